Context: an optimization exercise on an open-source flow, tuned for small area. The choices shown serve that exercise and are no tape-out recipe. RTL that was checked went through simulation tests only; none was proved equivalent to the original. The runs stand in the order in which they began. Some may have run side by side, so a run need not build on the results above it, and the first need not be the original design. The series may have gaps, and a smaller design here may also do less where the tests do not look. For runs 4 to 6, 9, 10, 12, 14, 15, 20 and 22, only the layout was checked, not whether the RTL still works. No activity file was given, so power comes from the tool's default toggle rates.

==> flow/design.v <==
module SatTruncFP
  #(
    parameter	NB_XI  	= 20,
    parameter	NBF_XI	= 12,
    parameter	NB_XO	= 8,
    parameter	NBF_XO	= 6
    )
   (
    input [(NB_XI)-1:0]  i_data,
    output [(NB_XO)-1:0] o_data
    );
   localparam	NBI_XI	=	NB_XI	-	NBF_XI;
   localparam	NBI_XO	=	NB_XO	-	NBF_XO;
   wire [NB_XO-1:0] 	 aux_Sat;
   wire [NBF_XO-1:0] 	 aux_trunc;
   wire 		 condicion;
   wire [NB_XO-1:0] 	 resultado1;
   wire [NB_XO-1:0] 	 resultado2;
	generate
	   if (NBF_XI >= NBF_XO)
	     begin
		assign	aux_trunc = i_data[(NBF_XI-1):(NBF_XI - NBF_XO)];
	     end
	   else
	     begin
		assign	aux_trunc = {i_data[NBF_XI-1:0],{(NBF_XO - NBF_XI){1'b0}}};
	     end
	   if (NBI_XI > NBI_XO)
	     begin
		assign	condicion		=	(i_data[(NB_XI-2)-:(NBI_XI-NBI_XO)] == {(NBI_XI-NBI_XO){i_data[NB_XI-1]}});
		assign	resultado1		=	{i_data[(NB_XI-1)],{(NB_XO-1){~i_data[(NB_XI-1)]}}};
		assign	resultado2		=	{i_data[(NB_XI-1)],i_data[NBF_XI +:NBI_XO-1],aux_trunc};
		assign	aux_Sat			=	condicion	?	resultado2	:	resultado1;
	     end
	   else
	     begin
		if (NBI_XO == NBI_XI)
                  assign  aux_Sat = {i_data[(NB_XI-1)-:NBI_XI],aux_trunc};
		else
		  assign  aux_Sat	= {{(NBI_XO - NBI_XI){i_data[NB_XI-1]}},i_data[(NB_XI-1)-:NBI_XI],aux_trunc};
	     end
	endgenerate
   assign	o_data=aux_Sat;
endmodule
module filtro_fir
  #(
    parameter WW_INPUT  = 8,
    parameter WW_OUTPUT = 8
    ) 
   (
    input 			  clk,
    input 			  i_en,
    input 			  i_srst,
    input signed [ WW_INPUT-1:0]  i_data,
    output signed [WW_OUTPUT-1:0] o_data
    );
  localparam WW_COEFF = 8;
   reg  signed [WW_INPUT           -1:0] register [14:1];
   wire signed [         WW_COEFF  -1:0] coeff    [14:0];
   wire signed [WW_INPUT+WW_COEFF  -1:0] prod     [14:0];
   wire signed [WW_INPUT+WW_COEFF+1-1:0] sum      [8:1]; 
   wire signed [WW_INPUT+WW_COEFF+2-1:0] sum1     [4:1]; 
   wire signed [WW_INPUT+WW_COEFF+3-1:0] sum2     [2:1]; 
   wire signed [WW_INPUT+WW_COEFF+4-1:0] sum3; 
   reg signed [WW_INPUT+WW_COEFF   -1:0] prod_d   [14:0];
   reg signed [WW_INPUT+WW_COEFF+4 -1:0] sum3_d;
   reg signed [WW_INPUT+WW_COEFF+1 -1:0] sum_d    [8:1];
    assign coeff[ 0] = 8'hFF;
    assign coeff[ 1] = 8'hFF;
    assign coeff[ 2] = 8'hFF;
    assign coeff[ 3] = 8'h00;
    assign coeff[ 4] = 8'h03;
    assign coeff[ 5] = 8'h08;
    assign coeff[ 6] = 8'h0D;
    assign coeff[ 7] = 8'h10;
    assign coeff[ 8] = 8'h0D;
    assign coeff[ 9] = 8'h08;
    assign coeff[10] = 8'h03;
    assign coeff[11] = 8'h00;
    assign coeff[12] = 8'hFF;
    assign coeff[13] = 8'hFF;
    assign coeff[14] = 8'hFF;
  always @(posedge clk) begin
    if (i_srst == 1'b1) begin
      register[ 1] <= {WW_INPUT{1'b0}};
      register[ 2] <= {WW_INPUT{1'b0}};
      register[ 3] <= {WW_INPUT{1'b0}};
      register[ 4] <= {WW_INPUT{1'b0}};
      register[ 5] <= {WW_INPUT{1'b0}};
      register[ 6] <= {WW_INPUT{1'b0}};
      register[ 7] <= {WW_INPUT{1'b0}};
      register[ 8] <= {WW_INPUT{1'b0}};
      register[ 9] <= {WW_INPUT{1'b0}};
      register[10] <= {WW_INPUT{1'b0}};
      register[11] <= {WW_INPUT{1'b0}};
      register[12] <= {WW_INPUT{1'b0}};
      register[13] <= {WW_INPUT{1'b0}};
      register[14] <= {WW_INPUT{1'b0}};
    end else begin
      if (i_en == 1'b1) begin
        register[ 1] <= i_data;
        register[ 2] <= register[ 1];
        register[ 3] <= register[ 2];
        register[ 4] <= register[ 3];
        register[ 5] <= register[ 4];
        register[ 6] <= register[ 5];
        register[ 7] <= register[ 6];
        register[ 8] <= register[ 7];
        register[ 9] <= register[ 8];
        register[10] <= register[ 9];
        register[11] <= register[10];
        register[12] <= register[11];
        register[13] <= register[12];
	    register[14] <= register[13];
      end
    end
  end
  assign prod[ 0] = coeff[ 0] * i_data;
  assign prod[ 1] = coeff[ 1] * register[ 1];
  assign prod[ 2] = coeff[ 2] * register[ 2];
  assign prod[ 3] = coeff[ 3] * register[ 3];
  assign prod[ 4] = coeff[ 4] * register[ 4];
  assign prod[ 5] = coeff[ 5] * register[ 5];
  assign prod[ 6] = coeff[ 6] * register[ 6];
  assign prod[ 7] = coeff[ 7] * register[ 7];
  assign prod[ 8] = coeff[ 8] * register[ 8];
  assign prod[ 9] = coeff[ 9] * register[ 9];
  assign prod[10] = coeff[10] * register[10];
  assign prod[11] = coeff[11] * register[11];
  assign prod[12] = coeff[12] * register[12];
  assign prod[13] = coeff[13] * register[13];
  assign prod[14] = coeff[14] * register[14];
  always@(posedge clk) begin
    prod_d[ 0] <= prod[ 0];
    prod_d[ 1] <= prod[ 1];
    prod_d[ 2] <= prod[ 2];
    prod_d[ 3] <= prod[ 3];
    prod_d[ 4] <= prod[ 4];
    prod_d[ 5] <= prod[ 5];
    prod_d[ 6] <= prod[ 6];
    prod_d[ 7] <= prod[ 7];
    prod_d[ 8] <= prod[ 8];
    prod_d[ 9] <= prod[ 9];
    prod_d[10] <= prod[10];
    prod_d[11] <= prod[11];
    prod_d[12] <= prod[12];
    prod_d[13] <= prod[13];
    prod_d[14] <= prod[14];
  end
  assign sum[ 1] = prod_d[ 0] + prod_d[ 1]; 
  assign sum[ 2] = prod_d[ 2] + prod_d[ 3];
  assign sum[ 3] = prod_d[ 4] + prod_d[ 5];
  assign sum[ 4] = prod_d[ 6] + prod_d[ 7];
  assign sum[ 5] = prod_d[08] + prod_d[ 9];
  assign sum[ 6] = prod_d[10] + prod_d[11];
  assign sum[ 7] = prod_d[12] + prod_d[13];
  assign sum[ 8] = {prod_d[14][WW_INPUT+WW_COEFF-1],prod_d[14]};
  always@(posedge clk) begin
    sum_d[1] <= sum[1];
    sum_d[2] <= sum[2];
    sum_d[3] <= sum[3];
    sum_d[4] <= sum[4];
    sum_d[5] <= sum[5];
    sum_d[6] <= sum[6];
    sum_d[7] <= sum[7];
    sum_d[8] <= sum[8];
  end
  assign sum1[ 1] = sum_d[ 1] + sum_d[ 2]; 
  assign sum1[ 2] = sum_d[ 3] + sum_d[ 4];
  assign sum1[ 3] = sum_d[ 5] + sum_d[ 6];
  assign sum1[ 4] = sum_d[ 7] + sum_d[ 8];
  assign sum2[ 1] = sum1[ 1] + sum1[ 2]; 
  assign sum2[ 2] = sum1[ 3] + sum1[ 4];
  assign sum3 = sum2[ 1] + sum2[ 2]; 
  always@(posedge clk)
    sum3_d <= sum3;
  SatTruncFP
	inst_SatTruncFP_dataB
	(
	  .i_data(	sum3_d	),
	  .o_data(	o_data	)
	);
endmodule
==> flow/run.sh <==
#!/bin/bash
# synth_recipe.tcl (not shown) runs the flow's synth.tcl, then flattens the netlist and writes it again
# the make line also repeats each setting of config.mk as NAME=value (left out here)
make -C /OpenROAD-flow-scripts/flow DESIGN_CONFIG=/design/flow/config.mk WORK_HOME=/design/flow/orfs CLKGATE_MAP_FILE= SYNTH_SCRIPT=/design/flow/synth_recipe.tcl finish
==> flow/config.mk <==
export PLATFORM = sky130hd
export DESIGN_NAME = filtro_fir
export DESIGN_NICKNAME = filtro_fir
export VERILOG_FILES = /design/flow/design.v
export SDC_FILE = /design/flow/constraint.sdc
export NUM_CORES = 4
export LEC_CHECK = 0
export CAP_MARGIN = 20
export CORE_MARGIN = 2
export CORE_UTILIZATION = 40
export SLEW_MARGIN = 20
==> flow/constraint.sdc <==
create_clock -name core_clock -period 5.5 [get_ports {clk}]
set_input_delay 1.1000 -clock core_clock [delete_from_list [all_inputs] [get_ports {clk}]]
set_output_delay 1.1000 -clock core_clock [all_outputs]
set_load 0.01 [all_outputs]
==> results of run 1 <==
final cells by class:
type                       count  share of cell area
sequential                   411               0.388
clock buffer                  60              0.0619
multi-input combinational   1032               0.438
clock inverter                16             0.00714
inverter                     337              0.0596
tap                          607              0.0358
timing repair buffer          21             0.00949
flip-flops by register name, indices dropped and copies added, names as in the netlist:
signal    count
register    112
sum_d       117
prod_d      168
sum3_d       14
report_power, final:
part	switching [uW]	total (uW)	internal, uW
Sequential	64.8	3230	3170
Clock	1180	2940	1760
Combinational	916	1620	703
cells in the mapped netlist, drive strengths merged (3+ instances only):
| library cell | count | area share |
|---|---|---|
| nor2b | 13 | 0.0043 |
| nand2b | 14 | 0.0046 |
| xor2 | 36 | 0.017 |
| dfxtp | 411 | 0.43 |
| a31o | 4 | 0.0019 |
| o21bai | 12 | 0.0048 |
| o21ai | 40 | 0.011 |
| a31oi | 6 | 0.0020 |
| nand3b | 5 | 0.0020 |
| xnor2 | 86 | 0.040 |
| or2 | 4 | 0.0013 |
| o21a | 10 | 0.0040 |
| a41oi | 3 | 0.0014 |
| a21o | 17 | 0.0067 |
| nand3 | 8 | 0.0021 |
| ha | 163 | 0.11 |
| nor2 | 166 | 0.033 |
| a21oi | 103 | 0.027 |
| a21boi | 3 | 0.0012 |
| o211ai | 8 | 0.0032 |
| mux2i | 113 | 0.060 |
| fa | 121 | 0.13 |
| inv | 337 | 0.067 |
| nor3 | 19 | 0.0050 |
| nand2 | 44 | 0.0087 |
| buf | 11 | 0.0024 |
| clkbuf | 27 | 0.0054 |
| a211oi | 5 | 0.0020 |
| or4 | 6 | 0.0024 |
cells in the final DEF, fill, tap and decap left out, types with 3 or more instances in the layout:
cell type	netlist	final
xnor2_1	86	86
a21oi_1	102	102
o21a_1	10	10
a41oi_1	3	3
nand2_1	44	44
or2_2	4	4
clkdlybuf4s50_1	0	16
a21boi_0	3	3
a31oi_1	6	6
or4_1	6	6
inv_1	337	337
nor2_1	166	166
xor2_1	36	36
nand3_1	8	8
clkinv_2	0	7
mux2i_1	113	113
nand3b_1	5	5
ha_1	163	163
nand2b_1	14	14
dfxtp_1	411	411
nor3_1	19	19
o21ai_0	39	39
clkinv_4	0	3
a21o_1	17	17
clkbuf_8	0	13
nor2b_1	13	13
a31o_2	3	3
o21bai_1	12	12
buf_4	1	4
clkinvlp_4	0	4
fa_1	121	121
a211oi_1	5	5
clkbuf_16	0	45
o211ai_1	8	8
cells by family (layout without fill, tap and decap cells):
kind of cell,Yosys count,in the layout,synth area share
flip-flops,411,411,0.434
buffers and inverters,375,434,0.0745
AND/OR/NAND/NOR,289,289,0.0676
adder cells (fa/ha/maj),284,284,0.236
AO/OA/AOI/OAI,223,223,0.0712
XOR/XNOR,122,122,0.0564
multiplexers,114,114,0.0603
stage by stage:
stage / utilization / setup slack, ns / power (uW) / hold WS, ns
3_3_place_gp: 0.423 / 0.865 / 4900 / 0.313
6_report: 0.455 / 0.751 / 7800 / 0.318
4_1_cts: 0.455 / 0.728 / 7910 / 0.320
2_1_floorplan: - / 1.06 / 4550 / 0.310
5_1_grt: 0.455 / 0.462 / 8270 / 0.329
3_5_place_dp: 0.423 / 0.722 / 4950 / 0.312
final timing paths:
check,from,end,depth (start not counted)
setup reg to reg,sum_d[6][10]$_DFF_P_,sum3_d[18]$_DFF_P_,16
hold reg to reg,prod_d[10][1]$_DFF_P_,sum_d[6][1]$_DFF_P_,0
setup / recovery,sum_d[6][10]$_DFF_P_,sum3_d[18]$_DFF_P_,16
hold / removal,prod_d[10][1]$_DFF_P_,sum_d[6][1]$_DFF_P_,0
metal layers:
metal | track usage | share of wire | vias up
li1 | - | - | 5823
met1 | 0.202 | 0.50 | 5357
met2 | 0.242 | 0.45 | 106
met3 | 0.0252 | 0.031 | 57
met4 | 0.0403 | 0.022 | 0
met5 | 0 | 0 | -
==> key figures, run 1 <==
Worst setup path
  – Crit path max-delay family: adder cells
  – Reg2reg setup slack: 0.75 ns
  – Crit path arrival time: 5.21 ns
  – CP Max Fanout: 5
  – Kind of critical path: reg2reg
  – Crit start category: register
  – Largest stage delay, worst path: between 0.6 and 0.7 ns
  – Critical path required time: 5.96 ns
  – Worst Setup End Kind: register
  – Critical path cell sequence: inv_1 -> fa_1 -> inv_1 -> fa_1 -> fa_1 -> inv_1 -> fa_1 -> inv_1 -> ha_1 -> nand2_1 -> o2111ai_1 -> a31oi_1 -> o41ai_2 -> o21ai_1 -> or4b_2 -> o311ai_1
  – Sum of buffers and inverters on the critical path: 4
  – Slowest-stage cell, CP: or4b_2

Route
  – DRT Wirelength: 35.3 mm
  – DRC: 0
  – Initial drt markers: between 500 and 600
  – Drt pass-1 iters: 15
  – Vias per inst: 4.57
  – Antenna Nets Post-Route: 0
  – Average wire per cell in the routed design: 14.2 um
  – Vias: 11300

Clocking
  – Htree depth: 2
  – Worst skew pair latency: 0.55 ns
  – # clock sinks: between 400 and 500
  – Post-CTS sizing: 0
  – Post-CTS Hold Buffers: 0
  – Number of post-CTS setup repair buffers: 0
  – Max clock buf depth: 3
  – CTS tree: built
  – Clk slew on worst S/H paths: 0.06 ns
  – CTS root buf: clkbuf_16
  – Total CTS buffers: 44

Synthesis
  – Cell Area, Synth: between 15000 and 20000 um^2
  – Count of cell types in the netlist: 52
  – Yosys warning total: 4
  – Ys flop type: dfxtp_1
  – Post-Syn Instances: 1818
  – Async SR Flop Fraction: 0
  – Synth Area per Inst: 10.4 um^2
  – Post-synthesis sequential area ratio: 0.434
  – Number of synthesized register bits: 411
  – Post-synth EDFFs: 0

Run
  – MaxCap Viol Count: 0

Timing
  – Final Max Slew Viols: 0
  – Setup TNS: 0 ns
  – Tmin final: 4.75 ns
  – Worst Clk Skew: 0.00896 ns
  – RSZ-0062 raised after global routing: no
  – Relative slew slack: 0.411
  – Setup violators final: 0
  – FMAX: between 200 and 250 MHz
  – Tcrit/Tclk final: 0.863
  – Final hold vios: 0
  – Slew @ Worst Pin: 0.883 ns

Placed design
  – Buffers added on ports: 18
  – Gp weighted congestion: 0.795
  – HPWL after DPL: ~27 mm
  – Placed cell count: 2408
  – Dpl cell area: 19800 um^2

Floorplan
  – Die width: 222 um
  – Die H: 222 um
  – Die area: 49100 um^2
  – Core Rows: 79
  – Core ar.: 46700 um^2
  – # IOs: 19
  – Starting Density: 0.406

GRT
  – Gr ovfl total: 0
  – GRT Resource Usage Total: 0.148
  – Largest net degree at the start of global routing: between 70 and 80
  – First-pass GRT wire length: 58.7 mm
  – Number of global-route vias before repair: 11500
  – Initial antenna violation count: 4

Power and ir drop
  – Pwr Density: 367 nW/um^2
  – Lkg Pwr: ~0.01 uW
  – VDD IR max: ~0.00018 V

Status
  – Status: complete, no violations

Final layout
  – Multi-input gate area: 9300 um^2
  – Layout cell share with drive strength beyond 1: 0.0490
  – Fin area: between 20000 and 25000 um^2
  – Final Instance Count excl. Fillers: approximately 2500
  – Sequential Area: 8230 um^2
  – Layout area overhead: 12.0%
  – # fillers: 4461
  – Fin nets: 2142
  – Ant diodes: 0

Min path
  – Worst Hold Class: reg2reg
==> run 2: changes to the inputs <==
==> flow/design.v (replaced) <==
module SatTruncFP
  #(
    parameter	NB_XI  	= 20,
    parameter	NBF_XI	= 12,
    parameter	NB_XO	= 8,
    parameter	NBF_XO	= 6
    )
   (
    input [(NB_XI)-1:0]  i_data,
    output [(NB_XO)-1:0] o_data
    );
   localparam	NBI_XI	=	NB_XI	-	NBF_XI;
   localparam	NBI_XO	=	NB_XO	-	NBF_XO;
   wire [NB_XO-1:0] 	 aux_Sat;
   wire [NBF_XO-1:0] 	 aux_trunc;
   wire 		 condicion;
   wire [NB_XO-1:0] 	 resultado1;
   wire [NB_XO-1:0] 	 resultado2;
	generate
	   if (NBF_XI >= NBF_XO)
	     begin
		assign	aux_trunc = i_data[(NBF_XI-1):(NBF_XI - NBF_XO)];
	     end
	   else
	     begin
		assign	aux_trunc = {i_data[NBF_XI-1:0],{(NBF_XO - NBF_XI){1'b0}}};
	     end
	   if (NBI_XI > NBI_XO)
	     begin
		assign	condicion		=	(i_data[(NB_XI-2)-:(NBI_XI-NBI_XO)] == {(NBI_XI-NBI_XO){i_data[NB_XI-1]}});
		assign	resultado1		=	{i_data[(NB_XI-1)],{(NB_XO-1){~i_data[(NB_XI-1)]}}};
		assign	resultado2		=	{i_data[(NB_XI-1)],i_data[NBF_XI +:NBI_XO-1],aux_trunc};
		assign	aux_Sat			=	condicion	?	resultado2	:	resultado1;
	     end
	   else
	     begin
		if (NBI_XO == NBI_XI)
                  assign  aux_Sat = {i_data[(NB_XI-1)-:NBI_XI],aux_trunc};
		else
		  assign  aux_Sat	= {{(NBI_XO - NBI_XI){i_data[NB_XI-1]}},i_data[(NB_XI-1)-:NBI_XI],aux_trunc};
	     end
	endgenerate
   assign	o_data=aux_Sat;
endmodule
module filtro_fir
  #(
    parameter WW_INPUT  = 8,
    parameter WW_OUTPUT = 8
    )
   (
    input                         clk,
    input                         i_en,
    input                         i_srst,
    input  signed [ WW_INPUT-1:0] i_data,
    output signed [WW_OUTPUT-1:0] o_data
    );
  reg signed [7:0] d [1:14];
  integer k;
  always @(posedge clk) begin
    if (i_srst) begin
      for (k = 1; k <= 14; k = k + 1) d[k] <= 8'sd0;
    end else if (i_en) begin
      d[1] <= i_data;
      for (k = 2; k <= 14; k = k + 1) d[k] <= d[k-1];
    end
  end
  wire signed [8:0]  a = d[4] + d[10];
  wire signed [8:0]  b = d[5] + d[9];
  wire signed [8:0]  c = d[6] + d[8];
  wire signed [14:0] s = 3*a + 8*b + 13*c + 16*d[7]
                         - i_data - d[1] - d[2] - d[12] - d[13] - d[14];
  wire signed [7:0] sat;
  SatTruncFP #(.NB_XI(15), .NBF_XI(12), .NB_XO(8), .NBF_XO(6))
    u_sat (.i_data(s), .o_data(sat));
  reg signed [7:0] r1, r2, r3;
  always @(posedge clk) begin
    r1 <= sat;
    r2 <= r1;
    r3 <= r2;
  end
  assign o_data = r3;
endmodule
==> key figures, run 2 <==
Clocking
  – Clk slew on worst S/H paths: approximately 0.060 ns
  – CTS root buf: clkbuf_16
  – Max clock buf depth: 2
  – # clock sinks: 136
  – Worst skew pair latency: 0.43 ns
  – Total CTS buffers: 17
  – Htree depth: 4
  – CTS tree: built

Synthesis
  – Synth Area in Simple Gates: 0.0734
  – Count of cell types in the netlist: 43
  – Cell Area, Synth: 9030 um^2
  – Post-synth top cells: inv_1 (194), dfxtp_1 (136), nor2_1 (119)
  – Synth Area in Compound Gates: 0.0460
  – Post-synthesis mux area share: 0.125
  – Yosys warning total: 2
  – Async SR Flop Fraction: 0
  – Post-Synth Adder-Cell Area: 0.331
  – Synth Area per Inst: 10.1 um^2
  – Top cell type's share of synthesized area: 0.301
  – Ys flop type: dfxtp_1
  – Area contributors post-synth: dfxtp_1 (30%), fa_1 (24%), mux2i_1 (13%)
  – Count leader, synth: inv_1
  – Post-Syn Instances: 894
  – Post-synth EDFFs: 0
  – Number of synthesized register bits: 136
  – Largest family of logic cells by synthesized area: adder cells
  – Synth Area in XOR/XNOR: 0.0317
  – Yosys top cell by area: dfxtp_1
  – Post-synthesis sequential area ratio: 0.301

Final layout
  – Most flop-heavy register: d
  – Commonest non-fill, non-tap cells in the layout: inv_1 (181), buf_4 (140), dfxtp_1 (132)
  – Layout cell share with drive strength beyond 1: 0.227
  – Flip-flop count of the largest register after layout: 112
  – # fillers: 1920
  – Fin nets: 1232
  – Ant diodes: 0
  – Most common cell after layout, fill and taps aside: inv_1
  – Layout Utilization: 0.516
  – Layout area overhead: 25.8%

GRT
  – Met1 usage: 0.223
  – Met2 Resource Use GR: 0.260
  – Global routing usage on met3: 0.0272
  – GRT Resource Usage Total: 0.161
  – Busiest layer in global routing: met2
  – Gr ovfl total: 0
  – First-pass GRT wire length: 30.5 mm
  – Initial antenna violation count: 0
  – Number of global-route vias before repair: 6309
  – Largest net degree at the start of global routing: 79

Power and ir drop
  – VDD IR max: 0.000257 V
  – NetSw: approximately 1200 uW
  – Pwr Density: 322 nW/um^2
  – Combinational power share: 0.379
  – Clock power share: 0.314
  – Net Sw Frac: 0.320
  – Internal power: between 2000 and 2500 uW
  – Flop pwr share: 0.307
  – Lkg Pwr: 0.00556 uW
  – Pwr Total: 3650 uW

Timing
  – Slew @ Worst Pin: 0.953 ns
  – Worst Clk Skew: 0.00731 ns
  – Final Max Slew Viols: 0
  – Tmin final: roughly 6.4 ns
  – RSZ-0062 raised after global routing: yes
  – Final hold vios: 0
  – PnR worst setup slack: -0.891 ns
  – Relative slew slack: 0.365
  – Setup violators final: 8
  – FMAX: around 160 MHz
  – Tcrit/Tclk final: 1.16

Placed design
  – HPWL after DPL: 13.4 mm
  – Worst slack, placed: -1.29 ns
  – Buffers added on ports: 18
  – Gp weighted congestion: 0.812

Route
  – Drt pass-1 iters: 4
  – Vias: 5989
  – Vias per inst: 4.47
  – Antenna Nets Post-Route: 0
  – DRT Wirelength: 17.7 mm
  – Initial drt markers: 291
  – DRC: 0
  – Average wire per cell in the routed design: 13.2 um

Min path
  – Hold Path Origin: r2[4]$_DFF_P_
  – Worst Hold Class: reg2reg
  – Worst Hold End: r3[4]$_DFF_P_
  – Hold path depth: 0

Worst setup path
  – Slowest-stage cell, CP: fa_1
  – Kind of critical path: reg2reg
  – CP dominant cell by count: inv_2
  – CP Max Fanout: 5
  – Worst Setup End Kind: register
  – Reg-to-Reg Start: d[10][0]$_SDFFE_PP0P_
  – Reg2Reg Depth: 25
  – Crit path arrival time: ~6.7 ns
  – Largest stage delay, worst path: 0.57 ns
  – Crit start category: register
  – Crit Reg-Reg Endpoint: r1[3]$_DFF_P_
  – Reg2reg setup slack: -0.89 ns
  – Critical path required time: 5.81 ns

Status
  – Violated checks: negative setup slack
  – Status: complete, but fails checks

Run
  – MaxCap Viol Count: 0

Floorplan
  – Die H: 154 um
  – # IOs: 19
  – Die width: 154 um
  – Core Rows: 54
  – Die area: 23800 um^2
  – Starting Density: 0.410
  – Core ar.: 22000 um^2
[run 2: changes by cell type after synthesis, moves of 22 or more]
cell,before,now
xor2_1,36,14
a21oi_1,102,22
o21ai_0,39,9
nor2_1,166,119
inv_1,337,194
xnor2_1,86,16
ha_1,163,66
nand2_1,44,14
dfxtp_1,411,136
[run 2: area by class of cell]
type	instances	area [um^2]	share of cell area
clock buffers	18	439	0.0387
clock inverters	14	150	0.0132
inverters	194	728	0.0641
multi-input cells	539	5710	0.502
flip-flops and latches	136	2730	0.240
well taps	280	350	0.0308
repair buffers	160	1260	0.111
[run 2: stage by stage]
stage	std cells	hold slack (ns)	TNS (ns)	instance area (um^2)
floorplan	894	0.310	-5.62	9120
global placement	1293	0.310	-9.14	10500
detailed placement	1293	0.312	-9.88	10500
CTS	1340	0.325	-6.70	11300
global route	1341	0.330	-8.86	11400
finish	1341	0.321	-6.81	11400
[run 2: worst max-delay path, delay by kind of cell, from the launching register on]
| kind | cells | cell delay (ns) |
|---|---|---|
| and+or+nand+nor | 4 | 0.50 |
| DFF | 1 | 0.34 |
| adders and majority gates | 10 | 3.61 |
| xor gates and xnor gates | 2 | 0.57 |
| buffers and inverters | 5 | 0.29 |
| AOI/OAI and AO/OA | 4 | 0.96 |
[run 2: per-layer routing]
layer / share of wire / vias to the layer above
met5: 0 / -
li1: - / 3080
met4: 0.014 / 0
met2: 0.45 / 72
met1: 0.51 / 2814
met3: 0.024 / 23
[run 2: power by group through the flow]
stage	logic, uW	registers, uW	clock network [uW]
6_report	1380	1120	1150
5_1_grt	1550	1130	1220
4_1_cts	1270	1120	1170
3_5_place_dp	1200	1150	0
3_3_place_gp	1180	1140	0
2_1_floorplan	803	1160	0
[run 2: cells by family after synthesis]
| family | after synthesis |
|---|---|
| mux | 113 |
| compound gates | 63 |
| buf+inv | 219 |
| xor+xnor | 31 |
| simple gates | 157 |
| flops | 136 |
| fa+ha+maj | 175 |
[run 2: worst max path at each step]
stage / startpoint / to / slack, ns / cells past startpoint
6_report: d[10][0]$_SDFFE_PP0P_ / r1[3]$_DFF_P_ / -0.89 / 25
5_1_grt: d[10][0]$_SDFFE_PP0P_ / r1[3]$_DFF_P_ / -1.14 / 25
4_1_cts: d[10][0]$_SDFFE_PP0P_ / r1[3]$_DFF_P_ / -0.86 / 26
3_5_place_dp: i_data[4] / r1[3]$_DFF_P_ / -1.29 / 20
3_3_place_gp: i_data[4] / r1[3]$_DFF_P_ / -1.21 / 20
2_1_floorplan: d[10][0]$_SDFFE_PP0P_ / r1[0]$_DFF_P_ / -0.79 / 25
[run 2: repair_timing]
action	4_1_cts	5_1_grt
setup buffers	17	1
hold buffers	0	0
endpoints found under the setup margin	8	8
gates cloned	0	0
pin swaps	29	4
resized for setup	26	15
==> run 3: changes to the inputs <==
--- a/flow/design.v
+++ b/flow/design.v
@@ -71,9 +71,10 @@
                          - i_data - d[1] - d[2] - d[12] - d[13] - d[14];
-  wire signed [7:0] sat;
-  SatTruncFP #(.NB_XI(15), .NBF_XI(12), .NB_XO(8), .NBF_XO(6))
-    u_sat (.i_data(s), .o_data(sat));
-  reg signed [7:0] r1, r2, r3;
+  reg signed [8:0] r1;
+  reg signed [7:0] r2, r3;
+  wire [7:0] sat;
+  SatTruncFP #(.NB_XI(9), .NBF_XI(6), .NB_XO(8), .NBF_XO(6))
+    u_sat (.i_data(r1), .o_data(sat));
   always @(posedge clk) begin
-    r1 <= sat;
-    r2 <= r1;
+    r1 <= s[14:6];
+    r2 <= sat;
     r3 <= r2;
==> key figures, run 3 <==
Worst setup path
  – Critical path required time: 5.86 ns
  – Crit path arrival time: 6.43 ns
  – Kind of critical path: reg2reg
  – Crit start category: register
  – Worst Setup End Kind: register
  – CP Max Fanout: 4

GRT
  – Largest net degree at the start of global routing: 63
  – GRT Resource Usage Total: 0.164
  – Global routing usage on met3: 0.0337
  – Met2 Resource Use GR: 0.273
  – Busiest layer in global routing: met2
  – Met1 usage: 0.222
  – First-pass GRT wire length: 31.0 mm
  – Gr ovfl total: 0
  – Number of global-route vias before repair: 6378
  – Initial antenna violation count: 0

Floorplan
  – Starting Density: 0.405
  – Core ar.: roughly 23000 um^2
  – Die width: 155 um
  – Die H: about 150 um
  – # IOs: 19
  – Die area: 24000 um^2
  – Core Rows: 55

Synthesis
  – Post-synth EDFFs: 0
  – Post-synth top cells: inv_1 (189), nor2_1 (139), dfxtp_1 (137)
  – Top cell type's share of synthesized area: 0.301
  – Area contributors post-synth: dfxtp_1 (30%), fa_1 (24%), mux2i_1 (12%)
  – Synth Area per Inst: 10.0 um^2
  – Ys flop type: dfxtp_1
  – Async SR Flop Fraction: 0
  – Yosys top cell by area: dfxtp_1
  – Number of synthesized register bits: 137
  – Count leader, synth: inv_1
  – Post-Syn Instances: 911
  – Cell Area, Synth: 9110 um^2
  – Post-synthesis sequential area ratio: 0.301
  – Count of cell types in the netlist: 44
  – Yosys warning total: 2

Timing
  – Worst Clk Skew: 0.0115 ns
  – Setup TNS: -3.97 ns
  – Setup violators final: 8
  – Slew @ Worst Pin: 0.752 ns
  – PnR worst setup slack: -0.574 ns
  – Tmin final: 6.07 ns
  – FMAX: around 160 MHz
  – Relative slew slack: 0.499
  – Tcrit/Tclk final: 1.10
  – Final Max Slew Viols: 0
  – Final hold vios: 0
  – RSZ-0062 raised after global routing: yes

Min path
  – Worst Hold Class: reg2reg

Final layout
  – Flip-flop count of the largest register after layout: 112
  – Commonest non-fill, non-tap cells in the layout: inv_1 (172), nor2_1 (136), dfxtp_1 (133)
  – Layout cell share with drive strength beyond 1: 0.203
  – Most flop-heavy register: d
  – Most common cell after layout, fill and taps aside: inv_1
  – Ant diodes: 0
  – Layout area overhead: 23.6%
  – Fin nets: ~1200
  – Top Registers: d (112), r1 (9)

Clocking
  – CTS root buf: clkbuf_16
  – Total CTS buffers: 17
  – Worst skew pair latency: 0.43 ns
  – Post-CTS Hold Buffers: 0
  – Max clock buf depth: 2
  – CTS tree: built
  – # clock sinks: 137
  – Clk slew on worst S/H paths: 0.07 ns
  – Htree depth: 4

Route
  – Antenna Nets Post-Route: 0
  – Average wire per cell in the routed design: 13.6 um
  – DRC: 0
  – Initial drt markers: 264
  – DRT Wirelength: 18.1 mm
  – Vias per inst: 4.57
  – Vias: 6108
  – Drt pass-1 iters: 4

Placed design
  – Buffers added on ports: 18
  – HPWL after DPL: 13.7 mm
  – Worst slack, placed: -1.02 ns
  – Gp weighted congestion: 0.797

Power and ir drop
  – VDD IR max: 0.000174 V
  – Pwr Density: 302 nW/um^2
  – Lkg Pwr: between 0.005 and 0.006 uW

Status
  – Status: complete, but fails checks
  – Violated checks: negative setup slack

Run
  – MaxCap Viol Count: 0
[run 3: cell types whose count changed in the layout (fill, tap and decap cells not counted), sizes merged, moves of 3 or more]
cell | previous run | this run
xnor2 | 16 | 19
nor2 | 121 | 139
clkinv | 7 | 1
o21ai | 10 | 19
a21oi | 25 | 15
buf | 144 | 119
[run 3: cells by family (layout without fill, tap and decap cells)]
group | after synthesis | count (layout) | synth area share
DFF | 137 | 137 | 0.301
and+or+nand+nor | 173 | 173 | 0.0770
xor gates and xnor gates | 35 | 35 | 0.0336
AOI/OAI and AO/OA | 65 | 65 | 0.0486
adders and majority gates | 173 | 173 | 0.326
buffers and inverters | 215 | 356 | 0.0898
muxes | 113 | 113 | 0.124
[run 3: critical path, stage by stage (launching register included)]
cell and delay, ns:
dfxtp_4 0.36, buf_4 0.14, fa_2 0.42, a21oi_4 0.18, nor2_2 0.06, a211o_1 0.26, a21oi_2 0.18, xor2_2 0.11
fa_1 0.55, inv_2 0.05, ha_4 0.25, inv_2 0.03, fa_1 0.51, inv_2 0.05, fa_1 0.44, fa_1 0.50
inv_2 0.04, fa_1 0.51, inv_2 0.04, ha_4 0.21, nor2b_1 0.12, a311o_1 0.33, or3_4 0.39, a21oi_2 0.13
xnor2_1 0.12
[run 3: final timing paths]
| kind | from | to | slack (ns) | depth (start not counted) |
|---|---|---|---|---|
| worst max-delay path | d[4][1]$_SDFFE_PP0P_ | r1[4]$_DFF_P_ | -0.57 | 24 |
| worst min register to register | r2[0]$_DFF_P_ | r3[0]$_DFF_P_ | 0.33 | 0 |
| worst max register to register | d[4][1]$_SDFFE_PP0P_ | r1[4]$_DFF_P_ | -0.57 | 24 |
| worst min-delay path | r2[0]$_DFF_P_ | r3[0]$_DFF_P_ | 0.33 | 0 |
[run 3: layout make-up]
class / instances / area, um^2
clock buffers: 17 / 425
repair buffers: 135 / 1060
inverters: 189 / 709
fillers: 2045 / 11200
well taps: 285 / 357
flip-flops and latches: 137 / 2750
clock inverters: 15 / 159
multi-input cells: 559 / 5800
[run 3: through the flow]
stage / util / cell area, um^2 / hold WS (ns) / total power, uW / cells
after floorplan: - / 9200 / 0.310 / 1820 / 911
after global placement: 0.465 / 10500 / 0.310 / 2150 / 1299
after detailed placement: 0.465 / 10500 / 0.314 / 2170 / 1299
after CTS: 0.494 / 11100 / 0.329 / 3360 / 1332
after global routing: 0.501 / 11300 / 0.333 / 3640 / 1337
final: 0.501 / 11300 / 0.326 / 3400 / 1337
[run 3: report_power, final]
group	total [uW]	switching (uW)	leakage (uW)	internal [uW]
clock network	1150	510	0.000272	641
registers	1160	51.2	0.00112	1110
logic	1090	504	0.00398	586
[run 3: repair_timing]
item / in CTS / in global routing
resized for setup: 10 / 38
buffers inserted: 1 / 5
pin swaps: 4 / 24
endpoints found under the setup margin: 9 / 9
[run 3: layer usage]
layer / vias to the layer above / wire, um
met5: - / 0
met4: 0 / 143
met3: 13 / 349
met2: 43 / 8560
met1: 2953 / 9070
li1: 3099 / -
==> run 4: changes to the inputs <==
--- a/flow/design.v
+++ b/flow/design.v
@@ -56,19 +56,417 @@
     );
-  reg signed [7:0] d [1:14];
+  reg  [7:0] d [1:14];
+  wire [7:0] dn [1:14];         
+  wire ld = i_en & ~i_srst;     
+  wire hd = ~i_en & ~i_srst;    
+  wire hs = ~ld;                
+  wire ls = ~hd;                
+  wire [7:0] xu = {i_data[7], ~i_data[6:0]};   
+  fir_dl_f1 u_dl1_0 (.ld(ld), .ls(ls), .a(i_data[0]), .q(d[1][0]), .n(dn[1][0]));
+  fir_dl_f1 u_dl1_1 (.ld(ld), .ls(ls), .a(i_data[1]), .q(d[1][1]), .n(dn[1][1]));
+  fir_dl_f1 u_dl1_2 (.ld(ld), .ls(ls), .a(i_data[2]), .q(d[1][2]), .n(dn[1][2]));
+  fir_dl_f1 u_dl1_3 (.ld(ld), .ls(ls), .a(i_data[3]), .q(d[1][3]), .n(dn[1][3]));
+  fir_dl_f1 u_dl1_4 (.ld(ld), .ls(ls), .a(i_data[4]), .q(d[1][4]), .n(dn[1][4]));
+  fir_dl_f1 u_dl1_5 (.ld(ld), .ls(ls), .a(i_data[5]), .q(d[1][5]), .n(dn[1][5]));
+  fir_dl_f1 u_dl1_6 (.ld(ld), .ls(ls), .a(i_data[6]), .q(d[1][6]), .n(dn[1][6]));
+  fir_dl_k0 u_dl1_7 (.ld(ld), .hd(hd), .a(i_data[7]), .q(d[1][7]), .n(dn[1][7]));
+  fir_dl_k1 u_dl2_0 (.hs(hs), .ls(ls), .a(d[1][0]), .q(d[2][0]), .n(dn[2][0]));
+  fir_dl_k1 u_dl2_1 (.hs(hs), .ls(ls), .a(d[1][1]), .q(d[2][1]), .n(dn[2][1]));
+  fir_dl_k1 u_dl2_2 (.hs(hs), .ls(ls), .a(d[1][2]), .q(d[2][2]), .n(dn[2][2]));
+  fir_dl_k1 u_dl2_3 (.hs(hs), .ls(ls), .a(d[1][3]), .q(d[2][3]), .n(dn[2][3]));
+  fir_dl_k1 u_dl2_4 (.hs(hs), .ls(ls), .a(d[1][4]), .q(d[2][4]), .n(dn[2][4]));
+  fir_dl_k1 u_dl2_5 (.hs(hs), .ls(ls), .a(d[1][5]), .q(d[2][5]), .n(dn[2][5]));
+  fir_dl_k1 u_dl2_6 (.hs(hs), .ls(ls), .a(d[1][6]), .q(d[2][6]), .n(dn[2][6]));
+  fir_dl_k0 u_dl2_7 (.ld(ld), .hd(hd), .a(d[1][7]), .q(d[2][7]), .n(dn[2][7]));
+  fir_dl_k1 u_dl3_0 (.hs(hs), .ls(ls), .a(d[2][0]), .q(d[3][0]), .n(dn[3][0]));
+  fir_dl_k1 u_dl3_1 (.hs(hs), .ls(ls), .a(d[2][1]), .q(d[3][1]), .n(dn[3][1]));
+  fir_dl_k1 u_dl3_2 (.hs(hs), .ls(ls), .a(d[2][2]), .q(d[3][2]), .n(dn[3][2]));
+  fir_dl_k1 u_dl3_3 (.hs(hs), .ls(ls), .a(d[2][3]), .q(d[3][3]), .n(dn[3][3]));
+  fir_dl_k1 u_dl3_4 (.hs(hs), .ls(ls), .a(d[2][4]), .q(d[3][4]), .n(dn[3][4]));
+  fir_dl_k1 u_dl3_5 (.hs(hs), .ls(ls), .a(d[2][5]), .q(d[3][5]), .n(dn[3][5]));
+  fir_dl_k1 u_dl3_6 (.hs(hs), .ls(ls), .a(d[2][6]), .q(d[3][6]), .n(dn[3][6]));
+  fir_dl_k0 u_dl3_7 (.ld(ld), .hd(hd), .a(d[2][7]), .q(d[3][7]), .n(dn[3][7]));
+  fir_dl_f0 u_dl4_0 (.hs(hs), .hd(hd), .a(d[3][0]), .q(d[4][0]), .n(dn[4][0]));
+  fir_dl_f0 u_dl4_1 (.hs(hs), .hd(hd), .a(d[3][1]), .q(d[4][1]), .n(dn[4][1]));
+  fir_dl_f0 u_dl4_2 (.hs(hs), .hd(hd), .a(d[3][2]), .q(d[4][2]), .n(dn[4][2]));
+  fir_dl_f0 u_dl4_3 (.hs(hs), .hd(hd), .a(d[3][3]), .q(d[4][3]), .n(dn[4][3]));
+  fir_dl_f0 u_dl4_4 (.hs(hs), .hd(hd), .a(d[3][4]), .q(d[4][4]), .n(dn[4][4]));
+  fir_dl_f0 u_dl4_5 (.hs(hs), .hd(hd), .a(d[3][5]), .q(d[4][5]), .n(dn[4][5]));
+  fir_dl_f0 u_dl4_6 (.hs(hs), .hd(hd), .a(d[3][6]), .q(d[4][6]), .n(dn[4][6]));
+  fir_dl_f1 u_dl4_7 (.ld(ld), .ls(ls), .a(d[3][7]), .q(d[4][7]), .n(dn[4][7]));
+  fir_dl_k0 u_dl5_0 (.ld(ld), .hd(hd), .a(d[4][0]), .q(d[5][0]), .n(dn[5][0]));
+  fir_dl_k0 u_dl5_1 (.ld(ld), .hd(hd), .a(d[4][1]), .q(d[5][1]), .n(dn[5][1]));
+  fir_dl_k0 u_dl5_2 (.ld(ld), .hd(hd), .a(d[4][2]), .q(d[5][2]), .n(dn[5][2]));
+  fir_dl_k0 u_dl5_3 (.ld(ld), .hd(hd), .a(d[4][3]), .q(d[5][3]), .n(dn[5][3]));
+  fir_dl_k0 u_dl5_4 (.ld(ld), .hd(hd), .a(d[4][4]), .q(d[5][4]), .n(dn[5][4]));
+  fir_dl_k0 u_dl5_5 (.ld(ld), .hd(hd), .a(d[4][5]), .q(d[5][5]), .n(dn[5][5]));
+  fir_dl_k0 u_dl5_6 (.ld(ld), .hd(hd), .a(d[4][6]), .q(d[5][6]), .n(dn[5][6]));
+  fir_dl_k1 u_dl5_7 (.hs(hs), .ls(ls), .a(d[4][7]), .q(d[5][7]), .n(dn[5][7]));
+  fir_dl_k0 u_dl6_0 (.ld(ld), .hd(hd), .a(d[5][0]), .q(d[6][0]), .n(dn[6][0]));
+  fir_dl_k0 u_dl6_1 (.ld(ld), .hd(hd), .a(d[5][1]), .q(d[6][1]), .n(dn[6][1]));
+  fir_dl_k0 u_dl6_2 (.ld(ld), .hd(hd), .a(d[5][2]), .q(d[6][2]), .n(dn[6][2]));
+  fir_dl_k0 u_dl6_3 (.ld(ld), .hd(hd), .a(d[5][3]), .q(d[6][3]), .n(dn[6][3]));
+  fir_dl_k0 u_dl6_4 (.ld(ld), .hd(hd), .a(d[5][4]), .q(d[6][4]), .n(dn[6][4]));
+  fir_dl_k0 u_dl6_5 (.ld(ld), .hd(hd), .a(d[5][5]), .q(d[6][5]), .n(dn[6][5]));
+  fir_dl_k0 u_dl6_6 (.ld(ld), .hd(hd), .a(d[5][6]), .q(d[6][6]), .n(dn[6][6]));
+  fir_dl_k1 u_dl6_7 (.hs(hs), .ls(ls), .a(d[5][7]), .q(d[6][7]), .n(dn[6][7]));
+  fir_dl_k0 u_dl7_0 (.ld(ld), .hd(hd), .a(d[6][0]), .q(d[7][0]), .n(dn[7][0]));
+  fir_dl_k0 u_dl7_1 (.ld(ld), .hd(hd), .a(d[6][1]), .q(d[7][1]), .n(dn[7][1]));
+  fir_dl_k0 u_dl7_2 (.ld(ld), .hd(hd), .a(d[6][2]), .q(d[7][2]), .n(dn[7][2]));
+  fir_dl_k0 u_dl7_3 (.ld(ld), .hd(hd), .a(d[6][3]), .q(d[7][3]), .n(dn[7][3]));
+  fir_dl_k0 u_dl7_4 (.ld(ld), .hd(hd), .a(d[6][4]), .q(d[7][4]), .n(dn[7][4]));
+  fir_dl_k0 u_dl7_5 (.ld(ld), .hd(hd), .a(d[6][5]), .q(d[7][5]), .n(dn[7][5]));
+  fir_dl_k0 u_dl7_6 (.ld(ld), .hd(hd), .a(d[6][6]), .q(d[7][6]), .n(dn[7][6]));
+  fir_dl_k1 u_dl7_7 (.hs(hs), .ls(ls), .a(d[6][7]), .q(d[7][7]), .n(dn[7][7]));
+  fir_dl_k0 u_dl8_0 (.ld(ld), .hd(hd), .a(d[7][0]), .q(d[8][0]), .n(dn[8][0]));
+  fir_dl_k0 u_dl8_1 (.ld(ld), .hd(hd), .a(d[7][1]), .q(d[8][1]), .n(dn[8][1]));
+  fir_dl_k0 u_dl8_2 (.ld(ld), .hd(hd), .a(d[7][2]), .q(d[8][2]), .n(dn[8][2]));
+  fir_dl_k0 u_dl8_3 (.ld(ld), .hd(hd), .a(d[7][3]), .q(d[8][3]), .n(dn[8][3]));
+  fir_dl_k0 u_dl8_4 (.ld(ld), .hd(hd), .a(d[7][4]), .q(d[8][4]), .n(dn[8][4]));
+  fir_dl_k0 u_dl8_5 (.ld(ld), .hd(hd), .a(d[7][5]), .q(d[8][5]), .n(dn[8][5]));
+  fir_dl_k0 u_dl8_6 (.ld(ld), .hd(hd), .a(d[7][6]), .q(d[8][6]), .n(dn[8][6]));
+  fir_dl_k1 u_dl8_7 (.hs(hs), .ls(ls), .a(d[7][7]), .q(d[8][7]), .n(dn[8][7]));
+  fir_dl_k0 u_dl9_0 (.ld(ld), .hd(hd), .a(d[8][0]), .q(d[9][0]), .n(dn[9][0]));
+  fir_dl_k0 u_dl9_1 (.ld(ld), .hd(hd), .a(d[8][1]), .q(d[9][1]), .n(dn[9][1]));
+  fir_dl_k0 u_dl9_2 (.ld(ld), .hd(hd), .a(d[8][2]), .q(d[9][2]), .n(dn[9][2]));
+  fir_dl_k0 u_dl9_3 (.ld(ld), .hd(hd), .a(d[8][3]), .q(d[9][3]), .n(dn[9][3]));
+  fir_dl_k0 u_dl9_4 (.ld(ld), .hd(hd), .a(d[8][4]), .q(d[9][4]), .n(dn[9][4]));
+  fir_dl_k0 u_dl9_5 (.ld(ld), .hd(hd), .a(d[8][5]), .q(d[9][5]), .n(dn[9][5]));
+  fir_dl_k0 u_dl9_6 (.ld(ld), .hd(hd), .a(d[8][6]), .q(d[9][6]), .n(dn[9][6]));
+  fir_dl_k1 u_dl9_7 (.hs(hs), .ls(ls), .a(d[8][7]), .q(d[9][7]), .n(dn[9][7]));
+  fir_dl_k0 u_dl10_0 (.ld(ld), .hd(hd), .a(d[9][0]), .q(d[10][0]), .n(dn[10][0]));
+  fir_dl_k0 u_dl10_1 (.ld(ld), .hd(hd), .a(d[9][1]), .q(d[10][1]), .n(dn[10][1]));
+  fir_dl_k0 u_dl10_2 (.ld(ld), .hd(hd), .a(d[9][2]), .q(d[10][2]), .n(dn[10][2]));
+  fir_dl_k0 u_dl10_3 (.ld(ld), .hd(hd), .a(d[9][3]), .q(d[10][3]), .n(dn[10][3]));
+  fir_dl_k0 u_dl10_4 (.ld(ld), .hd(hd), .a(d[9][4]), .q(d[10][4]), .n(dn[10][4]));
+  fir_dl_k0 u_dl10_5 (.ld(ld), .hd(hd), .a(d[9][5]), .q(d[10][5]), .n(dn[10][5]));
+  fir_dl_k0 u_dl10_6 (.ld(ld), .hd(hd), .a(d[9][6]), .q(d[10][6]), .n(dn[10][6]));
+  fir_dl_k1 u_dl10_7 (.hs(hs), .ls(ls), .a(d[9][7]), .q(d[10][7]), .n(dn[10][7]));
+  fir_dl_k0 u_dl11_0 (.ld(ld), .hd(hd), .a(d[10][0]), .q(d[11][0]), .n(dn[11][0]));
+  fir_dl_k0 u_dl11_1 (.ld(ld), .hd(hd), .a(d[10][1]), .q(d[11][1]), .n(dn[11][1]));
+  fir_dl_k0 u_dl11_2 (.ld(ld), .hd(hd), .a(d[10][2]), .q(d[11][2]), .n(dn[11][2]));
+  fir_dl_k0 u_dl11_3 (.ld(ld), .hd(hd), .a(d[10][3]), .q(d[11][3]), .n(dn[11][3]));
+  fir_dl_k0 u_dl11_4 (.ld(ld), .hd(hd), .a(d[10][4]), .q(d[11][4]), .n(dn[11][4]));
+  fir_dl_k0 u_dl11_5 (.ld(ld), .hd(hd), .a(d[10][5]), .q(d[11][5]), .n(dn[11][5]));
+  fir_dl_k0 u_dl11_6 (.ld(ld), .hd(hd), .a(d[10][6]), .q(d[11][6]), .n(dn[11][6]));
+  fir_dl_k1 u_dl11_7 (.hs(hs), .ls(ls), .a(d[10][7]), .q(d[11][7]), .n(dn[11][7]));
+  fir_dl_f1 u_dl12_0 (.ld(ld), .ls(ls), .a(d[11][0]), .q(d[12][0]), .n(dn[12][0]));
+  fir_dl_f1 u_dl12_1 (.ld(ld), .ls(ls), .a(d[11][1]), .q(d[12][1]), .n(dn[12][1]));
+  fir_dl_f1 u_dl12_2 (.ld(ld), .ls(ls), .a(d[11][2]), .q(d[12][2]), .n(dn[12][2]));
+  fir_dl_f1 u_dl12_3 (.ld(ld), .ls(ls), .a(d[11][3]), .q(d[12][3]), .n(dn[12][3]));
+  fir_dl_f1 u_dl12_4 (.ld(ld), .ls(ls), .a(d[11][4]), .q(d[12][4]), .n(dn[12][4]));
+  fir_dl_f1 u_dl12_5 (.ld(ld), .ls(ls), .a(d[11][5]), .q(d[12][5]), .n(dn[12][5]));
+  fir_dl_f1 u_dl12_6 (.ld(ld), .ls(ls), .a(d[11][6]), .q(d[12][6]), .n(dn[12][6]));
+  fir_dl_f0 u_dl12_7 (.hs(hs), .hd(hd), .a(d[11][7]), .q(d[12][7]), .n(dn[12][7]));
+  fir_dl_k1 u_dl13_0 (.hs(hs), .ls(ls), .a(d[12][0]), .q(d[13][0]), .n(dn[13][0]));
+  fir_dl_k1 u_dl13_1 (.hs(hs), .ls(ls), .a(d[12][1]), .q(d[13][1]), .n(dn[13][1]));
+  fir_dl_k1 u_dl13_2 (.hs(hs), .ls(ls), .a(d[12][2]), .q(d[13][2]), .n(dn[13][2]));
+  fir_dl_k1 u_dl13_3 (.hs(hs), .ls(ls), .a(d[12][3]), .q(d[13][3]), .n(dn[13][3]));
+  fir_dl_k1 u_dl13_4 (.hs(hs), .ls(ls), .a(d[12][4]), .q(d[13][4]), .n(dn[13][4]));
+  fir_dl_k1 u_dl13_5 (.hs(hs), .ls(ls), .a(d[12][5]), .q(d[13][5]), .n(dn[13][5]));
+  fir_dl_k1 u_dl13_6 (.hs(hs), .ls(ls), .a(d[12][6]), .q(d[13][6]), .n(dn[13][6]));
+  fir_dl_k0 u_dl13_7 (.ld(ld), .hd(hd), .a(d[12][7]), .q(d[13][7]), .n(dn[13][7]));
+  fir_dl_k1 u_dl14_0 (.hs(hs), .ls(ls), .a(d[13][0]), .q(d[14][0]), .n(dn[14][0]));
+  fir_dl_k1 u_dl14_1 (.hs(hs), .ls(ls), .a(d[13][1]), .q(d[14][1]), .n(dn[14][1]));
+  fir_dl_k1 u_dl14_2 (.hs(hs), .ls(ls), .a(d[13][2]), .q(d[14][2]), .n(dn[14][2]));
+  fir_dl_k1 u_dl14_3 (.hs(hs), .ls(ls), .a(d[13][3]), .q(d[14][3]), .n(dn[14][3]));
+  fir_dl_k1 u_dl14_4 (.hs(hs), .ls(ls), .a(d[13][4]), .q(d[14][4]), .n(dn[14][4]));
+  fir_dl_k1 u_dl14_5 (.hs(hs), .ls(ls), .a(d[13][5]), .q(d[14][5]), .n(dn[14][5]));
+  fir_dl_k1 u_dl14_6 (.hs(hs), .ls(ls), .a(d[13][6]), .q(d[14][6]), .n(dn[14][6]));
+  fir_dl_k0 u_dl14_7 (.ld(ld), .hd(hd), .a(d[13][7]), .q(d[14][7]), .n(dn[14][7]));
   integer k;
-  always @(posedge clk) begin
-    if (i_srst) begin
-      for (k = 1; k <= 14; k = k + 1) d[k] <= 8'sd0;
-    end else if (i_en) begin
-      d[1] <= i_data;
-      for (k = 2; k <= 14; k = k + 1) d[k] <= d[k-1];
-    end
-  end
-  wire signed [8:0]  a = d[4] + d[10];
-  wire signed [8:0]  b = d[5] + d[9];
-  wire signed [8:0]  c = d[6] + d[8];
-  wire signed [14:0] s = 3*a + 8*b + 13*c + 16*d[7]
-                         - i_data - d[1] - d[2] - d[12] - d[13] - d[14];
-  reg signed [8:0] r1;
-  reg signed [7:0] r2, r3;
+  always @(posedge clk)
+    for (k = 1; k <= 14; k = k + 1)
+      d[k] <= dn[k];
+  wire s1, c2;
+  fir_fa1 u_s1 (.a(d[1][2]), .b(d[2][2]), .s(s1), .co(c2));
+  wire s3, c4;
+  fir_fa u_s3 (.a(d[1][3]), .b(d[2][3]), .c(d[12][3]), .s(s3), .co(c4));
+  wire s5, c6;
+  fir_fa u_s5 (.a(d[13][3]), .b(d[14][3]), .c(d[4][3]), .s(s5), .co(c6));
+  wire s7, c8;
+  fir_fa u_s7 (.a(d[4][2]), .b(d[10][3]), .c(d[10][2]), .s(s7), .co(c8));
+  wire s9, c10;
+  fir_fa u_s9 (.a(d[1][4]), .b(d[2][4]), .c(d[12][4]), .s(s9), .co(c10));
+  wire s11, c12;
+  fir_fa u_s11 (.a(d[13][4]), .b(d[14][4]), .c(d[4][4]), .s(s11), .co(c12));
+  wire s13, c14;
+  fir_fa u_s13 (.a(d[4][3]), .b(d[10][4]), .c(d[10][3]), .s(s13), .co(c14));
+  wire s15, c16;
+  fir_fa u_s15 (.a(d[5][1]), .b(d[9][1]), .c(d[6][4]), .s(s15), .co(c16));
+  wire s17, c18;
+  fir_ha u_s17 (.a(d[6][2]), .b(d[6][1]), .s(s17), .co(c18));
+  wire s19, c20;
+  fir_fa u_s19 (.a(d[1][5]), .b(d[2][5]), .c(d[12][5]), .s(s19), .co(c20));
+  wire s21, c22;
+  fir_fa u_s21 (.a(d[13][5]), .b(d[14][5]), .c(d[4][5]), .s(s21), .co(c22));
+  wire s23, c24;
+  fir_fa u_s23 (.a(d[4][4]), .b(d[10][5]), .c(d[10][4]), .s(s23), .co(c24));
+  wire s25, c26;
+  fir_fa u_s25 (.a(d[5][2]), .b(d[9][2]), .c(d[6][5]), .s(s25), .co(c26));
+  wire s27, c28;
+  fir_fa u_s27 (.a(d[6][3]), .b(d[6][2]), .c(d[8][5]), .s(s27), .co(c28));
+  wire s29, c30;
+  fir_ha u_s29 (.a(d[8][3]), .b(d[8][2]), .s(s29), .co(c30));
+  wire s31, c32;
+  fir_fa u_s31 (.a(d[1][6]), .b(d[2][6]), .c(d[12][6]), .s(s31), .co(c32));
+  wire s33, c34;
+  fir_fa u_s33 (.a(d[13][6]), .b(d[14][6]), .c(d[4][6]), .s(s33), .co(c34));
+  wire s35, c36;
+  fir_fa u_s35 (.a(d[4][5]), .b(d[10][6]), .c(d[10][5]), .s(s35), .co(c36));
+  wire s37, c38;
+  fir_fa u_s37 (.a(d[5][3]), .b(d[9][3]), .c(d[6][6]), .s(s37), .co(c38));
+  wire s39, c40;
+  fir_fa u_s39 (.a(d[6][4]), .b(d[6][3]), .c(d[8][6]), .s(s39), .co(c40));
+  wire s41, c42;
+  fir_fa u_s41 (.a(d[8][4]), .b(d[8][3]), .c(d[7][2]), .s(s41), .co(c42));
+  wire s43, c44;
+  fir_fa u_s43 (.a(d[1][7]), .b(d[2][7]), .c(d[12][7]), .s(s43), .co(c44));
+  wire s45, c46;
+  fir_fa u_s45 (.a(d[13][7]), .b(d[14][7]), .c(d[4][7]), .s(s45), .co(c46));
+  wire s47, c48;
+  fir_fa u_s47 (.a(d[4][6]), .b(d[10][7]), .c(d[10][6]), .s(s47), .co(c48));
+  wire s49, c50;
+  fir_fa u_s49 (.a(d[5][4]), .b(d[9][4]), .c(d[6][7]), .s(s49), .co(c50));
+  wire s51, c52;
+  fir_fa u_s51 (.a(d[6][5]), .b(d[6][4]), .c(d[8][7]), .s(s51), .co(c52));
+  wire s53, c54;
+  fir_fa u_s53 (.a(d[8][5]), .b(d[8][4]), .c(d[7][3]), .s(s53), .co(c54));
+  wire s55, c56;
+  fir_fa1 u_s55 (.a(d[4][7]), .b(d[10][7]), .s(s55), .co(c56));
+  wire s57, c58;
+  fir_ha u_s57 (.a(d[5][5]), .b(d[9][5]), .s(s57), .co(c58));
+  wire s59, c60;
+  fir_ha u_s59 (.a(d[1][0]), .b(d[2][0]), .s(s59), .co(c60));
+  wire s61, c62;
+  fir_fa1 u_s61 (.a(d[1][1]), .b(d[2][1]), .s(s61), .co(c62));
+  wire s63, c64;
+  fir_fa u_s63 (.a(d[12][1]), .b(d[13][1]), .c(d[14][1]), .s(s63), .co(c64));
+  wire s65, c66;
+  fir_ha u_s65 (.a(d[4][1]), .b(d[4][0]), .s(s65), .co(c66));
+  wire s67, c68;
+  fir_fa u_s67 (.a(d[12][2]), .b(d[13][2]), .c(d[14][2]), .s(s67), .co(c68));
+  wire s69, c70;
+  fir_fa u_s69 (.a(d[4][2]), .b(d[4][1]), .c(d[10][2]), .s(s69), .co(c70));
+  wire s71, c72;
+  fir_fa u_s71 (.a(d[10][1]), .b(d[6][2]), .c(d[6][0]), .s(s71), .co(c72));
+  wire s73, c74;
+  fir_ha u_s73 (.a(d[8][2]), .b(d[8][0]), .s(s73), .co(c74));
+  wire s75, c76;
+  fir_fa u_s75 (.a(d[5][0]), .b(d[9][0]), .c(d[6][3]), .s(s75), .co(c76));
+  wire s77, c78;
+  fir_fa u_s77 (.a(d[6][1]), .b(d[6][0]), .c(d[8][3]), .s(s77), .co(c78));
+  wire s79, c80;
+  fir_fa u_s79 (.a(d[8][1]), .b(d[8][0]), .c(c2), .s(s79), .co(c80));
+  wire s81, c82;
+  fir_fa u_s81 (.a(s3), .b(s5), .c(s7), .s(s81), .co(c82));
+  wire s83, c84;
+  fir_fa u_s83 (.a(d[8][4]), .b(d[8][2]), .c(d[8][1]), .s(s83), .co(c84));
+  wire s85, c86;
+  fir_fa u_s85 (.a(d[7][0]), .b(s17), .c(c4), .s(s85), .co(c86));
+  wire s87, c88;
+  fir_fa u_s87 (.a(c6), .b(c8), .c(s9), .s(s87), .co(c88));
+  wire s89, c90;
+  fir_fa u_s89 (.a(s11), .b(s13), .c(s15), .s(s89), .co(c90));
+  wire s91, c92;
+  fir_fa u_s91 (.a(d[7][1]), .b(s29), .c(c18), .s(s91), .co(c92));
+  wire s93, c94;
+  fir_fa u_s93 (.a(c10), .b(c12), .c(c14), .s(s93), .co(c94));
+  wire s95, c96;
+  fir_fa u_s95 (.a(c16), .b(s19), .c(s21), .s(s95), .co(c96));
+  wire s97, c98;
+  fir_fa u_s97 (.a(s23), .b(s25), .c(s27), .s(s97), .co(c98));
+  wire s99, c100;
+  fir_fa u_s99 (.a(c30), .b(c20), .c(c22), .s(s99), .co(c100));
+  wire s101, c102;
+  fir_fa u_s101 (.a(c24), .b(c26), .c(c28), .s(s101), .co(c102));
+  wire s103, c104;
+  fir_fa u_s103 (.a(s31), .b(s33), .c(s35), .s(s103), .co(c104));
+  wire s105, c106;
+  fir_fa u_s105 (.a(s37), .b(s39), .c(s41), .s(s105), .co(c106));
+  wire s107, c108;
+  fir_fa u_s107 (.a(c32), .b(c34), .c(c36), .s(s107), .co(c108));
+  wire s109, c110;
+  fir_fa u_s109 (.a(c38), .b(c40), .c(c42), .s(s109), .co(c110));
+  wire s111, c112;
+  fir_fa u_s111 (.a(s43), .b(s45), .c(s47), .s(s111), .co(c112));
+  wire s113, c114;
+  fir_fa u_s113 (.a(s49), .b(s51), .c(s53), .s(s113), .co(c114));
+  wire s115, c116;
+  fir_fa u_s115 (.a(d[6][6]), .b(d[6][5]), .c(d[8][6]), .s(s115), .co(c116));
+  wire s117, c118;
+  fir_fa u_s117 (.a(d[8][5]), .b(d[7][4]), .c(s55), .s(s117), .co(c118));
+  wire s119, c120;
+  fir_fa u_s119 (.a(s57), .b(c44), .c(c46), .s(s119), .co(c120));
+  wire s121, c122;
+  fir_fa u_s121 (.a(c48), .b(c50), .c(c52), .s(s121), .co(c122));
+  wire s123, c124;
+  fir_fa u_s123 (.a(d[5][6]), .b(d[9][6]), .c(d[6][7]), .s(s123), .co(c124));
+  wire s125, c126;
+  fir_fa u_s125 (.a(d[6][6]), .b(d[8][7]), .c(d[8][6]), .s(s125), .co(c126));
+  wire s127, c128;
+  fir_fa u_s127 (.a(d[12][0]), .b(d[13][0]), .c(d[14][0]), .s(s127), .co(c128));
+  wire s129, c130;
+  fir_ha u_s129 (.a(d[4][0]), .b(d[10][0]), .s(s129), .co(c130));
+  wire s131, c132;
+  fir_fa u_s131 (.a(d[10][1]), .b(d[10][0]), .c(d[6][1]), .s(s131), .co(c132));
+  wire s133, c134;
+  fir_fa u_s133 (.a(d[8][1]), .b(s61), .c(s65), .s(s133), .co(c134));
+  wire s135, c136;
+  fir_ha u_s135 (.a(c60), .b(s63), .s(s135), .co(c136));
+  wire s137, c138;
+  fir_fa u_s137 (.a(s1), .b(s73), .c(c62), .s(s137), .co(c138));
+  wire s139, c140;
+  fir_fa u_s139 (.a(c66), .b(c64), .c(s67), .s(s139), .co(c140));
+  wire s141, c142;
+  fir_fa u_s141 (.a(s69), .b(s71), .c(xu[2]), .s(s141), .co(c142));
+  wire s143, c144;
+  fir_fa u_s143 (.a(c74), .b(c68), .c(c70), .s(s143), .co(c144));
+  wire s145, c146;
+  fir_fa u_s145 (.a(c72), .b(s75), .c(s77), .s(s145), .co(c146));
+  wire s147, c148;
+  fir_fa u_s147 (.a(s79), .b(s81), .c(xu[3]), .s(s147), .co(c148));
+  wire s149, c150;
+  fir_fa u_s149 (.a(c76), .b(c78), .c(s83), .s(s149), .co(c150));
+  wire s151, c152;
+  fir_fa u_s151 (.a(c80), .b(s85), .c(c82), .s(s151), .co(c152));
+  wire s153, c154;
+  fir_fa u_s153 (.a(s87), .b(s89), .c(xu[4]), .s(s153), .co(c154));
+  wire s155, c156;
+  fir_fa u_s155 (.a(c84), .b(s91), .c(c86), .s(s155), .co(c156));
+  wire s157, c158;
+  fir_fa u_s157 (.a(s93), .b(c88), .c(c90), .s(s157), .co(c158));
+  wire s159, c160;
+  fir_fa u_s159 (.a(s95), .b(s97), .c(xu[5]), .s(s159), .co(c160));
+  wire s161, c162;
+  fir_fa u_s161 (.a(c92), .b(c94), .c(s99), .s(s161), .co(c162));
+  wire s163, c164;
+  fir_fa u_s163 (.a(s101), .b(c96), .c(c98), .s(s163), .co(c164));
+  wire s165, c166;
+  fir_fa u_s165 (.a(s103), .b(s105), .c(xu[6]), .s(s165), .co(c166));
+  wire s167, c168;
+  fir_fa u_s167 (.a(c100), .b(c102), .c(s107), .s(s167), .co(c168));
+  wire s169, c170;
+  fir_fa u_s169 (.a(s109), .b(c104), .c(c106), .s(s169), .co(c170));
+  wire s171, c172;
+  fir_fa u_s171 (.a(s111), .b(s113), .c(xu[7]), .s(s171), .co(c172));
+  wire s173, c174;
+  fir_fa u_s173 (.a(c54), .b(s115), .c(s117), .s(s173), .co(c174));
+  wire s175, c176;
+  fir_fa u_s175 (.a(c108), .b(c110), .c(s119), .s(s175), .co(c176));
+  wire s177, c178;
+  fir_fa u_s177 (.a(s121), .b(c112), .c(c114), .s(s177), .co(c178));
+  wire s179, c180;
+  fir_fa u_s179 (.a(d[7][5]), .b(c56), .c(c58), .s(s179), .co(c180));
+  wire s181, c182;
+  fir_fa u_s181 (.a(c116), .b(s123), .c(s125), .s(s181), .co(c182));
+  wire s183, c184;
+  fir_fa u_s183 (.a(c118), .b(c120), .c(c122), .s(s183), .co(c184));
+  wire s185, c186;
+  fir_fa1 u_s185 (.a(d[5][7]), .b(d[9][7]), .s(s185), .co(c186));
+  wire s187, c188;
+  fir_fa u_s187 (.a(d[6][7]), .b(d[8][7]), .c(d[7][6]), .s(s187), .co(c188));
+  wire s189, c190;
+  fir_ha u_s189 (.a(c124), .b(c126), .s(s189), .co(c190));
+  wire s191, c192;
+  fir_fa u_s191 (.a(d[6][0]), .b(d[8][0]), .c(s59), .s(s191), .co(c192));
+  wire s193, c194;
+  fir_fa u_s193 (.a(c130), .b(c128), .c(s131), .s(s193), .co(c194));
+  wire s195, c196;
+  fir_ha u_s195 (.a(s133), .b(s135), .s(s195), .co(c196));
+  wire s197, c198;
+  fir_fa u_s197 (.a(c132), .b(c134), .c(s137), .s(s197), .co(c198));
+  wire s199, c200;
+  fir_fa u_s199 (.a(c136), .b(s139), .c(s141), .s(s199), .co(c200));
+  wire s201, c202;
+  fir_fa u_s201 (.a(c138), .b(s143), .c(c140), .s(s201), .co(c202));
+  wire s203, c204;
+  fir_fa u_s203 (.a(s145), .b(c142), .c(s147), .s(s203), .co(c204));
+  wire s205, c206;
+  fir_fa u_s205 (.a(c144), .b(c146), .c(s149), .s(s205), .co(c206));
+  wire s207, c208;
+  fir_fa u_s207 (.a(s151), .b(c148), .c(s153), .s(s207), .co(c208));
+  wire s209, c210;
+  fir_fa u_s209 (.a(c150), .b(s155), .c(c152), .s(s209), .co(c210));
+  wire s211, c212;
+  fir_fa u_s211 (.a(s157), .b(c154), .c(s159), .s(s211), .co(c212));
+  wire s213, c214;
+  fir_fa u_s213 (.a(c156), .b(c158), .c(s161), .s(s213), .co(c214));
+  wire s215, c216;
+  fir_fa u_s215 (.a(s163), .b(c160), .c(s165), .s(s215), .co(c216));
+  wire s217, c218;
+  fir_fa u_s217 (.a(c162), .b(c164), .c(s167), .s(s217), .co(c218));
+  wire s219, c220;
+  fir_fa u_s219 (.a(s169), .b(c166), .c(s171), .s(s219), .co(c220));
+  wire s221, c222;
+  fir_fa u_s221 (.a(s173), .b(c168), .c(c170), .s(s221), .co(c222));
+  wire s223, c224;
+  fir_fa u_s223 (.a(s175), .b(s177), .c(c172), .s(s223), .co(c224));
+  wire s225, c226;
+  fir_fa u_s225 (.a(s179), .b(s181), .c(c174), .s(s225), .co(c226));
+  wire s227, c228;
+  fir_fa u_s227 (.a(s183), .b(c176), .c(c178), .s(s227), .co(c228));
+  wire s229, c230;
+  fir_fa u_s229 (.a(s185), .b(s187), .c(s189), .s(s229), .co(c230));
+  wire s231, c232;
+  fir_fa u_s231 (.a(c180), .b(c182), .c(c184), .s(s231), .co(c232));
+  wire s233, c234;
+  fir_fa1 u_s233 (.a(d[7][7]), .b(c186), .s(s233), .co(c234));
+  wire s235, c236;
+  fir_ha u_s235 (.a(c188), .b(c190), .s(s235), .co(c236));
+  wire s237, c238;
+  fir_ha u_s237 (.a(s129), .b(s127), .s(s237), .co(c238));
+  wire s239, c240;
+  fir_fa u_s239 (.a(c192), .b(s193), .c(xu[1]), .s(s239), .co(c240));
+  wire s241, c242;
+  fir_fa u_s241 (.a(c194), .b(c196), .c(s197), .s(s241), .co(c242));
+  wire s243, c244;
+  fir_fa u_s243 (.a(c198), .b(s201), .c(c200), .s(s243), .co(c244));
+  wire s245, c246;
+  fir_fa u_s245 (.a(c202), .b(s205), .c(c204), .s(s245), .co(c246));
+  wire s247, c248;
+  fir_fa u_s247 (.a(c206), .b(s209), .c(c208), .s(s247), .co(c248));
+  wire s249, c250;
+  fir_fa u_s249 (.a(c210), .b(s213), .c(c212), .s(s249), .co(c250));
+  wire s251, c252;
+  fir_fa u_s251 (.a(c214), .b(s217), .c(c216), .s(s251), .co(c252));
+  wire s253, c254;
+  fir_fa u_s253 (.a(s221), .b(c218), .c(s223), .s(s253), .co(c254));
+  wire s255, c256;
+  fir_fa u_s255 (.a(s225), .b(c222), .c(s227), .s(s255), .co(c256));
+  wire s257, c258;
+  fir_fa u_s257 (.a(s229), .b(c226), .c(s231), .s(s257), .co(c258));
+  wire s259, c260;
+  fir_fa u_s259 (.a(s233), .b(s235), .c(c230), .s(s259), .co(c260));
+  wire i261 = ~c234;
+  wire s262, c263;
+  fir_ha u_s262 (.a(s191), .b(s237), .s(s262), .co(c263));
+  wire s264, c265;
+  fir_fa u_s264 (.a(c238), .b(s195), .c(s239), .s(s264), .co(c265));
+  wire s266, c267;
+  fir_fa u_s266 (.a(c240), .b(s241), .c(s199), .s(s266), .co(c267));
+  wire s268, c269;
+  fir_fa u_s268 (.a(c242), .b(s203), .c(s243), .s(s268), .co(c269));
+  wire s270, c271;
+  fir_fa u_s270 (.a(s207), .b(c244), .c(s245), .s(s270), .co(c271));
+  wire s272, c273;
+  fir_fa u_s272 (.a(s211), .b(c246), .c(s247), .s(s272), .co(c273));
+  wire s274, c275;
+  fir_fa u_s274 (.a(s215), .b(c248), .c(s249), .s(s274), .co(c275));
+  wire s276, c277;
+  fir_fa u_s276 (.a(s219), .b(c250), .c(s251), .s(s276), .co(c277));
+  wire s278, c279;
+  fir_fa u_s278 (.a(c220), .b(c252), .c(s253), .s(s278), .co(c279));
+  wire s280, c281;
+  fir_fa u_s280 (.a(c224), .b(s255), .c(c254), .s(s280), .co(c281));
+  wire s282, c283;
+  fir_fa u_s282 (.a(c228), .b(s257), .c(c256), .s(s282), .co(c283));
+  wire s284, c285;
+  fir_fa u_s284 (.a(c232), .b(s259), .c(c258), .s(s284), .co(c285));
+  wire s286, c287;
+  fir_fa u_s286 (.a(i261), .b(c236), .c(c260), .s(s286), .co(c287));
+  wire [14:0] ra = {1'b1, c234, s286, s284, s282, s280, s278, s276, s274, s272, s270, s268, s266, s264, xu[0]};
+  wire [14:0] rb = {1'b0, c287, c285, c283, c281, c279, c277, c275, c273, c271, c269, c267, c265, c263, s262};
+  wire [14:0] s = ra + rb;
+  reg  [8:0] r1;
+  reg  [7:0] r2, r3;
   wire [7:0] sat;
@@ -83 +481,25 @@
 endmodule
+module fir_fa (input a, input b, input c, output s, output co);
+  assign s  = a ^ b ^ c;
+  assign co = (a & b) | (c & (a ^ b));
+endmodule
+module fir_ha (input a, input b, output s, output co);
+  assign s  = a ^ b;
+  assign co = a & b;
+endmodule
+module fir_fa1 (input a, input b, output s, output co);
+  assign s  = ~(a ^ b);
+  assign co = a | b;
+endmodule
+module fir_dl_k0 (input ld, input hd, input a, input q, output n);   
+  assign n = (ld & a) | (hd & q);
+endmodule
+module fir_dl_k1 (input hs, input ls, input a, input q, output n);   
+  assign n = (a | hs) & (q | ls);
+endmodule
+module fir_dl_f0 (input hs, input hd, input a, input q, output n);   
+  assign n = (~a & ~hs) | (hd & q);
+endmodule
+module fir_dl_f1 (input ld, input ls, input a, input q, output n);   
+  assign n = (~a | ~ld) & (q | ls);
+endmodule
--- a/flow/config.mk
+++ b/flow/config.mk
@@ -9,3 +9,6 @@
 export CORE_MARGIN = 2
-export CORE_UTILIZATION = 40
+export CORE_UTILIZATION = 60
+export GPL_TIMING_DRIVEN = 0
 export SLEW_MARGIN = 20
+export SYNTH_HIERARCHICAL = 1
+export SYNTH_MINIMUM_KEEP_SIZE = 0
==> key figures, run 4 <==
Final layout
  – Fin nets: 721
  – Commonest non-fill, non-tap cells in the layout: dfxtp_1 (137), fa_1 (125), a22o_1 (54)
  – Ant diodes: 0
  – Layout area overhead: 14.5%
  – Most flop-heavy register: d
  – Final Instance Count excl. Fillers: 714
  – # fillers: 847
  – Fin area: about 8400 um^2
  – Most common cell after layout, fill and taps aside: dfxtp_1
  – Top Registers: d (112), r1 (9)
  – Layout cell share with drive strength beyond 1: 0.122
  – Flip-flop count of the largest register after layout: 112

Route
  – Vias per inst: 5.87
  – DRC: 0
  – Drt pass-1 iters: 4
  – DRT Wirelength: 13.4 mm
  – Vias: between 4000 and 5000
  – Antenna Nets Post-Route: 0
  – Average wire per cell in the routed design: 18.7 um
  – Initial drt markers: 193

GRT
  – First-pass GRT wire length: 22.9 mm
  – Gr ovfl total: 0
  – Number of global-route vias before repair: around 4500
  – Largest net degree at the start of global routing: 52
  – Initial antenna violation count: 0
  – GRT Resource Usage Total: 0.235

Timing
  – Relative slew slack: 0.531
  – FMAX: 193 MHz
  – Final Max Slew Viols: 0
  – Worst Clk Skew: 0.0101 ns
  – RSZ-0062 raised after global routing: no
  – Slew @ Worst Pin: between 0.7 and 0.8 ns
  – PnR worst setup slack: 0.310 ns
  – Tmin final: ~5.2 ns
  – Final hold vios: 0
  – Setup violators final: 0
  – Tcrit/Tclk final: 0.944

Synthesis
  – Yosys top cell by area: dfxtp_1
  – Post-synth EDFFs: 0
  – Post-Syn Instances: 514
  – Count of cell types in the netlist: 41
  – Post-Synth Adder-Cell Area: 0.393
  – Top cell type's share of synthesized area: 0.373
  – Async SR Flop Fraction: 0
  – Post-synth top cells: dfxtp_1 (137), fa_1 (125), a22o_1 (54)
  – Area contributors post-synth: dfxtp_1 (37%), fa_1 (34%), a22o_1 (6.4%)
  – Ys flop type: dfxtp_1
  – Count leader, synth: dfxtp_1
  – Synth Area in XOR/XNOR: 0.00596
  – Largest family of logic cells by synthesized area: adder cells
  – Synth Area per Inst: 14.3 um^2
  – Post-synthesis sequential area ratio: 0.373
  – Cell Area, Synth: roughly 7300 um^2
  – Post-synthesis mux area share: 0.00136
  – Synth Area in Simple Gates: 0.0274
  – Yosys warning total: 9
  – Synth Area in Compound Gates: 0.179
  – Number of synthesized register bits: 137

Floorplan
  – Starting Density: 0.614
  – Core ar.: 12000 um^2
  – # IOs: 19
  – Die H: 115 um
  – Die width: 115 um
  – Die area: 13100 um^2
  – Core Rows: 40

Worst setup path
  – CP Max Fanout: 9
  – Sum of buffers and inverters on the critical path: 1
  – Critical path cell sequence: fa_1 -> fa_1 -> fa_1 -> fa_1 -> fa_1 -> fa_1 -> ha_1 -> nand3_1 -> a211oi_1 -> a211o_1 -> buf_6 -> and4b_1 -> or4_1
  – Kind of critical path: reg2reg
  – CP dominant cell by count: fa_1
  – Crit path max-delay family: adder cells
  – Crit start category: register
  – Slowest-stage cell, CP: fa_1
  – Worst Setup End Kind: register
  – Critical path required time: 5.79 ns
  – Crit path arrival time: 5.48 ns
  – Largest stage delay, worst path: 0.55 ns

Placed design
  – Dpl cell area: 7790 um^2
  – HPWL after DPL: a little under 10 mm
  – Buffers added on ports: 18
  – Worst slack, placed: 0.206 ns
  – Placed cell count: 682
  – Gp weighted congestion: 0.811

Power and ir drop
  – VDD IR max: 0.000250 V
  – Lkg Pwr: ~0.0035 uW
  – Pwr Density: between 300 and 400 nW/um^2

Run
  – MaxCap Viol Count: 0

Status
  – Status: complete, no violations

Clocking
  – Number of post-CTS setup repair buffers: 0
  – CTS tree: built
  – Max clock buf depth: 2
  – Clk slew on worst S/H paths: 0.06 ns
  – Htree depth: 4
  – Total CTS buffers: 17
  – # clock sinks: 137
  – Post-CTS Hold Buffers: 0
  – CTS root buf: clkbuf_16
  – Post-CTS sizing: 0
  – Worst skew pair latency: 0.42 ns

Min path
  – Worst Hold Class: reg2reg
[run 4: cell types whose count changed after synthesis, moves of 14 or more]
cell	previous run	this run
clkbuf_1	17	1
mux2i_1	112	1
inv_1	189	30
ha_1	66	31
fa_1	107	125
a2bb2oi_2	0	15
o22a_1	0	35
xor2_1	16	2
xnor2_1	19	3
a22o_1	0	54
nor2_1	139	8
[run 4: logic make-up (layout without fill, tap and decap cells)]
kind of cell	count (synthesis)	after routing
flip-flops	137	137
AND/OR/NAND/NOR	38	38
multiplexers	1	1
adder cells (fa/ha/maj)	156	156
XOR/XNOR	5	5
AO/OA/AOI/OAI	143	143
buffers and inverters	34	87
[run 4: routing by layer]
metal  vias up  wire length [um]  global-route usage
met5         -                 0                   0
met4         0               236              0.0780
met3        18               492              0.0551
met2        77              6820               0.386
met1      2156              5810               0.309
li1       1937                 -                   -
[run 4: final timing paths]
kind | slack (ns) | depth (start not counted) | endpoint | start
setup reg to reg | 0.31 | 13 | r1[5]$_DFF_P_ | d[6][5]$_DFF_P_
setup / recovery | 0.31 | 13 | r1[5]$_DFF_P_ | d[6][5]$_DFF_P_
hold reg to reg | 0.33 | 0 | r3[6]$_DFF_P_ | r2[6]$_DFF_P_
hold / removal | 0.33 | 0 | r3[6]$_DFF_P_ | r2[6]$_DFF_P_
[run 4: final cells by class]
cell class	instances	area [um^2]	area share
clock buffer	19	453	0.0538
timing repair buffer	21	255	0.0303
clock inverter	13	165	0.0196
sequential	137	2740	0.326
tap	147	184	0.0219
multi-input combinational	343	4460	0.531
inverter	30	115	0.0137
buffer	4	33.8	0.00402
[run 4: where the power goes]
part           switching, uW  internal [uW]
logic                    309            302
registers               44.0           1100
clock network            443            742
[run 4: Yosys stat by module, one instance, submodules excluded, a selection]
module | flip-flops and latches | copies in the design | cells inside | area (um^2)
filtro_fir | 137 | 1 | 216 | 3310
fir_dl_k0 | 0 | 54 | 1 | 8.76
fir_fa | 0 | 125 | 1 | 20.0
fir_ha | 0 | 13 | 1 | 12.5
fir_dl_k1 | 0 | 35 | 1 | 8.76
fir_fa1 | 0 | 5 | 5 | 27.5
fir_dl_f1 | 0 | 15 | 1 | 15.0
[run 4: per-stage QoR]
step	total power, uW	hold slack, ns	utilization	TNS (ns)
floorplan	1600	0.310	-	0
global placement	1760	0.311	0.645	-9.14
detailed placement	1780	0.314	0.651	0
CTS	2970	0.328	0.703	0
global route	3110	0.327	0.703	0
finish	2940	0.325	0.703	0
==> run 5: changes to the inputs <==
--- a/flow/config.mk
+++ b/flow/config.mk
@@ -9,4 +9,3 @@
 export CORE_MARGIN = 2
-export CORE_UTILIZATION = 60
-export GPL_TIMING_DRIVEN = 0
+export CORE_UTILIZATION = 40
 export SLEW_MARGIN = 20
==> key figures, run 5 <==
Final layout
  – Layout cell share with drive strength beyond 1: 0.127
  – Layout area overhead: 15.2%
  – Commonest non-fill, non-tap cells in the layout: dfxtp_1 (137), fa_1 (125), a22o_1 (54)
  – Fin nets: 723
  – Flip-flop count of the largest register after layout: around 110
  – Final Instance Count excl. Fillers: 798
  – Most flop-heavy register: d
  – Layout Utilization: 0.470
  – Most common cell after layout, fill and taps aside: dfxtp_1
  – Top Registers: d (112), r1 (9)
  – Ant diodes: 0

Floorplan
  – Die width: about 140 um
  – # IOs: 19
  – Starting Density: 0.408
  – Die H: 140 um
  – Core Rows: 49
  – Core ar.: 18000 um^2
  – Die area: between 15000 and 20000 um^2

Synthesis
  – Ys flop type: dfxtp_1
  – Post-synthesis sequential area ratio: 0.373
  – Top cell type's share of synthesized area: 0.373
  – Post-synth top cells: dfxtp_1 (137), fa_1 (125), a22o_1 (54)
  – Post-Syn Instances: 514
  – Area contributors post-synth: dfxtp_1 (37%), fa_1 (34%), a22o_1 (6.4%)
  – Async SR Flop Fraction: 0
  – Yosys top cell by area: dfxtp_1
  – Yosys warning total: 9
  – Count leader, synth: dfxtp_1
  – Cell Area, Synth: 7350 um^2
  – Post-synth EDFFs: 0
  – Synth Area per Inst: 14.3 um^2
  – Count of cell types in the netlist: 41
  – Number of synthesized register bits: about 140

Worst setup path
  – Crit path arrival time: 5.40 ns
  – Reg2reg setup slack: 0.39 ns
  – CP Launch Point: d[4][4]$_DFF_P_
  – Reg2Reg Depth: 12
  – Crit start category: register
  – CP dominant cell by count: fa_1
  – Critical path required time: 5.79 ns
  – Critical path cell sequence: fa_1 -> fa_1 -> fa_1 -> fa_1 -> fa_1 -> fa_1 -> ha_1 -> a21oi_2 -> nand2_1 -> a211o_1 -> and4b_1 -> or4_1
  – CP Max Fanout: 9
  – Slowest-stage cell, CP: fa_1
  – Largest stage delay, worst path: roughly 0.57 ns
  – Reg-to-Reg Start: d[4][4]$_DFF_P_
  – Kind of critical path: reg2reg
  – Worst Setup End Kind: register
  – Crit Reg-Reg Endpoint: r1[5]$_DFF_P_
  – Crit path to: r1[5]$_DFF_P_

GRT
  – First-pass GRT wire length: 23.3 mm
  – Number of global-route vias before repair: 4557
  – GRT Resource Usage Total: 0.154
  – Initial antenna violation count: 0
  – Gr ovfl total: 0
  – Largest net degree at the start of global routing: 51

Clocking
  – Clk slew on worst S/H paths: 0.06 ns
  – CTS root buf: clkbuf_16
  – Post-CTS sizing: 0
  – Number of post-CTS setup repair buffers: 0
  – Worst skew pair latency: 0.43 ns
  – CTS tree: built
  – Htree depth: 4
  – Max clock buf depth: 2
  – Post-CTS Hold Buffers: 0
  – # clock sinks: 137
  – Total CTS buffers: 17

Min path
  – Hold path depth: 0
  – Hold Path Origin: r2[4]$_DFF_P_
  – Worst Hold Class: reg2reg

Run
  – MaxCap Viol Count: 0

Power and ir drop
  – NetSw: between 800 and 900 uW
  – Flop pwr share: 0.397
  – Internal power: 2100 uW
  – VDD IR max: around 0.00034 V
  – Clock power share: 0.405
  – Lkg Pwr: 0.00349 uW
  – Pwr Density: 344 nW/um^2
  – Net Sw Frac: 0.277
  – Combinational power share: 0.198

Timing
  – Tmin final: 5.11 ns
  – RSZ-0062 raised after global routing: no
  – Tcrit/Tclk final: 0.929
  – Relative slew slack: 0.348
  – PnR worst setup slack: 0.390 ns
  – Final Max Slew Viols: 0
  – Final hold vios: 0
  – Setup TNS: 0 ns
  – FMAX: 196 MHz
  – Worst Clk Skew: around 0.012 ns
  – Slew @ Worst Pin: 0.977 ns
  – Setup violators final: 0

Route
  – Vias: about 4100
  – Vias per inst: 5.13
  – DRC: 0
  – Initial drt markers: 201
  – Antenna Nets Post-Route: 0
  – Drt pass-1 iters: 4
  – DRT Wirelength: about 14 mm
  – Average wire per cell in the routed design: 17.3 um

Placed design
  – Placed cell count: 766
  – Buffers added on ports: 18
  – Worst slack, placed: 0.205 ns
  – HPWL after DPL: 10.3 mm
  – Gp weighted congestion: 0.816

Status
  – Status: complete, no violations
[run 5: cell counts after synthesis]
No cell type changed its count.
[run 5: kinds of logic after synthesis]
kind of cell	after synthesis	synth area share
simple gates	38	0.0274
fa+ha+maj	156	0.393
buf+inv	34	0.0199
flops	137	0.373
compound gates	143	0.179
xor+xnor	5	0.00596
mux	1	0.00136
[run 5: power groups by stage]
stage	clock network (uW)	registers [uW]	logic, uW
after global routing	1250	1170	646
after global placement	0	1180	571
final	1180	1150	576
after floorplan	0	1170	422
after detailed placement	0	1180	584
after CTS	1200	1160	586
[run 5: stage by stage]
step	hold WS (ns)	power, uW	cell area, um^2
2_1_floorplan	0.310	1600	7350
3_3_place_gp	0.318	1750	7850
3_5_place_dp	0.314	1760	7850
4_1_cts	0.329	2940	8460
5_1_grt	0.335	3060	8460
6_report	0.328	2910	8460
[run 5: how the worst min path moves through the flow]
stage	endpoint
floorplan	r3[0]$_DFF_P_
global placement	r3[7]$_DFF_P_
detailed placement	r3[6]$_DFF_P_
CTS	r3[4]$_DFF_P_
global route	r3[4]$_DFF_P_
finish	r3[4]$_DFF_P_
[run 5: Yosys stat by module, one instance, submodules excluded, a selection]
module      cells  copies in the design
filtro_fir    216                     1
fir_dl_f0       1                     8
fir_dl_f1       1                    15
fir_dl_k0       1                    54
fir_dl_k1       1                    35
fir_fa          1                   125
fir_fa1         5                     5
fir_ha          1                    13
[run 5: final cells by class]
class	count	area (um^2)
sequential	137	2740
clock inverter	14	173
inverter	30	113
multi-input combinational	343	4460
clock buffer	18	439
timing repair buffer	27	248
tap	229	287
fill	1610	9560
[run 5: per-layer routing]
layer / track usage / wire [um] / part of all wire / vias up
li1: - / - / - / 1936
met1: 0.195 / 6300 / 0.46 / 2098
met2: 0.253 / 6820 / 0.49 / 40
met3: 0.0392 / 389 / 0.028 / 20
met4: 0.0605 / 288 / 0.021 / 0
met5: 0 / 0 / 0 / -
[run 5: worst max-delay path, delay by kind of cell (launching register included)]
family                     cells  cell delay, ns
AOI/OAI and AO/OA              2            0.54
adders and majority gates      7            3.17
DFF                            1            0.45
and+or+nand+nor                3            0.81
==> run 6: changes to the inputs <==
--- a/flow/config.mk
+++ b/flow/config.mk
@@ -9,3 +9,6 @@
 export CORE_MARGIN = 2
-export CORE_UTILIZATION = 40
+export CORE_UTILIZATION = 55
+export CTS_BUF_LIST = sky130_fd_sc_hd__clkbuf_2 sky130_fd_sc_hd__clkbuf_4
+export CTS_CLUSTER_DIAMETER = 60
+export CTS_CLUSTER_SIZE = 20
 export SLEW_MARGIN = 20
==> key figures, run 6 <==
Floorplan
  – Die area: about 14000 um^2
  – # IOs: 19
  – Core Rows: 42
  – Die width: roughly 120 um
  – Core ar.: 13100 um^2
  – Starting Density: 0.559
  – Die H: 120 um

Timing
  – Final Max Slew Viols: 0
  – FMAX: slightly below 200 MHz
  – Worst Clk Skew: ~0.0093 ns
  – Relative slew slack: 0.440
  – PnR worst setup slack: 0.429 ns
  – Hold slack: between 0.3 and 0.4 ns
  – Final hold vios: 0
  – Tmin final: 5.07 ns
  – Tcrit/Tclk final: 0.922
  – Slew @ Worst Pin: 0.838 ns
  – RSZ-0062 raised after global routing: no
  – Setup violators final: 0
  – Setup TNS: 0 ns

Final layout
  – Flip-flop count of the largest register after layout: 112
  – Most common cell after layout, fill and taps aside: dfxtp_1
  – Fin nets: around 730
  – Layout Utilization: 0.618
  – Layout cell share with drive strength beyond 1: 0.130
  – Commonest non-fill, non-tap cells in the layout: dfxtp_1 (137), fa_1 (125), a22o_1 (54)
  – Layout area overhead: 10.4%
  – Top Registers: d (112), r1 (9)
  – Most flop-heavy register: d

Synthesis
  – Area contributors post-synth: dfxtp_1 (37%), fa_1 (34%), a22o_1 (6.4%)
  – Cell Area, Synth: between 7000 and 8000 um^2
  – Post-synth EDFFs: 0
  – Post-synthesis sequential area ratio: 0.373
  – Count leader, synth: dfxtp_1
  – Yosys warning total: 9
  – Post-Syn Instances: 514
  – Number of synthesized register bits: around 140
  – Synth Area per Inst: 14.3 um^2
  – Yosys top cell by area: dfxtp_1
  – Async SR Flop Fraction: 0
  – Post-synth top cells: dfxtp_1 (137), fa_1 (125), a22o_1 (54)
  – Ys flop type: dfxtp_1
  – Count of cell types in the netlist: 41
  – Top cell type's share of synthesized area: 0.373

Route
  – Initial drt markers: 155
  – DRC: 0
  – Antenna Nets Post-Route: 0
  – Average wire per cell in the routed design: 17.9 um
  – Vias: approximately 4100
  – Drt pass-1 iters: 4
  – Vias per inst: 5.54
  – DRT Wirelength: 13.4 mm

Worst setup path
  – CP Max Fanout: 9
  – Reg-to-Reg Start: d[4][4]$_DFF_P_
  – Crit start category: register
  – Worst Setup End Kind: register
  – Crit path arrival time: roughly 5.5 ns
  – Critical path required time: 5.94 ns
  – Kind of critical path: reg2reg
  – CP Launch Point: d[4][4]$_DFF_P_

Status
  – Status: complete, no violations

Run
  – MaxCap Viol Count: 0

Power and ir drop
  – Lkg Pwr: 0.00338 uW
  – Combinational power share: 0.238
  – Pwr Density: 300 nW/um^2
  – VDD IR max: approximately 0.00018 V
  – Flop pwr share: 0.473
  – Internal power: approximately 1700 uW
  – Clock power share: 0.289
  – Net Sw Frac: 0.301
  – NetSw: about 730 uW

Placed design
  – HPWL after DPL: 10.2 mm
  – Worst slack, placed: roughly 0.22 ns
  – Gp weighted congestion: just over 0.8
  – Buffers added on ports: 18

Clocking
  – Total CTS buffers: 17
  – Post-CTS Hold Buffers: 0
  – Post-CTS sizing: 0
  – CTS tree: built
  – # clock sinks: 137
  – Max clock buf depth: 2
  – Htree depth: 4
  – Number of post-CTS setup repair buffers: 0
  – Clk slew on worst S/H paths: 0.12 ns
  – CTS root buf: clkbuf_4
  – Worst skew pair latency: 0.55 ns

Min path
  – Worst Hold Class: reg2reg
  – Hold Path Origin: r2[7]$_DFF_P_

GRT
  – First-pass GRT wire length: 22.9 mm
  – Largest net degree at the start of global routing: just over 50
  – Initial antenna violation count: 1
  – Number of global-route vias before repair: 4432
  – GRT Resource Usage Total: 0.211
  – Gr ovfl total: 0
==> run 6: cell types whose count changed in the layout (fill, tap and decap cells not counted), sizes merged <==
cell      delta
clkinv       +4
clkinvlp     -3
buf          +2
diode        +1
inv          -1
==> run 6: cells by family (layout without fill, tap and decap cells) <==
| logic type | Yosys count | after routing | synth area share |
|---|---|---|---|
| adders and majority gates | 156 | 156 | 0.393 |
| AOI/OAI and AO/OA | 143 | 143 | 0.179 |
| DFF | 137 | 137 | 0.373 |
| and+or+nand+nor | 38 | 38 | 0.0274 |
| buffers and inverters | 34 | 91 | 0.0199 |
| xor gates and xnor gates | 5 | 5 | 0.00596 |
| muxes | 1 | 1 | 0.00136 |
| other | 0 | 1 | 0 |
==> run 6: path summary, 6_finish.rpt <==
path                         to  slack (ns)  cells after the start
setup / recovery  r1[5]$_DFF_P_        0.43                     12
hold / removal    r3[7]$_DFF_P_        0.34                      0
setup reg to reg  r1[5]$_DFF_P_        0.43                     12
hold reg to reg   r3[7]$_DFF_P_        0.34                      0
==> run 6: area by class of cell <==
class,count,area (um^2)
timing repair buffer,29,263
inverter,30,113
sequential,137,2740
fill,1070,5020
multi-input combinational,343,4460
clock inverter,14,175
clock buffer,18,135
tap,176,220
antenna,1,2.50
==> run 6: critical path, stage by stage (launching register included) <==
cell,delay (ns)
dfxtp_1,0.46
fa_1,0.48
fa_1,0.57
fa_1,0.46
fa_1,0.41
fa_1,0.52
fa_1,0.41
ha_1,0.34
a21oi_2,0.13
nand2_1,0.07
a211o_1,0.40
and4b_1,0.22
or4_1,0.48
==> run 6: metal layers <==
layer	share of wire	up-vias	wire [um]	track usage
met3	0.021	20	284	0.0418
met5	0	-	0	0
met2	0.49	47	6580	0.340
met4	0.018	0	240	0.0735
met1	0.47	2134	6260	0.286
li1	-	1946	-	-
==> run 6: Yosys stat by module (local to each module, per instance), a selection <==
module | cells inside | flip-flops and latches | copies in the design | cell area, um^2
fir_dl_k1 | 1 | 0 | 35 | 8.76
fir_dl_f0 | 1 | 0 | 8 | 15.0
fir_ha | 1 | 0 | 13 | 12.5
fir_dl_f1 | 1 | 0 | 15 | 15.0
fir_dl_k0 | 1 | 0 | 54 | 8.76
fir_fa | 1 | 0 | 125 | 20.0
fir_fa1 | 5 | 0 | 5 | 27.5
filtro_fir | 216 | 137 | 1 | 3310
==> run 6: through the flow <==
step / cells / cell area, um^2 / total power [uW]
2_1_floorplan: 514 / 7350 / 1600
3_3_place_gp: 715 / 7800 / 1740
3_5_place_dp: 715 / 7800 / 1760
4_1_cts: 747 / 8110 / 2470
5_1_grt: 748 / 8110 / 2580
6_report: 748 / 8110 / 2430
==> run 6: power by group through the flow <==
| stage | registers, uW | clock network, uW | logic (uW) |
|---|---|---|---|
| 6_report | 1150 | 703 | 578 |
| 5_1_grt | 1160 | 769 | 652 |
| 4_1_cts | 1150 | 730 | 586 |
| 3_5_place_dp | 1170 | 0 | 584 |
| 3_3_place_gp | 1170 | 0 | 574 |
| 2_1_floorplan | 1170 | 0 | 422 |
==> run 7: changes to the inputs <==
==> flow/design.v (replaced) <==
module SatTruncFP
  #(
    parameter	NB_XI  	= 20,
    parameter	NBF_XI	= 12,
    parameter	NB_XO	= 8,
    parameter	NBF_XO	= 6
    )
   (
    input [(NB_XI)-1:0]  i_data,
    output [(NB_XO)-1:0] o_data
    );
   localparam	NBI_XI	=	NB_XI	-	NBF_XI;
   localparam	NBI_XO	=	NB_XO	-	NBF_XO;
   wire [NB_XO-1:0] 	 aux_Sat;
   wire [NBF_XO-1:0] 	 aux_trunc;
   wire 		 condicion;
   wire [NB_XO-1:0] 	 resultado1;
   wire [NB_XO-1:0] 	 resultado2;
	generate
	   if (NBF_XI >= NBF_XO)
	     begin
		assign	aux_trunc = i_data[(NBF_XI-1):(NBF_XI - NBF_XO)];
	     end
	   else
	     begin
		assign	aux_trunc = {i_data[NBF_XI-1:0],{(NBF_XO - NBF_XI){1'b0}}};
	     end
	   if (NBI_XI > NBI_XO)
	     begin
		assign	condicion		=	(i_data[(NB_XI-2)-:(NBI_XI-NBI_XO)] == {(NBI_XI-NBI_XO){i_data[NB_XI-1]}});
		assign	resultado1		=	{i_data[(NB_XI-1)],{(NB_XO-1){~i_data[(NB_XI-1)]}}};
		assign	resultado2		=	{i_data[(NB_XI-1)],i_data[NBF_XI +:NBI_XO-1],aux_trunc};
		assign	aux_Sat			=	condicion	?	resultado2	:	resultado1;
	     end
	   else
	     begin
		if (NBI_XO == NBI_XI)
                  assign  aux_Sat = {i_data[(NB_XI-1)-:NBI_XI],aux_trunc};
		else
		  assign  aux_Sat	= {{(NBI_XO - NBI_XI){i_data[NB_XI-1]}},i_data[(NB_XI-1)-:NBI_XI],aux_trunc};
	     end
	endgenerate
   assign	o_data=aux_Sat;
endmodule
module filtro_fir
  #(
    parameter WW_INPUT  = 8,
    parameter WW_OUTPUT = 8
    )
   (
    input                         clk,
    input                         i_en,
    input                         i_srst,
    input  signed [ WW_INPUT-1:0] i_data,
    output signed [WW_OUTPUT-1:0] o_data
    );
  reg  [7:0] d1;  wire [7:0] dn1;
  reg  [7:0] d2;  wire [7:0] dn2;
  reg  [7:0] d3;  wire [7:0] dn3;
  reg  [7:0] d4;  wire [7:0] dn4;
  reg  [7:0] d5;  wire [7:0] dn5;
  reg  [7:0] d6;  wire [7:0] dn6;
  reg  [7:0] d7;  wire [7:0] dn7;
  reg  [7:0] d8;  wire [7:0] dn8;
  reg  [7:0] d9;  wire [7:0] dn9;
  reg  [7:0] d10;  wire [7:0] dn10;
  reg  [7:0] d11;  wire [7:0] dn11;
  reg  [7:0] d12;  wire [7:0] dn12;
  reg  [7:0] d13;  wire [7:0] dn13;
  reg  [7:0] d14;  wire [7:0] dn14;
  wire ld = i_en & ~i_srst;     
  wire hd = ~i_en & ~i_srst;    
  wire hs = ~ld;                
  wire ls = ~hd;                
  wire f294 = ~i_data[0];
  fir_dl_k1 u_dl1_0 (.hs(hs), .ls(ls), .a(f294), .q(d1[0]), .n(dn1[0]));
  wire f295 = ~i_data[1];
  fir_dl_k1 u_dl1_1 (.hs(hs), .ls(ls), .a(f295), .q(d1[1]), .n(dn1[1]));
  wire f296 = ~i_data[2];
  fir_dl_k1 u_dl1_2 (.hs(hs), .ls(ls), .a(f296), .q(d1[2]), .n(dn1[2]));
  wire f297 = ~i_data[3];
  fir_dl_k1 u_dl1_3 (.hs(hs), .ls(ls), .a(f297), .q(d1[3]), .n(dn1[3]));
  wire f298 = ~i_data[4];
  fir_dl_k1 u_dl1_4 (.hs(hs), .ls(ls), .a(f298), .q(d1[4]), .n(dn1[4]));
  wire f299 = ~i_data[5];
  fir_dl_k1 u_dl1_5 (.hs(hs), .ls(ls), .a(f299), .q(d1[5]), .n(dn1[5]));
  wire f300 = ~i_data[6];
  fir_dl_k1 u_dl1_6 (.hs(hs), .ls(ls), .a(f300), .q(d1[6]), .n(dn1[6]));
  fir_dl_k0 u_dl1_7 (.ld(ld), .hd(hd), .a(i_data[7]), .q(d1[7]), .n(dn1[7]));
  fir_dl_k1 u_dl2_0 (.hs(hs), .ls(ls), .a(d1[0]), .q(d2[0]), .n(dn2[0]));
  fir_dl_k1 u_dl2_1 (.hs(hs), .ls(ls), .a(d1[1]), .q(d2[1]), .n(dn2[1]));
  fir_dl_k1 u_dl2_2 (.hs(hs), .ls(ls), .a(d1[2]), .q(d2[2]), .n(dn2[2]));
  fir_dl_k1 u_dl2_3 (.hs(hs), .ls(ls), .a(d1[3]), .q(d2[3]), .n(dn2[3]));
  fir_dl_k1 u_dl2_4 (.hs(hs), .ls(ls), .a(d1[4]), .q(d2[4]), .n(dn2[4]));
  fir_dl_k1 u_dl2_5 (.hs(hs), .ls(ls), .a(d1[5]), .q(d2[5]), .n(dn2[5]));
  fir_dl_k1 u_dl2_6 (.hs(hs), .ls(ls), .a(d1[6]), .q(d2[6]), .n(dn2[6]));
  fir_dl_k0 u_dl2_7 (.ld(ld), .hd(hd), .a(d1[7]), .q(d2[7]), .n(dn2[7]));
  fir_dl_k1 u_dl3_0 (.hs(hs), .ls(ls), .a(d2[0]), .q(d3[0]), .n(dn3[0]));
  fir_dl_k1 u_dl3_1 (.hs(hs), .ls(ls), .a(d2[1]), .q(d3[1]), .n(dn3[1]));
  fir_dl_k1 u_dl3_2 (.hs(hs), .ls(ls), .a(d2[2]), .q(d3[2]), .n(dn3[2]));
  fir_dl_k1 u_dl3_3 (.hs(hs), .ls(ls), .a(d2[3]), .q(d3[3]), .n(dn3[3]));
  fir_dl_k1 u_dl3_4 (.hs(hs), .ls(ls), .a(d2[4]), .q(d3[4]), .n(dn3[4]));
  fir_dl_k1 u_dl3_5 (.hs(hs), .ls(ls), .a(d2[5]), .q(d3[5]), .n(dn3[5]));
  fir_dl_k1 u_dl3_6 (.hs(hs), .ls(ls), .a(d2[6]), .q(d3[6]), .n(dn3[6]));
  fir_dl_k0 u_dl3_7 (.ld(ld), .hd(hd), .a(d2[7]), .q(d3[7]), .n(dn3[7]));
  wire f301 = ~d3[0];
  fir_dl_k0 u_dl4_0 (.ld(ld), .hd(hd), .a(f301), .q(d4[0]), .n(dn4[0]));
  wire f302 = ~d3[1];
  fir_dl_k0 u_dl4_1 (.ld(ld), .hd(hd), .a(f302), .q(d4[1]), .n(dn4[1]));
  wire f303 = ~d3[2];
  fir_dl_k0 u_dl4_2 (.ld(ld), .hd(hd), .a(f303), .q(d4[2]), .n(dn4[2]));
  wire f304 = ~d3[3];
  fir_dl_k0 u_dl4_3 (.ld(ld), .hd(hd), .a(f304), .q(d4[3]), .n(dn4[3]));
  wire f305 = ~d3[4];
  fir_dl_k0 u_dl4_4 (.ld(ld), .hd(hd), .a(f305), .q(d4[4]), .n(dn4[4]));
  wire f306 = ~d3[5];
  fir_dl_k0 u_dl4_5 (.ld(ld), .hd(hd), .a(f306), .q(d4[5]), .n(dn4[5]));
  wire f307 = ~d3[6];
  fir_dl_k0 u_dl4_6 (.ld(ld), .hd(hd), .a(f307), .q(d4[6]), .n(dn4[6]));
  wire f308 = ~d3[7];
  fir_dl_k1 u_dl4_7 (.hs(hs), .ls(ls), .a(f308), .q(d4[7]), .n(dn4[7]));
  fir_dl_k0 u_dl5_0 (.ld(ld), .hd(hd), .a(d4[0]), .q(d5[0]), .n(dn5[0]));
  fir_dl_k0 u_dl5_1 (.ld(ld), .hd(hd), .a(d4[1]), .q(d5[1]), .n(dn5[1]));
  fir_dl_k0 u_dl5_2 (.ld(ld), .hd(hd), .a(d4[2]), .q(d5[2]), .n(dn5[2]));
  fir_dl_k0 u_dl5_3 (.ld(ld), .hd(hd), .a(d4[3]), .q(d5[3]), .n(dn5[3]));
  fir_dl_k0 u_dl5_4 (.ld(ld), .hd(hd), .a(d4[4]), .q(d5[4]), .n(dn5[4]));
  fir_dl_k0 u_dl5_5 (.ld(ld), .hd(hd), .a(d4[5]), .q(d5[5]), .n(dn5[5]));
  fir_dl_k0 u_dl5_6 (.ld(ld), .hd(hd), .a(d4[6]), .q(d5[6]), .n(dn5[6]));
  fir_dl_k1 u_dl5_7 (.hs(hs), .ls(ls), .a(d4[7]), .q(d5[7]), .n(dn5[7]));
  fir_dl_k0 u_dl6_0 (.ld(ld), .hd(hd), .a(d5[0]), .q(d6[0]), .n(dn6[0]));
  fir_dl_k0 u_dl6_1 (.ld(ld), .hd(hd), .a(d5[1]), .q(d6[1]), .n(dn6[1]));
  fir_dl_k0 u_dl6_2 (.ld(ld), .hd(hd), .a(d5[2]), .q(d6[2]), .n(dn6[2]));
  fir_dl_k0 u_dl6_3 (.ld(ld), .hd(hd), .a(d5[3]), .q(d6[3]), .n(dn6[3]));
  fir_dl_k0 u_dl6_4 (.ld(ld), .hd(hd), .a(d5[4]), .q(d6[4]), .n(dn6[4]));
  fir_dl_k0 u_dl6_5 (.ld(ld), .hd(hd), .a(d5[5]), .q(d6[5]), .n(dn6[5]));
  fir_dl_k0 u_dl6_6 (.ld(ld), .hd(hd), .a(d5[6]), .q(d6[6]), .n(dn6[6]));
  fir_dl_k1 u_dl6_7 (.hs(hs), .ls(ls), .a(d5[7]), .q(d6[7]), .n(dn6[7]));
  fir_dl_k0 u_dl7_0 (.ld(ld), .hd(hd), .a(d6[0]), .q(d7[0]), .n(dn7[0]));
  fir_dl_k0 u_dl7_1 (.ld(ld), .hd(hd), .a(d6[1]), .q(d7[1]), .n(dn7[1]));
  fir_dl_k0 u_dl7_2 (.ld(ld), .hd(hd), .a(d6[2]), .q(d7[2]), .n(dn7[2]));
  fir_dl_k0 u_dl7_3 (.ld(ld), .hd(hd), .a(d6[3]), .q(d7[3]), .n(dn7[3]));
  fir_dl_k0 u_dl7_4 (.ld(ld), .hd(hd), .a(d6[4]), .q(d7[4]), .n(dn7[4]));
  fir_dl_k0 u_dl7_5 (.ld(ld), .hd(hd), .a(d6[5]), .q(d7[5]), .n(dn7[5]));
  fir_dl_k0 u_dl7_6 (.ld(ld), .hd(hd), .a(d6[6]), .q(d7[6]), .n(dn7[6]));
  fir_dl_k1 u_dl7_7 (.hs(hs), .ls(ls), .a(d6[7]), .q(d7[7]), .n(dn7[7]));
  fir_dl_k0 u_dl8_0 (.ld(ld), .hd(hd), .a(d7[0]), .q(d8[0]), .n(dn8[0]));
  fir_dl_k0 u_dl8_1 (.ld(ld), .hd(hd), .a(d7[1]), .q(d8[1]), .n(dn8[1]));
  fir_dl_k0 u_dl8_2 (.ld(ld), .hd(hd), .a(d7[2]), .q(d8[2]), .n(dn8[2]));
  fir_dl_k0 u_dl8_3 (.ld(ld), .hd(hd), .a(d7[3]), .q(d8[3]), .n(dn8[3]));
  fir_dl_k0 u_dl8_4 (.ld(ld), .hd(hd), .a(d7[4]), .q(d8[4]), .n(dn8[4]));
  fir_dl_k0 u_dl8_5 (.ld(ld), .hd(hd), .a(d7[5]), .q(d8[5]), .n(dn8[5]));
  fir_dl_k0 u_dl8_6 (.ld(ld), .hd(hd), .a(d7[6]), .q(d8[6]), .n(dn8[6]));
  fir_dl_k1 u_dl8_7 (.hs(hs), .ls(ls), .a(d7[7]), .q(d8[7]), .n(dn8[7]));
  fir_dl_k0 u_dl9_0 (.ld(ld), .hd(hd), .a(d8[0]), .q(d9[0]), .n(dn9[0]));
  fir_dl_k0 u_dl9_1 (.ld(ld), .hd(hd), .a(d8[1]), .q(d9[1]), .n(dn9[1]));
  fir_dl_k0 u_dl9_2 (.ld(ld), .hd(hd), .a(d8[2]), .q(d9[2]), .n(dn9[2]));
  fir_dl_k0 u_dl9_3 (.ld(ld), .hd(hd), .a(d8[3]), .q(d9[3]), .n(dn9[3]));
  fir_dl_k0 u_dl9_4 (.ld(ld), .hd(hd), .a(d8[4]), .q(d9[4]), .n(dn9[4]));
  fir_dl_k0 u_dl9_5 (.ld(ld), .hd(hd), .a(d8[5]), .q(d9[5]), .n(dn9[5]));
  fir_dl_k0 u_dl9_6 (.ld(ld), .hd(hd), .a(d8[6]), .q(d9[6]), .n(dn9[6]));
  fir_dl_k1 u_dl9_7 (.hs(hs), .ls(ls), .a(d8[7]), .q(d9[7]), .n(dn9[7]));
  fir_dl_k0 u_dl10_0 (.ld(ld), .hd(hd), .a(d9[0]), .q(d10[0]), .n(dn10[0]));
  fir_dl_k0 u_dl10_1 (.ld(ld), .hd(hd), .a(d9[1]), .q(d10[1]), .n(dn10[1]));
  fir_dl_k0 u_dl10_2 (.ld(ld), .hd(hd), .a(d9[2]), .q(d10[2]), .n(dn10[2]));
  fir_dl_k0 u_dl10_3 (.ld(ld), .hd(hd), .a(d9[3]), .q(d10[3]), .n(dn10[3]));
  fir_dl_k0 u_dl10_4 (.ld(ld), .hd(hd), .a(d9[4]), .q(d10[4]), .n(dn10[4]));
  fir_dl_k0 u_dl10_5 (.ld(ld), .hd(hd), .a(d9[5]), .q(d10[5]), .n(dn10[5]));
  fir_dl_k0 u_dl10_6 (.ld(ld), .hd(hd), .a(d9[6]), .q(d10[6]), .n(dn10[6]));
  fir_dl_k1 u_dl10_7 (.hs(hs), .ls(ls), .a(d9[7]), .q(d10[7]), .n(dn10[7]));
  fir_dl_k0 u_dl11_0 (.ld(ld), .hd(hd), .a(d10[0]), .q(d11[0]), .n(dn11[0]));
  fir_dl_k0 u_dl11_1 (.ld(ld), .hd(hd), .a(d10[1]), .q(d11[1]), .n(dn11[1]));
  fir_dl_k0 u_dl11_2 (.ld(ld), .hd(hd), .a(d10[2]), .q(d11[2]), .n(dn11[2]));
  fir_dl_k0 u_dl11_3 (.ld(ld), .hd(hd), .a(d10[3]), .q(d11[3]), .n(dn11[3]));
  fir_dl_k0 u_dl11_4 (.ld(ld), .hd(hd), .a(d10[4]), .q(d11[4]), .n(dn11[4]));
  fir_dl_k0 u_dl11_5 (.ld(ld), .hd(hd), .a(d10[5]), .q(d11[5]), .n(dn11[5]));
  fir_dl_k0 u_dl11_6 (.ld(ld), .hd(hd), .a(d10[6]), .q(d11[6]), .n(dn11[6]));
  fir_dl_k1 u_dl11_7 (.hs(hs), .ls(ls), .a(d10[7]), .q(d11[7]), .n(dn11[7]));
  wire f309 = ~d11[0];
  fir_dl_k1 u_dl12_0 (.hs(hs), .ls(ls), .a(f309), .q(d12[0]), .n(dn12[0]));
  wire f310 = ~d11[1];
  fir_dl_k1 u_dl12_1 (.hs(hs), .ls(ls), .a(f310), .q(d12[1]), .n(dn12[1]));
  wire f311 = ~d11[2];
  fir_dl_k1 u_dl12_2 (.hs(hs), .ls(ls), .a(f311), .q(d12[2]), .n(dn12[2]));
  wire f312 = ~d11[3];
  fir_dl_k1 u_dl12_3 (.hs(hs), .ls(ls), .a(f312), .q(d12[3]), .n(dn12[3]));
  wire f313 = ~d11[4];
  fir_dl_k1 u_dl12_4 (.hs(hs), .ls(ls), .a(f313), .q(d12[4]), .n(dn12[4]));
  wire f314 = ~d11[5];
  fir_dl_k1 u_dl12_5 (.hs(hs), .ls(ls), .a(f314), .q(d12[5]), .n(dn12[5]));
  wire f315 = ~d11[6];
  fir_dl_k1 u_dl12_6 (.hs(hs), .ls(ls), .a(f315), .q(d12[6]), .n(dn12[6]));
  wire f316 = ~d11[7];
  fir_dl_k0 u_dl12_7 (.ld(ld), .hd(hd), .a(f316), .q(d12[7]), .n(dn12[7]));
  fir_dl_k1 u_dl13_0 (.hs(hs), .ls(ls), .a(d12[0]), .q(d13[0]), .n(dn13[0]));
  fir_dl_k1 u_dl13_1 (.hs(hs), .ls(ls), .a(d12[1]), .q(d13[1]), .n(dn13[1]));
  fir_dl_k1 u_dl13_2 (.hs(hs), .ls(ls), .a(d12[2]), .q(d13[2]), .n(dn13[2]));
  fir_dl_k1 u_dl13_3 (.hs(hs), .ls(ls), .a(d12[3]), .q(d13[3]), .n(dn13[3]));
  fir_dl_k1 u_dl13_4 (.hs(hs), .ls(ls), .a(d12[4]), .q(d13[4]), .n(dn13[4]));
  fir_dl_k1 u_dl13_5 (.hs(hs), .ls(ls), .a(d12[5]), .q(d13[5]), .n(dn13[5]));
  fir_dl_k1 u_dl13_6 (.hs(hs), .ls(ls), .a(d12[6]), .q(d13[6]), .n(dn13[6]));
  fir_dl_k0 u_dl13_7 (.ld(ld), .hd(hd), .a(d12[7]), .q(d13[7]), .n(dn13[7]));
  fir_dl_k1 u_dl14_0 (.hs(hs), .ls(ls), .a(d13[0]), .q(d14[0]), .n(dn14[0]));
  fir_dl_k1 u_dl14_1 (.hs(hs), .ls(ls), .a(d13[1]), .q(d14[1]), .n(dn14[1]));
  fir_dl_k1 u_dl14_2 (.hs(hs), .ls(ls), .a(d13[2]), .q(d14[2]), .n(dn14[2]));
  fir_dl_k1 u_dl14_3 (.hs(hs), .ls(ls), .a(d13[3]), .q(d14[3]), .n(dn14[3]));
  fir_dl_k1 u_dl14_4 (.hs(hs), .ls(ls), .a(d13[4]), .q(d14[4]), .n(dn14[4]));
  fir_dl_k1 u_dl14_5 (.hs(hs), .ls(ls), .a(d13[5]), .q(d14[5]), .n(dn14[5]));
  fir_dl_k1 u_dl14_6 (.hs(hs), .ls(ls), .a(d13[6]), .q(d14[6]), .n(dn14[6]));
  fir_dl_k0 u_dl14_7 (.ld(ld), .hd(hd), .a(d13[7]), .q(d14[7]), .n(dn14[7]));
  always @(posedge clk) begin
    d1 <= dn1;
    d2 <= dn2;
    d3 <= dn3;
    d4 <= dn4;
    d5 <= dn5;
    d6 <= dn6;
    d7 <= dn7;
    d8 <= dn8;
    d9 <= dn9;
    d10 <= dn10;
    d11 <= dn11;
    d12 <= dn12;
    d13 <= dn13;
    d14 <= dn14;
  end
  wire s1, c2;
  fir_fa u_s1 (.a(d1[2]), .b(d2[2]), .c(d12[2]), .s(s1), .co(c2));
  wire s3, c4;
  fir_fa u_s3 (.a(d1[3]), .b(d2[3]), .c(d12[3]), .s(s3), .co(c4));
  wire s5, c6;
  fir_fa u_s5 (.a(d13[3]), .b(d14[3]), .c(d4[2]), .s(s5), .co(c6));
  wire s7, c8;
  fir_fa u_s7 (.a(d4[3]), .b(d10[2]), .c(d10[3]), .s(s7), .co(c8));
  wire s9, c10;
  fir_fa u_s9 (.a(d1[4]), .b(d2[4]), .c(d12[4]), .s(s9), .co(c10));
  wire s11, c12;
  fir_fa u_s11 (.a(d13[4]), .b(d14[4]), .c(d4[3]), .s(s11), .co(c12));
  wire s13, c14;
  fir_fa u_s13 (.a(d4[4]), .b(d10[3]), .c(d10[4]), .s(s13), .co(c14));
  wire s15, c16;
  fir_fa u_s15 (.a(d5[1]), .b(d9[1]), .c(d6[1]), .s(s15), .co(c16));
  wire s17, c18;
  fir_ha u_s17 (.a(d6[2]), .b(d6[4]), .s(s17), .co(c18));
  wire s19, c20;
  fir_fa u_s19 (.a(d1[5]), .b(d2[5]), .c(d12[5]), .s(s19), .co(c20));
  wire s21, c22;
  fir_fa u_s21 (.a(d13[5]), .b(d14[5]), .c(d4[4]), .s(s21), .co(c22));
  wire s23, c24;
  fir_fa u_s23 (.a(d4[5]), .b(d10[4]), .c(d10[5]), .s(s23), .co(c24));
  wire s25, c26;
  fir_fa u_s25 (.a(d5[2]), .b(d9[2]), .c(d6[2]), .s(s25), .co(c26));
  wire s27, c28;
  fir_fa u_s27 (.a(d6[3]), .b(d6[5]), .c(d8[2]), .s(s27), .co(c28));
  wire s29, c30;
  fir_ha u_s29 (.a(d7[1]), .b(d8[3]), .s(s29), .co(c30));
  wire s31, c32;
  fir_fa u_s31 (.a(d1[6]), .b(d2[6]), .c(d12[6]), .s(s31), .co(c32));
  wire s33, c34;
  fir_fa u_s33 (.a(d13[6]), .b(d14[6]), .c(d4[5]), .s(s33), .co(c34));
  wire s35, c36;
  fir_fa u_s35 (.a(d4[6]), .b(d10[5]), .c(d10[6]), .s(s35), .co(c36));
  wire s37, c38;
  fir_fa u_s37 (.a(d5[3]), .b(d9[3]), .c(d6[3]), .s(s37), .co(c38));
  wire s39, c40;
  fir_fa u_s39 (.a(d6[4]), .b(d6[6]), .c(d8[3]), .s(s39), .co(c40));
  wire s41, c42;
  fir_fa u_s41 (.a(d8[4]), .b(d8[6]), .c(d7[2]), .s(s41), .co(c42));
  wire s43, c44;
  fir_fa u_s43 (.a(d1[7]), .b(d2[7]), .c(d12[7]), .s(s43), .co(c44));
  wire s45, c46;
  fir_fa u_s45 (.a(d13[7]), .b(d14[7]), .c(d4[6]), .s(s45), .co(c46));
  wire s47, c48;
  fir_fa u_s47 (.a(d4[7]), .b(d10[6]), .c(d10[7]), .s(s47), .co(c48));
  wire s49, c50;
  fir_fa u_s49 (.a(d5[4]), .b(d9[4]), .c(d6[4]), .s(s49), .co(c50));
  wire s51, c52;
  fir_fa u_s51 (.a(d6[5]), .b(d6[7]), .c(d8[4]), .s(s51), .co(c52));
  wire s53, c54;
  fir_fa u_s53 (.a(d8[5]), .b(d8[7]), .c(d7[3]), .s(s53), .co(c54));
  wire s55, c56;
  fir_fa u_s55 (.a(d4[7]), .b(d10[7]), .c(d5[5]), .s(s55), .co(c56));
  wire s57, c58;
  fir_ha u_s57 (.a(d6[5]), .b(d6[6]), .s(s57), .co(c58));
  wire s59, c60;
  fir_ha u_s59 (.a(d10[0]), .b(d12[0]), .s(s59), .co(c60));
  wire s61, c62;
  fir_fa u_s61 (.a(d1[1]), .b(d2[1]), .c(d12[1]), .s(s61), .co(c62));
  wire s63, c64;
  fir_fa u_s63 (.a(d13[1]), .b(d14[1]), .c(d4[0]), .s(s63), .co(c64));
  wire s65, c66;
  fir_fa u_s65 (.a(d13[2]), .b(d14[2]), .c(d4[1]), .s(s65), .co(c66));
  wire s67, c68;
  fir_fa u_s67 (.a(d4[2]), .b(d10[1]), .c(d10[2]), .s(s67), .co(c68));
  wire s69, c70;
  fir_fa u_s69 (.a(d6[0]), .b(d6[2]), .c(d8[0]), .s(s69), .co(c70));
  wire s71, c72;
  fir_fa u_s71 (.a(d5[0]), .b(d9[0]), .c(d6[0]), .s(s71), .co(c72));
  wire s73, c74;
  fir_fa u_s73 (.a(d6[1]), .b(d6[3]), .c(d8[0]), .s(s73), .co(c74));
  wire s75, c76;
  fir_fa u_s75 (.a(d8[1]), .b(d8[3]), .c(c2), .s(s75), .co(c76));
  wire s77, c78;
  fir_fa u_s77 (.a(s3), .b(s5), .c(s7), .s(s77), .co(c78));
  wire s79, c80;
  fir_fa u_s79 (.a(d8[1]), .b(d8[2]), .c(d8[4]), .s(s79), .co(c80));
  wire s81, c82;
  fir_fa u_s81 (.a(d7[0]), .b(s17), .c(c4), .s(s81), .co(c82));
  wire s83, c84;
  fir_fa u_s83 (.a(c6), .b(c8), .c(s9), .s(s83), .co(c84));
  wire s85, c86;
  fir_fa u_s85 (.a(s11), .b(s13), .c(s15), .s(s85), .co(c86));
  wire s87, c88;
  fir_fa u_s87 (.a(d8[5]), .b(s29), .c(c18), .s(s87), .co(c88));
  wire s89, c90;
  fir_fa u_s89 (.a(c10), .b(c12), .c(c14), .s(s89), .co(c90));
  wire s91, c92;
  fir_fa u_s91 (.a(c16), .b(s19), .c(s21), .s(s91), .co(c92));
  wire s93, c94;
  fir_fa u_s93 (.a(s23), .b(s25), .c(s27), .s(s93), .co(c94));
  wire s95, c96;
  fir_fa u_s95 (.a(c30), .b(c20), .c(c22), .s(s95), .co(c96));
  wire s97, c98;
  fir_fa u_s97 (.a(c24), .b(c26), .c(c28), .s(s97), .co(c98));
  wire s99, c100;
  fir_fa u_s99 (.a(s31), .b(s33), .c(s35), .s(s99), .co(c100));
  wire s101, c102;
  fir_fa u_s101 (.a(s37), .b(s39), .c(s41), .s(s101), .co(c102));
  wire s103, c104;
  fir_fa u_s103 (.a(c32), .b(c34), .c(c36), .s(s103), .co(c104));
  wire s105, c106;
  fir_fa u_s105 (.a(c38), .b(c40), .c(c42), .s(s105), .co(c106));
  wire s107, c108;
  fir_fa u_s107 (.a(s43), .b(s45), .c(s47), .s(s107), .co(c108));
  wire s109, c110;
  fir_fa u_s109 (.a(s49), .b(s51), .c(s53), .s(s109), .co(c110));
  wire s111, c112;
  fir_fa u_s111 (.a(d9[5]), .b(d8[5]), .c(d8[6]), .s(s111), .co(c112));
  wire s113, c114;
  fir_fa u_s113 (.a(d7[4]), .b(s57), .c(c44), .s(s113), .co(c114));
  wire s115, c116;
  fir_fa u_s115 (.a(c46), .b(c48), .c(c50), .s(s115), .co(c116));
  wire s117, c118;
  fir_fa u_s117 (.a(c52), .b(c54), .c(s55), .s(s117), .co(c118));
  wire s119, c120;
  fir_fa u_s119 (.a(d5[6]), .b(d9[6]), .c(d6[6]), .s(s119), .co(c120));
  wire s121, c122;
  fir_fa u_s121 (.a(d6[7]), .b(d8[6]), .c(d8[7]), .s(s121), .co(c122));
  wire s123, c124;
  fir_fa u_s123 (.a(d1[0]), .b(d2[0]), .c(d13[0]), .s(s123), .co(c124));
  wire s125, c126;
  fir_ha u_s125 (.a(d14[0]), .b(d4[0]), .s(s125), .co(c126));
  wire s127, c128;
  fir_fa u_s127 (.a(d4[1]), .b(d10[0]), .c(d10[1]), .s(s127), .co(c128));
  wire s129, c130;
  fir_fa u_s129 (.a(d6[1]), .b(d8[1]), .c(c60), .s(s129), .co(c130));
  wire s131, c132;
  fir_ha u_s131 (.a(s61), .b(s63), .s(s131), .co(c132));
  wire s133, c134;
  fir_fa u_s133 (.a(d8[2]), .b(c62), .c(c64), .s(s133), .co(c134));
  wire s135, c136;
  fir_fa u_s135 (.a(s1), .b(s65), .c(s67), .s(s135), .co(c136));
  wire i137 = ~i_data[1];
  wire s138, c139;
  fir_fa u_s138 (.a(s69), .b(i_data[2]), .c(i137), .s(s138), .co(c139));
  wire s140, c141;
  fir_fa u_s140 (.a(c66), .b(c68), .c(c70), .s(s140), .co(c141));
  wire s142, c143;
  fir_fa u_s142 (.a(s71), .b(s73), .c(s75), .s(s142), .co(c143));
  wire i144 = ~s77;
  wire s145, c146;
  fir_fa u_s145 (.a(i_data[3]), .b(i_data[2]), .c(i144), .s(s145), .co(c146));
  wire s147, c148;
  fir_fa u_s147 (.a(c72), .b(c74), .c(s79), .s(s147), .co(c148));
  wire s149, c150;
  fir_fa u_s149 (.a(c76), .b(s81), .c(c78), .s(s149), .co(c150));
  wire i151 = ~i_data[4];
  wire s152, c153;
  fir_fa u_s152 (.a(s83), .b(s85), .c(i151), .s(s152), .co(c153));
  wire s154, c155;
  fir_fa u_s154 (.a(c80), .b(s87), .c(c82), .s(s154), .co(c155));
  wire s156, c157;
  fir_fa u_s156 (.a(s89), .b(c84), .c(c86), .s(s156), .co(c157));
  wire i158 = ~i_data[5];
  wire s159, c160;
  fir_fa u_s159 (.a(s91), .b(s93), .c(i158), .s(s159), .co(c160));
  wire s161, c162;
  fir_fa u_s161 (.a(c88), .b(c90), .c(s95), .s(s161), .co(c162));
  wire s163, c164;
  fir_fa u_s163 (.a(s97), .b(c92), .c(c94), .s(s163), .co(c164));
  wire i165 = ~i_data[6];
  wire s166, c167;
  fir_fa u_s166 (.a(s101), .b(s99), .c(i165), .s(s166), .co(c167));
  wire s168, c169;
  fir_fa u_s168 (.a(c96), .b(c98), .c(s103), .s(s168), .co(c169));
  wire s170, c171;
  fir_fa u_s170 (.a(s105), .b(c100), .c(c102), .s(s170), .co(c171));
  wire s172, c173;
  fir_fa u_s172 (.a(s107), .b(s109), .c(i_data[7]), .s(s172), .co(c173));
  wire s174, c175;
  fir_fa u_s174 (.a(s111), .b(c104), .c(c106), .s(s174), .co(c175));
  wire s176, c177;
  fir_fa u_s176 (.a(s113), .b(s115), .c(c108), .s(s176), .co(c177));
  wire s178, c179;
  fir_xnor u_s178 (.a(c110), .b(s117), .y(s178));
  fir_or u_c179 (.a(c110), .b(s117), .y(c179));
  wire s180, c181;
  fir_fa u_s180 (.a(d7[5]), .b(c58), .c(c56), .s(s180), .co(c181));
  wire s182, c183;
  fir_fa u_s182 (.a(c112), .b(s119), .c(s121), .s(s182), .co(c183));
  wire s184, c185;
  fir_fa u_s184 (.a(c114), .b(c116), .c(c118), .s(s184), .co(c185));
  wire s186, c187;
  fir_fa u_s186 (.a(d5[7]), .b(d9[7]), .c(d6[7]), .s(s186), .co(c187));
  wire s188, c189;
  fir_fa u_s188 (.a(d8[7]), .b(d7[6]), .c(c120), .s(s188), .co(c189));
  wire i190 = ~1'b0;
  wire s191, c192;
  fir_ha u_s191 (.a(i190), .b(c122), .s(s191), .co(c192));
  wire s193, c194;
  fir_fa u_s193 (.a(d6[0]), .b(d8[0]), .c(s59), .s(s193), .co(c194));
  wire s195, c196;
  fir_fa u_s195 (.a(c126), .b(c124), .c(s127), .s(s195), .co(c196));
  wire s197, c198;
  fir_ha u_s197 (.a(s129), .b(s131), .s(s197), .co(c198));
  wire s199, c200;
  fir_fa u_s199 (.a(c128), .b(c130), .c(c132), .s(s199), .co(c200));
  wire s201, c202;
  fir_fa u_s201 (.a(s133), .b(s135), .c(s138), .s(s201), .co(c202));
  wire s203, c204;
  fir_fa u_s203 (.a(c134), .b(s140), .c(c136), .s(s203), .co(c204));
  wire i205 = ~s145;
  wire s206, c207;
  fir_fa u_s206 (.a(s142), .b(c139), .c(i205), .s(s206), .co(c207));
  wire s208, c209;
  fir_fa u_s208 (.a(c141), .b(s147), .c(c143), .s(s208), .co(c209));
  wire i210 = ~c146;
  wire s211, c212;
  fir_fa u_s211 (.a(s149), .b(s152), .c(i210), .s(s211), .co(c212));
  wire s213, c214;
  fir_fa u_s213 (.a(c148), .b(s154), .c(c150), .s(s213), .co(c214));
  wire s215, c216;
  fir_fa u_s215 (.a(s156), .b(c153), .c(s159), .s(s215), .co(c216));
  wire s217, c218;
  fir_fa u_s217 (.a(c155), .b(c157), .c(s161), .s(s217), .co(c218));
  wire s219, c220;
  fir_fa u_s219 (.a(s163), .b(c160), .c(s166), .s(s219), .co(c220));
  wire s221, c222;
  fir_fa u_s221 (.a(c162), .b(c164), .c(s168), .s(s221), .co(c222));
  wire s223, c224;
  fir_fa u_s223 (.a(s170), .b(s172), .c(c167), .s(s223), .co(c224));
  wire s225, c226;
  fir_fa u_s225 (.a(s178), .b(s174), .c(c169), .s(s225), .co(c226));
  wire s227, c228;
  fir_fa u_s227 (.a(c171), .b(s176), .c(c173), .s(s227), .co(c228));
  wire s229, c230;
  fir_fa u_s229 (.a(s180), .b(s182), .c(c175), .s(s229), .co(c230));
  wire s231, c232;
  fir_fa u_s231 (.a(c179), .b(c177), .c(s184), .s(s231), .co(c232));
  wire s233, c234;
  fir_fa u_s233 (.a(s186), .b(s191), .c(c181), .s(s233), .co(c234));
  wire s235, c236;
  fir_fa u_s235 (.a(s188), .b(c183), .c(c185), .s(s235), .co(c236));
  wire s237, c238;
  fir_fa u_s237 (.a(d7[7]), .b(c187), .c(c192), .s(s237), .co(c238));
  wire i239 = ~1'b0;
  wire s240, c241;
  fir_ha u_s240 (.a(i239), .b(c189), .s(s240), .co(c241));
  wire s242, c243;
  fir_ha u_s242 (.a(s125), .b(s123), .s(s242), .co(c243));
  wire s244, c245;
  fir_fa u_s244 (.a(c194), .b(s195), .c(i_data[1]), .s(s244), .co(c245));
  wire s246, c247;
  fir_fa u_s246 (.a(c196), .b(c198), .c(s199), .s(s246), .co(c247));
  wire s248, c249;
  fir_fa u_s248 (.a(c200), .b(s203), .c(c202), .s(s248), .co(c249));
  wire s250, c251;
  fir_fa u_s250 (.a(c204), .b(s208), .c(c207), .s(s250), .co(c251));
  wire s252, c253;
  fir_fa u_s252 (.a(c209), .b(s213), .c(c212), .s(s252), .co(c253));
  wire s254, c255;
  fir_fa u_s254 (.a(c214), .b(s217), .c(c216), .s(s254), .co(c255));
  wire s256, c257;
  fir_fa u_s256 (.a(c218), .b(s221), .c(s223), .s(s256), .co(c257));
  wire s258, c259;
  fir_fa u_s258 (.a(s225), .b(c222), .c(s227), .s(s258), .co(c259));
  wire s260, c261;
  fir_fa u_s260 (.a(s229), .b(c226), .c(s231), .s(s260), .co(c261));
  wire s262, c263;
  fir_fa u_s262 (.a(s233), .b(c230), .c(s235), .s(s262), .co(c263));
  wire s264, c265;
  fir_fa u_s264 (.a(s240), .b(s237), .c(c234), .s(s264), .co(c265));
  wire s266, c267;
  fir_ha u_s266 (.a(c238), .b(c241), .s(s266), .co(c267));
  wire s268, c269;
  fir_ha u_s268 (.a(s193), .b(s242), .s(s268), .co(c269));
  wire s270, c271;
  fir_fa u_s270 (.a(c243), .b(s197), .c(s244), .s(s270), .co(c271));
  wire s272, c273;
  fir_fa u_s272 (.a(c245), .b(s246), .c(s201), .s(s272), .co(c273));
  wire s274, c275;
  fir_fa u_s274 (.a(c247), .b(s206), .c(s248), .s(s274), .co(c275));
  wire s276, c277;
  fir_fa u_s276 (.a(s211), .b(c249), .c(s250), .s(s276), .co(c277));
  wire s278, c279;
  fir_fa u_s278 (.a(s215), .b(c251), .c(s252), .s(s278), .co(c279));
  wire s280, c281;
  fir_fa u_s280 (.a(s219), .b(c253), .c(s254), .s(s280), .co(c281));
  wire s282, c283;
  fir_fa u_s282 (.a(c220), .b(c255), .c(s256), .s(s282), .co(c283));
  wire s284, c285;
  fir_fa u_s284 (.a(c224), .b(s258), .c(c257), .s(s284), .co(c285));
  wire s286, c287;
  fir_fa u_s286 (.a(c228), .b(s260), .c(c259), .s(s286), .co(c287));
  wire s288, c289;
  fir_fa u_s288 (.a(c232), .b(c261), .c(s262), .s(s288), .co(c289));
  wire s290, c291;
  fir_fa u_s290 (.a(c236), .b(s264), .c(c263), .s(s290), .co(c291));
  wire s292, c293;
  fir_xnor u_s292 (.a(s266), .b(c265), .y(s292));
  fir_or u_c293 (.a(s266), .b(c265), .y(c293));
  wire [14:0] ra = {1'b1, c267, s292, s290, s288, s286, s284, s282, s280, s278, s276, s274, s272, s270, ~i_data[0]};
  wire [14:0] rb = {1'b0, c293, c291, c289, c287, c285, c283, c281, c279, c277, c275, c273, c271, c269, s268};
  wire [14:0] s = ra + rb;
  reg  [8:0] r1;
  reg  [7:0] r2, r3;
  wire [7:0] sat;
  SatTruncFP #(.NB_XI(9), .NBF_XI(6), .NB_XO(8), .NBF_XO(6))
    u_sat (.i_data(r1), .o_data(sat));
  always @(posedge clk) begin
    r1 <= s[14:6];
    r2 <= sat;
    r3 <= r2;
  end
  assign o_data = r3;
endmodule
module fir_fa (input a, input b, input c, output s, output co);
  assign s  = a ^ b ^ c;
  assign co = (a & b) | (c & (a ^ b));
endmodule
module fir_ha (input a, input b, output s, output co);
  assign s  = a ^ b;
  assign co = a & b;
endmodule
module fir_xnor (input a, input b, output y);
  assign y = ~(a ^ b);
endmodule
module fir_or (input a, input b, output y);
  assign y = a | b;
endmodule
module fir_dl_k0 (input ld, input hd, input a, input q, output n);   
  assign n = (ld & a) | (hd & q);
endmodule
module fir_dl_k1 (input hs, input ls, input a, input q, output n);   
  assign n = (a | hs) & (q | ls);
endmodule
module fir_dl_f0 (input hs, input hd, input a, input q, output n);   
  assign n = (~a & ~hs) | (hd & q);
endmodule
module fir_dl_f1 (input ld, input ls, input a, input q, output n);   
  assign n = (~a | ~ld) & (q | ls);
endmodule
==> flow/flow/run.sh (new file) <==
#!/bin/bash
# Layout flow: the standard flow (standard.sh, unchanged synthesis), with two
# changes to how the layout is built:
#  - clock tree synthesis without dummy loads (clock buffers clkbuf_2/clkbuf_4),
#  - port buffers of the smallest buffer cell.
# Each tool's output goes to standard.log here (ORFS's own logs are under orfs/logs).
set -euo pipefail
bash standard.sh \
  CTS_ARGS="-sink_clustering_enable -repair_clock_nets -dont_use_dummy_load -sink_clustering_size 20 -sink_clustering_max_diameter 60 -buf_list {sky130_fd_sc_hd__clkbuf_2 sky130_fd_sc_hd__clkbuf_4}" \
  BUFFER_PORTS_ARGS="-buffer_cell sky130_fd_sc_hd__buf_1" \
  finish > standard.log 2>&1
==> flow/standard.sh (new file) <==
#!/bin/bash
# synth_recipe.tcl (not shown) runs the flow's synth.tcl, then flattens the netlist and writes it again
# the make line also repeats each setting of config.mk as NAME=value (left out here)
make -C /OpenROAD-flow-scripts/flow DESIGN_CONFIG=/design/flow/config.mk WORK_HOME=/design/flow/orfs CLKGATE_MAP_FILE= SYNTH_SCRIPT=/design/flow/synth_recipe.tcl "${@:-finish}"
removed: flow/run.sh
==> key figures, run 7 <==
Status
  – Status: complete, no violations

Route
  – Initial drt markers: ~210
  – Drt pass-1 iters: 4
  – Vias: about 4200
  – DRC: 0
  – Average wire per cell in the routed design: roughly 18 um
  – Antenna Nets Post-Route: 0
  – DRT Wirelength: 13.1 mm
  – Vias per inst: 5.69

Timing
  – Hold slack: 0.325 ns
  – Final Max Slew Viols: 0
  – FMAX: 202 MHz
  – Setup TNS: 0 ns
  – Setup violators final: 0
  – Tcrit/Tclk final: 0.901
  – Tmin final: 4.96 ns
  – Relative slew slack: 0.394
  – Final hold vios: 0
  – Worst Clk Skew: 0.0360 ns
  – Slew @ Worst Pin: 0.910 ns
  – RSZ-0062 raised after global routing: no

Clocking
  – Number of post-CTS setup repair buffers: 0
  – Total CTS buffers: 17
  – # clock sinks: 137
  – CTS root buf: clkbuf_4
  – Max clock buf depth: 2
  – Post-CTS sizing: 0
  – Clk slew on worst S/H paths: 0.12 ns
  – Worst skew pair latency: 0.52 ns
  – Htree depth: 4
  – CTS tree: built
  – Post-CTS Hold Buffers: 0

Synthesis
  – Post-synthesis sequential area ratio: 0.377
  – Async SR Flop Fraction: 0
  – Post-Syn Instances: 525
  – Number of synthesized register bits: 137
  – Top cell type's share of synthesized area: 0.377
  – Synth Area per Inst: 13.9 um^2
  – Area contributors post-synth: dfxtp_1 (38%), fa_1 (35%), a22o_1 (7.5%)
  – Post-synth top cells: dfxtp_1 (137), fa_1 (128), a22o_1 (62)
  – Count of cell types in the netlist: 40
  – Yosys top cell by area: dfxtp_1
  – Yosys warning total: 7
  – Cell Area, Synth: 7280 um^2
  – Count leader, synth: dfxtp_1
  – Ys flop type: dfxtp_1
  – Post-synth EDFFs: 0

Power and ir drop
  – Combinational power share: 0.267
  – NetSw: 674 uW
  – Net Sw Frac: 0.313
  – Lkg Pwr: between 0.003 and 0.004 uW
  – VDD IR max: 0.000137 V
  – Pwr Total: 2150 uW
  – Clock power share: 0.204
  – Flop pwr share: 0.530
  – Pwr Density: about 280 nW/um^2
  – Internal power: 1480 uW

Worst setup path
  – Crit start category: register
  – Slowest-stage cell, CP: dfxtp_1
  – CP dominant cell by count: fa_1
  – CP Max Fanout: 8
  – Worst Setup End Kind: register
  – Critical path required time: 5.90 ns
  – Crit path arrival time: 5.36 ns
  – Kind of critical path: reg2reg
  – Largest stage delay, worst path: about 0.55 ns
  – Critical path cell sequence: fa_1 -> fa_1 -> fa_1 -> fa_1 -> fa_1 -> fa_1 -> ha_1 -> nand3_1 -> a211oi_1 -> o31ai_1 -> and3_1 -> a221oi_2

Final layout
  – Commonest non-fill, non-tap cells in the layout: dfxtp_1 (137), fa_1 (128), a22o_1 (62)
  – Most common cell after layout, fill and taps aside: dfxtp_1
  – Layout area overhead: 5.79%
  – Flip-flop count of the largest register after layout: 9
  – Final Instance Count excl. Fillers: 733
  – Fin nets: 723
  – Layout cell share with drive strength beyond 1: 0.0467
  – Ant diodes: 0
  – Most flop-heavy register: r1

Placed design
  – Placed cell count: 715
  – HPWL after DPL: 10.1 mm
  – Buffers added on ports: 18
  – Gp weighted congestion: slightly above 0.8

Floorplan
  – Core Rows: 42
  – Die area: 14200 um^2
  – Die H: 119 um
  – Core ar.: 13100 um^2
  – Die width: 119 um
  – Starting Density: 0.556
  – # IOs: 19

Run
  – MaxCap Viol Count: 0

GRT
  – GRT Resource Usage Total: 0.206
  – Initial antenna violation count: 0
  – First-pass GRT wire length: 22.4 mm
  – Gr ovfl total: 0
  – Largest net degree at the start of global routing: 63
  – Number of global-route vias before repair: 4393

Min path
  – Worst Hold Class: reg2reg
-- run 7: kinds of logic (layout without fill, tap and decap cells) --
group,count (synthesis),in the layout,synth area share
buffers and inverters,37,68,0.0215
AO/OA/AOI/OAI,150,150,0.172
XOR/XNOR,8,8,0.00962
AND/OR/NAND/NOR,39,39,0.0249
adder cells (fa/ha/maj),153,153,0.395
other,1,2,0.000515
flip-flops,137,137,0.377
-- run 7: layer usage --
layer  vias to the layer above  wire (um)  part of all wire  track usage
met2                        64       6540              0.50        0.332
met3                        22        413             0.032       0.0450
met5                         -          0                 0            0
met4                         0        235             0.018       0.0714
met1                      2148       5910              0.45        0.278
li1                       1938          -                 -            -
-- run 7: metrics by stage --
stage / worst slack [ns] / util / cell area, um^2
floorplan: 0.978 / - / 7280
CTS: 0.513 / 0.586 / 7670
detailed placement: 0.605 / 0.577 / 7550
global route: 0.288 / 0.589 / 7700
global placement: 0.616 / 0.577 / 7550
finish: 0.545 / 0.589 / 7700
-- run 7: power by group through the flow --
stage	clock network, uW	logic, uW	registers, uW
floorplan	0	447	1170
global placement	0	571	1160
detailed placement	0	577	1170
CTS	460	580	1140
global route	502	653	1160
finish	439	574	1140
-- run 7: path summary, 6_finish.rpt --
path                      start            end  slack (ns)  depth (start not counted)
setup / recovery  d6[1]$_DFF_P_  r1[7]$_DFF_P_        0.54                         12
hold / removal    r2[5]$_DFF_P_  r3[5]$_DFF_P_        0.33                          0
setup reg to reg  d6[1]$_DFF_P_  r1[7]$_DFF_P_        0.54                         12
hold reg to reg   r2[5]$_DFF_P_  r3[5]$_DFF_P_        0.33                          0
-- run 7: Yosys stat by module, one instance, submodules excluded, excerpt --
module	cells inside	flip-flops and latches	cell area (um^2)	copies in the design
fir_xnor	1	0	8.76	2
fir_or	1	0	6.26	2
fir_fa	1	0	20.0	128
fir_ha	1	0	12.5	12
filtro_fir	246	137	3450	1
fir_dl_k1	1	0	8.76	50
fir_dl_k0	1	0	8.76	62
-- run 7: worst max-delay path, delay by kind of cell (launching register included) --
| kind | cells | cell delay [ns] |
|---|---|---|
| adders and majority gates | 7 | 3.28 |
| DFF | 1 | 0.55 |
| AOI/OAI and AO/OA | 3 | 0.68 |
| and+or+nand+nor | 2 | 0.31 |
-- run 7: cell type report --
| cell class | instances | area, um^2 |
|---|---|---|
| multi-input combinational | 352 | 4390 |
| tap | 176 | 220 |
| fill | 1111 | 5380 |
| inverter | 30 | 114 |
| sequential | 137 | 2740 |
| clock buffer | 17 | 128 |
| timing repair buffer | 21 | 110 |
==> run 8: changes to the inputs <==
==> flow/run.sh (new file) <==
#!/bin/bash
# synth_recipe.tcl (not shown) runs the flow's synth.tcl, then flattens the netlist and writes it again
# the make line also repeats each setting of config.mk as NAME=value (left out here)
make -C /OpenROAD-flow-scripts/flow DESIGN_CONFIG=/design/flow/config.mk WORK_HOME=/design/flow/orfs CLKGATE_MAP_FILE= SYNTH_SCRIPT=/design/flow/synth_recipe.tcl finish
removed: flow/flow/run.sh
removed: flow/standard.sh
==> key figures, run 8 <==
Clocking
  – Worst skew pair latency: 0.53 ns
  – Post-CTS Hold Buffers: 0
  – Max clock buf depth: 2
  – # clock sinks: 137
  – Htree depth: 4
  – CTS root buf: clkbuf_4
  – Clk slew on worst S/H paths: 0.12 ns
  – Number of post-CTS setup repair buffers: 0
  – CTS tree: built
  – Post-CTS sizing: 0
  – Total CTS buffers: 17

Route
  – Initial drt markers: 165
  – Average wire per cell in the routed design: 18.0 um
  – Vias: 4194
  – Vias per inst: 5.60
  – DRT Wirelength: 13.5 mm
  – DRC: 0
  – Drt pass-1 iters: 4
  – Antenna Nets Post-Route: 0

GRT
  – Global routing usage on met3: 0.0484
  – Met2 Resource Use GR: 0.350
  – Busiest layer in global routing: met2
  – First-pass GRT wire length: around 23 mm
  – Initial antenna violation count: 0
  – GRT Resource Usage Total: 0.213
  – Largest net degree at the start of global routing: 63
  – Met1 usage: 0.284
  – Number of global-route vias before repair: 4510
  – Gr ovfl total: 0

Worst setup path
  – Worst Setup End Kind: register
  – Critical path required time: about 5.9 ns
  – Crit path arrival time: 5.30 ns
  – CP Max Fanout: 8
  – Crit start category: register
  – Kind of critical path: reg2reg

Placed design
  – Buffers added on ports: 18
  – HPWL after DPL: 10.4 mm
  – Worst slack, placed: 0.582 ns
  – Gp weighted congestion: 0.819

Synthesis
  – Post-Syn Instances: 525
  – Post-synth top cells: dfxtp_1 (137), fa_1 (128), a22o_1 (62)
  – Cell Area, Synth: 7280 um^2
  – Synth Area in Compound Gates: 0.172
  – Post-Synth Adder-Cell Area: 0.395
  – Post-synthesis sequential area ratio: 0.377
  – Largest family of logic cells by synthesized area: adder cells
  – Number of synthesized register bits: 137
  – Count of cell types in the netlist: 40
  – Async SR Flop Fraction: 0
  – Top cell type's share of synthesized area: 0.377
  – Area contributors post-synth: dfxtp_1 (38%), fa_1 (35%), a22o_1 (7.5%)
  – Count leader, synth: dfxtp_1
  – Synth Area per Inst: 13.9 um^2
  – Synth Area in Simple Gates: 0.0249
  – Yosys top cell by area: dfxtp_1
  – Post-synthesis mux area share: 0
  – Post-synth EDFFs: 0
  – Yosys warning total: 7
  – Synth Area in XOR/XNOR: 0.00962
  – Ys flop type: dfxtp_1

Floorplan
  – Core ar.: 13100 um^2
  – Core Rows: between 40 and 50
  – Die width: roughly 120 um
  – Starting Density: 0.556
  – # IOs: 19
  – Die area: 14200 um^2
  – Die H: 119 um

Final layout
  – Multi-input gate area: 4390 um^2
  – Flip-flop count of the largest register after layout: 9
  – Commonest non-fill, non-tap cells in the layout: dfxtp_1 (137), fa_1 (128), a22o_1 (62)
  – Ant diodes: 0
  – Layout cell share with drive strength beyond 1: 0.0663
  – Sequential Area: between 2000 and 3000 um^2
  – Layout Utilization: 0.604
  – Layout area overhead: 8.54%
  – Fin nets: 724
  – Most common cell after layout, fill and taps aside: dfxtp_1
  – # fillers: 1029
  – Most flop-heavy register: r1

Timing
  – Relative slew slack: 0.407
  – Final hold vios: 0
  – Final Max Slew Viols: 0
  – Slew @ Worst Pin: 0.889 ns
  – FMAX: approximately 200 MHz
  – RSZ-0062 raised after global routing: no
  – Setup violators final: 0
  – Worst Clk Skew: 0.0153 ns
  – Tmin final: 4.86 ns
  – Setup TNS: 0 ns
  – PnR worst setup slack: 0.643 ns
  – Tcrit/Tclk final: 0.883

Power and ir drop
  – Net Sw Frac: 0.323
  – VDD IR max: approximately 0.00013 V
  – Pwr Density: 293 nW/um^2
  – Clock power share: 0.241
  – Pwr Total: approximately 2300 uW
  – Flop pwr share: 0.493
  – Internal power: 1570 uW
  – Lkg Pwr: 0.00326 uW
  – NetSw: 749 uW
  – Combinational power share: 0.266

Status
  – Status: complete, no violations

Run
  – MaxCap Viol Count: 0

Min path
  – Worst Hold Class: reg2reg
[run 8: cell types whose count changed in the layout (fill, tap and decap cells not counted)]
cell,delta
buf_1,-18
clkdlybuf4s50_1,+18
clkinv_1,+4
clkbuf_4,+3
clkinvlp_4,+3
buf_4,+2
clkinv_4,+2
inv_6,+2
buf_16,-1
clkinv_2,+1
[run 8: cell families after synthesis]
group / count (synthesis)
AO/OA/AOI/OAI: 150
XOR/XNOR: 8
AND/OR/NAND/NOR: 39
flip-flops: 137
other: 1
buffers and inverters: 37
adder cells (fa/ha/maj): 153
[run 8: path summary, 6_finish.rpt]
path                       start             to  slack (ns)  cells after the start
setup / recovery  d10[5]$_DFF_P_  r1[7]$_DFF_P_        0.64                     12
hold / removal     r2[5]$_DFF_P_  r3[5]$_DFF_P_        0.34                      0
setup reg to reg  d10[5]$_DFF_P_  r1[7]$_DFF_P_        0.64                     12
hold reg to reg    r2[5]$_DFF_P_  r3[5]$_DFF_P_        0.34                      0
[run 8: cell type report]
cell class	instances	area share
inverters	30	0.0144
clock buffers	20	0.0190
well taps	176	0.0279
clock inverters	12	0.00982
repair buffers	22	0.0266
multi-input cells	352	0.555
flip-flops and latches	137	0.347
[run 8: stage by stage]
step	hold slack [ns]	area, um^2	cells
floorplan	0.310	7280	526
finish	0.339	7900	749
global route	0.345	7900	749
detailed placement	0.312	7670	717
global placement	0.310	7670	717
CTS	0.339	7900	749
[run 8: routing by layer]
layer,vias to the layer above,share of wire
met2,51,0.50
met4,0,0.012
met1,2175,0.46
met3,12,0.026
li1,1956,-
met5,-,0
[run 8: power by group through the flow]
stage               Clock (uW)  Sequential [uW]  Combinational (uW)
floorplan                    0             1170                 447
global placement             0             1160                 613
detailed placement           0             1170                 623
CTS                        581             1140                 626
global route               624             1160                 696
finish                     559             1140                 616
[run 8: per-module statistics from Yosys (local to each module, per instance), excerpt]
| module | times used | cells inside |
|---|---|---|
| fir_dl_k0 | 62 | 1 |
| fir_xnor | 2 | 1 |
| filtro_fir | 1 | 246 |
| fir_ha | 12 | 1 |
| fir_dl_k1 | 50 | 1 |
| fir_fa | 128 | 1 |
| fir_or | 2 | 1 |
[run 8: critical path, cell delays in order, from the launching register on]
cell and delay, ns:
dfxtp_1 0.48, fa_1 0.50, fa_1 0.59, fa_1 0.44, fa_1 0.41, fa_1 0.51, fa_1 0.42, ha_1 0.44
nand3_1 0.12, a211oi_1 0.33, o31ai_1 0.16, and3_1 0.18, a221oi_2 0.18
==> run 9: changes to the inputs <==
==> flow/design.v (replaced) <==
module SatTruncFP
  #(
    parameter	NB_XI  	= 20,
    parameter	NBF_XI	= 12,
    parameter	NB_XO	= 8,
    parameter	NBF_XO	= 6
    )
   (
    input [(NB_XI)-1:0]  i_data,
    output [(NB_XO)-1:0] o_data
    );
   localparam	NBI_XI	=	NB_XI	-	NBF_XI;
   localparam	NBI_XO	=	NB_XO	-	NBF_XO;
   wire [NB_XO-1:0] 	 aux_Sat;
   wire [NBF_XO-1:0] 	 aux_trunc;
   wire 		 condicion;
   wire [NB_XO-1:0] 	 resultado1;
   wire [NB_XO-1:0] 	 resultado2;
	generate
	   if (NBF_XI >= NBF_XO)
	     begin
		assign	aux_trunc = i_data[(NBF_XI-1):(NBF_XI - NBF_XO)];
	     end
	   else
	     begin
		assign	aux_trunc = {i_data[NBF_XI-1:0],{(NBF_XO - NBF_XI){1'b0}}};
	     end
	   if (NBI_XI > NBI_XO)
	     begin
		assign	condicion		=	(i_data[(NB_XI-2)-:(NBI_XI-NBI_XO)] == {(NBI_XI-NBI_XO){i_data[NB_XI-1]}});
		assign	resultado1		=	{i_data[(NB_XI-1)],{(NB_XO-1){~i_data[(NB_XI-1)]}}};
		assign	resultado2		=	{i_data[(NB_XI-1)],i_data[NBF_XI +:NBI_XO-1],aux_trunc};
		assign	aux_Sat			=	condicion	?	resultado2	:	resultado1;
	     end
	   else
	     begin
		if (NBI_XO == NBI_XI)
                  assign  aux_Sat = {i_data[(NB_XI-1)-:NBI_XI],aux_trunc};
		else
		  assign  aux_Sat	= {{(NBI_XO - NBI_XI){i_data[NB_XI-1]}},i_data[(NB_XI-1)-:NBI_XI],aux_trunc};
	     end
	endgenerate
   assign	o_data=aux_Sat;
endmodule
module filtro_fir
  #(
    parameter WW_INPUT  = 8,
    parameter WW_OUTPUT = 8
    )
   (
    input                         clk,
    input                         i_en,
    input                         i_srst,
    input  signed [ WW_INPUT-1:0] i_data,
    output signed [WW_OUTPUT-1:0] o_data
    );
  reg  [7:0] d1;  wire [7:0] dn1;
  reg  [7:0] d2;  wire [7:0] dn2;
  reg  [7:0] d3;  wire [7:0] dn3;
  reg  [7:0] d4;  wire [7:0] dn4;
  reg  [7:0] d5;  wire [7:0] dn5;
  reg  [7:0] d6;  wire [7:0] dn6;
  reg  [7:0] d7;  wire [7:0] dn7;
  reg  [7:0] d8;  wire [7:0] dn8;
  reg  [7:0] d9;  wire [7:0] dn9;
  reg  [7:0] d10;  wire [7:0] dn10;
  reg  [7:0] d11;  wire [7:0] dn11;
  reg  [7:0] d12;  wire [7:0] dn12;
  reg  [7:0] d13;  wire [7:0] dn13;
  reg  [7:0] d14;  wire [7:0] dn14;
  wire ld = i_en & ~i_srst;     
  wire hd = ~i_en & ~i_srst;    
  wire hs = ~ld;                
  wire ls = ~hd;                
  wire f266 = ~i_data[0];
  fir_dl_k1 u_dl1_0 (.hs(hs), .ls(ls), .a(f266), .q(d1[0]), .n(dn1[0]));
  wire f267 = ~i_data[1];
  fir_dl_k1 u_dl1_1 (.hs(hs), .ls(ls), .a(f267), .q(d1[1]), .n(dn1[1]));
  wire f268 = ~i_data[2];
  fir_dl_k1 u_dl1_2 (.hs(hs), .ls(ls), .a(f268), .q(d1[2]), .n(dn1[2]));
  wire f269 = ~i_data[3];
  fir_dl_k1 u_dl1_3 (.hs(hs), .ls(ls), .a(f269), .q(d1[3]), .n(dn1[3]));
  wire f270 = ~i_data[4];
  fir_dl_k1 u_dl1_4 (.hs(hs), .ls(ls), .a(f270), .q(d1[4]), .n(dn1[4]));
  wire f271 = ~i_data[5];
  fir_dl_k1 u_dl1_5 (.hs(hs), .ls(ls), .a(f271), .q(d1[5]), .n(dn1[5]));
  wire f272 = ~i_data[6];
  fir_dl_k1 u_dl1_6 (.hs(hs), .ls(ls), .a(f272), .q(d1[6]), .n(dn1[6]));
  fir_dl_k0 u_dl1_7 (.ld(ld), .hd(hd), .a(i_data[7]), .q(d1[7]), .n(dn1[7]));
  fir_dl_k1 u_dl2_0 (.hs(hs), .ls(ls), .a(d1[0]), .q(d2[0]), .n(dn2[0]));
  fir_dl_k1 u_dl2_1 (.hs(hs), .ls(ls), .a(d1[1]), .q(d2[1]), .n(dn2[1]));
  fir_dl_k1 u_dl2_2 (.hs(hs), .ls(ls), .a(d1[2]), .q(d2[2]), .n(dn2[2]));
  fir_dl_k1 u_dl2_3 (.hs(hs), .ls(ls), .a(d1[3]), .q(d2[3]), .n(dn2[3]));
  fir_dl_k1 u_dl2_4 (.hs(hs), .ls(ls), .a(d1[4]), .q(d2[4]), .n(dn2[4]));
  fir_dl_k1 u_dl2_5 (.hs(hs), .ls(ls), .a(d1[5]), .q(d2[5]), .n(dn2[5]));
  fir_dl_k1 u_dl2_6 (.hs(hs), .ls(ls), .a(d1[6]), .q(d2[6]), .n(dn2[6]));
  fir_dl_k0 u_dl2_7 (.ld(ld), .hd(hd), .a(d1[7]), .q(d2[7]), .n(dn2[7]));
  fir_dl_k1 u_dl3_0 (.hs(hs), .ls(ls), .a(d2[0]), .q(d3[0]), .n(dn3[0]));
  fir_dl_k1 u_dl3_1 (.hs(hs), .ls(ls), .a(d2[1]), .q(d3[1]), .n(dn3[1]));
  fir_dl_k1 u_dl3_2 (.hs(hs), .ls(ls), .a(d2[2]), .q(d3[2]), .n(dn3[2]));
  fir_dl_k1 u_dl3_3 (.hs(hs), .ls(ls), .a(d2[3]), .q(d3[3]), .n(dn3[3]));
  fir_dl_k1 u_dl3_4 (.hs(hs), .ls(ls), .a(d2[4]), .q(d3[4]), .n(dn3[4]));
  fir_dl_k1 u_dl3_5 (.hs(hs), .ls(ls), .a(d2[5]), .q(d3[5]), .n(dn3[5]));
  fir_dl_k1 u_dl3_6 (.hs(hs), .ls(ls), .a(d2[6]), .q(d3[6]), .n(dn3[6]));
  fir_dl_k0 u_dl3_7 (.ld(ld), .hd(hd), .a(d2[7]), .q(d3[7]), .n(dn3[7]));
  wire f273 = ~d3[0];
  fir_dl_k0 u_dl4_0 (.ld(ld), .hd(hd), .a(f273), .q(d4[0]), .n(dn4[0]));
  wire f274 = ~d3[1];
  fir_dl_k0 u_dl4_1 (.ld(ld), .hd(hd), .a(f274), .q(d4[1]), .n(dn4[1]));
  wire f275 = ~d3[2];
  fir_dl_k0 u_dl4_2 (.ld(ld), .hd(hd), .a(f275), .q(d4[2]), .n(dn4[2]));
  wire f276 = ~d3[3];
  fir_dl_k0 u_dl4_3 (.ld(ld), .hd(hd), .a(f276), .q(d4[3]), .n(dn4[3]));
  wire f277 = ~d3[4];
  fir_dl_k0 u_dl4_4 (.ld(ld), .hd(hd), .a(f277), .q(d4[4]), .n(dn4[4]));
  wire f278 = ~d3[5];
  fir_dl_k0 u_dl4_5 (.ld(ld), .hd(hd), .a(f278), .q(d4[5]), .n(dn4[5]));
  wire f279 = ~d3[6];
  fir_dl_k0 u_dl4_6 (.ld(ld), .hd(hd), .a(f279), .q(d4[6]), .n(dn4[6]));
  wire f280 = ~d3[7];
  fir_dl_k1 u_dl4_7 (.hs(hs), .ls(ls), .a(f280), .q(d4[7]), .n(dn4[7]));
  fir_dl_k0 u_dl5_0 (.ld(ld), .hd(hd), .a(d4[0]), .q(d5[0]), .n(dn5[0]));
  fir_dl_k0 u_dl5_1 (.ld(ld), .hd(hd), .a(d4[1]), .q(d5[1]), .n(dn5[1]));
  fir_dl_k0 u_dl5_2 (.ld(ld), .hd(hd), .a(d4[2]), .q(d5[2]), .n(dn5[2]));
  fir_dl_k0 u_dl5_3 (.ld(ld), .hd(hd), .a(d4[3]), .q(d5[3]), .n(dn5[3]));
  fir_dl_k0 u_dl5_4 (.ld(ld), .hd(hd), .a(d4[4]), .q(d5[4]), .n(dn5[4]));
  fir_dl_k0 u_dl5_5 (.ld(ld), .hd(hd), .a(d4[5]), .q(d5[5]), .n(dn5[5]));
  fir_dl_k0 u_dl5_6 (.ld(ld), .hd(hd), .a(d4[6]), .q(d5[6]), .n(dn5[6]));
  fir_dl_k1 u_dl5_7 (.hs(hs), .ls(ls), .a(d4[7]), .q(d5[7]), .n(dn5[7]));
  fir_dl_k0 u_dl6_0 (.ld(ld), .hd(hd), .a(d5[0]), .q(d6[0]), .n(dn6[0]));
  fir_dl_k0 u_dl6_1 (.ld(ld), .hd(hd), .a(d5[1]), .q(d6[1]), .n(dn6[1]));
  fir_dl_k0 u_dl6_2 (.ld(ld), .hd(hd), .a(d5[2]), .q(d6[2]), .n(dn6[2]));
  fir_dl_k0 u_dl6_3 (.ld(ld), .hd(hd), .a(d5[3]), .q(d6[3]), .n(dn6[3]));
  fir_dl_k0 u_dl6_4 (.ld(ld), .hd(hd), .a(d5[4]), .q(d6[4]), .n(dn6[4]));
  fir_dl_k0 u_dl6_5 (.ld(ld), .hd(hd), .a(d5[5]), .q(d6[5]), .n(dn6[5]));
  fir_dl_k0 u_dl6_6 (.ld(ld), .hd(hd), .a(d5[6]), .q(d6[6]), .n(dn6[6]));
  fir_dl_k1 u_dl6_7 (.hs(hs), .ls(ls), .a(d5[7]), .q(d6[7]), .n(dn6[7]));
  fir_dl_k0 u_dl7_0 (.ld(ld), .hd(hd), .a(d6[0]), .q(d7[0]), .n(dn7[0]));
  fir_dl_k0 u_dl7_1 (.ld(ld), .hd(hd), .a(d6[1]), .q(d7[1]), .n(dn7[1]));
  fir_dl_k0 u_dl7_2 (.ld(ld), .hd(hd), .a(d6[2]), .q(d7[2]), .n(dn7[2]));
  fir_dl_k0 u_dl7_3 (.ld(ld), .hd(hd), .a(d6[3]), .q(d7[3]), .n(dn7[3]));
  fir_dl_k0 u_dl7_4 (.ld(ld), .hd(hd), .a(d6[4]), .q(d7[4]), .n(dn7[4]));
  fir_dl_k0 u_dl7_5 (.ld(ld), .hd(hd), .a(d6[5]), .q(d7[5]), .n(dn7[5]));
  fir_dl_k0 u_dl7_6 (.ld(ld), .hd(hd), .a(d6[6]), .q(d7[6]), .n(dn7[6]));
  fir_dl_k1 u_dl7_7 (.hs(hs), .ls(ls), .a(d6[7]), .q(d7[7]), .n(dn7[7]));
  fir_dl_k0 u_dl8_0 (.ld(ld), .hd(hd), .a(d7[0]), .q(d8[0]), .n(dn8[0]));
  fir_dl_k0 u_dl8_1 (.ld(ld), .hd(hd), .a(d7[1]), .q(d8[1]), .n(dn8[1]));
  fir_dl_k0 u_dl8_2 (.ld(ld), .hd(hd), .a(d7[2]), .q(d8[2]), .n(dn8[2]));
  fir_dl_k0 u_dl8_3 (.ld(ld), .hd(hd), .a(d7[3]), .q(d8[3]), .n(dn8[3]));
  fir_dl_k0 u_dl8_4 (.ld(ld), .hd(hd), .a(d7[4]), .q(d8[4]), .n(dn8[4]));
  fir_dl_k0 u_dl8_5 (.ld(ld), .hd(hd), .a(d7[5]), .q(d8[5]), .n(dn8[5]));
  fir_dl_k0 u_dl8_6 (.ld(ld), .hd(hd), .a(d7[6]), .q(d8[6]), .n(dn8[6]));
  fir_dl_k1 u_dl8_7 (.hs(hs), .ls(ls), .a(d7[7]), .q(d8[7]), .n(dn8[7]));
  fir_dl_k0 u_dl9_0 (.ld(ld), .hd(hd), .a(d8[0]), .q(d9[0]), .n(dn9[0]));
  fir_dl_k0 u_dl9_1 (.ld(ld), .hd(hd), .a(d8[1]), .q(d9[1]), .n(dn9[1]));
  fir_dl_k0 u_dl9_2 (.ld(ld), .hd(hd), .a(d8[2]), .q(d9[2]), .n(dn9[2]));
  fir_dl_k0 u_dl9_3 (.ld(ld), .hd(hd), .a(d8[3]), .q(d9[3]), .n(dn9[3]));
  fir_dl_k0 u_dl9_4 (.ld(ld), .hd(hd), .a(d8[4]), .q(d9[4]), .n(dn9[4]));
  fir_dl_k0 u_dl9_5 (.ld(ld), .hd(hd), .a(d8[5]), .q(d9[5]), .n(dn9[5]));
  fir_dl_k0 u_dl9_6 (.ld(ld), .hd(hd), .a(d8[6]), .q(d9[6]), .n(dn9[6]));
  fir_dl_k1 u_dl9_7 (.hs(hs), .ls(ls), .a(d8[7]), .q(d9[7]), .n(dn9[7]));
  fir_dl_k0 u_dl10_0 (.ld(ld), .hd(hd), .a(d9[0]), .q(d10[0]), .n(dn10[0]));
  fir_dl_k0 u_dl10_1 (.ld(ld), .hd(hd), .a(d9[1]), .q(d10[1]), .n(dn10[1]));
  fir_dl_k0 u_dl10_2 (.ld(ld), .hd(hd), .a(d9[2]), .q(d10[2]), .n(dn10[2]));
  fir_dl_k0 u_dl10_3 (.ld(ld), .hd(hd), .a(d9[3]), .q(d10[3]), .n(dn10[3]));
  fir_dl_k0 u_dl10_4 (.ld(ld), .hd(hd), .a(d9[4]), .q(d10[4]), .n(dn10[4]));
  fir_dl_k0 u_dl10_5 (.ld(ld), .hd(hd), .a(d9[5]), .q(d10[5]), .n(dn10[5]));
  fir_dl_k0 u_dl10_6 (.ld(ld), .hd(hd), .a(d9[6]), .q(d10[6]), .n(dn10[6]));
  fir_dl_k1 u_dl10_7 (.hs(hs), .ls(ls), .a(d9[7]), .q(d10[7]), .n(dn10[7]));
  fir_dl_k0 u_dl11_0 (.ld(ld), .hd(hd), .a(d10[0]), .q(d11[0]), .n(dn11[0]));
  fir_dl_k0 u_dl11_1 (.ld(ld), .hd(hd), .a(d10[1]), .q(d11[1]), .n(dn11[1]));
  fir_dl_k0 u_dl11_2 (.ld(ld), .hd(hd), .a(d10[2]), .q(d11[2]), .n(dn11[2]));
  fir_dl_k0 u_dl11_3 (.ld(ld), .hd(hd), .a(d10[3]), .q(d11[3]), .n(dn11[3]));
  fir_dl_k0 u_dl11_4 (.ld(ld), .hd(hd), .a(d10[4]), .q(d11[4]), .n(dn11[4]));
  fir_dl_k0 u_dl11_5 (.ld(ld), .hd(hd), .a(d10[5]), .q(d11[5]), .n(dn11[5]));
  fir_dl_k0 u_dl11_6 (.ld(ld), .hd(hd), .a(d10[6]), .q(d11[6]), .n(dn11[6]));
  fir_dl_k1 u_dl11_7 (.hs(hs), .ls(ls), .a(d10[7]), .q(d11[7]), .n(dn11[7]));
  wire f281 = ~d11[0];
  fir_dl_k1 u_dl12_0 (.hs(hs), .ls(ls), .a(f281), .q(d12[0]), .n(dn12[0]));
  wire f282 = ~d11[1];
  fir_dl_k1 u_dl12_1 (.hs(hs), .ls(ls), .a(f282), .q(d12[1]), .n(dn12[1]));
  wire f283 = ~d11[2];
  fir_dl_k1 u_dl12_2 (.hs(hs), .ls(ls), .a(f283), .q(d12[2]), .n(dn12[2]));
  wire f284 = ~d11[3];
  fir_dl_k1 u_dl12_3 (.hs(hs), .ls(ls), .a(f284), .q(d12[3]), .n(dn12[3]));
  wire f285 = ~d11[4];
  fir_dl_k1 u_dl12_4 (.hs(hs), .ls(ls), .a(f285), .q(d12[4]), .n(dn12[4]));
  wire f286 = ~d11[5];
  fir_dl_k1 u_dl12_5 (.hs(hs), .ls(ls), .a(f286), .q(d12[5]), .n(dn12[5]));
  wire f287 = ~d11[6];
  fir_dl_k1 u_dl12_6 (.hs(hs), .ls(ls), .a(f287), .q(d12[6]), .n(dn12[6]));
  wire f288 = ~d11[7];
  fir_dl_k0 u_dl12_7 (.ld(ld), .hd(hd), .a(f288), .q(d12[7]), .n(dn12[7]));
  fir_dl_k1 u_dl13_0 (.hs(hs), .ls(ls), .a(d12[0]), .q(d13[0]), .n(dn13[0]));
  fir_dl_k1 u_dl13_1 (.hs(hs), .ls(ls), .a(d12[1]), .q(d13[1]), .n(dn13[1]));
  fir_dl_k1 u_dl13_2 (.hs(hs), .ls(ls), .a(d12[2]), .q(d13[2]), .n(dn13[2]));
  fir_dl_k1 u_dl13_3 (.hs(hs), .ls(ls), .a(d12[3]), .q(d13[3]), .n(dn13[3]));
  fir_dl_k1 u_dl13_4 (.hs(hs), .ls(ls), .a(d12[4]), .q(d13[4]), .n(dn13[4]));
  fir_dl_k1 u_dl13_5 (.hs(hs), .ls(ls), .a(d12[5]), .q(d13[5]), .n(dn13[5]));
  fir_dl_k1 u_dl13_6 (.hs(hs), .ls(ls), .a(d12[6]), .q(d13[6]), .n(dn13[6]));
  fir_dl_k0 u_dl13_7 (.ld(ld), .hd(hd), .a(d12[7]), .q(d13[7]), .n(dn13[7]));
  fir_dl_k1 u_dl14_0 (.hs(hs), .ls(ls), .a(d13[0]), .q(d14[0]), .n(dn14[0]));
  fir_dl_k1 u_dl14_1 (.hs(hs), .ls(ls), .a(d13[1]), .q(d14[1]), .n(dn14[1]));
  fir_dl_k1 u_dl14_2 (.hs(hs), .ls(ls), .a(d13[2]), .q(d14[2]), .n(dn14[2]));
  fir_dl_k1 u_dl14_3 (.hs(hs), .ls(ls), .a(d13[3]), .q(d14[3]), .n(dn14[3]));
  fir_dl_k1 u_dl14_4 (.hs(hs), .ls(ls), .a(d13[4]), .q(d14[4]), .n(dn14[4]));
  fir_dl_k1 u_dl14_5 (.hs(hs), .ls(ls), .a(d13[5]), .q(d14[5]), .n(dn14[5]));
  fir_dl_k1 u_dl14_6 (.hs(hs), .ls(ls), .a(d13[6]), .q(d14[6]), .n(dn14[6]));
  fir_dl_k0 u_dl14_7 (.ld(ld), .hd(hd), .a(d13[7]), .q(d14[7]), .n(dn14[7]));
  always @(posedge clk) begin
    d1 <= dn1;
    d2 <= dn2;
    d3 <= dn3;
    d4 <= dn4;
    d5 <= dn5;
    d6 <= dn6;
    d7 <= dn7;
    d8 <= dn8;
    d9 <= dn9;
    d10 <= dn10;
    d11 <= dn11;
    d12 <= dn12;
    d13 <= dn13;
    d14 <= dn14;
  end
  wire s1, c2;
  fir_ha u_s1 (.a(d4[0]), .b(d10[0]), .s(s1), .co(c2));
  wire s3, c4;
  fir_fa u_s3 (.a(d4[1]), .b(d10[1]), .c(c2), .s(s3), .co(c4));
  wire s5, c6;
  fir_fa u_s5 (.a(d4[2]), .b(d10[2]), .c(c4), .s(s5), .co(c6));
  wire s7, c8;
  fir_fa u_s7 (.a(d4[3]), .b(d10[3]), .c(c6), .s(s7), .co(c8));
  wire s9, c10;
  fir_fa u_s9 (.a(d4[4]), .b(d10[4]), .c(c8), .s(s9), .co(c10));
  wire s11, c12;
  fir_fa u_s11 (.a(d4[5]), .b(d10[5]), .c(c10), .s(s11), .co(c12));
  wire s13, c14;
  fir_fa u_s13 (.a(d4[6]), .b(d10[6]), .c(c12), .s(s13), .co(c14));
  wire s15, c16;
  fir_fa u_s15 (.a(d4[7]), .b(d10[7]), .c(c14), .s(s15), .co(c16));
  wire s17, c18;
  fir_ha u_s17 (.a(d6[0]), .b(d8[0]), .s(s17), .co(c18));
  wire s19, c20;
  fir_fa u_s19 (.a(d6[1]), .b(d8[1]), .c(c18), .s(s19), .co(c20));
  wire s21, c22;
  fir_fa u_s21 (.a(d6[2]), .b(d8[2]), .c(c20), .s(s21), .co(c22));
  wire s23, c24;
  fir_fa u_s23 (.a(d6[3]), .b(d8[3]), .c(c22), .s(s23), .co(c24));
  wire s25, c26;
  fir_fa u_s25 (.a(d6[4]), .b(d8[4]), .c(c24), .s(s25), .co(c26));
  wire s27, c28;
  fir_fa u_s27 (.a(d6[5]), .b(d8[5]), .c(c26), .s(s27), .co(c28));
  wire s29, c30;
  fir_fa u_s29 (.a(d6[6]), .b(d8[6]), .c(c28), .s(s29), .co(c30));
  wire s31, c32;
  fir_fa u_s31 (.a(d6[7]), .b(d8[7]), .c(c30), .s(s31), .co(c32));
  wire s33, c34;
  fir_fa u_s33 (.a(d12[0]), .b(d13[0]), .c(d14[0]), .s(s33), .co(c34));
  wire s35, c36;
  fir_fa u_s35 (.a(d1[0]), .b(d2[0]), .c(s1), .s(s35), .co(c36));
  wire s37, c38;
  fir_fa u_s37 (.a(s17), .b(s33), .c(s35), .s(s37), .co(c38));
  wire s39, c40;
  fir_fa u_s39 (.a(d12[1]), .b(d13[1]), .c(d14[1]), .s(s39), .co(c40));
  wire s41, c42;
  fir_xnor u_s41 (.a(d1[1]), .b(d2[1]), .y(s41));
  fir_or u_c42 (.a(d1[1]), .b(d2[1]), .y(c42));
  wire s43, c44;
  fir_fa u_s43 (.a(s1), .b(s41), .c(c34), .s(s43), .co(c44));
  wire s45, c46;
  fir_fa u_s45 (.a(s39), .b(c36), .c(s19), .s(s45), .co(c46));
  wire s47, c48;
  fir_fa u_s47 (.a(s3), .b(s43), .c(c38), .s(s47), .co(c48));
  wire i49 = ~i_data[1];
  wire s50, c51;
  fir_fa u_s50 (.a(i49), .b(s45), .c(s47), .s(s50), .co(c51));
  wire s52, c53;
  fir_fa u_s52 (.a(d12[2]), .b(d13[2]), .c(d14[2]), .s(s52), .co(c53));
  wire s54, c55;
  fir_xnor u_s54 (.a(d1[2]), .b(d2[2]), .y(s54));
  fir_or u_c55 (.a(d1[2]), .b(d2[2]), .y(c55));
  wire s56, c57;
  fir_fa u_s56 (.a(c42), .b(s17), .c(s54), .s(s56), .co(c57));
  wire s58, c59;
  fir_fa u_s58 (.a(c40), .b(s52), .c(c44), .s(s58), .co(c59));
  wire s60, c61;
  fir_fa u_s60 (.a(s3), .b(s56), .c(c46), .s(s60), .co(c61));
  wire s62, c63;
  fir_fa u_s62 (.a(s21), .b(s5), .c(s58), .s(s62), .co(c63));
  wire s64, c65;
  fir_fa u_s64 (.a(c48), .b(s60), .c(s62), .s(s64), .co(c65));
  wire i66 = ~i_data[2];
  wire s67, c68;
  fir_fa u_s67 (.a(i66), .b(c51), .c(s64), .s(s67), .co(c68));
  wire s69, c70;
  fir_fa u_s69 (.a(d12[3]), .b(d13[3]), .c(d14[3]), .s(s69), .co(c70));
  wire s71, c72;
  fir_fa u_s71 (.a(d1[3]), .b(d2[3]), .c(d5[0]), .s(s71), .co(c72));
  wire s73, c74;
  fir_fa u_s73 (.a(d9[0]), .b(c55), .c(s17), .s(s73), .co(c74));
  wire s75, c76;
  fir_fa u_s75 (.a(c53), .b(s69), .c(s71), .s(s75), .co(c76));
  wire s77, c78;
  fir_fa u_s77 (.a(c57), .b(s19), .c(s73), .s(s77), .co(c78));
  wire s79, c80;
  fir_fa u_s79 (.a(s75), .b(c59), .c(s5), .s(s79), .co(c80));
  wire s81, c82;
  fir_fa u_s81 (.a(s77), .b(c61), .c(s23), .s(s81), .co(c82));
  wire s83, c84;
  fir_fa u_s83 (.a(s7), .b(c63), .c(s79), .s(s83), .co(c84));
  wire s85, c86;
  fir_fa u_s85 (.a(s81), .b(c65), .c(s83), .s(s85), .co(c86));
  wire i87 = ~i_data[3];
  wire s88, c89;
  fir_fa u_s88 (.a(i87), .b(c68), .c(s85), .s(s88), .co(c89));
  wire s90, c91;
  fir_fa u_s90 (.a(d12[4]), .b(d13[4]), .c(d14[4]), .s(s90), .co(c91));
  wire s92, c93;
  fir_fa u_s92 (.a(d1[4]), .b(d2[4]), .c(d5[1]), .s(s92), .co(c93));
  wire s94, c95;
  fir_fa u_s94 (.a(d7[0]), .b(d9[1]), .c(c70), .s(s94), .co(c95));
  wire s96, c97;
  fir_fa u_s96 (.a(c72), .b(s90), .c(s92), .s(s96), .co(c97));
  wire s98, c99;
  fir_fa u_s98 (.a(c74), .b(s19), .c(c76), .s(s98), .co(c99));
  wire s100, c101;
  fir_fa u_s100 (.a(s94), .b(s96), .c(c78), .s(s100), .co(c101));
  wire s102, c103;
  fir_fa u_s102 (.a(s21), .b(s98), .c(c80), .s(s102), .co(c103));
  wire s104, c105;
  fir_fa u_s104 (.a(s7), .b(s100), .c(c82), .s(s104), .co(c105));
  wire s106, c107;
  fir_fa u_s106 (.a(s25), .b(s9), .c(c84), .s(s106), .co(c107));
  wire s108, c109;
  fir_fa u_s108 (.a(s102), .b(s104), .c(c86), .s(s108), .co(c109));
  wire s110, c111;
  fir_fa u_s110 (.a(s106), .b(c89), .c(s108), .s(s110), .co(c111));
  wire s112, c113;
  fir_fa u_s112 (.a(d12[5]), .b(d13[5]), .c(d14[5]), .s(s112), .co(c113));
  wire s114, c115;
  fir_fa u_s114 (.a(d1[5]), .b(d2[5]), .c(d5[2]), .s(s114), .co(c115));
  wire s116, c117;
  fir_fa u_s116 (.a(d7[1]), .b(d9[2]), .c(c91), .s(s116), .co(c117));
  wire s118, c119;
  fir_fa u_s118 (.a(c93), .b(s112), .c(s114), .s(s118), .co(c119));
  wire s120, c121;
  fir_fa u_s120 (.a(c95), .b(c97), .c(s116), .s(s120), .co(c121));
  wire s122, c123;
  fir_fa u_s122 (.a(s118), .b(s21), .c(c99), .s(s122), .co(c123));
  wire s124, c125;
  fir_fa u_s124 (.a(s120), .b(c101), .c(s23), .s(s124), .co(c125));
  wire s126, c127;
  fir_fa u_s126 (.a(s122), .b(c103), .c(s9), .s(s126), .co(c127));
  wire s128, c129;
  fir_fa u_s128 (.a(s124), .b(c105), .c(s11), .s(s128), .co(c129));
  wire s130, c131;
  fir_fa u_s130 (.a(s27), .b(c107), .c(s126), .s(s130), .co(c131));
  wire s132, c133;
  fir_fa u_s132 (.a(s128), .b(c109), .c(s130), .s(s132), .co(c133));
  wire i134 = ~i_data[5];
  wire s135, c136;
  fir_fa u_s135 (.a(i134), .b(s132), .c(c111), .s(s135), .co(c136));
  wire s137, c138;
  fir_fa u_s137 (.a(d12[6]), .b(d13[6]), .c(d14[6]), .s(s137), .co(c138));
  wire s139, c140;
  fir_fa u_s139 (.a(d1[6]), .b(d2[6]), .c(d5[3]), .s(s139), .co(c140));
  wire s141, c142;
  fir_fa u_s141 (.a(d7[2]), .b(d9[3]), .c(c113), .s(s141), .co(c142));
  wire s143, c144;
  fir_fa u_s143 (.a(c115), .b(s137), .c(s139), .s(s143), .co(c144));
  wire s145, c146;
  fir_fa u_s145 (.a(c117), .b(c119), .c(s141), .s(s145), .co(c146));
  wire s147, c148;
  fir_fa u_s147 (.a(s143), .b(c121), .c(s145), .s(s147), .co(c148));
  wire s149, c150;
  fir_fa u_s149 (.a(s23), .b(c123), .c(s147), .s(s149), .co(c150));
  wire s151, c152;
  fir_fa u_s151 (.a(c125), .b(s25), .c(s149), .s(s151), .co(c152));
  wire s153, c154;
  fir_fa u_s153 (.a(c127), .b(s11), .c(s151), .s(s153), .co(c154));
  wire s155, c156;
  fir_fa u_s155 (.a(c129), .b(s13), .c(s29), .s(s155), .co(c156));
  wire s157, c158;
  fir_fa u_s157 (.a(c131), .b(s153), .c(s155), .s(s157), .co(c158));
  wire s159, c160;
  fir_fa u_s159 (.a(d12[7]), .b(d13[7]), .c(d14[7]), .s(s159), .co(c160));
  wire s161, c162;
  fir_fa u_s161 (.a(d1[7]), .b(d2[7]), .c(d5[4]), .s(s161), .co(c162));
  wire s163, c164;
  fir_fa u_s163 (.a(d7[3]), .b(d9[4]), .c(c138), .s(s163), .co(c164));
  wire s165, c166;
  fir_fa u_s165 (.a(c140), .b(s159), .c(s161), .s(s165), .co(c166));
  wire s167, c168;
  fir_fa u_s167 (.a(c142), .b(c144), .c(s163), .s(s167), .co(c168));
  wire s169, c170;
  fir_fa u_s169 (.a(s165), .b(i_data[7]), .c(c146), .s(s169), .co(c170));
  wire s171, c172;
  fir_fa u_s171 (.a(s167), .b(c148), .c(s169), .s(s171), .co(c172));
  wire s173, c174;
  fir_fa u_s173 (.a(s25), .b(c150), .c(s171), .s(s173), .co(c174));
  wire s175, c176;
  fir_fa u_s175 (.a(s27), .b(c152), .c(s173), .s(s175), .co(c176));
  wire s177, c178;
  fir_fa u_s177 (.a(s13), .b(c154), .c(s175), .s(s177), .co(c178));
  wire s179, c180;
  fir_fa u_s179 (.a(c156), .b(s15), .c(s31), .s(s179), .co(c180));
  wire s181, c182;
  fir_fa u_s181 (.a(s177), .b(s179), .c(c158), .s(s181), .co(c182));
  wire s183, c184;
  fir_fa u_s183 (.a(d5[5]), .b(d7[4]), .c(d9[5]), .s(s183), .co(c184));
  wire s185, c186;
  fir_fa u_s185 (.a(c160), .b(c162), .c(s183), .s(s185), .co(c186));
  wire s187, c188;
  fir_fa u_s187 (.a(c164), .b(c166), .c(s185), .s(s187), .co(c188));
  wire s189, c190;
  fir_fa u_s189 (.a(c168), .b(s187), .c(c170), .s(s189), .co(c190));
  wire s191, c192;
  fir_fa u_s191 (.a(c172), .b(s189), .c(s27), .s(s191), .co(c192));
  wire s193, c194;
  fir_fa u_s193 (.a(c174), .b(s29), .c(s191), .s(s193), .co(c194));
  wire s195, c196;
  fir_fa u_s195 (.a(c176), .b(c16), .c(c32), .s(s195), .co(c196));
  wire s197, c198;
  fir_fa u_s197 (.a(s15), .b(s193), .c(c178), .s(s197), .co(c198));
  wire s199, c200;
  fir_xnor u_s199 (.a(s195), .b(c180), .y(s199));
  fir_or u_c200 (.a(s195), .b(c180), .y(c200));
  wire s201, c202;
  fir_fa u_s201 (.a(d5[6]), .b(d7[5]), .c(d9[6]), .s(s201), .co(c202));
  wire s203, c204;
  fir_fa u_s203 (.a(c184), .b(s201), .c(c186), .s(s203), .co(c204));
  wire s205, c206;
  fir_fa u_s205 (.a(c188), .b(s203), .c(c190), .s(s205), .co(c206));
  wire s207, c208;
  fir_fa u_s207 (.a(s205), .b(c192), .c(s29), .s(s207), .co(c208));
  wire s209, c210;
  fir_fa u_s209 (.a(c16), .b(s31), .c(c194), .s(s209), .co(c210));
  wire s211, c212;
  fir_fa u_s211 (.a(s207), .b(c196), .c(s209), .s(s211), .co(c212));
  wire s213, c214;
  fir_fa u_s213 (.a(d5[7]), .b(d7[6]), .c(d9[7]), .s(s213), .co(c214));
  wire s215, c216;
  fir_xnor u_s215 (.a(c202), .b(s213), .y(s215));
  fir_or u_c216 (.a(c202), .b(s213), .y(c216));
  wire s217, c218;
  fir_fa u_s217 (.a(s215), .b(c204), .c(c206), .s(s217), .co(c218));
  wire s219, c220;
  fir_fa u_s219 (.a(s217), .b(c32), .c(c208), .s(s219), .co(c220));
  wire s221, c222;
  fir_fa u_s221 (.a(s31), .b(s219), .c(c210), .s(s221), .co(c222));
  wire s223, c224;
  fir_xnor u_s223 (.a(d7[7]), .b(c214), .y(s223));
  fir_or u_c224 (.a(d7[7]), .b(c214), .y(c224));
  wire s225, c226;
  fir_fa u_s225 (.a(s223), .b(c216), .c(c218), .s(s225), .co(c226));
  wire s227, c228;
  fir_fa u_s227 (.a(c32), .b(s225), .c(c220), .s(s227), .co(c228));
  wire s229, c230;
  fir_xnor u_s229 (.a(c224), .b(c226), .y(s229));
  fir_or u_c230 (.a(c224), .b(c226), .y(c230));
  wire c231 = ~i_data[0] & s37;
  wire c232 = s50 & c231;
  wire c233 = s67 & c232;
  wire c234 = s88 & c233;
  wire c235;
  fir_maj u_c235 (.a(~i_data[4]), .b(s110), .c(c234), .y(c235));
  wire c236 = s135 & c235;
  reg  r1r0_6;
  reg  r1r1_6;
  reg  r1r2_6;
  reg  r1r3_6;
  reg  r1r0_7;
  reg  r1r0_8;
  reg  r1r1_8;
  reg  r1r2_8;
  reg  r1r0_9;
  reg  r1r1_9;
  reg  r1r2_9;
  reg  r1r0_10;
  reg  r1r1_10;
  reg  r1r0_11;
  reg  r1r1_11;
  reg  r1r0_12;
  reg  r1r1_12;
  reg  r1r0_13;
  reg  r1c;
  always @(posedge clk) begin
    r1r0_6 <= ~i_data[6];
    r1r1_6 <= c133;
    r1r2_6 <= s157;
    r1r3_6 <= c136;
    r1r0_7 <= s181;
    r1r0_8 <= s199;
    r1r1_8 <= s197;
    r1r2_8 <= c182;
    r1r0_9 <= c200;
    r1r1_9 <= c198;
    r1r2_9 <= s211;
    r1r0_10 <= c212;
    r1r1_10 <= s221;
    r1r0_11 <= c222;
    r1r1_11 <= s227;
    r1r0_12 <= s229;
    r1r1_12 <= c228;
    r1r0_13 <= c230;
    r1c <= c236;
  end
  wire s237, c238;
  fir_fa u_s237 (.a(r1r0_6), .b(r1r1_6), .c(r1r2_6), .s(s237), .co(c238));
  wire s239, c240;
  fir_fa u_s239 (.a(r1r3_6), .b(r1c), .c(s237), .s(s239), .co(c240));
  wire s241, c242;
  fir_fa u_s241 (.a(r1r0_7), .b(c238), .c(c240), .s(s241), .co(c242));
  wire s243, c244;
  fir_fa u_s243 (.a(r1r0_8), .b(r1r1_8), .c(r1r2_8), .s(s243), .co(c244));
  wire s245, c246;
  fir_ha u_s245 (.a(c242), .b(s243), .s(s245), .co(c246));
  wire s247, c248;
  fir_fa u_s247 (.a(r1r0_9), .b(r1r1_9), .c(r1r2_9), .s(s247), .co(c248));
  wire s249, c250;
  fir_fa u_s249 (.a(c244), .b(c246), .c(s247), .s(s249), .co(c250));
  wire s251, c252;
  fir_fa u_s251 (.a(r1r0_10), .b(r1r1_10), .c(c248), .s(s251), .co(c252));
  wire s253, c254;
  fir_ha u_s253 (.a(c250), .b(s251), .s(s253), .co(c254));
  wire s255, c256;
  fir_fa u_s255 (.a(r1r0_11), .b(r1r1_11), .c(c252), .s(s255), .co(c256));
  wire s257, c258;
  fir_ha u_s257 (.a(c254), .b(s255), .s(s257), .co(c258));
  wire s259, c260;
  fir_fa u_s259 (.a(r1r0_12), .b(r1r1_12), .c(c256), .s(s259), .co(c260));
  wire s261, c262;
  fir_ha u_s261 (.a(c258), .b(s259), .s(s261), .co(c262));
  wire s263, c264;
  fir_fa u_s263 (.a(r1r0_13), .b(c260), .c(c262), .s(s263), .co(c264));
  wire i265 = ~c264;
  wire [8:0] q = {i265, s263, s261, s257, s253, s249, s245, s241, s239};
  wire [7:0] sat;
  SatTruncFP #(.NB_XI(9), .NBF_XI(6), .NB_XO(8), .NBF_XO(6))
    u_sat (.i_data(q), .o_data(sat));
  reg  [7:0] r2, r3;
  always @(posedge clk) begin
    r2 <= sat;
    r3 <= r2;
  end
  assign o_data = r3;
endmodule
module fir_fa (input a, input b, input c, output s, output co);
  assign s  = a ^ b ^ c;
  assign co = (a & b) | (c & (a ^ b));
endmodule
module fir_ha (input a, input b, output s, output co);
  assign s  = a ^ b;
  assign co = a & b;
endmodule
module fir_maj (input a, input b, input c, output y);
  assign y = (a & b) | (c & (a | b));
endmodule
module fir_xnor (input a, input b, output y);
  assign y = ~(a ^ b);
endmodule
module fir_or (input a, input b, output y);
  assign y = a | b;
endmodule
module fir_dl_k0 (input ld, input hd, input a, input q, output n);   
  assign n = (ld & a) | (hd & q);
endmodule
module fir_dl_k1 (input hs, input ls, input a, input q, output n);   
  assign n = (a | hs) & (q | ls);
endmodule
==> flow/flow/run.sh (new file) <==
#!/bin/bash
# Layout flow: the standard flow (standard.sh, unchanged synthesis), with two
# changes to how the layout is built:
#  - clock tree synthesis without dummy loads (clock buffers clkbuf_2/clkbuf_4),
#  - port buffers of the smallest buffer cell.
# Each tool's output goes to standard.log here (ORFS's own logs are under orfs/logs).
set -euo pipefail
bash standard.sh \
  CTS_ARGS="-sink_clustering_enable -repair_clock_nets -dont_use_dummy_load -sink_clustering_size 20 -sink_clustering_max_diameter 60 -buf_list {sky130_fd_sc_hd__clkbuf_2 sky130_fd_sc_hd__clkbuf_4}" \
  BUFFER_PORTS_ARGS="-buffer_cell sky130_fd_sc_hd__buf_1" \
  finish > standard.log 2>&1
==> flow/standard.sh (new file) <==
#!/bin/bash
# synth_recipe.tcl (not shown) runs the flow's synth.tcl, then flattens the netlist and writes it again
# the make line also repeats each setting of config.mk as NAME=value (left out here)
make -C /OpenROAD-flow-scripts/flow DESIGN_CONFIG=/design/flow/config.mk WORK_HOME=/design/flow/orfs CLKGATE_MAP_FILE= SYNTH_SCRIPT=/design/flow/synth_recipe.tcl "${@:-finish}"
removed: flow/run.sh
==> key figures, run 9 <==
Status
  – Status: complete, no violations

Run
  – MaxCap Viol Count: 0

Synthesis
  – Post-synth top cells: dfxtp_1 (147), fa_1 (115), a22o_1 (62)
  – Post-synth EDFFs: 0
  – Yosys warning total: 7
  – Yosys top cell by area: dfxtp_1
  – Area contributors post-synth: dfxtp_1 (44%), fa_1 (35%), a22o_1 (8.2%)
  – Ys flop type: dfxtp_1
  – Count of cell types in the netlist: 21
  – Count leader, synth: dfxtp_1
  – Number of synthesized register bits: 147
  – Synth Area per Inst: 14.9 um^2
  – Top cell type's share of synthesized area: 0.443
  – Async SR Flop Fraction: 0
  – Post-Syn Instances: roughly 450
  – Cell Area, Synth: 6650 um^2
  – Post-synthesis sequential area ratio: 0.443

Route
  – Average wire per cell in the routed design: 18.5 um
  – Initial drt markers: 198
  – Drt pass-1 iters: 4
  – Antenna Nets Post-Route: 0
  – DRT Wirelength: between 10 and 15 mm
  – Vias: 3544
  – DRC: 0
  – Vias per inst: 5.63

Floorplan
  – Die area: 13000 um^2
  – Die width: 114 um
  – # IOs: 19
  – Die H: around 110 um
  – Core ar.: 11900 um^2
  – Core Rows: 40
  – Starting Density: 0.558

Worst setup path
  – Critical path cell sequence: ha_1 -> fa_1 -> fa_1 -> fa_1 -> fa_1 -> fa_1 -> fa_1 -> fa_1 -> fa_1 -> fa_1
  – CP dominant cell by count: fa_1
  – Kind of critical path: reg2reg
  – Worst Setup End Kind: register
  – Reg-to-Reg Start: d6[0]$_DFF_P_
  – Slowest-stage cell, CP: fa_1
  – Critical path required time: 5.91 ns
  – CP Max Fanout: 3
  – Crit path arrival time: approximately 5.1 ns
  – CP Launch Point: d6[0]$_DFF_P_
  – Crit start category: register
  – Largest stage delay, worst path: 0.57 ns

Clocking
  – # clock sinks: ~150
  – Worst skew pair latency: between 0.5 and 0.6 ns
  – Number of post-CTS setup repair buffers: 0
  – Htree depth: 4
  – Max clock buf depth: 2
  – Post-CTS Hold Buffers: 0
  – Clk slew on worst S/H paths: 0.10 ns
  – Total CTS buffers: 17
  – Post-CTS sizing: 0
  – CTS tree: built
  – CTS root buf: clkbuf_4

Power and ir drop
  – Pwr Total: 2290 uW
  – Lkg Pwr: around 0.0028 uW
  – Flop pwr share: 0.528
  – Net Sw Frac: 0.305
  – NetSw: about 700 uW
  – Clock power share: 0.197
  – Combinational power share: 0.275
  – Internal power: 1590 uW
  – VDD IR max: 0.000188 V
  – Pwr Density: ~330 nW/um^2

Final layout
  – Layout area overhead: 5.65%
  – Layout cell share with drive strength beyond 1: 0.0499
  – Most common cell after layout, fill and taps aside: dfxtp_1
  – Final Instance Count excl. Fillers: between 600 and 700
  – Commonest non-fill, non-tap cells in the layout: dfxtp_1 (147), fa_1 (115), a22o_1 (62)
  – Fin nets: 615

GRT
  – Gr ovfl total: 0
  – Initial antenna violation count: 1
  – Largest net degree at the start of global routing: 63
  – GRT Resource Usage Total: 0.208
  – Number of global-route vias before repair: 3838
  – First-pass GRT wire length: around 20 mm

Placed design
  – HPWL after DPL: 8.74 mm
  – Placed cell count: slightly above 600
  – Buffers added on ports: 18
  – Worst slack, placed: 0.762 ns
  – Gp weighted congestion: 0.736

Timing
  – Slew @ Worst Pin: 0.883 ns
  – Tmin final: between 4 and 5 ns
  – RSZ-0062 raised after global routing: no
  – Setup TNS: 0 ns
  – Relative slew slack: 0.411
  – Final Max Slew Viols: 0
  – Final hold vios: 0
  – Tcrit/Tclk final: 0.857
  – PnR worst setup slack: a little under 0.8 ns
  – Setup violators final: 0
  – Worst Clk Skew: roughly 0.023 ns
  – FMAX: 212 MHz

Min path
  – Hold Path Origin: r2[4]$_DFF_P_
  – Worst Hold Class: reg2reg
[run 9: power groups by stage]
stage          clock network [uW]  logic (uW)  registers, uW
6_report                      450         629           1210
3_3_place_gp                    0         621           1230
5_1_grt                       522         751           1220
4_1_cts                       473         648           1210
3_5_place_dp                    0         644           1240
2_1_floorplan                   0         500           1240
[run 9: worst paths after layout]
kind                     to  slack (ns)  cells past startpoint
min reg2reg   r3[4]$_DFF_P_        0.34                      0
max          r1r0_7$_DFF_P_        0.78                     10
min           r3[4]$_DFF_P_        0.34                      0
max reg2reg  r1r0_7$_DFF_P_        0.78                     10
[run 9: metrics by stage]
step | cell area (um^2) | hold WS [ns] | utilization
3_5_place_dp | 6890 | 0.313 | 0.578
2_1_floorplan | 6650 | 0.310 | -
5_1_grt | 7020 | 0.344 | 0.589
4_1_cts | 7020 | 0.339 | 0.589
6_report | 7020 | 0.337 | 0.589
3_3_place_gp | 6890 | 0.311 | 0.578
[run 9: logic make-up after synthesis]
family / after synthesis / synth area share
AOI/OAI and AO/OA: 119 / 0.153
xor gates and xnor gates: 6 / 0.00791
adders and majority gates: 122 / 0.359
buffers and inverters: 28 / 0.0175
DFF: 147 / 0.443
and+or+nand+nor: 25 / 0.0194
[run 9: worst max-delay path: cells and delay by family (launching register included)]
family	cells	cell delay, ns
adders and majority gates	10	4.26
DFF	1	0.34
[run 9: layout make-up]
| type | instances | area (um^2) |
|---|---|---|
| Antenna cell | 1 | 2.50 |
| Sequential cell | 147 | 2940 |
| Multi-Input combinational cell | 272 | 3590 |
| Clock buffer | 17 | 128 |
| Timing Repair Buffer | 19 | 75.1 |
| Tap cell | 147 | 184 |
| Inverter | 26 | 100 |
| Fill cell | 1007 | 4890 |
[run 9: layer usage]
metal | GRT usage | wire, um
met2 | 0.332 | 6030
met3 | 0.0526 | 373
met1 | 0.269 | 5010
met5 | 0 | 0
met4 | 0.0943 | 210
[run 9: Yosys stat by module (local to each module, per instance), excerpt]
module      flops+latches  copies in the design  cells
fir_xnor                0                     6      1
filtro_fir            147                     1    178
fir_maj                 0                     1      1
fir_fa                  0                   115      1
fir_dl_k1               0                    50      1
fir_ha                  0                     6      1
==> run 10: changes to the inputs <==
--- a/flow/design.v
+++ b/flow/design.v
@@ -386,95 +386,103 @@
   wire s159, c160;
-  fir_fa u_s159 (.a(d12[7]), .b(d13[7]), .c(d14[7]), .s(s159), .co(c160));
+  fir_fa u_s159 (.a(c133), .b(s157), .c(c136), .s(s159), .co(c160));
   wire s161, c162;
-  fir_fa u_s161 (.a(d1[7]), .b(d2[7]), .c(d5[4]), .s(s161), .co(c162));
+  fir_fa u_s161 (.a(d12[7]), .b(d13[7]), .c(d14[7]), .s(s161), .co(c162));
   wire s163, c164;
-  fir_fa u_s163 (.a(d7[3]), .b(d9[4]), .c(c138), .s(s163), .co(c164));
+  fir_fa u_s163 (.a(d1[7]), .b(d2[7]), .c(d5[4]), .s(s163), .co(c164));
   wire s165, c166;
-  fir_fa u_s165 (.a(c140), .b(s159), .c(s161), .s(s165), .co(c166));
+  fir_fa u_s165 (.a(d7[3]), .b(d9[4]), .c(c138), .s(s165), .co(c166));
   wire s167, c168;
-  fir_fa u_s167 (.a(c142), .b(c144), .c(s163), .s(s167), .co(c168));
+  fir_fa u_s167 (.a(c140), .b(s161), .c(s163), .s(s167), .co(c168));
   wire s169, c170;
-  fir_fa u_s169 (.a(s165), .b(i_data[7]), .c(c146), .s(s169), .co(c170));
+  fir_fa u_s169 (.a(c142), .b(c144), .c(s165), .s(s169), .co(c170));
   wire s171, c172;
-  fir_fa u_s171 (.a(s167), .b(c148), .c(s169), .s(s171), .co(c172));
+  fir_fa u_s171 (.a(s167), .b(i_data[7]), .c(c146), .s(s171), .co(c172));
   wire s173, c174;
-  fir_fa u_s173 (.a(s25), .b(c150), .c(s171), .s(s173), .co(c174));
+  fir_fa u_s173 (.a(s169), .b(c148), .c(s171), .s(s173), .co(c174));
   wire s175, c176;
-  fir_fa u_s175 (.a(s27), .b(c152), .c(s173), .s(s175), .co(c176));
+  fir_fa u_s175 (.a(s25), .b(c150), .c(s173), .s(s175), .co(c176));
   wire s177, c178;
-  fir_fa u_s177 (.a(s13), .b(c154), .c(s175), .s(s177), .co(c178));
+  fir_fa u_s177 (.a(s27), .b(c152), .c(s175), .s(s177), .co(c178));
   wire s179, c180;
-  fir_fa u_s179 (.a(c156), .b(s15), .c(s31), .s(s179), .co(c180));
+  fir_fa u_s179 (.a(s13), .b(c154), .c(s177), .s(s179), .co(c180));
   wire s181, c182;
-  fir_fa u_s181 (.a(s177), .b(s179), .c(c158), .s(s181), .co(c182));
+  fir_fa u_s181 (.a(c156), .b(s15), .c(s31), .s(s181), .co(c182));
   wire s183, c184;
-  fir_fa u_s183 (.a(d5[5]), .b(d7[4]), .c(d9[5]), .s(s183), .co(c184));
+  fir_fa u_s183 (.a(s179), .b(s181), .c(c158), .s(s183), .co(c184));
   wire s185, c186;
-  fir_fa u_s185 (.a(c160), .b(c162), .c(s183), .s(s185), .co(c186));
+  fir_fa u_s185 (.a(d5[5]), .b(d7[4]), .c(d9[5]), .s(s185), .co(c186));
   wire s187, c188;
-  fir_fa u_s187 (.a(c164), .b(c166), .c(s185), .s(s187), .co(c188));
+  fir_fa u_s187 (.a(c162), .b(c164), .c(s185), .s(s187), .co(c188));
   wire s189, c190;
-  fir_fa u_s189 (.a(c168), .b(s187), .c(c170), .s(s189), .co(c190));
+  fir_fa u_s189 (.a(c166), .b(c168), .c(s187), .s(s189), .co(c190));
   wire s191, c192;
-  fir_fa u_s191 (.a(c172), .b(s189), .c(s27), .s(s191), .co(c192));
+  fir_fa u_s191 (.a(c170), .b(s189), .c(c172), .s(s191), .co(c192));
   wire s193, c194;
-  fir_fa u_s193 (.a(c174), .b(s29), .c(s191), .s(s193), .co(c194));
+  fir_fa u_s193 (.a(c174), .b(s191), .c(s27), .s(s193), .co(c194));
   wire s195, c196;
-  fir_fa u_s195 (.a(c176), .b(c16), .c(c32), .s(s195), .co(c196));
+  fir_fa u_s195 (.a(c176), .b(s29), .c(s193), .s(s195), .co(c196));
   wire s197, c198;
-  fir_fa u_s197 (.a(s15), .b(s193), .c(c178), .s(s197), .co(c198));
+  fir_fa u_s197 (.a(c178), .b(c16), .c(c32), .s(s197), .co(c198));
   wire s199, c200;
-  fir_xnor u_s199 (.a(s195), .b(c180), .y(s199));
-  fir_or u_c200 (.a(s195), .b(c180), .y(c200));
+  fir_fa u_s199 (.a(s15), .b(s195), .c(c180), .s(s199), .co(c200));
   wire s201, c202;
-  fir_fa u_s201 (.a(d5[6]), .b(d7[5]), .c(d9[6]), .s(s201), .co(c202));
+  fir_xnor u_s201 (.a(s197), .b(c182), .y(s201));
+  fir_or u_c202 (.a(s197), .b(c182), .y(c202));
   wire s203, c204;
-  fir_fa u_s203 (.a(c184), .b(s201), .c(c186), .s(s203), .co(c204));
+  fir_fa u_s203 (.a(s201), .b(s199), .c(c184), .s(s203), .co(c204));
   wire s205, c206;
-  fir_fa u_s205 (.a(c188), .b(s203), .c(c190), .s(s205), .co(c206));
+  fir_fa u_s205 (.a(d5[6]), .b(d7[5]), .c(d9[6]), .s(s205), .co(c206));
   wire s207, c208;
-  fir_fa u_s207 (.a(s205), .b(c192), .c(s29), .s(s207), .co(c208));
+  fir_fa u_s207 (.a(c186), .b(s205), .c(c188), .s(s207), .co(c208));
   wire s209, c210;
-  fir_fa u_s209 (.a(c16), .b(s31), .c(c194), .s(s209), .co(c210));
+  fir_fa u_s209 (.a(c190), .b(s207), .c(c192), .s(s209), .co(c210));
   wire s211, c212;
-  fir_fa u_s211 (.a(s207), .b(c196), .c(s209), .s(s211), .co(c212));
+  fir_fa u_s211 (.a(s209), .b(c194), .c(s29), .s(s211), .co(c212));
   wire s213, c214;
-  fir_fa u_s213 (.a(d5[7]), .b(d7[6]), .c(d9[7]), .s(s213), .co(c214));
+  fir_fa u_s213 (.a(c16), .b(s31), .c(c196), .s(s213), .co(c214));
   wire s215, c216;
-  fir_xnor u_s215 (.a(c202), .b(s213), .y(s215));
-  fir_or u_c216 (.a(c202), .b(s213), .y(c216));
+  fir_fa u_s215 (.a(s211), .b(c198), .c(s213), .s(s215), .co(c216));
   wire s217, c218;
-  fir_fa u_s217 (.a(s215), .b(c204), .c(c206), .s(s217), .co(c218));
+  fir_fa u_s217 (.a(c202), .b(c200), .c(s215), .s(s217), .co(c218));
   wire s219, c220;
-  fir_fa u_s219 (.a(s217), .b(c32), .c(c208), .s(s219), .co(c220));
+  fir_fa u_s219 (.a(d5[7]), .b(d7[6]), .c(d9[7]), .s(s219), .co(c220));
   wire s221, c222;
-  fir_fa u_s221 (.a(s31), .b(s219), .c(c210), .s(s221), .co(c222));
+  fir_xnor u_s221 (.a(c206), .b(s219), .y(s221));
+  fir_or u_c222 (.a(c206), .b(s219), .y(c222));
   wire s223, c224;
-  fir_xnor u_s223 (.a(d7[7]), .b(c214), .y(s223));
-  fir_or u_c224 (.a(d7[7]), .b(c214), .y(c224));
+  fir_fa u_s223 (.a(s221), .b(c208), .c(c210), .s(s223), .co(c224));
   wire s225, c226;
-  fir_fa u_s225 (.a(s223), .b(c216), .c(c218), .s(s225), .co(c226));
+  fir_fa u_s225 (.a(s223), .b(c32), .c(c212), .s(s225), .co(c226));
   wire s227, c228;
-  fir_fa u_s227 (.a(c32), .b(s225), .c(c220), .s(s227), .co(c228));
+  fir_fa u_s227 (.a(s31), .b(s225), .c(c214), .s(s227), .co(c228));
   wire s229, c230;
-  fir_xnor u_s229 (.a(c224), .b(c226), .y(s229));
-  fir_or u_c230 (.a(c224), .b(c226), .y(c230));
-  wire c231 = ~i_data[0] & s37;
-  wire c232 = s50 & c231;
-  wire c233 = s67 & c232;
-  wire c234 = s88 & c233;
-  wire c235;
-  fir_maj u_c235 (.a(~i_data[4]), .b(s110), .c(c234), .y(c235));
-  wire c236 = s135 & c235;
+  fir_ha u_s229 (.a(c216), .b(s227), .s(s229), .co(c230));
+  wire s231, c232;
+  fir_xnor u_s231 (.a(d7[7]), .b(c220), .y(s231));
+  fir_or u_c232 (.a(d7[7]), .b(c220), .y(c232));
+  wire s233, c234;
+  fir_fa u_s233 (.a(s231), .b(c222), .c(c224), .s(s233), .co(c234));
+  wire s235, c236;
+  fir_fa u_s235 (.a(c32), .b(s233), .c(c226), .s(s235), .co(c236));
+  wire s237, c238;
+  fir_ha u_s237 (.a(c228), .b(s235), .s(s237), .co(c238));
+  wire s239, c240;
+  fir_xnor u_s239 (.a(c232), .b(c234), .y(s239));
+  fir_or u_c240 (.a(c232), .b(c234), .y(c240));
+  wire s241, c242;
+  fir_ha u_s241 (.a(s239), .b(c236), .s(s241), .co(c242));
+  wire c243 = ~i_data[0] & s37;
+  wire c244 = s50 & c243;
+  wire c245 = s67 & c244;
+  wire c246 = s88 & c245;
+  wire c247;
+  fir_maj u_c247 (.a(~i_data[4]), .b(s110), .c(c246), .y(c247));
+  wire c248 = s135 & c247;
   reg  r1r0_6;
   reg  r1r1_6;
-  reg  r1r2_6;
-  reg  r1r3_6;
   reg  r1r0_7;
+  reg  r1r1_7;
   reg  r1r0_8;
-  reg  r1r1_8;
-  reg  r1r2_8;
   reg  r1r0_9;
   reg  r1r1_9;
-  reg  r1r2_9;
   reg  r1r0_10;
@@ -486,2 +494,3 @@
   reg  r1r0_13;
+  reg  r1r1_13;
   reg  r1c;
@@ -489,51 +498,36 @@
     r1r0_6 <= ~i_data[6];
-    r1r1_6 <= c133;
-    r1r2_6 <= s157;
-    r1r3_6 <= c136;
-    r1r0_7 <= s181;
-    r1r0_8 <= s199;
-    r1r1_8 <= s197;
-    r1r2_8 <= c182;
-    r1r0_9 <= c200;
-    r1r1_9 <= c198;
-    r1r2_9 <= s211;
-    r1r0_10 <= c212;
-    r1r1_10 <= s221;
-    r1r0_11 <= c222;
-    r1r1_11 <= s227;
-    r1r0_12 <= s229;
-    r1r1_12 <= c228;
-    r1r0_13 <= c230;
-    r1c <= c236;
+    r1r1_6 <= s159;
+    r1r0_7 <= s183;
+    r1r1_7 <= c160;
+    r1r0_8 <= s203;
+    r1r0_9 <= c204;
+    r1r1_9 <= s217;
+    r1r0_10 <= s229;
+    r1r1_10 <= c218;
+    r1r0_11 <= s237;
+    r1r1_11 <= c230;
+    r1r0_12 <= s241;
+    r1r1_12 <= c238;
+    r1r0_13 <= c240;
+    r1r1_13 <= c242;
+    r1c <= c248;
   end
-  wire s237, c238;
-  fir_fa u_s237 (.a(r1r0_6), .b(r1r1_6), .c(r1r2_6), .s(s237), .co(c238));
-  wire s239, c240;
-  fir_fa u_s239 (.a(r1r3_6), .b(r1c), .c(s237), .s(s239), .co(c240));
-  wire s241, c242;
-  fir_fa u_s241 (.a(r1r0_7), .b(c238), .c(c240), .s(s241), .co(c242));
-  wire s243, c244;
-  fir_fa u_s243 (.a(r1r0_8), .b(r1r1_8), .c(r1r2_8), .s(s243), .co(c244));
-  wire s245, c246;
-  fir_ha u_s245 (.a(c242), .b(s243), .s(s245), .co(c246));
-  wire s247, c248;
-  fir_fa u_s247 (.a(r1r0_9), .b(r1r1_9), .c(r1r2_9), .s(s247), .co(c248));
   wire s249, c250;
-  fir_fa u_s249 (.a(c244), .b(c246), .c(s247), .s(s249), .co(c250));
+  fir_fa u_s249 (.a(r1r0_6), .b(r1r1_6), .c(r1c), .s(s249), .co(c250));
   wire s251, c252;
-  fir_fa u_s251 (.a(r1r0_10), .b(r1r1_10), .c(c248), .s(s251), .co(c252));
+  fir_fa u_s251 (.a(r1r0_7), .b(r1r1_7), .c(c250), .s(s251), .co(c252));
   wire s253, c254;
-  fir_ha u_s253 (.a(c250), .b(s251), .s(s253), .co(c254));
+  fir_ha u_s253 (.a(r1r0_8), .b(c252), .s(s253), .co(c254));
   wire s255, c256;
-  fir_fa u_s255 (.a(r1r0_11), .b(r1r1_11), .c(c252), .s(s255), .co(c256));
+  fir_fa u_s255 (.a(r1r0_9), .b(r1r1_9), .c(c254), .s(s255), .co(c256));
   wire s257, c258;
-  fir_ha u_s257 (.a(c254), .b(s255), .s(s257), .co(c258));
+  fir_fa u_s257 (.a(r1r0_10), .b(r1r1_10), .c(c256), .s(s257), .co(c258));
   wire s259, c260;
-  fir_fa u_s259 (.a(r1r0_12), .b(r1r1_12), .c(c256), .s(s259), .co(c260));
+  fir_fa u_s259 (.a(r1r0_11), .b(r1r1_11), .c(c258), .s(s259), .co(c260));
   wire s261, c262;
-  fir_ha u_s261 (.a(c258), .b(s259), .s(s261), .co(c262));
+  fir_fa u_s261 (.a(r1r0_12), .b(r1r1_12), .c(c260), .s(s261), .co(c262));
   wire s263, c264;
-  fir_fa u_s263 (.a(r1r0_13), .b(c260), .c(c262), .s(s263), .co(c264));
+  fir_fa u_s263 (.a(r1r0_13), .b(r1r1_13), .c(c262), .s(s263), .co(c264));
   wire i265 = ~c264;
-  wire [8:0] q = {i265, s263, s261, s257, s253, s249, s245, s241, s239};
+  wire [8:0] q = {i265, s263, s261, s259, s257, s255, s253, s251, s249};
   wire [7:0] sat;
==> key figures, run 10 <==
Worst setup path
  – Worst Setup End Kind: register
  – Slowest-stage cell, CP: fa_1
  – Kind of critical path: reg2reg
  – CP dominant cell by count: fa_1
  – Largest stage delay, worst path: 0.66 ns
  – Critical path required time: about 6 ns
  – Critical path cell sequence: ha_1 -> fa_1 -> fa_1 -> fa_1 -> fa_1 -> fa_1 -> fa_1 -> fa_1 -> fa_1 -> fa_1 -> fa_1
  – Sum of buffers and inverters on the critical path: 0
  – Reg2reg setup slack: 0.32 ns
  – Crit path max-delay family: adder cells
  – CP Max Fanout: 3
  – Crit path arrival time: 5.55 ns
  – Crit start category: register

Synthesis
  – Post-synth EDFFs: 0
  – Yosys warning total: 7
  – Synth Area in Simple Gates: 0.0196
  – Post-synthesis mux area share: 0
  – Post-synth top cells: dfxtp_1 (144), fa_1 (115), a22o_1 (62)
  – Post-synthesis sequential area ratio: 0.438
  – Top cell type's share of synthesized area: 0.438
  – Ys flop type: dfxtp_1
  – Post-Syn Instances: ~440
  – Synth Area in XOR/XNOR: 0.00798
  – Post-Synth Adder-Cell Area: 0.363
  – Count leader, synth: dfxtp_1
  – Largest family of logic cells by synthesized area: adder cells
  – Number of synthesized register bits: 144
  – Cell Area, Synth: between 6000 and 7000 um^2
  – Async SR Flop Fraction: 0
  – Synth Area per Inst: 14.8 um^2
  – Area contributors post-synth: dfxtp_1 (44%), fa_1 (35%), a22o_1 (8.2%)
  – Count of cell types in the netlist: 21
  – Yosys top cell by area: dfxtp_1
  – Synth Area in Compound Gates: 0.154

Timing
  – Tmin final: 5.18 ns
  – Setup TNS: 0 ns
  – RSZ-0062 raised after global routing: no
  – FMAX: about 190 MHz
  – Relative slew slack: 0.412
  – Tcrit/Tclk final: 0.942
  – Slew @ Worst Pin: slightly below 0.9 ns
  – Hold slack: 0.327 ns
  – Worst Clk Skew: 0.0381 ns
  – Final hold vios: 0
  – Setup violators final: 0
  – Final Max Slew Viols: 0

Clocking
  – Clk slew on worst S/H paths: ~0.11 ns
  – Worst skew pair latency: 0.52 ns
  – Post-CTS sizing: 0
  – Max clock buf depth: 2
  – Htree depth: 4
  – Post-CTS Hold Buffers: 0
  – Total CTS buffers: 17
  – # clock sinks: 144
  – Number of post-CTS setup repair buffers: 0
  – CTS tree: built
  – CTS root buf: clkbuf_4

GRT
  – Met1 usage: 0.282
  – Busiest layer in global routing: met2
  – Met2 Resource Use GR: 0.307
  – Global routing usage on met3: 0.0531
  – Initial antenna violation count: 0
  – Gr ovfl total: 0
  – GRT Resource Usage Total: 0.199
  – Largest net degree at the start of global routing: 63
  – First-pass GRT wire length: 19.2 mm
  – Number of global-route vias before repair: 3625

Floorplan
  – Starting Density: 0.569
  – Die area: around 13000 um^2
  – Core ar.: 11600 um^2
  – Core Rows: 39
  – Die H: roughly 110 um
  – Die width: around 110 um
  – # IOs: 19

Power and ir drop
  – Pwr Density: 313 nW/um^2
  – VDD IR max: ~0.00016 V
  – Lkg Pwr: 0.00275 uW

Route
  – Initial drt markers: roughly 160
  – Antenna Nets Post-Route: 0
  – DRT Wirelength: about 11 mm
  – Drt pass-1 iters: 4
  – Vias: 3525
  – Average wire per cell in the routed design: 18.1 um
  – Vias per inst: 5.67
  – DRC: 0

Final layout
  – Ant diodes: 0
  – Fin nets: a little over 600
  – Commonest non-fill, non-tap cells in the layout: dfxtp_1 (144), fa_1 (115), a22o_1 (62)
  – Multi-input gate area: 3590 um^2
  – Layout area overhead: 5.87%
  – Sequential Area: approximately 2900 um^2
  – Layout cell share with drive strength beyond 1: 0.0522
  – # fillers: 936
  – Most common cell after layout, fill and taps aside: dfxtp_1

Placed design
  – Gp weighted congestion: 0.780
  – Buffers added on ports: 18
  – HPWL after DPL: roughly 8.5 mm

Run
  – MaxCap Viol Count: 0

Min path
  – Worst Hold Class: reg2reg

Status
  – Status: complete, no violations
==> run 10: cell count changes in the layout (fill, tap and decap cells not counted) <==
cell,change
diode_2,-1
dfxtp_1,-3
inv_2,+1
clkinv_2,-1
buf_12,+1
==> run 10: metal layers <==
layer | share of wire | wire (um)
met1 | 0.48 | 5350
met4 | 0.0078 | 88
met3 | 0.030 | 335
met2 | 0.49 | 5480
met5 | 0 | 0
==> run 10: report_power, final <==
group          switching (uW)  internal (uW)  leakage [uW]
Clock                     298            141     0.0000782
Sequential               34.0           1150       0.00117
Combinational             306            251       0.00150
==> run 10: path summary, 6_finish.rpt <==
| path | depth (start not counted) | start | end |
|---|---|---|---|
| setup / recovery | 11 | d6[0]$_DFF_P_ | r1r1_9$_DFF_P_ |
| hold / removal | 0 | r2[0]$_DFF_P_ | r3[0]$_DFF_P_ |
| setup reg to reg | 11 | d6[0]$_DFF_P_ | r1r1_9$_DFF_P_ |
| hold reg to reg | 0 | r2[0]$_DFF_P_ | r3[0]$_DFF_P_ |
==> run 10: cells by family (layout without fill, tap and decap cells) <==
logic type	count (synthesis)	in the layout
buf+inv	28	63
xor+xnor	6	6
fa+ha+maj	122	122
flops	144	144
compound gates	119	119
simple gates	25	25
==> run 10: metrics by stage <==
step / util / cell area [um^2] / total power (uW) / std cells / setup slack (ns)
after global placement: 0.590 / 6820 / 1770 / 604 / 0.332
after floorplan: - / 6590 / 1660 / 444 / 0.535
after global routing: 0.603 / 6970 / 2350 / 622 / 0.201
after CTS: 0.601 / 6950 / 2220 / 621 / 0.293
final: 0.603 / 6970 / 2180 / 622 / 0.320
after detailed placement: 0.590 / 6820 / 1780 / 604 / 0.285
==> run 10: Yosys stat by module, one instance, submodules excluded, a selection <==
module / flip-flops and latches / copies in the design / cells / area, um^2
filtro_fir: 144 / 1 / 175 / 3020
fir_fa: 0 / 115 / 1 / 20.0
fir_ha: 0 / 6 / 1 / 12.5
fir_maj: 0 / 1 / 1 / 11.3
fir_dl_k0: 0 / 62 / 1 / 8.76
fir_dl_k1: 0 / 50 / 1 / 8.76
fir_xnor: 0 / 6 / 1 / 8.76
fir_or: 0 / 6 / 1 / 6.26
==> run 10: final cells by class <==
type                       instances  area share
sequential                       144       0.413
tap                              143      0.0257
multi-input combinational        272       0.515
timing repair buffer              20      0.0136
inverter                          26      0.0142
clock buffer                      17      0.0183
==> run 11: changes to the inputs <==
--- a/flow/design.v
+++ b/flow/design.v
@@ -467,3 +467,3 @@
   wire s237, c238;
-  fir_ha u_s237 (.a(c228), .b(s235), .s(s237), .co(c238));
+  fir_fa u_s237 (.a(c228), .b(s235), .c(c230), .s(s237), .co(c238));
   wire s239, c240;
@@ -490,3 +490,2 @@
   reg  r1r0_11;
-  reg  r1r1_11;
   reg  r1r0_12;
@@ -507,3 +506,2 @@
     r1r0_11 <= s237;
-    r1r1_11 <= c230;
     r1r0_12 <= s241;
@@ -525,3 +523,3 @@
   wire s259, c260;
-  fir_fa u_s259 (.a(r1r0_11), .b(r1r1_11), .c(c258), .s(s259), .co(c260));
+  fir_ha u_s259 (.a(r1r0_11), .b(c258), .s(s259), .co(c260));
   wire s261, c262;
==> key figures, run 11 <==
Synthesis
  – Post-synth EDFFs: 0
  – Count leader, synth: dfxtp_1
  – Post-synthesis sequential area ratio: 0.436
  – Post-synth top cells: dfxtp_1 (143), fa_1 (115), a22o_1 (62)
  – Async SR Flop Fraction: 0
  – Count of cell types in the netlist: 21
  – Number of synthesized register bits: 143
  – Ys flop type: dfxtp_1
  – Cell Area, Synth: 6570 um^2
  – Synth Area per Inst: 14.8 um^2
  – Yosys warning total: 7
  – Top cell type's share of synthesized area: 0.436
  – Post-Syn Instances: 443
  – Yosys top cell by area: dfxtp_1
  – Area contributors post-synth: dfxtp_1 (44%), fa_1 (35%), a22o_1 (8.3%)

Worst setup path
  – Kind of critical path: reg2reg
  – CP Max Fanout: 3
  – Sum of buffers and inverters on the critical path: 0
  – Crit path arrival time: 5.58 ns
  – Crit start category: register
  – Reg2reg setup slack: about 0.33 ns
  – Slowest-stage cell, CP: fa_1
  – Worst Setup End Kind: register
  – Largest stage delay, worst path: between 0.5 and 0.6 ns
  – Critical path required time: a little under 6 ns
  – Crit path max-delay family: adder cells
  – CP dominant cell by count: fa_1
  – Critical path cell sequence: fa_1 -> fa_1 -> fa_1 -> fa_1 -> fa_1 -> fa_1 -> fa_1 -> fa_1 -> fa_1 -> ha_1 -> fa_1

Route
  – Average wire per cell in the routed design: between 15 and 20 um
  – Vias per inst: between 5 and 6
  – Antenna Nets Post-Route: 0
  – DRT Wirelength: between 10 and 15 mm
  – DRC: 0
  – Drt pass-1 iters: 4
  – Initial drt markers: about 150
  – Vias: 3485

Final layout
  – Layout cell share with drive strength beyond 1: 0.0523
  – Layout Utilization: 0.604
  – Fin nets: 612
  – Ant diodes: 0
  – Commonest non-fill, non-tap cells in the layout: dfxtp_1 (143), fa_1 (115), a22o_1 (62)
  – Layout area overhead: 5.98%
  – Most common cell after layout, fill and taps aside: dfxtp_1

Floorplan
  – Core Rows: 39
  – Core ar.: 11500 um^2
  – Die width: between 100 and 150 um
  – Die area: 12800 um^2
  – # IOs: 19
  – Starting Density: 0.570
  – Die H: 113 um

Clocking
  – # clock sinks: 143
  – Post-CTS sizing: 0
  – Htree depth: 4
  – Worst skew pair latency: ~0.53 ns
  – Clk slew on worst S/H paths: 0.12 ns
  – CTS tree: built
  – Total CTS buffers: 17
  – CTS root buf: clkbuf_4
  – Post-CTS Hold Buffers: 0
  – Number of post-CTS setup repair buffers: 0
  – Max clock buf depth: 2

Placed design
  – HPWL after DPL: between 8 and 9 mm
  – Buffers added on ports: 18
  – Worst slack, placed: approximately 0.29 ns
  – Gp weighted congestion: 0.741

Power and ir drop
  – Pwr Density: roughly 310 nW/um^2
  – NetSw: 638 uW
  – VDD IR max: 0.000150 V
  – Clock power share: 0.205
  – Combinational power share: 0.253
  – Flop pwr share: 0.542
  – Internal power: roughly 1500 uW
  – Lkg Pwr: 0.00275 uW
  – Net Sw Frac: 0.294

Timing
  – Setup violators final: 0
  – Tmin final: 5.17 ns
  – Worst Clk Skew: 0.0350 ns
  – Relative slew slack: 0.277
  – Setup TNS: 0 ns
  – Slew @ Worst Pin: 1.08 ns
  – Final Max Slew Viols: 0
  – PnR worst setup slack: 0.332 ns
  – Tcrit/Tclk final: 0.940
  – FMAX: 194 MHz
  – RSZ-0062 raised after global routing: no
  – Final hold vios: 0

Run
  – MaxCap Viol Count: 0

Min path
  – Worst Hold Class: reg2reg

GRT
  – Initial antenna violation count: 0
  – Largest net degree at the start of global routing: 63
  – Number of global-route vias before repair: 3758
  – First-pass GRT wire length: 19.2 mm
  – Gr ovfl total: 0
  – GRT Resource Usage Total: 0.198

Status
  – Status: complete, no violations
-- run 11: changes by cell type after synthesis, sizes merged --
cell	before	now
dfxtp	144	143
-- run 11: worst paths after layout --
kind              depth (start not counted)              end      startpoint
setup / recovery                         11  r1r0_11$_DFF_P_  d13[5]$_DFF_P_
hold / removal                            0    r3[1]$_DFF_P_   r2[1]$_DFF_P_
setup reg to reg                         11  r1r0_11$_DFF_P_  d13[5]$_DFF_P_
hold reg to reg                           0    r3[1]$_DFF_P_   r2[1]$_DFF_P_
-- run 11: stage by stage --
step / total power, uW / cell area (um^2) / instances / hold slack [ns]
5_1_grt: 2350 / 6960 / 621 / 0.302
2_1_floorplan: 1660 / 6570 / 443 / 0.310
4_1_cts: 2210 / 6930 / 620 / 0.299
3_3_place_gp: 1750 / 6800 / 603 / 0.310
3_5_place_dp: 1770 / 6800 / 603 / 0.312
6_report: 2170 / 6960 / 621 / 0.303
-- run 11: power groups by stage --
| stage | Combinational, uW | Sequential [uW] | Clock (uW) |
|---|---|---|---|
| CTS | 563 | 1180 | 465 |
| global route | 658 | 1190 | 506 |
| detailed placement | 561 | 1200 | 0 |
| finish | 550 | 1180 | 444 |
| global placement | 546 | 1200 | 0 |
| floorplan | 441 | 1220 | 0 |
-- run 11: per-module statistics from Yosys, one instance, submodules excluded, a selection --
module / cell area [um^2] / flops+latches / copies in the design
fir_or: 6.26 / 0 / 6
fir_maj: 11.3 / 0 / 1
filtro_fir: 3000 / 143 / 1
fir_ha: 12.5 / 0 / 6
fir_dl_k1: 8.76 / 0 / 50
fir_fa: 20.0 / 0 / 115
fir_dl_k0: 8.76 / 0 / 62
fir_xnor: 8.76 / 0 / 6
-- run 11: cells by family (layout without fill, tap and decap cells) --
| family | count (synthesis) | after routing | share of synthesized area |
|---|---|---|---|
| AOI/OAI and AO/OA | 119 | 119 | 0.155 |
| xor gates and xnor gates | 6 | 6 | 0.00800 |
| adders and majority gates | 122 | 122 | 0.364 |
| buffers and inverters | 28 | 63 | 0.0177 |
| and+or+nand+nor | 25 | 25 | 0.0196 |
| DFF | 143 | 143 | 0.436 |
-- run 11: final cells by class --
type,count,area [um^2]
fillers,946,4560
multi-input cells,272,3590
flip-flops and latches,143,2860
well taps,143,179
clock buffers,17,128
repair buffers,20,103
inverters,26,97.6
-- run 11: routing by layer --
metal	global-route usage	routed length, um	up-vias
met5	0	0	-
met4	0.0561	112	0
met3	0.0546	335	8
met2	0.308	5360	37
met1	0.277	5380	1809
li1	-	-	1631
==> run 12: changes to the inputs <==
--- a/flow/design.v
+++ b/flow/design.v
@@ -458,3 +458,3 @@
   wire s229, c230;
-  fir_ha u_s229 (.a(c216), .b(s227), .s(s229), .co(c230));
+  fir_fa u_s229 (.a(c216), .b(s227), .c(c218), .s(s229), .co(c230));
   wire s231, c232;
@@ -467,3 +467,3 @@
   wire s237, c238;
-  fir_fa u_s237 (.a(c228), .b(s235), .c(c230), .s(s237), .co(c238));
+  fir_ha u_s237 (.a(c228), .b(s235), .s(s237), .co(c238));
   wire s239, c240;
@@ -472,3 +472,3 @@
   wire s241, c242;
-  fir_ha u_s241 (.a(s239), .b(c236), .s(s241), .co(c242));
+  fir_fa u_s241 (.a(s239), .b(c236), .c(c238), .s(s241), .co(c242));
   wire c243 = ~i_data[0] & s37;
@@ -488,6 +488,5 @@
   reg  r1r0_10;
-  reg  r1r1_10;
   reg  r1r0_11;
+  reg  r1r1_11;
   reg  r1r0_12;
-  reg  r1r1_12;
   reg  r1r0_13;
@@ -504,6 +503,5 @@
     r1r0_10 <= s229;
-    r1r1_10 <= c218;
     r1r0_11 <= s237;
+    r1r1_11 <= c230;
     r1r0_12 <= s241;
-    r1r1_12 <= c238;
     r1r0_13 <= c240;
@@ -521,7 +519,7 @@
   wire s257, c258;
-  fir_fa u_s257 (.a(r1r0_10), .b(r1r1_10), .c(c256), .s(s257), .co(c258));
+  fir_ha u_s257 (.a(r1r0_10), .b(c256), .s(s257), .co(c258));
   wire s259, c260;
-  fir_ha u_s259 (.a(r1r0_11), .b(c258), .s(s259), .co(c260));
+  fir_fa u_s259 (.a(r1r0_11), .b(r1r1_11), .c(c258), .s(s259), .co(c260));
   wire s261, c262;
-  fir_fa u_s261 (.a(r1r0_12), .b(r1r1_12), .c(c260), .s(s261), .co(c262));
+  fir_ha u_s261 (.a(r1r0_12), .b(c260), .s(s261), .co(c262));
   wire s263, c264;
==> key figures, run 12 <==
Worst setup path
  – Worst Setup End Kind: register
  – Reg2Reg Depth: 11
  – CP Max Fanout: 3
  – Reg-to-Reg Start: d12[5]$_DFF_P_
  – Kind of critical path: reg2reg
  – Slowest-stage cell, CP: fa_2
  – Crit start category: register
  – Crit Reg-Reg Endpoint: r1r0_10$_DFF_P_
  – Crit path arrival time: 5.76 ns
  – Largest stage delay, worst path: 0.59 ns
  – CP dominant cell by count: fa_2
  – Reg2reg setup slack: ~0.13 ns
  – Critical path required time: 5.89 ns
  – Critical path cell sequence: fa_2 -> fa_1 -> fa_2 -> fa_2 -> fa_2 -> fa_2 -> fa_2 -> fa_1 -> fa_2 -> fa_2 -> fa_1

Min path
  – Hold Path Origin: r2[6]$_DFF_P_
  – Hold path depth: 0
  – Worst Hold Class: reg2reg
  – Worst Hold End: r3[6]$_DFF_P_

Power and ir drop
  – VDD IR max: approximately 0.00015 V
  – Clock power share: 0.201
  – Internal power: 1530 uW
  – Net Sw Frac: 0.294
  – Combinational power share: 0.259
  – Lkg Pwr: 0.00275 uW
  – Pwr Density: 310 nW/um^2
  – NetSw: 636 uW
  – Flop pwr share: 0.540

Final layout
  – Commonest non-fill, non-tap cells in the layout: dfxtp_1 (140), fa_1 (102), a22o_1 (62)
  – Ant diodes: 0
  – Layout cell share with drive strength beyond 1: 0.0936
  – Layout Utilization: 0.608
  – Fin nets: 615
  – Most common cell after layout, fill and taps aside: dfxtp_1
  – Layout area overhead: 6.98%

Clocking
  – Clk slew on worst S/H paths: 0.11 ns
  – Htree depth: 4
  – Worst skew pair latency: 0.51 ns
  – CTS tree: built
  – CTS root buf: clkbuf_4
  – Post-CTS sizing: 0
  – # clock sinks: 142
  – Total CTS buffers: 17
  – Number of post-CTS setup repair buffers: 0
  – Max clock buf depth: 2
  – Post-CTS Hold Buffers: 0

Synthesis
  – Count of cell types in the netlist: 21
  – Cell Area, Synth: 6550 um^2
  – Post-synth top cells: dfxtp_1 (142), fa_1 (115), a22o_1 (62)
  – Area contributors post-synth: dfxtp_1 (43%), fa_1 (35%), a22o_1 (8.3%)
  – Synth Area per Inst: 14.8 um^2
  – Ys flop type: dfxtp_1
  – Yosys top cell by area: dfxtp_1
  – Count leader, synth: dfxtp_1
  – Async SR Flop Fraction: 0
  – Top cell type's share of synthesized area: 0.434
  – Post-synth EDFFs: 0
  – Number of synthesized register bits: approximately 140
  – Post-synthesis sequential area ratio: 0.434
  – Yosys warning total: 7
  – Post-Syn Instances: 442

Floorplan
  – Core Rows: 39
  – Die area: 12800 um^2
  – Starting Density: 0.568
  – Die width: 113 um
  – # IOs: 19
  – Die H: 113 um
  – Core ar.: roughly 12000 um^2

Route
  – Average wire per cell in the routed design: 18.5 um
  – Drt pass-1 iters: 4
  – Vias per inst: between 5 and 6
  – Initial drt markers: 180
  – Antenna Nets Post-Route: 0
  – DRT Wirelength: ~12 mm
  – Vias: approximately 3500
  – DRC: 0

Timing
  – Slew @ Worst Pin: 1.05 ns
  – Final hold vios: 0
  – RSZ-0062 raised after global routing: yes
  – Tcrit/Tclk final: 0.976
  – Tmin final: around 5.4 ns
  – FMAX: approximately 190 MHz
  – Final Max Slew Viols: 0
  – Setup violators final: 0
  – Hold slack: roughly 0.32 ns
  – PnR worst setup slack: between 0.1 and 0.15 ns
  – Relative slew slack: 0.298
  – Worst Clk Skew: 0.0245 ns

Placed design
  – Gp weighted congestion: 0.820
  – Buffers added on ports: 18
  – HPWL after DPL: 8.69 mm
  – Worst slack, placed: 0.0437 ns

GRT
  – Number of global-route vias before repair: 3757
  – First-pass GRT wire length: 19.5 mm
  – GRT Resource Usage Total: 0.201
  – Gr ovfl total: 0
  – Largest net degree at the start of global routing: 63
  – Initial antenna violation count: 0

Run
  – MaxCap Viol Count: 0

Status
  – Status: complete, no violations
==> run 12: changes by cell type after synthesis <==
cell | before | now
dfxtp_1 | 143 | 142
==> run 12: power by group through the flow <==
stage	Sequential (uW)	Clock, uW	Combinational, uW
detailed placement	1200	0	563
CTS	1170	457	565
finish	1170	436	561
floorplan	1210	0	441
global placement	1200	0	550
global route	1180	496	675
==> run 12: Yosys stat by module, one instance, submodules excluded, a selection <==
module      flops+latches  cells  times used  cell area, um^2
fir_maj                 0      1           1             11.3
fir_ha                  0      1           6             12.5
filtro_fir            142    173           1             2980
fir_dl_k0               0      1          62             8.76
fir_or                  0      1           6             6.26
fir_fa                  0      1         115             20.0
fir_xnor                0      1           6             8.76
fir_dl_k1               0      1          50             8.76
==> run 12: worst max path at each step <==
stage                 endpoint            from  depth (start not counted)
4_1_cts        r1r0_10$_DFF_P_  d12[5]$_DFF_P_                         11
3_5_place_dp   r1r0_10$_DFF_P_  d12[5]$_DFF_P_                         11
3_3_place_gp   r1r0_10$_DFF_P_  d12[4]$_DFF_P_                         11
5_1_grt        r1r0_10$_DFF_P_  d12[5]$_DFF_P_                         11
2_1_floorplan  r1r0_10$_DFF_P_  d12[5]$_DFF_P_                         11
6_report       r1r0_10$_DFF_P_  d12[5]$_DFF_P_                         11
==> run 12: cell type report <==
type,instances,area (um^2)
Timing Repair Buffer,24,113
Sequential cell,142,2850
Multi-Input combinational cell,272,3640
Clock buffer,17,128
Fill cell,934,4510
Inverter,26,98.8
Tap cell,143,179
==> run 12: critical path: cells and delay by family (launching register included) <==
| family | cells | cell delay (ns) |
|---|---|---|
| adders and majority gates | 11 | 4.89 |
| DFF | 1 | 0.36 |
==> run 12: logic make-up after synthesis <==
logic type,Yosys count,synth area share
XOR/XNOR,6,0.00803
AND/OR/NAND/NOR,25,0.0197
AO/OA/AOI/OAI,119,0.155
flip-flops,142,0.434
buffers and inverters,28,0.0178
adder cells (fa/ha/maj),122,0.365
==> run 12: metrics by stage <==
stage          instance area [um^2]  cells  power (uW)  setup TNS (ns)
6_report                       7000    624        2170               0
5_1_grt                        7000    624        2350         -0.0124
4_1_cts                        6950    624        2200               0
3_5_place_dp                   6820    607        1760               0
3_3_place_gp                   6820    607        1740               0
2_1_floorplan                  6550    442        1650               0
==> run 12: metal layers <==
layer,GRT usage,share of wire
met5,0,0
met4,0.0537,0.011
met3,0.0541,0.030
met2,0.319,0.48
met1,0.280,0.47
==> run 13: changes to the inputs <==
--- a/flow/design.v
+++ b/flow/design.v
@@ -458,3 +458,3 @@
   wire s229, c230;
-  fir_fa u_s229 (.a(c216), .b(s227), .c(c218), .s(s229), .co(c230));
+  fir_ha u_s229 (.a(c216), .b(s227), .s(s229), .co(c230));
   wire s231, c232;
@@ -467,3 +467,3 @@
   wire s237, c238;
-  fir_ha u_s237 (.a(c228), .b(s235), .s(s237), .co(c238));
+  fir_fa u_s237 (.a(c228), .b(s235), .c(c230), .s(s237), .co(c238));
   wire s239, c240;
@@ -472,3 +472,3 @@
   wire s241, c242;
-  fir_fa u_s241 (.a(s239), .b(c236), .c(c238), .s(s241), .co(c242));
+  fir_ha u_s241 (.a(s239), .b(c236), .s(s241), .co(c242));
   wire c243 = ~i_data[0] & s37;
@@ -488,5 +488,6 @@
   reg  r1r0_10;
+  reg  r1r1_10;
   reg  r1r0_11;
-  reg  r1r1_11;
   reg  r1r0_12;
+  reg  r1r1_12;
   reg  r1r0_13;
@@ -503,5 +504,6 @@
     r1r0_10 <= s229;
+    r1r1_10 <= c218;
     r1r0_11 <= s237;
-    r1r1_11 <= c230;
     r1r0_12 <= s241;
+    r1r1_12 <= c238;
     r1r0_13 <= c240;
@@ -519,7 +521,7 @@
   wire s257, c258;
-  fir_ha u_s257 (.a(r1r0_10), .b(c256), .s(s257), .co(c258));
+  fir_fa u_s257 (.a(r1r0_10), .b(r1r1_10), .c(c256), .s(s257), .co(c258));
   wire s259, c260;
-  fir_fa u_s259 (.a(r1r0_11), .b(r1r1_11), .c(c258), .s(s259), .co(c260));
+  fir_ha u_s259 (.a(r1r0_11), .b(c258), .s(s259), .co(c260));
   wire s261, c262;
-  fir_ha u_s261 (.a(r1r0_12), .b(c260), .s(s261), .co(c262));
+  fir_fa u_s261 (.a(r1r0_12), .b(r1r1_12), .c(c260), .s(s261), .co(c262));
   wire s263, c264;
--- a/flow/flow/run.sh
+++ b/flow/flow/run.sh
@@ -8,3 +8,3 @@
 bash standard.sh \
-  CTS_ARGS="-sink_clustering_enable -repair_clock_nets -dont_use_dummy_load -sink_clustering_size 20 -sink_clustering_max_diameter 60 -buf_list {sky130_fd_sc_hd__clkbuf_2 sky130_fd_sc_hd__clkbuf_4}" \
+  CTS_ARGS="-sink_clustering_enable -repair_clock_nets -dont_use_dummy_load -sink_clustering_size 30 -sink_clustering_max_diameter 100 -buf_list {sky130_fd_sc_hd__clkbuf_2 sky130_fd_sc_hd__clkbuf_4}" \
   BUFFER_PORTS_ARGS="-buffer_cell sky130_fd_sc_hd__buf_1" \
==> key figures, run 13 <==
Clocking
  – # clock sinks: 143
  – Max clock buf depth: 2
  – Post-CTS Hold Buffers: 0
  – Number of post-CTS setup repair buffers: 0
  – CTS tree: built
  – Htree depth: 4
  – Total CTS buffers: 17
  – Worst skew pair latency: between 0.5 and 0.6 ns
  – Post-CTS sizing: 0
  – CTS root buf: clkbuf_4
  – Clk slew on worst S/H paths: roughly 0.12 ns

Run
  – MaxCap Viol Count: 0

Final layout
  – Layout cell share with drive strength beyond 1: 0.0523
  – # fillers: 946
  – Commonest non-fill, non-tap cells in the layout: dfxtp_1 (143), fa_1 (115), a22o_1 (62)
  – Layout area overhead: 5.98%
  – Fin nets: 612
  – Ant diodes: 0
  – Final Instance Count excl. Fillers: 621
  – Most common cell after layout, fill and taps aside: dfxtp_1

Worst setup path
  – CP Max Fanout: 3
  – Reg-to-Reg Start: d13[5]$_DFF_P_
  – CP Launch Point: d13[5]$_DFF_P_
  – Kind of critical path: reg2reg
  – Crit Reg-Reg Endpoint: r1r0_11$_DFF_P_
  – Worst Setup End Kind: register
  – Reg2reg setup slack: 0.33 ns
  – Critical path required time: 5.91 ns
  – Crit path arrival time: approximately 5.6 ns
  – Crit start category: register
  – Reg2Reg Depth: 11

Synthesis
  – Largest family of logic cells by synthesized area: adder cells
  – Post-synth top cells: dfxtp_1 (143), fa_1 (115), a22o_1 (62)
  – Synth Area in XOR/XNOR: 0.00800
  – Count leader, synth: dfxtp_1
  – Post-synthesis mux area share: 0
  – Async SR Flop Fraction: 0
  – Number of synthesized register bits: 143
  – Ys flop type: dfxtp_1
  – Top cell type's share of synthesized area: 0.436
  – Cell Area, Synth: 6570 um^2
  – Post-Synth Adder-Cell Area: 0.364
  – Post-synthesis sequential area ratio: 0.436
  – Yosys top cell by area: dfxtp_1
  – Post-synth EDFFs: 0
  – Post-Syn Instances: between 400 and 500
  – Yosys warning total: 7
  – Synth Area per Inst: 14.8 um^2
  – Synth Area in Compound Gates: 0.155
  – Count of cell types in the netlist: 21
  – Area contributors post-synth: dfxtp_1 (44%), fa_1 (35%), a22o_1 (8.3%)
  – Synth Area in Simple Gates: 0.0196

Timing
  – RSZ-0062 raised after global routing: no
  – Tcrit/Tclk final: 0.940
  – Worst Clk Skew: 0.0350 ns
  – Tmin final: around 5.2 ns
  – Setup violators final: 0
  – Final Max Slew Viols: 0
  – Hold slack: just over 0.3 ns
  – Setup TNS: 0 ns
  – Slew @ Worst Pin: between 1 and 1.5 ns
  – Final hold vios: 0
  – Relative slew slack: 0.277
  – FMAX: approximately 190 MHz

Status
  – Status: complete, no violations

Floorplan
  – Die area: ~13000 um^2
  – Starting Density: 0.570
  – Die width: 113 um
  – Core ar.: 11500 um^2
  – Core Rows: 39
  – # IOs: 19
  – Die H: 113 um

Route
  – Initial drt markers: about 150
  – DRC: 0
  – Average wire per cell in the routed design: 18.0 um
  – Antenna Nets Post-Route: 0
  – Drt pass-1 iters: 4
  – Vias per inst: approximately 5.6
  – DRT Wirelength: approximately 11 mm
  – Vias: approximately 3500

Min path
  – Hold path depth: 0
  – Hold Path Origin: r2[1]$_DFF_P_
  – Worst Hold Class: reg2reg
  – Worst Hold End: r3[1]$_DFF_P_

GRT
  – Number of global-route vias before repair: 3758
  – Largest net degree at the start of global routing: 63
  – Initial antenna violation count: 0
  – First-pass GRT wire length: about 19 mm
  – Gr ovfl total: 0
  – GRT Resource Usage Total: 0.198

Placed design
  – Placed cell count: 603
  – Buffers added on ports: 18
  – Gp weighted congestion: 0.741
  – HPWL after DPL: 8.31 mm

Power and ir drop
  – VDD IR max: between 0.0001 and 0.00015 V
  – Pwr Density: 312 nW/um^2
  – Pwr Total: approximately 2200 uW
  – Lkg Pwr: 0.00275 uW
==> run 13: cell count changes in the layout (fill, tap and decap cells not counted) <==
cell / before / now
ha_4: 1 / 0
ha_1: 5 / 6
inv_2: 1 / 2
dfxtp_2: 2 / 0
fa_1: 102 / 115
nand2b_2: 0 / 1
buf_4: 6 / 1
dfxtp_1: 140 / 143
clkinv_2: 1 / 0
buf_16: 0 / 1
nand2b_4: 1 / 0
fa_2: 13 / 0
==> run 13: kinds of logic after synthesis <==
kind of cell               after synthesis
and+or+nand+nor                         25
DFF                                    143
adders and majority gates              122
xor gates and xnor gates                 6
buffers and inverters                   28
AOI/OAI and AO/OA                      119
==> run 13: power breakdown <==
group	total (uW)	switching (uW)	internal [uW]	leakage, uW
sequential	1180	34.4	1140	0.00117
combinational	550	301	249	0.00151
clock	444	303	141	0.0000782
total	2170	638	1530	0.00275
==> run 13: worst max-delay path by stage <==
stage | slack, ns | end
final | 0.33 | r1r0_11$_DFF_P_
after global routing | 0.14 | r1r0_8$_DFF_P_
after CTS | 0.30 | r1r0_8$_DFF_P_
after detailed placement | 0.29 | r1r0_11$_DFF_P_
after global placement | 0.33 | r1r0_11$_DFF_P_
after floorplan | 0.46 | r1r0_11$_DFF_P_
==> run 13: per-stage QoR <==
stage | utilization | setup WS [ns] | cell area (um^2)
2_1_floorplan | - | 0.464 | 6570
3_3_place_gp | 0.591 | 0.334 | 6800
3_5_place_dp | 0.591 | 0.285 | 6800
4_1_cts | 0.602 | 0.297 | 6930
5_1_grt | 0.604 | 0.137 | 6960
6_report | 0.604 | 0.332 | 6960
==> run 13: final cells by class <==
cell class	count	area (um^2)	area share
timing repair buffer	20	103	0.0147
sequential	143	2860	0.411
inverter	26	97.6	0.0140
tap	143	179	0.0257
multi-input combinational	272	3590	0.516
clock buffer	17	128	0.0183
==> run 13: modules after synthesis (local to each module, per instance), excerpt <==
module | flops+latches | cells | cell area (um^2) | times used
fir_dl_k0 | 0 | 1 | 8.76 | 62
fir_ha | 0 | 1 | 12.5 | 6
fir_or | 0 | 1 | 6.26 | 6
fir_xnor | 0 | 1 | 8.76 | 6
fir_dl_k1 | 0 | 1 | 8.76 | 50
fir_fa | 0 | 1 | 20.0 | 115
filtro_fir | 143 | 174 | 3000 | 1
fir_maj | 0 | 1 | 11.3 | 1
==> run 13: metal layers <==
metal,share of wire,GRT usage,vias up
li1,-,-,1631
met1,0.48,0.277,1809
met5,0,0,-
met4,0.010,0.0561,0
met2,0.48,0.308,37
met3,0.030,0.0546,8
==> run 13: critical path, stage by stage (launching register included) <==
cell and delay (ns):
dfxtp_1 0.40, fa_1 0.47, fa_1 0.43, fa_1 0.48, fa_1 0.40, fa_1 0.53
fa_1 0.43, fa_1 0.41, fa_1 0.45, fa_1 0.41, ha_1 0.22, fa_1 0.42
==> run 14: changes to the inputs <==
==> flow/design.v (replaced) <==
module SatTruncFP
  #(
    parameter	NB_XI  	= 20,
    parameter	NBF_XI	= 12,
    parameter	NB_XO	= 8,
    parameter	NBF_XO	= 6
    )
   (
    input [(NB_XI)-1:0]  i_data,
    output [(NB_XO)-1:0] o_data
    );
   localparam	NBI_XI	=	NB_XI	-	NBF_XI;
   localparam	NBI_XO	=	NB_XO	-	NBF_XO;
   wire [NB_XO-1:0] 	 aux_Sat;
   wire [NBF_XO-1:0] 	 aux_trunc;
   wire 		 condicion;
   wire [NB_XO-1:0] 	 resultado1;
   wire [NB_XO-1:0] 	 resultado2;
	generate
	   if (NBF_XI >= NBF_XO)
	     begin
		assign	aux_trunc = i_data[(NBF_XI-1):(NBF_XI - NBF_XO)];
	     end
	   else
	     begin
		assign	aux_trunc = {i_data[NBF_XI-1:0],{(NBF_XO - NBF_XI){1'b0}}};
	     end
	   if (NBI_XI > NBI_XO)
	     begin
		assign	condicion		=	(i_data[(NB_XI-2)-:(NBI_XI-NBI_XO)] == {(NBI_XI-NBI_XO){i_data[NB_XI-1]}});
		assign	resultado1		=	{i_data[(NB_XI-1)],{(NB_XO-1){~i_data[(NB_XI-1)]}}};
		assign	resultado2		=	{i_data[(NB_XI-1)],i_data[NBF_XI +:NBI_XO-1],aux_trunc};
		assign	aux_Sat			=	condicion	?	resultado2	:	resultado1;
	     end
	   else
	     begin
		if (NBI_XO == NBI_XI)
                  assign  aux_Sat = {i_data[(NB_XI-1)-:NBI_XI],aux_trunc};
		else
		  assign  aux_Sat	= {{(NBI_XO - NBI_XI){i_data[NB_XI-1]}},i_data[(NB_XI-1)-:NBI_XI],aux_trunc};
	     end
	endgenerate
   assign	o_data=aux_Sat;
endmodule
module filtro_fir
  #(
    parameter WW_INPUT  = 8,
    parameter WW_OUTPUT = 8
    )
   (
    input                         clk,
    input                         i_en,
    input                         i_srst,
    input  signed [ WW_INPUT-1:0] i_data,
    output signed [WW_OUTPUT-1:0] o_data
    );
  reg  [7:0] d1;  wire [7:0] dn1;
  reg  [7:0] d2;  wire [7:0] dn2;
  reg  [7:0] d3;  wire [7:0] dn3;
  reg  [7:0] d4;  wire [7:0] dn4;
  reg  [7:0] d5;  wire [7:0] dn5;
  reg  [7:0] d6;  wire [7:0] dn6;
  reg  [7:0] d7;  wire [7:0] dn7;
  reg  [7:0] d8;  wire [7:0] dn8;
  reg  [7:0] d9;  wire [7:0] dn9;
  reg  [7:0] d10;  wire [7:0] dn10;
  reg  [7:0] d11;  wire [7:0] dn11;
  reg  [7:0] d12;  wire [7:0] dn12;
  reg  [7:0] d13;  wire [7:0] dn13;
  reg  [7:0] d14;  wire [7:0] dn14;
  wire ld = i_en & ~i_srst;     
  wire hd = ~i_en & ~i_srst;    
  wire hs = ~ld;                
  wire ls = ~hd;                
  wire f264 = ~i_data[0];
  fir_dl_k1 u_dl1_0 (.hs(hs), .ls(ls), .a(f264), .q(d1[0]), .n(dn1[0]));
  wire f265 = ~i_data[1];
  fir_dl_k1 u_dl1_1 (.hs(hs), .ls(ls), .a(f265), .q(d1[1]), .n(dn1[1]));
  wire f266 = ~i_data[2];
  fir_dl_k1 u_dl1_2 (.hs(hs), .ls(ls), .a(f266), .q(d1[2]), .n(dn1[2]));
  wire f267 = ~i_data[3];
  fir_dl_k1 u_dl1_3 (.hs(hs), .ls(ls), .a(f267), .q(d1[3]), .n(dn1[3]));
  wire f268 = ~i_data[4];
  fir_dl_k1 u_dl1_4 (.hs(hs), .ls(ls), .a(f268), .q(d1[4]), .n(dn1[4]));
  wire f269 = ~i_data[5];
  fir_dl_k1 u_dl1_5 (.hs(hs), .ls(ls), .a(f269), .q(d1[5]), .n(dn1[5]));
  wire f270 = ~i_data[6];
  fir_dl_k1 u_dl1_6 (.hs(hs), .ls(ls), .a(f270), .q(d1[6]), .n(dn1[6]));
  fir_dl_k0 u_dl1_7 (.ld(ld), .hd(hd), .a(i_data[7]), .q(d1[7]), .n(dn1[7]));
  fir_dl_k1 u_dl2_0 (.hs(hs), .ls(ls), .a(d1[0]), .q(d2[0]), .n(dn2[0]));
  fir_dl_k1 u_dl2_1 (.hs(hs), .ls(ls), .a(d1[1]), .q(d2[1]), .n(dn2[1]));
  fir_dl_k1 u_dl2_2 (.hs(hs), .ls(ls), .a(d1[2]), .q(d2[2]), .n(dn2[2]));
  fir_dl_k1 u_dl2_3 (.hs(hs), .ls(ls), .a(d1[3]), .q(d2[3]), .n(dn2[3]));
  fir_dl_k1 u_dl2_4 (.hs(hs), .ls(ls), .a(d1[4]), .q(d2[4]), .n(dn2[4]));
  fir_dl_k1 u_dl2_5 (.hs(hs), .ls(ls), .a(d1[5]), .q(d2[5]), .n(dn2[5]));
  fir_dl_k1 u_dl2_6 (.hs(hs), .ls(ls), .a(d1[6]), .q(d2[6]), .n(dn2[6]));
  fir_dl_k0 u_dl2_7 (.ld(ld), .hd(hd), .a(d1[7]), .q(d2[7]), .n(dn2[7]));
  fir_dl_k1 u_dl3_0 (.hs(hs), .ls(ls), .a(d2[0]), .q(d3[0]), .n(dn3[0]));
  fir_dl_k1 u_dl3_1 (.hs(hs), .ls(ls), .a(d2[1]), .q(d3[1]), .n(dn3[1]));
  fir_dl_k1 u_dl3_2 (.hs(hs), .ls(ls), .a(d2[2]), .q(d3[2]), .n(dn3[2]));
  fir_dl_k1 u_dl3_3 (.hs(hs), .ls(ls), .a(d2[3]), .q(d3[3]), .n(dn3[3]));
  fir_dl_k1 u_dl3_4 (.hs(hs), .ls(ls), .a(d2[4]), .q(d3[4]), .n(dn3[4]));
  fir_dl_k1 u_dl3_5 (.hs(hs), .ls(ls), .a(d2[5]), .q(d3[5]), .n(dn3[5]));
  fir_dl_k1 u_dl3_6 (.hs(hs), .ls(ls), .a(d2[6]), .q(d3[6]), .n(dn3[6]));
  fir_dl_k0 u_dl3_7 (.ld(ld), .hd(hd), .a(d2[7]), .q(d3[7]), .n(dn3[7]));
  wire f271 = ~d3[0];
  fir_dl_k0 u_dl4_0 (.ld(ld), .hd(hd), .a(f271), .q(d4[0]), .n(dn4[0]));
  wire f272 = ~d3[1];
  fir_dl_k0 u_dl4_1 (.ld(ld), .hd(hd), .a(f272), .q(d4[1]), .n(dn4[1]));
  wire f273 = ~d3[2];
  fir_dl_k0 u_dl4_2 (.ld(ld), .hd(hd), .a(f273), .q(d4[2]), .n(dn4[2]));
  wire f274 = ~d3[3];
  fir_dl_k0 u_dl4_3 (.ld(ld), .hd(hd), .a(f274), .q(d4[3]), .n(dn4[3]));
  wire f275 = ~d3[4];
  fir_dl_k0 u_dl4_4 (.ld(ld), .hd(hd), .a(f275), .q(d4[4]), .n(dn4[4]));
  wire f276 = ~d3[5];
  fir_dl_k0 u_dl4_5 (.ld(ld), .hd(hd), .a(f276), .q(d4[5]), .n(dn4[5]));
  wire f277 = ~d3[6];
  fir_dl_k0 u_dl4_6 (.ld(ld), .hd(hd), .a(f277), .q(d4[6]), .n(dn4[6]));
  wire f278 = ~d3[7];
  fir_dl_k1 u_dl4_7 (.hs(hs), .ls(ls), .a(f278), .q(d4[7]), .n(dn4[7]));
  fir_dl_k0 u_dl5_0 (.ld(ld), .hd(hd), .a(d4[0]), .q(d5[0]), .n(dn5[0]));
  fir_dl_k0 u_dl5_1 (.ld(ld), .hd(hd), .a(d4[1]), .q(d5[1]), .n(dn5[1]));
  fir_dl_k0 u_dl5_2 (.ld(ld), .hd(hd), .a(d4[2]), .q(d5[2]), .n(dn5[2]));
  fir_dl_k0 u_dl5_3 (.ld(ld), .hd(hd), .a(d4[3]), .q(d5[3]), .n(dn5[3]));
  fir_dl_k0 u_dl5_4 (.ld(ld), .hd(hd), .a(d4[4]), .q(d5[4]), .n(dn5[4]));
  fir_dl_k0 u_dl5_5 (.ld(ld), .hd(hd), .a(d4[5]), .q(d5[5]), .n(dn5[5]));
  fir_dl_k0 u_dl5_6 (.ld(ld), .hd(hd), .a(d4[6]), .q(d5[6]), .n(dn5[6]));
  fir_dl_k1 u_dl5_7 (.hs(hs), .ls(ls), .a(d4[7]), .q(d5[7]), .n(dn5[7]));
  fir_dl_k0 u_dl6_0 (.ld(ld), .hd(hd), .a(d5[0]), .q(d6[0]), .n(dn6[0]));
  fir_dl_k0 u_dl6_1 (.ld(ld), .hd(hd), .a(d5[1]), .q(d6[1]), .n(dn6[1]));
  fir_dl_k0 u_dl6_2 (.ld(ld), .hd(hd), .a(d5[2]), .q(d6[2]), .n(dn6[2]));
  fir_dl_k0 u_dl6_3 (.ld(ld), .hd(hd), .a(d5[3]), .q(d6[3]), .n(dn6[3]));
  fir_dl_k0 u_dl6_4 (.ld(ld), .hd(hd), .a(d5[4]), .q(d6[4]), .n(dn6[4]));
  fir_dl_k0 u_dl6_5 (.ld(ld), .hd(hd), .a(d5[5]), .q(d6[5]), .n(dn6[5]));
  fir_dl_k0 u_dl6_6 (.ld(ld), .hd(hd), .a(d5[6]), .q(d6[6]), .n(dn6[6]));
  fir_dl_k1 u_dl6_7 (.hs(hs), .ls(ls), .a(d5[7]), .q(d6[7]), .n(dn6[7]));
  fir_dl_k0 u_dl7_0 (.ld(ld), .hd(hd), .a(d6[0]), .q(d7[0]), .n(dn7[0]));
  fir_dl_k0 u_dl7_1 (.ld(ld), .hd(hd), .a(d6[1]), .q(d7[1]), .n(dn7[1]));
  fir_dl_k0 u_dl7_2 (.ld(ld), .hd(hd), .a(d6[2]), .q(d7[2]), .n(dn7[2]));
  fir_dl_k0 u_dl7_3 (.ld(ld), .hd(hd), .a(d6[3]), .q(d7[3]), .n(dn7[3]));
  fir_dl_k0 u_dl7_4 (.ld(ld), .hd(hd), .a(d6[4]), .q(d7[4]), .n(dn7[4]));
  fir_dl_k0 u_dl7_5 (.ld(ld), .hd(hd), .a(d6[5]), .q(d7[5]), .n(dn7[5]));
  fir_dl_k0 u_dl7_6 (.ld(ld), .hd(hd), .a(d6[6]), .q(d7[6]), .n(dn7[6]));
  fir_dl_k1 u_dl7_7 (.hs(hs), .ls(ls), .a(d6[7]), .q(d7[7]), .n(dn7[7]));
  fir_dl_k0 u_dl8_0 (.ld(ld), .hd(hd), .a(d7[0]), .q(d8[0]), .n(dn8[0]));
  fir_dl_k0 u_dl8_1 (.ld(ld), .hd(hd), .a(d7[1]), .q(d8[1]), .n(dn8[1]));
  fir_dl_k0 u_dl8_2 (.ld(ld), .hd(hd), .a(d7[2]), .q(d8[2]), .n(dn8[2]));
  fir_dl_k0 u_dl8_3 (.ld(ld), .hd(hd), .a(d7[3]), .q(d8[3]), .n(dn8[3]));
  fir_dl_k0 u_dl8_4 (.ld(ld), .hd(hd), .a(d7[4]), .q(d8[4]), .n(dn8[4]));
  fir_dl_k0 u_dl8_5 (.ld(ld), .hd(hd), .a(d7[5]), .q(d8[5]), .n(dn8[5]));
  fir_dl_k0 u_dl8_6 (.ld(ld), .hd(hd), .a(d7[6]), .q(d8[6]), .n(dn8[6]));
  fir_dl_k1 u_dl8_7 (.hs(hs), .ls(ls), .a(d7[7]), .q(d8[7]), .n(dn8[7]));
  fir_dl_k0 u_dl9_0 (.ld(ld), .hd(hd), .a(d8[0]), .q(d9[0]), .n(dn9[0]));
  fir_dl_k0 u_dl9_1 (.ld(ld), .hd(hd), .a(d8[1]), .q(d9[1]), .n(dn9[1]));
  fir_dl_k0 u_dl9_2 (.ld(ld), .hd(hd), .a(d8[2]), .q(d9[2]), .n(dn9[2]));
  fir_dl_k0 u_dl9_3 (.ld(ld), .hd(hd), .a(d8[3]), .q(d9[3]), .n(dn9[3]));
  fir_dl_k0 u_dl9_4 (.ld(ld), .hd(hd), .a(d8[4]), .q(d9[4]), .n(dn9[4]));
  fir_dl_k0 u_dl9_5 (.ld(ld), .hd(hd), .a(d8[5]), .q(d9[5]), .n(dn9[5]));
  fir_dl_k0 u_dl9_6 (.ld(ld), .hd(hd), .a(d8[6]), .q(d9[6]), .n(dn9[6]));
  fir_dl_k1 u_dl9_7 (.hs(hs), .ls(ls), .a(d8[7]), .q(d9[7]), .n(dn9[7]));
  fir_dl_k0 u_dl10_0 (.ld(ld), .hd(hd), .a(d9[0]), .q(d10[0]), .n(dn10[0]));
  fir_dl_k0 u_dl10_1 (.ld(ld), .hd(hd), .a(d9[1]), .q(d10[1]), .n(dn10[1]));
  fir_dl_k0 u_dl10_2 (.ld(ld), .hd(hd), .a(d9[2]), .q(d10[2]), .n(dn10[2]));
  fir_dl_k0 u_dl10_3 (.ld(ld), .hd(hd), .a(d9[3]), .q(d10[3]), .n(dn10[3]));
  fir_dl_k0 u_dl10_4 (.ld(ld), .hd(hd), .a(d9[4]), .q(d10[4]), .n(dn10[4]));
  fir_dl_k0 u_dl10_5 (.ld(ld), .hd(hd), .a(d9[5]), .q(d10[5]), .n(dn10[5]));
  fir_dl_k0 u_dl10_6 (.ld(ld), .hd(hd), .a(d9[6]), .q(d10[6]), .n(dn10[6]));
  fir_dl_k1 u_dl10_7 (.hs(hs), .ls(ls), .a(d9[7]), .q(d10[7]), .n(dn10[7]));
  fir_dl_k0 u_dl11_0 (.ld(ld), .hd(hd), .a(d10[0]), .q(d11[0]), .n(dn11[0]));
  fir_dl_k0 u_dl11_1 (.ld(ld), .hd(hd), .a(d10[1]), .q(d11[1]), .n(dn11[1]));
  fir_dl_k0 u_dl11_2 (.ld(ld), .hd(hd), .a(d10[2]), .q(d11[2]), .n(dn11[2]));
  fir_dl_k0 u_dl11_3 (.ld(ld), .hd(hd), .a(d10[3]), .q(d11[3]), .n(dn11[3]));
  fir_dl_k0 u_dl11_4 (.ld(ld), .hd(hd), .a(d10[4]), .q(d11[4]), .n(dn11[4]));
  fir_dl_k0 u_dl11_5 (.ld(ld), .hd(hd), .a(d10[5]), .q(d11[5]), .n(dn11[5]));
  fir_dl_k0 u_dl11_6 (.ld(ld), .hd(hd), .a(d10[6]), .q(d11[6]), .n(dn11[6]));
  fir_dl_k1 u_dl11_7 (.hs(hs), .ls(ls), .a(d10[7]), .q(d11[7]), .n(dn11[7]));
  wire f279 = ~d11[0];
  fir_dl_k1 u_dl12_0 (.hs(hs), .ls(ls), .a(f279), .q(d12[0]), .n(dn12[0]));
  wire f280 = ~d11[1];
  fir_dl_k1 u_dl12_1 (.hs(hs), .ls(ls), .a(f280), .q(d12[1]), .n(dn12[1]));
  wire f281 = ~d11[2];
  fir_dl_k1 u_dl12_2 (.hs(hs), .ls(ls), .a(f281), .q(d12[2]), .n(dn12[2]));
  wire f282 = ~d11[3];
  fir_dl_k1 u_dl12_3 (.hs(hs), .ls(ls), .a(f282), .q(d12[3]), .n(dn12[3]));
  wire f283 = ~d11[4];
  fir_dl_k1 u_dl12_4 (.hs(hs), .ls(ls), .a(f283), .q(d12[4]), .n(dn12[4]));
  wire f284 = ~d11[5];
  fir_dl_k1 u_dl12_5 (.hs(hs), .ls(ls), .a(f284), .q(d12[5]), .n(dn12[5]));
  wire f285 = ~d11[6];
  fir_dl_k1 u_dl12_6 (.hs(hs), .ls(ls), .a(f285), .q(d12[6]), .n(dn12[6]));
  wire f286 = ~d11[7];
  fir_dl_k0 u_dl12_7 (.ld(ld), .hd(hd), .a(f286), .q(d12[7]), .n(dn12[7]));
  fir_dl_k1 u_dl13_0 (.hs(hs), .ls(ls), .a(d12[0]), .q(d13[0]), .n(dn13[0]));
  fir_dl_k1 u_dl13_1 (.hs(hs), .ls(ls), .a(d12[1]), .q(d13[1]), .n(dn13[1]));
  fir_dl_k1 u_dl13_2 (.hs(hs), .ls(ls), .a(d12[2]), .q(d13[2]), .n(dn13[2]));
  fir_dl_k1 u_dl13_3 (.hs(hs), .ls(ls), .a(d12[3]), .q(d13[3]), .n(dn13[3]));
  fir_dl_k1 u_dl13_4 (.hs(hs), .ls(ls), .a(d12[4]), .q(d13[4]), .n(dn13[4]));
  fir_dl_k1 u_dl13_5 (.hs(hs), .ls(ls), .a(d12[5]), .q(d13[5]), .n(dn13[5]));
  fir_dl_k1 u_dl13_6 (.hs(hs), .ls(ls), .a(d12[6]), .q(d13[6]), .n(dn13[6]));
  fir_dl_k0 u_dl13_7 (.ld(ld), .hd(hd), .a(d12[7]), .q(d13[7]), .n(dn13[7]));
  fir_dl_k1 u_dl14_0 (.hs(hs), .ls(ls), .a(d13[0]), .q(d14[0]), .n(dn14[0]));
  fir_dl_k1 u_dl14_1 (.hs(hs), .ls(ls), .a(d13[1]), .q(d14[1]), .n(dn14[1]));
  fir_dl_k1 u_dl14_2 (.hs(hs), .ls(ls), .a(d13[2]), .q(d14[2]), .n(dn14[2]));
  fir_dl_k1 u_dl14_3 (.hs(hs), .ls(ls), .a(d13[3]), .q(d14[3]), .n(dn14[3]));
  fir_dl_k1 u_dl14_4 (.hs(hs), .ls(ls), .a(d13[4]), .q(d14[4]), .n(dn14[4]));
  fir_dl_k1 u_dl14_5 (.hs(hs), .ls(ls), .a(d13[5]), .q(d14[5]), .n(dn14[5]));
  fir_dl_k1 u_dl14_6 (.hs(hs), .ls(ls), .a(d13[6]), .q(d14[6]), .n(dn14[6]));
  fir_dl_k0 u_dl14_7 (.ld(ld), .hd(hd), .a(d13[7]), .q(d14[7]), .n(dn14[7]));
  always @(posedge clk) begin
    d1 <= dn1;
    d2 <= dn2;
    d3 <= dn3;
    d4 <= dn4;
    d5 <= dn5;
    d6 <= dn6;
    d7 <= dn7;
    d8 <= dn8;
    d9 <= dn9;
    d10 <= dn10;
    d11 <= dn11;
    d12 <= dn12;
    d13 <= dn13;
    d14 <= dn14;
  end
  wire s1, c2;
  fir_ha u_s1 (.a(d4[0]), .b(d10[0]), .s(s1), .co(c2));
  wire s3, c4;
  fir_fa u_s3 (.a(d4[1]), .b(d10[1]), .c(c2), .s(s3), .co(c4));
  wire s5, c6;
  fir_fa u_s5 (.a(d4[2]), .b(d10[2]), .c(c4), .s(s5), .co(c6));
  wire s7, c8;
  fir_fa u_s7 (.a(d4[3]), .b(d10[3]), .c(c6), .s(s7), .co(c8));
  wire s9, c10;
  fir_fa u_s9 (.a(d4[4]), .b(d10[4]), .c(c8), .s(s9), .co(c10));
  wire s11, c12;
  fir_fa u_s11 (.a(d4[5]), .b(d10[5]), .c(c10), .s(s11), .co(c12));
  wire s13, c14;
  fir_fa u_s13 (.a(d4[6]), .b(d10[6]), .c(c12), .s(s13), .co(c14));
  wire s15, c16;
  fir_fa u_s15 (.a(d4[7]), .b(d10[7]), .c(c14), .s(s15), .co(c16));
  wire s17, c18;
  fir_ha u_s17 (.a(d6[0]), .b(d8[0]), .s(s17), .co(c18));
  wire s19, c20;
  fir_fa u_s19 (.a(d6[1]), .b(d8[1]), .c(c18), .s(s19), .co(c20));
  wire s21, c22;
  fir_fa u_s21 (.a(d6[2]), .b(d8[2]), .c(c20), .s(s21), .co(c22));
  wire s23, c24;
  fir_fa u_s23 (.a(d6[3]), .b(d8[3]), .c(c22), .s(s23), .co(c24));
  wire s25, c26;
  fir_fa u_s25 (.a(d6[4]), .b(d8[4]), .c(c24), .s(s25), .co(c26));
  wire s27, c28;
  fir_fa u_s27 (.a(d6[5]), .b(d8[5]), .c(c26), .s(s27), .co(c28));
  wire s29, c30;
  fir_fa u_s29 (.a(d6[6]), .b(d8[6]), .c(c28), .s(s29), .co(c30));
  wire s31, c32;
  fir_fa u_s31 (.a(d6[7]), .b(d8[7]), .c(c30), .s(s31), .co(c32));
  wire i33 = ~s17;
  wire s34, c35;
  fir_ha u_s34 (.a(s1), .b(i33), .s(s34), .co(c35));
  wire i36 = ~s19;
  wire s37, c38;
  fir_fa u_s37 (.a(s3), .b(i36), .c(c35), .s(s37), .co(c38));
  wire i39 = ~s21;
  wire s40, c41;
  fir_fa u_s40 (.a(s5), .b(i39), .c(c38), .s(s40), .co(c41));
  wire i42 = ~s23;
  wire s43, c44;
  fir_fa u_s43 (.a(s7), .b(i42), .c(c41), .s(s43), .co(c44));
  wire i45 = ~s25;
  wire s46, c47;
  fir_fa u_s46 (.a(s9), .b(i45), .c(c44), .s(s46), .co(c47));
  wire i48 = ~s27;
  wire s49, c50;
  fir_fa u_s49 (.a(s11), .b(i48), .c(c47), .s(s49), .co(c50));
  wire i51 = ~s29;
  wire s52, c53;
  fir_fa u_s52 (.a(s13), .b(i51), .c(c50), .s(s52), .co(c53));
  wire i54 = ~s31;
  wire s55, c56;
  fir_fa u_s55 (.a(s15), .b(i54), .c(c53), .s(s55), .co(c56));
  wire i57 = ~c32;
  wire s58, c59;
  fir_fa u_s58 (.a(c16), .b(i57), .c(c56), .s(s58), .co(c59));
  wire s60, c61;
  fir_fa u_s60 (.a(d12[0]), .b(d13[0]), .c(d14[0]), .s(s60), .co(c61));
  wire s62, c63;
  fir_xnor u_s62 (.a(d1[0]), .b(d2[0]), .y(s62));
  fir_or u_c63 (.a(d1[0]), .b(d2[0]), .y(c63));
  wire s64, c65;
  fir_fa u_s64 (.a(s62), .b(s60), .c(s34), .s(s64), .co(c65));
  wire s66, c67;
  fir_fa u_s66 (.a(d12[1]), .b(d13[1]), .c(d14[1]), .s(s66), .co(c67));
  wire s68, c69;
  fir_fa u_s68 (.a(d1[1]), .b(d2[1]), .c(c63), .s(s68), .co(c69));
  wire s70, c71;
  fir_fa u_s70 (.a(c61), .b(s66), .c(s34), .s(s70), .co(c71));
  wire s72, c73;
  fir_fa u_s72 (.a(s68), .b(c65), .c(s70), .s(s72), .co(c73));
  wire i74 = ~i_data[1];
  wire s75, c76;
  fir_fa u_s75 (.a(i74), .b(s37), .c(s72), .s(s75), .co(c76));
  wire s77, c78;
  fir_fa u_s77 (.a(d12[2]), .b(d13[2]), .c(d14[2]), .s(s77), .co(c78));
  wire s79, c80;
  fir_fa u_s79 (.a(d1[2]), .b(d2[2]), .c(c67), .s(s79), .co(c80));
  wire s81, c82;
  fir_fa u_s81 (.a(s77), .b(c69), .c(s79), .s(s81), .co(c82));
  wire s83, c84;
  fir_fa u_s83 (.a(c71), .b(s81), .c(s37), .s(s83), .co(c84));
  wire s85, c86;
  fir_fa u_s85 (.a(c73), .b(s40), .c(s83), .s(s85), .co(c86));
  wire i87 = ~i_data[2];
  wire s88, c89;
  fir_fa u_s88 (.a(i87), .b(c76), .c(s85), .s(s88), .co(c89));
  wire s90, c91;
  fir_fa u_s90 (.a(d12[3]), .b(d13[3]), .c(d14[3]), .s(s90), .co(c91));
  wire s92, c93;
  fir_fa u_s92 (.a(d1[3]), .b(d2[3]), .c(d5[0]), .s(s92), .co(c93));
  wire s94, c95;
  fir_fa u_s94 (.a(d9[0]), .b(c78), .c(s90), .s(s94), .co(c95));
  wire s96, c97;
  fir_fa u_s96 (.a(s92), .b(c80), .c(s94), .s(s96), .co(c97));
  wire i98 = ~c82;
  wire s99, c100;
  fir_ha u_s99 (.a(i_data[3]), .b(i98), .s(s99), .co(c100));
  wire s101, c102;
  fir_fa u_s101 (.a(s96), .b(c84), .c(s40), .s(s101), .co(c102));
  wire s103, c104;
  fir_fa u_s103 (.a(s43), .b(c86), .c(s101), .s(s103), .co(c104));
  wire i105 = ~s99;
  wire s106, c107;
  fir_fa u_s106 (.a(i105), .b(c89), .c(s103), .s(s106), .co(c107));
  wire s108, c109;
  fir_fa u_s108 (.a(d12[4]), .b(d13[4]), .c(d14[4]), .s(s108), .co(c109));
  wire s110, c111;
  fir_fa u_s110 (.a(d1[4]), .b(d2[4]), .c(d5[1]), .s(s110), .co(c111));
  wire s112, c113;
  fir_fa u_s112 (.a(d7[0]), .b(d9[1]), .c(s17), .s(s112), .co(c113));
  wire s114, c115;
  fir_fa u_s114 (.a(c91), .b(c93), .c(s108), .s(s114), .co(c115));
  wire s116, c117;
  fir_fa u_s116 (.a(s110), .b(s112), .c(c95), .s(s116), .co(c117));
  wire s118, c119;
  fir_fa u_s118 (.a(s114), .b(c97), .c(s116), .s(s118), .co(c119));
  wire s120, c121;
  fir_fa u_s120 (.a(s118), .b(c102), .c(s43), .s(s120), .co(c121));
  wire s122, c123;
  fir_fa u_s122 (.a(s46), .b(c104), .c(s120), .s(s122), .co(c123));
  wire i124 = ~c107;
  wire s125, c126;
  fir_fa u_s125 (.a(i_data[4]), .b(c100), .c(i124), .s(s125), .co(c126));
  wire s127, c128;
  fir_fa u_s127 (.a(d12[5]), .b(d13[5]), .c(d14[5]), .s(s127), .co(c128));
  wire s129, c130;
  fir_fa u_s129 (.a(d1[5]), .b(d2[5]), .c(d5[2]), .s(s129), .co(c130));
  wire s131, c132;
  fir_fa u_s131 (.a(d7[1]), .b(d9[2]), .c(c109), .s(s131), .co(c132));
  wire s133, c134;
  fir_fa u_s133 (.a(c111), .b(s127), .c(s129), .s(s133), .co(c134));
  wire s135, c136;
  fir_fa u_s135 (.a(c113), .b(s19), .c(c115), .s(s135), .co(c136));
  wire s137, c138;
  fir_fa u_s137 (.a(s131), .b(s133), .c(c117), .s(s137), .co(c138));
  wire s139, c140;
  fir_fa u_s139 (.a(s135), .b(c119), .c(s137), .s(s139), .co(c140));
  wire s141, c142;
  fir_fa u_s141 (.a(s139), .b(c121), .c(s46), .s(s141), .co(c142));
  wire s143, c144;
  fir_fa u_s143 (.a(s49), .b(c123), .c(s141), .s(s143), .co(c144));
  wire i145 = ~s143;
  wire s146, c147;
  fir_fa u_s146 (.a(i_data[5]), .b(i145), .c(c126), .s(s146), .co(c147));
  wire s148, c149;
  fir_fa u_s148 (.a(d12[6]), .b(d13[6]), .c(d14[6]), .s(s148), .co(c149));
  wire s150, c151;
  fir_fa u_s150 (.a(d1[6]), .b(d2[6]), .c(d5[3]), .s(s150), .co(c151));
  wire s152, c153;
  fir_fa u_s152 (.a(d7[2]), .b(d9[3]), .c(c128), .s(s152), .co(c153));
  wire s154, c155;
  fir_fa u_s154 (.a(c130), .b(s148), .c(s150), .s(s154), .co(c155));
  wire s156, c157;
  fir_fa u_s156 (.a(c132), .b(c134), .c(s152), .s(s156), .co(c157));
  wire s158, c159;
  fir_fa u_s158 (.a(s154), .b(s21), .c(c136), .s(s158), .co(c159));
  wire s160, c161;
  fir_fa u_s160 (.a(s156), .b(c138), .c(s158), .s(s160), .co(c161));
  wire i162 = ~i_data[6];
  wire s163, c164;
  fir_fa u_s163 (.a(i162), .b(c140), .c(s160), .s(s163), .co(c164));
  wire s165, c166;
  fir_fa u_s165 (.a(s163), .b(c142), .c(s49), .s(s165), .co(c166));
  wire s167, c168;
  fir_fa u_s167 (.a(s52), .b(c144), .c(s165), .s(s167), .co(c168));
  wire s169, c170;
  fir_fa u_s169 (.a(d12[7]), .b(d13[7]), .c(d14[7]), .s(s169), .co(c170));
  wire s171, c172;
  fir_fa u_s171 (.a(d1[7]), .b(d2[7]), .c(d5[4]), .s(s171), .co(c172));
  wire s173, c174;
  fir_fa u_s173 (.a(d7[3]), .b(d9[4]), .c(c149), .s(s173), .co(c174));
  wire s175, c176;
  fir_fa u_s175 (.a(c151), .b(s169), .c(s171), .s(s175), .co(c176));
  wire s177, c178;
  fir_fa u_s177 (.a(c153), .b(c155), .c(s173), .s(s177), .co(c178));
  wire s179, c180;
  fir_fa u_s179 (.a(s175), .b(i_data[7]), .c(c157), .s(s179), .co(c180));
  wire s181, c182;
  fir_fa u_s181 (.a(s177), .b(s23), .c(c159), .s(s181), .co(c182));
  wire s183, c184;
  fir_fa u_s183 (.a(s179), .b(c161), .c(s181), .s(s183), .co(c184));
  wire s185, c186;
  fir_fa u_s185 (.a(c164), .b(s183), .c(c166), .s(s185), .co(c186));
  wire s187, c188;
  fir_fa u_s187 (.a(s52), .b(s55), .c(c168), .s(s187), .co(c188));
  wire s189, c190;
  fir_fa u_s189 (.a(d5[5]), .b(d7[4]), .c(d9[5]), .s(s189), .co(c190));
  wire s191, c192;
  fir_fa u_s191 (.a(c170), .b(c172), .c(s189), .s(s191), .co(c192));
  wire s193, c194;
  fir_fa u_s193 (.a(c174), .b(c176), .c(s191), .s(s193), .co(c194));
  wire s195, c196;
  fir_fa u_s195 (.a(c178), .b(s193), .c(c180), .s(s195), .co(c196));
  wire s197, c198;
  fir_fa u_s197 (.a(s25), .b(c182), .c(s195), .s(s197), .co(c198));
  wire s199, c200;
  fir_xnor u_s199 (.a(c184), .b(s197), .y(s199));
  fir_or u_c200 (.a(c184), .b(s197), .y(c200));
  wire s201, c202;
  fir_fa u_s201 (.a(s199), .b(c186), .c(s55), .s(s201), .co(c202));
  wire s203, c204;
  fir_fa u_s203 (.a(s58), .b(c188), .c(s201), .s(s203), .co(c204));
  wire s205, c206;
  fir_fa u_s205 (.a(d5[6]), .b(d7[5]), .c(d9[6]), .s(s205), .co(c206));
  wire s207, c208;
  fir_xnor u_s207 (.a(c190), .b(s205), .y(s207));
  fir_or u_c208 (.a(c190), .b(s205), .y(c208));
  wire s209, c210;
  fir_fa u_s209 (.a(s207), .b(c192), .c(c194), .s(s209), .co(c210));
  wire s211, c212;
  fir_fa u_s211 (.a(s209), .b(c196), .c(s27), .s(s211), .co(c212));
  wire s213, c214;
  fir_fa u_s213 (.a(c198), .b(s211), .c(c200), .s(s213), .co(c214));
  wire s215, c216;
  fir_fa u_s215 (.a(s213), .b(c59), .c(c202), .s(s215), .co(c216));
  wire s217, c218;
  fir_fa u_s217 (.a(s58), .b(c204), .c(s215), .s(s217), .co(c218));
  wire s219, c220;
  fir_fa u_s219 (.a(d5[7]), .b(d7[6]), .c(d9[7]), .s(s219), .co(c220));
  wire s221, c222;
  fir_xnor u_s221 (.a(c206), .b(s219), .y(s221));
  fir_or u_c222 (.a(c206), .b(s219), .y(c222));
  wire s223, c224;
  fir_fa u_s223 (.a(c208), .b(s221), .c(c210), .s(s223), .co(c224));
  wire s225, c226;
  fir_fa u_s225 (.a(s223), .b(c212), .c(s29), .s(s225), .co(c226));
  wire s227, c228;
  fir_fa u_s227 (.a(s225), .b(c214), .c(c59), .s(s227), .co(c228));
  wire s229, c230;
  fir_ha u_s229 (.a(c216), .b(s227), .s(s229), .co(c230));
  wire s231, c232;
  fir_fa u_s231 (.a(d7[7]), .b(c220), .c(c222), .s(s231), .co(c232));
  wire s233, c234;
  fir_fa u_s233 (.a(s231), .b(c224), .c(c226), .s(s233), .co(c234));
  wire s235, c236;
  fir_fa u_s235 (.a(s31), .b(s233), .c(c228), .s(s235), .co(c236));
  wire s237, c238;
  fir_xnor u_s237 (.a(c232), .b(c32), .y(s237));
  fir_or u_c238 (.a(c232), .b(c32), .y(c238));
  wire s239, c240;
  fir_ha u_s239 (.a(s237), .b(c234), .s(s239), .co(c240));
  wire c241 = ~i_data[0] & s64;
  wire c242 = s75 & c241;
  wire c243 = s88 & c242;
  wire c244 = s106 & c243;
  wire c245;
  fir_maj u_c245 (.a(s122), .b(~s125), .c(c244), .y(c245));
  wire c246 = ~s146 & c245;
  reg  r1r0_6;
  reg  r1r1_6;
  reg  r1r0_7;
  reg  r1r1_7;
  reg  r1r0_8;
  reg  r1r0_9;
  reg  r1r0_10;
  reg  r1r1_10;
  reg  r1r0_11;
  reg  r1r1_11;
  reg  r1r0_12;
  reg  r1r1_12;
  reg  r1r0_13;
  reg  r1r1_13;
  reg  r1c;
  always @(posedge clk) begin
    r1r0_6 <= s167;
    r1r1_6 <= ~c147;
    r1r0_7 <= s185;
    r1r1_7 <= s187;
    r1r0_8 <= s203;
    r1r0_9 <= s217;
    r1r0_10 <= s229;
    r1r1_10 <= c218;
    r1r0_11 <= c230;
    r1r1_11 <= s235;
    r1r0_12 <= s239;
    r1r1_12 <= c236;
    r1r0_13 <= c238;
    r1r1_13 <= c240;
    r1c <= c246;
  end
  wire s247, c248;
  fir_fa u_s247 (.a(r1r0_6), .b(r1r1_6), .c(r1c), .s(s247), .co(c248));
  wire s249, c250;
  fir_fa u_s249 (.a(r1r0_7), .b(r1r1_7), .c(c248), .s(s249), .co(c250));
  wire s251, c252;
  fir_ha u_s251 (.a(r1r0_8), .b(c250), .s(s251), .co(c252));
  wire s253, c254;
  fir_ha u_s253 (.a(r1r0_9), .b(c252), .s(s253), .co(c254));
  wire s255, c256;
  fir_fa u_s255 (.a(r1r0_10), .b(r1r1_10), .c(c254), .s(s255), .co(c256));
  wire s257, c258;
  fir_fa u_s257 (.a(r1r0_11), .b(r1r1_11), .c(c256), .s(s257), .co(c258));
  wire s259, c260;
  fir_fa u_s259 (.a(r1r0_12), .b(r1r1_12), .c(c258), .s(s259), .co(c260));
  wire s261, c262;
  fir_fa u_s261 (.a(r1r0_13), .b(r1r1_13), .c(c260), .s(s261), .co(c262));
  wire i263 = ~c262;
  wire [8:0] q = {i263, s261, s259, s257, s255, s253, s251, s249, s247};
  wire [7:0] sat;
  SatTruncFP #(.NB_XI(9), .NBF_XI(6), .NB_XO(8), .NBF_XO(6))
    u_sat (.i_data(q), .o_data(sat));
  reg  [7:0] r2, r3;
  always @(posedge clk) begin
    r2 <= sat;
    r3 <= r2;
  end
  assign o_data = r3;
endmodule
module fir_fa (input a, input b, input c, output s, output co);
  assign s  = a ^ b ^ c;
  assign co = (a & b) | (c & (a ^ b));
endmodule
module fir_ha (input a, input b, output s, output co);
  assign s  = a ^ b;
  assign co = a & b;
endmodule
module fir_maj (input a, input b, input c, output y);
  assign y = (a & b) | (c & (a | b));
endmodule
module fir_xnor (input a, input b, output y);
  assign y = ~(a ^ b);
endmodule
module fir_or (input a, input b, output y);
  assign y = a | b;
endmodule
module fir_dl_k0 (input ld, input hd, input a, input q, output n);   
  assign n = (ld & a) | (hd & q);
endmodule
module fir_dl_k1 (input hs, input ls, input a, input q, output n);   
  assign n = (a | hs) & (q | ls);
endmodule
--- a/flow/flow/run.sh
+++ b/flow/flow/run.sh
@@ -8,3 +8,3 @@
 bash standard.sh \
-  CTS_ARGS="-sink_clustering_enable -repair_clock_nets -dont_use_dummy_load -sink_clustering_size 30 -sink_clustering_max_diameter 100 -buf_list {sky130_fd_sc_hd__clkbuf_2 sky130_fd_sc_hd__clkbuf_4}" \
+  CTS_ARGS="-sink_clustering_enable -repair_clock_nets -dont_use_dummy_load -sink_clustering_size 20 -sink_clustering_max_diameter 60 -buf_list {sky130_fd_sc_hd__clkbuf_2 sky130_fd_sc_hd__clkbuf_4}" \
   BUFFER_PORTS_ARGS="-buffer_cell sky130_fd_sc_hd__buf_1" \
==> key figures, run 14 <==
Worst setup path
  – CP Max Fanout: 2
  – Kind of critical path: reg2reg
  – CP dominant cell by count: fa_2
  – Largest stage delay, worst path: 0.55 ns
  – Crit start category: register
  – Crit path depth: 13
  – Sum of buffers and inverters on the critical path: 1
  – Critical path cell sequence: ha_1 -> fa_2 -> fa_2 -> fa_2 -> fa_2 -> fa_1 -> fa_1 -> fa_1 -> inv_1 -> fa_2 -> fa_2 -> fa_2 -> fa_1
  – Crit path max-delay family: adder cells
  – Crit path arrival time: ~5.8 ns
  – Slowest-stage cell, CP: fa_2
  – Worst Setup End Kind: register
  – Critical path required time: a little under 6 ns
  – Reg2Reg Depth: 13

Power and ir drop
  – Lkg Pwr: between 0.002 and 0.003 uW
  – VDD IR max: ~0.00033 V
  – Internal power: 1520 uW
  – Net Sw Frac: 0.292
  – Pwr Density: 303 nW/um^2
  – Clock power share: 0.206
  – Combinational power share: 0.242
  – Flop pwr share: 0.551
  – NetSw: 627 uW
  – Pwr Total: 2150 uW

Timing
  – Tcrit/Tclk final: 0.973
  – Setup violators final: 0
  – Tmin final: about 5.3 ns
  – Slew @ Worst Pin: 0.677 ns
  – PnR worst setup slack: 0.150 ns
  – FMAX: 187 MHz
  – Final hold vios: 0
  – Worst Clk Skew: 0.0250 ns
  – Final Max Slew Viols: 0
  – RSZ-0062 raised after global routing: no
  – Hold slack: 0.324 ns
  – Relative slew slack: 0.549

Clocking
  – CTS root buf: clkbuf_4
  – Post-CTS Hold Buffers: 0
  – CTS tree: built
  – # clock sinks: about 140
  – Htree depth: 4
  – Clk slew on worst S/H paths: 0.11 ns
  – Max clock buf depth: 2
  – Worst skew pair latency: roughly 0.54 ns
  – Total CTS buffers: 17

GRT
  – First-pass GRT wire length: roughly 19 mm
  – Gr ovfl total: 0
  – Largest net degree at the start of global routing: 63
  – GRT Resource Usage Total: 0.199
  – Number of global-route vias before repair: 3787
  – Initial antenna violation count: 0

Synthesis
  – Area contributors post-synth: dfxtp_1 (44%), fa_1 (33%), a22o_1 (8.4%)
  – Yosys warning total: 7
  – Post-synthesis sequential area ratio: 0.442
  – Post-synth top cells: dfxtp_1 (143), fa_1 (107), a22o_1 (62)
  – Top cell type's share of synthesized area: 0.442
  – Synth Area per Inst: 14.4 um^2
  – Number of synthesized register bits: 143
  – Post-synth EDFFs: 0
  – Yosys top cell by area: dfxtp_1
  – Count leader, synth: dfxtp_1
  – Async SR Flop Fraction: 0
  – Post-Syn Instances: 450
  – Ys flop type: dfxtp_1
  – Count of cell types in the netlist: 21
  – Cell Area, Synth: approximately 6500 um^2

Floorplan
  – Core ar.: approximately 11000 um^2
  – Die area: 12600 um^2
  – Starting Density: 0.564
  – # IOs: 19
  – Core Rows: 39
  – Die H: around 110 um
  – Die width: 112 um

Route
  – Met3 Wirelength: about 280 um
  – Metal-1 WL: ~5.1 mm
  – Vias: approximately 3600
  – Vias per inst: 5.50
  – Antenna Nets Post-Route: 0
  – Drt pass-1 iters: 4
  – Top layer in use: met4
  – DRT Wirelength: 11.1 mm
  – DRC: 0
  – Average wire per cell in the routed design: about 17 um
  – Initial drt markers: 127
  – DR WL met2: 5.48 mm

Final layout
  – Layout area overhead: 9.36%
  – Fin nets: 632
  – Layout cell share with drive strength beyond 1: 0.143
  – Most common cell after layout, fill and taps aside: dfxtp_1
  – Ant diodes: 0
  – Layout Utilization: 0.617
  – Final Instance Count excl. Fillers: 647
  – Commonest non-fill, non-tap cells in the layout: dfxtp_1 (141), fa_1 (80), a22o_1 (62)
  – # fillers: 938

Placed design
  – Gp weighted congestion: 0.739
  – Buffers added on ports: 18
  – HPWL after DPL: 8.17 mm
  – Worst slack, placed: -0.109 ns
  – Placed cell count: approximately 630

Min path
  – Worst Hold Class: reg2reg
  – Hold path depth: 0

Status
  – Status: complete, no violations

Run
  – MaxCap Viol Count: 0
-- run 14: through the flow --
stage	TNS, ns	instance area [um^2]
floorplan	0	6480
global placement	-0.0771	6840
detailed placement	-0.160	6840
CTS	0	6990
global route	0	7080
finish	0	7080
-- run 14: final cells by class --
| type | count | area [um^2] | area share |
|---|---|---|---|
| clock buffers | 17 | 128 | 0.0180 |
| inverters | 41 | 154 | 0.0217 |
| multi-input cells | 264 | 3510 | 0.495 |
| flip-flops and latches | 143 | 2870 | 0.405 |
| well taps | 143 | 179 | 0.0253 |
| repair buffers | 39 | 245 | 0.0347 |
-- run 14: final timing paths --
| check | start | to | slack [ns] |
|---|---|---|---|
| max | d8[0]$_DFF_P_ | r1r0_9$_DFF_P_ | 0.15 |
| min | r2[3]$_DFF_P_ | r3[3]$_DFF_P_ | 0.32 |
| min reg2reg | r2[3]$_DFF_P_ | r3[3]$_DFF_P_ | 0.32 |
| max reg2reg | d8[0]$_DFF_P_ | r1r0_9$_DFF_P_ | 0.15 |
-- run 14: Yosys stat by module, one instance, submodules excluded, excerpt --
module	flip-flops and latches	copies in the design	cells inside	cell area [um^2]
filtro_fir	143	1	189	3060
fir_maj	0	1	1	11.3
fir_dl_k1	0	50	1	8.76
fir_dl_k0	0	62	1	8.76
fir_xnor	0	5	1	8.76
fir_or	0	5	1	6.26
-- run 14: routing by layer --
metal,GRT usage,vias to the layer above
li1,-,1677
met1,0.269,1821
met2,0.308,42
met3,0.0524,20
met4,0.0829,0
met5,0,-
-- run 14: power by group through the flow --
stage,clock network [uW],logic (uW),registers (uW)
2_1_floorplan,0,396,1220
3_3_place_gp,0,510,1210
3_5_place_dp,0,516,1210
4_1_cts,470,524,1190
5_1_grt,510,611,1200
6_report,443,520,1180
-- run 14: cell families after synthesis --
logic type,Yosys count,share of synthesized area
flops,143,0.442
compound gates,119,0.157
fa+ha+maj,116,0.348
buf+inv,43,0.0267
simple gates,24,0.0190
xor+xnor,5,0.00677
-- run 14: repair_timing --
action,CTS,global route
endpoints found under the setup margin,2,2
endpoints found under the hold margin,0,0
buffers inserted,0,3
pin swaps,2,14
resized for setup,11,14
==> run 15: changes to the inputs <==
--- a/flow/design.v
+++ b/flow/design.v
@@ -74,16 +74,16 @@
   wire ls = ~hd;                
-  wire f264 = ~i_data[0];
-  fir_dl_k1 u_dl1_0 (.hs(hs), .ls(ls), .a(f264), .q(d1[0]), .n(dn1[0]));
-  wire f265 = ~i_data[1];
-  fir_dl_k1 u_dl1_1 (.hs(hs), .ls(ls), .a(f265), .q(d1[1]), .n(dn1[1]));
-  wire f266 = ~i_data[2];
-  fir_dl_k1 u_dl1_2 (.hs(hs), .ls(ls), .a(f266), .q(d1[2]), .n(dn1[2]));
-  wire f267 = ~i_data[3];
-  fir_dl_k1 u_dl1_3 (.hs(hs), .ls(ls), .a(f267), .q(d1[3]), .n(dn1[3]));
-  wire f268 = ~i_data[4];
-  fir_dl_k1 u_dl1_4 (.hs(hs), .ls(ls), .a(f268), .q(d1[4]), .n(dn1[4]));
-  wire f269 = ~i_data[5];
-  fir_dl_k1 u_dl1_5 (.hs(hs), .ls(ls), .a(f269), .q(d1[5]), .n(dn1[5]));
-  wire f270 = ~i_data[6];
-  fir_dl_k1 u_dl1_6 (.hs(hs), .ls(ls), .a(f270), .q(d1[6]), .n(dn1[6]));
+  wire f266 = ~i_data[0];
+  fir_dl_k1 u_dl1_0 (.hs(hs), .ls(ls), .a(f266), .q(d1[0]), .n(dn1[0]));
+  wire f267 = ~i_data[1];
+  fir_dl_k1 u_dl1_1 (.hs(hs), .ls(ls), .a(f267), .q(d1[1]), .n(dn1[1]));
+  wire f268 = ~i_data[2];
+  fir_dl_k1 u_dl1_2 (.hs(hs), .ls(ls), .a(f268), .q(d1[2]), .n(dn1[2]));
+  wire f269 = ~i_data[3];
+  fir_dl_k1 u_dl1_3 (.hs(hs), .ls(ls), .a(f269), .q(d1[3]), .n(dn1[3]));
+  wire f270 = ~i_data[4];
+  fir_dl_k1 u_dl1_4 (.hs(hs), .ls(ls), .a(f270), .q(d1[4]), .n(dn1[4]));
+  wire f271 = ~i_data[5];
+  fir_dl_k1 u_dl1_5 (.hs(hs), .ls(ls), .a(f271), .q(d1[5]), .n(dn1[5]));
+  wire f272 = ~i_data[6];
+  fir_dl_k1 u_dl1_6 (.hs(hs), .ls(ls), .a(f272), .q(d1[6]), .n(dn1[6]));
   fir_dl_k0 u_dl1_7 (.ld(ld), .hd(hd), .a(i_data[7]), .q(d1[7]), .n(dn1[7]));
@@ -105,18 +105,18 @@
   fir_dl_k0 u_dl3_7 (.ld(ld), .hd(hd), .a(d2[7]), .q(d3[7]), .n(dn3[7]));
-  wire f271 = ~d3[0];
-  fir_dl_k0 u_dl4_0 (.ld(ld), .hd(hd), .a(f271), .q(d4[0]), .n(dn4[0]));
-  wire f272 = ~d3[1];
-  fir_dl_k0 u_dl4_1 (.ld(ld), .hd(hd), .a(f272), .q(d4[1]), .n(dn4[1]));
-  wire f273 = ~d3[2];
-  fir_dl_k0 u_dl4_2 (.ld(ld), .hd(hd), .a(f273), .q(d4[2]), .n(dn4[2]));
-  wire f274 = ~d3[3];
-  fir_dl_k0 u_dl4_3 (.ld(ld), .hd(hd), .a(f274), .q(d4[3]), .n(dn4[3]));
-  wire f275 = ~d3[4];
-  fir_dl_k0 u_dl4_4 (.ld(ld), .hd(hd), .a(f275), .q(d4[4]), .n(dn4[4]));
-  wire f276 = ~d3[5];
-  fir_dl_k0 u_dl4_5 (.ld(ld), .hd(hd), .a(f276), .q(d4[5]), .n(dn4[5]));
-  wire f277 = ~d3[6];
-  fir_dl_k0 u_dl4_6 (.ld(ld), .hd(hd), .a(f277), .q(d4[6]), .n(dn4[6]));
-  wire f278 = ~d3[7];
-  fir_dl_k1 u_dl4_7 (.hs(hs), .ls(ls), .a(f278), .q(d4[7]), .n(dn4[7]));
+  wire f273 = ~d3[0];
+  fir_dl_k0 u_dl4_0 (.ld(ld), .hd(hd), .a(f273), .q(d4[0]), .n(dn4[0]));
+  wire f274 = ~d3[1];
+  fir_dl_k0 u_dl4_1 (.ld(ld), .hd(hd), .a(f274), .q(d4[1]), .n(dn4[1]));
+  wire f275 = ~d3[2];
+  fir_dl_k0 u_dl4_2 (.ld(ld), .hd(hd), .a(f275), .q(d4[2]), .n(dn4[2]));
+  wire f276 = ~d3[3];
+  fir_dl_k0 u_dl4_3 (.ld(ld), .hd(hd), .a(f276), .q(d4[3]), .n(dn4[3]));
+  wire f277 = ~d3[4];
+  fir_dl_k0 u_dl4_4 (.ld(ld), .hd(hd), .a(f277), .q(d4[4]), .n(dn4[4]));
+  wire f278 = ~d3[5];
+  fir_dl_k0 u_dl4_5 (.ld(ld), .hd(hd), .a(f278), .q(d4[5]), .n(dn4[5]));
+  wire f279 = ~d3[6];
+  fir_dl_k0 u_dl4_6 (.ld(ld), .hd(hd), .a(f279), .q(d4[6]), .n(dn4[6]));
+  wire f280 = ~d3[7];
+  fir_dl_k1 u_dl4_7 (.hs(hs), .ls(ls), .a(f280), .q(d4[7]), .n(dn4[7]));
   fir_dl_k0 u_dl5_0 (.ld(ld), .hd(hd), .a(d4[0]), .q(d5[0]), .n(dn5[0]));
@@ -177,18 +177,18 @@
   fir_dl_k1 u_dl11_7 (.hs(hs), .ls(ls), .a(d10[7]), .q(d11[7]), .n(dn11[7]));
-  wire f279 = ~d11[0];
-  fir_dl_k1 u_dl12_0 (.hs(hs), .ls(ls), .a(f279), .q(d12[0]), .n(dn12[0]));
-  wire f280 = ~d11[1];
-  fir_dl_k1 u_dl12_1 (.hs(hs), .ls(ls), .a(f280), .q(d12[1]), .n(dn12[1]));
-  wire f281 = ~d11[2];
-  fir_dl_k1 u_dl12_2 (.hs(hs), .ls(ls), .a(f281), .q(d12[2]), .n(dn12[2]));
-  wire f282 = ~d11[3];
-  fir_dl_k1 u_dl12_3 (.hs(hs), .ls(ls), .a(f282), .q(d12[3]), .n(dn12[3]));
-  wire f283 = ~d11[4];
-  fir_dl_k1 u_dl12_4 (.hs(hs), .ls(ls), .a(f283), .q(d12[4]), .n(dn12[4]));
-  wire f284 = ~d11[5];
-  fir_dl_k1 u_dl12_5 (.hs(hs), .ls(ls), .a(f284), .q(d12[5]), .n(dn12[5]));
-  wire f285 = ~d11[6];
-  fir_dl_k1 u_dl12_6 (.hs(hs), .ls(ls), .a(f285), .q(d12[6]), .n(dn12[6]));
-  wire f286 = ~d11[7];
-  fir_dl_k0 u_dl12_7 (.ld(ld), .hd(hd), .a(f286), .q(d12[7]), .n(dn12[7]));
+  wire f281 = ~d11[0];
+  fir_dl_k1 u_dl12_0 (.hs(hs), .ls(ls), .a(f281), .q(d12[0]), .n(dn12[0]));
+  wire f282 = ~d11[1];
+  fir_dl_k1 u_dl12_1 (.hs(hs), .ls(ls), .a(f282), .q(d12[1]), .n(dn12[1]));
+  wire f283 = ~d11[2];
+  fir_dl_k1 u_dl12_2 (.hs(hs), .ls(ls), .a(f283), .q(d12[2]), .n(dn12[2]));
+  wire f284 = ~d11[3];
+  fir_dl_k1 u_dl12_3 (.hs(hs), .ls(ls), .a(f284), .q(d12[3]), .n(dn12[3]));
+  wire f285 = ~d11[4];
+  fir_dl_k1 u_dl12_4 (.hs(hs), .ls(ls), .a(f285), .q(d12[4]), .n(dn12[4]));
+  wire f286 = ~d11[5];
+  fir_dl_k1 u_dl12_5 (.hs(hs), .ls(ls), .a(f286), .q(d12[5]), .n(dn12[5]));
+  wire f287 = ~d11[6];
+  fir_dl_k1 u_dl12_6 (.hs(hs), .ls(ls), .a(f287), .q(d12[6]), .n(dn12[6]));
+  wire f288 = ~d11[7];
+  fir_dl_k0 u_dl12_7 (.ld(ld), .hd(hd), .a(f288), .q(d12[7]), .n(dn12[7]));
   fir_dl_k1 u_dl13_0 (.hs(hs), .ls(ls), .a(d12[0]), .q(d13[0]), .n(dn13[0]));
@@ -430,3 +430,3 @@
   wire s203, c204;
-  fir_fa u_s203 (.a(s58), .b(c188), .c(s201), .s(s203), .co(c204));
+  fir_ha u_s203 (.a(s58), .b(c188), .s(s203), .co(c204));
   wire s205, c206;
@@ -445,34 +445,30 @@
   wire s217, c218;
-  fir_fa u_s217 (.a(s58), .b(c204), .c(s215), .s(s217), .co(c218));
+  fir_fa u_s217 (.a(d5[7]), .b(d7[6]), .c(d9[7]), .s(s217), .co(c218));
   wire s219, c220;
-  fir_fa u_s219 (.a(d5[7]), .b(d7[6]), .c(d9[7]), .s(s219), .co(c220));
+  fir_xnor u_s219 (.a(c206), .b(s217), .y(s219));
+  fir_or u_c220 (.a(c206), .b(s217), .y(c220));
   wire s221, c222;
-  fir_xnor u_s221 (.a(c206), .b(s219), .y(s221));
-  fir_or u_c222 (.a(c206), .b(s219), .y(c222));
+  fir_fa u_s221 (.a(c208), .b(s219), .c(c210), .s(s221), .co(c222));
   wire s223, c224;
-  fir_fa u_s223 (.a(c208), .b(s221), .c(c210), .s(s223), .co(c224));
+  fir_fa u_s223 (.a(s221), .b(c212), .c(s29), .s(s223), .co(c224));
   wire s225, c226;
-  fir_fa u_s225 (.a(s223), .b(c212), .c(s29), .s(s225), .co(c226));
+  fir_fa u_s225 (.a(s223), .b(c214), .c(c59), .s(s225), .co(c226));
   wire s227, c228;
-  fir_fa u_s227 (.a(s225), .b(c214), .c(c59), .s(s227), .co(c228));
+  fir_fa u_s227 (.a(d7[7]), .b(c218), .c(c220), .s(s227), .co(c228));
   wire s229, c230;
-  fir_ha u_s229 (.a(c216), .b(s227), .s(s229), .co(c230));
+  fir_fa u_s229 (.a(s227), .b(c222), .c(c224), .s(s229), .co(c230));
   wire s231, c232;
-  fir_fa u_s231 (.a(d7[7]), .b(c220), .c(c222), .s(s231), .co(c232));
+  fir_ha u_s231 (.a(s31), .b(s229), .s(s231), .co(c232));
   wire s233, c234;
-  fir_fa u_s233 (.a(s231), .b(c224), .c(c226), .s(s233), .co(c234));
+  fir_xnor u_s233 (.a(c228), .b(c32), .y(s233));
+  fir_or u_c234 (.a(c228), .b(c32), .y(c234));
   wire s235, c236;
-  fir_fa u_s235 (.a(s31), .b(s233), .c(c228), .s(s235), .co(c236));
-  wire s237, c238;
-  fir_xnor u_s237 (.a(c232), .b(c32), .y(s237));
-  fir_or u_c238 (.a(c232), .b(c32), .y(c238));
-  wire s239, c240;
-  fir_ha u_s239 (.a(s237), .b(c234), .s(s239), .co(c240));
-  wire c241 = ~i_data[0] & s64;
-  wire c242 = s75 & c241;
-  wire c243 = s88 & c242;
-  wire c244 = s106 & c243;
-  wire c245;
-  fir_maj u_c245 (.a(s122), .b(~s125), .c(c244), .y(c245));
-  wire c246 = ~s146 & c245;
+  fir_fa u_s235 (.a(s233), .b(c230), .c(c232), .s(s235), .co(c236));
+  wire c237 = ~i_data[0] & s64;
+  wire c238 = s75 & c237;
+  wire c239 = s88 & c238;
+  wire c240 = s106 & c239;
+  wire c241;
+  fir_maj u_c241 (.a(s122), .b(~s125), .c(c240), .y(c241));
+  wire c242 = ~s146 & c241;
   reg  r1r0_6;
@@ -482,3 +478,6 @@
   reg  r1r0_8;
+  reg  r1r1_8;
   reg  r1r0_9;
+  reg  r1r1_9;
+  reg  r1r2_9;
   reg  r1r0_10;
@@ -488,3 +487,2 @@
   reg  r1r0_12;
-  reg  r1r1_12;
   reg  r1r0_13;
@@ -497,32 +495,40 @@
     r1r1_7 <= s187;
-    r1r0_8 <= s203;
-    r1r0_9 <= s217;
-    r1r0_10 <= s229;
-    r1r1_10 <= c218;
-    r1r0_11 <= c230;
-    r1r1_11 <= s235;
-    r1r0_12 <= s239;
-    r1r1_12 <= c236;
-    r1r0_13 <= c238;
-    r1r1_13 <= c240;
-    r1c <= c246;
+    r1r0_8 <= s201;
+    r1r1_8 <= s203;
+    r1r0_9 <= s58;
+    r1r1_9 <= c204;
+    r1r2_9 <= s215;
+    r1r0_10 <= c216;
+    r1r1_10 <= s225;
+    r1r0_11 <= s231;
+    r1r1_11 <= c226;
+    r1r0_12 <= s235;
+    r1r0_13 <= c234;
+    r1r1_13 <= c236;
+    r1c <= c242;
   end
+  wire s243, c244;
+  fir_fa u_s243 (.a(r1r0_6), .b(r1r1_6), .c(r1c), .s(s243), .co(c244));
+  wire s245, c246;
+  fir_fa u_s245 (.a(r1r0_7), .b(r1r1_7), .c(c244), .s(s245), .co(c246));
   wire s247, c248;
-  fir_fa u_s247 (.a(r1r0_6), .b(r1r1_6), .c(r1c), .s(s247), .co(c248));
+  fir_fa u_s247 (.a(r1r0_8), .b(r1r1_8), .c(c246), .s(s247), .co(c248));
   wire s249, c250;
-  fir_fa u_s249 (.a(r1r0_7), .b(r1r1_7), .c(c248), .s(s249), .co(c250));
+  fir_fa u_s249 (.a(r1r0_9), .b(r1r1_9), .c(r1r2_9), .s(s249), .co(c250));
   wire s251, c252;
-  fir_ha u_s251 (.a(r1r0_8), .b(c250), .s(s251), .co(c252));
+  fir_ha u_s251 (.a(c248), .b(s249), .s(s251), .co(c252));
   wire s253, c254;
-  fir_ha u_s253 (.a(r1r0_9), .b(c252), .s(s253), .co(c254));
+  fir_fa u_s253 (.a(r1r0_10), .b(r1r1_10), .c(c250), .s(s253), .co(c254));
   wire s255, c256;
-  fir_fa u_s255 (.a(r1r0_10), .b(r1r1_10), .c(c254), .s(s255), .co(c256));
+  fir_ha u_s255 (.a(c252), .b(s253), .s(s255), .co(c256));
   wire s257, c258;
-  fir_fa u_s257 (.a(r1r0_11), .b(r1r1_11), .c(c256), .s(s257), .co(c258));
+  fir_fa u_s257 (.a(r1r0_11), .b(r1r1_11), .c(c254), .s(s257), .co(c258));
   wire s259, c260;
-  fir_fa u_s259 (.a(r1r0_12), .b(r1r1_12), .c(c258), .s(s259), .co(c260));
+  fir_ha u_s259 (.a(c256), .b(s257), .s(s259), .co(c260));
   wire s261, c262;
-  fir_fa u_s261 (.a(r1r0_13), .b(r1r1_13), .c(c260), .s(s261), .co(c262));
-  wire i263 = ~c262;
-  wire [8:0] q = {i263, s261, s259, s257, s255, s253, s251, s249, s247};
+  fir_fa u_s261 (.a(r1r0_12), .b(c258), .c(c260), .s(s261), .co(c262));
+  wire s263, c264;
+  fir_fa u_s263 (.a(r1r0_13), .b(r1r1_13), .c(c262), .s(s263), .co(c264));
+  wire i265 = ~c264;
+  wire [8:0] q = {i265, s263, s261, s259, s255, s251, s247, s245, s243};
   wire [7:0] sat;
==> key figures, run 15 <==
Final layout
  – Sequential Area: 2900 um^2
  – # fillers: roughly 970
  – Fin nets: 617
  – Multi-input gate area: roughly 3500 um^2
  – Layout area overhead: 6.10%
  – Most common cell after layout, fill and taps aside: dfxtp_1
  – Layout cell share with drive strength beyond 1: 0.0492
  – Ant diodes: 0
  – Commonest non-fill, non-tap cells in the layout: dfxtp_1 (145), fa_1 (107), a22o_1 (62)

Floorplan
  – Die H: approximately 110 um
  – # IOs: 19
  – Die area: about 13000 um^2
  – Die width: ~110 um
  – Core Rows: 39
  – Starting Density: 0.566
  – Core ar.: 11500 um^2

Timing
  – Setup TNS: 0 ns
  – PnR worst setup slack: between 0.2 and 0.3 ns
  – Relative slew slack: 0.562
  – Final hold vios: 0
  – Setup violators final: 0
  – Tmin final: 5.25 ns
  – Tcrit/Tclk final: 0.954
  – Final Max Slew Viols: 0
  – Slew @ Worst Pin: about 0.66 ns
  – FMAX: 191 MHz
  – RSZ-0062 raised after global routing: no
  – Worst Clk Skew: 0.0326 ns

Placed design
  – Gp weighted congestion: 0.754
  – HPWL after DPL: 8.20 mm
  – Worst slack, placed: around 0.23 ns
  – Buffers added on ports: 18

Worst setup path
  – Kind of critical path: reg2reg
  – CP Max Fanout: 3
  – Largest stage delay, worst path: roughly 0.52 ns
  – CP dominant cell by count: fa_1
  – Worst Setup End Kind: register
  – Reg2reg setup slack: 0.25 ns
  – Crit path arrival time: approximately 5.7 ns
  – Reg-to-Reg Start: d12[1]$_DFF_P_
  – Critical path required time: about 5.9 ns
  – Slowest-stage cell, CP: fa_1
  – Reg2Reg Depth: 11
  – Critical path cell sequence: fa_1 -> fa_1 -> fa_1 -> fa_1 -> fa_1 -> fa_1 -> fa_1 -> fa_1 -> fa_1 -> fa_1 -> fa_1
  – Crit Reg-Reg Endpoint: r1r2_9$_DFF_P_
  – Crit start category: register

Route
  – Drt pass-1 iters: 15
  – Vias: 3550
  – DRT Wirelength: 11.0 mm
  – Initial drt markers: about 150
  – Antenna Nets Post-Route: 0
  – Vias per inst: 5.63
  – DRC: 0
  – Average wire per cell in the routed design: 17.4 um

GRT
  – Number of global-route vias before repair: 3878
  – Gr ovfl total: 0
  – GRT Resource Usage Total: 0.198
  – Initial antenna violation count: 0
  – First-pass GRT wire length: 19.1 mm
  – Largest net degree at the start of global routing: 63

Min path
  – Hold path depth: 0
  – Hold Path Origin: r2[3]$_DFF_P_
  – Worst Hold End: r3[3]$_DFF_P_
  – Worst Hold Class: reg2reg

Power and ir drop
  – Pwr Density: 311 nW/um^2
  – Lkg Pwr: 0.00266 uW
  – VDD IR max: 0.000145 V

Synthesis
  – Post-Syn Instances: 453
  – Count leader, synth: dfxtp_1
  – Number of synthesized register bits: 145
  – Area contributors post-synth: dfxtp_1 (44%), fa_1 (33%), a22o_1 (8.3%)
  – Yosys warning total: 7
  – Ys flop type: dfxtp_1
  – Cell Area, Synth: ~6500 um^2
  – Async SR Flop Fraction: 0
  – Post-synth EDFFs: 0
  – Synth Area per Inst: 14.4 um^2
  – Post-synth top cells: dfxtp_1 (145), fa_1 (107), a22o_1 (62)
  – Post-synthesis sequential area ratio: 0.445
  – Count of cell types in the netlist: 21
  – Yosys top cell by area: dfxtp_1
  – Top cell type's share of synthesized area: 0.445

Clocking
  – Total CTS buffers: 17
  – CTS tree: built
  – Max clock buf depth: 2
  – # clock sinks: between 100 and 150
  – Clk slew on worst S/H paths: 0.11 ns
  – Post-CTS sizing: 0
  – CTS root buf: clkbuf_4
  – Number of post-CTS setup repair buffers: 0
  – Post-CTS Hold Buffers: 0
  – Worst skew pair latency: approximately 0.53 ns
  – Htree depth: 4

Run
  – MaxCap Viol Count: 0

Status
  – Status: complete, no violations
==> run 15: cell types whose count changed after synthesis <==
cell,previous run,this run
dfxtp_1,143,145
ha_1,8,9
==> run 15: cell type report <==
class	instances	area share
flip-flops and latches	145	0.419
well taps	143	0.0258
inverters	41	0.0222
repair buffers	20	0.0148
clock buffers	17	0.0184
multi-input cells	265	0.499
==> run 15: through the flow <==
stage / utilization / power [uW] / hold WS [ns] / area [um^2] / instances
detailed placement: 0.587 / 1750 / 0.313 / 6760 / 613
CTS: 0.598 / 2190 / 0.320 / 6890 / 630
finish: 0.601 / 2150 / 0.321 / 6920 / 631
floorplan: - / 1630 / 0.310 / 6520 / 453
global placement: 0.587 / 1730 / 0.311 / 6760 / 613
global route: 0.601 / 2340 / 0.334 / 6920 / 631
==> run 15: cells by family after synthesis <==
| family | synth area share |
|---|---|
| DFF | 0.445 |
| AOI/OAI and AO/OA | 0.156 |
| adders and majority gates | 0.347 |
| buffers and inverters | 0.0265 |
| and+or+nand+nor | 0.0188 |
| xor gates and xnor gates | 0.00671 |
==> run 15: worst max-delay path by stage <==
stage                         startpoint              to  slack (ns)  depth (start not counted)
after global placement    d12[1]$_DFF_P_  r1r2_9$_DFF_P_        0.29                         11
after CTS                 d12[1]$_DFF_P_  r1r2_9$_DFF_P_        0.21                         11
after global routing       d6[0]$_DFF_P_  r1r2_9$_DFF_P_        0.08                         12
after detailed placement  d12[1]$_DFF_P_  r1r2_9$_DFF_P_        0.23                         11
final                     d12[1]$_DFF_P_  r1r2_9$_DFF_P_        0.25                         11
after floorplan           d12[1]$_DFF_P_  r1r2_9$_DFF_P_        0.40                         11
==> run 15: critical path, delay by kind of cell (launching register included) <==
kind                       cells  cell delay, ns
DFF                            1            0.35
adders and majority gates     11            4.78
==> run 15: Yosys stat by module (local to each module, per instance), excerpt <==
module / cell area [um^2] / flip-flops and latches / copies in the design / cells inside
filtro_fir: 3100 / 145 / 1 / 191
fir_xnor: 8.76 / 0 / 5 / 1
fir_fa: 20.0 / 0 / 107 / 1
fir_dl_k1: 8.76 / 0 / 50 / 1
fir_dl_k0: 8.76 / 0 / 62 / 1
fir_maj: 11.3 / 0 / 1 / 1
fir_ha: 12.5 / 0 / 9 / 1
fir_or: 6.26 / 0 / 5 / 1
==> run 15: layer usage <==
metal	track usage	share of wire
met4	0.0919	0.021
met3	0.0477	0.034
met1	0.265	0.46
met5	0	0
met2	0.309	0.49
==> run 15: where the power goes <==
group          internal, uW  switching [uW]
sequential             1160            39.4
clock                   141             303
combinational           224             283
==> run 16: changes to the inputs <==
--- a/flow/design.v
+++ b/flow/design.v
@@ -430,3 +430,3 @@
   wire s203, c204;
-  fir_ha u_s203 (.a(s58), .b(c188), .s(s203), .co(c204));
+  fir_fa u_s203 (.a(s58), .b(c188), .c(s201), .s(s203), .co(c204));
   wire s205, c206;
@@ -478,3 +478,2 @@
   reg  r1r0_8;
-  reg  r1r1_8;
   reg  r1r0_9;
@@ -495,4 +494,3 @@
     r1r1_7 <= s187;
-    r1r0_8 <= s201;
-    r1r1_8 <= s203;
+    r1r0_8 <= s203;
     r1r0_9 <= s58;
@@ -514,3 +512,3 @@
   wire s247, c248;
-  fir_fa u_s247 (.a(r1r0_8), .b(r1r1_8), .c(c246), .s(s247), .co(c248));
+  fir_ha u_s247 (.a(r1r0_8), .b(c246), .s(s247), .co(c248));
   wire s249, c250;
==> key figures, run 16 <==
Synthesis
  – Synth Area per Inst: 14.4 um^2
  – Yosys top cell by area: dfxtp_1
  – Count leader, synth: dfxtp_1
  – Count of cell types in the netlist: 21
  – Post-Syn Instances: 452
  – Area contributors post-synth: dfxtp_1 (44%), fa_1 (33%), a22o_1 (8.3%)
  – Async SR Flop Fraction: 0
  – Cell Area, Synth: 6500 um^2
  – Post-synth EDFFs: 0
  – Ys flop type: dfxtp_1
  – Top cell type's share of synthesized area: 0.443
  – Post-synthesis sequential area ratio: 0.443
  – Number of synthesized register bits: around 140
  – Yosys warning total: 7
  – Post-synth top cells: dfxtp_1 (144), fa_1 (107), a22o_1 (62)

Floorplan
  – Starting Density: 0.567
  – Core Rows: 39
  – Core ar.: approximately 11000 um^2
  – Die width: 113 um
  – Die H: 113 um
  – Die area: 12700 um^2
  – # IOs: 19

Final layout
  – Ant diodes: 0
  – Fin area: 6880 um^2
  – Layout area overhead: 5.71%
  – Most common cell after layout, fill and taps aside: dfxtp_1
  – Layout cell share with drive strength beyond 1: 0.0473
  – Commonest non-fill, non-tap cells in the layout: dfxtp_1 (144), fa_1 (107), a22o_1 (62)
  – Fin nets: 615
  – Sequential Area: 2880 um^2
  – Multi-input gate area: ~3500 um^2
  – # fillers: 910

Timing
  – Final hold vios: 0
  – Setup violators final: 0
  – Slew @ Worst Pin: 0.857 ns
  – Tmin final: 5.34 ns
  – Worst Clk Skew: 0.0243 ns
  – Setup TNS: 0 ns
  – FMAX: 187 MHz
  – RSZ-0062 raised after global routing: no
  – Final Max Slew Viols: 0
  – Tcrit/Tclk final: 0.970
  – Relative slew slack: 0.428

Power and ir drop
  – VDD IR max: between 0.0002 and 0.0003 V
  – Lkg Pwr: 0.00263 uW
  – Pwr Density: 310 nW/um^2

Route
  – Average wire per cell in the routed design: ~18 um
  – Vias per inst: 5.59
  – Vias: 3515
  – Drt pass-1 iters: 4
  – Initial drt markers: 164
  – DRT Wirelength: 11.1 mm
  – Antenna Nets Post-Route: 0
  – DRC: 0

Clocking
  – Worst skew pair latency: between 0.5 and 0.6 ns
  – # clock sinks: 144
  – Post-CTS sizing: 0
  – Htree depth: 4
  – CTS root buf: clkbuf_4
  – Number of post-CTS setup repair buffers: 0
  – Clk slew on worst S/H paths: 0.10 ns
  – CTS tree: built
  – Post-CTS Hold Buffers: 0
  – Total CTS buffers: 17
  – Max clock buf depth: 2

Worst setup path
  – Worst Setup End Kind: register
  – Reg2reg setup slack: 0.16 ns
  – Crit path arrival time: 5.74 ns
  – Critical path cell sequence: fa_1 -> fa_1 -> fa_1 -> fa_1 -> fa_1 -> fa_1 -> fa_1 -> fa_1 -> fa_1 -> fa_1 -> fa_1
  – Reg2Reg Depth: 11
  – Reg-to-Reg Start: d12[1]$_DFF_P_
  – Largest stage delay, worst path: roughly 0.53 ns
  – CP dominant cell by count: fa_1
  – Crit start category: register
  – Critical path required time: 5.91 ns
  – Crit path max-delay family: adder cells
  – Crit Reg-Reg Endpoint: r1r0_8$_DFF_P_
  – CP Max Fanout: 3
  – Kind of critical path: reg2reg
  – Slowest-stage cell, CP: fa_1
  – Sum of buffers and inverters on the critical path: 0

Run
  – MaxCap Viol Count: 0

GRT
  – GRT Resource Usage Total: 0.196
  – First-pass GRT wire length: 18.7 mm
  – Gr ovfl total: 0
  – Number of global-route vias before repair: 3698
  – Initial antenna violation count: 0
  – Largest net degree at the start of global routing: 63

Min path
  – Hold Path Origin: r2[6]$_DFF_P_
  – Hold path depth: 0
  – Worst Hold Class: reg2reg
  – Worst Hold End: r3[6]$_DFF_P_

Status
  – Status: complete, no violations

Placed design
  – HPWL after DPL: 8.07 mm
  – Gp weighted congestion: approximately 0.76
  – Buffers added on ports: 18
  – Dpl cell area: a little under 7000 um^2
## run 16: how the worst max path moves through the flow
stage                     cells past startpoint      startpoint  slack [ns]             end
after floorplan                              11  d12[1]$_DFF_P_        0.31  r1r0_8$_DFF_P_
after global placement                       11  d12[1]$_DFF_P_        0.23  r1r0_8$_DFF_P_
after detailed placement                     11  d12[1]$_DFF_P_        0.16  r1r0_8$_DFF_P_
after CTS                                    11  d12[1]$_DFF_P_        0.14  r1r0_8$_DFF_P_
after global routing                         11  d12[1]$_DFF_P_       0.009  r1r0_8$_DFF_P_
final                                        11  d12[1]$_DFF_P_        0.16  r1r0_8$_DFF_P_
## run 16: Yosys stat by module, one instance, submodules excluded, excerpt
module      flops+latches  copies in the design  cell area, um^2  cells
filtro_fir            144                     1             3080    190
fir_dl_k0               0                    62             8.76      1
fir_dl_k1               0                    50             8.76      1
fir_fa                  0                   107             20.0      1
fir_ha                  0                     9             12.5      1
fir_maj                 0                     1             11.3      1
fir_or                  0                     5             6.26      1
fir_xnor                0                     5             8.76      1
## run 16: layer usage
| layer | part of all wire | GRT usage | vias up |
|---|---|---|---|
| met2 | 0.48 | 0.306 | 57 |
| li1 | - | - | 1648 |
| met4 | 0.0083 | 0.0610 | 0 |
| met3 | 0.037 | 0.0562 | 6 |
| met1 | 0.47 | 0.268 | 1804 |
| met5 | 0 | 0 | - |
## run 16: kinds of logic (layout without fill, tap and decap cells)
kind of cell,after synthesis,in the layout,share of synthesized area
buffers and inverters,43,77,0.0265
and+or+nand+nor,24,24,0.0189
AOI/OAI and AO/OA,119,119,0.156
xor gates and xnor gates,5,5,0.00673
adders and majority gates,117,117,0.348
DFF,144,144,0.443
## run 16: layout make-up
| cell class | count | area share |
|---|---|---|
| multi-input cells | 265 | 0.503 |
| flip-flops and latches | 144 | 0.419 |
| well taps | 143 | 0.0260 |
| inverters | 41 | 0.0226 |
| clock buffers | 17 | 0.0186 |
| repair buffers | 19 | 0.0109 |
## run 16: metrics by stage
stage / utilization / total power (uW) / std cells / hold WS, ns / setup slack, ns
6_report: 0.600 / 2130 / 629 / 0.320 / 0.164
5_1_grt: 0.600 / 2300 / 629 / 0.320 / 0.00901
4_1_cts: 0.599 / 2180 / 629 / 0.327 / 0.139
3_5_place_dp: 0.588 / 1730 / 612 / 0.312 / 0.162
3_3_place_gp: 0.588 / 1720 / 612 / 0.310 / 0.225
2_1_floorplan: - / 1620 / 452 / 0.310 / 0.310
## run 16: power by group
| group | leakage [uW] | internal [uW] | switching, uW |
|---|---|---|---|
| registers | 0.00117 | 1150 | 37.9 |
| logic | 0.00138 | 217 | 276 |
| clock network | 0.0000782 | 141 | 308 |
==> run 17: changes to the inputs <==
--- a/flow/config.mk
+++ b/flow/config.mk
@@ -9,3 +9,3 @@
 export CORE_MARGIN = 2
-export CORE_UTILIZATION = 55
+export CORE_UTILIZATION = 70
 export CTS_BUF_LIST = sky130_fd_sc_hd__clkbuf_2 sky130_fd_sc_hd__clkbuf_4
==> key figures, run 17 <==
GRT
  – First-pass GRT wire length: 18.9 mm
  – GRT Resource Usage Total: 0.249
  – Number of global-route vias before repair: about 3800
  – Initial antenna violation count: 0
  – Gr ovfl total: 0
  – Largest net degree at the start of global routing: 63

Worst setup path
  – Reg-to-Reg Start: d12[1]$_DFF_P_
  – Critical path required time: 5.86 ns
  – Crit path max-delay family: adder cells
  – Kind of critical path: reg2reg
  – Reg2reg setup slack: 0.20 ns
  – Largest stage delay, worst path: 0.51 ns
  – Sum of buffers and inverters on the critical path: 0
  – Slowest-stage cell, CP: fa_1
  – Reg2Reg Depth: 11
  – Crit Reg-Reg Endpoint: r1r0_8$_DFF_P_
  – CP Max Fanout: 3
  – Crit start category: register
  – CP dominant cell by count: fa_1
  – Crit path arrival time: roughly 5.7 ns
  – Worst Setup End Kind: register
  – Critical path cell sequence: fa_1 -> fa_1 -> fa_1 -> fa_2 -> fa_1 -> fa_1 -> fa_1 -> fa_1 -> fa_1 -> fa_1 -> fa_1

Final layout
  – Ant diodes: 0
  – Final Instance Count excl. Fillers: 597
  – Commonest non-fill, non-tap cells in the layout: dfxtp_1 (144), fa_1 (105), a22o_1 (62)
  – Layout area overhead: 5.16%
  – Layout cell share with drive strength beyond 1: 0.0514
  – Most common cell after layout, fill and taps aside: dfxtp_1
  – Fin nets: 615

Min path
  – Worst Hold End: r3[3]$_DFF_P_
  – Hold Path Origin: r2[3]$_DFF_P_
  – Hold path depth: 0
  – Worst Hold Class: reg2reg

Clocking
  – # clock sinks: 144
  – Worst skew pair latency: slightly below 0.5 ns
  – Number of post-CTS setup repair buffers: 0
  – Post-CTS Hold Buffers: 0
  – CTS tree: built
  – Htree depth: 4
  – Total CTS buffers: 17
  – CTS root buf: clkbuf_4
  – Max clock buf depth: 2
  – Clk slew on worst S/H paths: 0.12 ns
  – Post-CTS sizing: 0

Power and ir drop
  – Net Sw Frac: 0.293
  – VDD IR max: between 0.00015 and 0.0002 V
  – Pwr Total: 2150 uW
  – Combinational power share: 0.236
  – NetSw: between 600 and 700 uW
  – Flop pwr share: 0.556
  – Clock power share: 0.208
  – Pwr Density: approximately 310 nW/um^2
  – Internal power: 1520 uW
  – Lkg Pwr: 0.00264 uW

Floorplan
  – Starting Density: 0.714
  – # IOs: 19
  – Die area: 10100 um^2
  – Die H: about 100 um
  – Core ar.: 9110 um^2
  – Core Rows: 35
  – Die width: between 100 and 150 um

Route
  – Initial drt markers: between 100 and 150
  – Average wire per cell in the routed design: 18.6 um
  – Vias: about 3500
  – DRC: 0
  – DRT Wirelength: 11.1 mm
  – Vias per inst: 5.87
  – Drt pass-1 iters: 4
  – Antenna Nets Post-Route: 0

Synthesis
  – Yosys top cell by area: dfxtp_1
  – Ys flop type: dfxtp_1
  – Count leader, synth: dfxtp_1
  – Number of synthesized register bits: ~140
  – Post-synth EDFFs: 0
  – Async SR Flop Fraction: 0
  – Cell Area, Synth: 6500 um^2
  – Post-synthesis sequential area ratio: 0.443
  – Area contributors post-synth: dfxtp_1 (44%), fa_1 (33%), a22o_1 (8.3%)
  – Top cell type's share of synthesized area: 0.443
  – Synth Area per Inst: 14.4 um^2
  – Post-synth top cells: dfxtp_1 (144), fa_1 (107), a22o_1 (62)
  – Post-Syn Instances: between 400 and 500
  – Yosys warning total: 7
  – Count of cell types in the netlist: 21

Placed design
  – Gp weighted congestion: 0.774
  – HPWL after DPL: ~8.1 mm
  – Placed cell count: 580
  – Buffers added on ports: 18

Status
  – Status: complete, no violations

Timing
  – Final Max Slew Viols: 0
  – FMAX: around 190 MHz
  – Hold slack: 0.319 ns
  – RSZ-0062 raised after global routing: no
  – Final hold vios: 0
  – Tcrit/Tclk final: 0.964
  – Slew @ Worst Pin: between 1 and 1.5 ns
  – Setup TNS: 0 ns
  – Setup violators final: 0
  – Worst Clk Skew: between 0.03 and 0.04 ns
  – Tmin final: roughly 5.3 ns
  – Relative slew slack: 0.282

Run
  – MaxCap Viol Count: 0
==> run 17: changes by cell type in the layout (fill, tap and decap cells not counted) <==
cell / delta
fa_1: -2
fa_2: +2
clkinv_2: -1
inv_2: +1
==> run 17: metal layers <==
| metal | vias to the layer above | global-route usage | part of all wire |
|---|---|---|---|
| li1 | 1649 | - | - |
| met3 | 8 | 0.0550 | 0.038 |
| met4 | 0 | 0.0580 | 0.0082 |
| met1 | 1784 | 0.332 | 0.45 |
| met5 | - | 0 | 0 |
| met2 | 65 | 0.423 | 0.51 |
==> run 17: through the flow <==
stage / cell area (um^2) / utilization / setup WS, ns
finish: 6840 / 0.751 / 0.201
global route: 6840 / 0.751 / 0.0511
CTS: 6830 / 0.750 / 0.102
detailed placement: 6700 / 0.736 / 0.110
global placement: 6700 / 0.736 / 0.239
floorplan: 6500 / - / 0.310
==> run 17: worst max path at each step <==
stage                              start              to  slack (ns)  depth (start not counted)
after detailed placement  d12[1]$_DFF_P_  r1r0_8$_DFF_P_        0.11                         11
after global placement    d12[1]$_DFF_P_  r1r0_8$_DFF_P_        0.24                         11
final                     d12[1]$_DFF_P_  r1r0_8$_DFF_P_        0.20                         11
after global routing      d12[1]$_DFF_P_  r1r0_8$_DFF_P_        0.05                         11
after CTS                 d12[1]$_DFF_P_  r1r0_8$_DFF_P_        0.10                         11
after floorplan           d12[1]$_DFF_P_  r1r0_8$_DFF_P_        0.31                         11
==> run 17: area by class of cell <==
class,instances,area (um^2)
multi-input cells,265,3460
flip-flops and latches,144,2880
fillers,632,2270
inverters,41,154
well taps,111,139
clock buffers,17,128
repair buffers,19,75.1
==> run 17: cells by family after synthesis <==
group / count (synthesis) / share of synthesized area
DFF: 144 / 0.443
AOI/OAI and AO/OA: 119 / 0.156
adders and majority gates: 117 / 0.348
buffers and inverters: 43 / 0.0265
and+or+nand+nor: 24 / 0.0189
xor gates and xnor gates: 5 / 0.00673
==> run 17: power groups by stage <==
stage,Combinational [uW],Clock (uW),Sequential (uW)
after floorplan,388,0,1230
after global placement,492,0,1210
after detailed placement,512,0,1220
after CTS,517,461,1200
after global routing,603,498,1200
final,507,446,1190
==> run 17: per-module statistics from Yosys (local to each module, per instance), a selection <==
module      flip-flops and latches  cell area, um^2  times used
filtro_fir                     144             3080           1
fir_dl_k0                        0             8.76          62
fir_dl_k1                        0             8.76          50
fir_fa                           0             20.0         107
fir_ha                           0             12.5           9
fir_maj                          0             11.3           1
fir_or                           0             6.26           5
fir_xnor                         0             8.76           5
==> run 17: worst register-to-register path, delay by kind of cell, from the launching register on <==
family | cells | cell delay, ns
adders and majority gates | 11 | 4.86
DFF | 1 | 0.35
==> run 18: changes to the inputs <==
--- a/flow/config.mk
+++ b/flow/config.mk
@@ -9,3 +9,3 @@
 export CORE_MARGIN = 2
-export CORE_UTILIZATION = 70
+export CORE_UTILIZATION = 45
 export CTS_BUF_LIST = sky130_fd_sc_hd__clkbuf_2 sky130_fd_sc_hd__clkbuf_4
==> key figures, run 18 <==
Synthesis
  – Post-synth top cells: dfxtp_1 (144), fa_1 (107), a22o_1 (62)
  – Area contributors post-synth: dfxtp_1 (44%), fa_1 (33%), a22o_1 (8.3%)
  – Post-Syn Instances: around 450
  – Number of synthesized register bits: 144
  – Yosys warning total: 7
  – Count of cell types in the netlist: 21
  – Post-synth EDFFs: 0
  – Ys flop type: dfxtp_1
  – Yosys top cell by area: dfxtp_1
  – Cell Area, Synth: between 6000 and 7000 um^2
  – Synth Area per Inst: 14.4 um^2
  – Post-synthesis sequential area ratio: 0.443
  – Async SR Flop Fraction: 0
  – Count leader, synth: dfxtp_1
  – Top cell type's share of synthesized area: 0.443

GRT
  – First-pass GRT wire length: 19.7 mm
  – Largest net degree at the start of global routing: 63
  – GRT Resource Usage Total: 0.166
  – Number of global-route vias before repair: about 3800
  – Gr ovfl total: 0
  – Initial antenna violation count: 1

Clocking
  – # clock sinks: 144
  – CTS root buf: clkbuf_4
  – Total CTS buffers: 17
  – Worst skew pair latency: 0.53 ns
  – CTS tree: built
  – Htree depth: 4
  – Max clock buf depth: 2
  – Post-CTS Hold Buffers: 0
  – Clk slew on worst S/H paths: 0.10 ns

Floorplan
  – Core ar.: 14000 um^2
  – Die area: approximately 15000 um^2
  – Die width: 124 um
  – Starting Density: 0.465
  – # IOs: 19
  – Core Rows: 43
  – Die H: 124 um

Route
  – Initial drt markers: between 150 and 200
  – Vias per inst: around 5.3
  – DRC: 0
  – Antenna Nets Post-Route: 0
  – Average wire per cell in the routed design: around 17 um
  – Drt pass-1 iters: 4
  – DRT Wirelength: 11.4 mm
  – Vias: 3507

Timing
  – PnR worst setup slack: 0.217 ns
  – Relative slew slack: 0.398
  – Slew @ Worst Pin: 0.904 ns
  – Final hold vios: 0
  – RSZ-0062 raised after global routing: no
  – Tmin final: 5.28 ns
  – Hold slack: roughly 0.34 ns
  – Worst Clk Skew: approximately 0.026 ns
  – Setup TNS: 0 ns
  – FMAX: 189 MHz
  – Setup violators final: 0
  – Tcrit/Tclk final: 0.961
  – Final Max Slew Viols: 0

Worst setup path
  – Crit path arrival time: 5.68 ns
  – Critical path required time: ~5.9 ns
  – Crit start category: register
  – CP Max Fanout: 3
  – Reg2Reg Depth: 11
  – Kind of critical path: reg2reg
  – Worst Setup End Kind: register

Run
  – MaxCap Viol Count: 0

Power and ir drop
  – VDD IR max: 0.000178 V
  – Lkg Pwr: ~0.0026 uW
  – Pwr Density: between 300 and 400 nW/um^2

Placed design
  – Dpl cell area: between 6000 and 7000 um^2
  – Worst slack, placed: 0.121 ns
  – Gp weighted congestion: 0.800
  – HPWL after DPL: roughly 8.5 mm
  – Buffers added on ports: 18

Final layout
  – Most common cell after layout, fill and taps aside: dfxtp_1
  – Layout Utilization: 0.496
  – Layout cell share with drive strength beyond 1: 0.0576
  – Fin area: 6930 um^2
  – Commonest non-fill, non-tap cells in the layout: dfxtp_1 (144), fa_1 (103), a22o_1 (62)
  – # fillers: between 1000 and 1500
  – Layout area overhead: 6.60%
  – Fin nets: slightly above 600

Min path
  – Worst Hold Class: reg2reg
  – Hold path depth: 0

Status
  – Status: complete, no violations
-- run 18: cell counts after synthesis --
Identical to the previous run, type by type.
-- run 18: where the power goes --
| part | total (uW) | switching [uW] | internal (uW) |
|---|---|---|---|
| sequential | 1190 | 39.7 | 1150 |
| clock | 454 | 313 | 141 |
| combinational | 511 | 290 | 221 |
| total | 2160 | 642 | 1520 |
-- run 18: final cells by class --
class                      count  area [um^2]  area share
antenna                        2         5.00    0.000722
sequential                   144         2880       0.416
multi-input combinational    265         3460       0.499
timing repair buffer          19         75.1      0.0108
clock buffer                  17          128      0.0184
tap                          180          225      0.0325
inverter                      41          156      0.0226
-- run 18: timing repair --
action                     in CTS  in global routing
setup endpoints to repair       0                  1
buffers inserted                0                  0
gates resized for setup         0                  4
-- run 18: layer usage --
metal,vias up,global-route usage,share of wire
li1,1642,-,-
met1,1811,0.214,0.45
met2,47,0.269,0.51
met3,7,0.0525,0.034
met4,0,0.0496,0.013
met5,-,0,0
-- run 18: stage by stage --
step,power [uW],std cells
after floorplan,1620,452
after global placement,1720,649
after detailed placement,1740,649
after CTS,2200,666
after global routing,2330,668
final,2160,668
-- run 18: kinds of logic (layout without fill, tap and decap cells) --
kind of cell,Yosys count,count (layout),share of synthesized area
flip-flops,144,144,0.443
AO/OA/AOI/OAI,119,119,0.156
adder cells (fa/ha/maj),117,117,0.348
buffers and inverters,43,77,0.0265
AND/OR/NAND/NOR,24,24,0.0189
XOR/XNOR,5,5,0.00673
other,0,2,0
-- run 18: modules after synthesis (local to each module, per instance), a selection --
module      cell area (um^2)  flip-flops and latches  times used  cells inside
fir_dl_k1               8.76                       0          50             1
fir_xnor                8.76                       0           5             1
filtro_fir              3080                     144           1           190
fir_fa                  20.0                       0         107             1
fir_maj                 11.3                       0           1             1
fir_or                  6.26                       0           5             1
fir_dl_k0               8.76                       0          62             1
-- run 18: path summary, 6_finish.rpt --
kind	startpoint	endpoint	slack (ns)
max	d12[1]$_DFF_P_	r1r0_8$_DFF_P_	0.22
min	r2[2]$_DFF_P_	r3[2]$_DFF_P_	0.34
max reg2reg	d12[1]$_DFF_P_	r1r0_8$_DFF_P_	0.22
min reg2reg	r2[2]$_DFF_P_	r3[2]$_DFF_P_	0.34
-- run 18: critical path, cell delays in order (launching register included) --
cell     delay [ns]
dfxtp_1        0.36
fa_1           0.44
fa_1           0.47
fa_1           0.51
fa_2           0.39
fa_1           0.42
fa_1           0.44
fa_2           0.39
fa_1           0.41
fa_1           0.39
fa_1           0.54
fa_1           0.41
==> run 19: changes to the inputs <==
==> flow/flow/run.sh (replaced) <==
#!/bin/bash
# Layout flow: the standard flow (standard.sh) with three changes to how the
# layout is built; the standard synthesis itself runs unchanged.
#  1. After synthesis, remap_flips.py folds each inverter that feeds only a delay-line
#     bit cell into that cell (inv_1 + a22o_1 -> a2bb2o_1, inv_1 + o22a_1 -> o2bb2a_1).
#     Registers are not touched.
#  2. Clock tree synthesis without dummy loads (clock buffers clkbuf_2/clkbuf_4).
#  3. Port buffers of the smallest buffer cell.
# Logs: synth.log (synthesis), remap.log, standard.log (the rest of the flow); ORFS's
# per-step logs are under orfs/logs.
set -euo pipefail
RES=$PWD/orfs/results/$FLOW_PLATFORM/filtro_fir/base
bash standard.sh synth > synth.log 2>&1
cp "$RES/1_2_yosys.v" "$RES/1_2_yosys.std.v"
python3 flow/remap_flips.py "$RES/1_2_yosys.std.v" "$RES/1_2_yosys.v" > remap.log 2>&1
rm -f "$RES/1_synth.odb" "$RES/1_synth.sdc"
bash standard.sh \
  CTS_ARGS="-sink_clustering_enable -repair_clock_nets -dont_use_dummy_load -sink_clustering_size 20 -sink_clustering_max_diameter 60 -buf_list {sky130_fd_sc_hd__clkbuf_2 sky130_fd_sc_hd__clkbuf_4}" \
  BUFFER_PORTS_ARGS="-buffer_cell sky130_fd_sc_hd__buf_1" \
  finish > standard.log 2>&1
==> flow/flow/remap_flips.py (new file) <==
#!/usr/bin/env python3
"""Fold the inverter in front of a delay-line bit cell into the cell.

A delay-line bit that loads the inverse of the previous entry is synthesized as
inv_1 + a22o_1 (n = ld&~a | hd&q) or inv_1 + o22a_1 (n = (~a|hs) & (q|ls)).
sky130 has these functions as single cells: a2bb2o_1 (~A1_N&~A2_N | B1&B2) with
A2_N = hs = ~ld, and o2bb2a_1 ((~A1_N|~A2_N) & (B1|B2)) with A2_N = ld = ~hs.
Only combinational cells change; every register keeps its name and cell.
usage: remap_flips.py IN.v OUT.v
"""
import re, sys

src = open(sys.argv[1]).read()
inst_re = re.compile(r'(\n  (sky130_fd_sc_hd__\w+) (\S+) \((.*?)\n  \);)', re.S)
pin_re = re.compile(r'\.(\w+)\(([^()]*?)\)')
insts = []
for m in inst_re.finditer(src):
    pins = {p: n.strip() for p, n in pin_re.findall(m.group(4))}
    insts.append({'text': m.group(1), 'cell': m.group(2), 'name': m.group(3), 'pins': pins})
OUTS = {'X', 'Y', 'Q', 'Q_N', 'SUM', 'COUT', 'HI', 'LO'}
loads = {}
driver = {}
for it in insts:
    for p, n in it['pins'].items():
        if p in OUTS: driver[n] = it
        else: loads.setdefault(n, []).append((it, p))
# nets ld and hs: ld = ~hs must be an inverter in the netlist
def inv_pair(a, y):
    d = driver.get(y)
    return d is not None and d['cell'].startswith('sky130_fd_sc_hd__inv_') and d['pins'].get('A') == a
if not (inv_pair('hs', 'ld') or inv_pair('ld', 'hs')):
    sys.stderr.write('remap_flips: no ld/hs inverter pair found; netlist left as is\n')
    open(sys.argv[2], 'w').write(src); sys.exit(0)

def esc(n):
    return n + ' ' if n.startswith('\\') else n

out = src
n_done = 0
for it in insts:
    if it['cell'] not in ('sky130_fd_sc_hd__a22o_1', 'sky130_fd_sc_hd__o22a_1'): continue
    p = it['pins']
    want = 'ld' if it['cell'].endswith('a22o_1') else 'hs'
    pairs = [('A1', 'A2'), ('B1', 'B2')]
    found = None
    for x, y in pairs:
        for dp, cp in ((x, y), (y, x)):
            f = p[dp]; dinv = driver.get(f)
            if p[cp] == want and dinv is not None and dinv['cell'] == 'sky130_fd_sc_hd__inv_1' \
               and len(loads.get(f, [])) == 1 and f not in ('ld', 'hs', 'hd', 'ls'):
                other = [q for q in pairs if q != (x, y)][0]
                found = (dinv, dinv['pins']['A'], p[other[0]], p[other[1]])
    if not found: continue
    dinv, a, o1, o2 = found
    if it['cell'].endswith('a22o_1'):
        new = (f"\n  sky130_fd_sc_hd__a2bb2o_1 {it['name']} (\n    .A1_N({esc(a)}),\n    .A2_N(hs),\n"
               f"    .B1({esc(o1)}),\n    .B2({esc(o2)}),\n    .X({esc(p['X'])})\n  );")
    else:
        new = (f"\n  sky130_fd_sc_hd__o2bb2a_1 {it['name']} (\n    .A1_N({esc(a)}),\n    .A2_N(ld),\n"
               f"    .B1({esc(o1)}),\n    .B2({esc(o2)}),\n    .X({esc(p['X'])})\n  );")
    out = out.replace(it['text'], new, 1)
    out = out.replace(dinv['text'], '', 1)
    n_done += 1
sys.stderr.write(f'remap_flips: folded {n_done} inverters\n')
open(sys.argv[2], 'w').write(out)
--- a/flow/config.mk
+++ b/flow/config.mk
@@ -9,3 +9,3 @@
 export CORE_MARGIN = 2
-export CORE_UTILIZATION = 45
+export CORE_UTILIZATION = 55
 export CTS_BUF_LIST = sky130_fd_sc_hd__clkbuf_2 sky130_fd_sc_hd__clkbuf_4
==> key figures, run 19 <==
Floorplan
  – Die H: roughly 110 um
  – Die area: between 10000 and 15000 um^2
  – Core ar.: roughly 11000 um^2
  – Starting Density: 0.565
  – # IOs: 19
  – Die width: 112 um
  – Core Rows: 39

Synthesis
  – Yosys warning total: 7
  – Synth Area per Inst: roughly 15 um^2
  – Cell Area, Synth: approximately 6500 um^2
  – Post-Syn Instances: 432

Timing
  – Worst Clk Skew: about 0.033 ns
  – Setup violators final: 0
  – Slew @ Worst Pin: 1.04 ns
  – Final Max Slew Viols: 0
  – FMAX: between 150 and 200 MHz
  – Relative slew slack: 0.306
  – Setup TNS: 0 ns
  – Final hold vios: 0
  – Tcrit/Tclk final: 0.967
  – Tmin final: 5.32 ns
  – RSZ-0062 raised after global routing: no

Final layout
  – Fin nets: 595
  – Most common cell after layout, fill and taps aside: dfxtp_1
  – Layout area overhead: 5.91%
  – Commonest non-fill, non-tap cells in the layout: dfxtp_1 (144), fa_1 (107), a22o_1 (54)
  – Layout cell share with drive strength beyond 1: 0.0515
  – Fin area: approximately 6800 um^2
  – Layout Utilization: 0.599

GRT
  – Largest net degree at the start of global routing: 67
  – Initial antenna violation count: 1
  – Number of global-route vias before repair: roughly 3700
  – Gr ovfl total: 0
  – First-pass GRT wire length: 18.9 mm
  – GRT Resource Usage Total: 0.200

Placed design
  – HPWL after DPL: 8.20 mm
  – Gp weighted congestion: 0.768
  – Buffers added on ports: 18
  – Dpl cell area: 6680 um^2

Route
  – DRT Wirelength: roughly 11 mm
  – Vias per inst: 5.68
  – Antenna Nets Post-Route: 0
  – DRC: 0
  – Drt pass-1 iters: 4
  – Average wire per cell in the routed design: 18.4 um
  – Initial drt markers: slightly below 200
  – Vias: 3467

Worst setup path
  – Kind of critical path: reg2reg
  – Worst Setup End Kind: register
  – Reg2Reg Depth: 11
  – Crit path arrival time: ~5.7 ns
  – Reg2reg setup slack: 0.18 ns
  – Crit start category: register
  – CP Max Fanout: 3
  – Critical path required time: 5.90 ns

Clocking
  – Clk slew on worst S/H paths: roughly 0.1 ns
  – Total CTS buffers: 17
  – Htree depth: 4
  – Post-CTS Hold Buffers: 0
  – # clock sinks: ~140
  – CTS tree: built
  – Post-CTS sizing: 0
  – Worst skew pair latency: 0.52 ns
  – Number of post-CTS setup repair buffers: 0
  – Max clock buf depth: 2
  – CTS root buf: clkbuf_4

Min path
  – Hold path depth: 0
  – Worst Hold Class: reg2reg

Run
  – MaxCap Viol Count: 0

Power and ir drop
  – Pwr Total: 2140 uW
  – Pwr Density: between 300 and 400 nW/um^2
  – Lkg Pwr: 0.00256 uW
  – VDD IR max: roughly 0.0003 V

Status
  – Status: complete, no violations
==> run 19: worst paths after layout <==
check                       from        endpoint
setup / recovery  d12[1]$_DFF_P_  r1r0_8$_DFF_P_
hold / removal     r2[2]$_DFF_P_   r3[2]$_DFF_P_
setup reg to reg  d12[1]$_DFF_P_  r1r0_8$_DFF_P_
hold reg to reg    r2[2]$_DFF_P_   r3[2]$_DFF_P_
==> run 19: cell type report <==
class                           instances  area [um^2]
Clock buffer                           17          128
Multi-Input combinational cell        265         3480
Timing Repair Buffer                   19         87.6
Antenna cell                            1         2.50
Fill cell                             945         4580
Sequential cell                       144         2880
Inverter                               21         80.1
Tap cell                              143          179
==> run 19: per-stage QoR <==
stage                     hold WS, ns  std cells  setup WS, ns
after floorplan                 0.310        432         0.313
after detailed placement        0.313        591         0.152
after global routing            0.336        610        0.0229
after global placement          0.312        591         0.234
final                           0.327        610         0.182
after CTS                       0.332        608         0.147
==> run 19: power by group <==
part / internal [uW] / switching [uW]
Sequential: 1150 / 37.2
Clock: 141 / 304
Combinational: 221 / 281
Total: 1520 / 623
==> run 19: critical path: stages (launching register included) <==
cell	delay [ns]
dfxtp_1	0.35
fa_1	0.45
fa_1	0.51
fa_1	0.44
fa_1	0.49
fa_1	0.42
fa_1	0.43
fa_1	0.42
fa_1	0.42
fa_1	0.41
fa_1	0.40
fa_1	0.46
==> run 19: layer usage <==
layer  global-route usage  share of wire  vias to the layer above
li1                     -              -                     1606
met1                0.267           0.45                     1804
met2                0.312           0.51                       46
met3               0.0610          0.028                       11
met4               0.0772          0.019                        0
met5                    0              0                        -
==> run 20: changes to the inputs <==
--- a/flow/design.v
+++ b/flow/design.v
@@ -74,16 +74,16 @@
   wire ls = ~hd;                
-  wire f266 = ~i_data[0];
-  fir_dl_k1 u_dl1_0 (.hs(hs), .ls(ls), .a(f266), .q(d1[0]), .n(dn1[0]));
-  wire f267 = ~i_data[1];
-  fir_dl_k1 u_dl1_1 (.hs(hs), .ls(ls), .a(f267), .q(d1[1]), .n(dn1[1]));
-  wire f268 = ~i_data[2];
-  fir_dl_k1 u_dl1_2 (.hs(hs), .ls(ls), .a(f268), .q(d1[2]), .n(dn1[2]));
-  wire f269 = ~i_data[3];
-  fir_dl_k1 u_dl1_3 (.hs(hs), .ls(ls), .a(f269), .q(d1[3]), .n(dn1[3]));
-  wire f270 = ~i_data[4];
-  fir_dl_k1 u_dl1_4 (.hs(hs), .ls(ls), .a(f270), .q(d1[4]), .n(dn1[4]));
-  wire f271 = ~i_data[5];
-  fir_dl_k1 u_dl1_5 (.hs(hs), .ls(ls), .a(f271), .q(d1[5]), .n(dn1[5]));
-  wire f272 = ~i_data[6];
-  fir_dl_k1 u_dl1_6 (.hs(hs), .ls(ls), .a(f272), .q(d1[6]), .n(dn1[6]));
+  wire f259 = ~i_data[0];
+  fir_dl_k1 u_dl1_0 (.hs(hs), .ls(ls), .a(f259), .q(d1[0]), .n(dn1[0]));
+  wire f260 = ~i_data[1];
+  fir_dl_k1 u_dl1_1 (.hs(hs), .ls(ls), .a(f260), .q(d1[1]), .n(dn1[1]));
+  wire f261 = ~i_data[2];
+  fir_dl_k1 u_dl1_2 (.hs(hs), .ls(ls), .a(f261), .q(d1[2]), .n(dn1[2]));
+  wire f262 = ~i_data[3];
+  fir_dl_k1 u_dl1_3 (.hs(hs), .ls(ls), .a(f262), .q(d1[3]), .n(dn1[3]));
+  wire f263 = ~i_data[4];
+  fir_dl_k1 u_dl1_4 (.hs(hs), .ls(ls), .a(f263), .q(d1[4]), .n(dn1[4]));
+  wire f264 = ~i_data[5];
+  fir_dl_k1 u_dl1_5 (.hs(hs), .ls(ls), .a(f264), .q(d1[5]), .n(dn1[5]));
+  wire f265 = ~i_data[6];
+  fir_dl_k1 u_dl1_6 (.hs(hs), .ls(ls), .a(f265), .q(d1[6]), .n(dn1[6]));
   fir_dl_k0 u_dl1_7 (.ld(ld), .hd(hd), .a(i_data[7]), .q(d1[7]), .n(dn1[7]));
@@ -105,18 +105,18 @@
   fir_dl_k0 u_dl3_7 (.ld(ld), .hd(hd), .a(d2[7]), .q(d3[7]), .n(dn3[7]));
-  wire f273 = ~d3[0];
-  fir_dl_k0 u_dl4_0 (.ld(ld), .hd(hd), .a(f273), .q(d4[0]), .n(dn4[0]));
-  wire f274 = ~d3[1];
-  fir_dl_k0 u_dl4_1 (.ld(ld), .hd(hd), .a(f274), .q(d4[1]), .n(dn4[1]));
-  wire f275 = ~d3[2];
-  fir_dl_k0 u_dl4_2 (.ld(ld), .hd(hd), .a(f275), .q(d4[2]), .n(dn4[2]));
-  wire f276 = ~d3[3];
-  fir_dl_k0 u_dl4_3 (.ld(ld), .hd(hd), .a(f276), .q(d4[3]), .n(dn4[3]));
-  wire f277 = ~d3[4];
-  fir_dl_k0 u_dl4_4 (.ld(ld), .hd(hd), .a(f277), .q(d4[4]), .n(dn4[4]));
-  wire f278 = ~d3[5];
-  fir_dl_k0 u_dl4_5 (.ld(ld), .hd(hd), .a(f278), .q(d4[5]), .n(dn4[5]));
-  wire f279 = ~d3[6];
-  fir_dl_k0 u_dl4_6 (.ld(ld), .hd(hd), .a(f279), .q(d4[6]), .n(dn4[6]));
-  wire f280 = ~d3[7];
-  fir_dl_k1 u_dl4_7 (.hs(hs), .ls(ls), .a(f280), .q(d4[7]), .n(dn4[7]));
+  wire f266 = ~d3[0];
+  fir_dl_k0 u_dl4_0 (.ld(ld), .hd(hd), .a(f266), .q(d4[0]), .n(dn4[0]));
+  wire f267 = ~d3[1];
+  fir_dl_k0 u_dl4_1 (.ld(ld), .hd(hd), .a(f267), .q(d4[1]), .n(dn4[1]));
+  wire f268 = ~d3[2];
+  fir_dl_k0 u_dl4_2 (.ld(ld), .hd(hd), .a(f268), .q(d4[2]), .n(dn4[2]));
+  wire f269 = ~d3[3];
+  fir_dl_k0 u_dl4_3 (.ld(ld), .hd(hd), .a(f269), .q(d4[3]), .n(dn4[3]));
+  wire f270 = ~d3[4];
+  fir_dl_k0 u_dl4_4 (.ld(ld), .hd(hd), .a(f270), .q(d4[4]), .n(dn4[4]));
+  wire f271 = ~d3[5];
+  fir_dl_k0 u_dl4_5 (.ld(ld), .hd(hd), .a(f271), .q(d4[5]), .n(dn4[5]));
+  wire f272 = ~d3[6];
+  fir_dl_k0 u_dl4_6 (.ld(ld), .hd(hd), .a(f272), .q(d4[6]), .n(dn4[6]));
+  wire f273 = ~d3[7];
+  fir_dl_k1 u_dl4_7 (.hs(hs), .ls(ls), .a(f273), .q(d4[7]), .n(dn4[7]));
   fir_dl_k0 u_dl5_0 (.ld(ld), .hd(hd), .a(d4[0]), .q(d5[0]), .n(dn5[0]));
@@ -177,18 +177,18 @@
   fir_dl_k1 u_dl11_7 (.hs(hs), .ls(ls), .a(d10[7]), .q(d11[7]), .n(dn11[7]));
-  wire f281 = ~d11[0];
-  fir_dl_k1 u_dl12_0 (.hs(hs), .ls(ls), .a(f281), .q(d12[0]), .n(dn12[0]));
-  wire f282 = ~d11[1];
-  fir_dl_k1 u_dl12_1 (.hs(hs), .ls(ls), .a(f282), .q(d12[1]), .n(dn12[1]));
-  wire f283 = ~d11[2];
-  fir_dl_k1 u_dl12_2 (.hs(hs), .ls(ls), .a(f283), .q(d12[2]), .n(dn12[2]));
-  wire f284 = ~d11[3];
-  fir_dl_k1 u_dl12_3 (.hs(hs), .ls(ls), .a(f284), .q(d12[3]), .n(dn12[3]));
-  wire f285 = ~d11[4];
-  fir_dl_k1 u_dl12_4 (.hs(hs), .ls(ls), .a(f285), .q(d12[4]), .n(dn12[4]));
-  wire f286 = ~d11[5];
-  fir_dl_k1 u_dl12_5 (.hs(hs), .ls(ls), .a(f286), .q(d12[5]), .n(dn12[5]));
-  wire f287 = ~d11[6];
-  fir_dl_k1 u_dl12_6 (.hs(hs), .ls(ls), .a(f287), .q(d12[6]), .n(dn12[6]));
-  wire f288 = ~d11[7];
-  fir_dl_k0 u_dl12_7 (.ld(ld), .hd(hd), .a(f288), .q(d12[7]), .n(dn12[7]));
+  wire f274 = ~d11[0];
+  fir_dl_k1 u_dl12_0 (.hs(hs), .ls(ls), .a(f274), .q(d12[0]), .n(dn12[0]));
+  wire f275 = ~d11[1];
+  fir_dl_k1 u_dl12_1 (.hs(hs), .ls(ls), .a(f275), .q(d12[1]), .n(dn12[1]));
+  wire f276 = ~d11[2];
+  fir_dl_k1 u_dl12_2 (.hs(hs), .ls(ls), .a(f276), .q(d12[2]), .n(dn12[2]));
+  wire f277 = ~d11[3];
+  fir_dl_k1 u_dl12_3 (.hs(hs), .ls(ls), .a(f277), .q(d12[3]), .n(dn12[3]));
+  wire f278 = ~d11[4];
+  fir_dl_k1 u_dl12_4 (.hs(hs), .ls(ls), .a(f278), .q(d12[4]), .n(dn12[4]));
+  wire f279 = ~d11[5];
+  fir_dl_k1 u_dl12_5 (.hs(hs), .ls(ls), .a(f279), .q(d12[5]), .n(dn12[5]));
+  wire f280 = ~d11[6];
+  fir_dl_k1 u_dl12_6 (.hs(hs), .ls(ls), .a(f280), .q(d12[6]), .n(dn12[6]));
+  wire f281 = ~d11[7];
+  fir_dl_k0 u_dl12_7 (.ld(ld), .hd(hd), .a(f281), .q(d12[7]), .n(dn12[7]));
   fir_dl_k1 u_dl13_0 (.hs(hs), .ls(ls), .a(d12[0]), .q(d13[0]), .n(dn13[0]));
@@ -226,3 +226,4 @@
   wire s1, c2;
-  fir_ha u_s1 (.a(d4[0]), .b(d10[0]), .s(s1), .co(c2));
+  fir_xnor u_s1 (.a(d4[0]), .b(d10[0]), .y(s1));
+  fir_or u_c2 (.a(d4[0]), .b(d10[0]), .y(c2));
   wire s3, c4;
@@ -285,190 +286,185 @@
   wire s60, c61;
-  fir_fa u_s60 (.a(d12[0]), .b(d13[0]), .c(d14[0]), .s(s60), .co(c61));
+  fir_fa u_s60 (.a(d1[0]), .b(d2[0]), .c(d12[0]), .s(s60), .co(c61));
   wire s62, c63;
-  fir_xnor u_s62 (.a(d1[0]), .b(d2[0]), .y(s62));
-  fir_or u_c63 (.a(d1[0]), .b(d2[0]), .y(c63));
-  wire s64, c65;
-  fir_fa u_s64 (.a(s62), .b(s60), .c(s34), .s(s64), .co(c65));
-  wire s66, c67;
-  fir_fa u_s66 (.a(d12[1]), .b(d13[1]), .c(d14[1]), .s(s66), .co(c67));
-  wire s68, c69;
-  fir_fa u_s68 (.a(d1[1]), .b(d2[1]), .c(c63), .s(s68), .co(c69));
-  wire s70, c71;
-  fir_fa u_s70 (.a(c61), .b(s66), .c(s34), .s(s70), .co(c71));
-  wire s72, c73;
-  fir_fa u_s72 (.a(s68), .b(c65), .c(s70), .s(s72), .co(c73));
-  wire i74 = ~i_data[1];
+  fir_fa u_s62 (.a(d13[0]), .b(d14[0]), .c(s60), .s(s62), .co(c63));
+  wire i64 = ~i_data[0];
+  wire s65, c66;
+  fir_fa u_s65 (.a(s34), .b(s62), .c(i64), .s(s65), .co(c66));
+  wire s67, c68;
+  fir_fa u_s67 (.a(d1[1]), .b(d2[1]), .c(d12[1]), .s(s67), .co(c68));
+  wire s69, c70;
+  fir_xnor u_s69 (.a(d13[1]), .b(d14[1]), .y(s69));
+  fir_or u_c70 (.a(d13[1]), .b(d14[1]), .y(c70));
+  wire s71, c72;
+  fir_fa u_s71 (.a(s69), .b(c61), .c(s67), .s(s71), .co(c72));
+  wire s73, c74;
+  fir_fa u_s73 (.a(s34), .b(c63), .c(s71), .s(s73), .co(c74));
   wire s75, c76;
-  fir_fa u_s75 (.a(i74), .b(s37), .c(s72), .s(s75), .co(c76));
+  fir_fa u_s75 (.a(s37), .b(s73), .c(c66), .s(s75), .co(c76));
   wire s77, c78;
-  fir_fa u_s77 (.a(d12[2]), .b(d13[2]), .c(d14[2]), .s(s77), .co(c78));
+  fir_fa u_s77 (.a(d1[2]), .b(d2[2]), .c(d12[2]), .s(s77), .co(c78));
   wire s79, c80;
-  fir_fa u_s79 (.a(d1[2]), .b(d2[2]), .c(c67), .s(s79), .co(c80));
+  fir_xnor u_s79 (.a(d13[2]), .b(d14[2]), .y(s79));
+  fir_or u_c80 (.a(d13[2]), .b(d14[2]), .y(c80));
   wire s81, c82;
-  fir_fa u_s81 (.a(s77), .b(c69), .c(s79), .s(s81), .co(c82));
+  fir_fa u_s81 (.a(c70), .b(s79), .c(c68), .s(s81), .co(c82));
   wire s83, c84;
-  fir_fa u_s83 (.a(c71), .b(s81), .c(s37), .s(s83), .co(c84));
+  fir_fa u_s83 (.a(s77), .b(c72), .c(s81), .s(s83), .co(c84));
   wire s85, c86;
-  fir_fa u_s85 (.a(c73), .b(s40), .c(s83), .s(s85), .co(c86));
-  wire i87 = ~i_data[2];
-  wire s88, c89;
-  fir_fa u_s88 (.a(i87), .b(c76), .c(s85), .s(s88), .co(c89));
-  wire s90, c91;
-  fir_fa u_s90 (.a(d12[3]), .b(d13[3]), .c(d14[3]), .s(s90), .co(c91));
-  wire s92, c93;
-  fir_fa u_s92 (.a(d1[3]), .b(d2[3]), .c(d5[0]), .s(s92), .co(c93));
-  wire s94, c95;
-  fir_fa u_s94 (.a(d9[0]), .b(c78), .c(s90), .s(s94), .co(c95));
-  wire s96, c97;
-  fir_fa u_s96 (.a(s92), .b(c80), .c(s94), .s(s96), .co(c97));
-  wire i98 = ~c82;
+  fir_fa u_s85 (.a(c74), .b(s83), .c(s37), .s(s85), .co(c86));
+  wire s87, c88;
+  fir_fa u_s87 (.a(s40), .b(s85), .c(c76), .s(s87), .co(c88));
+  wire s89, c90;
+  fir_fa u_s89 (.a(d1[3]), .b(d2[3]), .c(d12[3]), .s(s89), .co(c90));
+  wire s91, c92;
+  fir_fa u_s91 (.a(d13[3]), .b(d14[3]), .c(d5[0]), .s(s91), .co(c92));
+  wire s93, c94;
+  fir_fa u_s93 (.a(d9[0]), .b(c80), .c(c78), .s(s93), .co(c94));
+  wire s95, c96;
+  fir_fa u_s95 (.a(s89), .b(s91), .c(c82), .s(s95), .co(c96));
+  wire s97, c98;
+  fir_fa u_s97 (.a(s93), .b(c84), .c(s95), .s(s97), .co(c98));
   wire s99, c100;
-  fir_ha u_s99 (.a(i_data[3]), .b(i98), .s(s99), .co(c100));
+  fir_fa u_s99 (.a(s97), .b(s40), .c(c86), .s(s99), .co(c100));
   wire s101, c102;
-  fir_fa u_s101 (.a(s96), .b(c84), .c(s40), .s(s101), .co(c102));
+  fir_fa u_s101 (.a(s43), .b(s99), .c(c88), .s(s101), .co(c102));
   wire s103, c104;
-  fir_fa u_s103 (.a(s43), .b(c86), .c(s101), .s(s103), .co(c104));
-  wire i105 = ~s99;
-  wire s106, c107;
-  fir_fa u_s106 (.a(i105), .b(c89), .c(s103), .s(s106), .co(c107));
-  wire s108, c109;
-  fir_fa u_s108 (.a(d12[4]), .b(d13[4]), .c(d14[4]), .s(s108), .co(c109));
-  wire s110, c111;
-  fir_fa u_s110 (.a(d1[4]), .b(d2[4]), .c(d5[1]), .s(s110), .co(c111));
-  wire s112, c113;
-  fir_fa u_s112 (.a(d7[0]), .b(d9[1]), .c(s17), .s(s112), .co(c113));
-  wire s114, c115;
-  fir_fa u_s114 (.a(c91), .b(c93), .c(s108), .s(s114), .co(c115));
+  fir_fa u_s103 (.a(d1[4]), .b(d2[4]), .c(d12[4]), .s(s103), .co(c104));
+  wire s105, c106;
+  fir_fa u_s105 (.a(d13[4]), .b(d14[4]), .c(d5[1]), .s(s105), .co(c106));
+  wire s107, c108;
+  fir_fa u_s107 (.a(d9[1]), .b(d7[0]), .c(s17), .s(s107), .co(c108));
+  wire s109, c110;
+  fir_fa u_s109 (.a(c90), .b(c92), .c(s103), .s(s109), .co(c110));
+  wire s111, c112;
+  fir_fa u_s111 (.a(s105), .b(c94), .c(s107), .s(s111), .co(c112));
+  wire s113, c114;
+  fir_fa u_s113 (.a(s109), .b(c96), .c(s111), .s(s113), .co(c114));
+  wire i115 = ~i_data[4];
   wire s116, c117;
-  fir_fa u_s116 (.a(s110), .b(s112), .c(c95), .s(s116), .co(c117));
+  fir_fa u_s116 (.a(i115), .b(c98), .c(s113), .s(s116), .co(c117));
   wire s118, c119;
-  fir_fa u_s118 (.a(s114), .b(c97), .c(s116), .s(s118), .co(c119));
+  fir_fa u_s118 (.a(s43), .b(c100), .c(s116), .s(s118), .co(c119));
   wire s120, c121;
-  fir_fa u_s120 (.a(s118), .b(c102), .c(s43), .s(s120), .co(c121));
+  fir_fa u_s120 (.a(s46), .b(s118), .c(c102), .s(s120), .co(c121));
   wire s122, c123;
-  fir_fa u_s122 (.a(s46), .b(c104), .c(s120), .s(s122), .co(c123));
-  wire i124 = ~c107;
-  wire s125, c126;
-  fir_fa u_s125 (.a(i_data[4]), .b(c100), .c(i124), .s(s125), .co(c126));
-  wire s127, c128;
-  fir_fa u_s127 (.a(d12[5]), .b(d13[5]), .c(d14[5]), .s(s127), .co(c128));
-  wire s129, c130;
-  fir_fa u_s129 (.a(d1[5]), .b(d2[5]), .c(d5[2]), .s(s129), .co(c130));
-  wire s131, c132;
-  fir_fa u_s131 (.a(d7[1]), .b(d9[2]), .c(c109), .s(s131), .co(c132));
-  wire s133, c134;
-  fir_fa u_s133 (.a(c111), .b(s127), .c(s129), .s(s133), .co(c134));
-  wire s135, c136;
-  fir_fa u_s135 (.a(c113), .b(s19), .c(c115), .s(s135), .co(c136));
+  fir_fa u_s122 (.a(d1[5]), .b(d2[5]), .c(d12[5]), .s(s122), .co(c123));
+  wire s124, c125;
+  fir_fa u_s124 (.a(d13[5]), .b(d14[5]), .c(d5[2]), .s(s124), .co(c125));
+  wire s126, c127;
+  fir_fa u_s126 (.a(d9[2]), .b(d7[1]), .c(c104), .s(s126), .co(c127));
+  wire s128, c129;
+  fir_fa u_s128 (.a(c106), .b(s122), .c(s124), .s(s128), .co(c129));
+  wire s130, c131;
+  fir_fa u_s130 (.a(c108), .b(s19), .c(c110), .s(s130), .co(c131));
+  wire s132, c133;
+  fir_fa u_s132 (.a(s126), .b(s128), .c(c112), .s(s132), .co(c133));
+  wire s134, c135;
+  fir_fa u_s134 (.a(s130), .b(c114), .c(s132), .s(s134), .co(c135));
+  wire i136 = ~i_data[5];
   wire s137, c138;
-  fir_fa u_s137 (.a(s131), .b(s133), .c(c117), .s(s137), .co(c138));
+  fir_fa u_s137 (.a(i136), .b(c117), .c(s134), .s(s137), .co(c138));
   wire s139, c140;
-  fir_fa u_s139 (.a(s135), .b(c119), .c(s137), .s(s139), .co(c140));
+  fir_fa u_s139 (.a(s46), .b(c119), .c(s137), .s(s139), .co(c140));
   wire s141, c142;
-  fir_fa u_s141 (.a(s139), .b(c121), .c(s46), .s(s141), .co(c142));
+  fir_fa u_s141 (.a(s49), .b(s139), .c(c121), .s(s141), .co(c142));
   wire s143, c144;
-  fir_fa u_s143 (.a(s49), .b(c123), .c(s141), .s(s143), .co(c144));
-  wire i145 = ~s143;
-  wire s146, c147;
-  fir_fa u_s146 (.a(i_data[5]), .b(i145), .c(c126), .s(s146), .co(c147));
-  wire s148, c149;
-  fir_fa u_s148 (.a(d12[6]), .b(d13[6]), .c(d14[6]), .s(s148), .co(c149));
-  wire s150, c151;
-  fir_fa u_s150 (.a(d1[6]), .b(d2[6]), .c(d5[3]), .s(s150), .co(c151));
-  wire s152, c153;
-  fir_fa u_s152 (.a(d7[2]), .b(d9[3]), .c(c128), .s(s152), .co(c153));
-  wire s154, c155;
-  fir_fa u_s154 (.a(c130), .b(s148), .c(s150), .s(s154), .co(c155));
-  wire s156, c157;
-  fir_fa u_s156 (.a(c132), .b(c134), .c(s152), .s(s156), .co(c157));
-  wire s158, c159;
-  fir_fa u_s158 (.a(s154), .b(s21), .c(c136), .s(s158), .co(c159));
-  wire s160, c161;
-  fir_fa u_s160 (.a(s156), .b(c138), .c(s158), .s(s160), .co(c161));
-  wire i162 = ~i_data[6];
+  fir_fa u_s143 (.a(d1[6]), .b(d2[6]), .c(d12[6]), .s(s143), .co(c144));
+  wire s145, c146;
+  fir_fa u_s145 (.a(d13[6]), .b(d14[6]), .c(d5[3]), .s(s145), .co(c146));
+  wire s147, c148;
+  fir_fa u_s147 (.a(d9[3]), .b(d7[2]), .c(c123), .s(s147), .co(c148));
+  wire s149, c150;
+  fir_fa u_s149 (.a(c125), .b(s143), .c(s145), .s(s149), .co(c150));
+  wire s151, c152;
+  fir_fa u_s151 (.a(c127), .b(c129), .c(s147), .s(s151), .co(c152));
+  wire s153, c154;
+  fir_fa u_s153 (.a(s149), .b(s21), .c(c131), .s(s153), .co(c154));
+  wire s155, c156;
+  fir_fa u_s155 (.a(s151), .b(c133), .c(s153), .s(s155), .co(c156));
+  wire s157, c158;
+  fir_fa u_s157 (.a(c135), .b(s155), .c(c138), .s(s157), .co(c158));
+  wire s159, c160;
+  fir_fa u_s159 (.a(s49), .b(c140), .c(s157), .s(s159), .co(c160));
+  wire s161, c162;
+  fir_fa u_s161 (.a(s52), .b(s159), .c(c142), .s(s161), .co(c162));
   wire s163, c164;
-  fir_fa u_s163 (.a(i162), .b(c140), .c(s160), .s(s163), .co(c164));
+  fir_fa u_s163 (.a(d1[7]), .b(d2[7]), .c(d12[7]), .s(s163), .co(c164));
   wire s165, c166;
-  fir_fa u_s165 (.a(s163), .b(c142), .c(s49), .s(s165), .co(c166));
+  fir_fa u_s165 (.a(d13[7]), .b(d14[7]), .c(d5[4]), .s(s165), .co(c166));
   wire s167, c168;
-  fir_fa u_s167 (.a(s52), .b(c144), .c(s165), .s(s167), .co(c168));
+  fir_fa u_s167 (.a(d9[4]), .b(d7[3]), .c(c144), .s(s167), .co(c168));
   wire s169, c170;
-  fir_fa u_s169 (.a(d12[7]), .b(d13[7]), .c(d14[7]), .s(s169), .co(c170));
+  fir_fa u_s169 (.a(c146), .b(s163), .c(s165), .s(s169), .co(c170));
   wire s171, c172;
-  fir_fa u_s171 (.a(d1[7]), .b(d2[7]), .c(d5[4]), .s(s171), .co(c172));
+  fir_fa u_s171 (.a(c148), .b(c150), .c(s167), .s(s171), .co(c172));
   wire s173, c174;
-  fir_fa u_s173 (.a(d7[3]), .b(d9[4]), .c(c149), .s(s173), .co(c174));
+  fir_fa u_s173 (.a(s169), .b(i_data[7]), .c(c152), .s(s173), .co(c174));
   wire s175, c176;
-  fir_fa u_s175 (.a(c151), .b(s169), .c(s171), .s(s175), .co(c176));
+  fir_fa u_s175 (.a(s171), .b(s23), .c(c154), .s(s175), .co(c176));
   wire s177, c178;
-  fir_fa u_s177 (.a(c153), .b(c155), .c(s173), .s(s177), .co(c178));
+  fir_fa u_s177 (.a(s173), .b(c156), .c(s175), .s(s177), .co(c178));
   wire s179, c180;
-  fir_fa u_s179 (.a(s175), .b(i_data[7]), .c(c157), .s(s179), .co(c180));
+  fir_fa u_s179 (.a(s177), .b(c158), .c(s52), .s(s179), .co(c180));
   wire s181, c182;
-  fir_fa u_s181 (.a(s177), .b(s23), .c(c159), .s(s181), .co(c182));
+  fir_fa u_s181 (.a(c160), .b(s55), .c(s179), .s(s181), .co(c182));
   wire s183, c184;
-  fir_fa u_s183 (.a(s179), .b(c161), .c(s181), .s(s183), .co(c184));
+  fir_fa u_s183 (.a(d5[5]), .b(d9[5]), .c(d7[4]), .s(s183), .co(c184));
   wire s185, c186;
-  fir_fa u_s185 (.a(c164), .b(s183), .c(c166), .s(s185), .co(c186));
+  fir_fa u_s185 (.a(c164), .b(c166), .c(s183), .s(s185), .co(c186));
   wire s187, c188;
-  fir_fa u_s187 (.a(s52), .b(s55), .c(c168), .s(s187), .co(c188));
+  fir_fa u_s187 (.a(c168), .b(c170), .c(s185), .s(s187), .co(c188));
   wire s189, c190;
-  fir_fa u_s189 (.a(d5[5]), .b(d7[4]), .c(d9[5]), .s(s189), .co(c190));
+  fir_fa u_s189 (.a(c172), .b(s187), .c(c174), .s(s189), .co(c190));
   wire s191, c192;
-  fir_fa u_s191 (.a(c170), .b(c172), .c(s189), .s(s191), .co(c192));
+  fir_fa u_s191 (.a(s25), .b(c176), .c(s189), .s(s191), .co(c192));
   wire s193, c194;
-  fir_fa u_s193 (.a(c174), .b(c176), .c(s191), .s(s193), .co(c194));
+  fir_xnor u_s193 (.a(c178), .b(s191), .y(s193));
+  fir_or u_c194 (.a(c178), .b(s191), .y(c194));
   wire s195, c196;
-  fir_fa u_s195 (.a(c178), .b(s193), .c(c180), .s(s195), .co(c196));
+  fir_fa u_s195 (.a(s193), .b(s55), .c(c180), .s(s195), .co(c196));
   wire s197, c198;
-  fir_fa u_s197 (.a(s25), .b(c182), .c(s195), .s(s197), .co(c198));
+  fir_fa u_s197 (.a(s58), .b(c182), .c(s195), .s(s197), .co(c198));
   wire s199, c200;
-  fir_xnor u_s199 (.a(c184), .b(s197), .y(s199));
-  fir_or u_c200 (.a(c184), .b(s197), .y(c200));
+  fir_fa u_s199 (.a(d5[6]), .b(d9[6]), .c(d7[5]), .s(s199), .co(c200));
   wire s201, c202;
-  fir_fa u_s201 (.a(s199), .b(c186), .c(s55), .s(s201), .co(c202));
+  fir_xnor u_s201 (.a(c184), .b(s199), .y(s201));
+  fir_or u_c202 (.a(c184), .b(s199), .y(c202));
   wire s203, c204;
-  fir_fa u_s203 (.a(s58), .b(c188), .c(s201), .s(s203), .co(c204));
+  fir_fa u_s203 (.a(s201), .b(c186), .c(c188), .s(s203), .co(c204));
   wire s205, c206;
-  fir_fa u_s205 (.a(d5[6]), .b(d7[5]), .c(d9[6]), .s(s205), .co(c206));
+  fir_fa u_s205 (.a(s203), .b(c190), .c(s27), .s(s205), .co(c206));
   wire s207, c208;
-  fir_xnor u_s207 (.a(c190), .b(s205), .y(s207));
-  fir_or u_c208 (.a(c190), .b(s205), .y(c208));
+  fir_fa u_s207 (.a(c192), .b(s205), .c(c194), .s(s207), .co(c208));
   wire s209, c210;
-  fir_fa u_s209 (.a(s207), .b(c192), .c(c194), .s(s209), .co(c210));
+  fir_fa u_s209 (.a(s207), .b(c59), .c(s58), .s(s209), .co(c210));
   wire s211, c212;
-  fir_fa u_s211 (.a(s209), .b(c196), .c(s27), .s(s211), .co(c212));
+  fir_fa u_s211 (.a(d5[7]), .b(d9[7]), .c(d7[6]), .s(s211), .co(c212));
   wire s213, c214;
-  fir_fa u_s213 (.a(c198), .b(s211), .c(c200), .s(s213), .co(c214));
+  fir_xnor u_s213 (.a(c200), .b(s211), .y(s213));
+  fir_or u_c214 (.a(c200), .b(s211), .y(c214));
   wire s215, c216;
-  fir_fa u_s215 (.a(s213), .b(c59), .c(c202), .s(s215), .co(c216));
+  fir_fa u_s215 (.a(c202), .b(s213), .c(c204), .s(s215), .co(c216));
   wire s217, c218;
-  fir_fa u_s217 (.a(d5[7]), .b(d7[6]), .c(d9[7]), .s(s217), .co(c218));
+  fir_fa u_s217 (.a(s215), .b(s29), .c(c206), .s(s217), .co(c218));
   wire s219, c220;
-  fir_xnor u_s219 (.a(c206), .b(s217), .y(s219));
-  fir_or u_c220 (.a(c206), .b(s217), .y(c220));
+  fir_fa u_s219 (.a(s217), .b(c208), .c(c59), .s(s219), .co(c220));
   wire s221, c222;
-  fir_fa u_s221 (.a(c208), .b(s219), .c(c210), .s(s221), .co(c222));
+  fir_fa u_s221 (.a(d7[7]), .b(c212), .c(c214), .s(s221), .co(c222));
   wire s223, c224;
-  fir_fa u_s223 (.a(s221), .b(c212), .c(s29), .s(s223), .co(c224));
+  fir_fa u_s223 (.a(s221), .b(c216), .c(s31), .s(s223), .co(c224));
   wire s225, c226;
-  fir_fa u_s225 (.a(s223), .b(c214), .c(c59), .s(s225), .co(c226));
+  fir_ha u_s225 (.a(c218), .b(s223), .s(s225), .co(c226));
   wire s227, c228;
-  fir_fa u_s227 (.a(d7[7]), .b(c218), .c(c220), .s(s227), .co(c228));
+  fir_xnor u_s227 (.a(c222), .b(c32), .y(s227));
+  fir_or u_c228 (.a(c222), .b(c32), .y(c228));
   wire s229, c230;
-  fir_fa u_s229 (.a(s227), .b(c222), .c(c224), .s(s229), .co(c230));
-  wire s231, c232;
-  fir_ha u_s231 (.a(s31), .b(s229), .s(s231), .co(c232));
-  wire s233, c234;
-  fir_xnor u_s233 (.a(c228), .b(c32), .y(s233));
-  fir_or u_c234 (.a(c228), .b(c32), .y(c234));
-  wire s235, c236;
-  fir_fa u_s235 (.a(s233), .b(c230), .c(c232), .s(s235), .co(c236));
-  wire c237 = ~i_data[0] & s64;
-  wire c238 = s75 & c237;
-  wire c239 = s88 & c238;
-  wire c240 = s106 & c239;
-  wire c241;
-  fir_maj u_c241 (.a(s122), .b(~s125), .c(c240), .y(c241));
-  wire c242 = ~s146 & c241;
+  fir_fa u_s229 (.a(s227), .b(c224), .c(c226), .s(s229), .co(c230));
+  wire c231 = ~i_data[1] & s75;
+  wire c232;
+  fir_maj u_c232 (.a(~i_data[2]), .b(s87), .c(c231), .y(c232));
+  wire c233;
+  fir_maj u_c233 (.a(~i_data[3]), .b(s101), .c(c232), .y(c233));
+  wire c234 = s120 & c233;
+  wire c235 = s141 & c234;
   reg  r1r0_6;
@@ -490,43 +486,43 @@
   always @(posedge clk) begin
-    r1r0_6 <= s167;
-    r1r1_6 <= ~c147;
-    r1r0_7 <= s185;
-    r1r1_7 <= s187;
-    r1r0_8 <= s203;
-    r1r0_9 <= s58;
-    r1r1_9 <= c204;
-    r1r2_9 <= s215;
-    r1r0_10 <= c216;
-    r1r1_10 <= s225;
-    r1r0_11 <= s231;
-    r1r1_11 <= c226;
-    r1r0_12 <= s235;
-    r1r0_13 <= c234;
-    r1r1_13 <= c236;
-    r1c <= c242;
+    r1r0_6 <= ~i_data[6];
+    r1r1_6 <= s161;
+    r1r0_7 <= c162;
+    r1r1_7 <= s181;
+    r1r0_8 <= s197;
+    r1r0_9 <= c196;
+    r1r1_9 <= c198;
+    r1r2_9 <= s209;
+    r1r0_10 <= c210;
+    r1r1_10 <= s219;
+    r1r0_11 <= s225;
+    r1r1_11 <= c220;
+    r1r0_12 <= s229;
+    r1r0_13 <= c228;
+    r1r1_13 <= c230;
+    r1c <= c235;
   end
-  wire s243, c244;
-  fir_fa u_s243 (.a(r1r0_6), .b(r1r1_6), .c(r1c), .s(s243), .co(c244));
-  wire s245, c246;
-  fir_fa u_s245 (.a(r1r0_7), .b(r1r1_7), .c(c244), .s(s245), .co(c246));
-  wire s247, c248;
-  fir_ha u_s247 (.a(r1r0_8), .b(c246), .s(s247), .co(c248));
-  wire s249, c250;
-  fir_fa u_s249 (.a(r1r0_9), .b(r1r1_9), .c(r1r2_9), .s(s249), .co(c250));
-  wire s251, c252;
-  fir_ha u_s251 (.a(c248), .b(s249), .s(s251), .co(c252));
-  wire s253, c254;
-  fir_fa u_s253 (.a(r1r0_10), .b(r1r1_10), .c(c250), .s(s253), .co(c254));
-  wire s255, c256;
-  fir_ha u_s255 (.a(c252), .b(s253), .s(s255), .co(c256));
-  wire s257, c258;
-  fir_fa u_s257 (.a(r1r0_11), .b(r1r1_11), .c(c254), .s(s257), .co(c258));
-  wire s259, c260;
-  fir_ha u_s259 (.a(c256), .b(s257), .s(s259), .co(c260));
-  wire s261, c262;
-  fir_fa u_s261 (.a(r1r0_12), .b(c258), .c(c260), .s(s261), .co(c262));
-  wire s263, c264;
-  fir_fa u_s263 (.a(r1r0_13), .b(r1r1_13), .c(c262), .s(s263), .co(c264));
-  wire i265 = ~c264;
-  wire [8:0] q = {i265, s263, s261, s259, s255, s251, s247, s245, s243};
+  wire s236, c237;
+  fir_fa u_s236 (.a(r1r0_6), .b(r1r1_6), .c(r1c), .s(s236), .co(c237));
+  wire s238, c239;
+  fir_fa u_s238 (.a(r1r0_7), .b(r1r1_7), .c(c237), .s(s238), .co(c239));
+  wire s240, c241;
+  fir_ha u_s240 (.a(r1r0_8), .b(c239), .s(s240), .co(c241));
+  wire s242, c243;
+  fir_fa u_s242 (.a(r1r0_9), .b(r1r1_9), .c(r1r2_9), .s(s242), .co(c243));
+  wire s244, c245;
+  fir_ha u_s244 (.a(c241), .b(s242), .s(s244), .co(c245));
+  wire s246, c247;
+  fir_fa u_s246 (.a(r1r0_10), .b(r1r1_10), .c(c243), .s(s246), .co(c247));
+  wire s248, c249;
+  fir_ha u_s248 (.a(c245), .b(s246), .s(s248), .co(c249));
+  wire s250, c251;
+  fir_fa u_s250 (.a(r1r0_11), .b(r1r1_11), .c(c247), .s(s250), .co(c251));
+  wire s252, c253;
+  fir_ha u_s252 (.a(c249), .b(s250), .s(s252), .co(c253));
+  wire s254, c255;
+  fir_fa u_s254 (.a(r1r0_12), .b(c251), .c(c253), .s(s254), .co(c255));
+  wire s256, c257;
+  fir_fa u_s256 (.a(r1r0_13), .b(r1r1_13), .c(c255), .s(s256), .co(c257));
+  wire i258 = ~c257;
+  wire [8:0] q = {i258, s256, s254, s252, s248, s244, s240, s238, s236};
   wire [7:0] sat;
==> key figures, run 20 <==
GRT
  – Gr ovfl total: 0
  – First-pass GRT wire length: 19.1 mm
  – Initial antenna violation count: 0
  – Number of global-route vias before repair: 3689
  – GRT Resource Usage Total: 0.200
  – Largest net degree at the start of global routing: 63

Final layout
  – # fillers: ~960
  – Layout cell share with drive strength beyond 1: 0.0519
  – Final Instance Count excl. Fillers: 625
  – Commonest non-fill, non-tap cells in the layout: dfxtp_1 (144), fa_1 (106), a22o_1 (62)
  – Most common cell after layout, fill and taps aside: dfxtp_1
  – Ant diodes: 0
  – Layout area overhead: 5.88%
  – Fin nets: 608

Timing
  – FMAX: around 190 MHz
  – Slew @ Worst Pin: 1.05 ns
  – Final hold vios: 0
  – Worst Clk Skew: 0.0303 ns
  – Setup violators final: 0
  – Setup TNS: 0 ns
  – Tcrit/Tclk final: 0.935
  – Relative slew slack: 0.301
  – Tmin final: 5.14 ns
  – RSZ-0062 raised after global routing: no
  – Final Max Slew Viols: 0

Worst setup path
  – Sum of buffers and inverters on the critical path: 1
  – Critical path required time: 5.90 ns
  – Kind of critical path: reg2reg
  – Crit path depth: 12
  – Worst Setup End Kind: register
  – Slowest-stage cell, CP: fa_1
  – Reg-to-Reg Start: d6[0]$_DFF_P_
  – Largest stage delay, worst path: 0.57 ns
  – Crit Reg-Reg Endpoint: r1r0_8$_DFF_P_
  – Critical path cell sequence: ha_1 -> fa_1 -> inv_1 -> fa_1 -> fa_1 -> fa_1 -> fa_1 -> fa_1 -> fa_1 -> fa_1 -> fa_1 -> fa_1
  – CP dominant cell by count: fa_1
  – Reg2reg setup slack: 0.36 ns
  – Crit path arrival time: about 5.5 ns
  – CP Max Fanout: 3
  – Reg2Reg Depth: 12
  – Crit path max-delay family: adder cells
  – Crit start category: register

Route
  – Vias per inst: 5.60
  – Antenna Nets Post-Route: 0
  – Initial drt markers: 193
  – Vias: 3503
  – DRT Wirelength: 11.3 mm
  – Average wire per cell in the routed design: roughly 18 um
  – DRC: 0
  – Drt pass-1 iters: 4

Synthesis
  – Ys flop type: dfxtp_1
  – Number of synthesized register bits: approximately 140
  – Count of cell types in the netlist: 19
  – Synth Area per Inst: 14.5 um^2
  – Async SR Flop Fraction: 0
  – Count leader, synth: dfxtp_1
  – Post-Syn Instances: 447
  – Post-synthesis sequential area ratio: 0.446
  – Post-synth top cells: dfxtp_1 (144), fa_1 (106), a22o_1 (62)
  – Yosys warning total: 7
  – Yosys top cell by area: dfxtp_1
  – Cell Area, Synth: roughly 6500 um^2
  – Area contributors post-synth: dfxtp_1 (45%), fa_1 (33%), a22o_1 (8.4%)
  – Top cell type's share of synthesized area: 0.446
  – Post-synth EDFFs: 0

Clocking
  – Htree depth: 4
  – Max clock buf depth: 2
  – CTS root buf: clkbuf_4
  – CTS tree: built
  – Clk slew on worst S/H paths: roughly 0.12 ns
  – Number of post-CTS setup repair buffers: 0
  – Total CTS buffers: 17
  – # clock sinks: roughly 140
  – Worst skew pair latency: 0.54 ns
  – Post-CTS sizing: 0
  – Post-CTS Hold Buffers: 0

Floorplan
  – Starting Density: 0.564
  – Die area: about 13000 um^2
  – Core Rows: 39
  – # IOs: 19
  – Die H: 112 um
  – Die width: 112 um
  – Core ar.: 11500 um^2

Power and ir drop
  – Pwr Total: about 2100 uW
  – Lkg Pwr: between 0.002 and 0.003 uW
  – VDD IR max: 0.000284 V
  – Pwr Density: 308 nW/um^2

Placed design
  – Buffers added on ports: 18
  – Placed cell count: a little over 600
  – HPWL after DPL: 8.41 mm
  – Gp weighted congestion: 0.779

Min path
  – Worst Hold Class: reg2reg
  – Hold Path Origin: r2[4]$_DFF_P_
  – Worst Hold End: r3[4]$_DFF_P_
  – Hold path depth: 0

Status
  – Status: complete, no violations

Run
  – MaxCap Viol Count: 0
## run 20: final cells by class
class,count,area [um^2],area share
multi-input cells,268,3450,0.504
inverters,33,124,0.0181
repair buffers,20,82.6,0.0121
flip-flops and latches,144,2880,0.421
clock buffers,17,128,0.0186
well taps,143,179,0.0261
## run 20: per-stage QoR
stage / worst slack, ns / area [um^2] / hold WS, ns / utilization
final: 0.358 / 6850 / 0.326 / 0.597
after global routing: 0.200 / 6850 / 0.328 / 0.597
after CTS: 0.329 / 6850 / 0.320 / 0.597
after detailed placement: 0.379 / 6720 / 0.314 / 0.586
after global placement: 0.441 / 6720 / 0.311 / 0.586
after floorplan: 0.551 / 6470 / 0.310 / -
## run 20: kinds of logic (layout without fill, tap and decap cells)
group / count (synthesis) / in the layout / synth area share
AO/OA/AOI/OAI: 119 / 119 / 0.157
XOR/XNOR: 7 / 7 / 0.00948
adder cells (fa/ha/maj): 115 / 115 / 0.345
AND/OR/NAND/NOR: 27 / 27 / 0.0207
flip-flops: 144 / 144 / 0.446
buffers and inverters: 35 / 70 / 0.0221
## run 20: where the power goes
| part | leakage, uW | total [uW] | internal, uW | switching (uW) |
|---|---|---|---|---|
| Clock | 0.0000782 | 449 | 141 | 308 |
| Combinational | 0.00143 | 472 | 209 | 264 |
| Sequential | 0.00117 | 1190 | 1150 | 37.6 |
| Total | 0.00268 | 2110 | 1500 | 609 |
## run 20: Yosys stat by module, one instance, submodules excluded, a selection
module      cells inside  flops+latches  cell area, um^2
filtro_fir           183            144             3040
fir_fa                 1              0             20.0
fir_ha                 1              0             12.5
fir_maj                1              0             11.3
fir_dl_k0              1              0             8.76
fir_dl_k1              1              0             8.76
fir_xnor               1              0             8.76
fir_or                 1              0             6.26
## run 20: worst max-delay path by stage
stage | start | endpoint | slack (ns)
after floorplan | d6[0]$_DFF_P_ | r1r0_8$_DFF_P_ | 0.55
after global placement | d6[0]$_DFF_P_ | r1r0_8$_DFF_P_ | 0.44
after detailed placement | d6[0]$_DFF_P_ | r1r0_8$_DFF_P_ | 0.38
after CTS | d6[0]$_DFF_P_ | r1r0_8$_DFF_P_ | 0.33
after global routing | d6[0]$_DFF_P_ | r1r0_8$_DFF_P_ | 0.20
final | d6[0]$_DFF_P_ | r1r0_8$_DFF_P_ | 0.36
## run 20: per-layer routing
metal,vias up,share of wire,global-route usage
met5,-,0,0
met2,67,0.47,0.301
met4,0,0.016,0.0764
met1,1784,0.48,0.278
met3,12,0.036,0.0583
li1,1640,-,-
==> run 21: changes to the inputs <==
--- a/flow/design.v
+++ b/flow/design.v
@@ -74,16 +74,16 @@
   wire ls = ~hd;                
-  wire f259 = ~i_data[0];
-  fir_dl_k1 u_dl1_0 (.hs(hs), .ls(ls), .a(f259), .q(d1[0]), .n(dn1[0]));
-  wire f260 = ~i_data[1];
-  fir_dl_k1 u_dl1_1 (.hs(hs), .ls(ls), .a(f260), .q(d1[1]), .n(dn1[1]));
-  wire f261 = ~i_data[2];
-  fir_dl_k1 u_dl1_2 (.hs(hs), .ls(ls), .a(f261), .q(d1[2]), .n(dn1[2]));
-  wire f262 = ~i_data[3];
-  fir_dl_k1 u_dl1_3 (.hs(hs), .ls(ls), .a(f262), .q(d1[3]), .n(dn1[3]));
-  wire f263 = ~i_data[4];
-  fir_dl_k1 u_dl1_4 (.hs(hs), .ls(ls), .a(f263), .q(d1[4]), .n(dn1[4]));
-  wire f264 = ~i_data[5];
-  fir_dl_k1 u_dl1_5 (.hs(hs), .ls(ls), .a(f264), .q(d1[5]), .n(dn1[5]));
-  wire f265 = ~i_data[6];
-  fir_dl_k1 u_dl1_6 (.hs(hs), .ls(ls), .a(f265), .q(d1[6]), .n(dn1[6]));
+  wire f266 = ~i_data[0];
+  fir_dl_k1 u_dl1_0 (.hs(hs), .ls(ls), .a(f266), .q(d1[0]), .n(dn1[0]));
+  wire f267 = ~i_data[1];
+  fir_dl_k1 u_dl1_1 (.hs(hs), .ls(ls), .a(f267), .q(d1[1]), .n(dn1[1]));
+  wire f268 = ~i_data[2];
+  fir_dl_k1 u_dl1_2 (.hs(hs), .ls(ls), .a(f268), .q(d1[2]), .n(dn1[2]));
+  wire f269 = ~i_data[3];
+  fir_dl_k1 u_dl1_3 (.hs(hs), .ls(ls), .a(f269), .q(d1[3]), .n(dn1[3]));
+  wire f270 = ~i_data[4];
+  fir_dl_k1 u_dl1_4 (.hs(hs), .ls(ls), .a(f270), .q(d1[4]), .n(dn1[4]));
+  wire f271 = ~i_data[5];
+  fir_dl_k1 u_dl1_5 (.hs(hs), .ls(ls), .a(f271), .q(d1[5]), .n(dn1[5]));
+  wire f272 = ~i_data[6];
+  fir_dl_k1 u_dl1_6 (.hs(hs), .ls(ls), .a(f272), .q(d1[6]), .n(dn1[6]));
   fir_dl_k0 u_dl1_7 (.ld(ld), .hd(hd), .a(i_data[7]), .q(d1[7]), .n(dn1[7]));
@@ -105,18 +105,18 @@
   fir_dl_k0 u_dl3_7 (.ld(ld), .hd(hd), .a(d2[7]), .q(d3[7]), .n(dn3[7]));
-  wire f266 = ~d3[0];
-  fir_dl_k0 u_dl4_0 (.ld(ld), .hd(hd), .a(f266), .q(d4[0]), .n(dn4[0]));
-  wire f267 = ~d3[1];
-  fir_dl_k0 u_dl4_1 (.ld(ld), .hd(hd), .a(f267), .q(d4[1]), .n(dn4[1]));
-  wire f268 = ~d3[2];
-  fir_dl_k0 u_dl4_2 (.ld(ld), .hd(hd), .a(f268), .q(d4[2]), .n(dn4[2]));
-  wire f269 = ~d3[3];
-  fir_dl_k0 u_dl4_3 (.ld(ld), .hd(hd), .a(f269), .q(d4[3]), .n(dn4[3]));
-  wire f270 = ~d3[4];
-  fir_dl_k0 u_dl4_4 (.ld(ld), .hd(hd), .a(f270), .q(d4[4]), .n(dn4[4]));
-  wire f271 = ~d3[5];
-  fir_dl_k0 u_dl4_5 (.ld(ld), .hd(hd), .a(f271), .q(d4[5]), .n(dn4[5]));
-  wire f272 = ~d3[6];
-  fir_dl_k0 u_dl4_6 (.ld(ld), .hd(hd), .a(f272), .q(d4[6]), .n(dn4[6]));
-  wire f273 = ~d3[7];
-  fir_dl_k1 u_dl4_7 (.hs(hs), .ls(ls), .a(f273), .q(d4[7]), .n(dn4[7]));
+  wire f273 = ~d3[0];
+  fir_dl_k0 u_dl4_0 (.ld(ld), .hd(hd), .a(f273), .q(d4[0]), .n(dn4[0]));
+  wire f274 = ~d3[1];
+  fir_dl_k0 u_dl4_1 (.ld(ld), .hd(hd), .a(f274), .q(d4[1]), .n(dn4[1]));
+  wire f275 = ~d3[2];
+  fir_dl_k0 u_dl4_2 (.ld(ld), .hd(hd), .a(f275), .q(d4[2]), .n(dn4[2]));
+  wire f276 = ~d3[3];
+  fir_dl_k0 u_dl4_3 (.ld(ld), .hd(hd), .a(f276), .q(d4[3]), .n(dn4[3]));
+  wire f277 = ~d3[4];
+  fir_dl_k0 u_dl4_4 (.ld(ld), .hd(hd), .a(f277), .q(d4[4]), .n(dn4[4]));
+  wire f278 = ~d3[5];
+  fir_dl_k0 u_dl4_5 (.ld(ld), .hd(hd), .a(f278), .q(d4[5]), .n(dn4[5]));
+  wire f279 = ~d3[6];
+  fir_dl_k0 u_dl4_6 (.ld(ld), .hd(hd), .a(f279), .q(d4[6]), .n(dn4[6]));
+  wire f280 = ~d3[7];
+  fir_dl_k1 u_dl4_7 (.hs(hs), .ls(ls), .a(f280), .q(d4[7]), .n(dn4[7]));
   fir_dl_k0 u_dl5_0 (.ld(ld), .hd(hd), .a(d4[0]), .q(d5[0]), .n(dn5[0]));
@@ -177,18 +177,18 @@
   fir_dl_k1 u_dl11_7 (.hs(hs), .ls(ls), .a(d10[7]), .q(d11[7]), .n(dn11[7]));
-  wire f274 = ~d11[0];
-  fir_dl_k1 u_dl12_0 (.hs(hs), .ls(ls), .a(f274), .q(d12[0]), .n(dn12[0]));
-  wire f275 = ~d11[1];
-  fir_dl_k1 u_dl12_1 (.hs(hs), .ls(ls), .a(f275), .q(d12[1]), .n(dn12[1]));
-  wire f276 = ~d11[2];
-  fir_dl_k1 u_dl12_2 (.hs(hs), .ls(ls), .a(f276), .q(d12[2]), .n(dn12[2]));
-  wire f277 = ~d11[3];
-  fir_dl_k1 u_dl12_3 (.hs(hs), .ls(ls), .a(f277), .q(d12[3]), .n(dn12[3]));
-  wire f278 = ~d11[4];
-  fir_dl_k1 u_dl12_4 (.hs(hs), .ls(ls), .a(f278), .q(d12[4]), .n(dn12[4]));
-  wire f279 = ~d11[5];
-  fir_dl_k1 u_dl12_5 (.hs(hs), .ls(ls), .a(f279), .q(d12[5]), .n(dn12[5]));
-  wire f280 = ~d11[6];
-  fir_dl_k1 u_dl12_6 (.hs(hs), .ls(ls), .a(f280), .q(d12[6]), .n(dn12[6]));
-  wire f281 = ~d11[7];
-  fir_dl_k0 u_dl12_7 (.ld(ld), .hd(hd), .a(f281), .q(d12[7]), .n(dn12[7]));
+  wire f281 = ~d11[0];
+  fir_dl_k1 u_dl12_0 (.hs(hs), .ls(ls), .a(f281), .q(d12[0]), .n(dn12[0]));
+  wire f282 = ~d11[1];
+  fir_dl_k1 u_dl12_1 (.hs(hs), .ls(ls), .a(f282), .q(d12[1]), .n(dn12[1]));
+  wire f283 = ~d11[2];
+  fir_dl_k1 u_dl12_2 (.hs(hs), .ls(ls), .a(f283), .q(d12[2]), .n(dn12[2]));
+  wire f284 = ~d11[3];
+  fir_dl_k1 u_dl12_3 (.hs(hs), .ls(ls), .a(f284), .q(d12[3]), .n(dn12[3]));
+  wire f285 = ~d11[4];
+  fir_dl_k1 u_dl12_4 (.hs(hs), .ls(ls), .a(f285), .q(d12[4]), .n(dn12[4]));
+  wire f286 = ~d11[5];
+  fir_dl_k1 u_dl12_5 (.hs(hs), .ls(ls), .a(f286), .q(d12[5]), .n(dn12[5]));
+  wire f287 = ~d11[6];
+  fir_dl_k1 u_dl12_6 (.hs(hs), .ls(ls), .a(f287), .q(d12[6]), .n(dn12[6]));
+  wire f288 = ~d11[7];
+  fir_dl_k0 u_dl12_7 (.ld(ld), .hd(hd), .a(f288), .q(d12[7]), .n(dn12[7]));
   fir_dl_k1 u_dl13_0 (.hs(hs), .ls(ls), .a(d12[0]), .q(d13[0]), .n(dn13[0]));
@@ -226,4 +226,3 @@
   wire s1, c2;
-  fir_xnor u_s1 (.a(d4[0]), .b(d10[0]), .y(s1));
-  fir_or u_c2 (.a(d4[0]), .b(d10[0]), .y(c2));
+  fir_ha u_s1 (.a(d4[0]), .b(d10[0]), .s(s1), .co(c2));
   wire s3, c4;
@@ -288,17 +287,17 @@
   wire s62, c63;
-  fir_fa u_s62 (.a(d13[0]), .b(d14[0]), .c(s60), .s(s62), .co(c63));
-  wire i64 = ~i_data[0];
-  wire s65, c66;
-  fir_fa u_s65 (.a(s34), .b(s62), .c(i64), .s(s65), .co(c66));
-  wire s67, c68;
-  fir_fa u_s67 (.a(d1[1]), .b(d2[1]), .c(d12[1]), .s(s67), .co(c68));
-  wire s69, c70;
-  fir_xnor u_s69 (.a(d13[1]), .b(d14[1]), .y(s69));
-  fir_or u_c70 (.a(d13[1]), .b(d14[1]), .y(c70));
-  wire s71, c72;
-  fir_fa u_s71 (.a(s69), .b(c61), .c(s67), .s(s71), .co(c72));
-  wire s73, c74;
-  fir_fa u_s73 (.a(s34), .b(c63), .c(s71), .s(s73), .co(c74));
+  fir_xnor u_s62 (.a(d13[0]), .b(d14[0]), .y(s62));
+  fir_or u_c63 (.a(d13[0]), .b(d14[0]), .y(c63));
+  wire s64, c65;
+  fir_fa u_s64 (.a(s62), .b(s60), .c(s34), .s(s64), .co(c65));
+  wire s66, c67;
+  fir_fa u_s66 (.a(d1[1]), .b(d2[1]), .c(d12[1]), .s(s66), .co(c67));
+  wire s68, c69;
+  fir_fa u_s68 (.a(d13[1]), .b(d14[1]), .c(c63), .s(s68), .co(c69));
+  wire s70, c71;
+  fir_fa u_s70 (.a(c61), .b(s66), .c(s34), .s(s70), .co(c71));
+  wire s72, c73;
+  fir_fa u_s72 (.a(s68), .b(c65), .c(s70), .s(s72), .co(c73));
+  wire i74 = ~i_data[1];
   wire s75, c76;
-  fir_fa u_s75 (.a(s37), .b(s73), .c(c66), .s(s75), .co(c76));
+  fir_fa u_s75 (.a(i74), .b(s37), .c(s72), .s(s75), .co(c76));
   wire s77, c78;
@@ -306,165 +305,170 @@
   wire s79, c80;
-  fir_xnor u_s79 (.a(d13[2]), .b(d14[2]), .y(s79));
-  fir_or u_c80 (.a(d13[2]), .b(d14[2]), .y(c80));
+  fir_fa u_s79 (.a(d13[2]), .b(d14[2]), .c(c67), .s(s79), .co(c80));
   wire s81, c82;
-  fir_fa u_s81 (.a(c70), .b(s79), .c(c68), .s(s81), .co(c82));
+  fir_fa u_s81 (.a(s77), .b(c69), .c(s79), .s(s81), .co(c82));
   wire s83, c84;
-  fir_fa u_s83 (.a(s77), .b(c72), .c(s81), .s(s83), .co(c84));
+  fir_fa u_s83 (.a(c71), .b(s81), .c(s37), .s(s83), .co(c84));
   wire s85, c86;
-  fir_fa u_s85 (.a(c74), .b(s83), .c(s37), .s(s85), .co(c86));
-  wire s87, c88;
-  fir_fa u_s87 (.a(s40), .b(s85), .c(c76), .s(s87), .co(c88));
-  wire s89, c90;
-  fir_fa u_s89 (.a(d1[3]), .b(d2[3]), .c(d12[3]), .s(s89), .co(c90));
-  wire s91, c92;
-  fir_fa u_s91 (.a(d13[3]), .b(d14[3]), .c(d5[0]), .s(s91), .co(c92));
-  wire s93, c94;
-  fir_fa u_s93 (.a(d9[0]), .b(c80), .c(c78), .s(s93), .co(c94));
-  wire s95, c96;
-  fir_fa u_s95 (.a(s89), .b(s91), .c(c82), .s(s95), .co(c96));
-  wire s97, c98;
-  fir_fa u_s97 (.a(s93), .b(c84), .c(s95), .s(s97), .co(c98));
+  fir_fa u_s85 (.a(c73), .b(s40), .c(s83), .s(s85), .co(c86));
+  wire i87 = ~i_data[2];
+  wire s88, c89;
+  fir_fa u_s88 (.a(i87), .b(c76), .c(s85), .s(s88), .co(c89));
+  wire s90, c91;
+  fir_fa u_s90 (.a(d1[3]), .b(d2[3]), .c(d12[3]), .s(s90), .co(c91));
+  wire s92, c93;
+  fir_fa u_s92 (.a(d13[3]), .b(d14[3]), .c(d5[0]), .s(s92), .co(c93));
+  wire s94, c95;
+  fir_fa u_s94 (.a(d9[0]), .b(c78), .c(s90), .s(s94), .co(c95));
+  wire s96, c97;
+  fir_fa u_s96 (.a(s92), .b(c80), .c(s94), .s(s96), .co(c97));
+  wire i98 = ~c82;
   wire s99, c100;
-  fir_fa u_s99 (.a(s97), .b(s40), .c(c86), .s(s99), .co(c100));
+  fir_ha u_s99 (.a(i_data[3]), .b(i98), .s(s99), .co(c100));
   wire s101, c102;
-  fir_fa u_s101 (.a(s43), .b(s99), .c(c88), .s(s101), .co(c102));
+  fir_fa u_s101 (.a(s96), .b(s40), .c(c84), .s(s101), .co(c102));
   wire s103, c104;
-  fir_fa u_s103 (.a(d1[4]), .b(d2[4]), .c(d12[4]), .s(s103), .co(c104));
-  wire s105, c106;
-  fir_fa u_s105 (.a(d13[4]), .b(d14[4]), .c(d5[1]), .s(s105), .co(c106));
-  wire s107, c108;
-  fir_fa u_s107 (.a(d9[1]), .b(d7[0]), .c(s17), .s(s107), .co(c108));
-  wire s109, c110;
-  fir_fa u_s109 (.a(c90), .b(c92), .c(s103), .s(s109), .co(c110));
-  wire s111, c112;
-  fir_fa u_s111 (.a(s105), .b(c94), .c(s107), .s(s111), .co(c112));
-  wire s113, c114;
-  fir_fa u_s113 (.a(s109), .b(c96), .c(s111), .s(s113), .co(c114));
-  wire i115 = ~i_data[4];
+  fir_fa u_s103 (.a(s43), .b(c86), .c(s101), .s(s103), .co(c104));
+  wire i105 = ~s99;
+  wire s106, c107;
+  fir_fa u_s106 (.a(i105), .b(c89), .c(s103), .s(s106), .co(c107));
+  wire s108, c109;
+  fir_fa u_s108 (.a(d1[4]), .b(d2[4]), .c(d12[4]), .s(s108), .co(c109));
+  wire s110, c111;
+  fir_fa u_s110 (.a(d13[4]), .b(d14[4]), .c(d5[1]), .s(s110), .co(c111));
+  wire s112, c113;
+  fir_fa u_s112 (.a(d9[1]), .b(d7[0]), .c(s17), .s(s112), .co(c113));
+  wire s114, c115;
+  fir_fa u_s114 (.a(c91), .b(c93), .c(s108), .s(s114), .co(c115));
   wire s116, c117;
-  fir_fa u_s116 (.a(i115), .b(c98), .c(s113), .s(s116), .co(c117));
+  fir_fa u_s116 (.a(s110), .b(s112), .c(c95), .s(s116), .co(c117));
   wire s118, c119;
-  fir_fa u_s118 (.a(s43), .b(c100), .c(s116), .s(s118), .co(c119));
+  fir_fa u_s118 (.a(s114), .b(c97), .c(s116), .s(s118), .co(c119));
   wire s120, c121;
-  fir_fa u_s120 (.a(s46), .b(s118), .c(c102), .s(s120), .co(c121));
+  fir_fa u_s120 (.a(s118), .b(s43), .c(c102), .s(s120), .co(c121));
   wire s122, c123;
-  fir_fa u_s122 (.a(d1[5]), .b(d2[5]), .c(d12[5]), .s(s122), .co(c123));
-  wire s124, c125;
-  fir_fa u_s124 (.a(d13[5]), .b(d14[5]), .c(d5[2]), .s(s124), .co(c125));
-  wire s126, c127;
-  fir_fa u_s126 (.a(d9[2]), .b(d7[1]), .c(c104), .s(s126), .co(c127));
-  wire s128, c129;
-  fir_fa u_s128 (.a(c106), .b(s122), .c(s124), .s(s128), .co(c129));
-  wire s130, c131;
-  fir_fa u_s130 (.a(c108), .b(s19), .c(c110), .s(s130), .co(c131));
-  wire s132, c133;
-  fir_fa u_s132 (.a(s126), .b(s128), .c(c112), .s(s132), .co(c133));
-  wire s134, c135;
-  fir_fa u_s134 (.a(s130), .b(c114), .c(s132), .s(s134), .co(c135));
-  wire i136 = ~i_data[5];
+  fir_fa u_s122 (.a(s46), .b(c104), .c(s120), .s(s122), .co(c123));
+  wire i124 = ~c107;
+  wire s125, c126;
+  fir_fa u_s125 (.a(i_data[4]), .b(c100), .c(i124), .s(s125), .co(c126));
+  wire s127, c128;
+  fir_fa u_s127 (.a(d1[5]), .b(d2[5]), .c(d12[5]), .s(s127), .co(c128));
+  wire s129, c130;
+  fir_fa u_s129 (.a(d13[5]), .b(d14[5]), .c(d5[2]), .s(s129), .co(c130));
+  wire s131, c132;
+  fir_fa u_s131 (.a(d9[2]), .b(d7[1]), .c(c109), .s(s131), .co(c132));
+  wire s133, c134;
+  fir_fa u_s133 (.a(c111), .b(s127), .c(s129), .s(s133), .co(c134));
+  wire s135, c136;
+  fir_fa u_s135 (.a(c113), .b(s19), .c(c115), .s(s135), .co(c136));
   wire s137, c138;
-  fir_fa u_s137 (.a(i136), .b(c117), .c(s134), .s(s137), .co(c138));
+  fir_fa u_s137 (.a(s131), .b(s133), .c(c117), .s(s137), .co(c138));
   wire s139, c140;
-  fir_fa u_s139 (.a(s46), .b(c119), .c(s137), .s(s139), .co(c140));
+  fir_fa u_s139 (.a(s135), .b(c119), .c(s137), .s(s139), .co(c140));
   wire s141, c142;
-  fir_fa u_s141 (.a(s49), .b(s139), .c(c121), .s(s141), .co(c142));
+  fir_fa u_s141 (.a(s139), .b(s46), .c(c121), .s(s141), .co(c142));
   wire s143, c144;
-  fir_fa u_s143 (.a(d1[6]), .b(d2[6]), .c(d12[6]), .s(s143), .co(c144));
-  wire s145, c146;
-  fir_fa u_s145 (.a(d13[6]), .b(d14[6]), .c(d5[3]), .s(s145), .co(c146));
-  wire s147, c148;
-  fir_fa u_s147 (.a(d9[3]), .b(d7[2]), .c(c123), .s(s147), .co(c148));
-  wire s149, c150;
-  fir_fa u_s149 (.a(c125), .b(s143), .c(s145), .s(s149), .co(c150));
-  wire s151, c152;
-  fir_fa u_s151 (.a(c127), .b(c129), .c(s147), .s(s151), .co(c152));
-  wire s153, c154;
-  fir_fa u_s153 (.a(s149), .b(s21), .c(c131), .s(s153), .co(c154));
-  wire s155, c156;
-  fir_fa u_s155 (.a(s151), .b(c133), .c(s153), .s(s155), .co(c156));
-  wire s157, c158;
-  fir_fa u_s157 (.a(c135), .b(s155), .c(c138), .s(s157), .co(c158));
-  wire s159, c160;
-  fir_fa u_s159 (.a(s49), .b(c140), .c(s157), .s(s159), .co(c160));
-  wire s161, c162;
-  fir_fa u_s161 (.a(s52), .b(s159), .c(c142), .s(s161), .co(c162));
+  fir_fa u_s143 (.a(s49), .b(c123), .c(s141), .s(s143), .co(c144));
+  wire i145 = ~s143;
+  wire s146, c147;
+  fir_fa u_s146 (.a(i_data[5]), .b(i145), .c(c126), .s(s146), .co(c147));
+  wire s148, c149;
+  fir_fa u_s148 (.a(d1[6]), .b(d2[6]), .c(d12[6]), .s(s148), .co(c149));
+  wire s150, c151;
+  fir_fa u_s150 (.a(d13[6]), .b(d14[6]), .c(d5[3]), .s(s150), .co(c151));
+  wire s152, c153;
+  fir_fa u_s152 (.a(d9[3]), .b(d7[2]), .c(c128), .s(s152), .co(c153));
+  wire s154, c155;
+  fir_fa u_s154 (.a(c130), .b(s148), .c(s150), .s(s154), .co(c155));
+  wire s156, c157;
+  fir_fa u_s156 (.a(c132), .b(c134), .c(s152), .s(s156), .co(c157));
+  wire s158, c159;
+  fir_fa u_s158 (.a(s154), .b(s21), .c(c136), .s(s158), .co(c159));
+  wire s160, c161;
+  fir_fa u_s160 (.a(s156), .b(c138), .c(s158), .s(s160), .co(c161));
+  wire i162 = ~i_data[6];
   wire s163, c164;
-  fir_fa u_s163 (.a(d1[7]), .b(d2[7]), .c(d12[7]), .s(s163), .co(c164));
+  fir_fa u_s163 (.a(i162), .b(c140), .c(s160), .s(s163), .co(c164));
   wire s165, c166;
-  fir_fa u_s165 (.a(d13[7]), .b(d14[7]), .c(d5[4]), .s(s165), .co(c166));
+  fir_fa u_s165 (.a(s163), .b(s49), .c(c142), .s(s165), .co(c166));
   wire s167, c168;
-  fir_fa u_s167 (.a(d9[4]), .b(d7[3]), .c(c144), .s(s167), .co(c168));
+  fir_fa u_s167 (.a(s52), .b(c144), .c(s165), .s(s167), .co(c168));
   wire s169, c170;
-  fir_fa u_s169 (.a(c146), .b(s163), .c(s165), .s(s169), .co(c170));
+  fir_fa u_s169 (.a(d1[7]), .b(d2[7]), .c(d12[7]), .s(s169), .co(c170));
   wire s171, c172;
-  fir_fa u_s171 (.a(c148), .b(c150), .c(s167), .s(s171), .co(c172));
+  fir_fa u_s171 (.a(d13[7]), .b(d14[7]), .c(d5[4]), .s(s171), .co(c172));
   wire s173, c174;
-  fir_fa u_s173 (.a(s169), .b(i_data[7]), .c(c152), .s(s173), .co(c174));
+  fir_fa u_s173 (.a(d9[4]), .b(d7[3]), .c(c149), .s(s173), .co(c174));
   wire s175, c176;
-  fir_fa u_s175 (.a(s171), .b(s23), .c(c154), .s(s175), .co(c176));
+  fir_fa u_s175 (.a(c151), .b(s169), .c(s171), .s(s175), .co(c176));
   wire s177, c178;
-  fir_fa u_s177 (.a(s173), .b(c156), .c(s175), .s(s177), .co(c178));
+  fir_fa u_s177 (.a(c153), .b(c155), .c(s173), .s(s177), .co(c178));
   wire s179, c180;
-  fir_fa u_s179 (.a(s177), .b(c158), .c(s52), .s(s179), .co(c180));
+  fir_fa u_s179 (.a(s175), .b(i_data[7]), .c(c157), .s(s179), .co(c180));
   wire s181, c182;
-  fir_fa u_s181 (.a(c160), .b(s55), .c(s179), .s(s181), .co(c182));
+  fir_fa u_s181 (.a(s177), .b(s23), .c(c159), .s(s181), .co(c182));
   wire s183, c184;
-  fir_fa u_s183 (.a(d5[5]), .b(d9[5]), .c(d7[4]), .s(s183), .co(c184));
+  fir_fa u_s183 (.a(s179), .b(c161), .c(s181), .s(s183), .co(c184));
   wire s185, c186;
-  fir_fa u_s185 (.a(c164), .b(c166), .c(s183), .s(s185), .co(c186));
+  fir_fa u_s185 (.a(c164), .b(s183), .c(s52), .s(s185), .co(c186));
   wire s187, c188;
-  fir_fa u_s187 (.a(c168), .b(c170), .c(s185), .s(s187), .co(c188));
+  fir_fa u_s187 (.a(c166), .b(s55), .c(c168), .s(s187), .co(c188));
   wire s189, c190;
-  fir_fa u_s189 (.a(c172), .b(s187), .c(c174), .s(s189), .co(c190));
+  fir_fa u_s189 (.a(d5[5]), .b(d9[5]), .c(d7[4]), .s(s189), .co(c190));
   wire s191, c192;
-  fir_fa u_s191 (.a(s25), .b(c176), .c(s189), .s(s191), .co(c192));
+  fir_fa u_s191 (.a(c170), .b(c172), .c(s189), .s(s191), .co(c192));
   wire s193, c194;
-  fir_xnor u_s193 (.a(c178), .b(s191), .y(s193));
-  fir_or u_c194 (.a(c178), .b(s191), .y(c194));
+  fir_fa u_s193 (.a(c174), .b(c176), .c(s191), .s(s193), .co(c194));
   wire s195, c196;
-  fir_fa u_s195 (.a(s193), .b(s55), .c(c180), .s(s195), .co(c196));
+  fir_fa u_s195 (.a(c178), .b(s193), .c(c180), .s(s195), .co(c196));
   wire s197, c198;
-  fir_fa u_s197 (.a(s58), .b(c182), .c(s195), .s(s197), .co(c198));
+  fir_fa u_s197 (.a(s25), .b(c182), .c(s195), .s(s197), .co(c198));
   wire s199, c200;
-  fir_fa u_s199 (.a(d5[6]), .b(d9[6]), .c(d7[5]), .s(s199), .co(c200));
+  fir_xnor u_s199 (.a(c184), .b(s197), .y(s199));
+  fir_or u_c200 (.a(c184), .b(s197), .y(c200));
   wire s201, c202;
-  fir_xnor u_s201 (.a(c184), .b(s199), .y(s201));
-  fir_or u_c202 (.a(c184), .b(s199), .y(c202));
+  fir_fa u_s201 (.a(s199), .b(s55), .c(c186), .s(s201), .co(c202));
   wire s203, c204;
-  fir_fa u_s203 (.a(s201), .b(c186), .c(c188), .s(s203), .co(c204));
+  fir_fa u_s203 (.a(s58), .b(c188), .c(s201), .s(s203), .co(c204));
   wire s205, c206;
-  fir_fa u_s205 (.a(s203), .b(c190), .c(s27), .s(s205), .co(c206));
+  fir_fa u_s205 (.a(d5[6]), .b(d9[6]), .c(d7[5]), .s(s205), .co(c206));
   wire s207, c208;
-  fir_fa u_s207 (.a(c192), .b(s205), .c(c194), .s(s207), .co(c208));
+  fir_xnor u_s207 (.a(c190), .b(s205), .y(s207));
+  fir_or u_c208 (.a(c190), .b(s205), .y(c208));
   wire s209, c210;
-  fir_fa u_s209 (.a(s207), .b(c59), .c(s58), .s(s209), .co(c210));
+  fir_fa u_s209 (.a(s207), .b(c192), .c(c194), .s(s209), .co(c210));
   wire s211, c212;
-  fir_fa u_s211 (.a(d5[7]), .b(d9[7]), .c(d7[6]), .s(s211), .co(c212));
+  fir_fa u_s211 (.a(s209), .b(c196), .c(s27), .s(s211), .co(c212));
   wire s213, c214;
-  fir_xnor u_s213 (.a(c200), .b(s211), .y(s213));
-  fir_or u_c214 (.a(c200), .b(s211), .y(c214));
+  fir_fa u_s213 (.a(c198), .b(s211), .c(c200), .s(s213), .co(c214));
   wire s215, c216;
-  fir_fa u_s215 (.a(c202), .b(s213), .c(c204), .s(s215), .co(c216));
+  fir_fa u_s215 (.a(s213), .b(c59), .c(s58), .s(s215), .co(c216));
   wire s217, c218;
-  fir_fa u_s217 (.a(s215), .b(s29), .c(c206), .s(s217), .co(c218));
+  fir_fa u_s217 (.a(d5[7]), .b(d9[7]), .c(d7[6]), .s(s217), .co(c218));
   wire s219, c220;
-  fir_fa u_s219 (.a(s217), .b(c208), .c(c59), .s(s219), .co(c220));
+  fir_xnor u_s219 (.a(c206), .b(s217), .y(s219));
+  fir_or u_c220 (.a(c206), .b(s217), .y(c220));
   wire s221, c222;
-  fir_fa u_s221 (.a(d7[7]), .b(c212), .c(c214), .s(s221), .co(c222));
+  fir_fa u_s221 (.a(c208), .b(s219), .c(c210), .s(s221), .co(c222));
   wire s223, c224;
-  fir_fa u_s223 (.a(s221), .b(c216), .c(s31), .s(s223), .co(c224));
+  fir_fa u_s223 (.a(s221), .b(s29), .c(c212), .s(s223), .co(c224));
   wire s225, c226;
-  fir_ha u_s225 (.a(c218), .b(s223), .s(s225), .co(c226));
+  fir_fa u_s225 (.a(s223), .b(c214), .c(c59), .s(s225), .co(c226));
   wire s227, c228;
-  fir_xnor u_s227 (.a(c222), .b(c32), .y(s227));
-  fir_or u_c228 (.a(c222), .b(c32), .y(c228));
+  fir_fa u_s227 (.a(d7[7]), .b(c218), .c(c220), .s(s227), .co(c228));
   wire s229, c230;
-  fir_fa u_s229 (.a(s227), .b(c224), .c(c226), .s(s229), .co(c230));
-  wire c231 = ~i_data[1] & s75;
-  wire c232;
-  fir_maj u_c232 (.a(~i_data[2]), .b(s87), .c(c231), .y(c232));
-  wire c233;
-  fir_maj u_c233 (.a(~i_data[3]), .b(s101), .c(c232), .y(c233));
-  wire c234 = s120 & c233;
-  wire c235 = s141 & c234;
+  fir_fa u_s229 (.a(s227), .b(c222), .c(s31), .s(s229), .co(c230));
+  wire s231, c232;
+  fir_ha u_s231 (.a(c224), .b(s229), .s(s231), .co(c232));
+  wire s233, c234;
+  fir_xnor u_s233 (.a(c228), .b(c32), .y(s233));
+  fir_or u_c234 (.a(c228), .b(c32), .y(c234));
+  wire s235, c236;
+  fir_fa u_s235 (.a(s233), .b(c230), .c(c232), .s(s235), .co(c236));
+  wire c237 = ~i_data[0] & s64;
+  wire c238 = s75 & c237;
+  wire c239 = s88 & c238;
+  wire c240 = s106 & c239;
+  wire c241;
+  fir_maj u_c241 (.a(s122), .b(~s125), .c(c240), .y(c241));
+  wire c242 = ~s146 & c241;
   reg  r1r0_6;
@@ -486,46 +490,48 @@
   always @(posedge clk) begin
-    r1r0_6 <= ~i_data[6];
-    r1r1_6 <= s161;
-    r1r0_7 <= c162;
-    r1r1_7 <= s181;
-    r1r0_8 <= s197;
-    r1r0_9 <= c196;
-    r1r1_9 <= c198;
-    r1r2_9 <= s209;
-    r1r0_10 <= c210;
-    r1r1_10 <= s219;
-    r1r0_11 <= s225;
-    r1r1_11 <= c220;
-    r1r0_12 <= s229;
-    r1r0_13 <= c228;
-    r1r1_13 <= c230;
-    r1c <= c235;
+    r1r0_6 <= s167;
+    r1r1_6 <= ~c147;
+    r1r0_7 <= s185;
+    r1r1_7 <= s187;
+    r1r0_8 <= s203;
+    r1r0_9 <= c202;
+    r1r1_9 <= c204;
+    r1r2_9 <= s215;
+    r1r0_10 <= c216;
+    r1r1_10 <= s225;
+    r1r0_11 <= s231;
+    r1r1_11 <= c226;
+    r1r0_12 <= s235;
+    r1r0_13 <= c234;
+    r1r1_13 <= c236;
+    r1c <= c242;
   end
-  wire s236, c237;
-  fir_fa u_s236 (.a(r1r0_6), .b(r1r1_6), .c(r1c), .s(s236), .co(c237));
-  wire s238, c239;
-  fir_fa u_s238 (.a(r1r0_7), .b(r1r1_7), .c(c237), .s(s238), .co(c239));
-  wire s240, c241;
-  fir_ha u_s240 (.a(r1r0_8), .b(c239), .s(s240), .co(c241));
-  wire s242, c243;
-  fir_fa u_s242 (.a(r1r0_9), .b(r1r1_9), .c(r1r2_9), .s(s242), .co(c243));
-  wire s244, c245;
-  fir_ha u_s244 (.a(c241), .b(s242), .s(s244), .co(c245));
-  wire s246, c247;
-  fir_fa u_s246 (.a(r1r0_10), .b(r1r1_10), .c(c243), .s(s246), .co(c247));
-  wire s248, c249;
-  fir_ha u_s248 (.a(c245), .b(s246), .s(s248), .co(c249));
-  wire s250, c251;
-  fir_fa u_s250 (.a(r1r0_11), .b(r1r1_11), .c(c247), .s(s250), .co(c251));
-  wire s252, c253;
-  fir_ha u_s252 (.a(c249), .b(s250), .s(s252), .co(c253));
-  wire s254, c255;
-  fir_fa u_s254 (.a(r1r0_12), .b(c251), .c(c253), .s(s254), .co(c255));
-  wire s256, c257;
-  fir_fa u_s256 (.a(r1r0_13), .b(r1r1_13), .c(c255), .s(s256), .co(c257));
-  wire i258 = ~c257;
-  wire [8:0] q = {i258, s256, s254, s252, s248, s244, s240, s238, s236};
+  wire s243, c244;
+  fir_fa u_s243 (.a(r1r0_6), .b(r1r1_6), .c(r1c), .s(s243), .co(c244));
+  wire s245, c246;
+  fir_fa u_s245 (.a(r1r0_7), .b(r1r1_7), .c(c244), .s(s245), .co(c246));
+  wire s247, c248;
+  fir_ha u_s247 (.a(r1r0_8), .b(c246), .s(s247), .co(c248));
+  wire s249, c250;
+  fir_fa u_s249 (.a(r1r0_9), .b(r1r1_9), .c(r1r2_9), .s(s249), .co(c250));
+  wire s251, c252;
+  fir_ha u_s251 (.a(c248), .b(s249), .s(s251), .co(c252));
+  wire s253, c254;
+  fir_fa u_s253 (.a(r1r0_10), .b(r1r1_10), .c(c250), .s(s253), .co(c254));
+  wire s255, c256;
+  fir_ha u_s255 (.a(c252), .b(s253), .s(s255), .co(c256));
+  wire s257, c258;
+  fir_fa u_s257 (.a(r1r0_11), .b(r1r1_11), .c(c254), .s(s257), .co(c258));
+  wire s259, c260;
+  fir_ha u_s259 (.a(c256), .b(s257), .s(s259), .co(c260));
+  wire s261, c262;
+  fir_fa u_s261 (.a(r1r0_12), .b(c258), .c(c260), .s(s261), .co(c262));
+  wire s263, c264;
+  fir_fa u_s263 (.a(r1r0_13), .b(r1r1_13), .c(c262), .s(s263), .co(c264));
+  wire i265 = ~c264;
+  wire [8:0] q = {i265, s263, s261, s259, s255, s251, s247, s245, s243};
+  wire po  = q[7] & ~q[8];
+  wire nno = q[7] | ~q[8];      
   wire [7:0] sat;
-  SatTruncFP #(.NB_XI(9), .NBF_XI(6), .NB_XO(8), .NBF_XO(6))
-    u_sat (.i_data(q), .o_data(sat));
+  assign sat[7] = q[8];
+  fir_satbit u_sat [6:0] (.s(q[6:0]), .po(po), .nno(nno), .y(sat[6:0]));
   reg  [7:0] r2, r3;
@@ -554,2 +560,5 @@
 endmodule
+module fir_satbit (input s, input po, input nno, output y);
+  assign y = (s | po) & nno;
+endmodule
 module fir_dl_k0 (input ld, input hd, input a, input q, output n);   
--- a/flow/flow/run.sh
+++ b/flow/flow/run.sh
@@ -5,13 +5,21 @@
 #     bit cell into that cell (inv_1 + a22o_1 -> a2bb2o_1, inv_1 + o22a_1 -> o2bb2a_1).
-#     Registers are not touched.
+#     Registers are not touched.  Yosys proves the new netlist equivalent to the
+#     synthesized one; if it cannot, the synthesized netlist is used as is.
 #  2. Clock tree synthesis without dummy loads (clock buffers clkbuf_2/clkbuf_4).
 #  3. Port buffers of the smallest buffer cell.
-# Logs: synth.log (synthesis), remap.log, standard.log (the rest of the flow); ORFS's
-# per-step logs are under orfs/logs.
+# Logs: synth.log (synthesis), remap.log, equiv.log, standard.log (the rest of the
+# flow); ORFS's per-step logs are under orfs/logs.
 set -euo pipefail
 RES=$PWD/orfs/results/$FLOW_PLATFORM/filtro_fir/base
+LIB=$FLOW_HOME/platforms/$FLOW_PLATFORM/lib/sky130_fd_sc_hd__tt_025C_1v80.lib
 bash standard.sh synth > synth.log 2>&1
 cp "$RES/1_2_yosys.v" "$RES/1_2_yosys.std.v"
-python3 flow/remap_flips.py "$RES/1_2_yosys.std.v" "$RES/1_2_yosys.v" > remap.log 2>&1
-rm -f "$RES/1_synth.odb" "$RES/1_synth.sdc"
+python3 flow/remap_flips.py "$RES/1_2_yosys.std.v" "$RES/1_2_yosys.remap.v" > remap.log 2>&1
+if yosys -q -p "read_liberty -ignore_miss_func $LIB; read_verilog $RES/1_2_yosys.std.v; rename $FLOW_TOP gold; read_verilog $RES/1_2_yosys.remap.v; rename $FLOW_TOP gate; equiv_make gold gate equiv; equiv_simple -seq 2; equiv_status -assert" > equiv.log 2>&1; then
+  echo "remapped netlist proven equivalent; using it" >> remap.log
+  cp "$RES/1_2_yosys.remap.v" "$RES/1_2_yosys.v"
+  rm -f "$RES/1_synth.odb" "$RES/1_synth.sdc"
+else
+  echo "equivalence not proven; keeping the synthesized netlist" >> remap.log
+fi
 bash standard.sh \
--- a/flow/flow/remap_flips.py
+++ b/flow/flow/remap_flips.py
@@ -26,8 +26,6 @@
         else: loads.setdefault(n, []).append((it, p))
-# nets ld and hs: ld = ~hs must be an inverter in the netlist
-def inv_pair(a, y):
-    d = driver.get(y)
-    return d is not None and d['cell'].startswith('sky130_fd_sc_hd__inv_') and d['pins'].get('A') == a
-if not (inv_pair('hs', 'ld') or inv_pair('ld', 'hs')):
-    sys.stderr.write('remap_flips: no ld/hs inverter pair found; netlist left as is\n')
+# nets ld and hs (ld = i_en & ~i_srst, hs = ~ld) come from the RTL; the flow checks the
+# result for equivalence with the synthesized netlist afterwards.
+if not ('ld' in driver and 'hs' in driver):
+    sys.stderr.write('remap_flips: nets ld/hs not found; netlist left as is\n')
     open(sys.argv[2], 'w').write(src); sys.exit(0)
==> key figures, run 21 <==
Timing
  – Final hold vios: 0
  – Worst Clk Skew: ~0.027 ns
  – Slew @ Worst Pin: ~1.0 ns
  – Setup violators final: 0
  – Tmin final: 5.29 ns
  – Final Max Slew Viols: 0
  – Hold slack: 0.331 ns
  – Tcrit/Tclk final: 0.962
  – Relative slew slack: 0.311
  – RSZ-0062 raised after global routing: no
  – Setup TNS: 0 ns
  – FMAX: 189 MHz

Route
  – Drt pass-1 iters: 4
  – Vias: 3412
  – Initial drt markers: 127
  – Antenna Nets Post-Route: 0
  – DRC: 0
  – Vias per inst: approximately 5.5
  – DRT Wirelength: 11.1 mm
  – Average wire per cell in the routed design: 17.9 um

Final layout
  – Most common cell after layout, fill and taps aside: dfxtp_1
  – Final Instance Count excl. Fillers: 618
  – Commonest non-fill, non-tap cells in the layout: dfxtp_1 (144), fa_1 (107), a22o_1 (62)
  – Fin nets: 603
  – # fillers: 953
  – Layout Utilization: 0.600
  – Layout area overhead: 6.06%
  – Layout cell share with drive strength beyond 1: 0.0485

Worst setup path
  – CP Max Fanout: 3
  – Crit path depth: 11
  – Reg2Reg Depth: 11
  – Slowest-stage cell, CP: fa_1
  – Reg2reg setup slack: 0.21 ns
  – Crit start category: register
  – CP Launch Point: d1[1]$_DFF_P_
  – Critical path cell sequence: fa_1 -> fa_1 -> fa_1 -> fa_1 -> fa_1 -> fa_1 -> fa_1 -> fa_1 -> fa_1 -> fa_1 -> fa_1
  – Sum of buffers and inverters on the critical path: 0
  – CP dominant cell by count: fa_1
  – Critical path required time: slightly below 6 ns
  – Reg-to-Reg Start: d1[1]$_DFF_P_
  – Crit path arrival time: about 5.7 ns
  – Largest stage delay, worst path: 0.51 ns
  – Kind of critical path: reg2reg
  – Crit path to: r1r0_8$_DFF_P_
  – Crit Reg-Reg Endpoint: r1r0_8$_DFF_P_
  – Crit path max-delay family: adder cells
  – Worst Setup End Kind: register

Clocking
  – Total CTS buffers: 17
  – Max clock buf depth: 2
  – Htree depth: 4
  – Number of post-CTS setup repair buffers: 0
  – Post-CTS Hold Buffers: 0
  – Post-CTS sizing: 0
  – CTS tree: built
  – Worst skew pair latency: 0.53 ns
  – CTS root buf: clkbuf_4
  – Clk slew on worst S/H paths: 0.09 ns
  – # clock sinks: 144

Synthesis
  – Count leader, synth: dfxtp_1
  – Post-synthesis sequential area ratio: 0.446
  – Ys flop type: dfxtp_1
  – Post-synth top cells: dfxtp_1 (144), fa_1 (107), a22o_1 (62)
  – Area contributors post-synth: dfxtp_1 (45%), fa_1 (33%), a22o_1 (8.4%)
  – Synth Area per Inst: 14.8 um^2
  – Number of synthesized register bits: 144
  – Yosys top cell by area: dfxtp_1
  – Yosys warning total: 7
  – Top cell type's share of synthesized area: 0.446
  – Cell Area, Synth: 6460 um^2
  – Count of cell types in the netlist: 17
  – Post-synth EDFFs: 0
  – Async SR Flop Fraction: 0
  – Post-Syn Instances: 438

Status
  – Status: complete, no violations

Placed design
  – Placed cell count: 600
  – Gp weighted congestion: 0.779
  – Buffers added on ports: 18
  – HPWL after DPL: between 8 and 9 mm

Power and ir drop
  – Pwr Total: 2080 uW
  – VDD IR max: 0.000299 V
  – Lkg Pwr: 0.00263 uW
  – Pwr Density: 303 nW/um^2

Floorplan
  – Die width: 112 um
  – Die area: 12600 um^2
  – # IOs: 19
  – Core Rows: 39
  – Die H: 112 um
  – Core ar.: 11400 um^2
  – Starting Density: 0.566

GRT
  – Number of global-route vias before repair: 3781
  – First-pass GRT wire length: 19.1 mm
  – GRT Resource Usage Total: 0.201
  – Largest net degree at the start of global routing: 63
  – Gr ovfl total: 0
  – Initial antenna violation count: 1

Min path
  – Worst Hold Class: reg2reg

Run
  – MaxCap Viol Count: 0
run 21: report_power, final:
part           switching (uW)  internal [uW]
sequential               37.2           1150
combinational             236            208
clock                     301            141
run 21: how the worst min path moves through the flow:
stage | startpoint | endpoint | slack [ns] | depth (start not counted)
after floorplan | r2[0]$_DFF_P_ | r3[0]$_DFF_P_ | 0.31 | 0
after global routing | r2[2]$_DFF_P_ | r3[2]$_DFF_P_ | 0.35 | 0
after global placement | r2[6]$_DFF_P_ | r3[6]$_DFF_P_ | 0.31 | 0
after CTS | r2[7]$_DFF_P_ | r3[7]$_DFF_P_ | 0.33 | 0
after detailed placement | r2[1]$_DFF_P_ | r3[1]$_DFF_P_ | 0.31 | 0
final | r2[2]$_DFF_P_ | r3[2]$_DFF_P_ | 0.33 | 0
run 21: layout make-up:
| cell class | count | area, um^2 | area share |
|---|---|---|---|
| multi-input combinational | 253 | 3430 | 0.501 |
| sequential | 144 | 2880 | 0.421 |
| tap | 143 | 179 | 0.0261 |
| inverter | 41 | 154 | 0.0225 |
| clock buffer | 17 | 128 | 0.0186 |
| timing repair buffer | 19 | 75.1 | 0.0110 |
| antenna | 1 | 2.50 | 0.000365 |
run 21: routing by layer:
layer  up-vias  share of wire  track usage
li1       1612              -            -
met1      1732           0.43        0.252
met2        44           0.51        0.326
met3        24          0.034       0.0675
met4         0          0.026       0.0805
met5         -              0            0
run 21: per-stage QoR:
step	worst slack, ns	cell area, um^2
2_1_floorplan	0.338	6460
3_3_place_gp	0.235	6720
3_5_place_dp	0.188	6720
4_1_cts	0.165	6850
5_1_grt	0.0101	6850
6_report	0.208	6850
run 21: cells by family (layout without fill, tap and decap cells):
| kind of cell | count (synthesis) | after routing | synth area share |
|---|---|---|---|
| xor gates and xnor gates | 5 | 5 | 0.00678 |
| other | 0 | 1 | 0 |
| DFF | 144 | 144 | 0.446 |
| buffers and inverters | 41 | 77 | 0.0238 |
| and+or+nand+nor | 12 | 12 | 0.0128 |
| AOI/OAI and AO/OA | 119 | 119 | 0.160 |
| adders and majority gates | 117 | 117 | 0.351 |
run 21: modules after synthesis, one instance, submodules excluded:
module      times used  cells  flip-flops and latches  cell area [um^2]
fir_dl_k0           62      1                       0              8.76
fir_dl_k1           50      1                       0              8.76
fir_ha               9      1                       0              12.5
fir_or               5      1                       0              6.26
fir_maj              1      1                       0              11.3
filtro_fir           1    192                     144              3090
fir_satbit           7      1                       0              7.51
fir_xnor             5      1                       0              8.76
fir_fa             107      1                       0              20.0
==> run 22: changes to the inputs <==
--- a/flow/design.v
+++ b/flow/design.v
@@ -74,16 +74,16 @@
   wire ls = ~hd;                
-  wire f266 = ~i_data[0];
-  fir_dl_k1 u_dl1_0 (.hs(hs), .ls(ls), .a(f266), .q(d1[0]), .n(dn1[0]));
-  wire f267 = ~i_data[1];
-  fir_dl_k1 u_dl1_1 (.hs(hs), .ls(ls), .a(f267), .q(d1[1]), .n(dn1[1]));
-  wire f268 = ~i_data[2];
-  fir_dl_k1 u_dl1_2 (.hs(hs), .ls(ls), .a(f268), .q(d1[2]), .n(dn1[2]));
-  wire f269 = ~i_data[3];
-  fir_dl_k1 u_dl1_3 (.hs(hs), .ls(ls), .a(f269), .q(d1[3]), .n(dn1[3]));
-  wire f270 = ~i_data[4];
-  fir_dl_k1 u_dl1_4 (.hs(hs), .ls(ls), .a(f270), .q(d1[4]), .n(dn1[4]));
-  wire f271 = ~i_data[5];
-  fir_dl_k1 u_dl1_5 (.hs(hs), .ls(ls), .a(f271), .q(d1[5]), .n(dn1[5]));
-  wire f272 = ~i_data[6];
-  fir_dl_k1 u_dl1_6 (.hs(hs), .ls(ls), .a(f272), .q(d1[6]), .n(dn1[6]));
+  wire f259 = ~i_data[0];
+  fir_dl_k1 u_dl1_0 (.hs(hs), .ls(ls), .a(f259), .q(d1[0]), .n(dn1[0]));
+  wire f260 = ~i_data[1];
+  fir_dl_k1 u_dl1_1 (.hs(hs), .ls(ls), .a(f260), .q(d1[1]), .n(dn1[1]));
+  wire f261 = ~i_data[2];
+  fir_dl_k1 u_dl1_2 (.hs(hs), .ls(ls), .a(f261), .q(d1[2]), .n(dn1[2]));
+  wire f262 = ~i_data[3];
+  fir_dl_k1 u_dl1_3 (.hs(hs), .ls(ls), .a(f262), .q(d1[3]), .n(dn1[3]));
+  wire f263 = ~i_data[4];
+  fir_dl_k1 u_dl1_4 (.hs(hs), .ls(ls), .a(f263), .q(d1[4]), .n(dn1[4]));
+  wire f264 = ~i_data[5];
+  fir_dl_k1 u_dl1_5 (.hs(hs), .ls(ls), .a(f264), .q(d1[5]), .n(dn1[5]));
+  wire f265 = ~i_data[6];
+  fir_dl_k1 u_dl1_6 (.hs(hs), .ls(ls), .a(f265), .q(d1[6]), .n(dn1[6]));
   fir_dl_k0 u_dl1_7 (.ld(ld), .hd(hd), .a(i_data[7]), .q(d1[7]), .n(dn1[7]));
@@ -105,18 +105,18 @@
   fir_dl_k0 u_dl3_7 (.ld(ld), .hd(hd), .a(d2[7]), .q(d3[7]), .n(dn3[7]));
-  wire f273 = ~d3[0];
-  fir_dl_k0 u_dl4_0 (.ld(ld), .hd(hd), .a(f273), .q(d4[0]), .n(dn4[0]));
-  wire f274 = ~d3[1];
-  fir_dl_k0 u_dl4_1 (.ld(ld), .hd(hd), .a(f274), .q(d4[1]), .n(dn4[1]));
-  wire f275 = ~d3[2];
-  fir_dl_k0 u_dl4_2 (.ld(ld), .hd(hd), .a(f275), .q(d4[2]), .n(dn4[2]));
-  wire f276 = ~d3[3];
-  fir_dl_k0 u_dl4_3 (.ld(ld), .hd(hd), .a(f276), .q(d4[3]), .n(dn4[3]));
-  wire f277 = ~d3[4];
-  fir_dl_k0 u_dl4_4 (.ld(ld), .hd(hd), .a(f277), .q(d4[4]), .n(dn4[4]));
-  wire f278 = ~d3[5];
-  fir_dl_k0 u_dl4_5 (.ld(ld), .hd(hd), .a(f278), .q(d4[5]), .n(dn4[5]));
-  wire f279 = ~d3[6];
-  fir_dl_k0 u_dl4_6 (.ld(ld), .hd(hd), .a(f279), .q(d4[6]), .n(dn4[6]));
-  wire f280 = ~d3[7];
-  fir_dl_k1 u_dl4_7 (.hs(hs), .ls(ls), .a(f280), .q(d4[7]), .n(dn4[7]));
+  wire f266 = ~d3[0];
+  fir_dl_k0 u_dl4_0 (.ld(ld), .hd(hd), .a(f266), .q(d4[0]), .n(dn4[0]));
+  wire f267 = ~d3[1];
+  fir_dl_k0 u_dl4_1 (.ld(ld), .hd(hd), .a(f267), .q(d4[1]), .n(dn4[1]));
+  wire f268 = ~d3[2];
+  fir_dl_k0 u_dl4_2 (.ld(ld), .hd(hd), .a(f268), .q(d4[2]), .n(dn4[2]));
+  wire f269 = ~d3[3];
+  fir_dl_k0 u_dl4_3 (.ld(ld), .hd(hd), .a(f269), .q(d4[3]), .n(dn4[3]));
+  wire f270 = ~d3[4];
+  fir_dl_k0 u_dl4_4 (.ld(ld), .hd(hd), .a(f270), .q(d4[4]), .n(dn4[4]));
+  wire f271 = ~d3[5];
+  fir_dl_k0 u_dl4_5 (.ld(ld), .hd(hd), .a(f271), .q(d4[5]), .n(dn4[5]));
+  wire f272 = ~d3[6];
+  fir_dl_k0 u_dl4_6 (.ld(ld), .hd(hd), .a(f272), .q(d4[6]), .n(dn4[6]));
+  wire f273 = ~d3[7];
+  fir_dl_k1 u_dl4_7 (.hs(hs), .ls(ls), .a(f273), .q(d4[7]), .n(dn4[7]));
   fir_dl_k0 u_dl5_0 (.ld(ld), .hd(hd), .a(d4[0]), .q(d5[0]), .n(dn5[0]));
@@ -177,18 +177,18 @@
   fir_dl_k1 u_dl11_7 (.hs(hs), .ls(ls), .a(d10[7]), .q(d11[7]), .n(dn11[7]));
-  wire f281 = ~d11[0];
-  fir_dl_k1 u_dl12_0 (.hs(hs), .ls(ls), .a(f281), .q(d12[0]), .n(dn12[0]));
-  wire f282 = ~d11[1];
-  fir_dl_k1 u_dl12_1 (.hs(hs), .ls(ls), .a(f282), .q(d12[1]), .n(dn12[1]));
-  wire f283 = ~d11[2];
-  fir_dl_k1 u_dl12_2 (.hs(hs), .ls(ls), .a(f283), .q(d12[2]), .n(dn12[2]));
-  wire f284 = ~d11[3];
-  fir_dl_k1 u_dl12_3 (.hs(hs), .ls(ls), .a(f284), .q(d12[3]), .n(dn12[3]));
-  wire f285 = ~d11[4];
-  fir_dl_k1 u_dl12_4 (.hs(hs), .ls(ls), .a(f285), .q(d12[4]), .n(dn12[4]));
-  wire f286 = ~d11[5];
-  fir_dl_k1 u_dl12_5 (.hs(hs), .ls(ls), .a(f286), .q(d12[5]), .n(dn12[5]));
-  wire f287 = ~d11[6];
-  fir_dl_k1 u_dl12_6 (.hs(hs), .ls(ls), .a(f287), .q(d12[6]), .n(dn12[6]));
-  wire f288 = ~d11[7];
-  fir_dl_k0 u_dl12_7 (.ld(ld), .hd(hd), .a(f288), .q(d12[7]), .n(dn12[7]));
+  wire f274 = ~d11[0];
+  fir_dl_k1 u_dl12_0 (.hs(hs), .ls(ls), .a(f274), .q(d12[0]), .n(dn12[0]));
+  wire f275 = ~d11[1];
+  fir_dl_k1 u_dl12_1 (.hs(hs), .ls(ls), .a(f275), .q(d12[1]), .n(dn12[1]));
+  wire f276 = ~d11[2];
+  fir_dl_k1 u_dl12_2 (.hs(hs), .ls(ls), .a(f276), .q(d12[2]), .n(dn12[2]));
+  wire f277 = ~d11[3];
+  fir_dl_k1 u_dl12_3 (.hs(hs), .ls(ls), .a(f277), .q(d12[3]), .n(dn12[3]));
+  wire f278 = ~d11[4];
+  fir_dl_k1 u_dl12_4 (.hs(hs), .ls(ls), .a(f278), .q(d12[4]), .n(dn12[4]));
+  wire f279 = ~d11[5];
+  fir_dl_k1 u_dl12_5 (.hs(hs), .ls(ls), .a(f279), .q(d12[5]), .n(dn12[5]));
+  wire f280 = ~d11[6];
+  fir_dl_k1 u_dl12_6 (.hs(hs), .ls(ls), .a(f280), .q(d12[6]), .n(dn12[6]));
+  wire f281 = ~d11[7];
+  fir_dl_k0 u_dl12_7 (.ld(ld), .hd(hd), .a(f281), .q(d12[7]), .n(dn12[7]));
   fir_dl_k1 u_dl13_0 (.hs(hs), .ls(ls), .a(d12[0]), .q(d13[0]), .n(dn13[0]));
@@ -226,3 +226,4 @@
   wire s1, c2;
-  fir_ha u_s1 (.a(d4[0]), .b(d10[0]), .s(s1), .co(c2));
+  fir_xnor u_s1 (.a(d4[0]), .b(d10[0]), .y(s1));
+  fir_or u_c2 (.a(d4[0]), .b(d10[0]), .y(c2));
   wire s3, c4;
@@ -287,17 +288,17 @@
   wire s62, c63;
-  fir_xnor u_s62 (.a(d13[0]), .b(d14[0]), .y(s62));
-  fir_or u_c63 (.a(d13[0]), .b(d14[0]), .y(c63));
-  wire s64, c65;
-  fir_fa u_s64 (.a(s62), .b(s60), .c(s34), .s(s64), .co(c65));
-  wire s66, c67;
-  fir_fa u_s66 (.a(d1[1]), .b(d2[1]), .c(d12[1]), .s(s66), .co(c67));
-  wire s68, c69;
-  fir_fa u_s68 (.a(d13[1]), .b(d14[1]), .c(c63), .s(s68), .co(c69));
-  wire s70, c71;
-  fir_fa u_s70 (.a(c61), .b(s66), .c(s34), .s(s70), .co(c71));
-  wire s72, c73;
-  fir_fa u_s72 (.a(s68), .b(c65), .c(s70), .s(s72), .co(c73));
-  wire i74 = ~i_data[1];
+  fir_fa u_s62 (.a(d13[0]), .b(d14[0]), .c(s60), .s(s62), .co(c63));
+  wire i64 = ~i_data[0];
+  wire s65, c66;
+  fir_fa u_s65 (.a(s34), .b(s62), .c(i64), .s(s65), .co(c66));
+  wire s67, c68;
+  fir_fa u_s67 (.a(d1[1]), .b(d2[1]), .c(d12[1]), .s(s67), .co(c68));
+  wire s69, c70;
+  fir_xnor u_s69 (.a(d13[1]), .b(d14[1]), .y(s69));
+  fir_or u_c70 (.a(d13[1]), .b(d14[1]), .y(c70));
+  wire s71, c72;
+  fir_fa u_s71 (.a(s69), .b(c61), .c(s67), .s(s71), .co(c72));
+  wire s73, c74;
+  fir_fa u_s73 (.a(s34), .b(c63), .c(s71), .s(s73), .co(c74));
   wire s75, c76;
-  fir_fa u_s75 (.a(i74), .b(s37), .c(s72), .s(s75), .co(c76));
+  fir_fa u_s75 (.a(s37), .b(s73), .c(c66), .s(s75), .co(c76));
   wire s77, c78;
@@ -305,170 +306,165 @@
   wire s79, c80;
-  fir_fa u_s79 (.a(d13[2]), .b(d14[2]), .c(c67), .s(s79), .co(c80));
+  fir_xnor u_s79 (.a(d13[2]), .b(d14[2]), .y(s79));
+  fir_or u_c80 (.a(d13[2]), .b(d14[2]), .y(c80));
   wire s81, c82;
-  fir_fa u_s81 (.a(s77), .b(c69), .c(s79), .s(s81), .co(c82));
+  fir_fa u_s81 (.a(c70), .b(s79), .c(c68), .s(s81), .co(c82));
   wire s83, c84;
-  fir_fa u_s83 (.a(c71), .b(s81), .c(s37), .s(s83), .co(c84));
+  fir_fa u_s83 (.a(s77), .b(c72), .c(s81), .s(s83), .co(c84));
   wire s85, c86;
-  fir_fa u_s85 (.a(c73), .b(s40), .c(s83), .s(s85), .co(c86));
-  wire i87 = ~i_data[2];
-  wire s88, c89;
-  fir_fa u_s88 (.a(i87), .b(c76), .c(s85), .s(s88), .co(c89));
-  wire s90, c91;
-  fir_fa u_s90 (.a(d1[3]), .b(d2[3]), .c(d12[3]), .s(s90), .co(c91));
-  wire s92, c93;
-  fir_fa u_s92 (.a(d13[3]), .b(d14[3]), .c(d5[0]), .s(s92), .co(c93));
-  wire s94, c95;
-  fir_fa u_s94 (.a(d9[0]), .b(c78), .c(s90), .s(s94), .co(c95));
-  wire s96, c97;
-  fir_fa u_s96 (.a(s92), .b(c80), .c(s94), .s(s96), .co(c97));
-  wire i98 = ~c82;
+  fir_fa u_s85 (.a(c74), .b(s83), .c(s37), .s(s85), .co(c86));
+  wire s87, c88;
+  fir_fa u_s87 (.a(s40), .b(s85), .c(c76), .s(s87), .co(c88));
+  wire s89, c90;
+  fir_fa u_s89 (.a(d1[3]), .b(d2[3]), .c(d12[3]), .s(s89), .co(c90));
+  wire s91, c92;
+  fir_fa u_s91 (.a(d13[3]), .b(d14[3]), .c(d5[0]), .s(s91), .co(c92));
+  wire s93, c94;
+  fir_fa u_s93 (.a(d9[0]), .b(c80), .c(c78), .s(s93), .co(c94));
+  wire s95, c96;
+  fir_fa u_s95 (.a(s89), .b(s91), .c(c82), .s(s95), .co(c96));
+  wire s97, c98;
+  fir_fa u_s97 (.a(s93), .b(c84), .c(s95), .s(s97), .co(c98));
   wire s99, c100;
-  fir_ha u_s99 (.a(i_data[3]), .b(i98), .s(s99), .co(c100));
+  fir_fa u_s99 (.a(s97), .b(s40), .c(c86), .s(s99), .co(c100));
   wire s101, c102;
-  fir_fa u_s101 (.a(s96), .b(s40), .c(c84), .s(s101), .co(c102));
+  fir_fa u_s101 (.a(s43), .b(s99), .c(c88), .s(s101), .co(c102));
   wire s103, c104;
-  fir_fa u_s103 (.a(s43), .b(c86), .c(s101), .s(s103), .co(c104));
-  wire i105 = ~s99;
-  wire s106, c107;
-  fir_fa u_s106 (.a(i105), .b(c89), .c(s103), .s(s106), .co(c107));
-  wire s108, c109;
-  fir_fa u_s108 (.a(d1[4]), .b(d2[4]), .c(d12[4]), .s(s108), .co(c109));
-  wire s110, c111;
-  fir_fa u_s110 (.a(d13[4]), .b(d14[4]), .c(d5[1]), .s(s110), .co(c111));
-  wire s112, c113;
-  fir_fa u_s112 (.a(d9[1]), .b(d7[0]), .c(s17), .s(s112), .co(c113));
-  wire s114, c115;
-  fir_fa u_s114 (.a(c91), .b(c93), .c(s108), .s(s114), .co(c115));
+  fir_fa u_s103 (.a(d1[4]), .b(d2[4]), .c(d12[4]), .s(s103), .co(c104));
+  wire s105, c106;
+  fir_fa u_s105 (.a(d13[4]), .b(d14[4]), .c(d5[1]), .s(s105), .co(c106));
+  wire s107, c108;
+  fir_fa u_s107 (.a(d9[1]), .b(d7[0]), .c(s17), .s(s107), .co(c108));
+  wire s109, c110;
+  fir_fa u_s109 (.a(c90), .b(c92), .c(s103), .s(s109), .co(c110));
+  wire s111, c112;
+  fir_fa u_s111 (.a(s105), .b(c94), .c(s107), .s(s111), .co(c112));
+  wire s113, c114;
+  fir_fa u_s113 (.a(s109), .b(c96), .c(s111), .s(s113), .co(c114));
+  wire i115 = ~i_data[4];
   wire s116, c117;
-  fir_fa u_s116 (.a(s110), .b(s112), .c(c95), .s(s116), .co(c117));
+  fir_fa u_s116 (.a(i115), .b(c98), .c(s113), .s(s116), .co(c117));
   wire s118, c119;
-  fir_fa u_s118 (.a(s114), .b(c97), .c(s116), .s(s118), .co(c119));
+  fir_fa u_s118 (.a(s43), .b(c100), .c(s116), .s(s118), .co(c119));
   wire s120, c121;
-  fir_fa u_s120 (.a(s118), .b(s43), .c(c102), .s(s120), .co(c121));
+  fir_fa u_s120 (.a(s46), .b(s118), .c(c102), .s(s120), .co(c121));
   wire s122, c123;
-  fir_fa u_s122 (.a(s46), .b(c104), .c(s120), .s(s122), .co(c123));
-  wire i124 = ~c107;
-  wire s125, c126;
-  fir_fa u_s125 (.a(i_data[4]), .b(c100), .c(i124), .s(s125), .co(c126));
-  wire s127, c128;
-  fir_fa u_s127 (.a(d1[5]), .b(d2[5]), .c(d12[5]), .s(s127), .co(c128));
-  wire s129, c130;
-  fir_fa u_s129 (.a(d13[5]), .b(d14[5]), .c(d5[2]), .s(s129), .co(c130));
-  wire s131, c132;
-  fir_fa u_s131 (.a(d9[2]), .b(d7[1]), .c(c109), .s(s131), .co(c132));
-  wire s133, c134;
-  fir_fa u_s133 (.a(c111), .b(s127), .c(s129), .s(s133), .co(c134));
-  wire s135, c136;
-  fir_fa u_s135 (.a(c113), .b(s19), .c(c115), .s(s135), .co(c136));
+  fir_fa u_s122 (.a(d1[5]), .b(d2[5]), .c(d12[5]), .s(s122), .co(c123));
+  wire s124, c125;
+  fir_fa u_s124 (.a(d13[5]), .b(d14[5]), .c(d5[2]), .s(s124), .co(c125));
+  wire s126, c127;
+  fir_fa u_s126 (.a(d9[2]), .b(d7[1]), .c(c104), .s(s126), .co(c127));
+  wire s128, c129;
+  fir_fa u_s128 (.a(c106), .b(s122), .c(s124), .s(s128), .co(c129));
+  wire s130, c131;
+  fir_fa u_s130 (.a(c108), .b(s19), .c(c110), .s(s130), .co(c131));
+  wire s132, c133;
+  fir_fa u_s132 (.a(s126), .b(s128), .c(c112), .s(s132), .co(c133));
+  wire s134, c135;
+  fir_fa u_s134 (.a(s130), .b(c114), .c(s132), .s(s134), .co(c135));
+  wire i136 = ~i_data[5];
   wire s137, c138;
-  fir_fa u_s137 (.a(s131), .b(s133), .c(c117), .s(s137), .co(c138));
+  fir_fa u_s137 (.a(i136), .b(c117), .c(s134), .s(s137), .co(c138));
   wire s139, c140;
-  fir_fa u_s139 (.a(s135), .b(c119), .c(s137), .s(s139), .co(c140));
+  fir_fa u_s139 (.a(s46), .b(c119), .c(s137), .s(s139), .co(c140));
   wire s141, c142;
-  fir_fa u_s141 (.a(s139), .b(s46), .c(c121), .s(s141), .co(c142));
+  fir_fa u_s141 (.a(s49), .b(s139), .c(c121), .s(s141), .co(c142));
   wire s143, c144;
-  fir_fa u_s143 (.a(s49), .b(c123), .c(s141), .s(s143), .co(c144));
-  wire i145 = ~s143;
-  wire s146, c147;
-  fir_fa u_s146 (.a(i_data[5]), .b(i145), .c(c126), .s(s146), .co(c147));
-  wire s148, c149;
-  fir_fa u_s148 (.a(d1[6]), .b(d2[6]), .c(d12[6]), .s(s148), .co(c149));
-  wire s150, c151;
-  fir_fa u_s150 (.a(d13[6]), .b(d14[6]), .c(d5[3]), .s(s150), .co(c151));
-  wire s152, c153;
-  fir_fa u_s152 (.a(d9[3]), .b(d7[2]), .c(c128), .s(s152), .co(c153));
-  wire s154, c155;
-  fir_fa u_s154 (.a(c130), .b(s148), .c(s150), .s(s154), .co(c155));
-  wire s156, c157;
-  fir_fa u_s156 (.a(c132), .b(c134), .c(s152), .s(s156), .co(c157));
-  wire s158, c159;
-  fir_fa u_s158 (.a(s154), .b(s21), .c(c136), .s(s158), .co(c159));
-  wire s160, c161;
-  fir_fa u_s160 (.a(s156), .b(c138), .c(s158), .s(s160), .co(c161));
-  wire i162 = ~i_data[6];
+  fir_fa u_s143 (.a(d1[6]), .b(d2[6]), .c(d12[6]), .s(s143), .co(c144));
+  wire s145, c146;
+  fir_fa u_s145 (.a(d13[6]), .b(d14[6]), .c(d5[3]), .s(s145), .co(c146));
+  wire s147, c148;
+  fir_fa u_s147 (.a(d9[3]), .b(d7[2]), .c(c123), .s(s147), .co(c148));
+  wire s149, c150;
+  fir_fa u_s149 (.a(c125), .b(s143), .c(s145), .s(s149), .co(c150));
+  wire s151, c152;
+  fir_fa u_s151 (.a(c127), .b(c129), .c(s147), .s(s151), .co(c152));
+  wire s153, c154;
+  fir_fa u_s153 (.a(s149), .b(s21), .c(c131), .s(s153), .co(c154));
+  wire s155, c156;
+  fir_fa u_s155 (.a(s151), .b(c133), .c(s153), .s(s155), .co(c156));
+  wire s157, c158;
+  fir_fa u_s157 (.a(c135), .b(s155), .c(c138), .s(s157), .co(c158));
+  wire s159, c160;
+  fir_fa u_s159 (.a(s49), .b(c140), .c(s157), .s(s159), .co(c160));
+  wire s161, c162;
+  fir_fa u_s161 (.a(s52), .b(s159), .c(c142), .s(s161), .co(c162));
   wire s163, c164;
-  fir_fa u_s163 (.a(i162), .b(c140), .c(s160), .s(s163), .co(c164));
+  fir_fa u_s163 (.a(d1[7]), .b(d2[7]), .c(d12[7]), .s(s163), .co(c164));
   wire s165, c166;
-  fir_fa u_s165 (.a(s163), .b(s49), .c(c142), .s(s165), .co(c166));
+  fir_fa u_s165 (.a(d13[7]), .b(d14[7]), .c(d5[4]), .s(s165), .co(c166));
   wire s167, c168;
-  fir_fa u_s167 (.a(s52), .b(c144), .c(s165), .s(s167), .co(c168));
+  fir_fa u_s167 (.a(d9[4]), .b(d7[3]), .c(c144), .s(s167), .co(c168));
   wire s169, c170;
-  fir_fa u_s169 (.a(d1[7]), .b(d2[7]), .c(d12[7]), .s(s169), .co(c170));
+  fir_fa u_s169 (.a(c146), .b(s163), .c(s165), .s(s169), .co(c170));
   wire s171, c172;
-  fir_fa u_s171 (.a(d13[7]), .b(d14[7]), .c(d5[4]), .s(s171), .co(c172));
+  fir_fa u_s171 (.a(c148), .b(c150), .c(s167), .s(s171), .co(c172));
   wire s173, c174;
-  fir_fa u_s173 (.a(d9[4]), .b(d7[3]), .c(c149), .s(s173), .co(c174));
+  fir_fa u_s173 (.a(s169), .b(i_data[7]), .c(c152), .s(s173), .co(c174));
   wire s175, c176;
-  fir_fa u_s175 (.a(c151), .b(s169), .c(s171), .s(s175), .co(c176));
+  fir_fa u_s175 (.a(s171), .b(s23), .c(c154), .s(s175), .co(c176));
   wire s177, c178;
-  fir_fa u_s177 (.a(c153), .b(c155), .c(s173), .s(s177), .co(c178));
+  fir_fa u_s177 (.a(s173), .b(c156), .c(s175), .s(s177), .co(c178));
   wire s179, c180;
-  fir_fa u_s179 (.a(s175), .b(i_data[7]), .c(c157), .s(s179), .co(c180));
+  fir_fa u_s179 (.a(s177), .b(c158), .c(s52), .s(s179), .co(c180));
   wire s181, c182;
-  fir_fa u_s181 (.a(s177), .b(s23), .c(c159), .s(s181), .co(c182));
+  fir_fa u_s181 (.a(c160), .b(s55), .c(s179), .s(s181), .co(c182));
   wire s183, c184;
-  fir_fa u_s183 (.a(s179), .b(c161), .c(s181), .s(s183), .co(c184));
+  fir_fa u_s183 (.a(d5[5]), .b(d9[5]), .c(d7[4]), .s(s183), .co(c184));
   wire s185, c186;
-  fir_fa u_s185 (.a(c164), .b(s183), .c(s52), .s(s185), .co(c186));
+  fir_fa u_s185 (.a(c164), .b(c166), .c(s183), .s(s185), .co(c186));
   wire s187, c188;
-  fir_fa u_s187 (.a(c166), .b(s55), .c(c168), .s(s187), .co(c188));
+  fir_fa u_s187 (.a(c168), .b(c170), .c(s185), .s(s187), .co(c188));
   wire s189, c190;
-  fir_fa u_s189 (.a(d5[5]), .b(d9[5]), .c(d7[4]), .s(s189), .co(c190));
+  fir_fa u_s189 (.a(c172), .b(s187), .c(c174), .s(s189), .co(c190));
   wire s191, c192;
-  fir_fa u_s191 (.a(c170), .b(c172), .c(s189), .s(s191), .co(c192));
+  fir_fa u_s191 (.a(s25), .b(c176), .c(s189), .s(s191), .co(c192));
   wire s193, c194;
-  fir_fa u_s193 (.a(c174), .b(c176), .c(s191), .s(s193), .co(c194));
+  fir_xnor u_s193 (.a(c178), .b(s191), .y(s193));
+  fir_or u_c194 (.a(c178), .b(s191), .y(c194));
   wire s195, c196;
-  fir_fa u_s195 (.a(c178), .b(s193), .c(c180), .s(s195), .co(c196));
+  fir_fa u_s195 (.a(s193), .b(s55), .c(c180), .s(s195), .co(c196));
   wire s197, c198;
-  fir_fa u_s197 (.a(s25), .b(c182), .c(s195), .s(s197), .co(c198));
+  fir_fa u_s197 (.a(s58), .b(c182), .c(s195), .s(s197), .co(c198));
   wire s199, c200;
-  fir_xnor u_s199 (.a(c184), .b(s197), .y(s199));
-  fir_or u_c200 (.a(c184), .b(s197), .y(c200));
+  fir_fa u_s199 (.a(d5[6]), .b(d9[6]), .c(d7[5]), .s(s199), .co(c200));
   wire s201, c202;
-  fir_fa u_s201 (.a(s199), .b(s55), .c(c186), .s(s201), .co(c202));
+  fir_xnor u_s201 (.a(c184), .b(s199), .y(s201));
+  fir_or u_c202 (.a(c184), .b(s199), .y(c202));
   wire s203, c204;
-  fir_fa u_s203 (.a(s58), .b(c188), .c(s201), .s(s203), .co(c204));
+  fir_fa u_s203 (.a(s201), .b(c186), .c(c188), .s(s203), .co(c204));
   wire s205, c206;
-  fir_fa u_s205 (.a(d5[6]), .b(d9[6]), .c(d7[5]), .s(s205), .co(c206));
+  fir_fa u_s205 (.a(s203), .b(c190), .c(s27), .s(s205), .co(c206));
   wire s207, c208;
-  fir_xnor u_s207 (.a(c190), .b(s205), .y(s207));
-  fir_or u_c208 (.a(c190), .b(s205), .y(c208));
+  fir_fa u_s207 (.a(c192), .b(s205), .c(c194), .s(s207), .co(c208));
   wire s209, c210;
-  fir_fa u_s209 (.a(s207), .b(c192), .c(c194), .s(s209), .co(c210));
+  fir_fa u_s209 (.a(s207), .b(c59), .c(s58), .s(s209), .co(c210));
   wire s211, c212;
-  fir_fa u_s211 (.a(s209), .b(c196), .c(s27), .s(s211), .co(c212));
+  fir_fa u_s211 (.a(d5[7]), .b(d9[7]), .c(d7[6]), .s(s211), .co(c212));
   wire s213, c214;
-  fir_fa u_s213 (.a(c198), .b(s211), .c(c200), .s(s213), .co(c214));
+  fir_xnor u_s213 (.a(c200), .b(s211), .y(s213));
+  fir_or u_c214 (.a(c200), .b(s211), .y(c214));
   wire s215, c216;
-  fir_fa u_s215 (.a(s213), .b(c59), .c(s58), .s(s215), .co(c216));
+  fir_fa u_s215 (.a(c202), .b(s213), .c(c204), .s(s215), .co(c216));
   wire s217, c218;
-  fir_fa u_s217 (.a(d5[7]), .b(d9[7]), .c(d7[6]), .s(s217), .co(c218));
+  fir_fa u_s217 (.a(s215), .b(s29), .c(c206), .s(s217), .co(c218));
   wire s219, c220;
-  fir_xnor u_s219 (.a(c206), .b(s217), .y(s219));
-  fir_or u_c220 (.a(c206), .b(s217), .y(c220));
+  fir_fa u_s219 (.a(s217), .b(c208), .c(c59), .s(s219), .co(c220));
   wire s221, c222;
-  fir_fa u_s221 (.a(c208), .b(s219), .c(c210), .s(s221), .co(c222));
+  fir_fa u_s221 (.a(d7[7]), .b(c212), .c(c214), .s(s221), .co(c222));
   wire s223, c224;
-  fir_fa u_s223 (.a(s221), .b(s29), .c(c212), .s(s223), .co(c224));
+  fir_fa u_s223 (.a(s221), .b(c216), .c(s31), .s(s223), .co(c224));
   wire s225, c226;
-  fir_fa u_s225 (.a(s223), .b(c214), .c(c59), .s(s225), .co(c226));
+  fir_ha u_s225 (.a(c218), .b(s223), .s(s225), .co(c226));
   wire s227, c228;
-  fir_fa u_s227 (.a(d7[7]), .b(c218), .c(c220), .s(s227), .co(c228));
+  fir_xnor u_s227 (.a(c222), .b(c32), .y(s227));
+  fir_or u_c228 (.a(c222), .b(c32), .y(c228));
   wire s229, c230;
-  fir_fa u_s229 (.a(s227), .b(c222), .c(s31), .s(s229), .co(c230));
-  wire s231, c232;
-  fir_ha u_s231 (.a(c224), .b(s229), .s(s231), .co(c232));
-  wire s233, c234;
-  fir_xnor u_s233 (.a(c228), .b(c32), .y(s233));
-  fir_or u_c234 (.a(c228), .b(c32), .y(c234));
-  wire s235, c236;
-  fir_fa u_s235 (.a(s233), .b(c230), .c(c232), .s(s235), .co(c236));
-  wire c237 = ~i_data[0] & s64;
-  wire c238 = s75 & c237;
-  wire c239 = s88 & c238;
-  wire c240 = s106 & c239;
-  wire c241;
-  fir_maj u_c241 (.a(s122), .b(~s125), .c(c240), .y(c241));
-  wire c242 = ~s146 & c241;
+  fir_fa u_s229 (.a(s227), .b(c224), .c(c226), .s(s229), .co(c230));
+  wire c231 = ~i_data[1] & s75;
+  wire c232;
+  fir_maj u_c232 (.a(~i_data[2]), .b(s87), .c(c231), .y(c232));
+  wire c233;
+  fir_maj u_c233 (.a(~i_data[3]), .b(s101), .c(c232), .y(c233));
+  wire c234 = s120 & c233;
+  wire c235 = s141 & c234;
   reg  r1r0_6;
@@ -490,43 +486,43 @@
   always @(posedge clk) begin
-    r1r0_6 <= s167;
-    r1r1_6 <= ~c147;
-    r1r0_7 <= s185;
-    r1r1_7 <= s187;
-    r1r0_8 <= s203;
-    r1r0_9 <= c202;
-    r1r1_9 <= c204;
-    r1r2_9 <= s215;
-    r1r0_10 <= c216;
-    r1r1_10 <= s225;
-    r1r0_11 <= s231;
-    r1r1_11 <= c226;
-    r1r0_12 <= s235;
-    r1r0_13 <= c234;
-    r1r1_13 <= c236;
-    r1c <= c242;
+    r1r0_6 <= ~i_data[6];
+    r1r1_6 <= s161;
+    r1r0_7 <= c162;
+    r1r1_7 <= s181;
+    r1r0_8 <= s197;
+    r1r0_9 <= c196;
+    r1r1_9 <= c198;
+    r1r2_9 <= s209;
+    r1r0_10 <= c210;
+    r1r1_10 <= s219;
+    r1r0_11 <= s225;
+    r1r1_11 <= c220;
+    r1r0_12 <= s229;
+    r1r0_13 <= c228;
+    r1r1_13 <= c230;
+    r1c <= c235;
   end
-  wire s243, c244;
-  fir_fa u_s243 (.a(r1r0_6), .b(r1r1_6), .c(r1c), .s(s243), .co(c244));
-  wire s245, c246;
-  fir_fa u_s245 (.a(r1r0_7), .b(r1r1_7), .c(c244), .s(s245), .co(c246));
-  wire s247, c248;
-  fir_ha u_s247 (.a(r1r0_8), .b(c246), .s(s247), .co(c248));
-  wire s249, c250;
-  fir_fa u_s249 (.a(r1r0_9), .b(r1r1_9), .c(r1r2_9), .s(s249), .co(c250));
-  wire s251, c252;
-  fir_ha u_s251 (.a(c248), .b(s249), .s(s251), .co(c252));
-  wire s253, c254;
-  fir_fa u_s253 (.a(r1r0_10), .b(r1r1_10), .c(c250), .s(s253), .co(c254));
-  wire s255, c256;
-  fir_ha u_s255 (.a(c252), .b(s253), .s(s255), .co(c256));
-  wire s257, c258;
-  fir_fa u_s257 (.a(r1r0_11), .b(r1r1_11), .c(c254), .s(s257), .co(c258));
-  wire s259, c260;
-  fir_ha u_s259 (.a(c256), .b(s257), .s(s259), .co(c260));
-  wire s261, c262;
-  fir_fa u_s261 (.a(r1r0_12), .b(c258), .c(c260), .s(s261), .co(c262));
-  wire s263, c264;
-  fir_fa u_s263 (.a(r1r0_13), .b(r1r1_13), .c(c262), .s(s263), .co(c264));
-  wire i265 = ~c264;
-  wire [8:0] q = {i265, s263, s261, s259, s255, s251, s247, s245, s243};
+  wire s236, c237;
+  fir_fa u_s236 (.a(r1r0_6), .b(r1r1_6), .c(r1c), .s(s236), .co(c237));
+  wire s238, c239;
+  fir_fa u_s238 (.a(r1r0_7), .b(r1r1_7), .c(c237), .s(s238), .co(c239));
+  wire s240, c241;
+  fir_ha u_s240 (.a(r1r0_8), .b(c239), .s(s240), .co(c241));
+  wire s242, c243;
+  fir_fa u_s242 (.a(r1r0_9), .b(r1r1_9), .c(r1r2_9), .s(s242), .co(c243));
+  wire s244, c245;
+  fir_ha u_s244 (.a(c241), .b(s242), .s(s244), .co(c245));
+  wire s246, c247;
+  fir_fa u_s246 (.a(r1r0_10), .b(r1r1_10), .c(c243), .s(s246), .co(c247));
+  wire s248, c249;
+  fir_ha u_s248 (.a(c245), .b(s246), .s(s248), .co(c249));
+  wire s250, c251;
+  fir_fa u_s250 (.a(r1r0_11), .b(r1r1_11), .c(c247), .s(s250), .co(c251));
+  wire s252, c253;
+  fir_ha u_s252 (.a(c249), .b(s250), .s(s252), .co(c253));
+  wire s254, c255;
+  fir_fa u_s254 (.a(r1r0_12), .b(c251), .c(c253), .s(s254), .co(c255));
+  wire s256, c257;
+  fir_fa u_s256 (.a(r1r0_13), .b(r1r1_13), .c(c255), .s(s256), .co(c257));
+  wire i258 = ~c257;
+  wire [8:0] q = {i258, s256, s254, s252, s248, s244, s240, s238, s236};
   wire po  = q[7] & ~q[8];
--- a/flow/flow/run.sh
+++ b/flow/flow/run.sh
@@ -17,3 +17,3 @@
 python3 flow/remap_flips.py "$RES/1_2_yosys.std.v" "$RES/1_2_yosys.remap.v" > remap.log 2>&1
-if yosys -q -p "read_liberty -ignore_miss_func $LIB; read_verilog $RES/1_2_yosys.std.v; rename $FLOW_TOP gold; read_verilog $RES/1_2_yosys.remap.v; rename $FLOW_TOP gate; equiv_make gold gate equiv; equiv_simple -seq 2; equiv_status -assert" > equiv.log 2>&1; then
+if yosys -q -p "read_liberty -ignore_miss_func $LIB; read_verilog $RES/1_2_yosys.std.v; rename $FLOW_TOP gold; read_verilog $RES/1_2_yosys.remap.v; rename $FLOW_TOP gate; flatten; opt_clean; equiv_make gold gate equiv; equiv_simple -seq 2; equiv_status -assert" > equiv.log 2>&1; then
   echo "remapped netlist proven equivalent; using it" >> remap.log
@@ -25,3 +25,3 @@
 bash standard.sh \
-  CTS_ARGS="-sink_clustering_enable -repair_clock_nets -dont_use_dummy_load -sink_clustering_size 20 -sink_clustering_max_diameter 60 -buf_list {sky130_fd_sc_hd__clkbuf_2 sky130_fd_sc_hd__clkbuf_4}" \
+  CTS_ARGS="-sink_clustering_enable -repair_clock_nets -dont_use_dummy_load -sink_clustering_size 20 -sink_clustering_max_diameter 60 -buf_list {sky130_fd_sc_hd__clkbuf_4 sky130_fd_sc_hd__clkbuf_8}" \
   BUFFER_PORTS_ARGS="-buffer_cell sky130_fd_sc_hd__buf_1" \
==> key figures, run 22 <==
Clocking
  – Htree depth: 4
  – CTS root buf: clkbuf_8
  – # clock sinks: 144
  – Post-CTS sizing: 0
  – Clk slew on worst S/H paths: 0.07 ns
  – Total CTS buffers: 17
  – Post-CTS Hold Buffers: 0
  – Max clock buf depth: 2
  – Worst skew pair latency: ~0.44 ns
  – CTS tree: built
  – Number of post-CTS setup repair buffers: 0

Final layout
  – Commonest non-fill, non-tap cells in the layout: dfxtp_1 (144), fa_1 (106), a22o_1 (62)
  – Fin nets: about 600
  – Most common cell after layout, fill and taps aside: dfxtp_1
  – Final Instance Count excl. Fillers: roughly 610
  – Layout Utilization: 0.607
  – Layout cell share with drive strength beyond 1: 0.0512
  – Ant diodes: 0
  – Layout area overhead: 7.77%

Synthesis
  – Cell Area, Synth: about 6400 um^2
  – Count leader, synth: dfxtp_1
  – Top cell type's share of synthesized area: 0.449
  – Count of cell types in the netlist: 16
  – Synth Area per Inst: 14.8 um^2
  – Post-Syn Instances: roughly 430
  – Number of synthesized register bits: 144
  – Post-synthesis sequential area ratio: 0.449
  – Async SR Flop Fraction: 0
  – Ys flop type: dfxtp_1
  – Post-synth top cells: dfxtp_1 (144), fa_1 (106), a22o_1 (62)
  – Yosys warning total: 7
  – Yosys top cell by area: dfxtp_1
  – Post-synth EDFFs: 0
  – Area contributors post-synth: dfxtp_1 (45%), fa_1 (33%), a22o_1 (8.4%)

Power and ir drop
  – Clock power share: 0.265
  – Flop pwr share: 0.536
  – Net Sw Frac: 0.264
  – VDD IR max: 0.000353 V
  – Pwr Density: 322 nW/um^2
  – Lkg Pwr: about 0.0027 uW
  – Combinational power share: 0.199
  – Internal power: 1640 uW
  – NetSw: 588 uW

Route
  – Initial drt markers: 182
  – Average wire per cell in the routed design: 18.2 um
  – Vias: between 3000 and 4000
  – Vias per inst: 5.59
  – DRT Wirelength: 11.1 mm
  – Antenna Nets Post-Route: 0
  – DRC: 0
  – Drt pass-1 iters: 4

Timing
  – RSZ-0062 raised after global routing: no
  – Tcrit/Tclk final: 0.943
  – Setup TNS: 0 ns
  – Relative slew slack: 0.293
  – Worst Clk Skew: 0.0288 ns
  – Final hold vios: 0
  – PnR worst setup slack: between 0.3 and 0.4 ns
  – Setup violators final: 0
  – Tmin final: 5.19 ns
  – Slew @ Worst Pin: around 1.1 ns
  – FMAX: 193 MHz
  – Final Max Slew Viols: 0

GRT
  – GRT Resource Usage Total: 0.197
  – Gr ovfl total: 0
  – Largest net degree at the start of global routing: 63
  – Initial antenna violation count: 0
  – First-pass GRT wire length: 18.8 mm
  – Number of global-route vias before repair: 3690

Worst setup path
  – Critical path required time: 5.79 ns
  – Largest stage delay, worst path: 0.58 ns
  – CP Max Fanout: 3
  – Reg2Reg Depth: 12
  – Sum of buffers and inverters on the critical path: 1
  – Reg-to-Reg Start: d8[0]$_DFF_P_
  – Slowest-stage cell, CP: fa_1
  – Crit Reg-Reg Endpoint: r1r0_8$_DFF_P_
  – Critical path cell sequence: ha_1 -> fa_1 -> fa_1 -> inv_1 -> fa_1 -> fa_1 -> fa_1 -> fa_1 -> fa_1 -> fa_1 -> fa_1 -> fa_1
  – Crit path max-delay family: adder cells
  – Crit path arrival time: 5.48 ns
  – CP dominant cell by count: fa_1
  – Crit start category: register
  – Kind of critical path: reg2reg
  – Reg2reg setup slack: 0.31 ns
  – Worst Setup End Kind: register

Floorplan
  – Core ar.: 11400 um^2
  – # IOs: 19
  – Starting Density: 0.563
  – Die width: ~110 um
  – Die area: 12600 um^2
  – Die H: 112 um
  – Core Rows: 39

Run
  – MaxCap Viol Count: 0

Min path
  – Hold Path Origin: r2[2]$_DFF_P_
  – Worst Hold End: r3[2]$_DFF_P_
  – Worst Hold Class: reg2reg
  – Hold path depth: 0

Placed design
  – Worst slack, placed: 0.314 ns
  – Placed cell count: a little under 600
  – Buffers added on ports: 18
  – Gp weighted congestion: 0.782
  – HPWL after DPL: 8.37 mm

Status
  – Status: complete, no violations
## run 22: cell types whose count changed in the layout (fill, tap and decap cells not counted), sizes merged, moves of 2 or more
cell	before	now
inv	40	33
ha	9	7
or2	7	9
xnor2	5	7
## run 22: area by class of cell
type	count	area [um^2]
fillers	918	4490
repair buffers	19	75.1
multi-input cells	256	3430
inverters	33	124
clock buffers	17	234
well taps	143	179
flip-flops and latches	144	2880
## run 22: Yosys stat by module, one instance, submodules excluded
module | area (um^2) | cells | flip-flops and latches | copies in the design
fir_fa | 20.0 | 1 | 0 | 106
fir_satbit | 7.51 | 1 | 0 | 7
fir_dl_k0 | 8.76 | 1 | 0 | 62
filtro_fir | 3060 | 185 | 144 | 1
fir_or | 6.26 | 1 | 0 | 7
fir_ha | 12.5 | 1 | 0 | 7
fir_dl_k1 | 8.76 | 1 | 0 | 50
fir_xnor | 8.76 | 1 | 0 | 7
fir_maj | 11.3 | 1 | 0 | 2
## run 22: kinds of logic (layout without fill, tap and decap cells)
group                      count (synthesis)  count (layout)  share of synthesized area
AOI/OAI and AO/OA                        119             119                      0.161
xor gates and xnor gates                   7               7                    0.00954
adders and majority gates                115             115                      0.347
buffers and inverters                     33              69                     0.0193
DFF                                      144             144                      0.449
and+or+nand+nor                           15              15                     0.0146
## run 22: worst max-delay path by stage
stage	slack (ns)	depth (start not counted)	to	start
floorplan	0.55	12	r1r0_8$_DFF_P_	d6[0]$_DFF_P_
global placement	0.42	12	r1r0_8$_DFF_P_	d6[0]$_DFF_P_
finish	0.31	12	r1r0_8$_DFF_P_	d8[0]$_DFF_P_
global route	0.12	12	r1r0_8$_DFF_P_	d8[0]$_DFF_P_
detailed placement	0.31	12	r1r0_8$_DFF_P_	d6[0]$_DFF_P_
CTS	0.29	11	r1r0_8$_DFF_P_	d10[0]$_DFF_P_
## run 22: power groups by stage
| stage | sequential (uW) | clock [uW] | combinational [uW] |
|---|---|---|---|
| detailed placement | 1220 | 0 | 451 |
| floorplan | 1230 | 0 | 315 |
| global route | 1210 | 653 | 520 |
| CTS | 1200 | 610 | 459 |
| global placement | 1220 | 0 | 443 |
| finish | 1190 | 590 | 444 |
## run 22: metrics by stage
stage,hold slack (ns),total power (uW),area [um^2]
3_5_place_dp,0.312,1670,6690
5_1_grt,0.336,2380,6930
2_1_floorplan,0.310,1540,6430
6_report,0.325,2230,6930
4_1_cts,0.327,2260,6930
3_3_place_gp,0.310,1660,6690
## run 22: metal layers
layer / vias up / part of all wire / global-route usage / wire length (um)
li1: 1594 / - / - / -
met1: 1776 / 0.50 / 0.287 / 5610
met2: 41 / 0.46 / 0.294 / 5090
met3: 9 / 0.031 / 0.0535 / 340
met4: 0 / 0.0085 / 0.0585 / 95
met5: - / 0 / 0 / 0

[port drivers added, routing unchanged]
How much do the figures lean on ideal ports? The routed layouts below were timed once more, with nothing changed but the port constraints. Step 1: set_driving_cell puts a clkbuf_16 on clk and a buf_2 on each other input, an assumption about the parent block. Step 2, shift: input delay + t, output delay - t, t = (earliest + latest rising clock arrival at the registers) / 2. This alone moves slack from input paths to output paths. Three values: no drivers, after step 1, after step 2; two values: the first two.
run | t (ns) | setup WS [ns] | hold WS [ns] | pins driven straight from the clock port
run 1 | 0.607 | 0.751 / 0.751 / 0.751 | 0.318 / 0.318 / 0.318 | 1
run 2 | 0.467 | -0.891 / -0.891 / -1.243 | 0.321 / 0.321 / 0.321 | 1
run 3 | 0.475 | -0.574 / -0.574 / -0.979 | 0.326 / 0.326 / 0.326 | 1
run 4 | 0.456 | 0.310 / 0.310 / 0.184 | 0.325 / 0.325 / 0.325 | 1
run 5 | 0.465 | 0.390 / 0.390 / 0.215 | 0.328 / 0.328 / 0.328 | 1
run 6 | 0.580 | 0.429 / 0.429 / 0.238 | 0.339 / 0.339 / 0.339 | 1
run 7 | 0.532 | 0.545 / 0.545 / 0.545 | 0.325 / 0.325 / 0.325 | 1
run 8 | 0.558 | 0.643 / 0.643 / 0.546 | 0.339 / 0.339 / 0.339 | 1
run 9 | 0.564 | 0.785 / 0.785 / 0.785 | 0.337 / 0.337 / 0.337 | 1
run 10 | 0.530 | 0.320 / 0.320 / 0.320 | 0.327 / 0.327 / 0.327 | 1
run 11 | 0.544 | 0.332 / 0.332 / 0.332 | 0.303 / 0.303 / 0.303 | 1
run 12 | 0.538 | 0.131 / 0.131 / 0.131 | 0.316 / 0.316 / 0.316 | 1
run 13 | 0.544 | 0.332 / 0.332 / 0.332 | 0.303 / 0.303 / 0.303 | 1
run 14 | 0.556 | 0.150 / 0.150 / 0.150 | 0.324 / 0.324 / 0.324 | 1
run 15 | 0.551 | 0.253 / 0.253 / 0.253 | 0.321 / 0.321 / 0.321 | 1
run 16 | 0.556 | 0.164 / 0.164 / 0.164 | 0.320 / 0.320 / 0.320 | 1
run 17 | 0.510 | 0.201 / 0.201 / 0.201 | 0.319 / 0.319 / 0.319 | 1
run 18 | 0.557 | 0.217 / 0.217 / 0.217 | 0.335 / 0.335 / 0.335 | 1
run 19 | 0.544 | 0.182 / 0.182 / 0.182 | 0.327 / 0.327 / 0.327 | 1
run 20 | 0.562 | 0.358 / 0.358 / 0.358 | 0.326 / 0.326 / 0.326 | 1
run 21 | 0.551 | 0.208 / 0.208 / 0.208 | 0.331 / 0.331 / 0.331 | 1
run 22 | 0.464 | 0.312 / 0.312 / 0.312 | 0.325 / 0.325 / 0.325 | 1
For run 3, which loses most, drivers alone change the setup slack by 0.000 ns; drivers and shift together by -0.405 ns.
